From an optimization exercise on the open Yosys and OpenROAD flow, aimed at small area and a short achievable clock period; shortcuts taken in it are not production practice. Where RTL was checked, it was by simulation tests only, not by an equivalence proof against the original. The runs stand in the order in which they began. Some may have run side by side, so a run need not build on the results above it, and the first need not be the original design. The series may have gaps, and a smaller design here may also do less where the tests do not look. Function not checked in runs 2 to 14, 17, 18, 20, 21, 25 to 27, 29, 30, 33, 35 to 39, 45, 47, 48, 58 and 59: the RTL went through the layout flow alone. No activity file was given, so power comes from the tool's default toggle rates.

File: flow/design.v
`timescale 1ns / 1ps
module top_fp_mul_N32_M23_E8(input  wire clk,
			  input  wire[32-1:0] a1,
              input  wire[32-1:0] b1,
              output reg[32-1:0] y);
      reg [24-2:0] m;
      reg [8-1:0] e;
      reg s;
      reg [24*2-1:0] product;
      reg [24*2-1:0] product_raw;
      reg G;
      reg R;
      reg S;
      reg normalized;
      reg [32-1:0] a,b;
      wire [32-1:0] y1;
      always @(posedge clk) begin
          a <= {a1};
          b <= {b1};
          y <= y1; 
      end
      always @(*) begin
          product_raw = {1'b1, a[22:0]} * {1'b1, b[22:0]};
          S = |product_raw[21:0]; 
          normalized = product_raw[2*23+1];
          if(!normalized) product = product_raw << 1; 
          else product = product_raw;
          s = a[31] ^ b[31];
          m = product[2*23:23+1] + (product[23] & (product[22] | S));
          e = a[30:23] + b[30:23] - 127 + normalized;
      end
      assign y1 = {s, e, m};
    endmodule
File: flow/run.sh
#!/bin/bash
# synth_recipe.tcl (not shown) runs the flow's synth.tcl, then flattens the netlist and writes it again
# the make line also repeats each setting of config.mk as NAME=value (left out here)
make -C /OpenROAD-flow-scripts/flow DESIGN_CONFIG=/design/flow/config.mk WORK_HOME=/design/flow/orfs CLKGATE_MAP_FILE= SYNTH_SCRIPT=/design/flow/synth_recipe.tcl finish
File: flow/config.mk
export PLATFORM = sky130hd
export DESIGN_NAME = top_fp_mul_N32_M23_E8
export DESIGN_NICKNAME = top_fp_mul_N32_M23_E8
export VERILOG_FILES = /design/flow/design.v
export SDC_FILE = /design/flow/constraint.sdc
export NUM_CORES = 4
export LEC_CHECK = 0
export CAP_MARGIN = 20
export CORE_MARGIN = 2
export CORE_UTILIZATION = 40
export SLEW_MARGIN = 20
File: flow/constraint.sdc
create_clock -name core_clock -period 8.5 [get_ports {clk}]
set_input_delay 1.7000 -clock core_clock [delete_from_list [all_inputs] [get_ports {clk}]]
set_output_delay 1.7000 -clock core_clock [all_outputs]
set_load 0.01 [all_outputs]
==> results of run 1 <==
==> cell usage in the layout, fill, tap and decap left out, types with 26 or more instances in the layout <==
master           instances
ha_1                   179
dfxtp_1                 59
nand3_1                 26
fa_1                   474
nor2_1                  82
o21ai_0                 26
buf_4                  147
dfxtp_4                 28
xnor2_1                 40
nand2_1                349
and2_1                 223
inv_1                  566
a21oi_1                 56
clkdlybuf4s50_1         96
==> metrics by stage <==
step | utilization | setup slack [ns] | hold slack [ns] | cell area, um^2
finish | 0.472 | 0.287 | 0.423 | 26600
global route | 0.472 | -0.0650 | 0.451 | 26600
CTS | 0.459 | 0.00183 | 0.429 | 25900
detailed placement | 0.454 | -0.0280 | 0.415 | 25600
global placement | 0.454 | 0.00632 | 0.407 | 25600
floorplan | - | 0.000466 | 0.406 | 23100
==> cell type report <==
cell class,count,area share
multi-input cells,1745,0.696
repair buffers,278,0.0994
inverters,574,0.0816
flip-flops and latches,96,0.0766
well taps,756,0.0356
clock buffers,9,0.00847
clock inverters,7,0.00254
diodes,1,0.0000941
==> timing repair <==
item / 4_1_cts / 5_1_grt
resized for setup: 6 / 136
buffers inserted: 0 / 23
endpoints found under the setup margin: 10 / 20
pin swaps: 0 / 35
cloned: 0 / 4
==> routing by layer <==
layer | global-route usage | share of wire | vias to the layer above
met4 | 0.0826 | 0.038 | 4
met3 | 0.0428 | 0.065 | 105
li1 | - | - | 7971
met5 | 0 | 0.00039 | -
met2 | 0.359 | 0.46 | 568
met1 | 0.310 | 0.43 | 8780
==> how the worst min path moves through the flow <==
| stage | start | endpoint | slack, ns | cells after the start |
|---|---|---|---|---|
| after floorplan | a[31] | y[31] | 0.41 | 1 |
| after global placement | a[31] | y[31] | 0.41 | 1 |
| after detailed placement | a[31] | y[31] | 0.41 | 1 |
| after CTS | a[31] | y[31] | 0.43 | 1 |
| after global routing | a[31] | y[31] | 0.45 | 1 |
| final | a[31] | y[31] | 0.42 | 1 |
==> logic make-up after synthesis <==
kind of cell	count (synthesis)	share of synthesized area
xor gates and xnor gates	65	0.0250
and+or+nand+nor	779	0.167
adders and majority gates	672	0.528
muxes	13	0.00609
DFF	96	0.0843
AOI/OAI and AO/OA	216	0.0727
buffers and inverters	698	0.117
==> synthesized netlist by cell type, types with 4 or more instances <==
cell type | n | share of area
and3_1 | 4 | 0.0011
nor4_1 | 16 | 0.0044
xor2_1 | 25 | 0.0096
nand2_1 | 351 | 0.058
nand2b_1 | 6 | 0.0016
fa_1 | 483 | 0.42
o2111ai_1 | 4 | 0.0015
nor2_1 | 86 | 0.014
o21bai_1 | 10 | 0.0033
ha_1 | 189 | 0.10
o211ai_1 | 9 | 0.0030
a21oi_1 | 63 | 0.014
dfxtp_1 | 96 | 0.084
o21ai_1 | 7 | 0.0015
and2_1 | 224 | 0.061
nand3_1 | 26 | 0.0057
inv_1 | 571 | 0.094
nor3_1 | 13 | 0.0029
nand4_1 | 19 | 0.0052
clkbuf_1 | 101 | 0.017
o21ai_0 | 31 | 0.0068
a21o_1 | 13 | 0.0043
xnor2_1 | 40 | 0.015
o21a_1 | 11 | 0.0036
buf_2 | 15 | 0.0033
mux2i_1 | 6 | 0.0026
a31oi_1 | 6 | 0.0016
o21ai_2 | 4 | 0.0015
mux2_2 | 7 | 0.0035
==> worst max-delay path: cells and delay by family, from the launching register on <==
kind	cells	cell delay, ns
buffers and inverters	5	0.52
AO/OA/AOI/OAI	5	0.93
flip-flops	1	0.44
AND/OR/NAND/NOR	9	1.85
adder cells (fa/ha/maj)	10	4.31
==> results.sh, run 1 <==
export IMPL_dp_cells=3422
export IMPL_slew_headroom=0.495
export IMPL_period_share=0.966
export IMPL_r2r_start="a[9]"
export IMPL_cts_made_buffers=9
export IMPL_setup_viol=0
export IMPL_nFillCells=5378
export IMPL_synth_edf_count=0
export IMPL_multi_input_area_mm2=0.0185
export IMPL_clk_pin_slew_ns=0.10
export IMPL_grt_overflow=0
export IMPL_seq_area_frac_synth=0.0843
export IMPL_endpoint_kind="flop"
export IMPL_period_needed_ns=8.21
export IMPL_worst_pin_slew_ns=0.749
export IMPL_ys_types=91
export IMPL_hp_class="reg -> reg"
export IMPL_nNetsFinal=3441
export IMPL_grt_pass1_wl_um=104000
export IMPL_slowest_stage="fa_1"
export IMPL_viasPerCell=5.03
export IMPL_crit_type="reg -> reg"
export IMPL_die_x_um=243
export IMPL_crit_path_frequent_cell="fa_1"
export IMPL_hold_viol=0
export IMPL_io_pins=97
export IMPL_clock_path_buffers=2
export IMPL_clock_skew_ns=0.0288
export IMPL_drc=0
export IMPL_numClockSinks=96
export IMPL_postSynthCellCount=2539
export IMPL_timing_critical_path_from="a[9]"
export IMPL_holdBufCountCts=0
export IMPL_fmax_ghz=0.122
export IMPL_core_rowCount=87
export IMPL_syn_area_per_cell_um2=8.98
export IMPL_io_buffers=96
export IMPL_start_kind="flop"
export IMPL_drive_above_1_share=0.128
export IMPL_dieHeight_um=243
export IMPL_tritoncts="yes"
export IMPL_fp_dieArea_mm2=0.0589
export IMPL_synth_flop_cell="dfxtp_1"
export IMPL_area_growth_pct=16.6
export IMPL_r2r_end="y[16]"
export IMPL_seqCellArea_mm2=0.00204
export IMPL_syn_area_mm2=0.0228
export IMPL_critical_path_endpoint="y[16]"
export IMPL_async_flop_share=0
export IMPL_drt_wl_total_um=64700
export IMPL_fin_cells=3466
export IMPL_ys_seq_elements=96
export IMPL_status="no timing/DRC/antenna violations"
export IMPL_drv_cap=0
export IMPL_drtIter0Drc=965
export IMPL_tns_ns=0
export IMPL_cp_data_arrival_time_ns=8.49
export IMPL_ant_nets=0
export IMPL_wire_per_inst_um=18.7
export IMPL_grt_use_total=0.227
export IMPL_r2r_slack_ns=0.29
export IMPL_clock_latency_ns=0.41
export IMPL_dr_pass1_iters=5
export IMPL_initial_core_util=0.404
export IMPL_crit_fanout=9
export IMPL_hpwl_um=54600
export IMPL_htree_num_levels=3
export IMPL_reg2reg_depth=29
export IMPL_yosysWarnings=1
export IMPL_slew_viol_final=0
export IMPL_grt_pass1_vias=19100
export IMPL_slowest_delay_ns=0.61
export IMPL_antenna_found_initial=3
export IMPL_vias=17400
export IMPL_root_buffer="clkbuf_16"
export IMPL_core_mm2=0.0564
export IMPL_grt_max_degree=32
export IMPL_required_ns=8.77
export IMPL_place_congestion=0.932
Power of run 1 is not shown: default switching activity piles up to over one toggle a cycle in this logic, so the estimate is an artifact.
## Run 2: large edit since run 1, in outline
flow/design.v: 33 -> 1346 lines; modules unchanged: 0
  fa: new, 4 lines
  ha: new, 4 lines
  top_fp_mul_N32_M23_E8: edited, 32 -> 1337 lines, shown in part
==> module fa as of run 2 <==
module fa(input wire a, input wire b, input wire ci, output wire s, output wire co);
  assign s = a ^ b ^ ci;
  assign co = (a & b) | (a & ci) | (b & ci);
endmodule
==> module ha as of run 2 <==
module ha(input wire a, input wire b, output wire s, output wire co);
  assign s = a ^ b;
  assign co = a & b;
endmodule
==> module top_fp_mul_N32_M23_E8, changes in run 2, first 42 of 1368 lines <==
@@ -1,32 +1,1337 @@
 module top_fp_mul_N32_M23_E8(input  wire clk,
-			  input  wire[32-1:0] a1,
-              input  wire[32-1:0] b1,
-              output reg[32-1:0] y);
-      reg [24-2:0] m;
-      reg [8-1:0] e;
-      reg s;
-      reg [24*2-1:0] product;
-      reg [24*2-1:0] product_raw;
-      reg G;
-      reg R;
-      reg S;
-      reg normalized;
-      reg [32-1:0] a,b;
-      wire [32-1:0] y1;
-      always @(posedge clk) begin
-          a <= {a1};
-          b <= {b1};
-          y <= y1; 
+                             input  wire [31:0] a1,
+                             input  wire [31:0] b1,
+                             output wire [31:0] y);
+  reg  [22:0] ra, rb;
+  reg  [7:0]  re;
+  reg         rs, rS;
+  wire [22:0] za, zb;    
+  genvar k;
+  assign za[0] = 1'b1;
+  assign zb[0] = 1'b1;
+  generate for (k = 1; k < 23; k = k + 1) begin : g_tz
+    assign za[k] = ~|a1[k-1:0];
+    assign zb[k] = ~|b1[k-1:0];
+  end endgenerate
+  wire [22:0] zab;
+  generate for (k = 0; k < 23; k = k + 1) begin : g_zab
+    assign zab[k] = za[k] & zb[22-k];
+  end endgenerate
+  wire sticky = ~|zab;
+  always @(posedge clk) begin
+    ra <= a1[22:0];
+    rb <= b1[22:0];
==> run 2 against run 1 <==
Still clean. Register-to-register slack improved by 1.4 ns. Worst hold slack got worse by 0.10 ns. Via count increased by 24%. Cell count decreased by 1.3%. Count of clock-buffer cells in the layout increased by 8. Non-clock buffer count decreased by 109. Wire length increased by 30%. Global-route usage increased by 7.6 points. Clock skew decreased by 0.0071 ns. Die area decreased by 5.4%. Final area decreased by 13%. Critical endpoint is now rp22.
==> results.sh, run 2 <==
export IMPL_fmax_ghz=0.148
export IMPL_grt_use_total=0.303
export IMPL_clock_skew_ns=0.0216
export IMPL_r2r_slack_ns=1.72
export IMPL_synth_simple_area_share=0.116
export IMPL_layout_commonest_cell="inv_1"
export IMPL_hold_end="re2[0]"
export IMPL_crit_fanout=31
export IMPL_crit_type="reg -> reg"
export IMPL_place_congestion=0.935
export IMPL_tns_ns=0
export IMPL_core_mm2=0.0535
export IMPL_grt_max_degree=83
export IMPL_tritoncts="yes"
export IMPL_postLayoutCellArea_mm2=0.0232
export IMPL_nNetsFinal=3124
export IMPL_syn_area_per_cell_um2=7.52
export IMPL_holdBufCountCts=0
export IMPL_n_antenna_cell=0
export IMPL_nFillCells=5369
export IMPL_postSynthCellCount=2866
export IMPL_endpoint_kind="flop"
export IMPL_grt_overflow=0
export IMPL_r2r_end="rp22"
export IMPL_slowest_delay_ns=1.03
export IMPL_slowest_stage="dfxtp_1"
export IMPL_die_x_um=236
export IMPL_reg2reg_depth=19
export IMPL_cts_made_buffers=17
export IMPL_synth_flop_cell="dfxtp_1"
export IMPL_slew_headroom=0.244
export IMPL_hpwl_um=60200
export IMPL_drt_wl_total_um=84400
export IMPL_htree_num_levels=4
export IMPL_viasPerCell=6.31
export IMPL_io_pins=97
export IMPL_fin_cells=3421
export IMPL_synthAdderAreaFrac=0.305
export IMPL_synth_top_cells_by_count="inv_1 (309), clkbuf_1 (283), a21oi_1 (281)"
export IMPL_worstHoldPathCells=0
export IMPL_drive_above_1_share=0.0547
export IMPL_status="no timing/DRC/antenna violations"
export IMPL_dr_pass1_iters=5
export IMPL_yosysTopAreaCellShare=0.245
export IMPL_numClockSinks=117
export IMPL_yosysMostFrequentCell="inv_1"
export IMPL_required_ns=8.89
export IMPL_post_cts_buffers=0
export IMPL_slew_viol_final=0
export IMPL_hold_viol=0
export IMPL_dieHeight_um=236
export IMPL_cp_data_arrival_time_ns=7.17
export IMPL_setup_viol=0
export IMPL_syn_area_mm2=0.0216
export IMPL_critical_path_endpoint="rp22"
export IMPL_hp_start="re[0]"
export IMPL_clock_path_buffers=2
export IMPL_wire_per_inst_um=24.7
export IMPL_r2r_start="rb[10]"
export IMPL_timing_critical_path_from="rb[10]"
export IMPL_synthMuxAreaShare=0.00447
export IMPL_synth_compound_area_frac=0.310
export IMPL_ys_seq_elements=117
export IMPL_synth_xor_area_frac=0.0386
export IMPL_start_kind="flop"
export IMPL_initial_core_util=0.403
export IMPL_seq_area_frac_synth=0.109
export IMPL_final_cell_mix="inv_1 (309), a21oi_1 (281), fa_1 (264), nor2_1 (259), o21ai_0 (211)"
export IMPL_synth_area_leaders="fa_1 (25%), dfxtp_1 (11%), a21oi_1 (6.5%), inv_1 (5.4%), a22oi_1 (5.1%)"
export IMPL_ant_nets=0
export IMPL_core_rowCount=85
==> run 2: changes by cell type in the layout (fill, tap and decap cells not counted), moves of 150 or more <==
cell	previous run	this run
nor2_1	82	259
nand2_1	349	199
o21ai_0	26	211
and2_1	223	20
inv_1	566	309
a21oi_1	56	281
fa_1	474	264
==> run 2: metrics by stage <==
stage                     hold slack, ns  total power [mW]
after floorplan                    0.310              5.01
after global placement             0.311              6.82
after detailed placement           0.312              6.93
after CTS                          0.323              7.70
after global routing               0.331              8.60
final                              0.322              7.62
==> run 2: final cells by class <==
type | count | area [um^2] | area share
Tap cell | 696 | 871 | 0.0375
Clock buffer | 17 | 425 | 0.0183
Clock inverter | 15 | 156 | 0.00674
Inverter | 314 | 1180 | 0.0508
Multi-Input combinational cell | 2093 | 16700 | 0.720
Timing Repair Buffer | 169 | 1510 | 0.0650
Sequential cell | 117 | 2360 | 0.102
==> run 2: layer usage <==
layer | share of wire | up-vias | global-route usage
li1 | - | 9565 | -
met1 | 0.40 | 10400 | 0.399
met2 | 0.44 | 1315 | 0.468
met3 | 0.098 | 256 | 0.0559
met4 | 0.062 | 0 | 0.168
met5 | 0 | - | 0
==> run 2: cell families (layout without fill, tap and decap cells) <==
kind of cell,after synthesis,count (layout)
AO/OA/AOI/OAI,1032,1032
XOR/XNOR,95,95
flip-flops,117,117
AND/OR/NAND/NOR,584,584
buffers and inverters,656,515
adder cells (fa/ha/maj),373,373
multiplexers,9,9
==> run 2: critical path: cells and delay by family (launching register included) <==
kind / cells / cell delay, ns
AO/OA/AOI/OAI: 8 / 1.91
XOR/XNOR: 1 / 0.15
adder cells (fa/ha/maj): 6 / 2.70
buffers and inverters: 4 / 0.92
flip-flops: 1 / 1.03
==> run 2: report_power, final <==
group          switching [mW]  leakage [nW]  total (mW)  internal (mW)
Combinational            3.33          8.22        6.04           2.71
Sequential              0.113         0.987       0.873          0.760
Clock                   0.320         0.281       0.711          0.391
==> run 3: too many edits to list; what changed since run 2 <==
flow/design.v: 1346 -> 2660 lines; modules unchanged: 2
  top_fp_mul_N32_M23_E8: edited, 1337 -> 2651 lines, shown in part
==> module top_fp_mul_N32_M23_E8 as of run 3, first 87 of 2651 lines <==
module top_fp_mul_N32_M23_E8(input  wire clk,
                             input  wire [31:0] a1,
                             input  wire [31:0] b1,
                             output wire [31:0] y);
  reg  [22:0] ra, rb;
  reg  [7:0]  re;
  reg         rs, rS;
  wire [22:0] za, zb;    
  genvar k;
  assign za[0] = 1'b1;
  assign zb[0] = 1'b1;
  generate for (k = 1; k < 23; k = k + 1) begin : g_tz
    assign za[k] = ~|a1[k-1:0];
    assign zb[k] = ~|b1[k-1:0];
  end endgenerate
  wire [22:0] zab;
  generate for (k = 0; k < 23; k = k + 1) begin : g_zab
    assign zab[k] = za[k] & zb[22-k];
  end endgenerate
  wire sticky = ~|zab;
  always @(posedge clk) begin
    ra <= a1[22:0];
    rb <= b1[22:0];
    re <= a1[30:23] + b1[30:23] + 8'd129;
    rs <= a1[31] ^ b1[31];
    rS <= sticky;
  end
  wire p1;
  wire p2;
  wire p3;
  wire p4;
  wire p5;
  wire p6;
  wire p7;
  wire p8;
  wire p9;
  wire p10;
  wire p11;
  wire p12;
  wire p13;
  wire p14;
  wire p15;
  wire p16;
  wire p17;
  wire p18;
  wire p19;
  wire p20;
  wire p21;
  wire p22;
  wire p23;
  wire p24;
  wire p25;
  wire p26;
  wire p27;
  wire p28;
  wire p29;
  wire p30;
  wire p31;
  wire p32;
  wire p33;
  wire p34;
  wire p35;
  wire p36;
  wire p37;
  wire p38;
  wire p39;
  wire p40;
  wire p41;
  wire p42;
  wire p43;
  wire p44;
  wire p45;
  wire p46;
  wire p47;
  wire p48;
  wire p49;
  wire p50;
  wire p51;
  wire p52;
  wire p53;
  wire p54;
  wire p55;
  wire p56;
  wire p57;
  wire p58;
  wire p59;
  wire p60;
==> run 3 against run 2 <==
Still clean on timing, DRC and antenna. Setup slack improved by 0.82 ns. Power grew 5.7%. Count of clock-buffer cells in the layout stayed put. Critical path depth is 6 lower. Maximum frequency is 14% higher. Core utilization rose by 1.5 points. Combinational power up 5.8%.
==> results.sh, run 3 <==
export IMPL_slowest_delay_ns=0.58
export IMPL_synth_top_cells_by_count="inv_1 (542), fa_1 (486), and2_1 (353)"
export IMPL_seq_area_frac_synth=0.111
export IMPL_core_rowCount=83
export IMPL_seqCellArea_mm2=0.00228
export IMPL_cts_made_buffers=17
export IMPL_synth_area_leaders="fa_1 (47%), dfxtp_1 (11%), and2_1 (11%), inv_1 (9.9%), ha_1 (6.3%)"
export IMPL_postSynthCellCount=2169
export IMPL_n_antenna_cell=2
export IMPL_holdBufCountCts=0
export IMPL_grt_use_total=0.231
export IMPL_synth_top_cell_by_area="fa_1"
export IMPL_largest_reg_flops=24
export IMPL_initial_core_util=0.402
export IMPL_dr_pass1_iters=5
export IMPL_synth_flop_cell="dfxtp_1"
export IMPL_hp_start="re[0]"
export IMPL_io_buffers=96
export IMPL_start_kind="flop"
export IMPL_tns_ns=0
export IMPL_clkbuf_count=17
export IMPL_place_congestion=0.857
export IMPL_multi_input_area_mm2=0.0158
export IMPL_drive_above_1_share=0.0384
export IMPL_slew_viol_final=0
export IMPL_buffers_excl_clock=141
export IMPL_syn_area_per_cell_um2=9.47
export IMPL_ys_seq_elements=114
export IMPL_drt_wl_total_um=57600
export IMPL_yosysMostFrequentCell="inv_1"
export IMPL_worstHoldPathCells=0
export IMPL_viasPerCell=4.99
export IMPL_multi_input_area_share=0.688
export IMPL_endpoint_kind="primary output"
export IMPL_die_x_um=231
export IMPL_status="no timing/DRC/antenna violations"
export IMPL_tritoncts="yes"
export IMPL_ant_nets=0
export IMPL_seq_cell_share=0.0994
export IMPL_n_tap_cell=680
export IMPL_setup_viol=0
export IMPL_numClockSinks=114
export IMPL_syn_area_mm2=0.0206
export IMPL_ys_types=58
export IMPL_clkCellAreaFrac=0.0296
export IMPL_r2r_end="ry[0]"
export IMPL_nFillCells=4938
export IMPL_nNonClkInverters=543
export IMPL_path_buf_inv=3
export IMPL_hold_viol=0
export IMPL_dieHeight_um=231
export IMPL_clock_skew_ns=0.0270
export IMPL_nNetsFinal=2879
export IMPL_largest_class="multi-input combinational cells"
export IMPL_slowest_stage="clkdlybuf4s50_1"
export IMPL_wire_per_inst_um=19.7
export IMPL_reg2reg_depth=18
export IMPL_clock_path_buffers=2
export IMPL_r2r_start="ra[5]"
export IMPL_io_pins=97
export IMPL_r2r_slack_ns=2.65
export IMPL_required_ns=6.80
export IMPL_layout_commonest_cell="inv_1"
export IMPL_seq_cells=114
export IMPL_cp_data_arrival_time_ns=4.26
export IMPL_hpwl_um=42200
export IMPL_cp_top_family="compound AO/OA/AOI/OAI gates"
export IMPL_htree_num_levels=4
export IMPL_multi_input_cells=1408
export IMPL_post_cts_buffers=0
export IMPL_fmax_ghz=0.168
==> run 3: changes by cell type after synthesis, moves of 123 or more <==
cell / change
a22oi_1: -146
fa_1: +222
inv_1: +233
clkbuf_1: -189
a21oi_1: -232
nor2_1: -223
o21ai_0: -192
a211oi_1: -123
and2_1: +334
==> run 3: cell families after synthesis <==
kind of cell	count (synthesis)	share of synthesized area
adders and majority gates	589	0.536
AOI/OAI and AO/OA	139	0.0455
and+or+nand+nor	622	0.162
buffers and inverters	647	0.120
muxes	7	0.00341
xor gates and xnor gates	51	0.0217
DFF	114	0.111
==> run 3: how the worst max path moves through the flow <==
stage / from / end / cells after the start
5_1_grt: ry[5] / y[28] / 13
4_1_cts: rx[3] / y[28] / 13
3_3_place_gp: rb[3] / ry[0] / 16
3_5_place_dp: ra[5] / ry[0] / 19
2_1_floorplan: rb[7] / ry[0] / 19
6_report: rx[3] / y[28] / 13
==> run 3: power by group <==
part           internal, mW  switching [mW]  total (mW)
clock network         0.554           0.284       0.837
logic                  2.83            3.56        6.39
registers             0.755          0.0729       0.828
==> run 3: layer usage <==
metal	vias up	wire, um	GRT usage
met2	542	27800	0.385
met4	2	2170	0.0893
met3	123	4360	0.0477
met5	-	13	0
li1	6368	-	-
met1	7522	23300	0.296
==> run 3: metrics by stage <==
stage | std cells | utilization | power, mW | cell area [um^2]
after floorplan | 2169 | - | 5.05 | 20600
after global placement | 2886 | 0.436 | 7.24 | 22300
after detailed placement | 2886 | 0.436 | 7.34 | 22300
after CTS | 2918 | 0.449 | 8.25 | 23000
after global routing | 2918 | 0.449 | 9.09 | 23000
final | 2920 | 0.450 | 8.06 | 23000
==> run 4: changes to the inputs <==
==> flow/design.v: back to that of run 2 <==
--- a/flow/config.mk
+++ b/flow/config.mk
@@ -5,7 +5,9 @@
 export SDC_FILE = /design/flow/constraint.sdc
 export NUM_CORES = 4
 export LEC_CHECK = 0
+export ABC_AREA = 1
 export CAP_MARGIN = 20
 export CORE_MARGIN = 2
 export CORE_UTILIZATION = 40
 export SLEW_MARGIN = 20
+export SYNTH_HIERARCHICAL = 1
==> run 4 against run 3 <==
Still clean on timing, DRC and antenna. Sequential share of layout area increased by 2.8 points. First-iteration DRC count increased by 65%. Register-to-register slack got worse by 0.12 ns. Critical path type is now reg -> reg. Highest routed layer is now met4.
==> results.sh, run 4 <==
export IMPL_status="no timing/DRC/antenna violations"
export IMPL_post_cts_buffers=0
export IMPL_yosysWarnings=7
export IMPL_drtIter0Drc=1449
export IMPL_wire_per_inst_um=22.0
export IMPL_start_kind="flop"
export IMPL_clock_skew_ns=0.0212
export IMPL_clock_path_buffers=2
export IMPL_drc=0
export IMPL_seq_area_frac_synth=0.143
export IMPL_core_mm2=0.0406
export IMPL_drive_above_1_share=0.0598
export IMPL_drv_cap=0
export IMPL_hp_class="reg -> reg"
export IMPL_slowest_delay_ns=0.89
export IMPL_layout_commonest_cell="xor2_1"
export IMPL_cp_top_family="adder cells"
export IMPL_tritoncts="yes"
export IMPL_drt_wl_total_um=52200
export IMPL_hold_viol=0
export IMPL_synth_top_cell_by_area="fa_1"
export IMPL_setup_ws_ns=2.53
export IMPL_yosysTopAreaCellShare=0.325
export IMPL_syn_area_per_cell_um2=9.07
export IMPL_setup_viol=0
export IMPL_ctsResizeCount=0
export IMPL_area_growth_pct=11.8
export IMPL_period_needed_ns=5.97
export IMPL_fp_dieArea_mm2=0.0427
export IMPL_nFillCells=3867
export IMPL_ant_nets=0
export IMPL_htree_num_levels=4
export IMPL_antenna_found_initial=0
export IMPL_final_cell_mix="xor2_1 (295), fa_1 (266), o22ai_1 (264), nand2_1 (241), inv_1 (127)"
export IMPL_clock_latency_ns=0.44
export IMPL_synth_top_cells_by_count="xor2_1 (295), fa_1 (266), o22ai_1 (264)"
export IMPL_io_buffers=96
export IMPL_rsz0062_at_grt="false"
export IMPL_ys_seq_elements=117
export IMPL_period_share=0.702
export IMPL_holdBufCountCts=0
export IMPL_slowest_stage="dfxtp_1"
export IMPL_path_buf_inv=1
export IMPL_tns_ns=0
export IMPL_io_pins=97
export IMPL_cp_data_arrival_time_ns=6.30
export IMPL_hpwl_um=37500
export IMPL_fmax_ghz=0.168
export IMPL_clk_pin_slew_ns=0.08
export IMPL_crit_path_cell_trace="nor2_1 -> inv_1 -> nand2_1 -> nand2_1 -> o22ai_1 -> xor2_1 -> fa_1 -> fa_1 -> fa_1 -> fa_1 -> fa_1 -> ha_1 -> ha_1 -> a21oi_1 -> a21oi_1 -> nor3_1 -> nand3_1 -> nand2_1 -> nand2_1"
export IMPL_post_place_ws_ns=2.59
export IMPL_required_ns=8.84
export IMPL_initial_core_util=0.404
export IMPL_slew_viol_final=0
export IMPL_cts_made_buffers=17
export IMPL_yosysMostFrequentCell="xor2_1"
export IMPL_slew_headroom=0.270
export IMPL_grt_overflow=0
export IMPL_synth_flop_cell="dfxtp_1"
export IMPL_syn_area_mm2=0.0164
export IMPL_async_flop_share=0
export IMPL_postSynthCellCount=1810
export IMPL_viasPerCell=5.69
export IMPL_dieHeight_um=207
export IMPL_grt_pass1_wl_um=80500
export IMPL_root_buffer="clkbuf_16"
export IMPL_nNetsFinal=2241
export IMPL_die_x_um=207
export IMPL_worst_pin_slew_ns=1.09
export IMPL_synth_area_leaders="fa_1 (32%), xor2_1 (16%), dfxtp_1 (14%), o22ai_1 (10%), ha_1 (6.3%)"
export IMPL_vias=13500
export IMPL_synth_edf_count=0
export IMPL_crit_fanout=23
export IMPL_crit_type="reg -> reg"
export IMPL_crit_path_frequent_cell="fa_1"
export IMPL_grt_pass1_vias=13500
export IMPL_dr_pass1_iters=5
export IMPL_n_antenna_cell=0
export IMPL_numClockSinks=117
export IMPL_core_rowCount=74
export IMPL_grt_use_total=0.248
export IMPL_grt_max_degree=30
export IMPL_place_congestion=0.880
export IMPL_endpoint_kind="flop"
export IMPL_ys_types=40
run 4: cells by family after synthesis:
group | Yosys count | synth area share
flops | 117 | 0.143
buf+inv | 276 | 0.0664
simple gates | 404 | 0.107
fa+ha+maj | 349 | 0.388
compound gates | 357 | 0.133
xor+xnor | 306 | 0.163
other cells | 1 | 0.000229
run 4: per-stage QoR:
step | hold slack [ns] | cells | cell area, um^2 | utilization
5_1_grt | 0.332 | 2372 | 18300 | 0.451
6_report | 0.325 | 2372 | 18300 | 0.451
3_5_place_dp | 0.314 | 2339 | 17700 | 0.437
3_3_place_gp | 0.310 | 2339 | 17700 | 0.437
4_1_cts | 0.327 | 2371 | 18300 | 0.451
2_1_floorplan | 0.310 | 1811 | 16400 | -
run 4: modules after synthesis (local to each module, per instance):
module / cell area (um^2) / copies in the design
fa: 20.0 / 264
ha: 12.5 / 22
top_fp_mul_N32_M23_E8: 10800 / 1
run 4: worst paths after layout:
check        start      to  slack [ns]  cells past startpoint
min          re[2]  re2[2]        0.32                      0
min reg2reg  re[2]  re2[2]        0.32                      0
max reg2reg  rb[5]    rp22        2.53                     19
max          rb[5]    rp22        2.53                     19
run 4: layout make-up:
class / instances / area [um^2] / area share
repair buffers: 133 / 1250 / 0.0679
inverters: 140 / 526 / 0.0286
flip-flops and latches: 117 / 2340 / 0.128
clock buffers: 20 / 447 / 0.0243
clock inverters: 12 / 143 / 0.00777
multi-input cells: 1418 / 13000 / 0.707
well taps: 532 / 666 / 0.0363
run 4: per-layer routing:
layer  track usage  share of wire
met5             0              0
met4        0.0709          0.023
met3        0.0874           0.13
met2         0.368           0.43
met1         0.342           0.42
Power of run 4 is not shown: the default activity estimate is doubtful for this run.
==> run 5: changes to the inputs <==
==> flow/design.v: back to that of run 3 <==
==> run 5 against run 4 <==
Area after synthesis is 22% higher. Maximum frequency is 6.9% higher. Sequential share of layout area is 2.4 points lower. Final area is 21% higher. Core utilization is 0.13 points higher. Synthesized cell count is 29% higher. Clock skew is 0.0018 ns lower.
==> results.sh, run 5 <==
export IMPL_slowest_delay_ns=0.68
export IMPL_n_antenna_cell=0
export IMPL_slew_viol_final=0
export IMPL_drive_above_1_share=0.0475
export IMPL_status="no timing/DRC/antenna violations"
export IMPL_holdBufCountCts=0
export IMPL_grt_util_met3=0.0401
export IMPL_drt_wl_total_um=57800
export IMPL_r2r_start="rb[15]"
export IMPL_dieHeight_um=227
export IMPL_yosysTopAreaCellShare=0.488
export IMPL_hp_start="re[7]"
export IMPL_grt_pass1_vias=16500
export IMPL_clock_latency_ns=0.46
export IMPL_placed_area_mm2=0.0216
export IMPL_postSynthCellCount=2333
export IMPL_grtUsageMet1=0.307
export IMPL_dp_cells=3032
export IMPL_crit_path_frequent_cell="fa_1"
export IMPL_grt_busiest_layer="met2"
export IMPL_post_cts_buffers=0
export IMPL_cp_data_arrival_time_ns=5.93
export IMPL_ant_nets=0
export IMPL_slew_headroom=0.474
export IMPL_place_congestion=0.880
export IMPL_clk_pin_slew_ns=0.06
export IMPL_root_buffer="clkbuf_16"
export IMPL_crit_type="reg -> reg"
export IMPL_cts_made_buffers=17
export IMPL_hold_viol=0
export IMPL_r2r_slack_ns=2.92
export IMPL_yosysMostFrequentCell="nand2_1"
export IMPL_core_mm2=0.0491
export IMPL_drc=0
export IMPL_hpwl_um=42500
export IMPL_ys_types=42
export IMPL_antenna_found_initial=0
export IMPL_start_kind="flop"
export IMPL_period_needed_ns=5.58
export IMPL_period_share=0.657
export IMPL_nNetsFinal=3019
export IMPL_post_place_ws_ns=2.85
export IMPL_initial_core_util=0.406
export IMPL_final_cell_mix="nand2_1 (685), inv_1 (592), fa_1 (486), dfxtp_1 (107), clkdlybuf4s50_1 (96)"
export IMPL_wire_per_inst_um=18.9
export IMPL_grt_overflow=0
export IMPL_synth_top_cells_by_count="nand2_1 (685), inv_1 (592), fa_1 (486)"
export IMPL_tritoncts="yes"
export IMPL_vias=15000
export IMPL_reg2reg_depth=18
export IMPL_yosysWarnings=7
export IMPL_endpoint_kind="flop"
export IMPL_synth_edf_count=0
export IMPL_synth_flop_cell="dfxtp_1"
export IMPL_gr_usage_met2=0.406
export IMPL_r2r_end="rp22"
export IMPL_utilization=0.453
export IMPL_hp_class="reg -> reg"
export IMPL_rsz0062_at_grt="false"
export IMPL_slowest_stage="dfxtp_1"
export IMPL_ys_seq_elements=114
export IMPL_path_buf_inv=2
export IMPL_drtIter0Drc=1362
export IMPL_io_pins=97
export IMPL_nFillCells=4809
export IMPL_numClockSinks=114
export IMPL_io_buffers=96
export IMPL_area_growth_pct=11.4
export IMPL_async_flop_share=0
export IMPL_fp_dieArea_mm2=0.0516
export IMPL_syn_area_mm2=0.0199
run 5: per-module statistics from Yosys (local to each module, per instance):
module / flops+latches / cell area (um^2)
fa: 0 / 20.0
ha: 0 / 12.5
top_fp_mul_N32_M23_E8: 114 / 9970
run 5: metal layers:
metal	up-vias	share of wire
met1	7507	0.40
met5	-	0
met4	0	0.028
met3	108	0.081
met2	692	0.49
li1	6716	-
run 5: worst max path at each step:
stage | depth (start not counted) | to | slack [ns] | from
2_1_floorplan | 18 | rp22 | 3.65 | ra[5]
3_3_place_gp | 17 | rp22 | 2.89 | rb[6]
3_5_place_dp | 17 | rp22 | 2.85 | ra[5]
4_1_cts | 17 | rp22 | 2.80 | ra[5]
5_1_grt | 18 | rp22 | 2.70 | rb[4]
6_report | 18 | rp22 | 2.92 | rb[15]
run 5: kinds of logic after synthesis:
group	after synthesis	share of synthesized area
simple gates	826	0.169
xor+xnor	45	0.0198
compound gates	84	0.0250
flops	114	0.114
fa+ha+maj	567	0.539
buf+inv	697	0.133
run 5: layout make-up:
class	count	area, um^2	share of cell area
multi-input cells	1522	15000	0.676
inverters	597	2240	0.101
flip-flops and latches	114	2290	0.103
clock buffers	17	425	0.0192
well taps	664	831	0.0374
repair buffers	135	1250	0.0565
clock inverters	15	161	0.00727
run 5: power groups by stage:
stage	Sequential (mW)	Combinational (mW)	Clock, mW
after floorplan	0.813	4.41	0
after global placement	0.846	6.39	0
after detailed placement	0.847	6.47	0
after CTS	0.836	6.54	0.736
after global routing	0.847	7.30	0.757
final	0.834	6.40	0.718
==> run 6: changes to the inputs <==
==> flow/design.v: back to that of run 2 <==
--- a/flow/config.mk
+++ b/flow/config.mk
@@ -9,5 +9,6 @@
 export CAP_MARGIN = 20
 export CORE_MARGIN = 2
 export CORE_UTILIZATION = 40
+export SETUP_SLACK_MARGIN = 4.5
 export SLEW_MARGIN = 20
 export SYNTH_HIERARCHICAL = 1
==> run 6 against run 5 <==
Still clean. Area after synthesis fell by 18%. Via count grew 0.75%. Maximum frequency up 19%. Setup slack gained 0.90 ns. Count of clock-buffer cells in the layout did not move. Wire length rose by 5.3%. Critical path type unchanged.
==> results.sh, run 6 <==
export IMPL_fin_hold_ws_ns=0.326
export IMPL_grt_use_total=0.275
export IMPL_io_buffers=96
export IMPL_numClockSinks=117
export IMPL_period_needed_ns=4.68
export IMPL_area_growth_pct=34.9
export IMPL_worst_pin_slew_ns=0.793
export IMPL_crit_type="reg -> reg"
export IMPL_yosysTopAreaCellShare=0.325
export IMPL_root_buffer="clkbuf_16"
export IMPL_grt_overflow=0
export IMPL_io_pins=97
export IMPL_crit_path_cell_trace="inv_2 -> o22ai_2 -> xor2_1 -> fa_2 -> fa_2 -> fa_2 -> fa_1 -> fa_1 -> ha_4 -> ha_4 -> inv_2 -> nor3_2 -> nand3_1 -> inv_1 -> nand3_1 -> nand4_1"
export IMPL_grt_pass1_wl_um=88400
export IMPL_core_rowCount=74
export IMPL_synth_area_leaders="fa_1 (32%), xor2_1 (16%), dfxtp_1 (14%), o22ai_1 (10%), ha_1 (6.3%)"
export IMPL_start_kind="flop"
export IMPL_final_cell_mix="xor2_1 (284), o22ai_1 (232), fa_1 (214), nand2_1 (173), buf_4 (129)"
export IMPL_nFillCells=3367
export IMPL_post_cts_buffers=80
export IMPL_placed_area_mm2=0.0180
export IMPL_fmax_ghz=0.213
export IMPL_core_mm2=0.0406
export IMPL_clock_path_buffers=2
export IMPL_required_ns=8.87
export IMPL_hp_class="reg -> reg"
export IMPL_grt_pass1_vias=14800
export IMPL_tritoncts="yes"
export IMPL_ys_seq_elements=117
export IMPL_endpoint_kind="flop"
export IMPL_drive_above_1_share=0.291
export IMPL_synth_flop_cell="dfxtp_1"
export IMPL_tns_ns=0
export IMPL_slowest_delay_ns=0.55
export IMPL_antenna_found_initial=0
export IMPL_postSynthCellCount=1810
export IMPL_n_antenna_cell=0
export IMPL_hold_viol=0
export IMPL_slew_viol_final=0
export IMPL_drc=0
export IMPL_syn_area_per_cell_um2=9.07
export IMPL_ant_nets=0
export IMPL_grt_max_degree=26
export IMPL_cts_made_buffers=17
export IMPL_slowest_stage="fa_2"
export IMPL_dr_pass1_iters=6
export IMPL_synth_edf_count=0
export IMPL_initial_core_util=0.404
export IMPL_yosysWarnings=7
export IMPL_syn_area_mm2=0.0164
export IMPL_hpwl_um=36400
export IMPL_cp_data_arrival_time_ns=5.05
export IMPL_die_x_um=207
export IMPL_clk_pin_slew_ns=0.07
export IMPL_fp_dieArea_mm2=0.0427
export IMPL_postLayoutCellArea_mm2=0.0221
export IMPL_clock_latency_ns=0.43
export IMPL_viasPerCell=5.96
export IMPL_clock_skew_ns=0.0146
export IMPL_vias=15100
export IMPL_rsz0062_at_grt="true"
export IMPL_crit_fanout=25
export IMPL_timing_critical_path_from="ra[20]"
export IMPL_layout_commonest_cell="xor2_1"
export IMPL_async_flop_share=0
export IMPL_drv_cap=0
export IMPL_synth_top_cell_by_area="fa_1"
export IMPL_drtIter0Drc=1800
export IMPL_slew_headroom=0.469
export IMPL_setup_viol=0
export IMPL_place_congestion=0.901
export IMPL_nNetsFinal=2410
export IMPL_hp_start="re[5]"
export IMPL_period_share=0.551
export IMPL_cp_top_family="adder cells"
export IMPL_path_buf_inv=3
export IMPL_ys_types=40
export IMPL_wire_per_inst_um=24.0
export IMPL_drt_wl_total_um=60900
export IMPL_crit_path_frequent_cell="fa_2"
export IMPL_synth_top_cells_by_count="xor2_1 (295), fa_1 (266), o22ai_1 (264)"
export IMPL_r2r_start="ra[20]"
export IMPL_seq_area_frac_synth=0.143
export IMPL_dieHeight_um=207
export IMPL_ctsResizeCount=291
export IMPL_yosysMostFrequentCell="xor2_1"
export IMPL_holdBufCountCts=0
export IMPL_htree_num_levels=4
export IMPL_status="no timing/DRC/antenna violations"
run 6: changes by cell type in the layout (fill, tap and decap cells not counted), moves of 90 or more:
cell	change
nand2_1	-512
inv_1	-480
fa_1	-272
xor2_1	+246
o22ai_1	+232
buf_4	+90
run 6: metal layers:
layer  vias to the layer above  wire length [um]  share of wire  GRT usage
met2                      1097             26900           0.44      0.413
met4                         4              2660          0.044      0.121
met1                      7392             23900           0.39      0.370
met3                       217              7340           0.12     0.0785
li1                       6425                 -              -          -
met5                         -                87         0.0014    0.00691
run 6: cells by family (layout without fill, tap and decap cells):
kind of cell,Yosys count,after routing,share of synthesized area
AO/OA/AOI/OAI,357,357,0.133
XOR/XNOR,306,306,0.163
adder cells (fa/ha/maj),349,349,0.388
buffers and inverters,276,460,0.0664
flip-flops,117,117,0.143
other,1,2,0.000229
AND/OR/NAND/NOR,404,418,0.107
run 6: final timing paths:
kind / end / slack, ns / cells past startpoint
setup / recovery: ry[0] / 3.82 / 16
hold / removal: re2[5] / 0.33 / 0
setup reg to reg: ry[0] / 3.82 / 16
hold reg to reg: re2[5] / 0.33 / 0
run 6: cell type report:
| class | instances | area [um^2] | area share |
|---|---|---|---|
| sequential | 117 | 2410 | 0.109 |
| multi-input combinational | 1432 | 14900 | 0.674 |
| tap | 532 | 666 | 0.0301 |
| inverter | 140 | 577 | 0.0261 |
| clock inverter | 15 | 159 | 0.00718 |
| timing repair inverter | 4 | 22.5 | 0.00102 |
| timing repair buffer | 284 | 2970 | 0.134 |
| clock buffer | 17 | 425 | 0.0192 |
run 6: through the flow:
| stage | utilization | instances | setup WS [ns] |
|---|---|---|---|
| global placement | 0.443 | 2332 | 2.67 |
| floorplan | - | 1811 | 3.99 |
| CTS | 0.514 | 2471 | 3.79 |
| finish | 0.545 | 2541 | 3.82 |
| detailed placement | 0.443 | 2332 | 2.58 |
| global route | 0.545 | 2541 | 3.65 |
Power of run 6 is not shown: the default activity estimate is doubtful for this run.
==> run 7: changes to the inputs <==
--- a/flow/config.mk
+++ b/flow/config.mk
@@ -9,6 +9,6 @@
 export CAP_MARGIN = 20
 export CORE_MARGIN = 2
 export CORE_UTILIZATION = 40
-export SETUP_SLACK_MARGIN = 4.5
+export SETUP_SLACK_MARGIN = 3.5
 export SLEW_MARGIN = 20
 export SYNTH_HIERARCHICAL = 1
==> run 7 against run 6 <==
Sequential share of layout area rose by 1.1 points. Sequential cell count unchanged. Non-clock buffer count down 106. Worst hold slack got worse by 0.00086 ns. Setup slack got worse by 0.26 ns. First-iteration DRC count fell by 14%. Core utilization shrank 5.7 points. Still clean. Critical path depth up 2. Maximum frequency shrank 5.2%. Cell count shrank 4.6%. Final area fell by 10%. Wire length fell by 6.8%.
==> results.sh, run 7 <==
export IMPL_hold_viol=0
export IMPL_cts_made_buffers=17
export IMPL_worst_pin_slew_ns=0.927
export IMPL_syn_area_mm2=0.0164
export IMPL_critical_path_endpoint="rp22"
export IMPL_grt_pass1_wl_um=85200
export IMPL_ys_types=40
export IMPL_start_kind="flop"
export IMPL_initial_core_util=0.404
export IMPL_layout_commonest_cell="xor2_1"
export IMPL_worst_path_stages=18
export IMPL_r2r_slack_ns=3.56
export IMPL_drtIter0Drc=1544
export IMPL_slowest_stage="fa_1"
export IMPL_synth_flop_cell="dfxtp_1"
export IMPL_ant_nets=0
export IMPL_clk_pin_slew_ns=0.08
export IMPL_htree_num_levels=4
export IMPL_status="no timing/DRC/antenna violations"
export IMPL_crit_type="reg -> reg"
export IMPL_postSynthCellCount=1810
export IMPL_utilization=0.488
export IMPL_yosysMostFrequentCell="xor2_1"
export IMPL_core_mm2=0.0406
export IMPL_dr_pass1_iters=8
export IMPL_endpoint_kind="flop"
export IMPL_io_buffers=96
export IMPL_numClockSinks=117
export IMPL_synth_edf_count=0
export IMPL_viasPerCell=5.91
export IMPL_cp_top_family="adder cells"
export IMPL_r2r_start="rb[0]"
export IMPL_tritoncts="yes"
export IMPL_crit_fanout=5
export IMPL_antenna_found_initial=0
export IMPL_hp_class="reg -> reg"
export IMPL_holdBufCountCts=0
export IMPL_setup_viol=0
export IMPL_async_flop_share=0
export IMPL_reg2reg_depth=18
export IMPL_syn_area_per_cell_um2=9.07
export IMPL_fmax_ghz=0.202
export IMPL_synth_top_cells_by_count="xor2_1 (295), fa_1 (266), o22ai_1 (264)"
export IMPL_period_needed_ns=4.94
export IMPL_clock_skew_ns=0.0214
export IMPL_area_growth_pct=20.8
export IMPL_fin_cells=2425
export IMPL_die_x_um=207
export IMPL_grt_use_total=0.264
export IMPL_rsz0062_at_grt="true"
export IMPL_seq_area_frac_synth=0.143
export IMPL_grt_max_degree=30
export IMPL_dieHeight_um=207
export IMPL_clock_latency_ns=0.44
export IMPL_worstHoldPathCells=0
export IMPL_slew_headroom=0.381
export IMPL_final_cell_mix="xor2_1 (295), fa_1 (261), o22ai_1 (259), nand2_1 (216), inv_1 (122)"
export IMPL_required_ns=8.89
export IMPL_drt_wl_total_um=56700
export IMPL_crit_path_frequent_cell="fa_1"
export IMPL_drc=0
export IMPL_io_pins=97
export IMPL_grt_pass1_vias=14100
export IMPL_setup_ws_ns=3.56
export IMPL_cp_data_arrival_time_ns=5.33
export IMPL_yosysWarnings=7
export IMPL_post_place_ws_ns=2.59
export IMPL_synth_area_leaders="fa_1 (32%), xor2_1 (16%), dfxtp_1 (14%), o22ai_1 (10%), ha_1 (6.3%)"
export IMPL_drv_cap=0
export IMPL_clock_path_buffers=2
export IMPL_grt_overflow=0
export IMPL_synth_top_cell_by_area="fa_1"
export IMPL_n_antenna_cell=0
export IMPL_tns_ns=0
export IMPL_root_buffer="clkbuf_16"
export IMPL_crit_path_cell_trace="clkinvlp_4 -> buf_4 -> o22ai_1 -> xor2_1 -> fa_1 -> fa_1 -> fa_1 -> fa_1 -> fa_1 -> ha_1 -> ha_1 -> nand2_1 -> nor2_2 -> a21boi_0 -> nor3_2 -> nand3_1 -> nand2_1 -> nand2_1"
export IMPL_nNetsFinal=2294
export IMPL_timing_critical_path_from="rb[0]"
export IMPL_hpwl_um=37500
export IMPL_period_share=0.582
export IMPL_ys_seq_elements=117
export IMPL_slowest_delay_ns=0.52
export IMPL_yosysTopAreaCellShare=0.325
export IMPL_slew_viol_final=0
export IMPL_wire_per_inst_um=23.4
export IMPL_r2r_end="rp22"
export IMPL_place_congestion=0.880
export IMPL_core_rowCount=74
export IMPL_dp_cells=2339
export IMPL_fp_dieArea_mm2=0.0427
export IMPL_vias=14300
export IMPL_drive_above_1_share=0.132
export IMPL_path_buf_inv=2
run 7: cell type report:
type,instances,area (um^2)
Timing Repair Buffer,178,2040
Timing Repair inverter,2,10.0
Clock buffer,20,447
Sequential cell,117,2370
Inverter,140,544
Multi-Input combinational cell,1424,13600
Clock inverter,12,143
Tap cell,532,666
Fill cell,3688,20800
run 7: routing by layer:
metal,GRT usage,part of all wire,up-vias
met5,0,0,-
met4,0.0786,0.033,0
met3,0.0931,0.13,148
met2,0.398,0.43,968
met1,0.358,0.40,7037
li1,-,-,6178
run 7: cell families (layout without fill, tap and decap cells):
kind of cell               after synthesis  in the layout  share of synthesized area
other                                    1              2                   0.000229
buffers and inverters                  276            352                     0.0664
AOI/OAI and AO/OA                      357            357                      0.133
adders and majority gates              349            349                      0.388
xor gates and xnor gates               306            306                      0.163
and+or+nand+nor                        404            410                      0.107
DFF                                    117            117                      0.143
run 7: stage by stage:
stage               cell area [um^2]  hold slack (ns)
finish                         19800            0.325
global route                   19800            0.332
CTS                            19400            0.327
detailed placement             17700            0.314
global placement               17700            0.310
floorplan                      16400            0.310
run 7: timing repair:
item,CTS,global route
gates cloned,16,4
pin swaps,11,20
gates resized for setup,126,72
endpoints found under the setup margin,13,15
buffers inserted,22,12
run 7: worst min-delay path by stage:
stage          start     end
2_1_floorplan     rS     rS2
3_3_place_gp   re[4]  re2[4]
3_5_place_dp   re[7]  re2[7]
4_1_cts        re[2]  re2[2]
5_1_grt        re[7]  re2[7]
6_report       re[2]  re2[2]
run 7: per-module statistics from Yosys, one instance, submodules excluded:
module                 copies in the design  area, um^2  flip-flops and latches
top_fp_mul_N32_M23_E8                     1       10800                     117
fa                                      264        20.0                       0
ha                                       22        12.5                       0
Power of run 7 is not shown: the default activity estimate is doubtful for this run.
--- run 8: outline of the changes from run 7 ---
flow/design.v: 1346 -> 1291 lines; modules unchanged: 2
  bsel: new, 3 lines
  top_fp_mul_N32_M23_E8: edited, 1337 -> 1279 lines, shown in part
==> module bsel as of run 8 <==
module bsel(input wire a, input wire am1, input wire one, input wire two, input wire neg, output wire pp);
  assign pp = neg ^ ((a & one) | (am1 & two));
endmodule
==> module top_fp_mul_N32_M23_E8, changes in run 8, first 34 of 939 lines <==
@@ -2,11 +2,22 @@
                              input  wire [31:0] a1,
                              input  wire [31:0] b1,
                              output wire [31:0] y);
-  reg  [22:0] ra, rb;
+  genvar k;
+  reg  [22:0] ra;
+  reg  [11:0] one, two;
+  reg  [10:0] negr;
+  wire [11:0] neg = {1'b1, negr};    
+  wire [11:0] nneg = ~neg;
+  wire [24:0] bx = {1'b1, b1[22:0], 1'b0};
+  wire [11:0] one_d, two_d, neg_d;
+  generate for (k = 0; k < 12; k = k + 1) begin : g_enc
+    assign one_d[k] = bx[2*k+1] ^ bx[2*k];
+    assign two_d[k] = (bx[2*k+2] & ~bx[2*k+1] & ~bx[2*k]) | (~bx[2*k+2] & bx[2*k+1] & bx[2*k]);
+    assign neg_d[k] = bx[2*k+2];
+  end endgenerate
   reg  [7:0]  re;
   reg         rs, rS;
   wire [22:0] za, zb;    
-  genvar k;
   assign za[0] = 1'b1;
   assign zb[0] = 1'b1;
   generate for (k = 1; k < 23; k = k + 1) begin : g_tz
@@ -20,47 +31,25 @@
   wire sticky = ~|zab;
   always @(posedge clk) begin
     ra <= a1[22:0];
-    rb <= b1[22:0];
+    one <= one_d;
+    two <= two_d;
+    negr <= neg_d[10:0];
     re <= a1[30:23] + b1[30:23] + 8'd129;
--- a/flow/config.mk
+++ b/flow/config.mk
@@ -9,6 +9,6 @@
 export CAP_MARGIN = 20
 export CORE_MARGIN = 2
 export CORE_UTILIZATION = 40
-export SETUP_SLACK_MARGIN = 3.5
+export SETUP_SLACK_MARGIN = 4.0
 export SLEW_MARGIN = 20
 export SYNTH_HIERARCHICAL = 1
==> run 8 against run 7 <==
Core utilization grew 2.9 points. Count of clock-buffer cells in the layout shrank 1. Synthesized cell count grew 68%. Final area grew 28%. Cell count grew 68%. Maximum frequency grew 5.8%. Area after synthesis grew 21%. Die area grew 21%. Setup slack gained 0.27 ns. Wire length grew 38%.
==> results.sh, run 8 <==
export IMPL_status="no timing/DRC/antenna violations"
export IMPL_yosysTopAreaCellShare=0.288
export IMPL_synthMuxAreaShare=0.00284
export IMPL_io_pins=97
export IMPL_antenna_found_initial=1
export IMPL_root_buffer="clkbuf_16"
export IMPL_setup_viol=0
export IMPL_numClockSinks=129
export IMPL_synth_xor_area_frac=0.0340
export IMPL_grt_pass1_vias=20700
export IMPL_grt_max_degree=48
export IMPL_worst_pin_slew_ns=0.701
export IMPL_fin_cells=4063
export IMPL_setup_ws_ns=3.83
export IMPL_fin_hold_ws_ns=0.325
export IMPL_ctsResizeCount=154
export IMPL_grt_pass1_wl_um=117000
export IMPL_ys_types=43
export IMPL_syn_area_per_cell_um2=6.54
export IMPL_reg2reg_depth=18
export IMPL_critical_path_endpoint="y[17]"
export IMPL_viasPerCell=5.35
export IMPL_final_cell_mix="nand2_1 (1511), inv_1 (367), nand3_1 (321), fa_1 (243), buf_4 (115)"
export IMPL_synth_top_cells_by_count="nand2_1 (1524), inv_1 (369), nand3_1 (327)"
export IMPL_dr_wl_met2_um=33400
export IMPL_layout_commonest_cell="nand2_1"
export IMPL_core_rowCount=81
export IMPL_yosysWarnings=7
export IMPL_r2r_start="negr[3]"
export IMPL_synthAdderAreaFrac=0.320
export IMPL_clk_pin_slew_ns=0.06
export IMPL_timing_critical_path_from="ry[4]"
export IMPL_slew_headroom=0.529
export IMPL_grt_util_met3=0.0665
export IMPL_highest_signal_layer="met5"
export IMPL_die_x_um=227
export IMPL_rsz0062_at_grt="true"
export IMPL_grt_use_total=0.304
export IMPL_hp_class="reg -> reg"
export IMPL_seqCellArea_mm2=0.00278
export IMPL_postSynthCellCount=3037
export IMPL_post_cts_buffers=112
export IMPL_grt_overflow=0
export IMPL_cts_made_buffers=17
export IMPL_post_place_ws_ns=3.25
export IMPL_tns_ns=0
export IMPL_yosysMostFrequentCell="nand2_1"
export IMPL_gr_usage_met2=0.466
export IMPL_worstHoldPathCells=0
export IMPL_nFillCells=4591
export IMPL_hold_end="re2[7]"
export IMPL_met1Wirelength_um=31600
export IMPL_drt_wl_total_um=78300
export IMPL_holdBufCountCts=0
export IMPL_period_share=0.550
export IMPL_tritoncts="yes"
export IMPL_placed_area_mm2=0.0219
export IMPL_crit_fanout=5
export IMPL_seq_area_frac_synth=0.130
export IMPL_wire_per_inst_um=19.3
export IMPL_period_needed_ns=4.67
export IMPL_synth_simple_area_share=0.406
export IMPL_fp_dieArea_mm2=0.0514
export IMPL_grt_busiest_layer="met2"
export IMPL_r2r_end="rp22"
export IMPL_core_mm2=0.0490
export IMPL_ant_nets=0
export IMPL_synth_area_leaders="nand2_1 (29%), fa_1 (27%), dfxtp_1 (13%), nand3_1 (8.2%), inv_1 (7.0%)"
export IMPL_area_growth_pct=27.3
export IMPL_ys_seq_elements=129
export IMPL_hp_start="re[7]"
-- run 8: cell count changes in the layout (fill, tap and decap cells not counted), sizes merged, moves of 5 or more --
| cell | previous run | this run |
|---|---|---|
| nand3 | 59 | 327 |
| buf | 72 | 192 |
| clkdlybuf4s50 | 91 | 67 |
| conb | 2 | 46 |
| dlymetal6s2s | 1 | 7 |
| mux2 | 0 | 5 |
| o22ai | 264 | 0 |
| a21oi | 42 | 55 |
| xor2 | 295 | 66 |
| nor2 | 55 | 68 |
| dlygate4sd2 | 1 | 15 |
| dfxtp | 117 | 129 |
| inv | 141 | 377 |
| nand2 | 264 | 1549 |
-- run 8: Yosys stat by module, one instance, submodules excluded --
| module | times used | flops+latches |
|---|---|---|
| bsel | 264 | 0 |
| fa | 264 | 0 |
| ha | 22 | 0 |
| top_fp_mul_N32_M23_E8 | 1 | 129 |
-- run 8: power by group --
part | total [mW] | switching [mW] | internal [mW]
Combinational | 7.35 | 4.05 | 3.31
Clock | 0.728 | 0.313 | 0.415
Sequential | 0.979 | 0.154 | 0.825
Total | 9.06 | 4.51 | 4.55
-- run 8: metrics by stage --
stage | util | power (mW)
2_1_floorplan | - | 5.16
3_3_place_gp | 0.447 | 6.94
3_5_place_dp | 0.447 | 7.10
4_1_cts | 0.497 | 8.31
5_1_grt | 0.516 | 9.91
6_report | 0.516 | 9.06
-- run 8: critical path, cell delays in order, from the launching register on --
cell             delay (ns)
dfxtp_1                0.32
ha_4                   0.29
nand2_2                0.10
nor2_4                 0.20
buf_4                  0.16
nand3_2                0.12
nand3_2                0.17
nand2_1                0.09
nand2_2                0.15
nand2_1                0.09
nand2_1                0.07
nand2_1                0.04
nand2_1                0.07
nand2_1                0.05
nand2_1                0.05
clkdlybuf4s50_1        0.53
-- run 8: area by class of cell --
cell class	count	area share
multi-input cells	2568	0.657
clock buffers	19	0.0175
repair buffers	296	0.122
clock inverters	13	0.00515
flip-flops and latches	129	0.110
inverters	374	0.0557
well taps	664	0.0329
==> run 9: changes to the inputs <==
--- a/flow/config.mk
+++ b/flow/config.mk
@@ -9,6 +9,6 @@
 export CAP_MARGIN = 20
 export CORE_MARGIN = 2
 export CORE_UTILIZATION = 40
-export SETUP_SLACK_MARGIN = 4.0
+export SETUP_SLACK_MARGIN = 3.5
 export SLEW_MARGIN = 20
 export SYNTH_HIERARCHICAL = 1
==> run 9 against run 8 <==
Critical endpoint is now y[10]. Count of clock-buffer cells in the layout rose by 2. Setup slack worse by 0.21 ns. Area after synthesis unchanged. Via count decreased by 6.4%. Sequential power shrank 4.8%. Still clean on timing, DRC and antenna. Synthesized cell count stayed put.
==> results.sh, run 9 <==
export IMPL_hp_class="reg -> reg"
export IMPL_reg2reg_depth=15
export IMPL_grt_overflow=0
export IMPL_period_share=0.574
export IMPL_crit_path_frequent_cell="nand2_2"
export IMPL_p_leak_nw=13.0
export IMPL_cp_top_family="simple AND/OR/NAND/NOR gates"
export IMPL_r2r_end="ry[0]"
export IMPL_core_rowCount=81
export IMPL_slowest_stage="clkdlybuf4s50_1"
export IMPL_synth_area_leaders="nand2_1 (29%), fa_1 (27%), dfxtp_1 (13%), nand3_1 (8.2%), inv_1 (7.0%)"
export IMPL_holdBufCountCts=0
export IMPL_post_cts_buffers=0
export IMPL_syn_area_per_cell_um2=6.54
export IMPL_io_pins=97
export IMPL_setup_viol=0
export IMPL_viasPerCell=5.19
export IMPL_synth_top_cells_by_count="nand2_1 (1524), inv_1 (369), nand3_1 (327)"
export IMPL_cts_made_buffers=17
export IMPL_r2r_start="ra[0]"
export IMPL_grt_pass1_vias=19500
export IMPL_grt_pass1_wl_um=108000
export IMPL_ant_nets=0
export IMPL_ys_seq_elements=129
export IMPL_grt_max_degree=50
export IMPL_yosysWarnings=7
export IMPL_core_mm2=0.0490
export IMPL_required_ns=6.80
export IMPL_timing_critical_path_from="rx[8]"
export IMPL_rsz0062_at_grt="true"
export IMPL_fin_hold_ws_ns=0.326
export IMPL_postSynthCellCount=3037
export IMPL_crit_fanout=15
export IMPL_slew_headroom=0.521
export IMPL_dp_cells=3876
export IMPL_ctsResizeCount=17
export IMPL_clk_pin_slew_ns=0.06
export IMPL_die_x_um=227
export IMPL_nFillCells=4924
export IMPL_path_buf_inv=1
export IMPL_crit_path_cell_trace="ha_1 -> nand2_2 -> nor2_4 -> nand2_2 -> nor2_4 -> nand2_2 -> nand2_4 -> nand2_4 -> nand2_2 -> nand2_4 -> nand2_8 -> nand3_1 -> nand2_1 -> clkdlybuf4s50_1"
export IMPL_slowest_delay_ns=0.54
export IMPL_yosysTopAreaCellShare=0.288
export IMPL_worst_path_stages=14
export IMPL_fin_cells=3916
export IMPL_utilization=0.470
export IMPL_final_cell_mix="nand2_1 (1523), inv_1 (369), nand3_1 (324), fa_1 (266), dfxtp_1 (111)"
export IMPL_tritoncts="yes"
export IMPL_slew_viol_final=0
export IMPL_critical_path_endpoint="y[10]"
export IMPL_drt_wl_total_um=69700
export IMPL_placed_area_mm2=0.0221
export IMPL_fp_dieArea_mm2=0.0514
export IMPL_tns_ns=0
export IMPL_status="no timing/DRC/antenna violations"
export IMPL_worst_pin_slew_ns=0.718
export IMPL_period_needed_ns=4.88
export IMPL_grt_use_total=0.277
export IMPL_antenna_found_initial=0
export IMPL_numClockSinks=129
export IMPL_yosysMostFrequentCell="nand2_1"
export IMPL_seq_area_frac_synth=0.130
export IMPL_wire_per_inst_um=17.8
export IMPL_layout_commonest_cell="nand2_1"
export IMPL_root_buffer="clkbuf_16"
export IMPL_seqCellArea_mm2=0.00264
export IMPL_setup_ws_ns=3.62
export IMPL_ys_types=43
export IMPL_area_growth_pct=15.9
export IMPL_finalPower_mw=7.99
export IMPL_post_place_ws_ns=3.19
-- run 9: worst min path at each step --
stage	startpoint	to	slack, ns	depth (start not counted)
after floorplan	rS	rS2	0.31	0
after global placement	rs	rs2	0.31	0
after detailed placement	rS	rS2	0.31	0
after CTS	rs	rs2	0.33	0
after global routing	rS	rS2	0.33	0
final	rs	rs2	0.33	0
-- run 9: modules after synthesis, one instance, submodules excluded --
module                 flip-flops and latches  copies in the design  cells inside  cell area, um^2
fa                                          0                   264             1             20.0
top_fp_mul_N32_M23_E8                     129                     1           903             7030
ha                                          0                    22             1             12.5
bsel                                        0                   264             7             27.5
-- run 9: logic make-up (layout without fill, tap and decap cells) --
| logic type | count (synthesis) | after routing | synth area share |
|---|---|---|---|
| multiplexers | 5 | 5 | 0.00284 |
| AND/OR/NAND/NOR | 1983 | 1988 | 0.406 |
| adder cells (fa/ha/maj) | 348 | 348 | 0.320 |
| flip-flops | 129 | 129 | 0.130 |
| other | 1 | 46 | 0.000189 |
| AO/OA/AOI/OAI | 106 | 106 | 0.0308 |
| XOR/XNOR | 77 | 77 | 0.0340 |
| buffers and inverters | 388 | 553 | 0.0763 |
-- run 9: report_power, final --
part	leakage, nW	internal (mW)	total (mW)	switching [mW]
clock network	0.262	0.396	0.705	0.309
registers	1.09	0.825	0.932	0.107
logic	11.6	2.71	6.35	3.64
-- run 9: area by class of cell --
type | count | share of cell area
inverter | 374 | 0.0610
clock buffer | 21 | 0.0204
tap | 664 | 0.0361
sequential | 129 | 0.115
multi-input combinational | 2570 | 0.701
clock inverter | 11 | 0.00348
timing repair buffer | 147 | 0.0635
-- run 9: metal layers --
layer	share of wire	up-vias	GRT usage	wire length [um]
met5	0	-	0	0
met4	0.035	0	0.0970	2460
met3	0.092	163	0.0505	6390
met2	0.44	923	0.440	30700
met1	0.43	9474	0.378	30100
li1	-	9766	-	-
==> run 10: too many edits to list; what changed since run 9 <==
flow/design.v: 1291 -> 1284 lines; modules unchanged: 2
  top_fp_mul_N32_M23_E8: edited, 1279 -> 1275 lines, shown in part
  removed: bsel
==> module top_fp_mul_N32_M23_E8 as of run 10, first 38 of 1275 lines <==
module top_fp_mul_N32_M23_E8(input  wire clk,
                             input  wire [31:0] a1,
                             input  wire [31:0] b1,
                             output wire [31:0] y);
  genvar k;
  reg  [22:0] ra;
  reg  [11:0] one, two;
  reg  [10:0] negr;
  wire [11:0] neg = {1'b1, negr};    
  wire [11:0] nneg = ~neg;
  wire [24:0] bx = {1'b1, b1[22:0], 1'b0};
  wire [11:0] one_d, two_d, neg_d;
  generate for (k = 0; k < 12; k = k + 1) begin : g_enc
    assign one_d[k] = bx[2*k+1] ^ bx[2*k];
    assign two_d[k] = (bx[2*k+2] & ~bx[2*k+1] & ~bx[2*k]) | (~bx[2*k+2] & bx[2*k+1] & bx[2*k]);
    assign neg_d[k] = bx[2*k+2];
  end endgenerate
  reg  [7:0]  re;
  reg         rs, rS;
  wire [22:0] za, zb;    
  assign za[0] = 1'b1;
  assign zb[0] = 1'b1;
  generate for (k = 1; k < 23; k = k + 1) begin : g_tz
    assign za[k] = ~|a1[k-1:0];
    assign zb[k] = ~|b1[k-1:0];
  end endgenerate
  wire [22:0] zab;
  generate for (k = 0; k < 23; k = k + 1) begin : g_zab
    assign zab[k] = za[k] & zb[22-k];
  end endgenerate
  wire sticky = ~|zab;
  always @(posedge clk) begin
    ra <= a1[22:0];
    one <= one_d;
    two <= two_d;
    negr <= neg_d[10:0];
    re <= a1[30:23] + b1[30:23] + 8'd129;
    rs <= a1[31] ^ b1[31];
--- a/flow/config.mk
+++ b/flow/config.mk
@@ -9,6 +9,6 @@
 export CAP_MARGIN = 20
 export CORE_MARGIN = 2
 export CORE_UTILIZATION = 40
-export SETUP_SLACK_MARGIN = 3.5
+export SETUP_SLACK_MARGIN = 3.0
 export SLEW_MARGIN = 20
 export SYNTH_HIERARCHICAL = 1
==> run 10 against run 9 <==
Critical path depth rose by 2. Non-clock buffer count fell by 18. Sequential cell count did not move. Die area fell by 14%. Clock skew fell by 0.0075 ns. Setup slack got worse by 0.31 ns. Final area fell by 17%. Worst hold slack got worse by 0.0013 ns. Still clean on timing, DRC and antenna. First-iteration DRC count fell by 43%. Maximum frequency fell by 6.0%. Via count fell by 32%. Cell count fell by 38%.
==> results.sh, run 10 <==
export IMPL_r2r_start="ra[2]"
export IMPL_clkbuf_count=17
export IMPL_slew_viol_final=0
export IMPL_period_share=0.611
export IMPL_status="no timing/DRC/antenna violations"
export IMPL_multi_input_area_share=0.699
export IMPL_grt_pass1_wl_um=80900
export IMPL_utilization=0.452
export IMPL_period_needed_ns=5.19
export IMPL_slew_headroom=0.352
export IMPL_r2r_end="rp22"
export IMPL_clkCellAreaFrac=0.0323
export IMPL_syn_area_per_cell_um2=9.08
export IMPL_hp_start="re[4]"
export IMPL_die_x_um=211
export IMPL_synth_area_leaders="fa_1 (31%), xor2_1 (16%), dfxtp_1 (15%), o22ai_1 (9.6%), ha_1 (5.8%)"
export IMPL_synth_flop_cell="dfxtp_1"
export IMPL_fin_cells=2444
export IMPL_antenna_found_initial=0
export IMPL_root_buffer="clkbuf_16"
export IMPL_tns_ns=0
export IMPL_crit_fanout=24
export IMPL_reg2reg_depth=16
export IMPL_setup_viol=0
export IMPL_clk_pin_slew_ns=0.06
export IMPL_n_tap_cell=539
export IMPL_io_pins=97
export IMPL_dp_cells=2412
export IMPL_numClockSinks=129
export IMPL_fp_dieArea_mm2=0.0445
export IMPL_required_ns=8.88
export IMPL_ant_nets=0
export IMPL_buffers_excl_clock=129
export IMPL_yosysMostFrequentCell="xor2_1"
export IMPL_seq_area_frac_synth=0.151
export IMPL_layout_commonest_cell="xor2_1"
export IMPL_grt_use_total=0.237
export IMPL_nNonClkInverters=171
export IMPL_ctsResizeCount=0
export IMPL_post_cts_buffers=0
export IMPL_grt_overflow=0
export IMPL_area_growth_pct=11.2
export IMPL_yosysWarnings=7
export IMPL_seq_cells=129
export IMPL_hold_end="re2[4]"
export IMPL_tritoncts="yes"
export IMPL_synth_edf_count=0
export IMPL_holdBufCountCts=0
export IMPL_viasPerCell=5.65
export IMPL_postSynthCellCount=1884
export IMPL_yosysTopAreaCellShare=0.311
export IMPL_post_place_ws_ns=3.38
export IMPL_fin_hold_ws_ns=0.325
export IMPL_largest_class="multi-input combinational cells"
export IMPL_wire_per_inst_um=21.0
export IMPL_ys_types=48
export IMPL_worstHoldPathCells=0
export IMPL_seqCellArea_mm2=0.00258
export IMPL_multi_input_cells=1444
export IMPL_synth_top_cells_by_count="xor2_1 (307), fa_1 (266), o22ai_1 (263)"
export IMPL_core_mm2=0.0421
export IMPL_placed_area_mm2=0.0184
export IMPL_seq_cell_share=0.136
export IMPL_worst_pin_slew_ns=0.971
export IMPL_grt_max_degree=33
export IMPL_rsz0062_at_grt="false"
export IMPL_hp_class="reg -> reg"
export IMPL_nFillCells=4067
export IMPL_final_cell_mix="xor2_1 (307), fa_1 (266), o22ai_1 (263), nand2_1 (203), inv_1 (158)"
export IMPL_area_share_nonclk_buffers=0.0635
export IMPL_core_rowCount=75
## run 10: cell types whose count changed after synthesis, sizes merged, moves of 3 or more
| cell | before | now |
|---|---|---|
| clkbuf | 3 | 104 |
| nand3 | 327 | 61 |
| o21ai | 30 | 36 |
| nor2 | 68 | 64 |
| o21bai | 6 | 3 |
| o22ai | 0 | 263 |
| buf | 11 | 36 |
| nand2 | 1546 | 234 |
| a21oi | 55 | 60 |
| inv | 373 | 169 |
| xor2 | 66 | 307 |
## run 10: logic make-up after synthesis
group                      synth area share
and+or+nand+nor                       0.106
AOI/OAI and AO/OA                     0.135
adders and majority gates             0.370
xor gates and xnor gates              0.163
buffers and inverters                0.0716
DFF                                   0.151
muxes                               0.00329
## run 10: per-layer routing
metal	global-route usage	routed length, um	vias to the layer above
met3	0.0598	4460	87
met4	0.0765	1350	0
met2	0.363	22700	626
li1	-	-	6283
met1	0.328	22800	6806
met5	0	0	-
## run 10: worst max path at each step
| stage | from | to | depth (start not counted) |
|---|---|---|---|
| 6_report | ra[2] | rp22 | 16 |
| 5_1_grt | ra[2] | rp22 | 16 |
| 4_1_cts | ra[2] | ry[0] | 16 |
| 3_5_place_dp | ra[2] | ry[0] | 16 |
| 3_3_place_gp | ra[2] | rp22 | 15 |
| 2_1_floorplan | negr[1] | ry[0] | 16 |
## run 10: critical path, stage by stage, from the launching register on
cell	delay (ns)
dfxtp_1	0.33
inv_1	0.64
o22ai_1	0.22
xor2_1	0.20
fa_1	0.46
fa_1	0.45
fa_1	0.41
fa_1	0.51
fa_1	0.42
ha_1	0.31
ha_1	0.35
nand4_1	0.16
nor4_1	0.31
nand2_1	0.11
nand3_1	0.12
nand2_1	0.05
nand2_1	0.05
## run 10: Yosys stat by module, one instance, submodules excluded
module | copies in the design | area [um^2] | cells | flip-flops and latches
fa | 264 | 20.0 | 1 | 0
top_fp_mul_N32_M23_E8 | 1 | 11600 | 1600 | 129
ha | 20 | 12.5 | 1 | 0
Power of run 10 is not shown: the default activity estimate is doubtful for this run.
==> run 11: changes to the inputs <==
--- a/flow/config.mk
+++ b/flow/config.mk
@@ -9,6 +9,6 @@
 export CAP_MARGIN = 20
 export CORE_MARGIN = 2
 export CORE_UTILIZATION = 40
-export SETUP_SLACK_MARGIN = 3.0
+export SETUP_SLACK_MARGIN = 3.5
 export SLEW_MARGIN = 20
 export SYNTH_HIERARCHICAL = 1
==> run 11 against run 10 <==
Still clean. Count of clock-buffer cells in the layout is the same. Via count grew 4.2%. Final area grew 4.2%.
==> results.sh, run 11 <==
export IMPL_final_cell_mix="xor2_1 (306), fa_1 (266), o22ai_1 (256), nand2_1 (202), inv_1 (143)"
export IMPL_die_x_um=211
export IMPL_wire_per_inst_um=22.0
export IMPL_fin_cells=2509
export IMPL_slew_headroom=0.422
export IMPL_postSynthCellCount=1884
export IMPL_synth_top_cells_by_count="xor2_1 (307), fa_1 (266), o22ai_1 (263)"
export IMPL_slowest_stage="fa_1"
export IMPL_core_mm2=0.0421
export IMPL_ctsResizeCount=15
export IMPL_fp_dieArea_mm2=0.0445
export IMPL_ant_nets=0
export IMPL_grt_overflow=0
export IMPL_slowest_delay_ns=0.61
export IMPL_synth_flop_cell="dfxtp_1"
export IMPL_status="no timing/DRC/antenna violations"
export IMPL_timing_critical_path_from="ra[22]"
export IMPL_grt_max_degree=33
export IMPL_core_rowCount=75
export IMPL_slew_viol_final=0
export IMPL_crit_path_cell_trace="buf_4 -> inv_1 -> o22ai_1 -> xor2_1 -> fa_1 -> fa_1 -> fa_1 -> fa_1 -> ha_1 -> inv_1 -> nor3_2 -> nand4_1 -> inv_1 -> nand2_1 -> o21ai_0"
export IMPL_viasPerCell=5.73
export IMPL_setup_viol=0
export IMPL_hp_start="re[4]"
export IMPL_clk_pin_slew_ns=0.06
export IMPL_path_buf_inv=4
export IMPL_grt_use_total=0.244
export IMPL_syn_area_per_cell_um2=9.08
export IMPL_synth_area_leaders="fa_1 (31%), xor2_1 (16%), dfxtp_1 (15%), o22ai_1 (9.6%), ha_1 (5.8%)"
export IMPL_yosysMostFrequentCell="xor2_1"
export IMPL_crit_path_frequent_cell="fa_1"
export IMPL_seq_area_frac_synth=0.151
export IMPL_ys_types=48
export IMPL_holdBufCountCts=0
export IMPL_r2r_end="ry[0]"
export IMPL_seqCellArea_mm2=0.00262
export IMPL_nNetsFinal=2368
export IMPL_r2r_start="ra[22]"
export IMPL_yosysWarnings=7
export IMPL_yosysTopAreaCellShare=0.311
export IMPL_io_pins=97
export IMPL_synth_edf_count=0
export IMPL_utilization=0.471
export IMPL_dp_cells=2412
export IMPL_area_growth_pct=15.9
export IMPL_tritoncts="yes"
export IMPL_grt_pass1_wl_um=83000
export IMPL_placed_area_mm2=0.0184
export IMPL_fin_hold_ws_ns=0.325
export IMPL_dr_wl_met2_um=24200
export IMPL_nFillCells=4027
export IMPL_crit_fanout=14
export IMPL_tns_ns=0
export IMPL_worstHoldPathCells=0
export IMPL_post_cts_buffers=9
export IMPL_rsz0062_at_grt="true"
export IMPL_period_share=0.584
export IMPL_reg2reg_depth=15
export IMPL_numClockSinks=129
export IMPL_met1Wirelength_um=23400
export IMPL_worst_path_stages=15
export IMPL_root_buffer="clkbuf_16"
export IMPL_antenna_found_initial=0
export IMPL_highest_signal_layer="met4"
export IMPL_dr_wl_met3_um=5480
export IMPL_cp_top_family="adder cells"
export IMPL_required_ns=8.85
export IMPL_dr_pass1_iters=5
export IMPL_layout_commonest_cell="xor2_1"
export IMPL_post_place_ws_ns=3.38
export IMPL_hold_end="re2[4]"
-- run 11: cell types whose count changed in the layout (fill, tap and decap cells not counted), sizes merged --
cell,change
nand2,+5
inv,-15
clkinvlp,+34
buf,+41
-- run 11: worst register-to-register path: cells and delay by family (launching register included) --
kind | cells | cell delay (ns)
adder cells (fa/ha/maj) | 5 | 2.48
buffers and inverters | 4 | 0.70
XOR/XNOR | 1 | 0.52
AO/OA/AOI/OAI | 2 | 0.49
AND/OR/NAND/NOR | 3 | 0.37
flip-flops | 1 | 0.31
-- run 11: final cells by class --
type                       count  area share
clock inverter                15     0.00953
timing repair buffer         170      0.0782
tap                          539      0.0340
clock buffer                  17      0.0215
sequential                   129       0.132
timing repair inverter        19     0.00568
inverter                     171      0.0362
multi-input combinational   1449       0.683
-- run 11: per-layer routing --
metal | track usage | vias to the layer above
met2 | 0.370 | 759
met5 | 0 | -
met4 | 0.0952 | 0
met1 | 0.337 | 7079
met3 | 0.0598 | 123
li1 | - | 6417
-- run 11: modules after synthesis (local to each module, per instance) --
| module | flops+latches | copies in the design | cells inside | cell area, um^2 |
|---|---|---|---|---|
| top_fp_mul_N32_M23_E8 | 129 | 1 | 1600 | 11600 |
| fa | 0 | 264 | 1 | 20.0 |
| ha | 0 | 20 | 1 | 12.5 |
-- run 11: how the worst max path moves through the flow --
stage,to
final,ry[0]
after global routing,rp22
after detailed placement,ry[0]
after floorplan,ry[0]
after CTS,ry[0]
after global placement,rp22
-- run 11: kinds of logic after synthesis --
family / count (synthesis) / share of synthesized area
DFF: 129 / 0.151
xor gates and xnor gates: 318 / 0.163
buffers and inverters: 311 / 0.0716
and+or+nand+nor: 401 / 0.106
muxes: 5 / 0.00329
adders and majority gates: 346 / 0.370
AOI/OAI and AO/OA: 374 / 0.135
Power of run 11 is not shown: the default activity estimate is doubtful for this run.
==> run 12: changes to the inputs <==
==> flow/flow/run.sh (new file) <==
#!/bin/bash
bash standard.sh MATCH_CELL_FOOTPRINT=0 "BUFFER_PORTS_ARGS=-buffer_cell sky130_fd_sc_hd__buf_2" finish > standard.log 2>&1
==> flow/standard.sh (new file) <==
#!/bin/bash
# synth_recipe.tcl (not shown) runs the flow's synth.tcl, then flattens the netlist and writes it again
# the make line also repeats each setting of config.mk as NAME=value (left out here)
make -C /OpenROAD-flow-scripts/flow DESIGN_CONFIG=/design/flow/config.mk WORK_HOME=/design/flow/orfs CLKGATE_MAP_FILE= SYNTH_SCRIPT=/design/flow/synth_recipe.tcl "${@:-finish}"
removed: flow/run.sh
==> run 12 against run 11 <==
Critical endpoint unchanged. Via count is 0.21% lower. Count of clock-buffer cells in the layout up 2. Critical path depth unchanged. Clock skew increased by 0.0016 ns. Still clean. Register-to-register slack gained 0.05 ns.
==> results.sh, run 12 <==
export IMPL_synth_flop_cell="dfxtp_1"
export IMPL_ant_nets=0
export IMPL_synthAdderAreaFrac=0.370
export IMPL_layout_commonest_cell="xor2_1"
export IMPL_required_ns=8.81
export IMPL_async_flop_share=0
export IMPL_status="no timing/DRC/antenna violations"
export IMPL_seq_area_frac_synth=0.151
export IMPL_postSynthCellCount=1884
export IMPL_io_buffers=96
export IMPL_root_buffer="clkbuf_16"
export IMPL_vias=14300
export IMPL_synth_xor_area_frac=0.163
export IMPL_fp_dieArea_mm2=0.0445
export IMPL_ctsResizeCount=15
export IMPL_viasPerCell=5.71
export IMPL_grt_util_met3=0.0633
export IMPL_post_cts_buffers=13
export IMPL_fmax_ghz=0.204
export IMPL_slew_viol_final=0
export IMPL_synth_top_cell_by_area="fa_1"
export IMPL_ys_types=48
export IMPL_drt_wl_total_um=54200
export IMPL_synth_edf_count=0
export IMPL_synth_top_family_by_area="adder cells"
export IMPL_die_x_um=211
export IMPL_syn_area_mm2=0.0171
export IMPL_grt_overflow=0
export IMPL_crit_fanout=14
export IMPL_clock_skew_ns=0.0131
export IMPL_nNetsFinal=2369
export IMPL_slowest_stage="dfxtp_2"
export IMPL_htree_num_levels=4
export IMPL_clock_latency_ns=0.45
export IMPL_synth_top_cells_by_count="xor2_1 (307), fa_1 (266), o22ai_1 (263)"
export IMPL_slew_headroom=0.335
export IMPL_final_cell_mix="xor2_1 (304), fa_1 (265), o22ai_1 (257), nand2_1 (203), inv_1 (143)"
export IMPL_numClockSinks=129
export IMPL_area_growth_pct=12.2
export IMPL_grt_pass1_vias=14400
export IMPL_initial_core_util=0.406
export IMPL_period_share=0.578
export IMPL_hpwl_um=38800
export IMPL_synth_simple_area_share=0.106
export IMPL_gr_usage_met2=0.369
export IMPL_dieHeight_um=211
export IMPL_endpoint_kind="flop"
export IMPL_yosysWarnings=7
export IMPL_synthMuxAreaShare=0.00329
export IMPL_core_rowCount=75
export IMPL_drive_above_1_share=0.174
export IMPL_synth_compound_area_frac=0.135
export IMPL_yosysTopAreaCellShare=0.311
export IMPL_grt_busiest_layer="met2"
export IMPL_hold_viol=0
export IMPL_start_kind="flop"
export IMPL_setup_viol=0
export IMPL_yosysMostFrequentCell="xor2_1"
export IMPL_grt_max_degree=33
export IMPL_drv_cap=0
export IMPL_worst_pin_slew_ns=0.987
export IMPL_cts_made_buffers=17
export IMPL_antenna_found_initial=0
export IMPL_rsz0062_at_grt="false"
export IMPL_drc=0
export IMPL_cp_top_family="adder cells"
export IMPL_slowest_delay_ns=0.54
export IMPL_crit_type="reg -> reg"
export IMPL_ys_seq_elements=129
export IMPL_grt_pass1_wl_um=82600
export IMPL_clock_path_buffers=2
export IMPL_grtUsageMet1=0.333
export IMPL_syn_area_per_cell_um2=9.08
export IMPL_crit_path_frequent_cell="fa_1"
export IMPL_synth_area_leaders="fa_1 (31%), xor2_1 (16%), dfxtp_1 (15%), o22ai_1 (9.6%), ha_1 (5.8%)"
export IMPL_period_needed_ns=4.91
export IMPL_drtIter0Drc=1501
export IMPL_grt_use_total=0.243
export IMPL_io_pins=97
export IMPL_core_mm2=0.0421
export IMPL_tritoncts="yes"
export IMPL_path_buf_inv=2
export IMPL_dr_pass1_iters=6
export IMPL_place_congestion=0.951
export IMPL_holdBufCountCts=0
export IMPL_clk_pin_slew_ns=0.06
export IMPL_wire_per_inst_um=21.6
export IMPL_hp_class="reg -> reg"
export IMPL_crit_path_cell_trace="buf_4 -> xor2_1 -> fa_1 -> fa_1 -> fa_1 -> fa_1 -> fa_1 -> fa_1 -> ha_1 -> inv_1 -> nor3_2 -> nand2_1 -> o311ai_0 -> a21oi_1 -> o21ai_0"
export IMPL_cp_data_arrival_time_ns=5.22
export IMPL_tns_ns=0
==> run 12: cell counts after synthesis <==
Identical to the previous run, type by type.
==> run 12: layout make-up <==
| type | instances | area, um^2 |
|---|---|---|
| tap | 539 | 674 |
| clock inverter | 13 | 151 |
| timing repair buffer | 173 | 1100 |
| antenna | 1 | 2.50 |
| timing repair inverter | 22 | 118 |
| inverter | 171 | 723 |
| multi-input combinational | 1444 | 13400 |
| fill | 3995 | 22900 |
| sequential | 129 | 2620 |
| clock buffer | 19 | 433 |
==> run 12: final timing paths <==
path / depth (start not counted) / end / slack (ns) / from
worst max register to register: 15 / ry[0] / 3.59 / negr[3]
worst min-delay path: 0 / re2[7] / 0.33 / re[7]
worst min register to register: 0 / re2[7] / 0.33 / re[7]
worst max-delay path: 15 / ry[0] / 3.59 / negr[3]
==> run 12: through the flow <==
step / util / hold WS [ns] / area, um^2 / worst slack [ns] / instances
2_1_floorplan: - / 0.310 / 17100 / 3.75 / 1884
6_report: 0.456 / 0.325 / 19200 / 3.59 / 2511
3_5_place_dp: 0.426 / 0.312 / 17900 / 3.35 / 2412
3_3_place_gp: 0.426 / 0.310 / 17900 / 3.51 / 2412
4_1_cts: 0.445 / 0.326 / 18800 / 3.50 / 2470
5_1_grt: 0.456 / 0.328 / 19200 / 3.44 / 2510
==> run 12: kinds of logic after synthesis <==
| group | count (synthesis) |
|---|---|
| buf+inv | 311 |
| mux | 5 |
| flops | 129 |
| compound gates | 374 |
| simple gates | 401 |
| xor+xnor | 318 |
| fa+ha+maj | 346 |
==> run 12: modules after synthesis, one instance, submodules excluded <==
module	flops+latches	times used	area (um^2)
ha	0	20	12.5
top_fp_mul_N32_M23_E8	129	1	11600
fa	0	264	20.0
==> run 12: routing by layer <==
| layer | share of wire | wire, um |
|---|---|---|
| met1 | 0.42 | 22600 |
| met2 | 0.43 | 23400 |
| met3 | 0.11 | 6000 |
| met5 | 0 | 0 |
| met4 | 0.040 | 2190 |
Power of run 12 is not shown: the default activity estimate is doubtful for this run.
==> run 13: changes to the inputs <==
--- a/flow/config.mk
+++ b/flow/config.mk
@@ -9,6 +9,6 @@
 export CAP_MARGIN = 20
 export CORE_MARGIN = 2
 export CORE_UTILIZATION = 40
-export SETUP_SLACK_MARGIN = 3.5
+export SETUP_SLACK_MARGIN = 4.0
 export SLEW_MARGIN = 20
 export SYNTH_HIERARCHICAL = 1
==> run 13 against run 12 <==
Maximum frequency is 4.5% higher. Core utilization is 3.1 points higher. Sequential share of layout area is 0.61 points lower. Sequential cell count stayed put. Setup slack better by 0.21 ns. Die area stayed put. Worst hold slack worse by 0.00054 ns. Global-route usage is 1.1 points higher. Synthesized cell count stayed put. Critical path depth is 2 higher. First-iteration DRC count is 4.4% higher. Cell count is 1.6% higher. Critical endpoint is now rp22.
==> results.sh, run 13 <==
export IMPL_grt_overflow=0
export IMPL_drc=0
export IMPL_synthMuxAreaShare=0.00329
export IMPL_slew_viol_final=0
export IMPL_cp_data_arrival_time_ns=5.08
export IMPL_clk_pin_slew_ns=0.06
export IMPL_grt_use_total=0.254
export IMPL_io_buffers=96
export IMPL_period_share=0.553
export IMPL_area_growth_pct=19.8
export IMPL_clock_path_buffers=2
export IMPL_endpoint_kind="flop"
export IMPL_synth_compound_area_frac=0.135
export IMPL_synth_flop_cell="dfxtp_1"
export IMPL_ant_nets=0
export IMPL_slowest_delay_ns=0.49
export IMPL_holdBufCountCts=0
export IMPL_cp_top_family="adder cells"
export IMPL_grt_pass1_wl_um=86600
export IMPL_drtIter0Drc=1567
export IMPL_rsz0062_at_grt="true"
export IMPL_synth_top_cells_by_count="xor2_1 (307), fa_1 (266), o22ai_1 (263)"
export IMPL_nFillCells=3855
export IMPL_slew_headroom=0.338
export IMPL_synth_top_family_by_area="adder cells"
export IMPL_path_buf_inv=2
export IMPL_io_pins=97
export IMPL_drive_above_1_share=0.249
export IMPL_grt_max_degree=33
export IMPL_ys_seq_elements=129
export IMPL_worst_pin_slew_ns=0.983
export IMPL_core_mm2=0.0421
export IMPL_viasPerCell=5.79
export IMPL_hpwl_um=38800
export IMPL_yosysTopAreaCellShare=0.311
export IMPL_drt_wl_total_um=57800
export IMPL_tritoncts="yes"
export IMPL_drv_cap=0
export IMPL_synth_area_leaders="fa_1 (31%), xor2_1 (16%), dfxtp_1 (15%), o22ai_1 (9.6%), ha_1 (5.8%)"
export IMPL_synth_xor_area_frac=0.163
export IMPL_status="no timing/DRC/antenna violations"
export IMPL_seq_area_frac_synth=0.151
export IMPL_vias=14800
export IMPL_numClockSinks=129
export IMPL_wire_per_inst_um=22.7
export IMPL_seqCellArea_mm2=0.00267
export IMPL_synth_top_cell_by_area="fa_1"
export IMPL_crit_fanout=8
export IMPL_required_ns=8.88
export IMPL_yosysMostFrequentCell="xor2_1"
export IMPL_crit_path_cell_trace="clkinvlp_4 -> buf_4 -> o22ai_1 -> xor2_1 -> fa_1 -> fa_1 -> fa_2 -> fa_1 -> ha_1 -> ha_1 -> ha_1 -> nand4_1 -> nor4_2 -> nand2_1 -> nand3_1 -> nand2_1 -> nand2_1"
export IMPL_fmax_ghz=0.213
export IMPL_slowest_stage="fa_2"
export IMPL_postSynthCellCount=1884
export IMPL_antenna_found_initial=0
export IMPL_place_congestion=0.937
export IMPL_htree_num_levels=4
export IMPL_crit_type="reg -> reg"
export IMPL_clock_latency_ns=0.44
export IMPL_final_cell_mix="xor2_1 (291), fa_1 (240), o22ai_1 (232), nand2_1 (202), inv_1 (136)"
export IMPL_async_flop_share=0
export IMPL_grt_pass1_vias=15100
export IMPL_fp_dieArea_mm2=0.0445
export IMPL_root_buffer="clkbuf_16"
export IMPL_setup_viol=0
export IMPL_cts_made_buffers=17
export IMPL_multi_input_area_mm2=0.0141
export IMPL_post_cts_buffers=62
export IMPL_hp_class="reg -> reg"
export IMPL_ctsResizeCount=166
export IMPL_syn_area_per_cell_um2=9.08
## run 13: cell types whose count changed in the layout (fill, tap and decap cells not counted), moves of 13 or more
cell / change
ha_1: -16
fa_2: +25
dfxtp_1: -14
o22ai_2: +21
o22ai_1: -25
dfxtp_4: +13
xor2_1: -13
fa_1: -25
buf_4: +18
## run 13: per-module statistics from Yosys (local to each module, per instance)
module,flops+latches,copies in the design
fa,0,264
ha,0,20
top_fp_mul_N32_M23_E8,129,1
## run 13: metrics by stage
step / utilization / setup WS (ns) / hold slack (ns) / instance area (um^2) / instances
3_5_place_dp: 0.425 / 3.23 / 0.312 / 17900 / 2407
2_1_floorplan: - / 3.98 / 0.310 / 17100 / 1884
6_report: 0.486 / 3.80 / 0.325 / 20500 / 2550
4_1_cts: 0.466 / 3.88 / 0.326 / 19600 / 2519
3_3_place_gp: 0.425 / 3.35 / 0.310 / 17900 / 2407
5_1_grt: 0.486 / 3.63 / 0.330 / 20500 / 2550
## run 13: cell type report
| class | instances | area share |
|---|---|---|
| clock buffer | 19 | 0.0211 |
| clock inverter | 13 | 0.00867 |
| inverter | 171 | 0.0371 |
| multi-input combinational | 1450 | 0.690 |
| sequential | 129 | 0.130 |
| tap | 539 | 0.0329 |
| timing repair buffer | 211 | 0.0745 |
| timing repair inverter | 18 | 0.00562 |
## run 13: worst paths after layout
| path | from | end | slack, ns | depth (start not counted) |
|---|---|---|---|---|
| hold reg to reg | rs | rs2 | 0.32 | 0 |
| hold / removal | rs | rs2 | 0.32 | 0 |
| setup reg to reg | two[3] | rp22 | 3.80 | 17 |
| setup / recovery | two[3] | rp22 | 3.80 | 17 |
## run 13: routing by layer
layer  up-vias  GRT usage  part of all wire
li1       6478          -                 -
met1      7205      0.345              0.42
met2       927      0.379              0.44
met3       148     0.0729              0.11
met4         0      0.105             0.034
met5         -          0                 0
Power of run 13 is not shown: the default activity estimate is doubtful for this run.
==> run 14: changes to the inputs <==
--- a/flow/design.v
+++ b/flow/design.v
@@ -1233,33 +1233,47 @@
   fa u575 (.a(nneg[10]), .b(ra[20]), .ci(ra[21]), .s(s574), .co(c575));
   fa u577 (.a(pp11[23]), .b(s574), .ci(c571), .s(s576), .co(c577));
   fa u579 (.a(n11), .b(c575), .ci(pp11[24]), .s(s578), .co(c579));
-  wire [22:0] lx = {c231, c211, c191, s188, c155, c139, c123, c109, c95, s92, c71, c61, c51, s48, c35, s32, s26, s20, s16, c13, pp1[0], pp0[1], neg[0]};
-  wire [22:0] ly = {s250, s230, s210, s190, s172, s154, s138, s122, s108, s94, s82, s70, s60, s50, s42, s34, s28, s22, s18, s14, s12, 1'b0, pp0[0]};
-  wire [23:0] lsum = {1'b0, lx} + {1'b0, ly};
+  wire [16:0] lx = {c123, c109, c95, s92, c71, c61, c51, s48, c35, s32, s26, s20, s16, c13, pp1[0], pp0[1], neg[0]};
+  wire [16:0] ly = {s138, s122, s108, s94, s82, s70, s60, s50, s42, s34, s28, s22, s18, s14, s12, 1'b0, pp0[0]};
+  wire [17:0] lsum = {1'b0, lx} + {1'b0, ly};
+  wire [5:0] mx = {c231, c211, c191, s188, c155, c139};
+  wire [5:0] my = {s250, s230, s210, s190, s172, s154};
   wire [24:0] hx = {c579, c577, c573, c569, c563, c557, c549, c541, c531, c521, c509, c497, c483, c469, c453, c437, c419, c401, c381, c361, c339, c317, c295, c273, s272};
-  wire [24:0] hy = {n11, s578, s576, s572, s568, s562, s556, s548, s540, s530, s520, s508, s496, s482, s468, s452, s436, s418, s400, s380, s360, s338, s316, s294, lsum[23]};
-  reg  [24:0] rx, ry;      
-  reg         rp22, rS2, rs2;
+  wire [23:0] hy = {n11, s578, s576, s572, s568, s562, s556, s548, s540, s530, s520, s508, s496, s482, s468, s452, s436, s418, s400, s380, s360, s338, s316, s294};
+  reg  [24:0] rx;           
+  reg  [23:0] ry;
+  reg  [5:0] rmx, rmy;     
+  reg         rcj, rS2, rs2;
   reg  [7:0]  re2;
   always @(posedge clk) begin
     rx   <= hx;
     ry   <= hy;
-    rp22 <= lsum[22];
+    rmx  <= mx;
+    rmy  <= my;
+    rcj  <= lsum[17];
     rS2  <= rS;
     rs2  <= rs;
     re2  <= re;
   end
-  wire r1 = rp22 | rS2;
-  wire r0 = rp22 & rS2;
-  wire [24:0] p = rx ^ ry;
-  wire [24:0] g = rx & ry;
-  wire [24:0] gl [0:5];
-  wire [24:0] pl [0:5];
-  assign gl[0] = g;
-  assign pl[0] = p;
+  wire [5+1:0] msum = {1'b0, rmx} + {1'b0, rmy} + {{(5+1){1'b0}}, rcj};
+  wire q_p22 = msum[5];
+  wire q_c23 = msum[5+1];
+  wire r1 = q_p22 | rS2;
+  wire r0 = q_p22 & rS2;
+  wire q_p0 = rx[0] ^ q_c23;
+  wire q_g0 = rx[0] & q_c23;
+  wire ci_n  = q_g0;                  
+  wire ci_r0 = q_g0 | (q_p0 & r0);
+  wire ci_r1 = q_g0 | (q_p0 & r1);
+  wire [24:1] p = rx[24:1] ^ ry[23:0];
+  wire [24:1] g = rx[24:1] & ry[23:0];
+  wire [23:0] gl [0:5];
+  wire [23:0] pl [0:5];
+  assign gl[0] = g[24:1];
+  assign pl[0] = p[24:1];
   genvar l, i;
   generate for (l = 0; l < 5; l = l + 1) begin : g_lvl
-    for (i = 0; i < 25; i = i + 1) begin : g_bit
+    for (i = 0; i < 24; i = i + 1) begin : g_bit
       if ((i >> l) & 1) begin : g_comb
         localparam integer J = ((i >> l) << l) - 1;
         assign gl[l+1][i] = gl[l][i] | (pl[l][i] & gl[l][J]);
@@ -1270,13 +1284,13 @@
       end
     end
   end endgenerate
-  wire [24:0] G = gl[5];
-  wire [24:0] Pp = pl[5];
-  wire [24:0] c0 = {G[23:0] | (Pp[23:0] & {24{r0}}), r0};
-  wire [24:0] c1 = {G[23:0] | (Pp[23:0] & {24{r1}}), r1};
-  wire [24:0] w0 = p ^ c0;
-  wire [24:0] w1 = p ^ c1;
-  wire n = p[24] ^ G[23];
+  wire [23:0] G = gl[5];
+  wire [23:0] Pp = pl[5];
+  wire [24:1] cr0 = {G[22:0] | (Pp[22:0] & {23{ci_r0}}), ci_r0};
+  wire [24:1] cr1 = {G[22:0] | (Pp[22:0] & {23{ci_r1}}), ci_r1};
+  wire [24:0] w0 = {p ^ cr0, q_p0 ^ r0};
+  wire [24:0] w1 = {p ^ cr1, q_p0 ^ r1};
+  wire n = p[24] ^ (G[22] | (Pp[22] & ci_n));
   wire [7:0] re2p1 = re2 + 8'd1;
   wire [7:0] e = n ? re2p1 : re2;
   wire [22:0] m = n ? w1[23:1] : w0[22:0];
==> run 14 against run 13 <==
Core utilization down 2.7 points. Maximum frequency up 0.70%. Die area up 0.59%. Worst hold slack worse by 0.0014 ns. Critical path depth down 1. First-iteration DRC count down 14%. Register-to-register slack better by 0.30 ns. Area after synthesis up 0.60%. Setup slack better by 0.032 ns. Cell count down 0.98%. Wire length down 5.3%. Global-route usage down 0.74 points.
==> results.sh, run 14 <==
export IMPL_status="no timing/DRC/antenna violations"
export IMPL_htree_num_levels=4
export IMPL_grt_pass1_wl_um=84200
export IMPL_crit_type="reg -> out"
export IMPL_seqCellArea_mm2=0.00282
export IMPL_r2r_end="rx[0]"
export IMPL_synth_flop_cell="dfxtp_1"
export IMPL_synth_top_cell_by_area="fa_1"
export IMPL_drive_above_1_share=0.185
export IMPL_fp_dieArea_mm2=0.0447
export IMPL_crit_fanout=3
export IMPL_worstHoldPathCells=0
export IMPL_clk_pin_slew_ns=0.06
export IMPL_timing_critical_path_from="rmy[4]"
export IMPL_holdBufCountCts=0
export IMPL_grt_pass1_vias=14800
export IMPL_grtUsageMet1=0.328
export IMPL_postLayoutCellArea_mm2=0.0197
export IMPL_multi_input_area_mm2=0.0135
export IMPL_slew_headroom=0.379
export IMPL_synthMuxAreaShare=0.00262
export IMPL_grt_use_total=0.246
export IMPL_root_buffer="clkbuf_16"
export IMPL_ant_nets=0
export IMPL_ctsResizeCount=62
export IMPL_required_ns=6.80
export IMPL_viasPerCell=5.73
export IMPL_synth_top_family_by_area="adder cells"
export IMPL_drv_cap=0
export IMPL_place_congestion=0.891
export IMPL_endpoint_kind="primary output"
export IMPL_tritoncts="yes"
export IMPL_async_flop_share=0
export IMPL_r2r_slack_ns=4.10
export IMPL_placed_area_mm2=0.0181
export IMPL_synth_area_leaders="fa_1 (31%), dfxtp_1 (16%), xor2_1 (15%), o22ai_1 (9.6%), ha_1 (5.8%)"
export IMPL_ys_seq_elements=140
export IMPL_numClockSinks=140
export IMPL_vias=14500
export IMPL_slew_viol_final=0
export IMPL_worst_pin_slew_ns=0.931
export IMPL_cp_data_arrival_time_ns=2.97
export IMPL_clock_latency_ns=0.45
export IMPL_setup_viol=0
export IMPL_core_mm2=0.0428
export IMPL_grt_max_degree=27
export IMPL_io_pins=97
export IMPL_utilization=0.459
export IMPL_period_share=0.549
export IMPL_setup_ws_ns=3.83
export IMPL_synth_xor_area_frac=0.152
export IMPL_reg2reg_depth=10
export IMPL_post_cts_buffers=16
export IMPL_hp_class="reg -> reg"
export IMPL_antenna_found_initial=0
export IMPL_io_buffers=96
export IMPL_yosysMostFrequentCell="xor2_1"
export IMPL_grt_overflow=0
export IMPL_hp_start="re[3]"
export IMPL_yosysTopAreaCellShare=0.312
export IMPL_gr_usage_met2=0.366
export IMPL_wire_per_inst_um=21.7
export IMPL_synth_compound_area_frac=0.128
export IMPL_final_cell_mix="xor2_1 (287), fa_1 (265), o22ai_1 (263), nand2_1 (210), inv_1 (156)"
export IMPL_drc=0
export IMPL_fmax_ghz=0.214
export IMPL_syn_area_per_cell_um2=9.11
export IMPL_synth_top_cells_by_count="xor2_1 (289), fa_1 (268), o22ai_1 (263)"
export IMPL_r2r_start="ra[14]"
export IMPL_grt_util_met3=0.0757
export IMPL_dr_wl_met2_um=23600
run 14: changes by cell type in the layout (fill, tap and decap cells not counted), sizes merged, moves of 3 or more:
cell      delta
clkinv       -3
nand4       -12
clkinvlp    -17
xor2        -18
a211oi       +3
nand2       +20
nor3        -10
buf         -36
inv         +26
dfxtp       +11
nand3b       -5
nand3       +13
o21ai       -13
nor2        +11
run 14: how the worst max path moves through the flow:
stage             to  depth (start not counted)
4_1_cts        y[27]                         23
2_1_floorplan  rx[0]                         10
3_5_place_dp    y[1]                         18
3_3_place_gp    y[1]                         18
5_1_grt        y[22]                         23
6_report        y[2]                         16
run 14: per-stage QoR:
step	hold WS, ns	instances	total power, mW
final	0.323	2525	8.00
after global routing	0.330	2525	8.94
after CTS	0.324	2498	7.82
after detailed placement	0.313	2438	6.69
after global placement	0.312	2438	6.57
after floorplan	0.310	1891	5.07
run 14: layout make-up:
cell class | instances | share of cell area
multi-input combinational | 1439 | 0.687
sequential | 140 | 0.143
timing repair buffer | 175 | 0.0616
inverter | 182 | 0.0390
tap | 546 | 0.0348
clock buffer | 18 | 0.0223
clock inverter | 14 | 0.00808
timing repair inverter | 11 | 0.00376
run 14: power groups by stage:
stage                     Clock, mW  Sequential [mW]  Combinational (mW)
after floorplan                   0            0.998                4.07
after global placement            0             1.01                5.55
after detailed placement          0             1.02                5.67
after CTS                     0.764             1.01                6.04
after global routing          0.795             1.04                7.11
final                         0.748             1.02                6.23
run 14: modules after synthesis, one instance, submodules excluded:
module	cells inside	area, um^2
fa	1	20.0
ha	1	12.5
top_fp_mul_N32_M23_E8	1607	11700
run 14: worst max-delay path, stage by stage, from the launching register on:
cell and delay [ns]:
dfxtp_2 0.33, ha_4 0.27, nand2_2 0.06, nor2_2 0.11
nand2_2 0.07, nand3_2 0.09, nand2_2 0.05, inv_2 0.06
nor2_4 0.03, buf_4 0.13, fa_2 0.43, buf_6 0.15
fa_2 0.33, xnor2_1 0.15, nand2_1 0.07, nand2_1 0.07
buf_2 0.12
==> run 15: changes to the inputs <==
--- a/flow/design.v
+++ b/flow/design.v
@@ -1233,16 +1233,16 @@
   fa u575 (.a(nneg[10]), .b(ra[20]), .ci(ra[21]), .s(s574), .co(c575));
   fa u577 (.a(pp11[23]), .b(s574), .ci(c571), .s(s576), .co(c577));
   fa u579 (.a(n11), .b(c575), .ci(pp11[24]), .s(s578), .co(c579));
-  wire [16:0] lx = {c123, c109, c95, s92, c71, c61, c51, s48, c35, s32, s26, s20, s16, c13, pp1[0], pp0[1], neg[0]};
-  wire [16:0] ly = {s138, s122, s108, s94, s82, s70, s60, s50, s42, s34, s28, s22, s18, s14, s12, 1'b0, pp0[0]};
-  wire [17:0] lsum = {1'b0, lx} + {1'b0, ly};
-  wire [5:0] mx = {c231, c211, c191, s188, c155, c139};
-  wire [5:0] my = {s250, s230, s210, s190, s172, s154};
+  wire [18:0] lx = {c155, c139, c123, c109, c95, s92, c71, c61, c51, s48, c35, s32, s26, s20, s16, c13, pp1[0], pp0[1], neg[0]};
+  wire [18:0] ly = {s172, s154, s138, s122, s108, s94, s82, s70, s60, s50, s42, s34, s28, s22, s18, s14, s12, 1'b0, pp0[0]};
+  wire [19:0] lsum = {1'b0, lx} + {1'b0, ly};
+  wire [3:0] mx = {c231, c211, c191, s188};
+  wire [3:0] my = {s250, s230, s210, s190};
   wire [24:0] hx = {c579, c577, c573, c569, c563, c557, c549, c541, c531, c521, c509, c497, c483, c469, c453, c437, c419, c401, c381, c361, c339, c317, c295, c273, s272};
   wire [23:0] hy = {n11, s578, s576, s572, s568, s562, s556, s548, s540, s530, s520, s508, s496, s482, s468, s452, s436, s418, s400, s380, s360, s338, s316, s294};
   reg  [24:0] rx;           
   reg  [23:0] ry;
-  reg  [5:0] rmx, rmy;     
+  reg  [3:0] rmx, rmy;     
   reg         rcj, rS2, rs2;
   reg  [7:0]  re2;
   always @(posedge clk) begin
@@ -1250,14 +1250,14 @@
     ry   <= hy;
     rmx  <= mx;
     rmy  <= my;
-    rcj  <= lsum[17];
+    rcj  <= lsum[19];
     rS2  <= rS;
     rs2  <= rs;
     re2  <= re;
   end
-  wire [5+1:0] msum = {1'b0, rmx} + {1'b0, rmy} + {{(5+1){1'b0}}, rcj};
-  wire q_p22 = msum[5];
-  wire q_c23 = msum[5+1];
+  wire [3+1:0] msum = {1'b0, rmx} + {1'b0, rmy} + {{(3+1){1'b0}}, rcj};
+  wire q_p22 = msum[3];
+  wire q_c23 = msum[3+1];
   wire r1 = q_p22 | rS2;
   wire r0 = q_p22 & rS2;
   wire q_p0 = rx[0] ^ q_c23;
==> run 15 against run 14 <==
Setup slack better by 0.15 ns. Core utilization is 2.1 points higher. Area after synthesis shrank 0.20%. Still clean. Non-clock buffer count increased by 14. Global-route usage fell by 0.19 points.
==> results.sh, run 15 <==
export IMPL_final_cell_mix="xor2_1 (293), fa_1 (265), o22ai_1 (263), nand2_1 (248), inv_1 (154)"
export IMPL_synth_flop_cell="dfxtp_1"
export IMPL_root_buffer="clkbuf_16"
export IMPL_ant_nets=0
export IMPL_yosysMostFrequentCell="xor2_1"
export IMPL_synth_area_leaders="fa_1 (31%), dfxtp_1 (16%), xor2_1 (15%), o22ai_1 (9.6%), nand2_1 (6.4%)"
export IMPL_setup_viol=0
export IMPL_slew_viol_final=0
export IMPL_grt_pass1_vias=14800
export IMPL_ys_seq_elements=136
export IMPL_yosysTopAreaCellShare=0.312
export IMPL_core_mm2=0.0421
export IMPL_drc=0
export IMPL_placed_area_mm2=0.0180
export IMPL_grt_use_total=0.244
export IMPL_r2r_start="two[1]"
export IMPL_cts_made_buffers=17
export IMPL_dr_wl_met2_um=24500
export IMPL_grtUsageMet1=0.328
export IMPL_postLayoutCellArea_mm2=0.0202
export IMPL_antenna_found_initial=1
export IMPL_crit_type="reg -> out"
export IMPL_grt_util_met3=0.0592
export IMPL_cp_data_arrival_time_ns=2.82
export IMPL_grt_busiest_layer="met2"
export IMPL_io_buffers=96
export IMPL_slew_headroom=0.376
export IMPL_post_cts_buffers=8
export IMPL_synth_top_cells_by_count="xor2_1 (295), nand2_1 (294), fa_1 (268)"
export IMPL_comb_cell_power_mw=6.90
export IMPL_r2r_slack_ns=4.05
export IMPL_htree_num_levels=4
export IMPL_ctsResizeCount=72
export IMPL_seq_area_frac_synth=0.158
export IMPL_endpoint_kind="primary output"
export IMPL_n_antenna_cell=0
export IMPL_required_ns=6.80
export IMPL_syn_area_per_cell_um2=8.94
export IMPL_grt_pass1_wl_um=83800
export IMPL_power_clock_mw=0.729
export IMPL_synth_top_cell_by_area="fa_1"
export IMPL_fmax_ghz=0.221
export IMPL_holdBufCountCts=0
export IMPL_worst_pin_slew_ns=0.935
export IMPL_wire_per_inst_um=21.5
export IMPL_gr_usage_met2=0.375
export IMPL_p_seq_mw=1.04
export IMPL_numClockSinks=136
export IMPL_period_share=0.531
export IMPL_crit_fanout=3
export IMPL_status="no timing/DRC/antenna violations"
export IMPL_drv_cap=0
export IMPL_reg2reg_depth=15
export IMPL_clock_latency_ns=0.44
export IMPL_tritoncts="yes"
export IMPL_hp_class="reg -> reg"
export IMPL_postSynthCellCount=1922
export IMPL_top_power_group="combinational cells"
export IMPL_utilization=0.480
export IMPL_vias=14700
export IMPL_viasPerCell=5.73
export IMPL_place_congestion=0.883
export IMPL_clk_pin_slew_ns=0.06
export IMPL_powerDensity_mw_per_mm2=428
export IMPL_fp_dieArea_mm2=0.0446
export IMPL_hp_start="re[0]"
export IMPL_r2r_end="rcj"
export IMPL_drive_above_1_share=0.201
export IMPL_io_pins=97
export IMPL_grt_overflow=0
export IMPL_synth_edf_count=0
==> run 15: changes by cell type in the layout (fill, tap and decap cells not counted), sizes merged, moves of 3 or more <==
cell and change:
a211oi -4, a21oi -3, buf +14, dfxtp -4
inv -3, nand2 +60, nand3 -22, nand3b +4
nand4 -3, o21bai +3, xor2 +6
==> run 15: kinds of logic (layout without fill, tap and decap cells) <==
family	Yosys count	count (layout)	share of synthesized area
buf+inv	321	413	0.0737
flops	136	136	0.158
mux	4	4	0.00262
compound gates	361	361	0.128
fa+ha+maj	348	348	0.370
xor+xnor	303	303	0.154
simple gates	449	460	0.112
==> run 15: worst max-delay path, stage by stage (launching register included) <==
cell     delay (ns)
dfxtp_1        0.32
ha_4           0.27
nand2_1        0.05
inv_1          0.04
nand2_1        0.06
nand2_1        0.07
nand2_2        0.06
nand2_2        0.08
inv_2          0.04
fa_2           0.41
buf_4          0.15
buf_6          0.11
nor2_4         0.09
nor2_2         0.05
nor2_1         0.10
nor2_1         0.06
xor2_1         0.14
nand2_1        0.07
nand2_1        0.08
buf_6          0.11
==> run 15: worst max path at each step <==
stage	slack, ns	from	to	cells after the start
floorplan	4.23	negr[1]	rx[0]	10
global placement	3.80	rmx[2]	y[0]	12
detailed placement	3.75	ra[0]	rcj	15
CTS	3.97	rmy[2]	y[11]	18
global route	3.80	rmy[2]	y[21]	19
finish	3.98	rmy[2]	y[7]	19
==> run 15: area by class of cell <==
type	count	area (um^2)	area share
flip-flops and latches	136	2750	0.136
multi-input cells	1476	14100	0.696
repair buffers	189	1360	0.0671
clock buffers	19	443	0.0219
clock inverters	13	145	0.00717
well taps	539	674	0.0333
inverters	181	733	0.0362
repair inverters	11	57.6	0.00284
==> run 15: through the flow <==
step	total power [mW]	cells	hold slack [ns]	worst slack [ns]
global route	9.61	2564	0.333	3.80
CTS	7.93	2509	0.325	3.97
floorplan	5.15	1922	0.310	4.23
global placement	6.60	2456	0.312	3.80
finish	8.67	2564	0.325	3.98
detailed placement	6.76	2456	0.312	3.75
==> run 16: changes to the inputs <==
--- a/flow/config.mk
+++ b/flow/config.mk
@@ -9,6 +9,6 @@
 export CAP_MARGIN = 20
 export CORE_MARGIN = 2
 export CORE_UTILIZATION = 40
-export SETUP_SLACK_MARGIN = 4.0
+export SETUP_SLACK_MARGIN = 3.5
 export SLEW_MARGIN = 20
 export SYNTH_HIERARCHICAL = 1
==> run 16 against run 15 <==
Still clean. Sequential cell count unchanged. Clock power barely moved. Sequential power shrank 6%. Sequential share of layout area is 1.0 points higher. Wire length fell by 7.1%. Final area is 7.7% lower. Non-clock buffer count fell by 51. Largest cell class unchanged.
==> results.sh, run 16 <==
export IMPL_io_pins=97
export IMPL_synth_top_cells_by_count="xor2_1 (295), nand2_1 (294), fa_1 (268)"
export IMPL_grt_pass1_wl_um=80800
export IMPL_root_buffer="clkbuf_16"
export IMPL_die_x_um=211
export IMPL_yosysMostFrequentCell="xor2_1"
export IMPL_n_antenna_cell=0
export IMPL_tritoncts="yes"
export IMPL_antenna_found_initial=1
export IMPL_syn_area_per_cell_um2=8.94
export IMPL_place_congestion=0.883
export IMPL_viasPerCell=5.62
export IMPL_synth_flop_cell="dfxtp_1"
export IMPL_power_clock_mw=0.730
export IMPL_postLayoutCellArea_mm2=0.0187
export IMPL_powerDensity_mw_per_mm2=401
export IMPL_post_place_ws_ns=3.75
export IMPL_cts_made_buffers=17
export IMPL_io_buffers=96
export IMPL_grt_use_total=0.234
export IMPL_slowest_stage="fa_2"
export IMPL_final_cell_mix="xor2_1 (295), nand2_1 (293), fa_1 (267), o22ai_1 (263), inv_1 (165)"
export IMPL_htree_num_levels=4
export IMPL_setup_ws_ns=3.82
export IMPL_synth_area_leaders="fa_1 (31%), dfxtp_1 (16%), xor2_1 (15%), o22ai_1 (9.6%), nand2_1 (6.4%)"
export IMPL_fmax_ghz=0.214
export IMPL_fp_dieArea_mm2=0.0446
export IMPL_cp_data_arrival_time_ns=2.98
export IMPL_vias=14000
export IMPL_crit_path_cell_trace="ha_1 -> a21oi_1 -> nand2_1 -> nand2_1 -> nand3_1 -> fa_2 -> clkinvlp_4 -> nand2_1 -> nand3_2 -> inv_1 -> o21ai_0 -> xor2_1 -> nand2_1 -> nand2_1 -> buf_2"
export IMPL_holdBufCountCts=0
export IMPL_drc=0
export IMPL_period_share=0.551
export IMPL_ant_nets=0
export IMPL_p_seq_mw=0.977
export IMPL_slew_viol_final=0
export IMPL_slew_headroom=0.380
export IMPL_yosysTopAreaCellShare=0.312
export IMPL_synth_edf_count=0
export IMPL_top_power_group="combinational cells"
export IMPL_nNetsFinal=2352
export IMPL_slowest_delay_ns=0.43
export IMPL_grt_overflow=0
export IMPL_required_ns=6.80
export IMPL_finalPower_mw=7.49
export IMPL_crit_path_frequent_cell="nand2_1"
export IMPL_path_buf_inv=3
export IMPL_drive_above_1_share=0.115
export IMPL_status="no timing/DRC/antenna violations"
export IMPL_numClockSinks=136
export IMPL_clock_latency_ns=0.45
export IMPL_clk_pin_slew_ns=0.06
export IMPL_p_leak_nw=8.48
export IMPL_drv_cap=0
export IMPL_endpoint_kind="primary output"
export IMPL_seq_area_frac_synth=0.158
export IMPL_crit_type="reg -> out"
export IMPL_setup_viol=0
export IMPL_core_mm2=0.0421
export IMPL_postSynthCellCount=1922
export IMPL_cp_top_family="adder cells"
export IMPL_seq_power_share=0.130
export IMPL_wire_per_inst_um=20.6
export IMPL_utilization=0.443
export IMPL_comb_cell_power_mw=5.79
export IMPL_ys_seq_elements=136
export IMPL_worst_pin_slew_ns=0.928
export IMPL_grt_pass1_vias=14500
export IMPL_synth_top_cell_by_area="fa_1"
export IMPL_area_growth_pct=8.65
export IMPL_placed_area_mm2=0.0180
run 16: cell types whose count changed in the layout (fill, tap and decap cells not counted), sizes merged:
cell / change
inv: +8
clkinvlp: -19
buf: -50
clkbuf: -1
nand2: -11
run 16: worst paths after layout:
check	from	to	slack (ns)	cells after the start
hold reg to reg	re[2]	re2[2]	0.32	0
setup / recovery	rmx[2]	y[11]	3.82	15
hold / removal	re[2]	re2[2]	0.32	0
setup reg to reg	one[2]	rcj	3.83	15
run 16: repair_timing:
item,in CTS,in global routing
buffers inserted,0,3
endpoints found under the setup margin,5,9
resized for setup,2,4
hold endpoints to repair,0,0
run 16: through the flow:
stage | std cells | hold WS (ns)
global route | 2491 | 0.332
global placement | 2456 | 0.312
finish | 2491 | 0.324
CTS | 2488 | 0.325
detailed placement | 2456 | 0.312
floorplan | 1922 | 0.310
run 16: cells by family (layout without fill, tap and decap cells):
kind of cell | count (synthesis) | count (layout) | share of synthesized area
adders and majority gates | 348 | 348 | 0.370
AOI/OAI and AO/OA | 361 | 361 | 0.128
muxes | 4 | 4 | 0.00262
DFF | 136 | 136 | 0.158
and+or+nand+nor | 449 | 449 | 0.112
buffers and inverters | 321 | 351 | 0.0737
xor gates and xnor gates | 303 | 303 | 0.154
run 16: per-module statistics from Yosys, one instance, submodules excluded:
module,cells,area (um^2),copies in the design
ha,1,12.5,20
fa,1,20.0,264
top_fp_mul_N32_M23_E8,1638,11600,1
run 16: layer usage:
metal / GRT usage / up-vias / routed length [um]
met3: 0.0559 / 123 / 4870
met1: 0.319 / 6824 / 22100
met4: 0.0894 / 0 / 1690
met5: 0 / - / 0
met2: 0.361 / 739 / 22500
li1: - / 6316 / -
run 16: final cells by class:
type,count,area [um^2]
Fill cell,4060,23500
Sequential cell,136,2720
Tap cell,539,674
Multi-Input combinational cell,1465,13200
Timing Repair Buffer,138,796
Clock buffer,19,443
Inverter,181,683
Clock inverter,13,145
## Run 17: large edit since run 16, in outline
flow/design.v: 1298 -> 1361 lines; modules unchanged: 2
  top_fp_mul_N32_M23_E8: edited, 1289 -> 1352 lines, shown in part
==> module top_fp_mul_N32_M23_E8, changes in run 17, first 48 of 2051 lines <==
@@ -3,20 +3,6 @@
                              input  wire [31:0] b1,
                              output wire [31:0] y);
   genvar k;
-  reg  [22:0] ra;
-  reg  [11:0] one, two;
-  reg  [10:0] negr;
-  wire [11:0] neg = {1'b1, negr};    
-  wire [11:0] nneg = ~neg;
-  wire [24:0] bx = {1'b1, b1[22:0], 1'b0};
-  wire [11:0] one_d, two_d, neg_d;
-  generate for (k = 0; k < 12; k = k + 1) begin : g_enc
-    assign one_d[k] = bx[2*k+1] ^ bx[2*k];
-    assign two_d[k] = (bx[2*k+2] & ~bx[2*k+1] & ~bx[2*k]) | (~bx[2*k+2] & bx[2*k+1] & bx[2*k]);
-    assign neg_d[k] = bx[2*k+2];
-  end endgenerate
-  reg  [7:0]  re;
-  reg         rs, rS;
   wire [22:0] za, zb;    
   assign za[0] = 1'b1;
   assign zb[0] = 1'b1;
@@ -29,18 +15,114 @@
     assign zab[k] = za[k] & zb[22-k];
   end endgenerate
   wire sticky = ~|zab;
-  always @(posedge clk) begin
-    ra <= a1[22:0];
-    one <= one_d;
-    two <= two_d;
-    negr <= neg_d[10:0];
-    re <= a1[30:23] + b1[30:23] + 8'd129;
-    rs <= a1[31] ^ b1[31];
-    rS <= sticky;
-  end
+  wire [24:0] bx = {1'b1, b1[22:0], 1'b0};
+  wire [11:0] one_d, two_d, neg_d;
+  generate for (k = 0; k < 12; k = k + 1) begin : g_enc
+    assign one_d[k] = bx[2*k+1] ^ bx[2*k];
+    assign two_d[k] = (bx[2*k+2] & ~bx[2*k+1] & ~bx[2*k]) | (~bx[2*k+2] & bx[2*k+1] & bx[2*k]);
+    assign neg_d[k] = bx[2*k+2];
+  end endgenerate
+  wire [11:0] nneg_d = ~neg_d;
+  wire [31:0] rsum1;    
   wire [24:0] pp0;
   wire [24:0] pp1;
   wire [24:0] pp2;
+  wire s1;
+  wire c2;
==> run 17 against run 16 <==
Die area increased by 9.8%. Sequential cell count increased by 16. Core utilization increased by 0.15 points. Largest cell class unchanged. Cell count increased by 15%. Still clean on timing, DRC and antenna. Count of clock-buffer cells in the layout decreased by 1.
==> results.sh, run 17 <==
export IMPL_status="no timing/DRC/antenna violations"
export IMPL_synth_top_cells_by_count="nand2_1 (373), xor2_1 (309), o22ai_1 (263)"
export IMPL_ant_nets=0
export IMPL_placed_area_mm2=0.0198
export IMPL_yosysTopAreaCellShare=0.261
export IMPL_synthMuxAreaShare=0.00119
export IMPL_setup_ws_ns=3.64
export IMPL_timing_critical_path_from="b1[0]"
export IMPL_hp_class="reg -> reg"
export IMPL_grt_pass1_wl_um=88600
export IMPL_initial_core_util=0.406
export IMPL_required_ns=8.85
export IMPL_slew_headroom=0.409
export IMPL_synth_area_leaders="fa_1 (26%), dfxtp_1 (16%), xor2_1 (14%), ha_1 (9.4%), o22ai_1 (8.7%)"
export IMPL_fin_hold_ws_ns=0.327
export IMPL_synth_xor_area_frac=0.148
export IMPL_endpoint_kind="flop"
export IMPL_crit_fanout=25
export IMPL_crit_type="in -> reg"
export IMPL_drive_above_1_share=0.0965
export IMPL_place_congestion=0.935
export IMPL_vias=16000
export IMPL_utilization=0.445
export IMPL_reg2reg_depth=12
export IMPL_syn_area_mm2=0.0189
export IMPL_r2r_end="rcj"
export IMPL_core_mm2=0.0466
export IMPL_postLayoutCellArea_mm2=0.0207
export IMPL_die_x_um=221
export IMPL_fp_dieArea_mm2=0.0490
export IMPL_grt_pass1_vias=15800
export IMPL_numClockSinks=152
export IMPL_fin_cells=2867
export IMPL_r2r_slack_ns=4.07
export IMPL_clk_pin_slew_ns=0.06
export IMPL_drtIter0Drc=1176
export IMPL_drc=0
export IMPL_nNetsFinal=2700
export IMPL_final_cell_mix="nand2_1 (366), xor2_1 (309), o22ai_1 (263), fa_1 (245), inv_1 (187)"
export IMPL_seq_area_frac_synth=0.161
export IMPL_hp_start="re[0]"
export IMPL_hpwl_um=43900
export IMPL_critical_path_endpoint="rR[22]"
export IMPL_clock_skew_ns=0.0117
export IMPL_ys_types=43
export IMPL_yosysMostFrequentCell="nand2_1"
export IMPL_slew_viol_final=0
export IMPL_tritoncts="yes"
export IMPL_post_place_ws_ns=2.13
export IMPL_synth_edf_count=0
export IMPL_synth_simple_area_share=0.133
export IMPL_synth_top_cell_by_area="fa_1"
export IMPL_period_share=0.572
export IMPL_synth_top_family_by_area="adder cells"
export IMPL_yosysWarnings=7
export IMPL_grt_overflow=0
export IMPL_ys_seq_elements=152
export IMPL_clock_path_buffers=2
export IMPL_rsz0062_at_grt="true"
export IMPL_tns_ns=0
export IMPL_dr_pass1_iters=6
export IMPL_dieHeight_um=221
export IMPL_period_needed_ns=4.86
export IMPL_async_flop_share=0
export IMPL_wire_per_inst_um=19.6
export IMPL_hold_viol=0
export IMPL_grt_max_degree=32
export IMPL_start_kind="primary input"
export IMPL_htree_num_levels=4
export IMPL_fmax_ghz=0.206
export IMPL_antenna_found_initial=2
export IMPL_synthAdderAreaFrac=0.355
export IMPL_area_growth_pct=9.51
export IMPL_postSynthCellCount=2215
export IMPL_syn_area_per_cell_um2=8.53
export IMPL_synth_compound_area_frac=0.133
export IMPL_grt_use_total=0.228
export IMPL_layout_commonest_cell="nand2_1"
export IMPL_dp_cells=2823
export IMPL_synth_flop_cell="dfxtp_1"
export IMPL_io_pins=97
export IMPL_core_rowCount=79
export IMPL_viasPerCell=5.56
export IMPL_cp_data_arrival_time_ns=5.21
export IMPL_worst_pin_slew_ns=0.885
export IMPL_io_buffers=96
export IMPL_drv_cap=0
export IMPL_setup_viol=0
export IMPL_clock_latency_ns=0.45
export IMPL_cts_made_buffers=17
export IMPL_r2r_start="ra[8]"
export IMPL_root_buffer="clkbuf_16"
export IMPL_drt_wl_total_um=56300
-- run 17: cell types whose count changed after synthesis, sizes merged, moves of 22 or more --
cell | before | now
clkinv | 0 | 24
nand3 | 52 | 80
fa | 268 | 246
nand2 | 309 | 387
clkbuf | 103 | 75
ha | 80 | 142
a21oi | 58 | 88
-- run 17: area by class of cell --
class	count	area (um^2)
Fill cell	4573	25900
Multi-Input combinational cell	1726	14700
Timing Repair inverter	2	12.5
Timing Repair Buffer	127	758
Sequential cell	152	3040
Clock inverter	13	171
Antenna cell	1	2.50
Inverter	221	842
Clock buffer	18	429
Tap cell	607	759
-- run 17: per-layer routing --
layer | GRT usage | wire (um) | vias to the layer above
met5 | 0 | 14 | -
met4 | 0.0847 | 1630 | 2
met3 | 0.0368 | 3860 | 96
met2 | 0.375 | 26400 | 683
met1 | 0.303 | 24400 | 7761
li1 | - | - | 7412
-- run 17: cells by family after synthesis --
logic type / Yosys count
other: 1
adder cells (fa/ha/maj): 388
AND/OR/NAND/NOR: 598
XOR/XNOR: 319
buffers and inverters: 337
flip-flops: 152
multiplexers: 2
AO/OA/AOI/OAI: 418
-- run 17: worst min path at each step --
stage / endpoint / cells past startpoint
final: re2[0] / 0
after global routing: re2[5] / 0
after CTS: rS2 / 0
after detailed placement: rS2 / 0
after global placement: re2[0] / 0
after floorplan: rS2 / 0
-- run 17: worst max-delay path: stages --
cell	delay, ns
buf_2	0.17
clkinv_2	0.38
nand2_8	0.31
o22ai_1	0.11
xor2_1	0.18
fa_1	0.54
ha_1	0.22
ha_1	0.40
nand2_1	0.15
nor2_2	0.20
inv_1	0.08
nor3_1	0.23
nand4_1	0.13
nand3_1	0.14
xor2_1	0.24
-- run 17: repair_timing --
action | 4_1_cts | 5_1_grt
pin swaps | 0 | 3
hold buffers | 0 | 0
buffers inserted | 4 | 6
gates resized for setup | 26 | 34
endpoints found under the setup margin | 47 | 51
cloned | 1 | 1
Power of run 17 is not shown: the default activity estimate is doubtful for this run.
==> run 18: too many edits to list; what changed since run 17 <==
flow/design.v: 1361 -> 1307 lines; modules unchanged: 2
  top_fp_mul_N32_M23_E8: edited, 1352 -> 1298 lines, shown in part
==> module top_fp_mul_N32_M23_E8 as of run 18, first 67 of 1298 lines <==
module top_fp_mul_N32_M23_E8(input  wire clk,
                             input  wire [31:0] a1,
                             input  wire [31:0] b1,
                             output wire [31:0] y);
  genvar k;
  wire [22:0] za, zb;    
  assign za[0] = 1'b1;
  assign zb[0] = 1'b1;
  generate for (k = 1; k < 23; k = k + 1) begin : g_tz
    assign za[k] = ~|a1[k-1:0];
    assign zb[k] = ~|b1[k-1:0];
  end endgenerate
  wire [22:0] zab;
  generate for (k = 0; k < 23; k = k + 1) begin : g_zab
    assign zab[k] = za[k] & zb[22-k];
  end endgenerate
  wire sticky = ~|zab;
  wire [24:0] bx = {1'b1, b1[22:0], 1'b0};
  wire [11:0] one_d, two_d, neg_d;
  generate for (k = 0; k < 12; k = k + 1) begin : g_enc
    assign one_d[k] = bx[2*k+1] ^ bx[2*k];
    assign two_d[k] = (bx[2*k+2] & ~bx[2*k+1] & ~bx[2*k]) | (~bx[2*k+2] & bx[2*k+1] & bx[2*k]);
    assign neg_d[k] = bx[2*k+2];
  end endgenerate
  wire [11:0] nneg_d = ~neg_d;
  wire [24:0] pp0;
  wire [24:0] pp1;
  wire [24:0] pp2;
  wire [24:0] pp3;
  wire [24:0] pp4;
  wire [24:0] pp5;
  wire [24:0] pp6;
  wire [24:0] pp7;
  wire [24:0] pp8;
  wire [24:0] pp9;
  wire [24:0] pp10;
  wire [24:0] pp11;
  wire i1;
  wire i2;
  wire i3;
  wire i4;
  wire i5;
  wire i6;
  wire i7;
  wire i8;
  wire i9;
  wire i10;
  wire i11;
  wire s12;
  wire c13;
  wire s14;
  wire c15;
  wire s16;
  wire c17;
  wire s18;
  wire c19;
  wire s20;
  wire c21;
  wire s22;
  wire c23;
  wire s24;
  wire c25;
  wire s26;
  wire c27;
  wire s28;
  wire c29;
  wire s30;
==> run 18 against run 17 <==
Cell count fell by 14%. Maximum frequency fell by 1.2%. Count of clock-buffer cells in the layout rose by 3. Worst hold slack got worse by 0.0020 ns. Non-clock buffer count rose by 59. Final area fell by 5.0%. Sequential cell count fell by 16. Clock skew rose by 0.0053 ns. Highest routed layer unchanged.
==> results.sh, run 18 <==
export IMPL_slew_headroom=0.545
export IMPL_clock_path_buffers=2
export IMPL_grt_max_degree=33
export IMPL_final_cell_mix="xor2_1 (291), fa_1 (256), o22ai_1 (239), nand2_1 (219), inv_1 (151)"
export IMPL_wire_per_inst_um=21.7
export IMPL_n_antenna_cell=0
export IMPL_reg2reg_depth=19
export IMPL_cp_top_family="adder cells"
export IMPL_core_rowCount=75
export IMPL_nNetsFinal=2328
export IMPL_syn_area_mm2=0.0170
export IMPL_endpoint_kind="flop"
export IMPL_crit_path_frequent_cell="fa_2"
export IMPL_viasPerCell=5.78
export IMPL_drt_wl_total_um=53300
export IMPL_clock_latency_ns=0.45
export IMPL_highest_signal_layer="met5"
export IMPL_grt_use_total=0.239
export IMPL_initial_core_util=0.406
export IMPL_post_place_ws_ns=2.88
export IMPL_slowest_stage="fa_2"
export IMPL_root_buffer="clkbuf_16"
export IMPL_dp_cells=2381
export IMPL_drc=0
export IMPL_postSynthCellCount=1844
export IMPL_dr_pass1_iters=6
export IMPL_worstHoldPathCells=0
export IMPL_crit_path_cell_trace="buf_12 -> inv_6 -> fa_2 -> fa_2 -> fa_2 -> fa_2 -> fa_2 -> fa_1 -> ha_2 -> fa_2 -> nand3_2 -> nand2_4 -> nand3_2 -> nand2_2 -> nand2_2 -> nand2_4 -> fa_2 -> o21bai_4 -> xor2_1"
export IMPL_slowest_delay_ns=0.57
export IMPL_core_mm2=0.0419
export IMPL_period_needed_ns=4.92
export IMPL_ys_seq_elements=136
export IMPL_setup_viol=0
export IMPL_tritoncts="yes"
export IMPL_hold_end="re2[2]"
export IMPL_r2r_start="ra_n[5]"
export IMPL_yosysMostFrequentCell="xor2_1"
export IMPL_met1Wirelength_um=21700
export IMPL_dieHeight_um=210
export IMPL_synth_area_leaders="fa_1 (32%), dfxtp_1 (16%), xor2_1 (15%), o22ai_1 (8.9%), ha_1 (6.0%)"
export IMPL_yosysWarnings=7
export IMPL_synth_top_cell_by_area="fa_1"
export IMPL_synth_flop_cell="dfxtp_1"
export IMPL_seq_area_frac_synth=0.160
export IMPL_dr_wl_met2_um=23500
export IMPL_drive_above_1_share=0.168
export IMPL_fp_dieArea_mm2=0.0442
export IMPL_area_growth_pct=15.5
export IMPL_placed_area_mm2=0.0180
export IMPL_async_flop_share=0
export IMPL_numClockSinks=136
export IMPL_fin_hold_ws_ns=0.325
export IMPL_period_share=0.579
export IMPL_antenna_found_initial=1
export IMPL_clk_pin_slew_ns=0.06
export IMPL_fmax_ghz=0.203
export IMPL_ant_nets=0
export IMPL_required_ns=8.82
export IMPL_worst_pin_slew_ns=0.677
export IMPL_clock_skew_ns=0.0170
export IMPL_cp_data_arrival_time_ns=5.24
export IMPL_holdBufCountCts=0
export IMPL_synth_top_cells_by_count="xor2_1 (292), fa_1 (272), o22ai_1 (241)"
export IMPL_status="no timing/DRC/antenna violations"
export IMPL_synth_edf_count=0
export IMPL_ys_types=48
export IMPL_r2r_end="rh1[9]"
export IMPL_syn_area_per_cell_um2=9.24
export IMPL_setup_ws_ns=3.58
export IMPL_crit_type="reg -> reg"
export IMPL_hold_viol=0
==> run 18: cell count changes after synthesis, moves of 15 or more <==
cell / delta
clkbuf_1: +19
inv_1: -34
nor2_1: -48
a22oi_1: +22
xor2_1: -17
nand2_1: -148
nand4_1: -15
dfxtp_1: -16
o22ai_1: -22
clkinv_1: -24
fa_1: +26
ha_1: -61
nand3_1: -16
a21oi_1: -42
==> run 18: per-layer routing <==
layer	track usage	vias to the layer above
met5	0	-
met4	0.0866	2
met3	0.0691	165
met2	0.371	861
met1	0.318	6946
li1	-	6247
==> run 18: repair_timing <==
action,CTS,global route
endpoints found under the setup margin,52,38
pin swaps,6,8
endpoints found under the hold margin,0,0
buffers inserted,24,12
gates cloned,8,5
resized for setup,103,61
==> run 18: per-module statistics from Yosys, one instance, submodules excluded <==
module | cell area [um^2] | flip-flops and latches
ha | 12.5 | 0
fa | 20.0 | 0
top_fp_mul_N32_M23_E8 | 11500 | 136
==> run 18: layout make-up <==
| class | count | area (um^2) | area share |
|---|---|---|---|
| Multi-Input combinational cell | 1406 | 13300 | 0.675 |
| Tap cell | 539 | 674 | 0.0343 |
| Clock buffer | 21 | 450 | 0.0229 |
| Inverter | 161 | 624 | 0.0317 |
| Sequential cell | 136 | 2830 | 0.144 |
| Clock inverter | 11 | 138 | 0.00700 |
| Timing Repair inverter | 2 | 15.0 | 0.000763 |
| Timing Repair Buffer | 186 | 1670 | 0.0848 |
==> run 18: cell families (layout without fill, tap and decap cells) <==
kind of cell / after synthesis / after routing / share of synthesized area
AND/OR/NAND/NOR: 373 / 373 / 0.0951
AO/OA/AOI/OAI: 366 / 366 / 0.133
adder cells (fa/ha/maj): 353 / 353 / 0.379
XOR/XNOR: 312 / 312 / 0.160
buffers and inverters: 302 / 381 / 0.0713
flip-flops: 136 / 136 / 0.160
multiplexers: 2 / 2 / 0.00132
Power of run 18 is not shown: the default activity estimate is doubtful for this run.
==> run 19: changes to the inputs <==
==> flow/design.v: back to that of run 15 <==
--- a/flow/config.mk
+++ b/flow/config.mk
@@ -8,7 +8,8 @@
 export ABC_AREA = 1
 export CAP_MARGIN = 20
 export CORE_MARGIN = 2
-export CORE_UTILIZATION = 40
+export CORE_UTILIZATION = 60
+export CTS_BUF_LIST = sky130_fd_sc_hd__clkbuf_8
 export SETUP_SLACK_MARGIN = 3.5
 export SLEW_MARGIN = 20
 export SYNTH_HIERARCHICAL = 1
==> run 19 against run 18 <==
Wire length is 3.5% lower. Global-route usage is 11 points higher. Sequential cell count stayed put. Register-to-register slack better by 0.13 ns. Highest routed layer is now met4. Critical path type is now reg -> out. Sequential share of layout area is 0.53 points higher.
==> results.sh, run 19 <==
export IMPL_status="no timing/DRC/antenna violations"
export IMPL_clock_path_buffers=2
export IMPL_crit_type="reg -> out"
export IMPL_dp_cells=2292
export IMPL_clock_latency_ns=0.47
export IMPL_tritoncts="yes"
export IMPL_fmax_ghz=0.209
export IMPL_crit_path_cell_trace="ha_1 -> a21oi_1 -> nand2_1 -> nand2_1 -> nand3_1 -> fa_2 -> clkinvlp_4 -> nand2_1 -> nand3_2 -> nand2_1 -> nand2_1 -> nand2_1 -> nand2_1 -> nand2_1 -> nand2_1 -> nand2_1 -> nand2_1 -> buf_2"
export IMPL_ys_types=44
export IMPL_slowest_delay_ns=0.43
export IMPL_grt_max_degree=37
export IMPL_initial_core_util=0.613
export IMPL_reg2reg_depth=15
export IMPL_fin_cells=2326
export IMPL_setup_ws_ns=3.71
export IMPL_synth_edf_count=0
export IMPL_drive_above_1_share=0.113
export IMPL_r2r_end="rcj"
export IMPL_period_share=0.564
export IMPL_slew_headroom=0.290
export IMPL_postSynthCellCount=1922
export IMPL_seq_area_frac_synth=0.158
export IMPL_numClockSinks=136
export IMPL_setup_viol=0
export IMPL_syn_area_per_cell_um2=8.94
export IMPL_n_antenna_cell=0
export IMPL_power_clock_mw=0.566
export IMPL_synth_area_leaders="fa_1 (31%), dfxtp_1 (16%), xor2_1 (15%), o22ai_1 (9.6%), nand2_1 (6.4%)"
export IMPL_synth_flop_cell="dfxtp_1"
export IMPL_syn_area_mm2=0.0172
export IMPL_yosysMostFrequentCell="xor2_1"
export IMPL_nNetsFinal=2348
export IMPL_endpoint_kind="primary output"
export IMPL_holdBufCountCts=0
export IMPL_hold_viol=0
export IMPL_synth_top_cell_by_area="fa_1"
export IMPL_area_growth_pct=6.31
export IMPL_r2r_start="two[4]"
export IMPL_yosysWarnings=7
export IMPL_p_seq_mw=0.974
export IMPL_crit_path_frequent_cell="nand2_1"
export IMPL_final_cell_mix="xor2_1 (295), nand2_1 (293), fa_1 (267), o22ai_1 (263), inv_1 (165)"
export IMPL_worst_pin_slew_ns=1.06
export IMPL_grt_use_total=0.353
export IMPL_hold_end="re2[6]"
export IMPL_dr_pass1_iters=5
export IMPL_slowest_stage="fa_2"
export IMPL_drc=0
export IMPL_p_leak_nw=8.38
export IMPL_fin_hold_ws_ns=0.318
export IMPL_io_buffers=96
export IMPL_core_mm2=0.0280
export IMPL_placed_area_mm2=0.0178
export IMPL_post_place_ws_ns=3.71
export IMPL_clk_pin_slew_ns=0.10
export IMPL_async_flop_share=0
export IMPL_worstHoldPathCells=0
export IMPL_core_rowCount=61
export IMPL_drt_wl_total_um=51500
export IMPL_hp_start="re[6]"
export IMPL_clock_skew_ns=0.0219
export IMPL_cp_data_arrival_time_ns=3.09
export IMPL_root_buffer="clkbuf_8"
export IMPL_fp_dieArea_mm2=0.0300
export IMPL_wire_per_inst_um=22.1
export IMPL_synth_top_cells_by_count="xor2_1 (295), nand2_1 (294), fa_1 (268)"
export IMPL_dieHeight_um=173
export IMPL_period_needed_ns=4.79
export IMPL_required_ns=6.80
export IMPL_antenna_found_initial=0
export IMPL_yosysTopAreaCellShare=0.312
run 19: changes by cell type in the layout (fill, tap and decap cells not counted), sizes merged, moves of 14 or more:
cell,delta
nor2,+31
nand2,+72
o21ai,-22
a22oi,-21
clkbuf,-14
a21oi,+14
buf,-41
inv,+22
o22ai,+22
run 19: cell type report:
type | count | area (um^2)
timing repair buffer | 134 | 766
sequential | 136 | 2720
multi-input combinational | 1465 | 13200
fill | 2448 | 9740
clock inverter | 14 | 161
tap | 378 | 473
inverter | 181 | 683
clock buffer | 18 | 248
run 19: timing repair:
item                       in CTS  in global routing
gates cloned                    0                  0
buffers inserted                2                  0
resized for setup               2                  4
setup endpoints to repair       8                  8
run 19: worst max-delay path by stage:
stage,endpoint,cells past startpoint,slack [ns]
floorplan,rx[0],10,4.23
finish,y[20],18,3.71
CTS,y[20],18,3.59
global placement,y[20],18,3.84
global route,rcj,15,3.49
detailed placement,rcj,15,3.71
run 19: per-layer routing:
metal / part of all wire / GRT usage
met1: 0.41 / 0.496
met2: 0.43 / 0.528
met3: 0.12 / 0.0928
met4: 0.029 / 0.132
met5: 0 / 0
run 19: kinds of logic after synthesis:
family / share of synthesized area
AND/OR/NAND/NOR: 0.112
flip-flops: 0.158
AO/OA/AOI/OAI: 0.128
multiplexers: 0.00262
buffers and inverters: 0.0737
adder cells (fa/ha/maj): 0.370
XOR/XNOR: 0.154
run 19: modules after synthesis (local to each module, per instance):
module	area (um^2)	flops+latches	times used
fa	20.0	0	264
ha	12.5	0	20
top_fp_mul_N32_M23_E8	11600	136	1
run 19: critical path, delay by kind of cell, from the launching register on:
family	cells	cell delay (ns)
compound gates	1	0.21
fa+ha+maj	2	0.73
buf+inv	2	0.26
flops	1	0.32
simple gates	13	1.12
==> run 20: too many edits to list; what changed since run 19 <==
flow/design.v: 1298 -> 1307 lines; modules unchanged: 2
  top_fp_mul_N32_M23_E8: edited, 1289 -> 1298 lines, shown in part
==> module top_fp_mul_N32_M23_E8, changes in run 20, first 37 of 917 lines <==
@@ -3,20 +3,6 @@
                              input  wire [31:0] b1,
                              output wire [31:0] y);
   genvar k;
-  reg  [22:0] ra;
-  reg  [11:0] one, two;
-  reg  [10:0] negr;
-  wire [11:0] neg = {1'b1, negr};    
-  wire [11:0] nneg = ~neg;
-  wire [24:0] bx = {1'b1, b1[22:0], 1'b0};
-  wire [11:0] one_d, two_d, neg_d;
-  generate for (k = 0; k < 12; k = k + 1) begin : g_enc
-    assign one_d[k] = bx[2*k+1] ^ bx[2*k];
-    assign two_d[k] = (bx[2*k+2] & ~bx[2*k+1] & ~bx[2*k]) | (~bx[2*k+2] & bx[2*k+1] & bx[2*k]);
-    assign neg_d[k] = bx[2*k+2];
-  end endgenerate
-  reg  [7:0]  re;
-  reg         rs, rS;
   wire [22:0] za, zb;    
   assign za[0] = 1'b1;
   assign zb[0] = 1'b1;
@@ -29,15 +15,14 @@
     assign zab[k] = za[k] & zb[22-k];
   end endgenerate
   wire sticky = ~|zab;
-  always @(posedge clk) begin
-    ra <= a1[22:0];
-    one <= one_d;
-    two <= two_d;
-    negr <= neg_d[10:0];
-    re <= a1[30:23] + b1[30:23] + 8'd129;
-    rs <= a1[31] ^ b1[31];
-    rS <= sticky;
-  end
+  wire [24:0] bx = {1'b1, b1[22:0], 1'b0};
+  wire [11:0] one_d, two_d, neg_d;
+  generate for (k = 0; k < 12; k = k + 1) begin : g_enc
--- a/flow/config.mk
+++ b/flow/config.mk
@@ -8,8 +8,7 @@
 export ABC_AREA = 1
 export CAP_MARGIN = 20
 export CORE_MARGIN = 2
-export CORE_UTILIZATION = 60
-export CTS_BUF_LIST = sky130_fd_sc_hd__clkbuf_8
+export CORE_UTILIZATION = 40
 export SETUP_SLACK_MARGIN = 3.5
 export SLEW_MARGIN = 20
 export SYNTH_HIERARCHICAL = 1
==> run 20 against run 19 <==
Critical path type is now reg -> reg. Wire length shrank 4.7%. Area after synthesis down 1.2%. Maximum frequency is 0.76% higher. Largest cell class unchanged. Final area is 1.9% higher. Synthesized cell count fell by 3.1%. Setup slack better by 0.036 ns. Critical path depth is 4 lower. Non-clock buffer count is 15 higher. Count of clock-buffer cells in the layout is 1 higher. Register-to-register slack better by 0.04 ns. Die area is 47% higher.
==> results.sh, run 20 <==
export IMPL_ys_types=42
export IMPL_period_share=0.560
export IMPL_fp_dieArea_mm2=0.0441
export IMPL_reg2reg_depth=14
export IMPL_syn_area_mm2=0.0170
export IMPL_grt_use_total=0.226
export IMPL_synth_top_cells_by_count="xor2_1 (281), fa_1 (270), o22ai_1 (241)"
export IMPL_hold_viol=0
export IMPL_final_cell_mix="xor2_1 (281), fa_1 (269), o22ai_1 (241), nand2_1 (235), inv_1 (160)"
export IMPL_wire_per_inst_um=20.0
export IMPL_endpoint_kind="flop"
export IMPL_period_needed_ns=4.76
export IMPL_clk_pin_slew_ns=0.07
export IMPL_status="no timing/DRC/antenna violations"
export IMPL_synth_edf_count=0
export IMPL_dp_cells=2407
export IMPL_yosysTopAreaCellShare=0.318
export IMPL_largest_register="ra_n"
export IMPL_dieHeight_um=210
export IMPL_synth_top_cell_by_area="fa_1"
export IMPL_core_rowCount=75
export IMPL_grt_pass1_wl_um=77700
export IMPL_r2r_end="rcj"
export IMPL_slew_headroom=0.239
export IMPL_io_pins=97
export IMPL_utilization=0.444
export IMPL_initial_core_util=0.405
export IMPL_layout_commonest_cell="xor2_1"
export IMPL_required_ns=8.89
export IMPL_synth_area_leaders="fa_1 (32%), dfxtp_1 (16%), xor2_1 (15%), o22ai_1 (8.9%), ha_1 (6.0%)"
export IMPL_fin_cells=2448
export IMPL_cp_data_arrival_time_ns=5.15
export IMPL_worst_pin_slew_ns=1.14
export IMPL_drc=0
export IMPL_numClockSinks=136
export IMPL_synth_flop_cell="dfxtp_1"
export IMPL_grt_max_degree=37
export IMPL_seq_area_frac_synth=0.160
export IMPL_ant_nets=0
export IMPL_slowest_delay_ns=1.06
export IMPL_nNetsFinal=2311
export IMPL_clock_latency_ns=0.44
export IMPL_drive_above_1_share=0.115
export IMPL_yosysWarnings=7
export IMPL_slowest_stage="dfxtp_1"
export IMPL_tritoncts="yes"
export IMPL_grt_overflow=0
export IMPL_setup_viol=0
export IMPL_core_mm2=0.0419
export IMPL_place_congestion=0.900
export IMPL_io_buffers=96
export IMPL_async_flop_share=0
export IMPL_yosysMostFrequentCell="xor2_1"
export IMPL_root_buffer="clkbuf_16"
export IMPL_clock_path_buffers=2
export IMPL_hp_start="re[4]"
export IMPL_antenna_found_initial=1
export IMPL_crit_path_cell_trace="o22ai_1 -> xor2_1 -> fa_1 -> fa_1 -> fa_1 -> fa_1 -> ha_1 -> ha_1 -> nand2_1 -> inv_1 -> nand3_1 -> nor3_1 -> o2111ai_1 -> nand3_1"
export IMPL_drt_wl_total_um=49100
export IMPL_fin_hold_ws_ns=0.326
export IMPL_area_growth_pct=9.64
export IMPL_crit_type="reg -> reg"
export IMPL_crit_path_frequent_cell="fa_1"
export IMPL_syn_area_per_cell_um2=9.11
export IMPL_grt_pass1_vias=14000
export IMPL_clock_skew_ns=0.0126
export IMPL_r2r_start="two_n[2]"
export IMPL_critical_path_endpoint="rcj"
export IMPL_postSynthCellCount=1863
export IMPL_fmax_ghz=0.210
export IMPL_dr_pass1_iters=8
==> run 20: stage by stage <==
| step | setup WS (ns) | instance area [um^2] |
|---|---|---|
| finish | 3.74 | 18600 |
| global route | 3.50 | 18600 |
| CTS | 3.48 | 18500 |
| detailed placement | 3.52 | 17900 |
| global placement | 3.66 | 17900 |
| floorplan | 3.67 | 17000 |
==> run 20: layout make-up <==
cell class              count  area (um^2)
diodes                      1         2.50
clock buffers              19          453
clock inverters            13          155
fillers                  4016        23300
inverters                 164          624
multi-input cells        1427        13100
flip-flops and latches    136         2730
well taps                 539          674
repair buffers            149          895
==> run 20: cells by family (layout without fill, tap and decap cells) <==
family,after synthesis,in the layout,share of synthesized area
and+or+nand+nor,414,414,0.106
AOI/OAI and AO/OA,360,360,0.129
adders and majority gates,351,351,0.378
xor gates and xnor gates,301,301,0.155
buffers and inverters,300,345,0.0703
DFF,136,136,0.160
muxes,1,1,0.000663
other,0,1,0
==> run 20: routing by layer <==
layer	global-route usage	part of all wire	wire (um)
met3	0.0603	0.10	5130
met2	0.339	0.43	21300
met5	0	0	0
met1	0.319	0.44	21500
met4	0.0690	0.022	1090
==> run 20: worst min-delay path by stage <==
stage	endpoint	slack [ns]	cells after the start
after floorplan	rS2	0.31	0
after global placement	re2[7]	0.31	0
after detailed placement	re2[4]	0.31	0
after CTS	re2[4]	0.33	0
after global routing	re2[3]	0.33	0
final	re2[4]	0.33	0
==> run 20: worst max-delay path: cells and delay by family (launching register included) <==
kind                       cells  cell delay, ns
AOI/OAI and AO/OA              2            0.34
adders and majority gates      6            2.54
xor gates and xnor gates       1            0.21
DFF                            1            1.06
buffers and inverters          1            0.06
and+or+nand+nor                4            0.46
==> run 20: timing repair <==
action / in CTS / in global routing
pin swaps: 0 / 2
setup endpoints to repair: 22 / 28
buffers inserted: 0 / 8
hold buffers: 0 / 0
gates cloned: 0 / 0
resized for setup: 6 / 8
Power of run 20 is not shown: the default activity estimate is doubtful for this run.
==> run 21: changes to the inputs <==
--- a/flow/design.v
+++ b/flow/design.v
@@ -1237,7 +1237,44 @@
   fa u579 (.a(i11), .b(c575), .ci(pp11[24]), .s(s578), .co(c579));
   wire [18:0] lx = {c155, c139, c123, c109, c95, s92, c71, c61, c51, s48, c35, s32, s26, s20, s16, c13, pp1[0], pp0[1], neg[0]};
   wire [18:0] ly = {s172, s154, s138, s122, s108, s94, s82, s70, s60, s50, s42, s34, s28, s22, s18, s14, s12, 1'b0, pp0[0]};
-  wire [19:0] lsum = {1'b0, lx} + {1'b0, ly};
+  wire cg1 = (lx[1] & ly[1]) | ((lx[1] | ly[1]) & (lx[0] & ly[0]));
+  wire cp1 = (lx[1] | ly[1]) & (lx[0] | ly[0]);
+  wire cg2 = (lx[3] & ly[3]) | ((lx[3] | ly[3]) & (lx[2] & ly[2]));
+  wire cp2 = (lx[3] | ly[3]) & (lx[2] | ly[2]);
+  wire cg3 = cg2 | (cp2 & cg1);
+  wire cp3 = cp2 & cp1;
+  wire cg4 = (lx[4] & ly[4]) | ((lx[4] | ly[4]) & cg3);
+  wire cp4 = (lx[4] | ly[4]) & cp3;
+  wire cg5 = (lx[5] & ly[5]) | ((lx[5] | ly[5]) & cg4);
+  wire cp5 = (lx[5] | ly[5]) & cp4;
+  wire cg6 = (lx[6] & ly[6]) | ((lx[6] | ly[6]) & cg5);
+  wire cp6 = (lx[6] | ly[6]) & cp5;
+  wire cg7 = (lx[7] & ly[7]) | ((lx[7] | ly[7]) & cg6);
+  wire cp7 = (lx[7] | ly[7]) & cp6;
+  wire cg8 = (lx[8] & ly[8]) | ((lx[8] | ly[8]) & cg7);
+  wire cp8 = (lx[8] | ly[8]) & cp7;
+  wire cg9 = (lx[9] & ly[9]) | ((lx[9] | ly[9]) & cg8);
+  wire cp9 = (lx[9] | ly[9]) & cp8;
+  wire cg10 = (lx[11] & ly[11]) | ((lx[11] | ly[11]) & (lx[10] & ly[10]));
+  wire cp10 = (lx[11] | ly[11]) & (lx[10] | ly[10]);
+  wire cg11 = (lx[12] & ly[12]) | ((lx[12] | ly[12]) & cg10);
+  wire cp11 = (lx[12] | ly[12]) & cp10;
+  wire cg12 = cg11 | (cp11 & cg9);
+  wire cp12 = cp11 & cp9;
+  wire cg13 = (lx[14] & ly[14]) | ((lx[14] | ly[14]) & (lx[13] & ly[13]));
+  wire cp13 = (lx[14] | ly[14]) & (lx[13] | ly[13]);
+  wire cg14 = (lx[16] & ly[16]) | ((lx[16] | ly[16]) & (lx[15] & ly[15]));
+  wire cp14 = (lx[16] | ly[16]) & (lx[15] | ly[15]);
+  wire cg15 = (lx[18] & ly[18]) | ((lx[18] | ly[18]) & (lx[17] & ly[17]));
+  wire cp15 = (lx[18] | ly[18]) & (lx[17] | ly[17]);
+  wire cg16 = cg13 | (cp13 & cg12);
+  wire cp16 = cp13 & cp12;
+  wire cg17 = cg15 | (cp15 & cg14);
+  wire cp17 = cp15 & cp14;
+  wire cg18 = cg17 | (cp17 & cg16);
+  wire cp18 = cp17 & cp16;
+  wire [19:19] lsum;
+  assign lsum[19] = cg18;
   wire [3:0] mx = {c231, c211, c191, s188};
   wire [3:0] my = {s250, s230, s210, s190};
   wire x23 = s272;
==> run 21 against run 20 <==
Setup slack worse by 0.068 ns. Final area down 1.1%. First-iteration DRC count up 8.0%. Cell count down 1.9%. Clock skew up 0.0053 ns. Core utilization up 0.42 points. Area after synthesis down 1.4%. Register-to-register slack worse by 0.07 ns. Highest routed layer unchanged. Critical path depth up 6. Non-clock buffer count up 4. Synthesized cell count down 2.2%. Worst hold slack worse by 0.0035 ns. Critical endpoint is now rh1[7].
==> results.sh, run 21 <==
export IMPL_ys_types=50
export IMPL_endpoint_kind="flop"
export IMPL_grtUsageMet1=0.320
export IMPL_core_rowCount=74
export IMPL_synth_top_cell_by_area="fa_1"
export IMPL_fin_cells=2402
export IMPL_postSynthCellCount=1822
export IMPL_clk_pin_slew_ns=0.07
export IMPL_status="no timing/DRC/antenna violations"
export IMPL_syn_area_per_cell_um2=9.18
export IMPL_grt_util_met3=0.0518
export IMPL_dr_pass1_iters=6
export IMPL_fmax_ghz=0.207
export IMPL_slew_headroom=0.260
export IMPL_utilization=0.448
export IMPL_drive_above_1_share=0.122
export IMPL_clock_latency_ns=0.45
export IMPL_drt_wl_total_um=49300
export IMPL_dr_wl_met2_um=22300
export IMPL_grt_pass1_vias=13900
export IMPL_gr_usage_met2=0.358
export IMPL_dieHeight_um=209
export IMPL_synth_flop_cell="dfxtp_1"
export IMPL_clock_path_buffers=2
export IMPL_grt_pass1_wl_um=78300
export IMPL_setup_ws_ns=3.67
export IMPL_n_antenna_cell=0
export IMPL_r2r_end="rh1[7]"
export IMPL_seqCellArea_mm2=0.00273
export IMPL_post_place_ws_ns=3.38
export IMPL_antenna_found_initial=0
export IMPL_final_cell_mix="xor2_1 (286), fa_1 (270), o22ai_1 (245), nand2_1 (218), inv_1 (152)"
export IMPL_grt_overflow=0
export IMPL_area_growth_pct=10.0
export IMPL_fin_hold_ws_ns=0.323
export IMPL_nFillCells=4009
export IMPL_core_mm2=0.0411
export IMPL_yosysTopAreaCellShare=0.324
export IMPL_synth_area_leaders="fa_1 (32%), dfxtp_1 (16%), xor2_1 (15%), o22ai_1 (9.2%), nand2_1 (4.9%)"
export IMPL_seq_area_frac_synth=0.163
export IMPL_wire_per_inst_um=20.5
export IMPL_r2r_start="negr[6]"
export IMPL_setup_viol=0
export IMPL_syn_area_mm2=0.0167
export IMPL_dp_cells=2364
export IMPL_drc=0
export IMPL_die_x_um=209
export IMPL_synth_edf_count=0
export IMPL_fp_dieArea_mm2=0.0435
export IMPL_placed_area_mm2=0.0177
export IMPL_root_buffer="clkbuf_16"
export IMPL_largest_register="ra_n"
export IMPL_crit_type="reg -> reg"
export IMPL_io_buffers=96
export IMPL_cp_data_arrival_time_ns=5.20
export IMPL_postLayoutCellArea_mm2=0.0184
export IMPL_highest_signal_layer="met4"
export IMPL_period_needed_ns=4.83
export IMPL_numClockSinks=136
export IMPL_initial_core_util=0.407
export IMPL_grt_busiest_layer="met2"
export IMPL_ant_nets=0
export IMPL_nNetsFinal=2257
export IMPL_hp_start="re[3]"
export IMPL_place_congestion=0.886
export IMPL_clock_skew_ns=0.0179
export IMPL_required_ns=8.87
export IMPL_async_flop_share=0
export IMPL_tritoncts="yes"
export IMPL_yosysMostFrequentCell="xor2_1"
export IMPL_worst_pin_slew_ns=1.11
## run 21: timing repair
action / in CTS / in global routing
pin swaps: 1 / 1
setup endpoints to repair: 32 / 35
gates resized for setup: 14 / 11
setup buffers: 3 / 2
cloned: 1 / 0
hold buffers: 0 / 0
## run 21: layout make-up
cell class / count / share of cell area
Timing Repair Buffer: 153 / 0.0502
Clock buffer: 18 / 0.0239
Multi-Input combinational cell: 1389 / 0.702
Tap cell: 532 / 0.0362
Sequential cell: 136 / 0.148
Clock inverter: 14 / 0.00700
Inverter: 160 / 0.0330
## run 21: cells by family after synthesis
group / count (synthesis) / share of synthesized area
adder cells (fa/ha/maj): 335 / 0.372
XOR/XNOR: 307 / 0.161
flip-flops: 136 / 0.163
AO/OA/AOI/OAI: 395 / 0.148
AND/OR/NAND/NOR: 351 / 0.0881
buffers and inverters: 298 / 0.0689
## run 21: how the worst max path moves through the flow
stage | startpoint | end | slack (ns)
CTS | rlx[1] | y[0] | 3.48
detailed placement | rlx[1] | y[0] | 3.38
global route | negr[6] | rh1[7] | 3.36
global placement | rlx[1] | y[0] | 3.41
finish | negr[6] | rh1[7] | 3.67
floorplan | negr[5] | rh1[5] | 3.62
## run 21: worst max-delay path, stage by stage, from the launching register on
cell and delay [ns]:
dfxtp_1 0.34, buf_8 0.28, inv_1 0.12, fa_1 0.52, fa_1 0.39, fa_1 0.40, fa_1 0.39, fa_1 0.51
ha_1 0.14, inv_1 0.05, fa_1 0.38, inv_1 0.10, a31oi_1 0.08, nand2_1 0.12, inv_1 0.05, o21ai_0 0.25
inv_1 0.07, nor2_1 0.17, nor2_1 0.09, o21ai_0 0.12, xor2_1 0.19
## run 21: modules after synthesis (local to each module, per instance)
module	cells	cell area, um^2	copies in the design	flip-flops and latches
fa	1	20.0	264	0
ha	1	12.5	20	0
top_fp_mul_N32_M23_E8	1538	11200	1	136
Power of run 21 is not shown: the default activity estimate is doubtful for this run.
==> run 22: changes to the inputs <==
==> flow/design.v: back to that of run 15 <==
--- a/flow/config.mk
+++ b/flow/config.mk
@@ -10,5 +10,5 @@
 export CORE_MARGIN = 2
 export CORE_UTILIZATION = 40
 export SETUP_SLACK_MARGIN = 3.5
-export SLEW_MARGIN = 20
+export SLEW_MARGIN = 70
 export SYNTH_HIERARCHICAL = 1
==> run 22 against run 21 <==
Count of clock-buffer cells in the layout grew 2. Via count increased by 3.2%. Core utilization shrank 0.22 points.
==> results.sh, run 22 <==
export IMPL_largest_register="rx"
export IMPL_postSynthCellCount=1922
export IMPL_clock_path_buffers=2
export IMPL_post_cts_buffers=0
export IMPL_drc=0
export IMPL_ys_types=44
export IMPL_slew_headroom=0.716
export IMPL_crit_path_frequent_cell="nand2_2"
export IMPL_synth_flop_cell="dfxtp_1"
export IMPL_syn_area_mm2=0.0172
export IMPL_grt_overflow=0
export IMPL_nFillCells=4034
export IMPL_dieHeight_um=211
export IMPL_crit_type="reg -> out"
export IMPL_drive_above_1_share=0.122
export IMPL_initial_core_util=0.408
export IMPL_crit_path_cell_trace="ha_1 -> nand2_2 -> nor2_4 -> inv_2 -> nor2_2 -> nand2_1 -> nand2_2 -> nand3_4 -> nand2_4 -> nand2_2 -> nand2_4 -> nand2_1 -> o21ai_1 -> buf_2"
export IMPL_yosysMostFrequentCell="xor2_1"
export IMPL_core_rowCount=75
export IMPL_grt_pass1_wl_um=81500
export IMPL_r2r_end="rcj"
export IMPL_n_antenna_cell=0
export IMPL_nNetsFinal=2349
export IMPL_grt_pass1_vias=14500
export IMPL_status="no timing/DRC/antenna violations"
export IMPL_place_congestion=0.883
export IMPL_required_ns=6.80
export IMPL_endpoint_kind="primary output"
export IMPL_cp_data_arrival_time_ns=2.99
export IMPL_hp_start="re[4]"
export IMPL_wire_per_inst_um=20.6
export IMPL_antenna_found_initial=0
export IMPL_clk_pin_slew_ns=0.06
export IMPL_fp_dieArea_mm2=0.0446
export IMPL_async_flop_share=0
export IMPL_ant_nets=0
export IMPL_synth_area_leaders="fa_1 (31%), dfxtp_1 (16%), xor2_1 (15%), o22ai_1 (9.6%), nand2_1 (6.4%)"
export IMPL_ctsResizeCount=0
export IMPL_postLayoutCellArea_mm2=0.0188
export IMPL_seq_area_frac_synth=0.158
export IMPL_holdBufCountCts=0
export IMPL_slowest_delay_ns=0.43
export IMPL_root_buffer="clkbuf_16"
export IMPL_layout_commonest_cell="nand2_1"
export IMPL_core_mm2=0.0421
export IMPL_dp_cells=2456
export IMPL_clock_skew_ns=0.0116
export IMPL_cp_top_family="simple AND/OR/NAND/NOR gates"
export IMPL_die_x_um=211
export IMPL_peakVddDrop_uv=197
export IMPL_synth_top_cell_by_area="fa_1"
export IMPL_worst_pin_slew_ns=0.426
export IMPL_area_growth_pct=9.27
export IMPL_slowest_stage="ha_1"
export IMPL_synth_edf_count=0
export IMPL_hold_viol=0
export IMPL_yosysTopAreaCellShare=0.312
export IMPL_setup_viol=0
export IMPL_drt_wl_total_um=51300
export IMPL_fin_cells=2488
export IMPL_worst_path_stages=14
export IMPL_period_needed_ns=4.69
export IMPL_io_buffers=96
export IMPL_fmax_ghz=0.213
export IMPL_clock_latency_ns=0.44
export IMPL_path_buf_inv=2
export IMPL_tritoncts="yes"
export IMPL_syn_area_per_cell_um2=8.94
export IMPL_placed_area_mm2=0.0182
export IMPL_final_cell_mix="nand2_1 (293), xor2_1 (289), fa_1 (267), o22ai_1 (263), inv_1 (155)"
export IMPL_r2r_start="one[2]"
-- run 22: kinds of logic after synthesis --
logic type,count (synthesis),synth area share
and+or+nand+nor,449,0.112
AOI/OAI and AO/OA,361,0.128
adders and majority gates,348,0.370
buffers and inverters,321,0.0737
xor gates and xnor gates,303,0.154
DFF,136,0.158
muxes,4,0.00262
-- run 22: stage by stage --
step,hold WS (ns),setup WS [ns],power [mW],util
2_1_floorplan,0.310,4.23,5.15,-
3_3_place_gp,0.312,3.80,6.60,0.428
3_5_place_dp,0.314,4.03,6.77,0.431
4_1_cts,0.324,3.54,7.57,0.445
5_1_grt,0.330,3.49,8.47,0.446
6_report,0.323,3.81,7.50,0.446
-- run 22: power by group --
part	switching (mW)	total, mW	internal (mW)
sequential	0.0807	0.978	0.898
clock	0.281	0.747	0.467
combinational	3.39	5.77	2.38
-- run 22: worst max path at each step --
stage             from  endpoint  slack (ns)
3_5_place_dp     ra[0]       rcj        4.03
4_1_cts         rmx[2]     y[11]        3.54
5_1_grt         rmx[2]     y[11]        3.49
6_report         rx[9]      y[0]        3.81
2_1_floorplan  negr[1]     rx[0]        4.23
3_3_place_gp    rmx[2]      y[0]        3.80
-- run 22: Yosys stat by module (local to each module, per instance) --
module	copies in the design	cells inside
top_fp_mul_N32_M23_E8	1	1638
ha	20	1
fa	264	1
-- run 22: final cells by class --
type,instances,area (um^2),area share
Multi-Input combinational cell,1465,13300,0.706
Sequential cell,136,2730,0.145
Timing Repair Buffer,135,811,0.0432
Inverter,181,712,0.0379
Tap cell,539,674,0.0359
Clock buffer,20,447,0.0238
Clock inverter,12,150,0.00800
-- run 22: metal layers --
metal	vias up	global-route usage	wire length [um]	share of wire
met1	6785	0.324	22200	0.43
li1	6320	-	-	-
met5	-	0	0	0
met4	0	0.0906	1680	0.033
met2	767	0.360	22400	0.44
met3	107	0.0599	5000	0.097
==> run 23: changes to the inputs <==
--- a/flow/config.mk
+++ b/flow/config.mk
@@ -9,6 +9,6 @@
 export CAP_MARGIN = 20
 export CORE_MARGIN = 2
 export CORE_UTILIZATION = 40
-export SETUP_SLACK_MARGIN = 3.5
+export SETUP_SLACK_MARGIN = 3.75
 export SLEW_MARGIN = 70
 export SYNTH_HIERARCHICAL = 1
==> run 23 against run 22 <==
Still clean on timing, DRC and antenna. Combinational power grew 2%. Global-route usage is essentially flat. Critical path depth shrank 1. Cell count grew 0.20%. Worst hold slack is essentially flat. Critical endpoint is now y[13]. Largest cell class unchanged. Highest routed layer unchanged.
==> results.sh, run 23 <==
export IMPL_slowest_delay_ns=0.38
export IMPL_internal_power_mw=3.81
export IMPL_postSynthCellCount=1922
export IMPL_r2r_start="one[2]"
export IMPL_root_buffer="clkbuf_16"
export IMPL_status="no timing/DRC/antenna violations"
export IMPL_ys_types=44
export IMPL_wire_per_inst_um=20.7
export IMPL_core_rowCount=75
export IMPL_area_growth_pct=9.94
export IMPL_switching_share=0.500
export IMPL_fp_dieArea_mm2=0.0446
export IMPL_dr_wl_met3_um=5130
export IMPL_synthAdderAreaFrac=0.370
export IMPL_syn_area_per_cell_um2=8.94
export IMPL_cp_data_arrival_time_ns=2.90
export IMPL_synth_top_family_by_area="adder cells"
export IMPL_hp_start="re[4]"
export IMPL_drive_above_1_share=0.130
export IMPL_n_antenna_cell=0
export IMPL_clock_latency_ns=0.44
export IMPL_synth_xor_area_frac=0.154
export IMPL_p_comb_frac=0.773
export IMPL_grt_pass1_wl_um=81500
export IMPL_worst_pin_slew_ns=0.430
export IMPL_hold_viol=0
export IMPL_die_x_um=211
export IMPL_seq_area_frac_synth=0.158
export IMPL_highest_signal_layer="met4"
export IMPL_slew_headroom=0.713
export IMPL_pwr_share_clk=0.098
export IMPL_clk_pin_slew_ns=0.06
export IMPL_seq_power_share=0.129
export IMPL_met1Wirelength_um=22200
export IMPL_timing_critical_path_from="rx[6]"
export IMPL_slowest_stage="ha_1"
export IMPL_io_buffers=96
export IMPL_syn_area_mm2=0.0172
export IMPL_synth_flop_cell="dfxtp_1"
export IMPL_tritoncts="yes"
export IMPL_antenna_found_initial=0
export IMPL_crit_path_cell_trace="ha_1 -> nand2_1 -> nand2_1 -> a21oi_2 -> nand2_4 -> nand2_1 -> nand2_4 -> nand3_4 -> nand3_2 -> nand2_4 -> nand2_1 -> nand2_1 -> buf_2"
export IMPL_final_cell_mix="nand2_1 (289), xor2_1 (289), fa_1 (267), o22ai_1 (263), inv_1 (155)"
export IMPL_required_ns=6.80
export IMPL_synth_area_leaders="fa_1 (31%), dfxtp_1 (16%), xor2_1 (15%), o22ai_1 (9.6%), nand2_1 (6.4%)"
export IMPL_holdBufCountCts=0
export IMPL_synth_compound_area_frac=0.128
export IMPL_placed_area_mm2=0.0182
export IMPL_path_buf_inv=1
export IMPL_gr_usage_met2=0.360
export IMPL_yosysTopAreaCellShare=0.312
export IMPL_peakVddDrop_uv=197
export IMPL_clock_skew_ns=0.0128
export IMPL_initial_core_util=0.408
export IMPL_nNetsFinal=2354
export IMPL_dr_wl_met2_um=22700
export IMPL_drc=0
export IMPL_postLayoutCellArea_mm2=0.0189
export IMPL_nFillCells=4026
export IMPL_yosysMostFrequentCell="xor2_1"
export IMPL_synthMuxAreaShare=0.00262
export IMPL_clock_path_buffers=2
export IMPL_crit_type="reg -> out"
export IMPL_cp_top_family="simple AND/OR/NAND/NOR gates"
export IMPL_largest_register="rx"
export IMPL_grt_pass1_vias=14500
export IMPL_core_mm2=0.0421
export IMPL_grt_util_met3=0.0599
export IMPL_async_flop_share=0
export IMPL_place_congestion=0.883
export IMPL_setup_viol=0
run 23: cell counts after synthesis:
Identical to the previous run, type by type.
run 23: power by group through the flow:
stage | Clock [mW] | Combinational, mW | Sequential [mW]
5_1_grt | 0.786 | 6.80 | 0.998
4_1_cts | 0.764 | 5.86 | 0.980
2_1_floorplan | 0 | 4.18 | 0.966
6_report | 0.748 | 5.89 | 0.981
3_3_place_gp | 0 | 5.62 | 0.986
3_5_place_dp | 0 | 5.78 | 0.993
run 23: path summary, 6_finish.rpt:
check	to	slack, ns	cells after the start
worst min register to register	re2[4]	0.32	0
worst max register to register	rcj	4.04	15
worst max-delay path	y[13]	3.90	13
worst min-delay path	re2[4]	0.32	0
run 23: cells by family (layout without fill, tap and decap cells):
logic type,after synthesis,in the layout
mux,4,4
compound gates,361,361
xor+xnor,303,303
flops,136,136
buf+inv,321,352
fa+ha+maj,348,348
simple gates,449,450
run 23: timing repair:
action | in CTS | in global routing
pin swaps | 0 | 3
gates cloned | 0 | 1
gates resized for setup | 6 | 15
endpoints found under the setup margin | 7 | 28
hold endpoints to repair | 0 | 0
setup buffers | 0 | 4
run 23: per-stage QoR:
stage / setup WS [ns] / std cells / hold slack (ns) / power [mW] / utilization
floorplan: 4.23 / 1922 / 0.310 / 5.15 / -
global placement: 3.80 / 2456 / 0.312 / 6.60 / 0.428
detailed placement: 4.03 / 2456 / 0.314 / 6.77 / 0.431
CTS: 3.75 / 2488 / 0.324 / 7.60 / 0.446
global route: 3.73 / 2493 / 0.330 / 8.59 / 0.448
finish: 3.90 / 2493 / 0.323 / 7.62 / 0.448
run 23: area by class of cell:
| cell class | count | area (um^2) | area share |
|---|---|---|---|
| clock buffers | 20 | 447 | 0.0236 |
| clock inverters | 12 | 150 | 0.00795 |
| inverters | 181 | 712 | 0.0377 |
| multi-input cells | 1466 | 13300 | 0.706 |
| flip-flops and latches | 136 | 2730 | 0.144 |
| well taps | 539 | 674 | 0.0357 |
| repair buffers | 139 | 841 | 0.0445 |
==> run 24: changes to the inputs <==
--- a/flow/config.mk
+++ b/flow/config.mk
@@ -8,7 +8,7 @@
 export ABC_AREA = 1
 export CAP_MARGIN = 20
 export CORE_MARGIN = 2
-export CORE_UTILIZATION = 40
-export SETUP_SLACK_MARGIN = 3.75
+export CORE_UTILIZATION = 55
+export SETUP_SLACK_MARGIN = 3.5
 export SLEW_MARGIN = 70
 export SYNTH_HIERARCHICAL = 1
==> run 24 against run 23 <==
Non-clock buffer count shrank 3. Largest power group unchanged. Clock skew grew 0.013 ns. First-iteration DRC count shrank 4.4%. Final area shrank 1.9%. Cell count shrank 5.9%. Count of clock-buffer cells in the layout shrank 3. Highest routed layer unchanged. Core utilization grew 16 points. Wire length shrank 1.2%. Clock power shrank 6.1%. Combinational power shrank 3%.
==> results.sh, run 24 <==
export IMPL_status="no timing/DRC/antenna violations"
export IMPL_cp_data_arrival_time_ns=3.04
export IMPL_comb_cell_power_mw=5.73
export IMPL_slowest_delay_ns=0.50
export IMPL_dr_wl_met2_um=22800
export IMPL_endpoint_kind="primary output"
export IMPL_area_growth_pct=7.87
export IMPL_ys_types=44
export IMPL_p_comb_frac=0.773
export IMPL_clock_skew_ns=0.0257
export IMPL_fin_cells=2347
export IMPL_wire_per_inst_um=21.8
export IMPL_internal_power_mw=3.66
export IMPL_synth_edf_count=0
export IMPL_largest_register="rx"
export IMPL_dr_wl_met3_um=4830
export IMPL_die_x_um=181
export IMPL_clock_latency_ns=0.44
export IMPL_synth_area_leaders="fa_1 (31%), dfxtp_1 (16%), xor2_1 (15%), o22ai_1 (9.6%), nand2_1 (6.4%)"
export IMPL_antenna_found_initial=0
export IMPL_top_power_group="combinational cells"
export IMPL_required_ns=6.80
export IMPL_timing_critical_path_from="rmx[2]"
export IMPL_hold_viol=0
export IMPL_critical_path_endpoint="y[20]"
export IMPL_hp_start="re[2]"
export IMPL_postSynthCellCount=1922
export IMPL_p_seq_mw=0.978
export IMPL_tritoncts="yes"
export IMPL_worstHoldPathCells=0
export IMPL_slew_headroom=0.674
export IMPL_switching_share=0.507
export IMPL_highest_signal_layer="met4"
export IMPL_peakVddDrop_uv=497
export IMPL_met1Wirelength_um=22100
export IMPL_final_cell_mix="nand2_1 (293), xor2_1 (292), fa_1 (268), o22ai_1 (263), inv_1 (155)"
export IMPL_yosysTopAreaCellShare=0.312
export IMPL_clock_path_buffers=2
export IMPL_seq_area_frac_synth=0.158
export IMPL_core_mm2=0.0307
export IMPL_drive_above_1_share=0.122
export IMPL_ctsResizeCount=0
export IMPL_drc=0
export IMPL_setup_viol=0
export IMPL_seq_power_share=0.132
export IMPL_fp_dieArea_mm2=0.0327
export IMPL_syn_area_mm2=0.0172
export IMPL_nNetsFinal=2350
export IMPL_place_congestion=0.878
export IMPL_synth_flop_cell="dfxtp_1"
export IMPL_grt_pass1_vias=14400
export IMPL_async_flop_share=0
export IMPL_r2r_end="rcj"
export IMPL_syn_area_per_cell_um2=8.94
export IMPL_initial_core_util=0.560
export IMPL_powerDensity_mw_per_mm2=400
export IMPL_grt_pass1_wl_um=80600
export IMPL_r2r_slack_ns=4.00
export IMPL_slowest_stage="fa_1"
export IMPL_pwr_share_clk=0.095
export IMPL_r2r_start="two[2]"
export IMPL_dp_cells=2314
export IMPL_core_rowCount=64
export IMPL_hold_end="re2[2]"
export IMPL_io_buffers=96
export IMPL_clk_pin_slew_ns=0.06
export IMPL_crit_path_cell_trace="ha_1 -> a21oi_1 -> nand2_1 -> nand2_1 -> nand3_1 -> fa_1 -> clkinv_4 -> nand2_1 -> nand3_2 -> nand2_1 -> nand2_1 -> nand2_1 -> nand2_1 -> nand2_1 -> nand2_1 -> nand2_1 -> nand2_1 -> buf_2"
export IMPL_post_cts_buffers=0
export IMPL_root_buffer="clkbuf_16"
export IMPL_yosysMostFrequentCell="xor2_1"
export IMPL_holdBufCountCts=0
run 24: cell types whose count changed in the layout (fill, tap and decap cells not counted), sizes merged, moves of 3 or more:
cell    change
inv         +6
clkbuf      -3
bufinv      -3
buf         -3
run 24: cell families (layout without fill, tap and decap cells):
group,after synthesis,count (layout),share of synthesized area
flops,136,136,0.158
simple gates,449,449,0.112
mux,4,4,0.00262
fa+ha+maj,348,348,0.370
xor+xnor,303,303,0.154
buf+inv,321,349,0.0737
other cells,0,1,0
compound gates,361,361,0.128
run 24: area by class of cell:
cell class              count  area [um^2]
inverters                 181          711
well taps                 396          495
clock inverters            15          134
multi-input cells        1465        13200
clock buffers              17          425
fillers                  2718        12100
repair buffers            136          815
flip-flops and latches    136         2730
diodes                      1         2.50
run 24: Yosys stat by module (local to each module, per instance):
module                 cells  flops+latches  area, um^2  copies in the design
top_fp_mul_N32_M23_E8   1638            136       11600                     1
fa                         1              0        20.0                   264
ha                         1              0        12.5                    20
run 24: per-layer routing:
layer,vias to the layer above,GRT usage
met5,-,0
met4,0,0.110
met3,91,0.0669
met2,754,0.489
met1,6785,0.445
li1,6329,-
run 24: critical path, delay by kind of cell (launching register included):
| family | cells | cell delay (ns) |
|---|---|---|
| adder cells (fa/ha/maj) | 2 | 0.79 |
| AND/OR/NAND/NOR | 13 | 1.03 |
| flip-flops | 1 | 0.30 |
| AO/OA/AOI/OAI | 1 | 0.19 |
| buffers and inverters | 2 | 0.28 |
run 24: metrics by stage:
stage | hold slack [ns] | utilization | power [mW] | area (um^2) | setup WS, ns
global route | 0.330 | 0.604 | 8.36 | 18500 | 3.50
floorplan | 0.310 | - | 5.15 | 17200 | 4.23
finish | 0.325 | 0.604 | 7.41 | 18500 | 3.76
detailed placement | 0.312 | 0.585 | 6.73 | 17900 | 4.08
global placement | 0.309 | 0.583 | 6.54 | 17900 | 3.92
CTS | 0.327 | 0.603 | 7.48 | 18500 | 3.60
==> run 25: changes to the inputs <==
--- a/flow/design.v
+++ b/flow/design.v
@@ -1238,8 +1238,8 @@
   wire [19:0] lsum = {1'b0, lx} + {1'b0, ly};
   wire [3:0] mx = {c231, c211, c191, s188};
   wire [3:0] my = {s250, s230, s210, s190};
-  wire [24:0] hx = {c579, c577, c573, c569, c563, c557, c549, c541, c531, c521, c509, c497, c483, c469, c453, c437, c419, c401, c381, c361, c339, c317, c295, c273, s272};
-  wire [23:0] hy = {n11, s578, s576, s572, s568, s562, s556, s548, s540, s530, s520, s508, s496, s482, s468, s452, s436, s418, s400, s380, s360, s338, s316, s294};
+  wire [24:0] hx = {(c579 ^ n11), (c577 ^ s578), (c573 ^ s576), (c569 ^ s572), (c563 ^ s568), (c557 ^ s562), (c549 ^ s556), (c541 ^ s548), (c531 ^ s540), (c521 ^ s530), (c509 ^ s520), (c497 ^ s508), (c483 ^ s496), (c469 ^ s482), (c453 ^ s468), (c437 ^ s452), (c419 ^ s436), (c401 ^ s418), (c381 ^ s400), (c361 ^ s380), (c339 ^ s360), (c317 ^ s338), c295, c273, s272};
+  wire [23:0] hy = {(c579 & n11), (c577 & s578), (c573 & s576), (c569 & s572), (c563 & s568), (c557 & s562), (c549 & s556), (c541 & s548), (c531 & s540), (c521 & s530), (c509 & s520), (c497 & s508), (c483 & s496), (c469 & s482), (c453 & s468), (c437 & s452), (c419 & s436), (c401 & s418), (c381 & s400), (c361 & s380), (c339 & s360), (c317 & s338), s316, s294};
   reg  [24:0] rx;           
   reg  [23:0] ry;
   reg  [3:0] rmx, rmy;     
@@ -1265,8 +1265,17 @@
   wire ci_n  = q_g0;                  
   wire ci_r0 = q_g0 | (q_p0 & r0);
   wire ci_r1 = q_g0 | (q_p0 & r1);
-  wire [24:1] p = rx[24:1] ^ ry[23:0];
-  wire [24:1] g = rx[24:1] & ry[23:0];
+  wire [24:1] p, g;
+  genvar b;
+  generate for (b = 1; b <= 24; b = b + 1) begin : g_pg
+    if (b > 2) begin : g_reg
+      assign p[b] = rx[b];
+      assign g[b] = ry[b-1];
+    end else begin : g_add
+      assign p[b] = rx[b] ^ ry[b-1];
+      assign g[b] = rx[b] & ry[b-1];
+    end
+  end endgenerate
   wire [23:0] gl [0:5];
   wire [23:0] pl [0:5];
   assign gl[0] = g[24:1];
--- a/flow/config.mk
+++ b/flow/config.mk
@@ -8,7 +8,7 @@
 export ABC_AREA = 1
 export CAP_MARGIN = 20
 export CORE_MARGIN = 2
-export CORE_UTILIZATION = 55
+export CORE_UTILIZATION = 40
 export SETUP_SLACK_MARGIN = 3.5
 export SLEW_MARGIN = 70
 export SYNTH_HIERARCHICAL = 1
==> run 25 against run 24 <==
Synthesized cell count increased by 0.21%. Worst hold slack gained 0.00075 ns. Area after synthesis decreased by 0.17%. Via count up 1.6%. Critical path depth stayed put. Wire length rose by 2.8%. Critical endpoint unchanged.
==> results.sh, run 25 <==
export IMPL_drc=0
export IMPL_cp_top_family="simple AND/OR/NAND/NOR gates"
export IMPL_seqCellArea_mm2=0.00271
export IMPL_status="no timing/DRC/antenna violations"
export IMPL_grt_busiest_layer="met2"
export IMPL_setup_ws_ns=3.76
export IMPL_synth_edf_count=0
export IMPL_ys_types=43
export IMPL_grt_util_met3=0.0669
export IMPL_postSynthCellCount=1926
export IMPL_r2r_start="two[2]"
export IMPL_syn_area_mm2=0.0172
export IMPL_placed_area_mm2=0.0181
export IMPL_synthMuxAreaShare=0.00131
export IMPL_multi_input_area_mm2=0.0133
export IMPL_timing_critical_path_from="rmx[2]"
export IMPL_core_rowCount=75
export IMPL_setup_viol=0
export IMPL_utilization=0.448
export IMPL_place_congestion=0.957
export IMPL_powerDensity_mw_per_mm2=391
export IMPL_crit_path_cell_trace="ha_1 -> a21oi_1 -> nand2_1 -> nand2_1 -> nand3_1 -> fa_2 -> inv_4 -> nand2_1 -> nand3_2 -> nand2_1 -> nand2_1 -> nand2_1 -> nand2_1 -> nand2_1 -> nand2_1 -> nand2_1 -> nand2_1 -> buf_2"
export IMPL_initial_core_util=0.407
export IMPL_worstHoldPathCells=0
export IMPL_finalPower_mw=7.37
export IMPL_n_antenna_cell=0
export IMPL_nNetsFinal=2357
export IMPL_slowest_delay_ns=0.44
export IMPL_io_buffers=96
export IMPL_r2r_end="rcj"
export IMPL_fin_hold_ws_ns=0.326
export IMPL_seq_area_frac_synth=0.158
export IMPL_worst_path_stages=18
export IMPL_fin_cells=2495
export IMPL_required_ns=6.80
export IMPL_drive_above_1_share=0.126
export IMPL_synth_xor_area_frac=0.155
export IMPL_cp_data_arrival_time_ns=3.04
export IMPL_slowest_stage="fa_2"
export IMPL_hp_start="re[5]"
export IMPL_core_mm2=0.0421
export IMPL_clk_pin_slew_ns=0.06
export IMPL_postLayoutCellArea_mm2=0.0189
export IMPL_grtUsageMet1=0.325
export IMPL_async_flop_share=0
export IMPL_synthAdderAreaFrac=0.371
export IMPL_clock_skew_ns=0.0122
export IMPL_fp_dieArea_mm2=0.0446
export IMPL_critical_path_endpoint="y[20]"
export IMPL_nFillCells=4043
export IMPL_viasPerCell=5.68
export IMPL_peakVddDrop_uv=194
export IMPL_synth_flop_cell="dfxtp_1"
export IMPL_wire_per_inst_um=21.1
export IMPL_holdBufCountCts=0
export IMPL_tritoncts="yes"
export IMPL_area_growth_pct=9.93
export IMPL_final_cell_mix="nand2_1 (298), xor2_1 (288), fa_1 (267), o22ai_1 (263), inv_1 (156)"
export IMPL_hold_viol=0
export IMPL_yosysTopAreaCellShare=0.313
export IMPL_endpoint_kind="primary output"
export IMPL_dp_cells=2459
export IMPL_hp_class="reg -> reg"
export IMPL_r2r_slack_ns=3.94
export IMPL_slew_headroom=0.699
export IMPL_synth_area_leaders="fa_1 (31%), dfxtp_1 (16%), xor2_1 (15%), o22ai_1 (9.6%), nand2_1 (6.5%)"
export IMPL_synth_simple_area_share=0.113
export IMPL_clock_path_buffers=2
export IMPL_clock_latency_ns=0.45
export IMPL_antenna_found_initial=0
export IMPL_largest_register="rx"
[run 25: changes by cell type after synthesis, moves of 3 or more]
cell,delta
o21ai_2,+3
nor2_1,+4
inv_1,+3
nand2_1,+5
a21oi_1,-3
[run 25: cell type report]
type / count / area share
well taps: 539 / 0.0358
inverters: 183 / 0.0384
multi-input cells: 1468 / 0.703
clock inverters: 13 / 0.0117
repair buffers: 139 / 0.0446
flip-flops and latches: 135 / 0.144
clock buffers: 18 / 0.0233
[run 25: cell families after synthesis]
| family | count (synthesis) |
|---|---|
| flip-flops | 135 |
| AO/OA/AOI/OAI | 360 |
| multiplexers | 2 |
| AND/OR/NAND/NOR | 455 |
| XOR/XNOR | 303 |
| adder cells (fa/ha/maj) | 348 |
| buffers and inverters | 323 |
[run 25: routing by layer]
layer  up-vias  routed length [um]
met1      6849               22100
met5         -                   0
met4         0                1950
met2       884               22700
met3       123                5740
li1       6325                   -
[run 25: power breakdown]
part,switching (mW),internal [mW]
Sequential,0.161,0.916
Combinational,3.13,2.34
Clock,0.295,0.530
[run 25: per-module statistics from Yosys (local to each module, per instance)]
module	flip-flops and latches	area, um^2	cells inside
ha	0	12.5	1
top_fp_mul_N32_M23_E8	135	11600	1642
fa	0	20.0	1
[run 25: worst reg2reg max path, stage by stage, from the launching register on]
cell and delay [ns]:
dfxtp_1 0.39, clkinv_2 0.35, o22ai_1 0.33, xor2_1 0.20, fa_1 0.48, fa_1 0.47, fa_1 0.56, fa_1 0.43
ha_1 0.30, ha_1 0.30, nand2_1 0.05, inv_1 0.06, nand3_1 0.10, nor3_1 0.20, nand3_1 0.11, o211ai_1 0.16
[run 25: what timing repair did]
action,in CTS,in global routing
endpoints found under the setup margin,2,7
hold endpoints to repair,0,0
resized for setup,1,4
buffers inserted,0,5
## Run 26: large edit since run 25, in outline
flow/design.v: 1307 -> 925 lines; modules unchanged: 2
  top_fp_mul_N32_M23_E8: edited, 1298 -> 916 lines, not shown
--- a/flow/config.mk
+++ b/flow/config.mk
@@ -9,6 +9,6 @@
 export CAP_MARGIN = 20
 export CORE_MARGIN = 2
 export CORE_UTILIZATION = 40
-export SETUP_SLACK_MARGIN = 3.5
+export SETUP_SLACK_MARGIN = 3.75
 export SLEW_MARGIN = 70
 export SYNTH_HIERARCHICAL = 1
==> run 26 against run 25 <==
Wire length is 25% higher. Die area is 2.9% higher. Global-route usage is 3.4 points higher. Synthesized cell count is 7.2% higher. Critical path depth is 4 lower. Power is 8.1% higher. Sequential power is 13% higher. Sequential share of layout area is 1.9 points higher. Non-clock buffer count is 39 higher. Cell count is 8.0% higher. Largest cell class unchanged.
==> results.sh, run 26 <==
export IMPL_area_growth_pct=14.0
export IMPL_multi_input_area_share=0.676
export IMPL_hp_class="reg -> reg"
export IMPL_drc=0
export IMPL_r2r_slack_ns=3.97
export IMPL_holdBufCountCts=0
export IMPL_antenna_found_initial=0
export IMPL_tritoncts="yes"
export IMPL_n_tap_cell=585
export IMPL_area_share_nonclk_buffers=0.0560
export IMPL_postSynthCellCount=2064
export IMPL_die_x_um=214
export IMPL_clkbuf_count=18
export IMPL_buffers_excl_clock=178
export IMPL_viasPerCell=6.14
export IMPL_fmax_ghz=0.213
export IMPL_slowest_delay_ns=0.43
export IMPL_powerDensity_mw_per_mm2=396
export IMPL_initial_core_util=0.407
export IMPL_place_congestion=0.983
export IMPL_hold_viol=0
export IMPL_core_mm2=0.0434
export IMPL_cp_data_arrival_time_ns=2.99
export IMPL_n_antenna_cell=0
export IMPL_required_ns=6.80
export IMPL_ys_types=49
export IMPL_core_rowCount=76
export IMPL_drtIter0Drc=2070
export IMPL_fp_dieArea_mm2=0.0459
export IMPL_ctsResizeCount=14
export IMPL_setup_viol=0
export IMPL_r2r_start="s2[0]"
export IMPL_io_buffers=96
export IMPL_clk_pin_slew_ns=0.07
export IMPL_seqCellArea_mm2=0.00328
export IMPL_hp_start="re[3]"
export IMPL_final_cell_mix="nand2_1 (277), xor2_1 (229), fa_1 (172), o22ai_1 (169), inv_1 (152)"
export IMPL_crit_path_cell_trace="ha_4 -> a21oi_4 -> fa_1 -> inv_2 -> nand2_2 -> fa_2 -> clkinv_4 -> buf_6 -> nand3_1 -> nand3_1 -> xor2_1 -> nand2_1 -> nand2_1 -> buf_2"
export IMPL_multi_input_cells=1547
export IMPL_seq_area_frac_synth=0.182
export IMPL_seq_cells=161
export IMPL_wire_per_inst_um=24.4
export IMPL_multi_input_area_mm2=0.0136
export IMPL_root_buffer="clkbuf_16"
export IMPL_async_flop_share=0
export IMPL_slowest_stage="fa_1"
export IMPL_status="no timing/DRC/antenna violations"
export IMPL_peakVddDrop_uv=240
export IMPL_synth_area_leaders="fa_1 (20%), dfxtp_1 (18%), xor2_1 (12%), ha_1 (9.6%), a221oi_1 (9.1%)"
export IMPL_vias=16600
export IMPL_drt_wl_total_um=65700
export IMPL_worst_pin_slew_ns=0.638
export IMPL_synth_flop_cell="dfxtp_1"
export IMPL_timing_critical_path_from="rmy[0]"
export IMPL_slew_headroom=0.574
export IMPL_clkCellAreaFrac=0.0298
export IMPL_nNonClkInverters=192
export IMPL_utilization=0.464
export IMPL_clock_latency_ns=0.45
export IMPL_drive_above_1_share=0.173
export IMPL_nFillCells=4287
export IMPL_synth_edf_count=0
export IMPL_nNetsFinal=2472
export IMPL_post_cts_buffers=3
export IMPL_seq_cell_share=0.163
export IMPL_yosysTopAreaCellShare=0.197
export IMPL_clock_skew_ns=0.0239
export IMPL_endpoint_kind="primary output"
export IMPL_worstHoldPathCells=0
export IMPL_htree_num_levels=4
export IMPL_syn_area_mm2=0.0177
run 26: report_power, final:
part	total, mW	switching [mW]	internal, mW
Combinational	5.96	3.50	2.46
Sequential	1.22	0.201	1.02
Clock	0.784	0.381	0.403
Total	7.97	4.08	3.89
run 26: worst max-delay path: cells and delay by family (launching register included):
family	cells	cell delay, ns
xor gates and xnor gates	1	0.14
AOI/OAI and AO/OA	1	0.12
adders and majority gates	3	1.07
DFF	1	0.33
buffers and inverters	4	0.45
and+or+nand+nor	5	0.43
run 26: metal layers:
layer  wire [um]  share of wire  track usage  vias to the layer above
met5           0              0            0                        -
met4        3110          0.047        0.113                        0
met3        7420           0.11       0.0776                      209
met2       28200           0.43        0.417                     1109
met1       26900           0.41        0.371                     7931
li1            -              -            -                     7309
run 26: cell families (layout without fill, tap and decap cells):
logic type / Yosys count / after routing / share of synthesized area
AO/OA/AOI/OAI: 508 / 508 / 0.201
adder cells (fa/ha/maj): 310 / 310 / 0.294
buffers and inverters: 360 / 402 / 0.0824
flip-flops: 161 / 161 / 0.182
XOR/XNOR: 250 / 250 / 0.124
AND/OR/NAND/NOR: 475 / 479 / 0.117
run 26: per-module statistics from Yosys (local to each module, per instance):
module / cells / copies in the design
top_fp_mul_N32_M23_E8: 1877 / 1
fa: 1 / 168
ha: 1 / 19
run 26: stage by stage:
| stage | setup slack, ns | power, mW | hold slack, ns | std cells | area (um^2) |
|---|---|---|---|---|---|
| 6_report | 3.81 | 7.97 | 0.326 | 2695 | 20100 |
| 2_1_floorplan | 4.16 | 5.12 | 0.310 | 2064 | 17700 |
| 3_3_place_gp | 3.57 | 6.55 | 0.312 | 2602 | 18300 |
| 5_1_grt | 3.67 | 8.80 | 0.335 | 2695 | 20100 |
| 4_1_cts | 3.74 | 7.68 | 0.327 | 2664 | 19600 |
| 3_5_place_dp | 3.74 | 6.79 | 0.312 | 2629 | 18900 |
==> run 27: too many edits to list; what changed since run 26 <==
flow/design.v: 925 -> 1344 lines; modules unchanged: 2
  top_fp_mul_N32_M23_E8: edited, 916 -> 1335 lines, not shown
==> run 27 against run 26 <==
Setup slack improved by 0.11 ns. Largest power group unchanged. Sequential power down 19%. Critical path type unchanged. Critical path depth increased by 1. Largest cell class unchanged. Combinational power is 4.7% higher. Clock skew shrank 0.015 ns. Sequential cell count decreased by 25.
==> results.sh, run 27 <==
export IMPL_p_leak_nw=8.41
export IMPL_hp_class="reg -> reg"
export IMPL_synth_flop_cell="dfxtp_1"
export IMPL_tritoncts="yes"
export IMPL_antenna_found_initial=0
export IMPL_internal_power_mw=3.96
export IMPL_dr_wl_met2_um=23200
export IMPL_multi_input_area_mm2=0.0133
export IMPL_seq_cell_share=0.144
export IMPL_ys_types=52
export IMPL_core_mm2=0.0419
export IMPL_comb_cell_power_mw=6.24
export IMPL_clkCellAreaFrac=0.0303
export IMPL_nNonClkInverters=173
export IMPL_wire_per_inst_um=21.6
export IMPL_seq_power_share=0.125
export IMPL_status="no timing/DRC/antenna violations"
export IMPL_pwr_share_clk=0.090
export IMPL_postSynthCellCount=1878
export IMPL_endpoint_kind="primary output"
export IMPL_grt_overflow=0
export IMPL_seq_cells=136
export IMPL_power_clock_mw=0.719
export IMPL_seqCellArea_mm2=0.00274
export IMPL_synth_area_leaders="fa_1 (32%), dfxtp_1 (16%), xor2_1 (16%), o22ai_1 (9.8%), nand2_1 (5.7%)"
export IMPL_nNetsFinal=2316
export IMPL_p_sw_mw=3.98
export IMPL_multi_input_cells=1434
export IMPL_place_congestion=0.907
export IMPL_slowest_stage="fa_2"
export IMPL_highest_signal_layer="met4"
export IMPL_syn_area_mm2=0.0169
export IMPL_clock_skew_ns=0.00928
export IMPL_setup_viol=0
export IMPL_seq_area_frac_synth=0.161
export IMPL_clkbuf_count=18
export IMPL_fmax_ghz=0.218
export IMPL_async_flop_share=0
export IMPL_met1Wirelength_um=22900
export IMPL_viasPerCell=5.72
export IMPL_cp_top_family="adder cells"
export IMPL_n_antenna_cell=0
export IMPL_drive_above_1_share=0.153
export IMPL_p_comb_frac=0.785
export IMPL_area_share_nonclk_buffers=0.0539
export IMPL_synth_top_cell_by_area="fa_1"
export IMPL_top_power_group="combinational cells"
export IMPL_dr_wl_met3_um=5300
export IMPL_p_seq_mw=0.989
export IMPL_clock_latency_ns=0.45
export IMPL_grt_util_met3=0.0543
export IMPL_io_buffers=96
export IMPL_synth_edf_count=0
export IMPL_powerDensity_mw_per_mm2=418
export IMPL_postLayoutCellArea_mm2=0.0190
export IMPL_area_growth_pct=12.4
export IMPL_gr_usage_met2=0.369
export IMPL_root_buffer="clkbuf_16"
export IMPL_drt_wl_total_um=53300
export IMPL_worst_pin_slew_ns=0.466
export IMPL_peakVddDrop_uv=246
export IMPL_htree_num_levels=4
export IMPL_multi_input_area_share=0.700
export IMPL_grt_busiest_layer="met2"
export IMPL_hold_viol=0
export IMPL_path_buf_inv=2
export IMPL_die_x_um=210
export IMPL_slew_headroom=0.687
export IMPL_fp_dieArea_mm2=0.0439
export IMPL_crit_path_cell_trace="ha_4 -> a21oi_2 -> o21ai_1 -> nand2_1 -> nand2_1 -> nand2_2 -> nand2_4 -> nor2_4 -> fa_2 -> buf_12 -> fa_2 -> xor2_1 -> nand2_1 -> nand2_1 -> buf_2"
export IMPL_core_rowCount=75
-- run 27: cell count changes after synthesis, moves of 18 or more --
cell / before / now
o21ai_0: 50 / 20
a221oi_1: 183 / 1
a21oi_1: 65 / 47
buf_2: 27 / 3
xor2_1: 232 / 301
o22ai_1: 169 / 264
dfxtp_1: 161 / 136
ha_1: 136 / 63
nand2_1: 284 / 257
fa_1: 174 / 268
inv_1: 178 / 158
nor3_1: 30 / 10
clkbuf_2: 18 / 0
-- run 27: kinds of logic after synthesis --
kind of cell / after synthesis / share of synthesized area
XOR/XNOR: 304 / 0.157
multiplexers: 5 / 0.00333
buffers and inverters: 312 / 0.0720
flip-flops: 136 / 0.161
adder cells (fa/ha/maj): 331 / 0.364
AO/OA/AOI/OAI: 376 / 0.138
AND/OR/NAND/NOR: 414 / 0.104
-- run 27: per-stage QoR --
| stage | power, mW | hold slack (ns) | worst slack (ns) | util | instances |
|---|---|---|---|---|---|
| after floorplan | 5.01 | 0.310 | 4.25 | - | 1878 |
| after detailed placement | 6.78 | 0.312 | 3.86 | 0.429 | 2416 |
| after global routing | 8.79 | 0.332 | 3.73 | 0.454 | 2472 |
| after global placement | 6.67 | 0.311 | 3.74 | 0.425 | 2414 |
| after CTS | 7.69 | 0.325 | 3.74 | 0.446 | 2458 |
| final | 7.95 | 0.325 | 3.92 | 0.454 | 2472 |
-- run 27: worst paths after layout --
check | cells after the start | slack, ns | endpoint | start
max | 15 | 3.92 | y[2] | rmx[0]
min | 0 | 0.32 | re2[6] | re[6]
max reg2reg | 10 | 3.93 | rx[0] | two[1]
min reg2reg | 0 | 0.32 | re2[6] | re[6]
-- run 27: repair_timing --
action	CTS	global route
gates cloned	2	2
gates resized for setup	12	53
buffers inserted	8	12
setup endpoints to repair	31	31
pin swaps	5	22
-- run 27: modules after synthesis (local to each module, per instance) --
module,copies in the design,cells inside,flip-flops and latches
top_fp_mul_N32_M23_E8,1,1594,136
fa,264,1,0
ha,20,1,0
==> run 28: changes to the inputs <==
==> flow/design.v: back to that of run 15 <==
--- a/flow/config.mk
+++ b/flow/config.mk
@@ -9,6 +9,8 @@
 export CAP_MARGIN = 20
 export CORE_MARGIN = 2
 export CORE_UTILIZATION = 40
+export CTS_CLUSTER_SIZE = 30
+export PLACE_DENSITY = 0.75
 export SETUP_SLACK_MARGIN = 3.75
 export SLEW_MARGIN = 70
 export SYNTH_HIERARCHICAL = 1
==> run 28 against run 27 <==
Maximum frequency rose by 1.1%. Count of clock-buffer cells in the layout down 1. Sequential power shrank 0.7%. Cell count grew 0.69%. Non-clock buffer count down 22. Sequential share of layout area increased by 0.074 points. Via count grew 3.5%.
==> results.sh, run 28 <==
export IMPL_synth_edf_count=0
export IMPL_rsz0062_at_grt="false"
export IMPL_n_antenna_cell=0
export IMPL_tns_ns=0
export IMPL_p_leak_nw=8.50
export IMPL_tritoncts="yes"
export IMPL_cp_top_family="adder cells"
export IMPL_powerDensity_mw_per_mm2=407
export IMPL_seq_area_frac_synth=0.158
export IMPL_hold_viol=0
export IMPL_synth_flop_cell="dfxtp_1"
export IMPL_endpoint_kind="primary output"
export IMPL_root_buffer="clkbuf_16"
export IMPL_htree_num_levels=4
export IMPL_largest_reg_flops=25
export IMPL_grt_overflow=0
export IMPL_syn_area_mm2=0.0172
export IMPL_core_mm2=0.0421
export IMPL_drive_above_1_share=0.127
export IMPL_io_pins=97
export IMPL_synth_area_leaders="fa_1 (31%), dfxtp_1 (16%), xor2_1 (15%), o22ai_1 (9.6%), nand2_1 (6.4%)"
export IMPL_die_x_um=211
export IMPL_grt_util_met3=0.0717
export IMPL_met1Wirelength_um=20700
export IMPL_crit_fanout=6
export IMPL_drt_wl_total_um=52100
export IMPL_period_share=0.533
export IMPL_ant_nets=0
export IMPL_fmax_ghz=0.221
export IMPL_dr_wl_met3_um=6770
export IMPL_nNetsFinal=2350
export IMPL_dieHeight_um=211
export IMPL_crit_path_cell_trace="ha_1 -> a21oi_1 -> nand2_1 -> nand2_1 -> nand2_1 -> inv_1 -> fa_2 -> clkinv_4 -> buf_4 -> fa_1 -> xor2_1 -> nand2_1 -> nand2_1 -> buf_2"
export IMPL_fp_dieArea_mm2=0.0446
export IMPL_drc=0
export IMPL_peakVddDrop_uv=229
export IMPL_gr_usage_met2=0.351
export IMPL_worst_pin_slew_ns=0.435
export IMPL_status="no timing/DRC/antenna violations"
export IMPL_grt_busiest_layer="met2"
export IMPL_grt_pass1_wl_um=82100
export IMPL_synth_top_cell_by_area="fa_1"
export IMPL_start_kind="flop"
export IMPL_path_buf_inv=4
export IMPL_drv_cap=0
export IMPL_drtIter0Drc=1850
export IMPL_clock_latency_ns=0.44
export IMPL_slew_headroom=0.710
export IMPL_wire_per_inst_um=20.9
export IMPL_highest_signal_layer="met4"
export IMPL_viasPerCell=5.88
export IMPL_slowest_stage="fa_1"
export IMPL_dr_wl_met2_um=22100
export IMPL_antenna_found_initial=0
export IMPL_crit_path_frequent_cell="nand2_1"
export IMPL_hp_class="reg -> reg"
export IMPL_core_rowCount=75
export IMPL_crit_type="reg -> out"
export IMPL_area_growth_pct=9.53
export IMPL_io_buffers=96
export IMPL_place_congestion=0.949
export IMPL_postSynthCellCount=1922
export IMPL_yosysMostFrequentCell="xor2_1"
export IMPL_clock_skew_ns=0.0191
export IMPL_hpwl_um=37200
export IMPL_ys_types=44
export IMPL_utilization=0.447
export IMPL_setup_viol=0
export IMPL_largest_register="rx"
export IMPL_async_flop_share=0
export IMPL_synth_top_cells_by_count="xor2_1 (295), nand2_1 (294), fa_1 (268)"
==> run 28: metrics by stage <==
step                      hold slack (ns)  area (um^2)  instances  worst slack (ns)  total power [mW]
after floorplan                     0.310        17200       1922              4.23              5.15
after global placement              0.310        18000       2454              3.94              6.55
after detailed placement            0.313        18100       2454              3.87              6.79
after CTS                           0.327        18700       2486              3.82              7.60
after global routing                0.327        18800       2489              3.76              8.56
final                               0.326        18800       2489              3.97              7.67
==> run 28: worst paths after layout <==
kind	start	end	slack, ns	cells past startpoint
hold reg to reg	re[2]	re2[2]	0.33	0
setup / recovery	rmx[2]	y[2]	3.97	14
setup reg to reg	ra[5]	rcj	4.04	15
hold / removal	re[2]	re2[2]	0.33	0
==> run 28: layout make-up <==
class	instances	area (um^2)
fillers	3892	23300
multi-input cells	1465	13300
flip-flops and latches	136	2720
repair buffers	136	818
inverters	181	717
well taps	539	674
clock buffers	17	425
clock inverters	15	163
==> run 28: worst register-to-register path, delay by kind of cell (launching register included) <==
kind	cells	cell delay (ns)
adder cells (fa/ha/maj)	6	2.44
AO/OA/AOI/OAI	2	0.47
AND/OR/NAND/NOR	4	0.47
buffers and inverters	2	0.43
flip-flops	1	0.37
XOR/XNOR	1	0.25
==> run 28: kinds of logic after synthesis <==
kind of cell    after synthesis  share of synthesized area
simple gates                449                      0.112
compound gates              361                      0.128
fa+ha+maj                   348                      0.370
buf+inv                     321                     0.0737
xor+xnor                    303                      0.154
flops                       136                      0.158
mux                           4                    0.00262
==> run 28: report_power, final <==
| group | internal (mW) | leakage, nW | switching, mW |
|---|---|---|---|
| clock network | 0.416 | 0.281 | 0.333 |
| registers | 0.897 | 1.15 | 0.0846 |
| logic | 2.44 | 7.07 | 3.50 |
==> run 28: repair_timing <==
action	in CTS	in global routing
pin swaps	0	2
buffers inserted	0	3
hold buffers	0	0
endpoints found under the hold margin	0	0
gates cloned	0	0
gates resized for setup	3	9
endpoints found under the setup margin	3	26
==> run 29: changes to the inputs <==
--- a/flow/design.v
+++ b/flow/design.v
@@ -1233,16 +1233,16 @@
   fa u575 (.a(nneg[10]), .b(ra[20]), .ci(ra[21]), .s(s574), .co(c575));
   fa u577 (.a(pp11[23]), .b(s574), .ci(c571), .s(s576), .co(c577));
   fa u579 (.a(n11), .b(c575), .ci(pp11[24]), .s(s578), .co(c579));
-  wire [18:0] lx = {c155, c139, c123, c109, c95, s92, c71, c61, c51, s48, c35, s32, s26, s20, s16, c13, pp1[0], pp0[1], neg[0]};
-  wire [18:0] ly = {s172, s154, s138, s122, s108, s94, s82, s70, s60, s50, s42, s34, s28, s22, s18, s14, s12, 1'b0, pp0[0]};
-  wire [19:0] lsum = {1'b0, lx} + {1'b0, ly};
-  wire [3:0] mx = {c231, c211, c191, s188};
-  wire [3:0] my = {s250, s230, s210, s190};
+  wire [20:0] lx = {c191, s188, c155, c139, c123, c109, c95, s92, c71, c61, c51, s48, c35, s32, s26, s20, s16, c13, pp1[0], pp0[1], neg[0]};
+  wire [20:0] ly = {s210, s190, s172, s154, s138, s122, s108, s94, s82, s70, s60, s50, s42, s34, s28, s22, s18, s14, s12, 1'b0, pp0[0]};
+  wire [21:0] lsum = {1'b0, lx} + {1'b0, ly};
+  wire [1:0] mx = {c231, c211};
+  wire [1:0] my = {s250, s230};
   wire [24:0] hx = {c579, c577, c573, c569, c563, c557, c549, c541, c531, c521, c509, c497, c483, c469, c453, c437, c419, c401, c381, c361, c339, c317, c295, c273, s272};
   wire [23:0] hy = {n11, s578, s576, s572, s568, s562, s556, s548, s540, s530, s520, s508, s496, s482, s468, s452, s436, s418, s400, s380, s360, s338, s316, s294};
   reg  [24:0] rx;           
   reg  [23:0] ry;
-  reg  [3:0] rmx, rmy;     
+  reg  [1:0] rmx, rmy;     
   reg         rcj, rS2, rs2;
   reg  [7:0]  re2;
   always @(posedge clk) begin
@@ -1250,14 +1250,14 @@
     ry   <= hy;
     rmx  <= mx;
     rmy  <= my;
-    rcj  <= lsum[19];
+    rcj  <= lsum[21];
     rS2  <= rS;
     rs2  <= rs;
     re2  <= re;
   end
-  wire [3+1:0] msum = {1'b0, rmx} + {1'b0, rmy} + {{(3+1){1'b0}}, rcj};
-  wire q_p22 = msum[3];
-  wire q_c23 = msum[3+1];
+  wire [1+1:0] msum = {1'b0, rmx} + {1'b0, rmy} + {{(1+1){1'b0}}, rcj};
+  wire q_p22 = msum[1];
+  wire q_c23 = msum[1+1];
   wire r1 = q_p22 | rS2;
   wire r0 = q_p22 & rS2;
   wire q_p0 = rx[0] ^ q_c23;
--- a/flow/config.mk
+++ b/flow/config.mk
@@ -9,8 +9,6 @@
 export CAP_MARGIN = 20
 export CORE_MARGIN = 2
 export CORE_UTILIZATION = 40
-export CTS_CLUSTER_SIZE = 30
-export PLACE_DENSITY = 0.75
 export SETUP_SLACK_MARGIN = 3.75
 export SLEW_MARGIN = 70
 export SYNTH_HIERARCHICAL = 1
==> run 29 against run 28 <==
Still clean on timing, DRC and antenna. Wire length decreased by 1.4%. Maximum frequency decreased by 3.7%. Sequential cell count fell by 4. Via count down 7.0%. Final area shrank 0.45%. Critical path type unchanged. Largest cell class unchanged. Largest power group unchanged. Highest routed layer unchanged.
==> results.sh, run 29 <==
export IMPL_status="no timing/DRC/antenna violations"
export IMPL_reg2reg_depth=15
export IMPL_highest_signal_layer="met4"
export IMPL_crit_path_cell_trace="ha_4 -> a21oi_4 -> fa_1 -> inv_2 -> nand2_2 -> fa_2 -> clkinv_4 -> buf_4 -> fa_2 -> nand2_1 -> nand2_1 -> buf_2"
export IMPL_peakVddDrop_uv=370
export IMPL_post_place_ws_ns=3.82
export IMPL_drtIter0Drc=1106
export IMPL_multi_input_area_mm2=0.0132
export IMPL_met1Wirelength_um=21600
export IMPL_synth_area_leaders="fa_1 (32%), xor2_1 (16%), dfxtp_1 (16%), o22ai_1 (9.9%), ha_1 (5.9%)"
export IMPL_postLayoutCellArea_mm2=0.0187
export IMPL_nFillCells=3999
export IMPL_fp_dieArea_mm2=0.0437
export IMPL_period_share=0.554
export IMPL_p_leak_nw=8.31
export IMPL_area_growth_pct=11.5
export IMPL_nNetsFinal=2263
export IMPL_core_mm2=0.0417
export IMPL_ant_nets=0
export IMPL_crit_fanout=7
export IMPL_n_antenna_cell=0
export IMPL_utilization=0.450
export IMPL_cp_data_arrival_time_ns=3.01
export IMPL_slew_headroom=0.711
export IMPL_htree_num_levels=4
export IMPL_crit_type="reg -> out"
export IMPL_grt_overflow=0
export IMPL_io_buffers=96
export IMPL_rsz0062_at_grt="true"
export IMPL_synth_flop_cell="dfxtp_1"
export IMPL_yosysMostFrequentCell="xor2_1"
export IMPL_worst_pin_slew_ns=0.431
export IMPL_wire_per_inst_um=21.4
export IMPL_cp_top_family="adder cells"
export IMPL_hold_viol=0
export IMPL_synth_top_cell_by_area="fa_1"
export IMPL_postSynthCellCount=1823
export IMPL_tns_ns=0
export IMPL_start_kind="flop"
export IMPL_timing_critical_path_from="rmy[0]"
export IMPL_hp_class="reg -> reg"
export IMPL_placed_area_mm2=0.0178
export IMPL_clock_skew_ns=0.0169
export IMPL_slew_viol_final=0
export IMPL_largest_reg_flops=25
export IMPL_worstHoldPathCells=0
export IMPL_dp_cells=2361
export IMPL_path_buf_inv=4
export IMPL_viasPerCell=5.67
export IMPL_die_x_um=209
export IMPL_slowest_stage="fa_1"
export IMPL_dieHeight_um=209
export IMPL_setup_viol=0
export IMPL_core_rowCount=75
export IMPL_largest_register="rx"
export IMPL_synth_edf_count=0
export IMPL_fmax_ghz=0.212
export IMPL_place_congestion=0.920
export IMPL_hold_end="re2[3]"
export IMPL_async_flop_share=0
export IMPL_synth_top_cells_by_count="xor2_1 (312), fa_1 (269), o22ai_1 (266)"
export IMPL_endpoint_kind="primary output"
export IMPL_powerDensity_mw_per_mm2=418
export IMPL_r2r_start="ra[5]"
export IMPL_hpwl_um=36700
export IMPL_tritoncts="yes"
export IMPL_clock_latency_ns=0.44
export IMPL_drv_cap=0
export IMPL_dr_wl_met2_um=22600
export IMPL_fin_cells=2402
export IMPL_drc=0
==> run 29: changes by cell type after synthesis, sizes merged, moves of 8 or more <==
| cell | before | now |
|---|---|---|
| o21ai | 23 | 15 |
| nand2 | 309 | 241 |
| nor2 | 75 | 51 |
| nand4 | 2 | 14 |
| xor2 | 295 | 312 |
| inv | 181 | 161 |
==> run 29: metal layers <==
metal  vias to the layer above  global-route usage
li1                       6066                   -
met1                      6646               0.323
met4                         0              0.0980
met2                       790               0.356
met3                       114              0.0625
met5                         -                   0
==> run 29: final cells by class <==
type / instances / share of cell area
well taps: 539 / 0.0360
multi-input cells: 1389 / 0.705
clock buffers: 19 / 0.0236
clock inverters: 13 / 0.00908
inverters: 163 / 0.0345
repair buffers: 147 / 0.0497
flip-flops and latches: 132 / 0.142
==> run 29: how the worst max path moves through the flow <==
stage / end / depth (start not counted)
6_report: y[1] / 12
4_1_cts: y[20] / 18
3_5_place_dp: y[20] / 18
2_1_floorplan: rcj / 14
3_3_place_gp: y[20] / 18
5_1_grt: y[17] / 16
==> run 29: power by group <==
| part | leakage [nW] | internal [mW] | total, mW | switching, mW |
|---|---|---|---|---|
| clock network | 0.291 | 0.473 | 0.764 | 0.292 |
| registers | 1.11 | 0.863 | 0.944 | 0.0812 |
| logic | 6.91 | 2.61 | 6.11 | 3.51 |
| total | 8.31 | 3.94 | 7.82 | 3.88 |
==> run 29: kinds of logic (layout without fill, tap and decap cells) <==
family          Yosys count  count (layout)  synth area share
simple gates            363             363            0.0946
compound gates          353             353             0.129
fa+ha+maj               348             348             0.379
xor+xnor                321             321             0.167
buf+inv                 302             342            0.0701
flops                   132             132             0.157
mux                       4               4           0.00268
==> run 29: what timing repair did <==
action,CTS,global route
cloned,1,0
endpoints found under the setup margin,22,22
gates resized for setup,13,49
setup buffers,3,5
pin swaps,1,21
==> run 30: changes to the inputs <==
--- a/flow/design.v
+++ b/flow/design.v
@@ -1238,8 +1238,8 @@
   wire [21:0] lsum = {1'b0, lx} + {1'b0, ly};
   wire [1:0] mx = {c231, c211};
   wire [1:0] my = {s250, s230};
-  wire [24:0] hx = {c579, c577, c573, c569, c563, c557, c549, c541, c531, c521, c509, c497, c483, c469, c453, c437, c419, c401, c381, c361, c339, c317, c295, c273, s272};
-  wire [23:0] hy = {n11, s578, s576, s572, s568, s562, s556, s548, s540, s530, s520, s508, s496, s482, s468, s452, s436, s418, s400, s380, s360, s338, s316, s294};
+  wire [24:0] hx = {(c579 ^ n11), (c577 ^ s578), (c573 ^ s576), (c569 ^ s572), (c563 ^ s568), (c557 ^ s562), (c549 ^ s556), (c541 ^ s548), (c531 ^ s540), (c521 ^ s530), (c509 ^ s520), (c497 ^ s508), (c483 ^ s496), (c469 ^ s482), (c453 ^ s468), (c437 ^ s452), (c419 ^ s436), (c401 ^ s418), (c381 ^ s400), (c361 ^ s380), (c339 ^ s360), (c317 ^ s338), c295, c273, s272};
+  wire [23:0] hy = {(c579 & n11), (c577 & s578), (c573 & s576), (c569 & s572), (c563 & s568), (c557 & s562), (c549 & s556), (c541 & s548), (c531 & s540), (c521 & s530), (c509 & s520), (c497 & s508), (c483 & s496), (c469 & s482), (c453 & s468), (c437 & s452), (c419 & s436), (c401 & s418), (c381 & s400), (c361 & s380), (c339 & s360), (c317 & s338), s316, s294};
   reg  [24:0] rx;           
   reg  [23:0] ry;
   reg  [1:0] rmx, rmy;     
@@ -1265,8 +1265,17 @@
   wire ci_n  = q_g0;                  
   wire ci_r0 = q_g0 | (q_p0 & r0);
   wire ci_r1 = q_g0 | (q_p0 & r1);
-  wire [24:1] p = rx[24:1] ^ ry[23:0];
-  wire [24:1] g = rx[24:1] & ry[23:0];
+  wire [24:1] p, g;
+  genvar b;
+  generate for (b = 1; b <= 24; b = b + 1) begin : g_pg
+    if (b > 2) begin : g_reg
+      assign p[b] = rx[b];
+      assign g[b] = ry[b-1];
+    end else begin : g_add
+      assign p[b] = rx[b] ^ ry[b-1];
+      assign g[b] = rx[b] & ry[b-1];
+    end
+  end endgenerate
   wire [23:0] gl [0:5];
   wire [23:0] pl [0:5];
   assign gl[0] = g[24:1];
==> run 30 against run 29 <==
First-iteration DRC count rose by 8.7%. Still clean on timing, DRC and antenna. Sequential cell count fell by 1. Register-to-register slack got worse by 0.12 ns. Clock power rose by 6.3%. Die area rose by 0.40%. Maximum frequency fell by 0.80%. Sequential share of layout area fell by 0.089 points. Via count rose by 1.1%. Area after synthesis rose by 0.41%. Sequential power rose by 9%. Synthesized cell count rose by 1.8%.
==> results.sh, run 30 <==
export IMPL_fp_dieArea_mm2=0.0438
export IMPL_hold_end="re2[6]"
export IMPL_hp_class="reg -> reg"
export IMPL_grt_util_met3=0.0524
export IMPL_grt_busiest_layer="met2"
export IMPL_dr_pass1_iters=5
export IMPL_slowest_stage="fa_1"
export IMPL_htree_num_levels=4
export IMPL_clock_skew_ns=0.0236
export IMPL_synth_flop_cell="dfxtp_1"
export IMPL_wire_per_inst_um=21.1
export IMPL_start_kind="flop"
export IMPL_endpoint_kind="primary output"
export IMPL_tritoncts="yes"
export IMPL_place_congestion=0.923
export IMPL_grt_overflow=0
export IMPL_slew_headroom=0.693
export IMPL_drtIter0Drc=1202
export IMPL_worst_pin_slew_ns=0.459
export IMPL_reg2reg_depth=13
export IMPL_async_flop_share=0
export IMPL_synth_area_leaders="fa_1 (32%), xor2_1 (16%), dfxtp_1 (16%), o22ai_1 (9.8%), ha_1 (5.9%)"
export IMPL_slew_viol_final=0
export IMPL_yosysMostFrequentCell="xor2_1"
export IMPL_crit_path_cell_trace="ha_1 -> a21oi_2 -> fa_1 -> inv_2 -> nand2_2 -> fa_2 -> clkinv_4 -> nand3_2 -> nand3_2 -> buf_4 -> a21oi_1 -> xor2_1 -> nand2_1 -> nand2_1 -> buf_2"
export IMPL_grtUsageMet1=0.324
export IMPL_syn_area_per_cell_um2=9.10
export IMPL_crit_type="reg -> out"
export IMPL_post_place_ws_ns=3.76
export IMPL_core_mm2=0.0418
export IMPL_die_x_um=209
export IMPL_nFillCells=4007
export IMPL_r2r_start="negr[10]"
export IMPL_hp_start="re[6]"
export IMPL_hpwl_um=36900
export IMPL_path_buf_inv=4
export IMPL_rsz0062_at_grt="true"
export IMPL_peakVddDrop_uv=182
export IMPL_worstHoldPathCells=0
export IMPL_largest_register="rx"
export IMPL_period_share=0.558
export IMPL_viasPerCell=5.67
export IMPL_gr_usage_met2=0.359
export IMPL_tns_ns=0
export IMPL_fin_cells=2429
export IMPL_ant_nets=0
export IMPL_highest_signal_layer="met4"
export IMPL_r2r_slack_ns=3.80
export IMPL_met1Wirelength_um=22300
export IMPL_area_growth_pct=10.6
export IMPL_p_leak_nw=8.29
export IMPL_dieHeight_um=209
export IMPL_drv_cap=0
export IMPL_cp_top_family="adder cells"
export IMPL_clock_latency_ns=0.44
export IMPL_status="no timing/DRC/antenna violations"
export IMPL_drc=0
export IMPL_crit_fanout=5
export IMPL_io_buffers=96
export IMPL_setup_viol=0
export IMPL_postSynthCellCount=1855
export IMPL_synth_top_cell_by_area="fa_1"
export IMPL_core_rowCount=75
export IMPL_fmax_ghz=0.211
export IMPL_timing_critical_path_from="rmy[0]"
export IMPL_powerDensity_mw_per_mm2=400
export IMPL_hold_viol=0
export IMPL_cp_data_arrival_time_ns=3.05
export IMPL_period_needed_ns=4.75
export IMPL_synth_top_cells_by_count="xor2_1 (310), fa_1 (269), o22ai_1 (263)"
export IMPL_dp_cells=2388
-- run 30: report_power, final --
| group | total, mW | leakage [nW] | switching (mW) | internal (mW) |
|---|---|---|---|---|
| combinational | 5.64 | 6.89 | 3.19 | 2.45 |
| clock | 0.812 | 0.306 | 0.285 | 0.527 |
| sequential | 1.03 | 1.10 | 0.146 | 0.881 |
| total | 7.48 | 8.29 | 3.62 | 3.86 |
-- run 30: through the flow --
step,util,instance area [um^2]
detailed placement,0.427,17800
finish,0.447,18700
global placement,0.425,17800
CTS,0.444,18500
floorplan,-,16900
global route,0.447,18700
-- run 30: area by class of cell --
class,count,area (um^2),area share
multi-input cells,1419,13200,0.706
flip-flops and latches,131,2630,0.141
repair buffers,142,870,0.0466
well taps,539,674,0.0361
inverters,166,672,0.0360
clock buffers,19,443,0.0237
clock inverters,12,204,0.0109
diodes,1,2.50,0.000134
-- run 30: cells by family after synthesis --
logic type,Yosys count,share of synthesized area
DFF,131,0.155
muxes,4,0.00267
AOI/OAI and AO/OA,349,0.126
buffers and inverters,305,0.0698
xor gates and xnor gates,320,0.166
and+or+nand+nor,398,0.102
adders and majority gates,348,0.378
-- run 30: what timing repair did --
item | in CTS | in global routing
resized for setup | 8 | 19
pin swaps | 1 | 12
setup endpoints to repair | 22 | 22
gates cloned | 0 | 0
setup buffers | 2 | 7
endpoints found under the hold margin | 0 | 0
-- run 30: modules after synthesis, one instance, submodules excluded --
module	area (um^2)	copies in the design
top_fp_mul_N32_M23_E8	11300	1
fa	20.0	264
ha	12.5	20
-- run 30: how the worst max path moves through the flow --
stage            end  slack (ns)  cells after the start
3_3_place_gp     rcj        3.62                     14
6_report       y[13]        3.75                     15
4_1_cts        y[20]        3.71                     18
3_5_place_dp     rcj        3.76                     14
5_1_grt        y[15]        3.59                     14
2_1_floorplan    rcj        3.99                     14
==> run 31: changes to the inputs <==
--- a/flow/design.v
+++ b/flow/design.v
@@ -1233,16 +1233,16 @@
   fa u575 (.a(nneg[10]), .b(ra[20]), .ci(ra[21]), .s(s574), .co(c575));
   fa u577 (.a(pp11[23]), .b(s574), .ci(c571), .s(s576), .co(c577));
   fa u579 (.a(n11), .b(c575), .ci(pp11[24]), .s(s578), .co(c579));
-  wire [20:0] lx = {c191, s188, c155, c139, c123, c109, c95, s92, c71, c61, c51, s48, c35, s32, s26, s20, s16, c13, pp1[0], pp0[1], neg[0]};
-  wire [20:0] ly = {s210, s190, s172, s154, s138, s122, s108, s94, s82, s70, s60, s50, s42, s34, s28, s22, s18, s14, s12, 1'b0, pp0[0]};
-  wire [21:0] lsum = {1'b0, lx} + {1'b0, ly};
-  wire [1:0] mx = {c231, c211};
-  wire [1:0] my = {s250, s230};
+  wire [21:0] lx = {c211, c191, s188, c155, c139, c123, c109, c95, s92, c71, c61, c51, s48, c35, s32, s26, s20, s16, c13, pp1[0], pp0[1], neg[0]};
+  wire [21:0] ly = {s230, s210, s190, s172, s154, s138, s122, s108, s94, s82, s70, s60, s50, s42, s34, s28, s22, s18, s14, s12, 1'b0, pp0[0]};
+  wire [22:0] lsum = {1'b0, lx} + {1'b0, ly};
+  wire [0:0] mx = {c231};
+  wire [0:0] my = {s250};
   wire [24:0] hx = {(c579 ^ n11), (c577 ^ s578), (c573 ^ s576), (c569 ^ s572), (c563 ^ s568), (c557 ^ s562), (c549 ^ s556), (c541 ^ s548), (c531 ^ s540), (c521 ^ s530), (c509 ^ s520), (c497 ^ s508), (c483 ^ s496), (c469 ^ s482), (c453 ^ s468), (c437 ^ s452), (c419 ^ s436), (c401 ^ s418), (c381 ^ s400), (c361 ^ s380), (c339 ^ s360), (c317 ^ s338), c295, c273, s272};
   wire [23:0] hy = {(c579 & n11), (c577 & s578), (c573 & s576), (c569 & s572), (c563 & s568), (c557 & s562), (c549 & s556), (c541 & s548), (c531 & s540), (c521 & s530), (c509 & s520), (c497 & s508), (c483 & s496), (c469 & s482), (c453 & s468), (c437 & s452), (c419 & s436), (c401 & s418), (c381 & s400), (c361 & s380), (c339 & s360), (c317 & s338), s316, s294};
   reg  [24:0] rx;           
   reg  [23:0] ry;
-  reg  [1:0] rmx, rmy;     
+  reg  [0:0] rmx, rmy;     
   reg         rcj, rS2, rs2;
   reg  [7:0]  re2;
   always @(posedge clk) begin
@@ -1250,14 +1250,14 @@
     ry   <= hy;
     rmx  <= mx;
     rmy  <= my;
-    rcj  <= lsum[21];
+    rcj  <= lsum[22];
     rS2  <= rS;
     rs2  <= rs;
     re2  <= re;
   end
-  wire [1+1:0] msum = {1'b0, rmx} + {1'b0, rmy} + {{(1+1){1'b0}}, rcj};
-  wire q_p22 = msum[1];
-  wire q_c23 = msum[1+1];
+  wire [0+1:0] msum = {1'b0, rmx} + {1'b0, rmy} + {{(0+1){1'b0}}, rcj};
+  wire q_p22 = msum[0];
+  wire q_c23 = msum[0+1];
   wire r1 = q_p22 | rS2;
   wire r0 = q_p22 & rS2;
   wire q_p0 = rx[0] ^ q_c23;
==> run 31 against run 30 <==
Sequential share of layout area increased by 0.055 points. Non-clock buffer count decreased by 19. Still clean on timing, DRC and antenna. Largest cell class unchanged. Setup slack improved by 0.091 ns. Critical endpoint is now rcj.
==> results.sh, run 31 <==
export IMPL_status="no timing/DRC/antenna violations"
export IMPL_dr_pass1_iters=5
export IMPL_endpoint_kind="flop"
export IMPL_cts_made_buffers=17
export IMPL_hpwl_um=38300
export IMPL_io_buffers=96
export IMPL_start_kind="flop"
export IMPL_r2r_slack_ns=3.85
export IMPL_drc=0
export IMPL_period_needed_ns=4.65
export IMPL_slowest_stage="fa_1"
export IMPL_utilization=0.446
export IMPL_crit_fanout=22
export IMPL_peakVddDrop_uv=221
export IMPL_largest_register="rx"
export IMPL_slew_headroom=0.708
export IMPL_core_mm2=0.0410
export IMPL_fp_dieArea_mm2=0.0435
export IMPL_worst_pin_slew_ns=0.438
export IMPL_fin_cells=2369
export IMPL_powerDensity_mw_per_mm2=397
export IMPL_synthMuxAreaShare=0.00269
export IMPL_path_buf_inv=2
export IMPL_yosysMostFrequentCell="xor2_1"
export IMPL_synth_area_leaders="fa_1 (32%), xor2_1 (16%), dfxtp_1 (15%), o22ai_1 (9.8%), ha_1 (5.9%)"
export IMPL_seq_area_frac_synth=0.154
export IMPL_slew_viol_final=0
export IMPL_syn_area_per_cell_um2=9.19
export IMPL_cp_top_family="adder cells"
export IMPL_viasPerCell=5.63
export IMPL_post_place_ws_ns=3.71
export IMPL_postSynthCellCount=1821
export IMPL_synth_compound_area_frac=0.128
export IMPL_clock_skew_ns=0.0168
export IMPL_required_ns=8.87
export IMPL_fmax_ghz=0.215
export IMPL_clock_latency_ns=0.44
export IMPL_crit_path_frequent_cell="fa_1"
export IMPL_rsz0062_at_grt="true"
export IMPL_n_antenna_cell=0
export IMPL_place_congestion=0.933
export IMPL_dieHeight_um=209
export IMPL_synth_xor_area_frac=0.168
export IMPL_tritoncts="yes"
export IMPL_drv_cap=0
export IMPL_area_growth_pct=9.28
export IMPL_period_share=0.548
export IMPL_cp_data_arrival_time_ns=5.03
export IMPL_setup_viol=0
export IMPL_nNetsFinal=2238
export IMPL_grt_overflow=0
export IMPL_drtIter0Drc=1302
export IMPL_crit_path_cell_trace="clkinv_2 -> o22ai_1 -> xor2_1 -> fa_1 -> fa_1 -> fa_1 -> fa_1 -> fa_1 -> ha_1 -> ha_1 -> nand2_1 -> inv_1 -> nand3_1 -> nor3_2 -> nand3_1 -> nand3_1"
export IMPL_grt_use_total=0.237
export IMPL_die_x_um=209
export IMPL_synth_top_cell_by_area="fa_1"
export IMPL_syn_area_mm2=0.0167
export IMPL_tns_ns=0
export IMPL_largest_reg_flops=25
export IMPL_dp_cells=2336
export IMPL_synthAdderAreaFrac=0.381
export IMPL_hold_viol=0
export IMPL_hp_class="reg -> reg"
export IMPL_synth_flop_cell="dfxtp_1"
export IMPL_synth_top_family_by_area="adder cells"
export IMPL_synth_simple_area_share=0.0971
export IMPL_p_leak_nw=8.06
export IMPL_htree_num_levels=4
export IMPL_crit_type="reg -> reg"
export IMPL_placed_area_mm2=0.0176
export IMPL_synth_top_cells_by_count="xor2_1 (305), fa_1 (269), o22ai_1 (263)"
-- run 31: per-module statistics from Yosys (local to each module, per instance) --
module                 cell area (um^2)  flip-flops and latches  copies in the design  cells inside
top_fp_mul_N32_M23_E8             11200                     129                     1          1537
fa                                 20.0                       0                   264             1
ha                                 12.5                       0                    20             1
-- run 31: kinds of logic (layout without fill, tap and decap cells) --
| family | count (synthesis) | in the layout |
|---|---|---|
| compound gates | 351 | 351 |
| xor+xnor | 320 | 320 |
| fa+ha+maj | 348 | 348 |
| buf+inv | 294 | 310 |
| flops | 129 | 129 |
| mux | 4 | 4 |
| simple gates | 375 | 375 |
-- run 31: power by group --
group          internal (mW)  switching, mW  total (mW)  leakage [nW]
clock network          0.405          0.297       0.701         0.276
registers              0.862          0.156        1.02          1.08
logic                   2.41           3.13        5.54          6.70
-- run 31: cell type report --
class,instances,area (um^2)
Timing Repair Buffer,123,721
Inverter,156,647
Fill cell,3923,22700
Multi-Input combinational cell,1398,13100
Tap cell,532,666
Sequential cell,129,2580
Clock buffer,17,425
Clock inverter,14,134
-- run 31: per-layer routing --
metal | vias to the layer above | GRT usage | share of wire
met5 | - | 0 | 0
met4 | 0 | 0.0585 | 0.016
met3 | 79 | 0.0531 | 0.094
met2 | 679 | 0.362 | 0.44
met1 | 6565 | 0.341 | 0.45
li1 | 6021 | - | -
-- run 31: timing repair --
item,CTS,global route
buffers inserted,2,0
cloned,0,0
resized for setup,2,16
pin swaps,1,1
setup endpoints to repair,2,7
-- run 31: path summary, 6_finish.rpt --
check	endpoint	start	cells after the start
min	re2[4]	re[4]	0
min reg2reg	re2[4]	re[4]	0
max	rcj	two[6]	16
max reg2reg	rcj	two[6]	16
==> run 32: changes to the inputs <==
==> flow/design.v: back to that of run 15 <==
--- a/flow/config.mk
+++ b/flow/config.mk
@@ -9,6 +9,8 @@
 export CAP_MARGIN = 20
 export CORE_MARGIN = 2
 export CORE_UTILIZATION = 40
+export CTS_CLUSTER_SIZE = 40
+export PLACE_DENSITY = 0.9
 export SETUP_SLACK_MARGIN = 3.75
 export SLEW_MARGIN = 70
 export SYNTH_HIERARCHICAL = 1
==> run 32 against run 31 <==
First-iteration DRC count rose by 88%. Still clean. Non-clock buffer count rose by 13. Cell count up 5.1%. Critical endpoint is now y[1]. Sequential share of layout area rose by 0.34 points. Sequential cell count is 7 higher. Setup slack improved by 0.055 ns.
==> results.sh, run 32 <==
export IMPL_yosysWarnings=7
export IMPL_period_needed_ns=4.60
export IMPL_worst_pin_slew_ns=0.446
export IMPL_grt_use_total=0.247
export IMPL_hp_start="rs"
export IMPL_nNetsFinal=2351
export IMPL_drtIter0Drc=2452
export IMPL_htree_num_levels=4
export IMPL_cts_made_buffers=17
export IMPL_area_growth_pct=9.60
export IMPL_syn_area_per_cell_um2=8.94
export IMPL_die_x_um=211
export IMPL_largest_register="rx"
export IMPL_required_ns=6.80
export IMPL_period_share=0.541
export IMPL_rsz0062_at_grt="false"
export IMPL_viasPerCell=6.19
export IMPL_fp_dieArea_mm2=0.0446
export IMPL_cp_top_family="adder cells"
export IMPL_syn_area_mm2=0.0172
export IMPL_status="no timing/DRC/antenna violations"
export IMPL_slew_headroom=0.702
export IMPL_slew_viol_final=0
export IMPL_reg2reg_depth=10
export IMPL_ys_types=44
export IMPL_tritoncts="yes"
export IMPL_timing_critical_path_from="rmx[2]"
export IMPL_worst_path_stages=14
export IMPL_synth_top_cells_by_count="xor2_1 (295), nand2_1 (294), fa_1 (268)"
export IMPL_hold_end="rs2"
export IMPL_hpwl_um=38800
export IMPL_initial_core_util=0.408
export IMPL_synth_top_cell_by_area="fa_1"
export IMPL_slowest_stage="fa_1"
export IMPL_start_kind="flop"
export IMPL_clock_latency_ns=0.43
export IMPL_cp_data_arrival_time_ns=2.90
export IMPL_core_mm2=0.0421
export IMPL_hold_viol=0
export IMPL_io_buffers=96
export IMPL_seq_area_frac_synth=0.158
export IMPL_r2r_end="rx[0]"
export IMPL_dieHeight_um=211
export IMPL_worstHoldPathCells=0
export IMPL_hp_class="reg -> reg"
export IMPL_clock_skew_ns=0.0108
export IMPL_r2r_start="ra[14]"
export IMPL_critical_path_endpoint="y[1]"
export IMPL_path_buf_inv=2
export IMPL_r2r_slack_ns=3.96
export IMPL_crit_fanout=11
export IMPL_setup_viol=0
export IMPL_postSynthCellCount=1922
export IMPL_synth_flop_cell="dfxtp_1"
export IMPL_place_congestion=0.999
export IMPL_tns_ns=0
export IMPL_yosysMostFrequentCell="xor2_1"
export IMPL_endpoint_kind="primary output"
export IMPL_wire_per_inst_um=22.4
export IMPL_crit_type="reg -> out"
export IMPL_drc=0
export IMPL_fmax_ghz=0.217
export IMPL_largest_reg_flops=25
export IMPL_nFillCells=3761
export IMPL_drv_cap=0
export IMPL_synth_area_leaders="fa_1 (31%), dfxtp_1 (16%), xor2_1 (15%), o22ai_1 (9.6%), nand2_1 (6.4%)"
export IMPL_crit_path_frequent_cell="nand2_1"
export IMPL_n_antenna_cell=0
export IMPL_grt_overflow=0
export IMPL_dr_pass1_iters=22
export IMPL_crit_path_cell_trace="ha_1 -> nand2_1 -> inv_1 -> nand2_1 -> nand2_1 -> nand2_1 -> nand2_1 -> ha_1 -> nand2_4 -> nand2_4 -> fa_1 -> xnor2_1 -> o21ai_2 -> buf_2"
## run 32: cell count changes after synthesis, moves of 4 or more
cell | before | now
xnor2_1 | 15 | 8
nand4_1 | 15 | 2
nor2_1 | 56 | 67
nand2_1 | 225 | 294
o21ai_2 | 0 | 4
dfxtp_1 | 129 | 136
a21oi_1 | 53 | 57
inv_2 | 10 | 15
inv_1 | 146 | 166
xor2_1 | 305 | 295
## run 32: final cells by class
class,count,area [um^2],area share
tap,539,674,0.0358
timing repair buffer,136,815,0.0432
inverter,181,713,0.0379
clock buffer,17,425,0.0226
multi-input combinational,1466,13300,0.706
clock inverter,15,178,0.00943
sequential,136,2730,0.145
## run 32: repair_timing
item / 4_1_cts / 5_1_grt
setup endpoints to repair: 4 / 31
gates cloned: 0 / 1
buffers inserted: 0 / 1
resized for setup: 2 / 10
pin swaps: 0 / 3
## run 32: stage by stage
stage,util,area (um^2),cells,setup WS [ns]
3_3_place_gp,0.428,18000,2456,3.93
5_1_grt,0.447,18800,2490,3.76
2_1_floorplan,-,17200,1922,4.23
6_report,0.447,18800,2490,3.90
4_1_cts,0.445,18700,2488,3.69
3_5_place_dp,0.430,18100,2456,3.95
## run 32: logic make-up (layout without fill, tap and decap cells)
| kind of cell | Yosys count | in the layout | synth area share |
|---|---|---|---|
| xor gates and xnor gates | 303 | 303 | 0.154 |
| DFF | 136 | 136 | 0.158 |
| buffers and inverters | 321 | 349 | 0.0737 |
| muxes | 4 | 4 | 0.00262 |
| adders and majority gates | 348 | 348 | 0.370 |
| AOI/OAI and AO/OA | 361 | 361 | 0.128 |
| and+or+nand+nor | 449 | 450 | 0.112 |
## run 32: layer usage
layer  vias up  part of all wire  GRT usage
li1       6321                 -          -
met1      7206              0.35      0.299
met2      1474              0.43      0.377
met3       418              0.15     0.0944
met4         4             0.067      0.139
met5         -           0.00081          0
## run 32: Yosys stat by module (local to each module, per instance)
module | flip-flops and latches | cells
top_fp_mul_N32_M23_E8 | 136 | 1638
fa | 0 | 1
ha | 0 | 1
Power of run 32 is not shown: the default activity estimate is doubtful for this run.
==> run 33: changes to the inputs <==
--- a/flow/design.v
+++ b/flow/design.v
@@ -1233,16 +1233,59 @@
   fa u575 (.a(nneg[10]), .b(ra[20]), .ci(ra[21]), .s(s574), .co(c575));
   fa u577 (.a(pp11[23]), .b(s574), .ci(c571), .s(s576), .co(c577));
   fa u579 (.a(n11), .b(c575), .ci(pp11[24]), .s(s578), .co(c579));
-  wire [18:0] lx = {c155, c139, c123, c109, c95, s92, c71, c61, c51, s48, c35, s32, s26, s20, s16, c13, pp1[0], pp0[1], neg[0]};
-  wire [18:0] ly = {s172, s154, s138, s122, s108, s94, s82, s70, s60, s50, s42, s34, s28, s22, s18, s14, s12, 1'b0, pp0[0]};
-  wire [19:0] lsum = {1'b0, lx} + {1'b0, ly};
-  wire [3:0] mx = {c231, c211, c191, s188};
-  wire [3:0] my = {s250, s230, s210, s190};
-  wire [24:0] hx = {c579, c577, c573, c569, c563, c557, c549, c541, c531, c521, c509, c497, c483, c469, c453, c437, c419, c401, c381, c361, c339, c317, c295, c273, s272};
-  wire [23:0] hy = {n11, s578, s576, s572, s568, s562, s556, s548, s540, s530, s520, s508, s496, s482, s468, s452, s436, s418, s400, s380, s360, s338, s316, s294};
+  wire [21:0] lx = {c211, c191, s188, c155, c139, c123, c109, c95, s92, c71, c61, c51, s48, c35, s32, s26, s20, s16, c13, pp1[0], pp0[1], neg[0]};
+  wire [21:0] ly = {s230, s210, s190, s172, s154, s138, s122, s108, s94, s82, s70, s60, s50, s42, s34, s28, s22, s18, s14, s12, 1'b0, pp0[0]};
+  wire cg1 = (lx[1] & ly[1]) | ((lx[1] | ly[1]) & (lx[0] & ly[0]));
+  wire cp1 = (lx[1] | ly[1]) & (lx[0] | ly[0]);
+  wire cg2 = (lx[3] & ly[3]) | ((lx[3] | ly[3]) & (lx[2] & ly[2]));
+  wire cp2 = (lx[3] | ly[3]) & (lx[2] | ly[2]);
+  wire cg3 = cg2 | (cp2 & cg1);
+  wire cp3 = cp2 & cp1;
+  wire cg4 = (lx[4] & ly[4]) | ((lx[4] | ly[4]) & cg3);
+  wire cp4 = (lx[4] | ly[4]) & cp3;
+  wire cg5 = (lx[5] & ly[5]) | ((lx[5] | ly[5]) & cg4);
+  wire cp5 = (lx[5] | ly[5]) & cp4;
+  wire cg6 = (lx[6] & ly[6]) | ((lx[6] | ly[6]) & cg5);
+  wire cp6 = (lx[6] | ly[6]) & cp5;
+  wire cg7 = (lx[7] & ly[7]) | ((lx[7] | ly[7]) & cg6);
+  wire cp7 = (lx[7] | ly[7]) & cp6;
+  wire cg8 = (lx[8] & ly[8]) | ((lx[8] | ly[8]) & cg7);
+  wire cp8 = (lx[8] | ly[8]) & cp7;
+  wire cg9 = (lx[9] & ly[9]) | ((lx[9] | ly[9]) & cg8);
+  wire cp9 = (lx[9] | ly[9]) & cp8;
+  wire cg10 = (lx[11] & ly[11]) | ((lx[11] | ly[11]) & (lx[10] & ly[10]));
+  wire cp10 = (lx[11] | ly[11]) & (lx[10] | ly[10]);
+  wire cg11 = (lx[12] & ly[12]) | ((lx[12] | ly[12]) & cg10);
+  wire cp11 = (lx[12] | ly[12]) & cp10;
+  wire cg12 = (lx[13] & ly[13]) | ((lx[13] | ly[13]) & cg11);
+  wire cp12 = (lx[13] | ly[13]) & cp11;
+  wire cg13 = (lx[14] & ly[14]) | ((lx[14] | ly[14]) & cg12);
+  wire cp13 = (lx[14] | ly[14]) & cp12;
+  wire cg14 = (lx[16] & ly[16]) | ((lx[16] | ly[16]) & (lx[15] & ly[15]));
+  wire cp14 = (lx[16] | ly[16]) & (lx[15] | ly[15]);
+  wire cg15 = (lx[18] & ly[18]) | ((lx[18] | ly[18]) & (lx[17] & ly[17]));
+  wire cp15 = (lx[18] | ly[18]) & (lx[17] | ly[17]);
+  wire cg16 = cg13 | (cp13 & cg9);
+  wire cp16 = cp13 & cp9;
+  wire cg17 = cg15 | (cp15 & cg14);
+  wire cp17 = cp15 & cp14;
+  wire cg18 = (lx[19] & ly[19]) | ((lx[19] | ly[19]) & cg17);
+  wire cp18 = (lx[19] | ly[19]) & cp17;
+  wire cg19 = (lx[21] & ly[21]) | ((lx[21] | ly[21]) & (lx[20] & ly[20]));
+  wire cp19 = (lx[21] | ly[21]) & (lx[20] | ly[20]);
+  wire cg20 = cg18 | (cp18 & cg16);
+  wire cp20 = cp18 & cp16;
+  wire cg21 = cg19 | (cp19 & cg20);
+  wire cp21 = cp19 & cp20;
+  wire [22:22] lsum;
+  assign lsum[22] = cg21;
+  wire [0:0] mx = {c231};
+  wire [0:0] my = {s250};
+  wire [24:0] hx = {(c579 ^ n11), (c577 ^ s578), (c573 ^ s576), (c569 ^ s572), (c563 ^ s568), (c557 ^ s562), (c549 ^ s556), (c541 ^ s548), (c531 ^ s540), (c521 ^ s530), (c509 ^ s520), (c497 ^ s508), (c483 ^ s496), (c469 ^ s482), (c453 ^ s468), (c437 ^ s452), (c419 ^ s436), (c401 ^ s418), (c381 ^ s400), (c361 ^ s380), (c339 ^ s360), (c317 ^ s338), c295, c273, s272};
+  wire [23:0] hy = {(c579 & n11), (c577 & s578), (c573 & s576), (c569 & s572), (c563 & s568), (c557 & s562), (c549 & s556), (c541 & s548), (c531 & s540), (c521 & s530), (c509 & s520), (c497 & s508), (c483 & s496), (c469 & s482), (c453 & s468), (c437 & s452), (c419 & s436), (c401 & s418), (c381 & s400), (c361 & s380), (c339 & s360), (c317 & s338), s316, s294};
   reg  [24:0] rx;           
   reg  [23:0] ry;
-  reg  [3:0] rmx, rmy;     
+  reg  [0:0] rmx, rmy;     
   reg         rcj, rS2, rs2;
   reg  [7:0]  re2;
   always @(posedge clk) begin
@@ -1250,14 +1293,14 @@
     ry   <= hy;
     rmx  <= mx;
     rmy  <= my;
-    rcj  <= lsum[19];
+    rcj  <= lsum[22];
     rS2  <= rS;
     rs2  <= rs;
     re2  <= re;
   end
-  wire [3+1:0] msum = {1'b0, rmx} + {1'b0, rmy} + {{(3+1){1'b0}}, rcj};
-  wire q_p22 = msum[3];
-  wire q_c23 = msum[3+1];
+  wire [0+1:0] msum = {1'b0, rmx} + {1'b0, rmy} + {{(0+1){1'b0}}, rcj};
+  wire q_p22 = msum[0];
+  wire q_c23 = msum[0+1];
   wire r1 = q_p22 | rS2;
   wire r0 = q_p22 & rS2;
   wire q_p0 = rx[0] ^ q_c23;
@@ -1265,8 +1308,17 @@
   wire ci_n  = q_g0;                  
   wire ci_r0 = q_g0 | (q_p0 & r0);
   wire ci_r1 = q_g0 | (q_p0 & r1);
-  wire [24:1] p = rx[24:1] ^ ry[23:0];
-  wire [24:1] g = rx[24:1] & ry[23:0];
+  wire [24:1] p, g;
+  genvar b;
+  generate for (b = 1; b <= 24; b = b + 1) begin : g_pg
+    if (b > 2) begin : g_reg
+      assign p[b] = rx[b];
+      assign g[b] = ry[b-1];
+    end else begin : g_add
+      assign p[b] = rx[b] ^ ry[b-1];
+      assign g[b] = rx[b] & ry[b-1];
+    end
+  end endgenerate
   wire [23:0] gl [0:5];
   wire [23:0] pl [0:5];
   assign gl[0] = g[24:1];
--- a/flow/config.mk
+++ b/flow/config.mk
@@ -9,8 +9,8 @@
 export CAP_MARGIN = 20
 export CORE_MARGIN = 2
 export CORE_UTILIZATION = 40
-export CTS_CLUSTER_SIZE = 40
-export PLACE_DENSITY = 0.9
+export CTS_CLUSTER_SIZE = 30
+export PLACE_DENSITY = 0.75
 export SETUP_SLACK_MARGIN = 3.75
 export SLEW_MARGIN = 70
 export SYNTH_HIERARCHICAL = 1
==> run 33 against run 32 <==
Cell count is 5.6% lower. Register-to-register slack improved by 0.03 ns. Core utilization decreased by 0.24 points. First-iteration DRC count shrank 18%. Synthesized cell count down 7.3%. Sequential cell count fell by 7. Sequential share of layout area shrank 0.20 points. Maximum frequency is 0.29% higher.
==> results.sh, run 33 <==
export IMPL_dr_wl_met2_um=22300
export IMPL_tritoncts="yes"
export IMPL_crit_path_cell_trace="ha_2 -> nand2_1 -> nor2_1 -> nand2_1 -> inv_1 -> nand2_2 -> inv_2 -> nand3_2 -> nand4_1 -> buf_6 -> nand2_8 -> inv_8 -> nand2_1 -> nand2_1 -> buf_2"
export IMPL_slew_headroom=0.699
export IMPL_drtIter0Drc=2016
export IMPL_multi_input_area_mm2=0.0128
export IMPL_syn_area_per_cell_um2=9.22
export IMPL_area_share_nonclk_buffers=0.0458
export IMPL_multi_input_area_share=0.708
export IMPL_grt_util_met3=0.0906
export IMPL_seq_cells=129
export IMPL_largest_reg_flops=25
export IMPL_grtUsageMet1=0.319
export IMPL_hold_viol=0
export IMPL_largest_class="multi-input combinational cells"
export IMPL_io_buffers=96
export IMPL_synth_flop_cell="dfxtp_1"
export IMPL_period_share=0.540
export IMPL_postSynthCellCount=1782
export IMPL_n_antenna_cell=1
export IMPL_worst_path_stages=15
export IMPL_area_growth_pct=10.2
export IMPL_endpoint_kind="primary output"
export IMPL_nNonClkInverters=159
export IMPL_clkbuf_count=18
export IMPL_crit_fanout=17
export IMPL_setup_viol=0
export IMPL_cp_data_arrival_time_ns=2.89
export IMPL_wire_per_inst_um=22.0
export IMPL_highest_signal_layer="met4"
export IMPL_n_tap_cell=532
export IMPL_reg2reg_depth=17
export IMPL_period_needed_ns=4.59
export IMPL_r2r_slack_ns=3.99
export IMPL_start_kind="flop"
export IMPL_met1Wirelength_um=19900
export IMPL_post_cts_buffers=2
export IMPL_clock_latency_ns=0.42
export IMPL_buffers_excl_clock=137
export IMPL_dr_pass1_iters=6
export IMPL_dieHeight_um=207
export IMPL_die_x_um=207
export IMPL_worst_pin_slew_ns=0.450
export IMPL_fmax_ghz=0.218
export IMPL_r2r_start="ra[0]"
export IMPL_multi_input_cells=1360
export IMPL_tns_ns=0
export IMPL_gr_usage_met2=0.368
export IMPL_core_mm2=0.0407
export IMPL_drc=0
export IMPL_cts_made_buffers=17
export IMPL_grt_use_total=0.243
export IMPL_nNetsFinal=2197
export IMPL_dp_cells=2308
export IMPL_slew_viol_final=0
export IMPL_critical_path_endpoint="y[4]"
export IMPL_place_congestion=0.943
export IMPL_fin_cells=2350
export IMPL_status="no timing/DRC/antenna violations"
export IMPL_hp_class="reg -> reg"
export IMPL_seq_cell_share=0.143
export IMPL_yosysMostFrequentCell="xor2_1"
export IMPL_r2r_end="rcj"
export IMPL_syn_area_mm2=0.0164
export IMPL_dr_wl_met3_um=7570
export IMPL_clkCellAreaFrac=0.0314
export IMPL_initial_core_util=0.403
export IMPL_grt_overflow=0
export IMPL_rsz0062_at_grt="true"
export IMPL_yosysWarnings=7
export IMPL_crit_path_frequent_cell="nand2_1"
==> run 33: cell types whose count changed in the layout (fill, tap and decap cells not counted), sizes merged, moves of 4 or more <==
cell / before / now
nand2: 310 / 208
nor2: 75 / 58
xnor2: 8 / 21
a21oi: 58 / 51
dfxtp: 136 / 129
inv: 187 / 157
o211ai: 2 / 6
ha: 80 / 59
clkinv: 6 / 11
nand3: 52 / 44
o21ai: 23 / 33
==> run 33: worst min-delay path by stage <==
stage                     startpoint  endpoint  cells past startpoint  slack [ns]
after floorplan                   rS       rS2                      0        0.31
after global placement            rs       rs2                      0        0.31
after detailed placement       re[0]    re2[0]                      0        0.31
after CTS                      re[0]    re2[0]                      0        0.33
after global routing           re[0]    re2[0]                      0        0.33
final                          re[0]    re2[0]                      0        0.32
==> run 33: stage by stage <==
| stage | worst slack, ns | instance area (um^2) | hold WS (ns) |
|---|---|---|---|
| floorplan | 4.22 | 16400 | 0.310 |
| global placement | 3.85 | 17300 | 0.310 |
| detailed placement | 3.78 | 17400 | 0.312 |
| CTS | 3.74 | 18000 | 0.326 |
| global route | 3.69 | 18100 | 0.334 |
| finish | 3.91 | 18100 | 0.325 |
==> run 33: report_power, final <==
group | total [mW] | switching (mW) | internal (mW) | leakage [nW]
clock network | 0.693 | 0.281 | 0.412 | 0.273
logic | 5.74 | 3.25 | 2.49 | 6.57
registers | 1.02 | 0.155 | 0.861 | 1.08
==> run 33: kinds of logic (layout without fill, tap and decap cells) <==
| group | after synthesis | count (layout) | share of synthesized area |
|---|---|---|---|
| XOR/XNOR | 319 | 319 | 0.170 |
| flip-flops | 129 | 129 | 0.157 |
| AO/OA/AOI/OAI | 380 | 380 | 0.142 |
| multiplexers | 5 | 5 | 0.00343 |
| adder cells (fa/ha/maj) | 328 | 328 | 0.373 |
| other | 0 | 1 | 0 |
| buffers and inverters | 296 | 328 | 0.0709 |
| AND/OR/NAND/NOR | 325 | 328 | 0.0840 |
==> run 34: changes to the inputs <==
==> flow/design.v: back to that of run 31 <==
==> run 34 against run 33 <==
Area after synthesis up 1.8%. Sequential power about the same. Combinational power down 0.7%. Non-clock buffer count down 13. Clock skew up 0.0057 ns. Final area up 1.3%. Still clean.
==> results.sh, run 34 <==
export IMPL_n_tap_cell=532
export IMPL_buffers_excl_clock=124
export IMPL_seq_cells=129
export IMPL_hpwl_um=38800
export IMPL_synth_edf_count=0
export IMPL_slowest_delay_ns=0.49
export IMPL_io_pins=97
export IMPL_status="no timing/DRC/antenna violations"
export IMPL_slew_viol_final=0
export IMPL_setup_viol=0
export IMPL_synth_flop_cell="dfxtp_1"
export IMPL_drc=0
export IMPL_yosysMostFrequentCell="xor2_1"
export IMPL_fin_hold_ws_ns=0.322
export IMPL_multi_input_area_share=0.713
export IMPL_start_kind="flop"
export IMPL_io_buffers=96
export IMPL_n_antenna_cell=0
export IMPL_clkbuf_count=17
export IMPL_largest_reg_flops=25
export IMPL_rsz0062_at_grt="true"
export IMPL_endpoint_kind="primary output"
export IMPL_tns_ns=0
export IMPL_grt_overflow=0
export IMPL_postLayoutCellArea_mm2=0.0184
export IMPL_dieHeight_um=209
export IMPL_core_mm2=0.0410
export IMPL_fin_cells=2371
export IMPL_nNetsFinal=2239
export IMPL_grt_use_total=0.238
export IMPL_viasPerCell=5.77
export IMPL_crit_path_cell_trace="fa_1 -> ha_1 -> inv_1 -> nand2_2 -> inv_1 -> nor2_4 -> o21ai_0 -> nand2_1 -> xor2_1 -> nand2_1 -> nand2_1 -> buf_2"
export IMPL_nNonClkInverters=156
export IMPL_initial_core_util=0.408
export IMPL_syn_area_per_cell_um2=9.19
export IMPL_crit_path_frequent_cell="nand2_1"
export IMPL_postSynthCellCount=1821
export IMPL_dp_cells=2337
export IMPL_drtIter0Drc=1386
export IMPL_path_buf_inv=3
export IMPL_place_congestion=0.971
export IMPL_largest_class="multi-input combinational cells"
export IMPL_dr_pass1_iters=5
export IMPL_clock_latency_ns=0.44
export IMPL_multi_input_cells=1398
export IMPL_worst_pin_slew_ns=0.480
export IMPL_slew_headroom=0.679
export IMPL_htree_num_levels=4
export IMPL_clkCellAreaFrac=0.0335
export IMPL_tritoncts="yes"
export IMPL_r2r_slack_ns=3.92
export IMPL_post_place_ws_ns=3.67
export IMPL_nFillCells=3867
export IMPL_multi_input_area_mm2=0.0131
export IMPL_period_needed_ns=4.61
export IMPL_area_growth_pct=9.68
export IMPL_wire_per_inst_um=21.6
export IMPL_syn_area_mm2=0.0167
export IMPL_period_share=0.542
export IMPL_hp_class="reg -> reg"
export IMPL_utilization=0.447
export IMPL_crit_fanout=10
export IMPL_grt_pass1_vias=14300
export IMPL_hold_viol=0
export IMPL_seq_cell_share=0.141
export IMPL_antenna_found_initial=1
export IMPL_area_share_nonclk_buffers=0.0406
export IMPL_fmax_ghz=0.217
export IMPL_yosysWarnings=7
export IMPL_cts_made_buffers=17
export IMPL_die_x_um=209
run 34: worst register-to-register path, stage by stage (launching register included):
cell,delay [ns]
dfxtp_1,0.36
inv_1,0.08
buf_4,0.35
o22ai_1,0.16
xor2_1,0.21
fa_1,0.45
fa_1,0.44
fa_1,0.39
fa_1,0.51
fa_1,0.43
ha_1,0.29
ha_1,0.31
nand2_1,0.06
inv_1,0.07
nand3_1,0.08
nor3_2,0.14
nand3_1,0.10
nand3_1,0.11
run 34: per-layer routing:
layer  up-vias  wire length [um]  global-route usage
met5         -                 0                   0
met4         0              1290              0.0816
met1      6697             20700               0.313
met2       854             23100               0.373
li1       6023                 -                   -
met3       107              6120              0.0732
run 34: path summary, 6_finish.rpt:
| check | from | endpoint | depth (start not counted) |
|---|---|---|---|
| worst min register to register | re[4] | re2[4] | 0 |
| worst max-delay path | rmx | y[12] | 12 |
| worst max register to register | two[6] | rcj | 17 |
| worst min-delay path | re[4] | re2[4] | 0 |
run 34: cell families (layout without fill, tap and decap cells):
kind of cell / Yosys count / count (layout) / synth area share
flops: 129 / 129 / 0.154
simple gates: 375 / 375 / 0.0971
compound gates: 351 / 351 / 0.128
xor+xnor: 320 / 320 / 0.168
mux: 4 / 4 / 0.00269
buf+inv: 294 / 312 / 0.0691
fa+ha+maj: 348 / 348 / 0.381
run 34: modules after synthesis, one instance, submodules excluded:
module / cells / flip-flops and latches / times used / area (um^2)
top_fp_mul_N32_M23_E8: 1537 / 129 / 1 / 11200
fa: 1 / 0 / 264 / 20.0
ha: 1 / 0 / 20 / 12.5
run 34: where the power goes:
part           total, mW  leakage [nW]  switching [mW]  internal [mW]
sequential          1.01          1.08           0.154          0.861
clock              0.760         0.300           0.313          0.447
combinational       5.70          6.70            3.24           2.46
run 34: what timing repair did:
action,CTS,global route
pin swaps,1,0
endpoints found under the setup margin,6,8
setup buffers,2,0
hold endpoints to repair,0,0
gates resized for setup,2,21
--- run 35: outline of the changes from run 34 ---
flow/design.v: 1307 -> 1350 lines; modules unchanged: 2
  top_fp_mul_N32_M23_E8: edited, 1298 -> 1341 lines, shown in part
==> module top_fp_mul_N32_M23_E8, changes in run 35, first 40 of 700 lines <==
@@ -3,8 +3,9 @@
                              input  wire [31:0] b1,
                              output wire [31:0] y);
   genvar k;
-  reg  [22:0] ra;
-  reg  [11:0] one, two;
+  reg  [22:0] ra_n;           
+  reg  [11:0] one_n, two_n;   
+  wire [22:0] ra = ~ra_n;
   reg  [10:0] negr;
   wire [11:0] neg = {1'b1, negr};    
   wire [11:0] nneg = ~neg;
@@ -30,9 +31,9 @@
   end endgenerate
   wire sticky = ~|zab;
   always @(posedge clk) begin
-    ra <= a1[22:0];
-    one <= one_d;
-    two <= two_d;
+    ra_n <= ~a1[22:0];
+    one_n <= ~one_d;
+    two_n <= ~two_d;
     negr <= neg_d[10:0];
     re <= a1[30:23] + b1[30:23] + 8'd129;
     rs <= a1[31] ^ b1[31];
@@ -629,306 +630,306 @@
   wire c577;
   wire s578;
   wire c579;
-  assign pp0[0] = neg[0] ^ ((ra[0] & one[0]));
-  assign pp0[1] = neg[0] ^ ((ra[1] & one[0]) | (ra[0] & two[0]));
-  assign pp0[2] = neg[0] ^ ((ra[2] & one[0]) | (ra[1] & two[0]));
-  assign pp0[3] = neg[0] ^ ((ra[3] & one[0]) | (ra[2] & two[0]));
-  assign pp0[4] = neg[0] ^ ((ra[4] & one[0]) | (ra[3] & two[0]));
-  assign pp0[5] = neg[0] ^ ((ra[5] & one[0]) | (ra[4] & two[0]));
-  assign pp0[6] = neg[0] ^ ((ra[6] & one[0]) | (ra[5] & two[0]));
-  assign pp0[7] = neg[0] ^ ((ra[7] & one[0]) | (ra[6] & two[0]));
-  assign pp0[8] = neg[0] ^ ((ra[8] & one[0]) | (ra[7] & two[0]));
-  assign pp0[9] = neg[0] ^ ((ra[9] & one[0]) | (ra[8] & two[0]));
-  assign pp0[10] = neg[0] ^ ((ra[10] & one[0]) | (ra[9] & two[0]));
==> run 35 against run 34 <==
Cell count decreased by 1.8%. Area after synthesis decreased by 2.3%. Final area decreased by 1.4%. Highest routed layer unchanged. Power decreased by 2.5%. Clock power decreased by 4.1%. Non-clock buffer count increased by 13. Setup slack improved by 0.012 ns.
==> results.sh, run 35 <==
export IMPL_nNetsFinal=2178
export IMPL_die_x_um=206
export IMPL_period_share=0.541
export IMPL_critical_path_endpoint="y[2]"
export IMPL_hpwl_um=35200
export IMPL_cts_made_buffers=17
export IMPL_crit_fanout=10
export IMPL_grt_pass1_vias=13800
export IMPL_multi_input_cells=1359
export IMPL_grt_use_total=0.232
export IMPL_p_comb_frac=0.756
export IMPL_slew_viol_final=0
export IMPL_drtIter0Drc=1493
export IMPL_synth_top_family_by_area="adder cells"
export IMPL_nNonClkInverters=140
export IMPL_synthMuxAreaShare=0.000689
export IMPL_postSynthCellCount=1765
export IMPL_tritoncts="yes"
export IMPL_pwr_share_clk=0.100
export IMPL_endpoint_kind="primary output"
export IMPL_synth_simple_area_share=0.0828
export IMPL_place_congestion=0.920
export IMPL_multi_input_area_share=0.707
export IMPL_slew_headroom=0.693
export IMPL_synth_top_cell_by_area="fa_1"
export IMPL_largest_class="multi-input combinational cells"
export IMPL_dp_cells=2288
export IMPL_initial_core_util=0.403
export IMPL_r2r_end="rcj"
export IMPL_switching_share=0.493
export IMPL_viasPerCell=5.75
export IMPL_n_antenna_cell=0
export IMPL_r2r_start="one_n[5]"
export IMPL_yosysMostFrequentCell="xor2_1"
export IMPL_seq_power_share=0.144
export IMPL_fin_hold_ws_ns=0.328
export IMPL_timing_critical_path_from="rx[2]"
export IMPL_clkCellAreaFrac=0.0324
export IMPL_required_ns=6.80
export IMPL_synth_edf_count=0
export IMPL_worst_pin_slew_ns=0.460
export IMPL_multi_input_area_mm2=0.0128
export IMPL_drc=0
export IMPL_n_tap_cell=532
export IMPL_tns_ns=0
export IMPL_fin_cells=2329
export IMPL_io_pins=97
export IMPL_syn_area_per_cell_um2=9.26
export IMPL_postLayoutCellArea_mm2=0.0181
export IMPL_hp_class="reg -> reg"
export IMPL_yosysWarnings=7
export IMPL_htree_num_levels=4
export IMPL_start_kind="flop"
export IMPL_r2r_slack_ns=4.04
export IMPL_wire_per_inst_um=20.9
export IMPL_setup_viol=0
export IMPL_dieHeight_um=206
export IMPL_clkbuf_count=18
export IMPL_syn_area_mm2=0.0163
export IMPL_status="no timing/DRC/antenna violations"
export IMPL_largest_reg_flops=25
export IMPL_worstHoldPathCells=0
export IMPL_antenna_found_initial=0
export IMPL_synth_compound_area_frac=0.146
export IMPL_buffers_excl_clock=137
export IMPL_rsz0062_at_grt="false"
export IMPL_p_sw_mw=3.59
export IMPL_area_growth_pct=10.7
export IMPL_grt_overflow=0
export IMPL_nFillCells=3875
export IMPL_synthAdderAreaFrac=0.375
## run 35: changes by cell type in the layout (fill, tap and decap cells not counted), moves of 22 or more
cell,delta
a22oi_1,+25
dfxtp_1,-22
dfxtp_4,+22
inv_4,-26
nand2_1,-29
o21ai_0,+36
## run 35: what timing repair did
| item | CTS | global route |
|---|---|---|
| resized for setup | 12 | 20 |
| endpoints found under the setup margin | 27 | 31 |
| pin swaps | 2 | 3 |
| buffers inserted | 3 | 4 |
| gates cloned | 1 | 1 |
## run 35: power groups by stage
stage	combinational [mW]	clock [mW]	sequential [mW]
after CTS	5.50	0.741	1.04
after global routing	6.33	0.769	1.07
final	5.51	0.729	1.05
after floorplan	3.85	0	0.970
after detailed placement	5.35	0	1.05
after global placement	5.12	0	1.04
## run 35: kinds of logic after synthesis
family	Yosys count
AO/OA/AOI/OAI	388
XOR/XNOR	320
adder cells (fa/ha/maj)	329
buffers and inverters	279
flip-flops	129
multiplexers	1
AND/OR/NAND/NOR	319
## run 35: how the worst min path moves through the flow
stage | slack, ns | to | startpoint
after detailed placement | 0.31 | re2[1] | re[1]
after global routing | 0.33 | re2[1] | re[1]
after global placement | 0.31 | rs2 | rs
after floorplan | 0.31 | rS2 | rS
after CTS | 0.33 | re2[1] | re[1]
final | 0.33 | re2[1] | re[1]
## run 35: layer usage
metal | up-vias | track usage | part of all wire
met1 | 6612 | 0.313 | 0.42
met3 | 114 | 0.0564 | 0.099
met2 | 755 | 0.369 | 0.46
met4 | 0 | 0.0702 | 0.025
li1 | 5921 | - | -
met5 | - | 0 | 0
## run 35: worst max-delay path: stages (launching register included)
cell and delay [ns]:
dfxtp_1 0.33, ha_4 0.29, a21o_1 0.14, a21oi_2 0.06, o21bai_2 0.20, nand2_1 0.12, nand2_4 0.14, nand2_2 0.09
nand2_2 0.12, nand2_1 0.09, nand3_1 0.12, nand2_4 0.12, nand2_8 0.16, buf_6 0.15, nand2_1 0.05, o21ai_0 0.10
buf_2 0.18
## Run 36: large edit since run 35, in outline
flow/design.v: 1350 -> 1350 lines; modules unchanged: 2
  top_fp_mul_N32_M23_E8: edited, 1341 -> 1341 lines, not shown
==> run 36 against run 35 <==
Final area up 0.37%. Combinational power down 3%. Non-clock buffer count up 2. Core utilization up 0.065 points. Still clean. Critical path type unchanged. Area after synthesis up 0.17%. Sequential share of layout area down 0.50 points.
==> results.sh, run 36 <==
export IMPL_dieHeight_um=206
export IMPL_synth_edf_count=0
export IMPL_postSynthCellCount=1775
export IMPL_die_x_um=206
export IMPL_grt_busiest_layer="met2"
export IMPL_p_seq_mw=1.01
export IMPL_p_comb_frac=0.748
export IMPL_slew_viol_final=0
export IMPL_hpwl_um=35800
export IMPL_io_pins=97
export IMPL_hp_class="reg -> reg"
export IMPL_pwr_share_clk=0.110
export IMPL_root_buffer="clkbuf_16"
export IMPL_p_sw_mw=3.43
export IMPL_grtUsageMet1=0.320
export IMPL_endpoint_kind="primary output"
export IMPL_timing_critical_path_from="rmx"
export IMPL_initial_core_util=0.403
export IMPL_n_tap_cell=532
export IMPL_nNetsFinal=2191
export IMPL_buffers_excl_clock=139
export IMPL_syn_area_mm2=0.0164
export IMPL_syn_area_per_cell_um2=9.22
export IMPL_clkbuf_count=17
export IMPL_clkCellAreaFrac=0.0348
export IMPL_nNonClkInverters=154
export IMPL_reg2reg_depth=9
export IMPL_grt_pass1_vias=14200
export IMPL_cts_made_buffers=17
export IMPL_top_power_group="combinational cells"
export IMPL_met1Wirelength_um=19700
export IMPL_cp_data_arrival_time_ns=2.85
export IMPL_grt_util_met3=0.0705
export IMPL_yosysWarnings=7
export IMPL_highest_signal_layer="met4"
export IMPL_grt_overflow=0
export IMPL_layout_commonest_cell="xor2_1"
export IMPL_drtIter0Drc=1759
export IMPL_worstHoldPathCells=0
export IMPL_required_ns=6.80
export IMPL_nFillCells=3797
export IMPL_hold_end="re2[3]"
export IMPL_synth_top_cell_by_area="fa_1"
export IMPL_n_antenna_cell=0
export IMPL_period_share=0.536
export IMPL_dr_wl_met2_um=21800
export IMPL_crit_fanout=4
export IMPL_fin_cells=2343
export IMPL_htree_num_levels=4
export IMPL_multi_input_cells=1357
export IMPL_fp_dieArea_mm2=0.0426
export IMPL_multi_input_area_share=0.705
export IMPL_area_growth_pct=11.0
export IMPL_grt_use_total=0.240
export IMPL_largest_reg_flops=25
export IMPL_dr_wl_met3_um=6600
export IMPL_dp_cells=2304
export IMPL_drc=0
export IMPL_tns_ns=0
export IMPL_hp_start="re[3]"
export IMPL_setup_viol=0
export IMPL_yosysMostFrequentCell="xor2_1"
export IMPL_worst_pin_slew_ns=0.471
export IMPL_rsz0062_at_grt="true"
export IMPL_wire_per_inst_um=21.4
export IMPL_comb_cell_power_mw=5.32
export IMPL_critical_path_endpoint="y[14]"
export IMPL_start_kind="flop"
export IMPL_largest_class="multi-input combinational cells"
export IMPL_status="no timing/DRC/antenna violations"
export IMPL_r2r_slack_ns=4.19
==> run 36: changes by cell type after synthesis, sizes merged, moves of 3 or more <==
cell | before | now
o311ai | 0 | 3
nand3 | 42 | 36
inv | 139 | 154
o22ai | 244 | 266
a22oi | 25 | 0
nand2 | 204 | 214
xnor2 | 27 | 17
o21ai | 56 | 37
mux2 | 1 | 5
xor2 | 293 | 300
==> run 36: Yosys stat by module (local to each module, per instance) <==
module                 flops+latches  area, um^2  times used
top_fp_mul_N32_M23_E8            129       10800           1
fa                                 0        20.0         264
ha                                 0        12.5          20
==> run 36: critical path: stages (launching register included) <==
cell and delay [ns]:
dfxtp_1 0.32, fa_1 0.55, nand2_1 0.05, inv_1 0.08, fa_2 0.23, inv_1 0.09, nor2_1 0.11, inv_1 0.07
nor2_2 0.12, inv_1 0.09, o311ai_2 0.25, xor2_1 0.19, nand2_1 0.07, nand2_1 0.06, buf_2 0.12
==> run 36: timing repair <==
item	4_1_cts	5_1_grt
setup endpoints to repair	26	31
hold buffers	0	0
pin swaps	3	1
buffers inserted	2	2
gates resized for setup	8	13
cloned	3	0
endpoints found under the hold margin	0	0
==> run 36: through the flow <==
| step | power, mW | hold WS (ns) | area [um^2] | setup slack [ns] |
|---|---|---|---|---|
| 2_1_floorplan | 4.63 | 0.310 | 16400 | 4.44 |
| 3_3_place_gp | 5.89 | 0.310 | 17200 | 3.82 |
| 3_5_place_dp | 6.10 | 0.312 | 17400 | 3.93 |
| 4_1_cts | 7.06 | 0.325 | 18100 | 3.76 |
| 5_1_grt | 7.90 | 0.326 | 18200 | 3.73 |
| 6_report | 7.12 | 0.325 | 18200 | 3.95 |
==> run 36: cell families (layout without fill, tap and decap cells) <==
group,after synthesis,after routing,synth area share
AOI/OAI and AO/OA,376,376,0.141
xor gates and xnor gates,317,317,0.170
adders and majority gates,328,328,0.374
buffers and inverters,292,325,0.0691
DFF,129,129,0.158
muxes,5,5,0.00344
and+or+nand+nor,328,331,0.0847
## Run 37: large edit since run 36, in outline
flow/design.v: 1350 -> 1350 lines; modules unchanged: 2
  top_fp_mul_N32_M23_E8: edited, 1341 -> 1341 lines, shown in part
==> module top_fp_mul_N32_M23_E8, changes in run 37, first 40 of 670 lines <==
@@ -3,8 +3,9 @@
                              input  wire [31:0] b1,
                              output wire [31:0] y);
   genvar k;
-  reg  [22:0] ra;
-  reg  [11:0] one, two;
+  reg  [22:0] ra_n;           
+  reg  [11:0] one_n, two_n;   
+  wire [22:0] ra = ~ra_n;
   reg  [10:0] negr;
   wire [11:0] neg = {1'b1, negr};    
   wire [11:0] nneg = ~neg;
@@ -30,9 +31,9 @@
   end endgenerate
   wire sticky = ~|zab;
   always @(posedge clk) begin
-    ra <= a1[22:0];
-    one <= one_d;
-    two <= two_d;
+    ra_n <= ~a1[22:0];
+    one_n <= ~one_d;
+    two_n <= ~two_d;
     negr <= neg_d[10:0];
     re <= a1[30:23] + b1[30:23] + 8'd129;
     rs <= a1[31] ^ b1[31];
@@ -629,306 +630,306 @@
   wire c577;
   wire s578;
   wire c579;
-  assign pp0[0] = neg[0] ^ ((ra[0] & one[0]));
-  assign pp0[1] = neg[0] ^ ((ra[1] & one[0]) | (ra[0] & two[0]));
-  assign pp0[2] = neg[0] ^ ((ra[2] & one[0]) | (ra[1] & two[0]));
-  assign pp0[3] = neg[0] ^ ((ra[3] & one[0]) | (ra[2] & two[0]));
-  assign pp0[4] = neg[0] ^ ((ra[4] & one[0]) | (ra[3] & two[0]));
-  assign pp0[5] = neg[0] ^ ((ra[5] & one[0]) | (ra[4] & two[0]));
-  assign pp0[6] = neg[0] ^ ((ra[6] & one[0]) | (ra[5] & two[0]));
-  assign pp0[7] = neg[0] ^ ((ra[7] & one[0]) | (ra[6] & two[0]));
-  assign pp0[8] = neg[0] ^ ((ra[8] & one[0]) | (ra[7] & two[0]));
-  assign pp0[9] = neg[0] ^ ((ra[9] & one[0]) | (ra[8] & two[0]));
-  assign pp0[10] = neg[0] ^ ((ra[10] & one[0]) | (ra[9] & two[0]));
==> run 37 against run 36 <==
Core utilization is 0.41 points higher. Count of clock-buffer cells in the layout increased by 1. Sequential cell count decreased by 1. Largest power group unchanged. Area after synthesis decreased by 0.94%. Combinational power up 2%. Global-route usage down 0.55 points. Still clean. Worst hold slack improved by 0.00054 ns.
==> results.sh, run 37 <==
export IMPL_largest_class="multi-input combinational cells"
export IMPL_grt_busiest_layer="met2"
export IMPL_clkbuf_count=18
export IMPL_met1Wirelength_um=20300
export IMPL_period_share=0.547
export IMPL_dieHeight_um=205
export IMPL_drtIter0Drc=1535
export IMPL_crit_path_cell_trace="buf_4 -> o22ai_1 -> xor2_1 -> fa_1 -> fa_1 -> fa_1 -> fa_1 -> fa_1 -> or2_2 -> o221a_2 -> nand2_1 -> nand3_1 -> a21oi_1 -> fa_1 -> inv_1"
export IMPL_htree_num_levels=4
export IMPL_layout_commonest_cell="xor2_1"
export IMPL_clkCellAreaFrac=0.0325
export IMPL_path_buf_inv=2
export IMPL_clock_skew_ns=0.0225
export IMPL_yosysMostFrequentCell="xor2_1"
export IMPL_crit_fanout=24
export IMPL_crit_path_frequent_cell="fa_1"
export IMPL_status="no timing/DRC/antenna violations"
export IMPL_nFillCells=3727
export IMPL_slowest_delay_ns=0.50
export IMPL_cts_made_buffers=17
export IMPL_hold_end="re2[6]"
export IMPL_wire_per_inst_um=21.3
export IMPL_hp_start="re[6]"
export IMPL_io_pins=97
export IMPL_n_tap_cell=525
export IMPL_hp_class="reg -> reg"
export IMPL_worst_pin_slew_ns=0.456
export IMPL_rsz0062_at_grt="false"
export IMPL_endpoint_kind="flop"
export IMPL_postSynthCellCount=1732
export IMPL_holdBufCountCts=0
export IMPL_nNetsFinal=2154
export IMPL_grt_pass1_vias=13800
export IMPL_clock_path_buffers=2
export IMPL_setup_viol=0
export IMPL_multi_input_cells=1327
export IMPL_tns_ns=0
export IMPL_n_antenna_cell=0
export IMPL_worst_path_stages=15
export IMPL_cp_data_arrival_time_ns=5.02
export IMPL_area_growth_pct=11.0
export IMPL_dr_wl_met3_um=5760
export IMPL_dr_wl_met2_um=21800
export IMPL_grt_util_met3=0.0736
export IMPL_syn_area_per_cell_um2=9.36
export IMPL_start_kind="flop"
export IMPL_io_buffers=96
export IMPL_drc=0
export IMPL_root_buffer="clkbuf_16"
export IMPL_highest_signal_layer="met4"
export IMPL_largest_register="rx"
export IMPL_synth_top_cell_by_area="fa_1"
export IMPL_hpwl_um=34600
export IMPL_grtUsageMet1=0.316
export IMPL_initial_core_util=0.406
export IMPL_required_ns=8.87
export IMPL_reg2reg_depth=15
export IMPL_timing_critical_path_from="ra_n[8]"
export IMPL_grt_use_total=0.234
export IMPL_yosysWarnings=7
export IMPL_r2r_start="ra_n[8]"
export IMPL_slew_viol_final=0
export IMPL_grt_overflow=0
export IMPL_r2r_slack_ns=3.85
export IMPL_buffers_excl_clock=146
export IMPL_fp_dieArea_mm2=0.0422
export IMPL_finalPower_mw=7.17
export IMPL_critical_path_endpoint="rp22"
export IMPL_die_x_um=205
export IMPL_largest_reg_flops=25
export IMPL_synth_edf_count=0
==> run 37: changes by cell type in the layout (fill, tap and decap cells not counted), moves of 7 or more <==
| cell | previous run | this run |
|---|---|---|
| a22oi_1 | 0 | 23 |
| buf_6 | 8 | 21 |
| dfxtp_1 | 126 | 111 |
| dfxtp_4 | 0 | 16 |
| inv_1 | 128 | 135 |
| inv_2 | 10 | 3 |
| inv_4 | 9 | 1 |
| nand2_1 | 208 | 166 |
| nand3_1 | 35 | 26 |
| nor2_1 | 52 | 59 |
| o21ai_0 | 24 | 41 |
| o22ai_1 | 266 | 243 |
| xnor2_1 | 17 | 27 |
==> run 37: cells by family (layout without fill, tap and decap cells) <==
group                    count (synthesis)  in the layout  share of synthesized area
AO/OA/AOI/OAI                          395            395                      0.151
XOR/XNOR                               327            327                      0.177
adder cells (fa/ha/maj)                328            328                      0.378
buffers and inverters                  279            319                     0.0672
flip-flops                             128            128                      0.158
AND/OR/NAND/NOR                        275            277                     0.0694
==> run 37: repair_timing <==
item | in CTS | in global routing
setup buffers | 0 | 8
pin swaps | 0 | 5
endpoints found under the setup margin | 17 | 31
gates cloned | 0 | 2
gates resized for setup | 5 | 23
==> run 37: per-stage QoR <==
| stage | util | std cells | cell area [um^2] | setup WS (ns) | hold WS, ns |
|---|---|---|---|---|---|
| 2_1_floorplan | - | 1732 | 16200 | 3.78 | 0.310 |
| 6_report | 0.451 | 2299 | 18000 | 3.85 | 0.325 |
| 4_1_cts | 0.446 | 2289 | 17800 | 3.81 | 0.328 |
| 5_1_grt | 0.451 | 2299 | 18000 | 3.73 | 0.332 |
| 3_3_place_gp | 0.429 | 2257 | 17100 | 3.51 | 0.310 |
| 3_5_place_dp | 0.431 | 2257 | 17200 | 3.90 | 0.315 |
==> run 37: where the power goes <==
group          internal, mW  switching, mW  leakage [nW]
Clock                 0.436          0.288         0.284
Combinational          2.39           3.03          6.42
Sequential            0.856          0.162          1.08
==> run 38: changes to the inputs <==
--- a/flow/design.v
+++ b/flow/design.v
@@ -1280,27 +1280,27 @@
   wire cp21 = cp20 & cp16;
   wire [22:22] lsum;
   assign lsum[22] = cg21;
-  wire q_h22 = c231 ^ s250;
-  wire q_k22 = c231 & s250;
-  wire q_p22s = q_h22 ^ lsum[22];
-  wire q_c23s = q_k22 | (q_h22 & lsum[22]);
-  wire [24:0] hx = {(c579 ^ n11), (c577 ^ s578), (c573 ^ s576), (c569 ^ s572), (c563 ^ s568), (c557 ^ s562), (c549 ^ s556), (c541 ^ s548), (c531 ^ s540), (c521 ^ s530), (c509 ^ s520), (c497 ^ s508), (c483 ^ s496), (c469 ^ s482), (c453 ^ s468), (c437 ^ s452), (c419 ^ s436), (c401 ^ s418), (c381 ^ s400), (c361 ^ s380), (c339 ^ s360), (c317 ^ s338), c295, c273, s272};
-  wire [23:0] hy = {(c579 & n11), (c577 & s578), (c573 & s576), (c569 & s572), (c563 & s568), (c557 & s562), (c549 & s556), (c541 & s548), (c531 & s540), (c521 & s530), (c509 & s520), (c497 & s508), (c483 & s496), (c469 & s482), (c453 & s468), (c437 & s452), (c419 & s436), (c401 & s418), (c381 & s400), (c361 & s380), (c339 & s360), (c317 & s338), s316, s294};
+  wire [0:0] mx = {c231 ^ s250};    
+  wire [0:0] my = {c231 & s250};    
+  wire [24:0] hx = {(c579 ^ n11), (c577 ^ s578), (c573 ^ s576), (c569 ^ s572), (c563 ^ s568), (c557 ^ s562), (c549 ^ s556), (c541 ^ s548), (c531 ^ s540), (c521 ^ s530), (c509 ^ s520), (c497 ^ s508), (c483 ^ s496), (c469 ^ s482), (c453 ^ s468), (c437 ^ s452), (c419 ^ s436), (c401 ^ s418), (c381 ^ s400), (c361 ^ s380), (c339 ^ s360), (c317 ^ s338), (c295 ^ s316), (c273 ^ s294), s272};
+  wire [23:0] hy = {(c579 & n11), (c577 & s578), (c573 & s576), (c569 & s572), (c563 & s568), (c557 & s562), (c549 & s556), (c541 & s548), (c531 & s540), (c521 & s530), (c509 & s520), (c497 & s508), (c483 & s496), (c469 & s482), (c453 & s468), (c437 & s452), (c419 & s436), (c401 & s418), (c381 & s400), (c361 & s380), (c339 & s360), (c317 & s338), (c295 & s316), (c273 & s294)};
   reg  [24:0] rx;           
   reg  [23:0] ry;
-  reg         rp22, rc23, rS2, rs2;
+  reg  [0:0] rmx, rmy;     
+  reg         rcj, rS2, rs2;
   reg  [7:0]  re2;
   always @(posedge clk) begin
     rx   <= hx;
     ry   <= hy;
-    rp22 <= q_p22s;
-    rc23 <= q_c23s;
+    rmx  <= mx;
+    rmy  <= my;
+    rcj  <= lsum[22];
     rS2  <= rS;
     rs2  <= rs;
     re2  <= re;
   end
-  wire q_p22 = rp22;
-  wire q_c23 = rc23;
+  wire q_p22 = rmx[0] ^ rcj;
+  wire q_c23 = rmy[0] | (rmx[0] & rcj);
   wire r1 = q_p22 | rS2;
   wire r0 = q_p22 & rS2;
   wire q_p0 = rx[0] ^ q_c23;
@@ -1311,7 +1311,7 @@
   wire [24:1] p, g;
   genvar b;
   generate for (b = 1; b <= 24; b = b + 1) begin : g_pg
-    if (b > 2) begin : g_reg
+    if (b > 0) begin : g_reg
       assign p[b] = rx[b];
       assign g[b] = ry[b-1];
     end else begin : g_add
==> run 38 against run 37 <==
Core utilization shrank 0.12 points. Power shrank 0.19%. Sequential cell count grew 1. Synthesized cell count grew 1.8%. Clock skew is essentially flat. Non-clock buffer count grew 5.
==> results.sh, run 38 <==
export IMPL_status="no timing/DRC/antenna violations"
export IMPL_cp_top_family="adder cells"
export IMPL_grt_util_met3=0.0900
export IMPL_syn_area_per_cell_um2=9.25
export IMPL_cp_data_arrival_time_ns=2.87
export IMPL_post_cts_buffers=0
export IMPL_period_needed_ns=4.57
export IMPL_cts_made_buffers=17
export IMPL_crit_path_cell_trace="ha_1 -> or2_2 -> fa_1 -> inv_1 -> o21ai_0 -> a21oi_1 -> xor2_1 -> nand2_1 -> nand2_1 -> buf_2"
export IMPL_grt_use_total=0.237
export IMPL_pwr_share_clk=0.103
export IMPL_n_antenna_cell=0
export IMPL_postSynthCellCount=1763
export IMPL_reg2reg_depth=10
export IMPL_slowest_delay_ns=0.58
export IMPL_largest_reg_flops=25
export IMPL_p_comb_frac=0.757
export IMPL_dp_cells=2302
export IMPL_synth_edf_count=0
export IMPL_hp_start="re[2]"
export IMPL_r2r_start="ra_n[4]"
export IMPL_place_congestion=0.921
export IMPL_internal_power_mw=3.66
export IMPL_synth_top_cell_by_area="fa_1"
export IMPL_root_buffer="clkbuf_16"
export IMPL_holdBufCountCts=0
export IMPL_yosysWarnings=7
export IMPL_fin_cells=2334
export IMPL_grt_pass1_vias=14500
export IMPL_dieHeight_um=206
export IMPL_slew_viol_final=0
export IMPL_nNetsFinal=2191
export IMPL_r2r_slack_ns=4.21
export IMPL_wire_per_inst_um=21.3
export IMPL_htree_num_levels=4
export IMPL_layout_commonest_cell="xor2_1"
export IMPL_crit_type="reg -> out"
export IMPL_postLayoutCellArea_mm2=0.0180
export IMPL_crit_fanout=8
export IMPL_vias=13900
export IMPL_clock_path_buffers=2
export IMPL_hold_end="re2[2]"
export IMPL_setup_viol=0
export IMPL_worst_pin_slew_ns=0.445
export IMPL_seq_power_share=0.140
export IMPL_rsz0062_at_grt="true"
export IMPL_p_sw_mw=3.49
export IMPL_path_buf_inv=2
export IMPL_start_kind="flop"
export IMPL_tns_ns=0
export IMPL_ctsResizeCount=1
export IMPL_endpoint_kind="primary output"
export IMPL_crit_path_frequent_cell="nand2_1"
export IMPL_worst_path_stages=10
export IMPL_fmax_ghz=0.219
export IMPL_fin_hold_ws_ns=0.326
export IMPL_io_pins=97
export IMPL_switching_share=0.489
export IMPL_grtUsageMet1=0.302
export IMPL_period_share=0.538
export IMPL_io_buffers=96
export IMPL_yosysMostFrequentCell="xor2_1"
export IMPL_grt_busiest_layer="met2"
export IMPL_drc=0
export IMPL_hp_class="reg -> reg"
export IMPL_hpwl_um=33800
export IMPL_placed_area_mm2=0.0174
export IMPL_grt_overflow=0
export IMPL_numClockSinks=129
export IMPL_area_growth_pct=10.4
export IMPL_clock_skew_ns=0.0220
## run 38: worst max path at each step
stage                  from    end  slack (ns)
detailed placement      rcj  y[16]        4.26
floorplan           negr[2]  rx[8]        4.23
CTS                  rx[10]  y[14]        3.83
global placement        rcj  y[16]        4.04
finish                  rcj   y[4]        3.93
global route            rcj  y[12]        3.73
## run 38: metrics by stage
step | setup slack, ns | total power [mW]
2_1_floorplan | 4.23 | 4.68
3_3_place_gp | 4.04 | 6.04
3_5_place_dp | 4.26 | 6.30
4_1_cts | 3.83 | 7.13
5_1_grt | 3.73 | 7.94
6_report | 3.93 | 7.15
## run 38: cell families after synthesis
family	Yosys count	synth area share
xor+xnor	318	0.171
fa+ha+maj	329	0.375
flops	129	0.158
compound gates	382	0.147
simple gates	337	0.0861
buf+inv	268	0.0634
## run 38: power by group through the flow
stage	sequential, mW	combinational, mW	clock (mW)
CTS	0.999	5.38	0.749
global route	1.02	6.15	0.773
detailed placement	1.01	5.29	0
global placement	1.00	5.04	0
floorplan	0.976	3.70	0
finish	1.00	5.42	0.734
## run 38: layout make-up
| cell class | count | area, um^2 |
|---|---|---|
| clock inverter | 11 | 130 |
| multi-input combinational | 1366 | 12700 |
| fill | 3762 | 22000 |
| tap | 525 | 657 |
| clock buffer | 20 | 457 |
| timing repair buffer | 151 | 935 |
| sequential | 129 | 2600 |
| inverter | 132 | 500 |
## run 38: layer usage
| layer | share of wire | routed length [um] |
|---|---|---|
| met5 | 0 | 0 |
| met3 | 0.14 | 6950 |
| met2 | 0.43 | 21500 |
| met1 | 0.38 | 19000 |
| met4 | 0.046 | 2270 |
## run 38: per-module statistics from Yosys, one instance, submodules excluded
| module | cells | flip-flops and latches | area, um^2 | times used |
|---|---|---|---|---|
| fa | 1 | 0 | 20.0 | 264 |
| ha | 1 | 0 | 12.5 | 20 |
| top_fp_mul_N32_M23_E8 | 1479 | 129 | 10800 | 1 |
==> run 39: changes to the inputs <==
--- a/flow/design.v
+++ b/flow/design.v
@@ -1282,8 +1282,8 @@
   assign lsum[22] = cg21;
   wire [0:0] mx = {c231 ^ s250};    
   wire [0:0] my = {c231 & s250};    
-  wire [24:0] hx = {(c579 ^ n11), (c577 ^ s578), (c573 ^ s576), (c569 ^ s572), (c563 ^ s568), (c557 ^ s562), (c549 ^ s556), (c541 ^ s548), (c531 ^ s540), (c521 ^ s530), (c509 ^ s520), (c497 ^ s508), (c483 ^ s496), (c469 ^ s482), (c453 ^ s468), (c437 ^ s452), (c419 ^ s436), (c401 ^ s418), (c381 ^ s400), (c361 ^ s380), (c339 ^ s360), (c317 ^ s338), (c295 ^ s316), (c273 ^ s294), s272};
-  wire [23:0] hy = {(c579 & n11), (c577 & s578), (c573 & s576), (c569 & s572), (c563 & s568), (c557 & s562), (c549 & s556), (c541 & s548), (c531 & s540), (c521 & s530), (c509 & s520), (c497 & s508), (c483 & s496), (c469 & s482), (c453 & s468), (c437 & s452), (c419 & s436), (c401 & s418), (c381 & s400), (c361 & s380), (c339 & s360), (c317 & s338), (c295 & s316), (c273 & s294)};
+  wire [24:0] hx = {(c579 ^ n11), (c577 ^ s578), (c573 ^ s576), (c569 ^ s572), (c563 ^ s568), (c557 ^ s562), (c549 ^ s556), (c541 ^ s548), (c531 ^ s540), (c521 ^ s530), (c509 ^ s520), (c497 ^ s508), (c483 ^ s496), (c469 ^ s482), (c453 ^ s468), (c437 ^ s452), (c419 ^ s436), (c401 ^ s418), (c381 ^ s400), (c361 ^ s380), (c339 ^ s360), (c317 ^ s338), (c295 ^ s316), c273, s272};
+  wire [23:0] hy = {(c579 & n11), (c577 & s578), (c573 & s576), (c569 & s572), (c563 & s568), (c557 & s562), (c549 & s556), (c541 & s548), (c531 & s540), (c521 & s530), (c509 & s520), (c497 & s508), (c483 & s496), (c469 & s482), (c453 & s468), (c437 & s452), (c419 & s436), (c401 & s418), (c381 & s400), (c361 & s380), (c339 & s360), (c317 & s338), (c295 & s316), s294};
   reg  [24:0] rx;           
   reg  [23:0] ry;
   reg  [0:0] rmx, rmy;     
@@ -1311,7 +1311,7 @@
   wire [24:1] p, g;
   genvar b;
   generate for (b = 1; b <= 24; b = b + 1) begin : g_pg
-    if (b > 0) begin : g_reg
+    if (b > 1) begin : g_reg
       assign p[b] = rx[b];
       assign g[b] = ry[b-1];
     end else begin : g_add
==> run 39 against run 38 <==
Via count shrank 1.2%. First-iteration DRC count shrank 5.2%. Clock power shrank 4.2%. Critical path type unchanged. Largest cell class unchanged. Highest routed layer unchanged.
==> results.sh, run 39 <==
export IMPL_status="no timing/DRC/antenna violations"
export IMPL_rsz0062_at_grt="false"
export IMPL_met1Wirelength_um=19300
export IMPL_pwr_share_clk=0.099
export IMPL_n_antenna_cell=0
export IMPL_nNetsFinal=2189
export IMPL_yosysWarnings=7
export IMPL_endpoint_kind="primary output"
export IMPL_comb_cell_power_mw=5.38
export IMPL_highest_signal_layer="met4"
export IMPL_postSynthCellCount=1760
export IMPL_reg2reg_depth=14
export IMPL_root_buffer="clkbuf_16"
export IMPL_tns_ns=0
export IMPL_area_growth_pct=10.8
export IMPL_top_power_group="combinational cells"
export IMPL_slew_viol_final=0
export IMPL_seq_power_share=0.142
export IMPL_synth_area_leaders="fa_1 (33%), dfxtp_1 (16%), xor2_1 (16%), o22ai_1 (9.3%), nand2_1 (5.0%)"
export IMPL_post_place_ws_ns=4.04
export IMPL_switching_share=0.488
export IMPL_p_comb_frac=0.759
export IMPL_dr_wl_met2_um=21400
export IMPL_io_buffers=96
export IMPL_required_ns=6.80
export IMPL_p_sw_mw=3.46
export IMPL_slowest_delay_ns=0.36
export IMPL_yosysMostFrequentCell="xor2_1"
export IMPL_internal_power_mw=3.63
export IMPL_clock_skew_ns=0.00932
export IMPL_largest_reg_flops=25
export IMPL_numClockSinks=129
export IMPL_start_kind="flop"
export IMPL_synth_edf_count=0
export IMPL_syn_area_per_cell_um2=9.27
export IMPL_holdBufCountCts=0
export IMPL_drc=0
export IMPL_setup_ws_ns=3.96
export IMPL_synth_top_cells_by_count="xor2_1 (294), fa_1 (268), o22ai_1 (243)"
export IMPL_wire_per_inst_um=20.9
export IMPL_hpwl_um=33400
export IMPL_crit_fanout=10
export IMPL_fin_cells=2340
export IMPL_hp_class="reg -> reg"
export IMPL_grt_overflow=0
export IMPL_clock_path_buffers=2
export IMPL_p_seq_mw=1.01
export IMPL_power_clock_mw=0.703
export IMPL_core_mm2=0.0406
export IMPL_postLayoutCellArea_mm2=0.0181
export IMPL_vias=13800
export IMPL_dr_wl_met3_um=6490
export IMPL_finalPower_mw=7.09
export IMPL_fin_hold_ws_ns=0.325
export IMPL_yosysTopAreaCellShare=0.329
export IMPL_layout_commonest_cell="xor2_1"
export IMPL_htree_num_levels=4
export IMPL_fmax_ghz=0.220
export IMPL_crit_type="reg -> out"
export IMPL_crit_path_cell_trace="ha_1 -> nand2_1 -> nor3_4 -> inv_2 -> nor2_4 -> inv_2 -> nor2_4 -> nand3_2 -> nand4_4 -> nand2_4 -> o21ai_0 -> buf_2"
export IMPL_setup_viol=0
export IMPL_seq_area_frac_synth=0.158
export IMPL_cts_made_buffers=17
export IMPL_io_pins=97
export IMPL_grt_use_total=0.231
export IMPL_place_congestion=0.915
export IMPL_period_share=0.534
export IMPL_placed_area_mm2=0.0174
export IMPL_cp_data_arrival_time_ns=2.84
export IMPL_worst_pin_slew_ns=0.421
export IMPL_period_needed_ns=4.54
==> run 39: Yosys stat by module (local to each module, per instance) <==
module                 times used  cells
top_fp_mul_N32_M23_E8           1   1476
ha                             20      1
fa                            264      1
==> run 39: worst max-delay path: cells and delay by family, from the launching register on <==
| family | cells | cell delay (ns) |
|---|---|---|
| buffers and inverters | 3 | 0.37 |
| AND/OR/NAND/NOR | 7 | 1.12 |
| flip-flops | 1 | 0.36 |
| adder cells (fa/ha/maj) | 1 | 0.29 |
| AO/OA/AOI/OAI | 1 | 0.27 |
==> run 39: what timing repair did <==
item                                    4_1_cts  5_1_grt
hold endpoints to repair                      0        0
cloned                                        0        3
setup buffers                                 0        2
pin swaps                                     0        2
resized for setup                             5        7
endpoints found under the setup margin       22       25
==> run 39: worst paths after layout <==
| path | slack [ns] | end | startpoint |
|---|---|---|---|
| setup reg to reg | 4.23 | rcj | one_n[5] |
| hold reg to reg | 0.33 | rs2 | rs |
| setup / recovery | 3.96 | y[2] | rx[1] |
| hold / removal | 0.33 | rs2 | rs |
==> run 39: final cells by class <==
type	count	area (um^2)
Multi-Input combinational cell	1370	12800
Tap cell	532	666
Inverter	127	492
Clock buffer	19	453
Timing Repair Buffer	150	943
Fill cell	3807	22500
Sequential cell	129	2600
Clock inverter	13	126
==> run 39: cell families (layout without fill, tap and decap cells) <==
group,Yosys count,count (layout),share of synthesized area
AO/OA/AOI/OAI,380,380,0.145
flip-flops,129,129,0.158
buffers and inverters,264,309,0.0625
AND/OR/NAND/NOR,339,342,0.0879
multiplexers,1,1,0.000690
adder cells (fa/ha/maj),329,329,0.375
XOR/XNOR,318,318,0.171
==> run 39: routing by layer <==
layer | GRT usage | up-vias
li1 | - | 5938
met1 | 0.301 | 6570
met2 | 0.350 | 1067
met3 | 0.0823 | 197
met4 | 0.0946 | 0
met5 | 0 | -
==> run 40: changes to the inputs <==
--- a/flow/design.v
+++ b/flow/design.v
@@ -1282,8 +1282,8 @@
   assign lsum[22] = cg21;
   wire [0:0] mx = {c231 ^ s250};    
   wire [0:0] my = {c231 & s250};    
-  wire [24:0] hx = {(c579 ^ n11), (c577 ^ s578), (c573 ^ s576), (c569 ^ s572), (c563 ^ s568), (c557 ^ s562), (c549 ^ s556), (c541 ^ s548), (c531 ^ s540), (c521 ^ s530), (c509 ^ s520), (c497 ^ s508), (c483 ^ s496), (c469 ^ s482), (c453 ^ s468), (c437 ^ s452), (c419 ^ s436), (c401 ^ s418), (c381 ^ s400), (c361 ^ s380), (c339 ^ s360), (c317 ^ s338), (c295 ^ s316), c273, s272};
-  wire [23:0] hy = {(c579 & n11), (c577 & s578), (c573 & s576), (c569 & s572), (c563 & s568), (c557 & s562), (c549 & s556), (c541 & s548), (c531 & s540), (c521 & s530), (c509 & s520), (c497 & s508), (c483 & s496), (c469 & s482), (c453 & s468), (c437 & s452), (c419 & s436), (c401 & s418), (c381 & s400), (c361 & s380), (c339 & s360), (c317 & s338), (c295 & s316), s294};
+  wire [24:0] hx = {(c579 ^ n11), (c577 ^ s578), (c573 ^ s576), (c569 ^ s572), (c563 ^ s568), (c557 ^ s562), (c549 ^ s556), (c541 ^ s548), (c531 ^ s540), (c521 ^ s530), (c509 ^ s520), (c497 ^ s508), (c483 ^ s496), (c469 ^ s482), (c453 ^ s468), (c437 ^ s452), (c419 ^ s436), (c401 ^ s418), (c381 ^ s400), (c361 ^ s380), (c339 ^ s360), (c317 ^ s338), c295, c273, s272};
+  wire [23:0] hy = {(c579 & n11), (c577 & s578), (c573 & s576), (c569 & s572), (c563 & s568), (c557 & s562), (c549 & s556), (c541 & s548), (c531 & s540), (c521 & s530), (c509 & s520), (c497 & s508), (c483 & s496), (c469 & s482), (c453 & s468), (c437 & s452), (c419 & s436), (c401 & s418), (c381 & s400), (c361 & s380), (c339 & s360), (c317 & s338), s316, s294};
   reg  [24:0] rx;           
   reg  [23:0] ry;
   reg  [0:0] rmx, rmy;     
@@ -1311,7 +1311,7 @@
   wire [24:1] p, g;
   genvar b;
   generate for (b = 1; b <= 24; b = b + 1) begin : g_pg
-    if (b > 1) begin : g_reg
+    if (b > 2) begin : g_reg
       assign p[b] = rx[b];
       assign g[b] = ry[b-1];
     end else begin : g_add
==> run 40 against run 39 <==
Still clean. Worst hold slack improved by 0.0022 ns. Critical path depth rose by 2. Sequential power is essentially flat. Wire length increased by 0.42%. Count of clock-buffer cells in the layout is the same. Combinational power about the same. Critical path type unchanged. Critical endpoint is now y[15]. Largest power group unchanged.
==> results.sh, run 40 <==
export IMPL_status="no timing/DRC/antenna violations"
export IMPL_final_cell_mix="xor2_1 (294), fa_1 (268), o22ai_1 (243), nand2_1 (217), dfxtp_1 (121)"
export IMPL_clock_skew_ns=0.00944
export IMPL_htree_num_levels=4
export IMPL_postLayoutCellArea_mm2=0.0181
export IMPL_finalPower_mw=7.16
export IMPL_syn_area_per_cell_um2=9.28
export IMPL_layout_commonest_cell="xor2_1"
export IMPL_n_antenna_cell=0
export IMPL_grt_pass1_vias=14200
export IMPL_dp_cells=2301
export IMPL_crit_fanout=20
export IMPL_fin_hold_ws_ns=0.327
export IMPL_fin_cells=2337
export IMPL_cp_data_arrival_time_ns=2.84
export IMPL_fmax_ghz=0.220
export IMPL_period_needed_ns=4.54
export IMPL_place_congestion=0.900
export IMPL_post_place_ws_ns=4.06
export IMPL_viasPerCell=5.94
export IMPL_period_share=0.535
export IMPL_slowest_stage="ha_1"
export IMPL_hp_class="reg -> reg"
export IMPL_dr_pass1_iters=6
export IMPL_holdBufCountCts=0
export IMPL_seq_area_frac_synth=0.158
export IMPL_cp_top_family="simple AND/OR/NAND/NOR gates"
export IMPL_grt_overflow=0
export IMPL_tritoncts="yes"
export IMPL_grt_use_total=0.233
export IMPL_die_x_um=206
export IMPL_drt_wl_total_um=49200
export IMPL_synth_top_cells_by_count="xor2_1 (294), fa_1 (268), o22ai_1 (243)"
export IMPL_drtIter0Drc=1504
export IMPL_antenna_found_initial=0
export IMPL_numClockSinks=129
export IMPL_synth_flop_cell="dfxtp_1"
export IMPL_powerDensity_mw_per_mm2=396
export IMPL_crit_path_frequent_cell="nand2_2"
export IMPL_cts_made_buffers=17
export IMPL_largest_reg_flops=25
export IMPL_core_mm2=0.0406
export IMPL_grt_max_degree=42
export IMPL_io_pins=97
export IMPL_p_leak_nw=7.90
export IMPL_crit_path_cell_trace="ha_1 -> a21o_1 -> a21oi_2 -> o21bai_4 -> nand2_1 -> nand2_2 -> nand2_2 -> nand2_2 -> nand2_1 -> nand3_1 -> nand2_4 -> nand2_4 -> o21ai_2 -> buf_2"
export IMPL_hold_viol=0
export IMPL_setup_viol=0
export IMPL_worstHoldPathCells=0
export IMPL_clock_path_buffers=2
export IMPL_fp_dieArea_mm2=0.0425
export IMPL_rsz0062_at_grt="true"
export IMPL_root_buffer="clkbuf_16"
export IMPL_nNetsFinal=2186
export IMPL_setup_ws_ns=3.96
export IMPL_slew_viol_final=0
export IMPL_worst_pin_slew_ns=0.443
export IMPL_dieHeight_um=206
export IMPL_slowest_delay_ns=0.35
export IMPL_postSynthCellCount=1763
export IMPL_endpoint_kind="primary output"
export IMPL_vias=13900
export IMPL_wire_per_inst_um=21.1
export IMPL_required_ns=6.80
export IMPL_ys_types=51
export IMPL_synth_top_cell_by_area="fa_1"
export IMPL_drive_above_1_share=0.125
export IMPL_placed_area_mm2=0.0174
export IMPL_syn_area_mm2=0.0164
export IMPL_synth_area_leaders="fa_1 (33%), dfxtp_1 (16%), xor2_1 (16%), o22ai_1 (9.3%), nand2_1 (5.0%)"
export IMPL_peakVddDrop_uv=210
export IMPL_ant_nets=0
export IMPL_slew_headroom=0.705
export IMPL_start_kind="flop"
export IMPL_clock_latency_ns=0.43
export IMPL_yosysWarnings=7
export IMPL_area_growth_pct=10.4
export IMPL_async_flop_share=0
export IMPL_drc=0
export IMPL_worst_path_stages=14
export IMPL_crit_type="reg -> out"
export IMPL_core_rowCount=74
export IMPL_synth_edf_count=0
export IMPL_tns_ns=0
export IMPL_ys_seq_elements=129
export IMPL_clk_pin_slew_ns=0.06
export IMPL_hpwl_um=33600
export IMPL_drv_cap=0
export IMPL_io_buffers=96
export IMPL_path_buf_inv=1
export IMPL_reg2reg_depth=16
export IMPL_yosysMostFrequentCell="xor2_1"
export IMPL_grt_pass1_wl_um=76900
export IMPL_initial_core_util=0.403
export IMPL_utilization=0.445
export IMPL_yosysTopAreaCellShare=0.328
export IMPL_largest_register="rx"
-- run 40: Yosys stat by module (local to each module, per instance) --
module,cells inside,cell area [um^2],flops+latches,times used
fa,1,20.0,0,264
top_fp_mul_N32_M23_E8,1479,10800,129,1
ha,1,12.5,0,20
-- run 40: final timing paths --
check        slack (ns)  startpoint     to
max                3.96       rx[2]  y[15]
min                0.33          rs    rs2
max reg2reg        4.40    ra_n[17]    rcj
min reg2reg        0.33          rs    rs2
-- run 40: cells by family (layout without fill, tap and decap cells) --
group	count (synthesis)	after routing	synth area share
mux	1	1	0.000688
flops	129	129	0.158
compound gates	381	381	0.148
buf+inv	268	308	0.0642
fa+ha+maj	329	329	0.374
xor+xnor	318	318	0.170
simple gates	337	339	0.0851
-- run 40: report_power, final --
part / internal [mW] / leakage, nW / switching (mW)
clock: 0.454 / 0.296 / 0.286
combinational: 2.35 / 6.52 / 3.06
sequential: 0.860 / 1.09 / 0.152
total: 3.66 / 7.90 / 3.50
-- run 40: timing repair --
item	CTS	global route
setup endpoints to repair	21	31
pin swaps	0	1
endpoints found under the hold margin	0	0
cloned	0	2
setup buffers	0	2
gates resized for setup	3	9
-- run 40: layout make-up --
type                            instances  area, um^2
Sequential cell                       129        2610
Clock buffer                           19         454
Inverter                              130         503
Tap cell                              532         666
Fill cell                            3753       22600
Clock inverter                         13         148
Timing Repair Buffer                  146         897
Multi-Input combinational cell       1368       12800
-- run 40: routing by layer --
layer  track usage  wire length (um)  vias to the layer above
met5             0                 0                        -
met4        0.0895              1720                        0
met3        0.0826              6970                      170
met2         0.351             21500                     1082
met1         0.308             19000                     6698
li1              -                 -                     5935
==> run 41: changes to the inputs <==
--- a/flow/config.mk
+++ b/flow/config.mk
@@ -5,7 +5,7 @@
 export SDC_FILE = /design/flow/constraint.sdc
 export NUM_CORES = 4
 export LEC_CHECK = 0
-export ABC_AREA = 1
+export ABC_AREA = 0
 export CAP_MARGIN = 20
 export CORE_MARGIN = 2
 export CORE_UTILIZATION = 40
==> run 41 against run 40 <==
Non-clock buffer count decreased by 5. Sequential cell count unchanged. Cell count decreased by 7.1%. Highest routed layer unchanged. Via count decreased by 4.8%. Register-to-register slack got worse by 0.53 ns. Sequential share of layout area increased by 0.36 points. First-iteration DRC count decreased by 2.3%. Wire length increased by 1.8%. Clock skew increased by 0.0042 ns. Critical endpoint is now y[18]. Synthesized cell count decreased by 7.8%.
==> results.sh, run 41 <==
export IMPL_endpoint_kind="primary output"
export IMPL_cp_top_family="simple AND/OR/NAND/NOR gates"
export IMPL_synth_area_leaders="fa_1 (33%), xnor2_1 (17%), dfxtp_1 (16%), o22ai_1 (9.5%), ha_1 (4.7%)"
export IMPL_htree_num_levels=4
export IMPL_clk_pin_slew_ns=0.07
export IMPL_slew_viol_final=0
export IMPL_viasPerCell=6.08
export IMPL_fp_dieArea_mm2=0.0420
export IMPL_setup_viol=0
export IMPL_seqCellArea_mm2=0.00266
export IMPL_hold_viol=0
export IMPL_timing_critical_path_from="rcj"
export IMPL_ant_nets=0
export IMPL_r2r_slack_ns=3.87
export IMPL_hp_class="reg -> reg"
export IMPL_grt_max_degree=38
export IMPL_utilization=0.452
export IMPL_core_mm2=0.0398
export IMPL_postSynthCellCount=1626
export IMPL_area_growth_pct=11.4
export IMPL_ys_seq_elements=129
export IMPL_numClockSinks=129
export IMPL_tritoncts="yes"
export IMPL_drt_wl_total_um=50100
export IMPL_place_congestion=1.04
export IMPL_grt_overflow=0
export IMPL_yosysTopAreaCellShare=0.332
export IMPL_clock_latency_ns=0.44
export IMPL_worst_pin_slew_ns=0.470
export IMPL_clock_skew_ns=0.0136
export IMPL_reg2reg_depth=13
export IMPL_seq_area_frac_synth=0.160
export IMPL_nFillCells=3753
export IMPL_async_flop_share=0
export IMPL_status="no timing/DRC/antenna violations"
export IMPL_cts_made_buffers=17
export IMPL_synth_top_cell_by_area="fa_1"
export IMPL_r2r_end="rcj"
export IMPL_tns_ns=0
export IMPL_cp_data_arrival_time_ns=2.95
export IMPL_largest_reg_flops=25
export IMPL_core_rowCount=73
export IMPL_dp_cells=2125
export IMPL_syn_area_mm2=0.0161
export IMPL_grt_use_total=0.242
export IMPL_largest_register="rx"
export IMPL_drc=0
export IMPL_p_leak_nw=6.65
export IMPL_worstHoldPathCells=0
export IMPL_drv_cap=0
export IMPL_crit_type="reg -> out"
export IMPL_initial_core_util=0.405
export IMPL_wire_per_inst_um=23.1
export IMPL_period_needed_ns=4.65
export IMPL_yosysMostFrequentCell="xnor2_1"
export IMPL_antenna_found_initial=0
export IMPL_n_antenna_cell=0
export IMPL_final_cell_mix="xnor2_1 (314), fa_1 (267), o22ai_1 (246), dfxtp_1 (104), buf_2 (96)"
export IMPL_crit_fanout=6
export IMPL_clock_path_buffers=2
export IMPL_vias=13200
export IMPL_postLayoutCellArea_mm2=0.0180
export IMPL_dr_pass1_iters=5
export IMPL_finalPower_mw=7.63
export IMPL_yosysWarnings=7
export IMPL_nNetsFinal=2028
export IMPL_drive_above_1_share=0.155
export IMPL_io_pins=97
export IMPL_grt_pass1_vias=13700
export IMPL_crit_path_cell_trace="ha_1 -> or2_2 -> ha_2 -> o21ai_0 -> nand2b_2 -> buf_6 -> a211oi_4 -> or4b_1 -> a41oi_2 -> a21o_1 -> buf_2"
export IMPL_fmax_ghz=0.215
-- run 41: changes by cell type after synthesis, sizes merged, moves of 19 or more --
cell | before | now
a22oi | 23 | 1
inv | 130 | 75
a21oi | 33 | 57
xnor2 | 24 | 318
nand3 | 33 | 10
xor2 | 294 | 20
nand2 | 224 | 37
o22a | 3 | 22
-- run 41: modules after synthesis (local to each module, per instance) --
module,times used,cells
ha,20,1
fa,264,1
top_fp_mul_N32_M23_E8,1,1342
-- run 41: kinds of logic after synthesis --
family / after synthesis / share of synthesized area
XOR/XNOR: 338 / 0.183
buffers and inverters: 227 / 0.0539
AND/OR/NAND/NOR: 163 / 0.0470
adder cells (fa/ha/maj): 335 / 0.384
flip-flops: 129 / 0.160
multiplexers: 7 / 0.00457
AO/OA/AOI/OAI: 427 / 0.167
-- run 41: report_power, final --
part | leakage (nW) | internal, mW | total (mW) | switching, mW
combinational | 5.27 | 2.72 | 5.78 | 3.07
sequential | 1.09 | 0.868 | 1.12 | 0.253
clock | 0.291 | 0.395 | 0.721 | 0.326
total | 6.65 | 3.98 | 7.63 | 3.64
-- run 41: what timing repair did --
item,CTS,global route
cloned,0,0
resized for setup,14,23
endpoints found under the setup margin,30,20
buffers inserted,8,7
pin swaps,6,6
hold buffers,0,0
-- run 41: final cells by class --
type,count,area share
clock buffers,17,0.0237
repair buffers,141,0.0472
clock inverters,15,0.00898
multi-input cells,1270,0.717
inverters,75,0.0182
flip-flops and latches,129,0.148
well taps,525,0.0365
-- run 41: per-layer routing --
layer,global-route usage,share of wire,up-vias
li1,-,-,5608
met1,0.310,0.39,6522
met2,0.380,0.45,905
met3,0.0670,0.11,179
met4,0.110,0.043,0
met5,0,0,-
-- run 41: worst max path at each step --
stage | end | slack, ns | cells past startpoint
global route | y[18] | 3.70 | 11
global placement | rcj | 3.47 | 12
detailed placement | y[0] | 3.64 | 10
floorplan | rcj | 3.96 | 14
CTS | y[13] | 3.75 | 11
finish | y[18] | 3.85 | 11
==> run 42: changes to the inputs <==
--- a/flow/config.mk
+++ b/flow/config.mk
@@ -5,12 +5,12 @@
 export SDC_FILE = /design/flow/constraint.sdc
 export NUM_CORES = 4
 export LEC_CHECK = 0
-export ABC_AREA = 0
+export ABC_AREA = 1
 export CAP_MARGIN = 20
 export CORE_MARGIN = 2
 export CORE_UTILIZATION = 40
 export CTS_CLUSTER_SIZE = 30
 export PLACE_DENSITY = 0.75
-export SETUP_SLACK_MARGIN = 3.75
+export SETUP_SLACK_MARGIN = 4.0
 export SLEW_MARGIN = 70
 export SYNTH_HIERARCHICAL = 1
==> run 42 against run 41 <==
Combinational power down 3.5%. Area after synthesis is 1.4% higher. Setup slack better by 0.21 ns. Die area rose by 1.4%. Critical path depth rose by 5. Largest power group unchanged.
==> results.sh, run 42 <==
export IMPL_cp_data_arrival_time_ns=2.74
export IMPL_grt_use_total=0.237
export IMPL_clock_skew_ns=0.0108
export IMPL_pwr_share_clk=0.101
export IMPL_yosysWarnings=7
export IMPL_layout_commonest_cell="xor2_1"
export IMPL_fp_dieArea_mm2=0.0425
export IMPL_yosysTopAreaCellShare=0.328
export IMPL_yosysMostFrequentCell="xor2_1"
export IMPL_status="no timing/DRC/antenna violations"
export IMPL_antenna_found_initial=0
export IMPL_core_rowCount=74
export IMPL_tritoncts="yes"
export IMPL_r2r_slack_ns=4.38
export IMPL_hp_class="reg -> reg"
export IMPL_post_place_ws_ns=4.06
export IMPL_wire_per_inst_um=21.3
export IMPL_clk_pin_slew_ns=0.06
export IMPL_final_cell_mix="xor2_1 (294), fa_1 (267), o22ai_1 (243), nand2_1 (215), inv_1 (120)"
export IMPL_fmax_ghz=0.225
export IMPL_grt_max_degree=28
export IMPL_worst_pin_slew_ns=0.440
export IMPL_setup_viol=0
export IMPL_crit_type="reg -> out"
export IMPL_p_seq_mw=1.02
export IMPL_worstHoldPathCells=0
export IMPL_n_antenna_cell=0
export IMPL_largest_register="rx"
export IMPL_initial_core_util=0.403
export IMPL_drt_wl_total_um=50200
export IMPL_dp_cells=2301
export IMPL_hold_viol=0
export IMPL_r2r_end="rcj"
export IMPL_utilization=0.451
export IMPL_internal_power_mw=3.76
export IMPL_area_growth_pct=12.1
export IMPL_p_leak_nw=8.05
export IMPL_nFillCells=3710
export IMPL_place_congestion=0.900
export IMPL_timing_critical_path_from="ry[1]"
export IMPL_crit_path_cell_trace="ha_4 -> a21o_1 -> a21oi_2 -> o21bai_4 -> nand2_2 -> nand2_4 -> nand2_4 -> nand2_4 -> nand2_4 -> nand4_1 -> buf_6 -> nand2_8 -> clkinv_8 -> nand2_1 -> nand2_1 -> buf_2"
export IMPL_p_comb_frac=0.760
export IMPL_cts_made_buffers=17
export IMPL_vias=14100
export IMPL_seqCellArea_mm2=0.00262
export IMPL_grt_overflow=0
export IMPL_period_needed_ns=4.44
export IMPL_ant_nets=0
export IMPL_switching_share=0.488
export IMPL_top_power_group="combinational cells"
export IMPL_tns_ns=0
export IMPL_grt_pass1_vias=14400
export IMPL_slew_viol_final=0
export IMPL_synth_area_leaders="fa_1 (33%), dfxtp_1 (16%), xor2_1 (16%), o22ai_1 (9.3%), nand2_1 (5.0%)"
export IMPL_reg2reg_depth=16
export IMPL_numClockSinks=129
export IMPL_viasPerCell=5.97
export IMPL_endpoint_kind="primary output"
export IMPL_io_pins=97
export IMPL_drc=0
export IMPL_seq_power_share=0.139
export IMPL_dr_pass1_iters=6
export IMPL_clock_path_buffers=2
export IMPL_largest_reg_flops=25
export IMPL_async_flop_share=0
export IMPL_p_sw_mw=3.58
export IMPL_postLayoutCellArea_mm2=0.0184
export IMPL_cp_top_family="simple AND/OR/NAND/NOR gates"
export IMPL_nNetsFinal=2203
export IMPL_core_mm2=0.0406
export IMPL_htree_num_levels=4
-- run 42: cell types whose count changed in the layout (fill, tap and decap cells not counted), moves of 11 or more --
cell	before	now
xor2_1	20	294
xnor2_1	314	23
nand2_1	36	215
dfxtp_1	104	118
a21oi_1	50	26
dfxtp_4	20	8
buf_4	39	50
inv_1	64	120
a22oi_1	0	23
o22a_1	22	3
nand3_1	10	30
nor2_1	68	57
-- run 42: worst max path at each step --
stage	endpoint	slack, ns
4_1_cts	y[15]	4.03
6_report	y[13]	4.06
3_5_place_dp	y[11]	4.06
2_1_floorplan	rx[8]	4.23
3_3_place_gp	y[11]	4.14
5_1_grt	y[13]	3.93
-- run 42: area by class of cell --
type | instances | share of cell area
Multi-Input combinational cell | 1370 | 0.705
Sequential cell | 129 | 0.143
Timing Repair Buffer | 159 | 0.0551
Tap cell | 532 | 0.0363
Inverter | 130 | 0.0275
Clock buffer | 19 | 0.0248
Clock inverter | 13 | 0.00805
Timing Repair inverter | 2 | 0.00109
-- run 42: per-module statistics from Yosys, one instance, submodules excluded --
module | copies in the design | cells inside
ha | 20 | 1
fa | 264 | 1
top_fp_mul_N32_M23_E8 | 1 | 1479
-- run 42: cells by family after synthesis --
family                     after synthesis  synth area share
AOI/OAI and AO/OA                      381             0.148
xor gates and xnor gates               318             0.170
adders and majority gates              329             0.374
buffers and inverters                  268            0.0642
DFF                                    129             0.158
muxes                                    1          0.000688
and+or+nand+nor                        337            0.0851
-- run 42: routing by layer --
layer / share of wire / track usage / up-vias
li1: - / - / 5968
met1: 0.39 / 0.310 / 6856
met2: 0.44 / 0.359 / 1048
met3: 0.14 / 0.0836 / 181
met4: 0.038 / 0.0916 / 0
met5: 0 / 0 / -
-- run 42: what timing repair did --
action,in CTS,in global routing
pin swaps,5,12
setup buffers,4,11
resized for setup,18,23
cloned,5,1
setup endpoints to repair,31,31
hold buffers,0,0
==> run 43: changes to the inputs <==
--- a/flow/config.mk
+++ b/flow/config.mk
@@ -8,9 +8,9 @@
 export ABC_AREA = 1
 export CAP_MARGIN = 20
 export CORE_MARGIN = 2
-export CORE_UTILIZATION = 40
+export CORE_UTILIZATION = 50
 export CTS_CLUSTER_SIZE = 30
-export PLACE_DENSITY = 0.75
+export PLACE_DENSITY = 0.8
 export SETUP_SLACK_MARGIN = 4.0
 export SLEW_MARGIN = 70
 export SYNTH_HIERARCHICAL = 1
==> run 43 against run 42 <==
Final area down 0.72%. Still clean on timing, DRC and antenna. Cell count down 4.1%. Worst hold slack worse by 0.0023 ns.
==> results.sh, run 43 <==
export IMPL_status="no timing/DRC/antenna violations"
export IMPL_yosysMostFrequentCell="xor2_1"
export IMPL_synth_simple_area_share=0.0851
export IMPL_htree_num_levels=4
export IMPL_synth_compound_area_frac=0.148
export IMPL_timing_critical_path_from="ry[1]"
export IMPL_nNetsFinal=2197
export IMPL_tritoncts="yes"
export IMPL_layout_commonest_cell="xor2_1"
export IMPL_grt_max_degree=28
export IMPL_crit_type="reg -> out"
export IMPL_endpoint_kind="primary output"
export IMPL_cp_top_family="simple AND/OR/NAND/NOR gates"
export IMPL_ctsResizeCount=18
export IMPL_numClockSinks=129
export IMPL_pwr_share_clk=0.099
export IMPL_fp_dieArea_mm2=0.0342
export IMPL_antenna_found_initial=1
export IMPL_synthAdderAreaFrac=0.374
export IMPL_core_mm2=0.0324
export IMPL_area_growth_pct=11.3
export IMPL_grt_overflow=0
export IMPL_fmax_ghz=0.226
export IMPL_period_needed_ns=4.42
export IMPL_ant_nets=0
export IMPL_synth_top_family_by_area="adder cells"
export IMPL_n_antenna_cell=0
export IMPL_largest_register="rx"
export IMPL_dp_cells=2203
export IMPL_drc=0
export IMPL_slew_headroom=0.699
export IMPL_cts_made_buffers=17
export IMPL_hp_class="reg -> reg"
export IMPL_postLayoutCellArea_mm2=0.0182
export IMPL_synth_xor_area_frac=0.170
export IMPL_async_flop_share=0
export IMPL_synth_area_leaders="fa_1 (33%), dfxtp_1 (16%), xor2_1 (16%), o22ai_1 (9.3%), nand2_1 (5.0%)"
export IMPL_clock_skew_ns=0.0132
export IMPL_post_cts_buffers=4
export IMPL_viasPerCell=6.21
export IMPL_initial_core_util=0.506
export IMPL_internal_power_mw=3.72
export IMPL_place_congestion=0.922
export IMPL_hpwl_um=32000
export IMPL_final_cell_mix="xor2_1 (294), fa_1 (267), o22ai_1 (243), nand2_1 (212), inv_1 (120)"
export IMPL_holdBufCountCts=0
export IMPL_dr_pass1_iters=7
export IMPL_post_place_ws_ns=4.03
export IMPL_seq_power_share=0.144
export IMPL_yosysTopAreaCellShare=0.328
export IMPL_p_leak_nw=8.00
export IMPL_crit_path_cell_trace="ha_4 -> a21o_1 -> a21oi_2 -> o21bai_4 -> nand2_2 -> nand2_4 -> nand2_4 -> nand2_4 -> nand2_2 -> nand3_2 -> nand2_8 -> nand2_4 -> inv_8 -> nand2_1 -> nand2_1 -> buf_2"
export IMPL_grt_use_total=0.282
export IMPL_tns_ns=0
export IMPL_utilization=0.563
export IMPL_yosysWarnings=7
export IMPL_synthMuxAreaShare=0.000688
export IMPL_hold_viol=0
export IMPL_core_rowCount=66
export IMPL_nFillCells=2758
export IMPL_clk_pin_slew_ns=0.07
export IMPL_cp_data_arrival_time_ns=2.72
export IMPL_p_sw_mw=3.56
export IMPL_drt_wl_total_um=47800
export IMPL_clock_path_buffers=2
export IMPL_largest_reg_flops=25
export IMPL_wire_per_inst_um=21.2
export IMPL_switching_share=0.489
export IMPL_die_x_um=185
export IMPL_p_comb_frac=0.757
export IMPL_worst_pin_slew_ns=0.446
==> run 43: cell counts after synthesis <==
Identical to the previous run, type by type.
==> run 43: modules after synthesis (local to each module, per instance) <==
module,area [um^2],cells
ha,12.5,1
fa,20.0,1
top_fp_mul_N32_M23_E8,10800,1479
==> run 43: worst register-to-register path: stages (launching register included) <==
cell and delay (ns):
dfxtp_1 0.31, buf_4 0.28, buf_8 0.21, inv_1 0.10, fa_1 0.46, fa_1 0.50, fa_1 0.52, fa_1 0.43
fa_1 0.54, fa_1 0.45, ha_1 0.29
==> run 43: metal layers <==
layer	part of all wire	track usage	up-vias
li1	-	-	5963
met4	0.049	0.123	0
met1	0.37	0.357	6751
met3	0.12	0.0861	250
met2	0.46	0.446	1060
met5	0	0	-
==> run 43: area by class of cell <==
| type | count | area, um^2 | area share |
|---|---|---|---|
| inverter | 130 | 508 | 0.0279 |
| sequential | 129 | 2650 | 0.146 |
| timing repair buffer | 152 | 965 | 0.0529 |
| clock buffer | 18 | 439 | 0.0241 |
| tap | 442 | 553 | 0.0304 |
| timing repair inverter | 3 | 36.3 | 0.00199 |
| multi-input combinational | 1370 | 12900 | 0.709 |
| clock inverter | 14 | 148 | 0.00810 |
==> run 43: power groups by stage <==
stage,registers (mW),logic (mW),clock network (mW)
after floorplan,0.970,3.74,0
after global placement,1.04,4.84,0
after detailed placement,1.04,5.12,0
after CTS,1.04,5.33,0.727
after global routing,1.07,6.26,0.760
final,1.05,5.51,0.717
==> run 43: path summary, 6_finish.rpt <==
check	cells past startpoint	endpoint	slack (ns)
worst max register to register	10	rx[6]	4.30
worst max-delay path	16	y[13]	4.08
worst min register to register	0	rs2	0.33
worst min-delay path	0	rs2	0.33
==> run 43: cells by family after synthesis <==
family	Yosys count
adder cells (fa/ha/maj)	329
AO/OA/AOI/OAI	381
XOR/XNOR	318
AND/OR/NAND/NOR	337
multiplexers	1
buffers and inverters	268
flip-flops	129
==> run 44: changes to the inputs <==
--- a/flow/config.mk
+++ b/flow/config.mk
@@ -8,9 +8,9 @@
 export ABC_AREA = 1
 export CAP_MARGIN = 20
 export CORE_MARGIN = 2
-export CORE_UTILIZATION = 50
+export CORE_UTILIZATION = 40
 export CTS_CLUSTER_SIZE = 30
-export PLACE_DENSITY = 0.8
-export SETUP_SLACK_MARGIN = 4.0
+export PLACE_DENSITY = 0.75
+export SETUP_SLACK_MARGIN = 4.25
 export SLEW_MARGIN = 70
 export SYNTH_HIERARCHICAL = 1
==> run 44 against run 43 <==
Largest power group unchanged. Still clean. Die area grew 24%. Final area up 2.6%. Power is 4.0% higher. Cell count increased by 4.5%. Area after synthesis unchanged. First-iteration DRC count is 13% lower. Sequential power about the same. Via count grew 0.42%. Sequential share of layout area down 0.53 points.
==> results.sh, run 44 <==
export IMPL_ys_seq_elements=129
export IMPL_largest_register="rx"
export IMPL_area_growth_pct=14.2
export IMPL_layout_commonest_cell="xor2_1"
export IMPL_grt_overflow=0
export IMPL_gr_usage_met2=0.381
export IMPL_powerDensity_mw_per_mm2=405
export IMPL_async_flop_share=0
export IMPL_crit_type="reg -> out"
export IMPL_grt_busiest_layer="met2"
export IMPL_slew_headroom=0.692
export IMPL_cp_data_arrival_time_ns=2.65
export IMPL_n_antenna_cell=0
export IMPL_initial_core_util=0.403
export IMPL_highest_signal_layer="met4"
export IMPL_grtUsageMet1=0.304
export IMPL_drt_wl_total_um=51300
export IMPL_clock_path_buffers=2
export IMPL_setup_viol=0
export IMPL_synth_top_family_by_area="adder cells"
export IMPL_worst_pin_slew_ns=0.456
export IMPL_p_comb_frac=0.760
export IMPL_viasPerCell=5.97
export IMPL_antenna_found_initial=0
export IMPL_final_cell_mix="xor2_1 (294), fa_1 (267), o22ai_1 (243), nand2_1 (195), inv_1 (120)"
export IMPL_start_kind="flop"
export IMPL_switching_share=0.487
export IMPL_yosysWarnings=7
export IMPL_htree_num_levels=4
export IMPL_fmax_ghz=0.230
export IMPL_synthMuxAreaShare=0.000688
export IMPL_synth_compound_area_frac=0.148
export IMPL_met1Wirelength_um=19500
export IMPL_p_leak_nw=8.17
export IMPL_dr_wl_met2_um=23300
export IMPL_dieHeight_um=206
export IMPL_synth_simple_area_share=0.0851
export IMPL_drc=0
export IMPL_dp_cells=2301
export IMPL_core_mm2=0.0406
export IMPL_yosysMostFrequentCell="xor2_1"
export IMPL_holdBufCountCts=0
export IMPL_grt_pass1_wl_um=79100
export IMPL_multi_input_area_mm2=0.0131
export IMPL_grt_util_met3=0.0817
export IMPL_synth_area_leaders="fa_1 (33%), dfxtp_1 (16%), xor2_1 (16%), o22ai_1 (9.3%), nand2_1 (5.0%)"
export IMPL_ant_nets=0
export IMPL_period_needed_ns=4.35
export IMPL_largest_reg_flops=25
export IMPL_wire_per_inst_um=21.7
export IMPL_seqCellArea_mm2=0.00262
export IMPL_status="no timing/DRC/antenna violations"
export IMPL_place_congestion=0.904
export IMPL_hpwl_um=33600
export IMPL_cts_made_buffers=17
export IMPL_synthAdderAreaFrac=0.374
export IMPL_hold_viol=0
export IMPL_dr_wl_met3_um=6570
export IMPL_hp_class="reg -> reg"
export IMPL_grt_use_total=0.241
export IMPL_tns_ns=0
export IMPL_endpoint_kind="primary output"
export IMPL_seq_power_share=0.137
export IMPL_fp_dieArea_mm2=0.0425
export IMPL_die_x_um=206
export IMPL_yosysTopAreaCellShare=0.328
export IMPL_crit_path_cell_trace="ha_1 -> a21o_1 -> a21oi_2 -> o21bai_4 -> nand2_2 -> nand2_4 -> nand2_4 -> nand2_4 -> nand2_4 -> nand4_1 -> buf_12 -> nand2_8 -> clkinv_8 -> nand2_2 -> nand2_1 -> buf_2"
export IMPL_clock_skew_ns=0.0215
export IMPL_core_rowCount=74
export IMPL_pwr_share_clk=0.103
export IMPL_internal_power_mw=3.88
[run 44: worst max-delay path: cells and delay by family (launching register included)]
family | cells | cell delay [ns]
and+or+nand+nor | 9 | 0.77
buffers and inverters | 3 | 0.46
AOI/OAI and AO/OA | 3 | 0.45
DFF | 1 | 0.35
adders and majority gates | 1 | 0.20
[run 44: final timing paths]
check / start / endpoint / slack (ns) / depth (start not counted)
hold reg to reg: re[0] / re2[0] / 0.32 / 0
hold / removal: re[0] / re2[0] / 0.32 / 0
setup reg to reg: ra_n[4] / rx[8] / 4.38 / 9
setup / recovery: rx[1] / y[12] / 4.15 / 16
[run 44: layout make-up]
class | count | share of cell area
clock buffers | 18 | 0.0235
clock inverters | 14 | 0.0104
inverters | 130 | 0.0272
multi-input cells | 1371 | 0.702
flip-flops and latches | 129 | 0.140
well taps | 532 | 0.0356
repair buffers | 163 | 0.0594
repair inverters | 3 | 0.00181
[run 44: timing repair]
action	CTS	global route
gates resized for setup	54	52
setup endpoints to repair	31	32
buffers inserted	12	7
hold endpoints to repair	0	0
cloned	7	1
pin swaps	17	18
[run 44: stage by stage]
step	cell area, um^2	util	total power [mW]	setup WS [ns]	hold slack [ns]
after floorplan	16400	-	4.71	4.27	0.310
after global placement	17300	0.426	6.02	3.99	0.310
after detailed placement	17400	0.428	6.22	4.07	0.314
after CTS	18400	0.452	7.32	4.14	0.323
after global routing	18700	0.460	8.34	4.03	0.331
final	18700	0.460	7.56	4.15	0.323
[run 44: power by group through the flow]
stage	Sequential, mW	Clock (mW)	Combinational (mW)
2_1_floorplan	0.970	0	3.74
3_3_place_gp	1.02	0	5.01
3_5_place_dp	1.02	0	5.20
4_1_cts	1.02	0.792	5.51
5_1_grt	1.05	0.821	6.47
6_report	1.03	0.779	5.75
[run 44: Yosys stat by module, one instance, submodules excluded]
module / area [um^2] / cells / copies in the design / flops+latches
fa: 20.0 / 1 / 264 / 0
ha: 12.5 / 1 / 20 / 0
top_fp_mul_N32_M23_E8: 10800 / 1479 / 1 / 129
==> run 45: changes to the inputs <==
--- a/flow/design.v
+++ b/flow/design.v
@@ -1270,39 +1270,36 @@
   wire cp16 = cp14 & cp13;
   wire cg17 = (lx[18] & ly[18]) | ((lx[18] | ly[18]) & cg15);
   wire cp17 = (lx[18] | ly[18]) & cp15;
-  wire cg18 = (lx[21] & ly[21]) | ((lx[21] | ly[21]) & (lx[20] & ly[20]));
-  wire cp18 = (lx[21] | ly[21]) & (lx[20] | ly[20]);
-  wire cg19 = (lx[19] & ly[19]) | ((lx[19] | ly[19]) & cg17);
-  wire cp19 = (lx[19] | ly[19]) & cp17;
+  wire cg18 = (lx[20] & ly[20]) | ((lx[20] | ly[20]) & (lx[19] & ly[19]));
+  wire cp18 = (lx[20] | ly[20]) & (lx[19] | ly[19]);
+  wire cg19 = cg17 | (cp17 & cg16);
+  wire cp19 = cp17 & cp16;
   wire cg20 = cg18 | (cp18 & cg19);
   wire cp20 = cp18 & cp19;
-  wire cg21 = cg20 | (cp20 & cg16);
-  wire cp21 = cp20 & cp16;
-  wire [22:22] lsum;
-  assign lsum[22] = cg21;
-  wire [0:0] mx = {c231 ^ s250};    
-  wire [0:0] my = {c231 & s250};    
-  wire [24:0] hx = {(c579 ^ n11), (c577 ^ s578), (c573 ^ s576), (c569 ^ s572), (c563 ^ s568), (c557 ^ s562), (c549 ^ s556), (c541 ^ s548), (c531 ^ s540), (c521 ^ s530), (c509 ^ s520), (c497 ^ s508), (c483 ^ s496), (c469 ^ s482), (c453 ^ s468), (c437 ^ s452), (c419 ^ s436), (c401 ^ s418), (c381 ^ s400), (c361 ^ s380), (c339 ^ s360), (c317 ^ s338), c295, c273, s272};
-  wire [23:0] hy = {(c579 & n11), (c577 & s578), (c573 & s576), (c569 & s572), (c563 & s568), (c557 & s562), (c549 & s556), (c541 & s548), (c531 & s540), (c521 & s530), (c509 & s520), (c497 & s508), (c483 & s496), (c469 & s482), (c453 & s468), (c437 & s452), (c419 & s436), (c401 & s418), (c381 & s400), (c361 & s380), (c339 & s360), (c317 & s338), s316, s294};
+  wire q_c21 = cg20;    
+  wire q_g21 = lx[21] & ly[21], q_t21 = lx[21] | ly[21];
+  wire q_g22 = c231 & s250, q_t22 = c231 | s250;
+  wire q_c22 = q_g21 | (q_t21 & q_c21);
+  wire q_c23n = q_g22 | (q_t22 & q_g21) | (q_t22 & q_t21 & q_c21);
+  wire q_p22n = (c231 ^ s250) ^ q_c22;
+  wire [24:0] hx = {(c579 ^ n11), (c577 ^ s578), (c573 ^ s576), (c569 ^ s572), (c563 ^ s568), (c557 ^ s562), (c549 ^ s556), (c541 ^ s548), (c531 ^ s540), (c521 ^ s530), (c509 ^ s520), (c497 ^ s508), (c483 ^ s496), (c469 ^ s482), (c453 ^ s468), (c437 ^ s452), (c419 ^ s436), (c401 ^ s418), (c381 ^ s400), (c361 ^ s380), (c339 ^ s360), (c317 ^ s338), (c295 ^ s316), (c273 ^ s294), s272};
+  wire [23:0] hy = {(c579 & n11), (c577 & s578), (c573 & s576), (c569 & s572), (c563 & s568), (c557 & s562), (c549 & s556), (c541 & s548), (c531 & s540), (c521 & s530), (c509 & s520), (c497 & s508), (c483 & s496), (c469 & s482), (c453 & s468), (c437 & s452), (c419 & s436), (c401 & s418), (c381 & s400), (c361 & s380), (c339 & s360), (c317 & s338), (c295 & s316), (c273 & s294)};
   reg  [24:0] rx;           
   reg  [23:0] ry;
-  reg  [0:0] rmx, rmy;     
-  reg         rcj, rS2, rs2;
+  reg         rc23, rr0, rr1, rs2;   
   reg  [7:0]  re2;
   always @(posedge clk) begin
     rx   <= hx;
     ry   <= hy;
-    rmx  <= mx;
-    rmy  <= my;
-    rcj  <= lsum[22];
-    rS2  <= rS;
+    rc23 <= q_c23n;
+    rr0  <= q_p22n & rS;
+    rr1  <= q_p22n | rS;
     rs2  <= rs;
     re2  <= re;
   end
-  wire q_p22 = rmx[0] ^ rcj;
-  wire q_c23 = rmy[0] | (rmx[0] & rcj);
-  wire r1 = q_p22 | rS2;
-  wire r0 = q_p22 & rS2;
+  wire q_c23 = rc23;
+  wire r1 = rr1;
+  wire r0 = rr0;
   wire q_p0 = rx[0] ^ q_c23;
   wire q_g0 = rx[0] & q_c23;
   wire ci_n  = q_g0;                  
@@ -1311,7 +1308,7 @@
   wire [24:1] p, g;
   genvar b;
   generate for (b = 1; b <= 24; b = b + 1) begin : g_pg
-    if (b > 2) begin : g_reg
+    if (b > 0) begin : g_reg
       assign p[b] = rx[b];
       assign g[b] = ry[b-1];
     end else begin : g_add
--- a/flow/config.mk
+++ b/flow/config.mk
@@ -11,6 +11,6 @@
 export CORE_UTILIZATION = 40
 export CTS_CLUSTER_SIZE = 30
 export PLACE_DENSITY = 0.75
-export SETUP_SLACK_MARGIN = 4.25
+export SETUP_SLACK_MARGIN = 4.0
 export SLEW_MARGIN = 70
 export SYNTH_HIERARCHICAL = 1
==> run 45 against run 44 <==
Sequential share of layout area up 0.54 points. Core utilization down 0.51 points. Largest cell class unchanged. Register-to-register slack worse by 0.03 ns.
==> results.sh, run 45 <==
export IMPL_viasPerCell=5.99
export IMPL_seq_area_frac_synth=0.160
export IMPL_grt_overflow=0
export IMPL_core_rowCount=73
export IMPL_ys_seq_elements=128
export IMPL_htree_num_levels=4
export IMPL_yosysTopAreaCellShare=0.332
export IMPL_grt_use_total=0.232
export IMPL_tns_ns=0
export IMPL_endpoint_kind="primary output"
export IMPL_crit_type="reg -> out"
export IMPL_grt_util_met3=0.0717
export IMPL_cts_made_buffers=17
export IMPL_largest_reg_flops=25
export IMPL_async_flop_share=0
export IMPL_grt_pass1_wl_um=75900
export IMPL_post_cts_buffers=4
export IMPL_area_growth_pct=12.4
export IMPL_hpwl_um=32500
export IMPL_hp_class="reg -> reg"
export IMPL_path_buf_inv=2
export IMPL_met1Wirelength_um=18600
export IMPL_yosysMostFrequentCell="xor2_1"
export IMPL_clock_skew_ns=0.0141
export IMPL_dieHeight_um=204
export IMPL_grtUsageMet1=0.296
export IMPL_ant_nets=0
export IMPL_clock_latency_ns=0.44
export IMPL_postSynthCellCount=1708
export IMPL_powerDensity_mw_per_mm2=413
export IMPL_initial_core_util=0.405
export IMPL_place_congestion=0.906
export IMPL_crit_path_cell_trace="nand2_1 -> nor3_4 -> nand2_2 -> nor2_4 -> nand3_1 -> nand3_4 -> or2_4 -> nand2_8 -> buf_12 -> nor2_1 -> xor2_1 -> buf_2"
export IMPL_final_cell_mix="xor2_1 (312), fa_1 (266), o22ai_1 (245), nand2_1 (141), inv_1 (135)"
export IMPL_fp_dieArea_mm2=0.0417
export IMPL_status="no timing/DRC/antenna violations"
export IMPL_worstHoldPathCells=0
export IMPL_die_x_um=204
export IMPL_p_leak_nw=7.83
export IMPL_layout_commonest_cell="xor2_1"
export IMPL_wire_per_inst_um=21.3
export IMPL_io_pins=97
export IMPL_synth_flop_cell="dfxtp_1"
export IMPL_fmax_ghz=0.223
export IMPL_clock_path_buffers=2
export IMPL_gr_usage_met2=0.367
export IMPL_antenna_found_initial=0
export IMPL_highest_signal_layer="met4"
export IMPL_period_needed_ns=4.49
export IMPL_cp_top_family="simple AND/OR/NAND/NOR gates"
export IMPL_r2r_slack_ns=4.35
export IMPL_synth_area_leaders="fa_1 (33%), xor2_1 (17%), dfxtp_1 (16%), o22ai_1 (9.6%), ha_1 (4.9%)"
export IMPL_drc=0
export IMPL_r2r_start="ra_n[12]"
export IMPL_start_kind="flop"
export IMPL_dr_wl_met3_um=6290
export IMPL_slew_headroom=0.696
export IMPL_core_mm2=0.0396
export IMPL_worst_pin_slew_ns=0.452
export IMPL_drt_wl_total_um=48800
export IMPL_cp_data_arrival_time_ns=2.79
export IMPL_hold_end="re2[2]"
export IMPL_hp_start="re[2]"
export IMPL_setup_viol=0
export IMPL_holdBufCountCts=0
export IMPL_worst_path_stages=12
export IMPL_r2r_end="rr1"
export IMPL_dr_wl_met2_um=21900
export IMPL_yosysWarnings=7
export IMPL_ctsResizeCount=16
export IMPL_hold_viol=0
## run 45: cells by family (layout without fill, tap and decap cells)
group | count (synthesis) | after routing | synth area share
other | 0 | 1 | 0
buffers and inverters | 274 | 325 | 0.0662
AND/OR/NAND/NOR | 258 | 260 | 0.0639
AO/OA/AOI/OAI | 391 | 391 | 0.150
adder cells (fa/ha/maj) | 329 | 329 | 0.381
flip-flops | 128 | 128 | 0.160
XOR/XNOR | 328 | 328 | 0.179
## run 45: worst max-delay path by stage
stage,start,end,slack (ns)
6_report,rx[13],y[26],4.01
5_1_grt,rx[13],y[30],3.86
4_1_cts,g[0],y[1],4.00
3_5_place_dp,rx[2],y[0],3.89
3_3_place_gp,rx[2],y[0],3.92
2_1_floorplan,negr[2],rx[8],4.23
## run 45: through the flow
step | hold slack [ns] | worst slack [ns] | util | total power, mW | std cells
after CTS | 0.324 | 4.00 | 0.448 | 7.28 | 2274
after detailed placement | 0.312 | 3.89 | 0.430 | 6.38 | 2236
after global routing | 0.324 | 3.86 | 0.455 | 8.30 | 2286
after global placement | 0.311 | 3.92 | 0.428 | 6.08 | 2236
after floorplan | 0.310 | 4.23 | - | 4.78 | 1708
final | 0.324 | 4.01 | 0.455 | 7.45 | 2287
## run 45: area by class of cell
cell class,count,area (um^2)
fill,3697,21600
multi-input combinational,1308,12600
sequential,128,2630
timing repair buffer,154,970
tap,525,657
inverter,139,537
clock buffer,19,433
clock inverter,13,175
antenna,1,2.50
## run 45: report_power, final
group	leakage [nW]	switching, mW	internal, mW	total [mW]
sequential	1.08	0.166	0.863	1.03
combinational	6.45	3.20	2.47	5.67
clock	0.300	0.285	0.468	0.752
total	7.83	3.65	3.80	7.45
## run 45: Yosys stat by module (local to each module, per instance)
module / copies in the design / cells inside / flip-flops and latches
fa: 264 / 1 / 0
ha: 20 / 1 / 0
top_fp_mul_N32_M23_E8: 1 / 1424 / 128
==> run 46: changes to the inputs <==
==> flow/design.v: back to that of run 40 <==
--- a/flow/config.mk
+++ b/flow/config.mk
@@ -8,9 +8,9 @@
 export ABC_AREA = 1
 export CAP_MARGIN = 20
 export CORE_MARGIN = 2
-export CORE_UTILIZATION = 40
+export CORE_UTILIZATION = 50
 export CTS_CLUSTER_SIZE = 30
-export PLACE_DENSITY = 0.75
-export SETUP_SLACK_MARGIN = 4.0
+export PLACE_DENSITY = 0.8
+export SETUP_SLACK_MARGIN = 4.5
 export SLEW_MARGIN = 70
 export SYNTH_HIERARCHICAL = 1
==> run 46 against run 45 <==
Setup slack better by 0.075 ns. Sequential power hardly changed. Register-to-register slack better by 0.18 ns.
==> results.sh, run 46 <==
export IMPL_status="no timing/DRC/antenna violations"
export IMPL_core_mm2=0.0324
export IMPL_path_buf_inv=3
export IMPL_hpwl_um=31900
export IMPL_grt_pass1_wl_um=76600
export IMPL_fmax_ghz=0.226
export IMPL_drt_wl_total_um=50600
export IMPL_period_needed_ns=4.42
export IMPL_dp_cells=2209
export IMPL_postSynthCellCount=1763
export IMPL_io_pins=97
export IMPL_post_place_ws_ns=4.11
export IMPL_p_sw_mw=3.74
export IMPL_r2r_end="rx[9]"
export IMPL_top_power_group="combinational cells"
export IMPL_worstHoldPathCells=0
export IMPL_yosysTopAreaCellShare=0.328
export IMPL_place_congestion=0.933
export IMPL_crit_type="reg -> out"
export IMPL_largest_reg_flops=25
export IMPL_yosysMostFrequentCell="xor2_1"
export IMPL_p_seq_mw=1.05
export IMPL_seq_area_frac_synth=0.158
export IMPL_power_clock_mw=0.795
export IMPL_grt_use_total=0.289
export IMPL_ys_seq_elements=129
export IMPL_hold_viol=0
export IMPL_ant_nets=0
export IMPL_root_buffer="clkbuf_16"
export IMPL_pwr_share_clk=0.103
export IMPL_setup_ws_ns=4.08
export IMPL_p_comb_frac=0.761
export IMPL_switching_share=0.485
export IMPL_fp_dieArea_mm2=0.0342
export IMPL_final_cell_mix="xor2_1 (292), fa_1 (265), o22ai_1 (237), nand2_1 (194), inv_1 (119)"
export IMPL_clock_skew_ns=0.0185
export IMPL_drc=0
export IMPL_tns_ns=0
export IMPL_cts_made_buffers=17
export IMPL_wire_per_inst_um=22.2
export IMPL_reg2reg_depth=9
export IMPL_r2r_start="ra_n[5]"
export IMPL_powerDensity_mw_per_mm2=405
export IMPL_period_share=0.519
export IMPL_dieHeight_um=185
export IMPL_clock_latency_ns=0.42
export IMPL_setup_viol=0
export IMPL_crit_path_cell_trace="ha_4 -> a21o_1 -> a21oi_2 -> o21bai_4 -> nand2_1 -> nand2_2 -> nand2_2 -> nand2_4 -> nand2_4 -> nand4_1 -> buf_6 -> nand2_8 -> clkinv_8 -> nand2_1 -> nand2_1 -> buf_2"
export IMPL_fin_hold_ws_ns=0.325
export IMPL_comb_cell_power_mw=5.86
export IMPL_async_flop_share=0
export IMPL_hp_start="rs"
export IMPL_cp_top_family="simple AND/OR/NAND/NOR gates"
export IMPL_die_x_um=185
export IMPL_hold_end="rs2"
export IMPL_endpoint_kind="primary output"
export IMPL_antenna_found_initial=0
export IMPL_start_kind="flop"
export IMPL_worst_pin_slew_ns=0.395
export IMPL_cp_data_arrival_time_ns=2.72
export IMPL_fin_cells=2280
export IMPL_r2r_slack_ns=4.53
export IMPL_area_growth_pct=16.2
export IMPL_layout_commonest_cell="xor2_1"
export IMPL_synth_area_leaders="fa_1 (33%), dfxtp_1 (16%), xor2_1 (16%), o22ai_1 (9.3%), nand2_1 (5.0%)"
export IMPL_yosysWarnings=7
export IMPL_grt_overflow=0
export IMPL_htree_num_levels=4
export IMPL_core_rowCount=66
export IMPL_hp_class="reg -> reg"
export IMPL_synth_flop_cell="dfxtp_1"
run 46: Yosys stat by module, one instance, submodules excluded:
module	flip-flops and latches	cell area, um^2	cells inside
top_fp_mul_N32_M23_E8	129	10800	1479
fa	0	20.0	1
ha	0	12.5	1
run 46: per-stage QoR:
step	utilization	power, mW
after global routing	0.587	8.44
after CTS	0.565	7.29
after detailed placement	0.533	6.15
after floorplan	-	4.71
after global placement	0.531	5.90
final	0.587	7.70
run 46: per-layer routing:
layer | vias up | wire length, um | track usage
li1 | 6018 | - | -
met1 | 6800 | 18500 | 0.374
met2 | 1213 | 23100 | 0.459
met3 | 232 | 6900 | 0.0775
met4 | 0 | 2060 | 0.117
met5 | - | 0 | 0
run 46: repair_timing:
| item | 4_1_cts | 5_1_grt |
|---|---|---|
| setup buffers | 12 | 14 |
| hold buffers | 0 | 0 |
| gates resized for setup | 59 | 114 |
| endpoints found under the setup margin | 38 | 46 |
| gates cloned | 7 | 6 |
| pin swaps | 16 | 26 |
run 46: layout make-up:
class	instances	area, um^2
tap	442	553
clock inverter	10	129
inverter	130	509
fill	2658	13400
timing repair buffer	173	1480
timing repair inverter	3	38.8
clock buffer	22	518
sequential	129	2640
multi-input combinational	1371	13100
run 46: cells by family (layout without fill, tap and decap cells):
logic type | Yosys count | in the layout | share of synthesized area
AO/OA/AOI/OAI | 381 | 381 | 0.148
XOR/XNOR | 318 | 318 | 0.170
flip-flops | 129 | 129 | 0.158
adder cells (fa/ha/maj) | 329 | 329 | 0.374
multiplexers | 1 | 1 | 0.000688
buffers and inverters | 268 | 338 | 0.0642
AND/OR/NAND/NOR | 337 | 342 | 0.0851
run 46: worst max path at each step:
stage                        from  slack [ns]     to  cells after the start
after global placement      rx[2]        4.20  y[14]                     16
final                       rx[2]        4.08  y[12]                     16
after global routing        rx[2]        3.99  y[14]                     16
after detailed placement    rx[2]        4.11  y[18]                     16
after floorplan           negr[9]        4.51    rcj                     12
after CTS                   ry[1]        4.16  y[12]                     16
==> run 47: changes to the inputs <==
==> flow/design.v: back to that of run 45 <==
--- a/flow/config.mk
+++ b/flow/config.mk
@@ -11,6 +11,6 @@
 export CORE_UTILIZATION = 50
 export CTS_CLUSTER_SIZE = 30
 export PLACE_DENSITY = 0.8
-export SETUP_SLACK_MARGIN = 4.5
+export SETUP_SLACK_MARGIN = 4.25
 export SLEW_MARGIN = 70
 export SYNTH_HIERARCHICAL = 1
==> run 47 against run 46 <==
Still clean. Final area decreased by 4.7%. Global-route usage about the same. Worst hold slack worse by 0.00059 ns. Combinational power decreased by 0.9%. Via count decreased by 3.1%. First-iteration DRC count decreased by 7.2%. Sequential share of layout area is 0.49 points higher. Clock skew is 0.0099 ns lower. Core utilization fell by 1.3 points. Critical endpoint is now y[22]. Largest cell class unchanged.
==> results.sh, run 47 <==
export IMPL_endpoint_kind="primary output"
export IMPL_worst_pin_slew_ns=0.426
export IMPL_layout_commonest_cell="xor2_1"
export IMPL_fp_dieArea_mm2=0.0335
export IMPL_switching_share=0.492
export IMPL_ys_seq_elements=128
export IMPL_tns_ns=0
export IMPL_fin_cells=2170
export IMPL_io_pins=97
export IMPL_period_needed_ns=4.48
export IMPL_hp_class="reg -> reg"
export IMPL_final_cell_mix="xor2_1 (311), fa_1 (266), o22ai_1 (242), nand2_1 (137), inv_1 (135)"
export IMPL_cp_top_family="simple AND/OR/NAND/NOR gates"
export IMPL_required_ns=6.80
export IMPL_grt_pass1_vias=14400
export IMPL_viasPerCell=6.37
export IMPL_synth_flop_cell="dfxtp_1"
export IMPL_post_place_ws_ns=4.14
export IMPL_die_x_um=183
export IMPL_path_buf_inv=3
export IMPL_dp_cells=2119
export IMPL_largest_reg_flops=25
export IMPL_area_growth_pct=13.0
export IMPL_core_mm2=0.0316
export IMPL_pwr_share_clk=0.093
export IMPL_cp_data_arrival_time_ns=2.78
export IMPL_yosysTopAreaCellShare=0.332
export IMPL_postSynthCellCount=1708
export IMPL_crit_path_frequent_cell="nand2_1"
export IMPL_synth_edf_count=0
export IMPL_powerDensity_mw_per_mm2=415
export IMPL_cts_made_buffers=17
export IMPL_wire_per_inst_um=22.5
export IMPL_antenna_found_initial=0
export IMPL_crit_type="reg -> out"
export IMPL_utilization=0.574
export IMPL_multi_input_area_mm2=0.0127
export IMPL_ant_nets=0
export IMPL_setup_ws_ns=4.02
export IMPL_drc=0
export IMPL_fin_hold_ws_ns=0.325
export IMPL_period_share=0.526
export IMPL_n_antenna_cell=0
export IMPL_p_comb_frac=0.772
export IMPL_grt_pass1_wl_um=75600
export IMPL_nFillCells=2562
export IMPL_place_congestion=0.939
export IMPL_clock_skew_ns=0.00859
export IMPL_async_flop_share=0
export IMPL_grt_overflow=0
export IMPL_seqCellArea_mm2=0.00261
export IMPL_hold_viol=0
export IMPL_tritoncts="yes"
export IMPL_seq_area_frac_synth=0.160
export IMPL_hpwl_um=31500
export IMPL_yosysWarnings=7
export IMPL_start_kind="flop"
export IMPL_setup_viol=0
export IMPL_yosysMostFrequentCell="xor2_1"
export IMPL_status="no timing/DRC/antenna violations"
export IMPL_fmax_ghz=0.223
export IMPL_p_sw_mw=3.70
export IMPL_crit_fanout=5
export IMPL_clock_latency_ns=0.43
export IMPL_slowest_stage="dfxtp_2"
export IMPL_grt_use_total=0.289
export IMPL_root_buffer="clkbuf_16"
export IMPL_drt_wl_total_um=48900
export IMPL_finalPower_mw=7.53
export IMPL_dieHeight_um=183
export IMPL_crit_path_cell_trace="a21oi_2 -> nor2_1 -> nor2_2 -> nor2_1 -> nor2_2 -> inv_2 -> a21oi_4 -> o21ai_4 -> buf_4 -> a21oi_4 -> o21ai_1 -> nand2_1 -> nand2_1 -> nand2_1 -> nand3_1 -> and2_1 -> buf_2"
## run 47: cells by family after synthesis
| kind of cell | after synthesis | synth area share |
|---|---|---|
| adder cells (fa/ha/maj) | 329 | 0.381 |
| AND/OR/NAND/NOR | 258 | 0.0639 |
| flip-flops | 128 | 0.160 |
| buffers and inverters | 274 | 0.0662 |
| AO/OA/AOI/OAI | 391 | 0.150 |
| XOR/XNOR | 328 | 0.179 |
## run 47: layout make-up
type	instances	share of cell area
clock buffer	20	0.0253
clock inverter	12	0.00676
inverter	139	0.0298
multi-input combinational	1307	0.699
sequential	128	0.144
tap	402	0.0277
timing repair buffer	162	0.0674
## run 47: per-layer routing
layer | wire (um) | vias to the layer above | track usage | part of all wire
met4 | 2680 | 0 | 0.155 | 0.055
met1 | 17900 | 6569 | 0.360 | 0.37
met2 | 21800 | 1200 | 0.445 | 0.45
li1 | - | 5765 | - | -
met5 | 0 | - | 0 | 0
met3 | 6540 | 289 | 0.0977 | 0.13
## run 47: power by group through the flow
stage               clock network (mW)  logic, mW  registers [mW]
floorplan                            0       3.81           0.969
global placement                     0       4.99           0.998
detailed placement                   0       5.31            1.00
CTS                              0.712       5.54           0.993
global route                     0.739       6.52            1.03
finish                           0.703       5.81            1.01
## run 47: worst reg2reg max path: cells and delay by family (launching register included)
kind	cells	cell delay, ns
flip-flops	1	0.32
adder cells (fa/ha/maj)	7	3.02
AO/OA/AOI/OAI	1	0.18
buffers and inverters	1	0.33
XOR/XNOR	1	0.19
## run 47: worst paths after layout
path / start / to / slack, ns / cells after the start
max: rx[10] / y[22] / 4.02 / 17
min: re[6] / re2[6] / 0.32 / 0
max reg2reg: ra_n[18] / rx[1] / 4.33 / 10
min reg2reg: re[6] / re2[6] / 0.32 / 0
## run 47: what timing repair did
item,in CTS,in global routing
resized for setup,31,86
setup endpoints to repair,31,34
cloned,1,0
hold buffers,0,0
pin swaps,9,16
buffers inserted,7,11
endpoints found under the hold margin,0,0
==> run 48: changes to the inputs <==
--- a/flow/config.mk
+++ b/flow/config.mk
@@ -11,6 +11,6 @@
 export CORE_UTILIZATION = 50
 export CTS_CLUSTER_SIZE = 30
 export PLACE_DENSITY = 0.8
-export SETUP_SLACK_MARGIN = 4.25
+export SETUP_SLACK_MARGIN = 4.0
 export SLEW_MARGIN = 70
 export SYNTH_HIERARCHICAL = 1
==> run 48 against run 47 <==
Via count is 1.6% lower. Largest power group unchanged. Count of clock-buffer cells in the layout stayed put. Cell count is 0.23% lower. Still clean on timing, DRC and antenna.
==> results.sh, run 48 <==
export IMPL_status="no timing/DRC/antenna violations"
export IMPL_ant_nets=0
export IMPL_final_cell_mix="xor2_1 (312), fa_1 (266), o22ai_1 (245), nand2_1 (144), inv_1 (136)"
export IMPL_hp_start="re[7]"
export IMPL_cts_made_buffers=17
export IMPL_async_flop_share=0
export IMPL_layout_commonest_cell="xor2_1"
export IMPL_io_pins=97
export IMPL_largest_class="multi-input combinational cells"
export IMPL_required_ns=6.80
export IMPL_synth_simple_area_share=0.0639
export IMPL_die_x_um=183
export IMPL_multi_input_cells=1307
export IMPL_clkbuf_count=20
export IMPL_synthMuxAreaShare=0
export IMPL_seq_cell_share=0.146
export IMPL_hold_viol=0
export IMPL_slowest_stage="dfxtp_1"
export IMPL_wire_per_inst_um=21.8
export IMPL_area_share_nonclk_buffers=0.0575
export IMPL_fin_cells=2165
export IMPL_period_share=0.527
export IMPL_yosysMostFrequentCell="xor2_1"
export IMPL_reg2reg_depth=14
export IMPL_yosysTopAreaCellShare=0.332
export IMPL_synth_compound_area_frac=0.150
export IMPL_postSynthCellCount=1708
export IMPL_worst_path_stages=12
export IMPL_antenna_found_initial=0
export IMPL_cp_data_arrival_time_ns=2.78
export IMPL_numClockSinks=128
export IMPL_buffers_excl_clock=157
export IMPL_viasPerCell=6.28
export IMPL_clock_skew_ns=0.00941
export IMPL_path_buf_inv=3
export IMPL_multi_input_area_share=0.704
export IMPL_dp_cells=2121
export IMPL_fin_hold_ws_ns=0.328
export IMPL_drt_wl_total_um=47100
export IMPL_grt_overflow=0
export IMPL_n_tap_cell=402
export IMPL_crit_path_cell_trace="inv_1 -> nor3_2 -> nand2_2 -> nor2_4 -> nand3_1 -> nand3_2 -> or2_4 -> nand2_8 -> buf_12 -> nor2_1 -> xor2_1 -> buf_2"
export IMPL_grt_pass1_vias=14000
export IMPL_nNonClkInverters=139
export IMPL_yosysWarnings=7
export IMPL_fmax_ghz=0.223
export IMPL_clock_latency_ns=0.44
export IMPL_start_kind="flop"
export IMPL_synthAdderAreaFrac=0.381
export IMPL_worstHoldPathCells=0
export IMPL_dieHeight_um=183
export IMPL_endpoint_kind="primary output"
export IMPL_largest_reg_flops=25
export IMPL_grt_use_total=0.282
export IMPL_ys_seq_elements=128
export IMPL_grt_pass1_wl_um=73800
export IMPL_core_mm2=0.0316
export IMPL_crit_type="reg -> out"
export IMPL_hpwl_um=31600
export IMPL_synth_edf_count=0
export IMPL_fp_dieArea_mm2=0.0335
export IMPL_crit_fanout=6
export IMPL_root_buffer="clkbuf_16"
export IMPL_tritoncts="yes"
export IMPL_powerDensity_mw_per_mm2=406
export IMPL_multi_input_area_mm2=0.0125
export IMPL_cp_top_family="simple AND/OR/NAND/NOR gates"
export IMPL_seqCellArea_mm2=0.00260
export IMPL_drc=0
export IMPL_holdBufCountCts=0
export IMPL_hp_class="reg -> reg"
==> run 48: cell count changes in the layout (fill, tap and decap cells not counted), moves of 3 or more <==
cell     previous run  this run
o22ai_1           242       245
buf_4              25        48
nor2_2             10         6
a21oi_2             7        10
o21ai_0            57        60
nand2_4             5         1
o22ai_2             3         0
buf_12              6         2
buf_6              30         9
nor2_1             65        69
buf_8               7         1
nand2_1           137       144
==> run 48: worst paths after layout <==
check	slack, ns	endpoint
max	4.02	y[26]
min	0.33	re2[7]
max reg2reg	4.29	rr1
min reg2reg	0.33	re2[7]
==> run 48: per-module statistics from Yosys, one instance, submodules excluded <==
module	flip-flops and latches	cells	area (um^2)	copies in the design
top_fp_mul_N32_M23_E8	128	1424	10500	1
fa	0	1	20.0	264
ha	0	1	12.5	20
==> run 48: metal layers <==
| layer | part of all wire | vias to the layer above | wire length (um) | global-route usage |
|---|---|---|---|---|
| met2 | 0.45 | 1139 | 21200 | 0.447 |
| met3 | 0.14 | 229 | 6400 | 0.0917 |
| met4 | 0.043 | 0 | 2030 | 0.116 |
| li1 | - | 5755 | - | - |
| met5 | 0 | - | 0 | 0 |
| met1 | 0.37 | 6476 | 17500 | 0.358 |
==> run 48: per-stage QoR <==
stage,instance area (um^2),total power [mW],utilization,setup WS [ns]
after detailed placement,17000,6.26,0.537,3.99
after CTS,17600,7.11,0.559,4.02
after global placement,16800,5.98,0.534,4.00
after floorplan,16000,4.78,-,4.23
final,17800,7.24,0.565,4.02
after global routing,17800,8.05,0.565,3.88
==> run 48: what timing repair did <==
action,in CTS,in global routing
gates resized for setup,8,29
buffers inserted,2,9
pin swaps,2,12
cloned,1,0
setup endpoints to repair,22,31
==> run 48: power breakdown <==
group	switching [mW]	internal (mW)	total [mW]	leakage, nW
clock network	0.283	0.456	0.739	0.293
registers	0.152	0.863	1.02	1.08
logic	3.08	2.40	5.49	6.44
==> run 49: changes to the inputs <==
--- a/flow/design.v
+++ b/flow/design.v
@@ -1282,64 +1282,58 @@
   wire q_c22 = q_g21 | (q_t21 & q_c21);
   wire q_c23n = q_g22 | (q_t22 & q_g21) | (q_t22 & q_t21 & q_c21);
   wire q_p22n = (c231 ^ s250) ^ q_c22;
-  wire [24:0] hx = {(c579 ^ n11), (c577 ^ s578), (c573 ^ s576), (c569 ^ s572), (c563 ^ s568), (c557 ^ s562), (c549 ^ s556), (c541 ^ s548), (c531 ^ s540), (c521 ^ s530), (c509 ^ s520), (c497 ^ s508), (c483 ^ s496), (c469 ^ s482), (c453 ^ s468), (c437 ^ s452), (c419 ^ s436), (c401 ^ s418), (c381 ^ s400), (c361 ^ s380), (c339 ^ s360), (c317 ^ s338), (c295 ^ s316), (c273 ^ s294), s272};
-  wire [23:0] hy = {(c579 & n11), (c577 & s578), (c573 & s576), (c569 & s572), (c563 & s568), (c557 & s562), (c549 & s556), (c541 & s548), (c531 & s540), (c521 & s530), (c509 & s520), (c497 & s508), (c483 & s496), (c469 & s482), (c453 & s468), (c437 & s452), (c419 & s436), (c401 & s418), (c381 & s400), (c361 & s380), (c339 & s360), (c317 & s338), (c295 & s316), (c273 & s294)};
-  reg  [24:0] rx;           
-  reg  [23:0] ry;
-  reg         rc23, rr0, rr1, rs2;   
+  wire x23 = s272;
+  wire [15:0] lgp = {c531 ^ s540, c521 ^ s530, c509 ^ s520, c497 ^ s508, c483 ^ s496, c469 ^ s482, c453 ^ s468, c437 ^ s452, c419 ^ s436, c401 ^ s418, c381 ^ s400, c361 ^ s380, c339 ^ s360, c317 ^ s338, c295 ^ s316, c273 ^ s294};
+  wire [15:0] lgg = {c531 & s540, c521 & s530, c509 & s520, c497 & s508, c483 & s496, c469 & s482, c453 & s468, c437 & s452, c419 & s436, c401 & s418, c381 & s400, c361 & s380, c339 & s360, c317 & s338, c295 & s316, c273 & s294};
+  wire [7:0] hgx = {c579, c577, c573, c569, c563, c557, c549, c541};
+  wire [7:0] hgy = {n11, s578, s576, s572, s568, s562, s556, s548};
+  wire [7:0] hg0 = hgx & hgy;
+  wire [7:0] hp0 = hgx ^ hgy;
+  wire [7:0] hg1 = {(hg0[7] | (hp0[7] & hg0[6])), (hg0[6]), (hg0[5] | (hp0[5] & hg0[4])), (hg0[4]), (hg0[3] | (hp0[3] & hg0[2])), (hg0[2]), (hg0[1] | (hp0[1] & hg0[0])), (hg0[0])};
+  wire [7:0] hp1 = {(hp0[7] & hp0[6]), (hp0[6]), (hp0[5] & hp0[4]), (hp0[4]), (hp0[3] & hp0[2]), (hp0[2]), (hp0[1] & hp0[0]), (hp0[0])};
+  wire [7:0] hg2 = {(hg1[7] | (hp1[7] & hg1[5])), (hg1[6] | (hp1[6] & hg1[5])), (hg1[5]), (hg1[4]), (hg1[3] | (hp1[3] & hg1[1])), (hg1[2] | (hp1[2] & hg1[1])), (hg1[1]), (hg1[0])};
+  wire [7:0] hp2 = {(hp1[7] & hp1[5]), (hp1[6] & hp1[5]), (hp1[5]), (hp1[4]), (hp1[3] & hp1[1]), (hp1[2] & hp1[1]), (hp1[1]), (hp1[0])};
+  wire [7:0] hg3 = {(hg2[7] | (hp2[7] & hg2[3])), (hg2[6] | (hp2[6] & hg2[3])), (hg2[5] | (hp2[5] & hg2[3])), (hg2[4] | (hp2[4] & hg2[3])), (hg2[3]), (hg2[2]), (hg2[1]), (hg2[0])};
+  wire [7:0] hp3 = {(hp2[7] & hp2[3]), (hp2[6] & hp2[3]), (hp2[5] & hp2[3]), (hp2[4] & hp2[3]), (hp2[3]), (hp2[2]), (hp2[1]), (hp2[0])};
+  wire [7:0] hs0 = (hgx ^ hgy) ^ {hg3[6:0], 1'b0};
+  wire [7:0] hs1 = (hgx ^ hgy) ^ {hg3[6:0] | hp3[6:0], 1'b1};
+  reg         rx23, rc23, rr0, rr1, rs2;   
+  reg  [15:0] rlp, rlg;     
+  reg  [7:0] rh0, rh1;     
   reg  [7:0]  re2;
   always @(posedge clk) begin
-    rx   <= hx;
-    ry   <= hy;
+    rx23 <= x23;
+    rlp  <= lgp;
+    rlg  <= lgg;
+    rh0  <= hs0;
+    rh1  <= hs1;
     rc23 <= q_c23n;
     rr0  <= q_p22n & rS;
     rr1  <= q_p22n | rS;
     rs2  <= rs;
     re2  <= re;
   end
-  wire q_c23 = rc23;
-  wire r1 = rr1;
-  wire r0 = rr0;
-  wire q_p0 = rx[0] ^ q_c23;
-  wire q_g0 = rx[0] & q_c23;
-  wire ci_n  = q_g0;                  
-  wire ci_r0 = q_g0 | (q_p0 & r0);
-  wire ci_r1 = q_g0 | (q_p0 & r1);
-  wire [24:1] p, g;
-  genvar b;
-  generate for (b = 1; b <= 24; b = b + 1) begin : g_pg
-    if (b > 0) begin : g_reg
-      assign p[b] = rx[b];
-      assign g[b] = ry[b-1];
-    end else begin : g_add
-      assign p[b] = rx[b] ^ ry[b-1];
-      assign g[b] = rx[b] & ry[b-1];
-    end
-  end endgenerate
-  wire [23:0] gl [0:5];
-  wire [23:0] pl [0:5];
-  assign gl[0] = g[24:1];
-  assign pl[0] = p[24:1];
-  genvar l, i;
-  generate for (l = 0; l < 5; l = l + 1) begin : g_lvl
-    for (i = 0; i < 24; i = i + 1) begin : g_bit
-      if ((i >> l) & 1) begin : g_comb
-        localparam integer J = ((i >> l) << l) - 1;
-        assign gl[l+1][i] = gl[l][i] | (pl[l][i] & gl[l][J]);
-        assign pl[l+1][i] = pl[l][i] & pl[l][J];
-      end else begin : g_pass
-        assign gl[l+1][i] = gl[l][i];
-        assign pl[l+1][i] = pl[l][i];
-      end
-    end
-  end endgenerate
-  wire [23:0] G = gl[5];
-  wire [23:0] Pp = pl[5];
-  wire [24:1] cr0 = {G[22:0] | (Pp[22:0] & {23{ci_r0}}), ci_r0};
-  wire [24:1] cr1 = {G[22:0] | (Pp[22:0] & {23{ci_r1}}), ci_r1};
-  wire [24:0] w0 = {p ^ cr0, q_p0 ^ r0};
-  wire [24:0] w1 = {p ^ cr1, q_p0 ^ r1};
-  wire n = p[24] ^ (G[22] | (Pp[22] & ci_n));
+  wire q_p0 = rx23 ^ rc23;
+  wire q_g0 = rx23 & rc23;
+  wire ci_n  = q_g0;                    
+  wire ci_r0 = q_g0 | (q_p0 & rr0);
+  wire ci_r1 = q_g0 | (q_p0 & rr1);
+  wire [15:0] lg0 = rlg;
+  wire [15:0] lp0 = rlp;
+  wire [15:0] lg1 = {(lg0[15] | (lp0[15] & lg0[14])), (lg0[14]), (lg0[13] | (lp0[13] & lg0[12])), (lg0[12]), (lg0[11] | (lp0[11] & lg0[10])), (lg0[10]), (lg0[9] | (lp0[9] & lg0[8])), (lg0[8]), (lg0[7] | (lp0[7] & lg0[6])), (lg0[6]), (lg0[5] | (lp0[5] & lg0[4])), (lg0[4]), (lg0[3] | (lp0[3] & lg0[2])), (lg0[2]), (lg0[1] | (lp0[1] & lg0[0])), (lg0[0])};
+  wire [15:0] lp1 = {(lp0[15] & lp0[14]), (lp0[14]), (lp0[13] & lp0[12]), (lp0[12]), (lp0[11] & lp0[10]), (lp0[10]), (lp0[9] & lp0[8]), (lp0[8]), (lp0[7] & lp0[6]), (lp0[6]), (lp0[5] & lp0[4]), (lp0[4]), (lp0[3] & lp0[2]), (lp0[2]), (lp0[1] & lp0[0]), (lp0[0])};
+  wire [15:0] lg2 = {(lg1[15] | (lp1[15] & lg1[13])), (lg1[14] | (lp1[14] & lg1[13])), (lg1[13]), (lg1[12]), (lg1[11] | (lp1[11] & lg1[9])), (lg1[10] | (lp1[10] & lg1[9])), (lg1[9]), (lg1[8]), (lg1[7] | (lp1[7] & lg1[5])), (lg1[6] | (lp1[6] & lg1[5])), (lg1[5]), (lg1[4]), (lg1[3] | (lp1[3] & lg1[1])), (lg1[2] | (lp1[2] & lg1[1])), (lg1[1]), (lg1[0])};
+  wire [15:0] lp2 = {(lp1[15] & lp1[13]), (lp1[14] & lp1[13]), (lp1[13]), (lp1[12]), (lp1[11] & lp1[9]), (lp1[10] & lp1[9]), (lp1[9]), (lp1[8]), (lp1[7] & lp1[5]), (lp1[6] & lp1[5]), (lp1[5]), (lp1[4]), (lp1[3] & lp1[1]), (lp1[2] & lp1[1]), (lp1[1]), (lp1[0])};
+  wire [15:0] lg3 = {(lg2[15] | (lp2[15] & lg2[11])), (lg2[14] | (lp2[14] & lg2[11])), (lg2[13] | (lp2[13] & lg2[11])), (lg2[12] | (lp2[12] & lg2[11])), (lg2[11]), (lg2[10]), (lg2[9]), (lg2[8]), (lg2[7] | (lp2[7] & lg2[3])), (lg2[6] | (lp2[6] & lg2[3])), (lg2[5] | (lp2[5] & lg2[3])), (lg2[4] | (lp2[4] & lg2[3])), (lg2[3]), (lg2[2]), (lg2[1]), (lg2[0])};
+  wire [15:0] lp3 = {(lp2[15] & lp2[11]), (lp2[14] & lp2[11]), (lp2[13] & lp2[11]), (lp2[12] & lp2[11]), (lp2[11]), (lp2[10]), (lp2[9]), (lp2[8]), (lp2[7] & lp2[3]), (lp2[6] & lp2[3]), (lp2[5] & lp2[3]), (lp2[4] & lp2[3]), (lp2[3]), (lp2[2]), (lp2[1]), (lp2[0])};
+  wire [15:0] lg4 = {(lg3[15] | (lp3[15] & lg3[7])), (lg3[14] | (lp3[14] & lg3[7])), (lg3[13] | (lp3[13] & lg3[7])), (lg3[12] | (lp3[12] & lg3[7])), (lg3[11] | (lp3[11] & lg3[7])), (lg3[10] | (lp3[10] & lg3[7])), (lg3[9] | (lp3[9] & lg3[7])), (lg3[8] | (lp3[8] & lg3[7])), (lg3[7]), (lg3[6]), (lg3[5]), (lg3[4]), (lg3[3]), (lg3[2]), (lg3[1]), (lg3[0])};
+  wire [15:0] lp4 = {(lp3[15] & lp3[7]), (lp3[14] & lp3[7]), (lp3[13] & lp3[7]), (lp3[12] & lp3[7]), (lp3[11] & lp3[7]), (lp3[10] & lp3[7]), (lp3[9] & lp3[7]), (lp3[8] & lp3[7]), (lp3[7]), (lp3[6]), (lp3[5]), (lp3[4]), (lp3[3]), (lp3[2]), (lp3[1]), (lp3[0])};
+  wire [16:0] cn  = {lg4 | (lp4 & {16{ci_n}}),  ci_n};
+  wire [16:0] cr0 = {lg4 | (lp4 & {16{ci_r0}}), ci_r0};
+  wire [16:0] cr1 = {lg4 | (lp4 & {16{ci_r1}}), ci_r1};
+  wire [24:0] w0 = {cr0[16] ? rh1 : rh0, rlp ^ cr0[15:0], q_p0 ^ rr0};
+  wire [24:0] w1 = {cr1[16] ? rh1 : rh0, rlp ^ cr1[15:0], q_p0 ^ rr1};
+  wire n = cn[16] ? rh1[7] : rh0[7];
   wire [7:0] re2p1 = re2 + 8'd1;
   wire [7:0] e = n ? re2p1 : re2;
   wire [22:0] m = n ? w1[23:1] : w0[22:0];
--- a/flow/config.mk
+++ b/flow/config.mk
@@ -8,9 +8,9 @@
 export ABC_AREA = 1
 export CAP_MARGIN = 20
 export CORE_MARGIN = 2
-export CORE_UTILIZATION = 50
+export CORE_UTILIZATION = 40
 export CTS_CLUSTER_SIZE = 30
-export PLACE_DENSITY = 0.8
+export PLACE_DENSITY = 0.75
 export SETUP_SLACK_MARGIN = 4.0
 export SLEW_MARGIN = 70
 export SYNTH_HIERARCHICAL = 1
==> run 49 against run 48 <==
Critical endpoint is now y[30]. Area after synthesis rose by 1.4%. Largest cell class unchanged. Maximum frequency is 2.2% higher. Worst hold slack got worse by 0.0099 ns. Power up 4.4%. Wire length up 5.4%.
==> results.sh, run 49 <==
export IMPL_power_clock_mw=0.726
export IMPL_io_pins=97
export IMPL_async_flop_share=0
export IMPL_hp_class="reg -> reg"
export IMPL_largest_reg_flops=23
export IMPL_utilization=0.458
export IMPL_dp_cells=2259
export IMPL_p_seq_mw=1.06
export IMPL_switching_share=0.495
export IMPL_clock_skew_ns=0.0187
export IMPL_cts_made_buffers=17
export IMPL_path_buf_inv=2
export IMPL_pwr_share_clk=0.096
export IMPL_ant_nets=0
export IMPL_io_buffers=96
export IMPL_post_place_ws_ns=3.88
export IMPL_die_x_um=206
export IMPL_period_share=0.515
export IMPL_root_buffer="clkbuf_16"
export IMPL_placed_area_mm2=0.0172
export IMPL_ctsResizeCount=27
export IMPL_yosysMostFrequentCell="xor2_1"
export IMPL_drt_wl_total_um=49700
export IMPL_setup_ws_ns=4.12
export IMPL_grt_pass1_wl_um=76800
export IMPL_holdBufCountCts=0
export IMPL_top_power_group="combinational cells"
export IMPL_multi_input_area_share=0.692
export IMPL_seq_power_share=0.140
export IMPL_crit_type="reg -> out"
export IMPL_final_cell_mix="xor2_1 (298), fa_1 (262), o22ai_1 (245), nand2_1 (154), inv_1 (145)"
export IMPL_ys_seq_elements=129
export IMPL_endpoint_kind="primary output"
export IMPL_grt_use_total=0.237
export IMPL_antenna_found_initial=0
export IMPL_seqCellArea_mm2=0.00267
export IMPL_hpwl_um=34800
export IMPL_postSynthCellCount=1739
export IMPL_clkbuf_count=17
export IMPL_powerDensity_mw_per_mm2=413
export IMPL_slowest_delay_ns=0.35
export IMPL_postLayoutCellArea_mm2=0.0183
export IMPL_crit_fanout=5
export IMPL_buffers_excl_clock=150
export IMPL_numClockSinks=129
export IMPL_seq_cell_share=0.146
export IMPL_post_cts_buffers=4
export IMPL_dieHeight_um=206
export IMPL_clock_latency_ns=0.44
export IMPL_yosysWarnings=7
export IMPL_crit_path_cell_trace="a21o_1 -> a21boi_4 -> o21ai_4 -> a21oi_4 -> inv_2 -> nand3_2 -> a31o_4 -> nand2_8 -> nor2_2 -> nand4_1 -> xnor2_1 -> buf_2"
export IMPL_synth_edf_count=0
export IMPL_vias=13500
export IMPL_tritoncts="yes"
export IMPL_status="no timing/DRC/antenna violations"
export IMPL_n_tap_cell=525
export IMPL_wire_per_inst_um=21.5
export IMPL_largest_class="multi-input combinational cells"
export IMPL_grt_overflow=0
export IMPL_grt_pass1_vias=13900
export IMPL_multi_input_area_mm2=0.0127
export IMPL_fin_hold_ws_ns=0.318
export IMPL_fmax_ghz=0.228
export IMPL_p_comb_frac=0.764
export IMPL_hold_viol=0
export IMPL_yosysTopAreaCellShare=0.331
export IMPL_slowest_stage="dfxtp_1"
export IMPL_layout_commonest_cell="xor2_1"
export IMPL_start_kind="flop"
export IMPL_required_ns=6.80
export IMPL_internal_power_mw=3.81
## run 49: cell count changes after synthesis, sizes merged, moves of 2 or more
| cell | delta |
|---|---|
| xnor2 | +9 |
| xor2 | -14 |
| nand2 | +6 |
| fa | +3 |
| nand4 | +4 |
| buf | +4 |
| nand3 | -5 |
| o211ai | +2 |
| inv | +16 |
| nor2 | -4 |
| a31oi | +5 |
## run 49: Yosys stat by module, one instance, submodules excluded
| module | cells inside | copies in the design | flip-flops and latches | area, um^2 |
|---|---|---|---|---|
| fa | 1 | 264 | 0 | 20.0 |
| ha | 1 | 20 | 0 | 12.5 |
| top_fp_mul_N32_M23_E8 | 1455 | 1 | 129 | 10700 |
## run 49: per-layer routing
layer	routed length, um	track usage	share of wire
met1	20200	0.318	0.41
met2	21800	0.362	0.44
met3	6170	0.0698	0.12
met4	1530	0.0884	0.031
met5	0	0	0
## run 49: worst register-to-register path: stages (launching register included)
cell	delay [ns]
dfxtp_4	0.39
buf_12	0.17
inv_1	0.11
fa_1	0.49
fa_2	0.37
fa_2	0.36
fa_2	0.36
fa_1	0.50
ha_1	0.20
inv_1	0.06
fa_1	0.20
inv_2	0.05
a31oi_1	0.12
nand2_1	0.12
fa_2	0.35
xor2_1	0.17
a21oi_1	0.13
nor2_1	0.07
## run 49: logic make-up after synthesis
logic type                 Yosys count  share of synthesized area
and+or+nand+nor                    259                     0.0651
xor gates and xnor gates           323                      0.174
adders and majority gates          333                      0.380
muxes                                1                   0.000615
DFF                                129                      0.159
AOI/OAI and AO/OA                  400                      0.152
buffers and inverters              294                     0.0697
## run 49: final timing paths
check | start | endpoint | slack (ns) | depth (start not counted)
worst max-delay path | rlp[1] | y[30] | 4.12 | 12
worst min-delay path | re[5] | re2[5] | 0.32 | 0
worst max register to register | ra_n[13] | rh1[5] | 4.18 | 17
worst min register to register | re[5] | re2[5] | 0.32 | 0
==> run 50: changes to the inputs <==
--- a/flow/config.mk
+++ b/flow/config.mk
@@ -8,9 +8,9 @@
 export ABC_AREA = 1
 export CAP_MARGIN = 20
 export CORE_MARGIN = 2
-export CORE_UTILIZATION = 40
+export CORE_UTILIZATION = 50
 export CTS_CLUSTER_SIZE = 30
-export PLACE_DENSITY = 0.75
+export PLACE_DENSITY = 0.8
 export SETUP_SLACK_MARGIN = 4.0
 export SLEW_MARGIN = 70
 export SYNTH_HIERARCHICAL = 1
==> run 50 against run 49 <==
Still clean. Non-clock buffer count is 3 lower. Sequential cell count stayed put. Setup slack better by 0.0026 ns. Core utilization is 10 points higher. Wire length is 3.2% lower. Via count is 0.97% higher. First-iteration DRC count is 7.9% higher. Maximum frequency hardly changed. Clock power is 7.3% higher. Clock skew is 0.0015 ns lower. Count of clock-buffer cells in the layout is 2 higher. Largest power group unchanged.
==> results.sh, run 50 <==
export IMPL_grt_busiest_layer="met2"
export IMPL_grt_util_met3=0.0812
export IMPL_powerDensity_mw_per_mm2=427
export IMPL_crit_type="reg -> out"
export IMPL_synth_top_cell_by_area="fa_1"
export IMPL_root_buffer="clkbuf_16"
export IMPL_largest_reg_flops=23
export IMPL_hp_class="reg -> reg"
export IMPL_cts_made_buffers=17
export IMPL_reg2reg_depth=17
export IMPL_async_flop_share=0
export IMPL_ant_nets=0
export IMPL_gr_usage_met2=0.439
export IMPL_clock_latency_ns=0.43
export IMPL_required_ns=6.80
export IMPL_synth_edf_count=0
export IMPL_worst_path_stages=11
export IMPL_ys_seq_elements=129
export IMPL_postSynthCellCount=1739
export IMPL_slew_headroom=0.725
export IMPL_drt_wl_total_um=48100
export IMPL_slowest_delay_ns=0.35
export IMPL_holdBufCountCts=0
export IMPL_multi_input_area_mm2=0.0127
export IMPL_die_x_um=184
export IMPL_n_tap_cell=442
export IMPL_nNonClkInverters=155
export IMPL_hold_viol=0
export IMPL_clkCellAreaFrac=0.0344
export IMPL_dr_wl_met3_um=5970
export IMPL_clkbuf_count=19
export IMPL_yosysTopAreaCellShare=0.331
export IMPL_layout_commonest_cell="xor2_1"
export IMPL_buffers_excl_clock=147
export IMPL_grt_use_total=0.280
export IMPL_fmax_ghz=0.229
export IMPL_slowest_stage="dfxtp_2"
export IMPL_status="no timing/DRC/antenna violations"
export IMPL_seq_area_frac_synth=0.159
export IMPL_yosysMostFrequentCell="xor2_1"
export IMPL_crit_path_cell_trace="a21o_1 -> a21boi_2 -> o21ai_4 -> a21oi_4 -> o21ai_1 -> a21oi_1 -> o21ai_0 -> nand2_1 -> nand3_1 -> a31oi_1 -> buf_2"
export IMPL_worstHoldPathCells=0
export IMPL_highest_signal_layer="met4"
export IMPL_crit_fanout=5
export IMPL_final_cell_mix="xor2_1 (298), fa_1 (265), o22ai_1 (245), nand2_1 (154), inv_1 (147)"
export IMPL_wire_per_inst_um=21.6
export IMPL_met1Wirelength_um=18600
export IMPL_dr_wl_met2_um=22100
export IMPL_clock_skew_ns=0.0172
export IMPL_io_buffers=96
export IMPL_endpoint_kind="primary output"
export IMPL_period_share=0.515
export IMPL_grt_overflow=0
export IMPL_grt_pass1_vias=13800
export IMPL_start_kind="flop"
export IMPL_hpwl_um=32900
export IMPL_numClockSinks=129
export IMPL_seqCellArea_mm2=0.00268
export IMPL_dieHeight_um=184
export IMPL_area_growth_pct=11.4
export IMPL_antenna_found_initial=0
export IMPL_io_pins=97
export IMPL_grt_pass1_wl_um=74000
export IMPL_multi_input_area_share=0.698
export IMPL_yosysWarnings=7
export IMPL_path_buf_inv=1
export IMPL_seq_cell_share=0.148
export IMPL_grtUsageMet1=0.374
export IMPL_largest_class="multi-input combinational cells"
export IMPL_vias=13600
export IMPL_tritoncts="yes"
==> run 50: per-stage QoR <==
| step | setup slack (ns) | area, um^2 | instances | hold WS (ns) | util |
|---|---|---|---|---|---|
| detailed placement | 3.93 | 17100 | 2174 | 0.312 | 0.531 |
| global route | 3.95 | 18100 | 2223 | 0.334 | 0.561 |
| floorplan | 4.01 | 16300 | 1739 | 0.310 | - |
| CTS | 4.01 | 17800 | 2207 | 0.326 | 0.552 |
| global placement | 3.63 | 17000 | 2174 | 0.310 | 0.527 |
| finish | 4.12 | 18100 | 2223 | 0.325 | 0.561 |
==> run 50: worst paths after layout <==
path | start | end | slack (ns)
min reg2reg | re[3] | re2[3] | 0.33
min | re[3] | re2[3] | 0.33
max reg2reg | ra_n[16] | rh1[5] | 4.16
max | rlp[1] | y[14] | 4.12
==> run 50: report_power, final <==
part	switching, mW	internal (mW)	leakage, nW	total, mW
clock	0.295	0.484	0.305	0.779
combinational	3.34	2.56	6.54	5.90
sequential	0.171	0.886	1.09	1.06
total	3.80	3.93	7.94	7.73
==> run 50: timing repair <==
action,CTS,global route
pin swaps,0,7
cloned,1,5
gates resized for setup,11,30
buffers inserted,0,11
endpoints found under the setup margin,22,32
==> run 50: modules after synthesis (local to each module, per instance) <==
| module | cells inside | flip-flops and latches | copies in the design |
|---|---|---|---|
| top_fp_mul_N32_M23_E8 | 1455 | 129 | 1 |
| ha | 1 | 0 | 20 |
| fa | 1 | 0 | 264 |
==> run 50: kinds of logic (layout without fill, tap and decap cells) <==
family | count (synthesis) | in the layout | synth area share
AND/OR/NAND/NOR | 259 | 261 | 0.0651
flip-flops | 129 | 129 | 0.159
XOR/XNOR | 323 | 323 | 0.174
adder cells (fa/ha/maj) | 333 | 333 | 0.380
multiplexers | 1 | 1 | 0.000615
AO/OA/AOI/OAI | 400 | 400 | 0.152
buffers and inverters | 294 | 334 | 0.0697
==> run 51: changes to the inputs <==
--- a/flow/config.mk
+++ b/flow/config.mk
@@ -11,6 +11,6 @@
 export CORE_UTILIZATION = 50
 export CTS_CLUSTER_SIZE = 30
 export PLACE_DENSITY = 0.8
-export SETUP_SLACK_MARGIN = 4.0
+export SETUP_SLACK_MARGIN = 4.25
 export SLEW_MARGIN = 70
 export SYNTH_HIERARCHICAL = 1
==> run 51 against run 50 <==
Still clean. Non-clock buffer count rose by 24. Maximum frequency rose by 3.0%. Critical path type unchanged. Register-to-register slack improved by 0.15 ns. First-iteration DRC count rose by 15%.
==> results.sh, run 51 <==
export IMPL_synth_simple_area_share=0.0651
export IMPL_area_growth_pct=15.8
export IMPL_synth_top_cells_by_count="xor2_1 (298), fa_1 (269), o22ai_1 (245)"
export IMPL_synth_top_family_by_area="adder cells"
export IMPL_area_share_nonclk_buffers=0.0740
export IMPL_synth_compound_area_frac=0.152
export IMPL_clock_latency_ns=0.44
export IMPL_multi_input_area_share=0.687
export IMPL_root_buffer="clkbuf_16"
export IMPL_status="no timing/DRC/antenna violations"
export IMPL_cts_made_buffers=17
export IMPL_cp_data_arrival_time_ns=2.55
export IMPL_slew_viol_final=0
export IMPL_drc=0
export IMPL_rsz0062_at_grt="true"
export IMPL_final_cell_mix="xor2_1 (295), fa_1 (256), o22ai_1 (240), nand2_1 (147), inv_1 (143)"
export IMPL_vias=14100
export IMPL_async_flop_share=0
export IMPL_drive_above_1_share=0.185
export IMPL_largest_reg_flops=23
export IMPL_multi_input_area_mm2=0.0129
export IMPL_crit_type="reg -> out"
export IMPL_reg2reg_depth=10
export IMPL_synth_flop_cell="dfxtp_1"
export IMPL_htree_num_levels=4
export IMPL_grt_pass1_vias=14400
export IMPL_n_tap_cell=442
export IMPL_nFillCells=2541
export IMPL_clock_path_buffers=2
export IMPL_hold_viol=0
export IMPL_io_buffers=96
export IMPL_clk_pin_slew_ns=0.06
export IMPL_grt_overflow=0
export IMPL_yosysTopAreaCellShare=0.331
export IMPL_clkbuf_count=17
export IMPL_largest_class="multi-input combinational cells"
export IMPL_seq_area_frac_synth=0.159
export IMPL_buffers_excl_clock=171
export IMPL_clkCellAreaFrac=0.0317
export IMPL_hpwl_um=33100
export IMPL_hp_class="reg -> reg"
export IMPL_core_rowCount=66
export IMPL_tns_ns=0
export IMPL_initial_core_util=0.504
export IMPL_drv_cap=0
export IMPL_largest_register="ra_n"
export IMPL_seq_cell_share=0.144
export IMPL_hp_start="re[1]"
export IMPL_drt_wl_total_um=50700
export IMPL_dr_pass1_iters=7
export IMPL_r2r_slack_ns=4.31
export IMPL_slew_headroom=0.695
export IMPL_hold_end="re2[1]"
export IMPL_setup_viol=0
export IMPL_antenna_found_initial=0
export IMPL_seqCellArea_mm2=0.00271
export IMPL_core_mm2=0.0323
export IMPL_syn_area_per_cell_um2=9.36
export IMPL_grt_use_total=0.287
export IMPL_endpoint_kind="primary output"
export IMPL_layout_commonest_cell="xor2_1"
export IMPL_numClockSinks=129
export IMPL_synthMuxAreaShare=0.000615
export IMPL_r2r_start="ra_n[21]"
export IMPL_postLayoutCellArea_mm2=0.0188
export IMPL_nNetsFinal=2193
export IMPL_place_congestion=0.970
export IMPL_start_kind="flop"
export IMPL_fmax_ghz=0.235
export IMPL_crit_fanout=4
export IMPL_yosysWarnings=7
export IMPL_grt_max_degree=30
export IMPL_synth_xor_area_frac=0.174
export IMPL_syn_area_mm2=0.0163
export IMPL_wire_per_inst_um=22.6
export IMPL_dieHeight_um=184
export IMPL_synth_top_cell_by_area="fa_1"
export IMPL_ys_seq_elements=129
export IMPL_synth_edf_count=0
export IMPL_worstHoldPathCells=0
export IMPL_tritoncts="yes"
export IMPL_period_share=0.500
export IMPL_r2r_end="rlp[0]"
export IMPL_postSynthCellCount=1739
export IMPL_grt_pass1_wl_um=75500
export IMPL_multi_input_cells=1319
export IMPL_synthAdderAreaFrac=0.380
export IMPL_drtIter0Drc=2256
export IMPL_seq_cells=129
export IMPL_ys_types=50
export IMPL_nNonClkInverters=157
export IMPL_yosysMostFrequentCell="xor2_1"
export IMPL_required_ns=6.80
export IMPL_ant_nets=0
export IMPL_die_x_um=184
export IMPL_worst_pin_slew_ns=0.456
export IMPL_io_pins=97
export IMPL_n_antenna_cell=0
export IMPL_viasPerCell=6.27
export IMPL_holdBufCountCts=0
export IMPL_clock_skew_ns=0.0142
export IMPL_placed_area_mm2=0.0171
## run 51: cell counts after synthesis
Identical to the previous run, type by type.
## run 51: timing repair
item,4_1_cts,5_1_grt
endpoints found under the setup margin,33,41
pin swaps,5,23
setup buffers,13,22
hold endpoints to repair,0,0
gates resized for setup,60,111
gates cloned,5,6
## run 51: critical path, stage by stage, from the launching register on
cell and delay, ns:
dfxtp_1 0.36, nand2_1 0.08, nand2_1 0.04, a21oi_1 0.25
o21ai_4 0.12, a21oi_4 0.19, inv_2 0.09, nand3_4 0.09
a31o_4 0.25, nand2_8 0.11, nor2_4 0.12, nand4_1 0.11
xnor2_1 0.14, buf_2 0.14
## run 51: modules after synthesis, one instance, submodules excluded
module / flip-flops and latches / area (um^2) / copies in the design
fa: 0 / 20.0 / 264
ha: 0 / 12.5 / 20
top_fp_mul_N32_M23_E8: 129 / 10700 / 1
## run 51: stage by stage
step	hold slack [ns]	utilization	std cells	setup WS [ns]
floorplan	0.310	-	1739	4.24
global placement	0.310	0.527	2171	3.90
detailed placement	0.312	0.531	2172	3.97
CTS	0.326	0.562	2222	4.23
global route	0.328	0.584	2250	4.08
finish	0.324	0.584	2250	4.25
## run 51: worst max path at each step
| stage | start | to | cells after the start |
|---|---|---|---|
| after floorplan | negr[6] | rh1[5] | 18 |
| after CTS | rlp[8] | y[10] | 13 |
| final | rlp[5] | y[30] | 13 |
| after detailed placement | ra_n[12] | rh1[5] | 17 |
| after global routing | rlp[5] | y[29] | 13 |
| after global placement | ra_n[16] | rh1[5] | 16 |
## run 51: layer usage
| layer | track usage | part of all wire | up-vias |
|---|---|---|---|
| met2 | 0.443 | 0.44 | 1184 |
| li1 | - | - | 5886 |
| met3 | 0.0937 | 0.14 | 291 |
| met1 | 0.362 | 0.36 | 6754 |
| met5 | 0 | 0 | - |
| met4 | 0.145 | 0.058 | 0 |
Power of run 51 is not shown: the default activity estimate is doubtful for this run.
==> run 52: changes to the inputs <==
--- a/flow/config.mk
+++ b/flow/config.mk
@@ -9,8 +9,9 @@
 export CAP_MARGIN = 20
 export CORE_MARGIN = 2
 export CORE_UTILIZATION = 50
+export CTS_BUF_LIST = sky130_fd_sc_hd__clkbuf_4 sky130_fd_sc_hd__clkbuf_8
 export CTS_CLUSTER_SIZE = 30
 export PLACE_DENSITY = 0.8
-export SETUP_SLACK_MARGIN = 4.25
-export SLEW_MARGIN = 70
+export SETUP_SLACK_MARGIN = 4.0
+export SLEW_MARGIN = 80
 export SYNTH_HIERARCHICAL = 1
==> run 52 against run 51 <==
Still clean. Final area fell by 1.2%. Non-clock buffer count rose by 7. Count of clock-buffer cells in the layout rose by 1. Clock skew fell by 0.00070 ns. Maximum frequency fell by 2.8%. Register-to-register slack got worse by 0.11 ns. Area after synthesis did not move. Cell count rose by 0.13%. Critical path depth fell by 2. Wire length fell by 6.1%. Synthesized cell count did not move.
==> results.sh, run 52 <==
export IMPL_start_kind="flop"
export IMPL_period_share=0.514
export IMPL_status="no timing/DRC/antenna violations"
export IMPL_io_pins=97
export IMPL_postSynthCellCount=1739
export IMPL_grt_pass1_wl_um=73300
export IMPL_grt_busiest_layer="met2"
export IMPL_timing_critical_path_from="rlp[1]"
export IMPL_reg2reg_depth=17
export IMPL_seq_area_frac_synth=0.159
export IMPL_clk_pin_slew_ns=0.08
export IMPL_critical_path_endpoint="y[22]"
export IMPL_grt_pass1_vias=13800
export IMPL_r2r_slack_ns=4.20
export IMPL_ys_types=50
export IMPL_yosysTopAreaCellShare=0.331
export IMPL_synth_top_cell_by_area="fa_1"
export IMPL_area_growth_pct=14.4
export IMPL_worstHoldPathCells=0
export IMPL_syn_area_mm2=0.0163
export IMPL_dr_wl_met3_um=5880
export IMPL_yosysMostFrequentCell="xor2_1"
export IMPL_htree_num_levels=4
export IMPL_antenna_found_initial=0
export IMPL_placed_area_mm2=0.0175
export IMPL_slew_viol_final=0
export IMPL_core_rowCount=66
export IMPL_root_buffer="clkbuf_8"
export IMPL_setup_viol=0
export IMPL_hp_start="re[6]"
export IMPL_required_ns=6.80
export IMPL_hold_viol=0
export IMPL_drtIter0Drc=1763
export IMPL_clock_path_buffers=2
export IMPL_drive_above_1_share=0.161
export IMPL_drt_wl_total_um=47600
export IMPL_drv_cap=0
export IMPL_nFillCells=2672
export IMPL_vias=13700
export IMPL_cts_made_buffers=17
export IMPL_grt_use_total=0.278
export IMPL_synth_top_cells_by_count="xor2_1 (298), fa_1 (269), o22ai_1 (245)"
export IMPL_gr_usage_met2=0.434
export IMPL_r2r_end="rh1[5]"
export IMPL_io_buffers=96
export IMPL_crit_type="reg -> out"
export IMPL_dr_pass1_iters=6
export IMPL_largest_register="ra_n"
export IMPL_largest_reg_flops=23
export IMPL_rsz0062_at_grt="true"
export IMPL_n_antenna_cell=0
export IMPL_r2r_start="ra_n[12]"
export IMPL_postLayoutCellArea_mm2=0.0186
export IMPL_fmax_ghz=0.229
export IMPL_core_mm2=0.0323
export IMPL_tns_ns=0
export IMPL_ys_seq_elements=129
export IMPL_synth_edf_count=0
export IMPL_ant_nets=0
export IMPL_final_cell_mix="xor2_1 (292), fa_1 (259), o22ai_1 (244), nand2_1 (153), inv_1 (146)"
export IMPL_synth_flop_cell="dfxtp_1"
export IMPL_dieHeight_um=184
export IMPL_tritoncts="yes"
export IMPL_drc=0
export IMPL_cp_data_arrival_time_ns=2.67
export IMPL_crit_fanout=12
export IMPL_dr_wl_met2_um=21800
export IMPL_slew_headroom=0.782
export IMPL_clock_latency_ns=0.46
export IMPL_post_cts_buffers=0
export IMPL_initial_core_util=0.504
## run 52: cell counts after synthesis
No cell type changed its count.
## run 52: critical path, stage by stage (launching register included)
cell	delay, ns
dfxtp_2	0.35
a21o_1	0.22
a21boi_2	0.22
o21ai_4	0.09
a21oi_4	0.23
inv_2	0.10
nand3_4	0.10
nand4_1	0.23
buf_4	0.24
nand2_4	0.16
o21ai_0	0.13
buf_2	0.15
## run 52: power by group through the flow
stage / logic [mW] / clock network [mW] / registers (mW)
floorplan: 4.12 / 0 / 0.984
global placement: 5.27 / 0 / 1.05
detailed placement: 5.73 / 0 / 1.05
CTS: 5.80 / 0.624 / 1.04
global route: 6.77 / 0.656 / 1.05
finish: 5.95 / 0.615 / 1.04
## run 52: layout make-up
class	instances	area, um^2	share of cell area
clock inverter	14	226	0.0122
timing repair buffer	178	1570	0.0844
multi-input combinational	1317	12700	0.685
inverter	155	594	0.0319
sequential	129	2680	0.144
tap	442	553	0.0297
clock buffer	18	241	0.0130
## run 52: cell families after synthesis
| kind of cell | synth area share |
|---|---|
| AO/OA/AOI/OAI | 0.152 |
| XOR/XNOR | 0.174 |
| adder cells (fa/ha/maj) | 0.380 |
| buffers and inverters | 0.0697 |
| flip-flops | 0.159 |
| multiplexers | 0.000615 |
| AND/OR/NAND/NOR | 0.0651 |
## run 52: stage by stage
step                       util  setup WS, ns  hold slack [ns]  std cells  power (mW)
final                     0.576          4.13            0.331       2253        7.60
after global routing      0.576          3.95            0.335       2253        8.48
after CTS                 0.560          3.99            0.333       2223        7.46
after detailed placement  0.543          3.94            0.315       2189        6.78
after global placement    0.527          3.63            0.310       2174        6.32
after floorplan               -          4.01            0.310       1739        5.11
## run 52: Yosys stat by module, one instance, submodules excluded
| module | flip-flops and latches | cell area (um^2) | copies in the design | cells |
|---|---|---|---|---|
| top_fp_mul_N32_M23_E8 | 129 | 10700 | 1 | 1455 |
| fa | 0 | 20.0 | 264 | 1 |
| ha | 0 | 12.5 | 20 | 1 |
==> run 53: changes to the inputs <==
--- a/flow/config.mk
+++ b/flow/config.mk
@@ -8,10 +8,10 @@
 export ABC_AREA = 1
 export CAP_MARGIN = 20
 export CORE_MARGIN = 2
-export CORE_UTILIZATION = 50
+export CORE_UTILIZATION = 55
 export CTS_BUF_LIST = sky130_fd_sc_hd__clkbuf_4 sky130_fd_sc_hd__clkbuf_8
 export CTS_CLUSTER_SIZE = 30
-export PLACE_DENSITY = 0.8
+export PLACE_DENSITY = 0.85
 export SETUP_SLACK_MARGIN = 4.0
-export SLEW_MARGIN = 80
+export SLEW_MARGIN = 70
 export SYNTH_HIERARCHICAL = 1
==> run 53 against run 52 <==
Setup slack lost 0.026 ns. Synthesized cell count did not move. Combinational power down 1%. Clock power decreased by 18%. Critical endpoint is now y[1]. Highest routed layer is now met5.
==> results.sh, run 53 <==
export IMPL_status="no timing/DRC/antenna violations"
export IMPL_start_kind="flop"
export IMPL_path_buf_inv=3
export IMPL_grt_busiest_layer="met2"
export IMPL_drc=0
export IMPL_final_cell_mix="xor2_1 (298), fa_1 (260), o22ai_1 (245), nand2_1 (154), inv_1 (146)"
export IMPL_drt_wl_total_um=47400
export IMPL_clock_path_buffers=2
export IMPL_area_growth_pct=9.53
export IMPL_synth_top_cell_by_area="fa_1"
export IMPL_dieHeight_um=176
export IMPL_synth_edf_count=0
export IMPL_drive_above_1_share=0.137
export IMPL_hp_class="reg -> reg"
export IMPL_setup_ws_ns=4.10
export IMPL_ant_nets=0
export IMPL_synth_top_cells_by_count="xor2_1 (298), fa_1 (269), o22ai_1 (245)"
export IMPL_vias=13700
export IMPL_io_pins=97
export IMPL_period_share=0.517
export IMPL_clock_latency_ns=0.46
export IMPL_htree_num_levels=4
export IMPL_slew_viol_final=0
export IMPL_crit_path_cell_trace="a21o_1 -> a21boi_2 -> o21ai_4 -> a21oi_4 -> inv_2 -> nand3_2 -> nand4_1 -> buf_4 -> nand2_4 -> o21ai_0 -> buf_2"
export IMPL_hold_viol=0
export IMPL_antenna_found_initial=1
export IMPL_crit_fanout=12
export IMPL_worstHoldPathCells=0
export IMPL_highest_signal_layer="met5"
export IMPL_slowest_stage="dfxtp_2"
export IMPL_cp_data_arrival_time_ns=2.70
export IMPL_largest_reg_flops=23
export IMPL_rsz0062_at_grt="true"
export IMPL_required_ns=6.80
export IMPL_slew_headroom=0.728
export IMPL_drv_cap=0
export IMPL_core_mm2=0.0289
export IMPL_worst_path_stages=11
export IMPL_dr_wl_met3_um=6220
export IMPL_io_buffers=96
export IMPL_nFillCells=2223
export IMPL_core_rowCount=62
export IMPL_setup_viol=0
export IMPL_cts_made_buffers=17
export IMPL_syn_area_mm2=0.0163
export IMPL_grt_overflow=0
export IMPL_reg2reg_depth=17
export IMPL_cp_top_family="compound AO/OA/AOI/OAI gates"
export IMPL_gr_usage_met2=0.469
export IMPL_clk_pin_slew_ns=0.08
export IMPL_n_antenna_cell=0
export IMPL_tritoncts="yes"
export IMPL_drtIter0Drc=1682
export IMPL_yosysTopAreaCellShare=0.331
export IMPL_initial_core_util=0.562
export IMPL_post_cts_buffers=0
export IMPL_seq_area_frac_synth=0.159
export IMPL_ys_types=50
export IMPL_tns_ns=0
export IMPL_grt_pass1_wl_um=73300
export IMPL_grt_use_total=0.301
export IMPL_crit_type="reg -> out"
export IMPL_grt_pass1_vias=14000
export IMPL_slowest_delay_ns=0.36
export IMPL_synth_flop_cell="dfxtp_1"
export IMPL_root_buffer="clkbuf_8"
export IMPL_ys_seq_elements=129
export IMPL_dr_pass1_iters=8
export IMPL_yosysMostFrequentCell="xor2_1"
export IMPL_post_place_ws_ns=3.89
export IMPL_dr_wl_met2_um=21500
==> run 53: cell counts after synthesis <==
Identical to the previous run, type by type.
==> run 53: logic make-up (layout without fill, tap and decap cells) <==
logic type      after synthesis  after routing  share of synthesized area
simple gates                259            260                     0.0651
mux                           1              1                   0.000615
compound gates              400            400                      0.152
flops                       129            129                      0.159
xor+xnor                    323            323                      0.174
fa+ha+maj                   333            333                      0.380
buf+inv                     294            328                     0.0697
==> run 53: cell type report <==
| type | instances | area, um^2 | area share |
|---|---|---|---|
| Clock buffer | 17 | 234 | 0.0131 |
| Clock inverter | 15 | 148 | 0.00829 |
| Inverter | 155 | 592 | 0.0332 |
| Multi-Input combinational cell | 1317 | 12600 | 0.710 |
| Sequential cell | 129 | 2690 | 0.151 |
| Tap cell | 384 | 480 | 0.0270 |
| Timing Repair Buffer | 141 | 1030 | 0.0576 |
==> run 53: power by group through the flow <==
stage | Clock, mW | Combinational, mW | Sequential (mW)
CTS | 0.510 | 5.75 | 1.05
finish | 0.504 | 5.87 | 1.06
global route | 0.536 | 6.68 | 1.08
detailed placement | 0 | 5.59 | 1.06
global placement | 0 | 5.23 | 1.06
floorplan | 0 | 4.12 | 0.984
==> run 53: final timing paths <==
| kind | start | endpoint | slack, ns |
|---|---|---|---|
| setup / recovery | rlp[1] | y[1] | 4.10 |
| hold / removal | re[7] | re2[7] | 0.33 |
| setup reg to reg | ra_n[12] | rh1[5] | 4.18 |
| hold reg to reg | re[7] | re2[7] | 0.33 |
==> run 53: per-stage QoR <==
step	hold slack (ns)	area [um^2]	power (mW)	utilization	std cells
2_1_floorplan	0.310	16300	5.11	-	1739
3_3_place_gp	0.311	16900	6.29	0.585	2112
3_5_place_dp	0.312	17100	6.65	0.589	2112
4_1_cts	0.331	17500	7.31	0.606	2146
5_1_grt	0.338	17800	8.30	0.616	2158
6_report	0.331	17800	7.44	0.616	2158
==> run 54: changes to the inputs <==
--- a/flow/config.mk
+++ b/flow/config.mk
@@ -8,10 +8,10 @@
 export ABC_AREA = 1
 export CAP_MARGIN = 20
 export CORE_MARGIN = 2
-export CORE_UTILIZATION = 55
+export CORE_UTILIZATION = 50
 export CTS_BUF_LIST = sky130_fd_sc_hd__clkbuf_4 sky130_fd_sc_hd__clkbuf_8
 export CTS_CLUSTER_SIZE = 30
-export PLACE_DENSITY = 0.85
+export PLACE_DENSITY = 0.8
 export SETUP_SLACK_MARGIN = 4.0
 export SLEW_MARGIN = 70
 export SYNTH_HIERARCHICAL = 1
==> run 54 against run 53 <==
Area after synthesis unchanged. Sequential cell count unchanged. Setup slack improved by 0.052 ns. Count of clock-buffer cells in the layout increased by 1. Critical path type unchanged.
==> results.sh, run 54 <==
export IMPL_seqCellArea_mm2=0.00268
export IMPL_multi_input_area_mm2=0.0127
export IMPL_grt_overflow=0
export IMPL_final_cell_mix="xor2_1 (298), fa_1 (265), o22ai_1 (245), nand2_1 (153), inv_1 (147)"
export IMPL_grt_pass1_wl_um=73100
export IMPL_grt_busiest_layer="met2"
export IMPL_slowest_delay_ns=0.35
export IMPL_hold_viol=0
export IMPL_clk_pin_slew_ns=0.09
export IMPL_tritoncts="yes"
export IMPL_seq_area_frac_synth=0.159
export IMPL_highest_signal_layer="met4"
export IMPL_cts_made_buffers=17
export IMPL_drc=0
export IMPL_dr_wl_met2_um=21500
export IMPL_worstHoldPathCells=0
export IMPL_synthMuxAreaShare=0.000615
export IMPL_yosysMostFrequentCell="xor2_1"
export IMPL_drive_above_1_share=0.140
export IMPL_synth_xor_area_frac=0.174
export IMPL_timing_critical_path_from="rlp[1]"
export IMPL_dr_wl_met3_um=5840
export IMPL_crit_fanout=12
export IMPL_grt_use_total=0.276
export IMPL_r2r_start="ra_n[12]"
export IMPL_hp_start="re[3]"
export IMPL_setup_ws_ns=4.15
export IMPL_post_cts_buffers=0
export IMPL_drtIter0Drc=1794
export IMPL_drv_cap=0
export IMPL_synth_top_cells_by_count="xor2_1 (298), fa_1 (269), o22ai_1 (245)"
export IMPL_synth_edf_count=0
export IMPL_n_antenna_cell=0
export IMPL_hold_end="re2[3]"
export IMPL_r2r_slack_ns=4.20
export IMPL_vias=13600
export IMPL_post_place_ws_ns=3.93
export IMPL_start_kind="flop"
export IMPL_initial_core_util=0.504
export IMPL_ys_seq_elements=129
export IMPL_core_mm2=0.0323
export IMPL_period_share=0.511
export IMPL_core_rowCount=66
export IMPL_largest_reg_flops=23
export IMPL_slew_viol_final=0
export IMPL_synth_simple_area_share=0.0651
export IMPL_clock_path_buffers=2
export IMPL_setup_viol=0
export IMPL_grt_pass1_vias=13700
export IMPL_gr_usage_met2=0.434
export IMPL_clock_skew_ns=0.0197
export IMPL_rsz0062_at_grt="true"
export IMPL_cp_data_arrival_time_ns=2.65
export IMPL_yosysTopAreaCellShare=0.331
export IMPL_htree_num_levels=4
export IMPL_nFillCells=2730
export IMPL_status="no timing/DRC/antenna violations"
export IMPL_dr_pass1_iters=6
export IMPL_synth_compound_area_frac=0.152
export IMPL_slowest_stage="dfxtp_2"
export IMPL_ys_types=50
export IMPL_tns_ns=0
export IMPL_crit_type="reg -> out"
export IMPL_hp_class="reg -> reg"
export IMPL_required_ns=6.80
export IMPL_dieHeight_um=184
export IMPL_crit_path_cell_trace="a21o_1 -> a21boi_2 -> o21ai_4 -> a21oi_4 -> inv_2 -> nand3_4 -> a31o_4 -> buf_4 -> nand2_4 -> o21ai_0 -> buf_2"
export IMPL_root_buffer="clkbuf_8"
export IMPL_io_pins=97
export IMPL_antenna_found_initial=0
export IMPL_syn_area_mm2=0.0163
==> run 54: worst max-delay path by stage <==
stage	endpoint	slack [ns]	cells after the start
after CTS	y[30]	4.01	13
after global placement	rh1[5]	3.63	16
final	y[1]	4.15	11
after floorplan	rh1[5]	4.01	18
after detailed placement	rh1[5]	3.93	17
after global routing	y[14]	3.96	11
==> run 54: cell type report <==
type	instances	share of cell area
Timing Repair Buffer	149	0.0583
Multi-Input combinational cell	1318	0.704
Sequential cell	129	0.149
Clock inverter	14	0.0111
Inverter	155	0.0333
Tap cell	442	0.0308
Clock buffer	18	0.0134
==> run 54: per-stage QoR <==
step | util | cell area (um^2) | cells | power (mW) | hold WS, ns
floorplan | - | 16300 | 1739 | 5.11 | 0.310
global placement | 0.527 | 17000 | 2174 | 6.32 | 0.310
detailed placement | 0.531 | 17100 | 2174 | 6.69 | 0.312
CTS | 0.546 | 17600 | 2207 | 7.37 | 0.332
global route | 0.557 | 18000 | 2225 | 8.37 | 0.340
finish | 0.557 | 18000 | 2225 | 7.50 | 0.328
==> run 54: worst max-delay path, delay by kind of cell (launching register included) <==
| kind | cells | cell delay [ns] |
|---|---|---|
| flops | 1 | 0.35 |
| compound gates | 6 | 1.22 |
| simple gates | 2 | 0.21 |
| buf+inv | 3 | 0.41 |
==> run 54: power groups by stage <==
| stage | Sequential (mW) | Clock (mW) | Combinational, mW |
|---|---|---|---|
| 5_1_grt | 1.07 | 0.637 | 6.66 |
| 2_1_floorplan | 0.984 | 0 | 4.12 |
| 4_1_cts | 1.04 | 0.605 | 5.72 |
| 3_3_place_gp | 1.05 | 0 | 5.27 |
| 6_report | 1.06 | 0.598 | 5.84 |
| 3_5_place_dp | 1.06 | 0 | 5.63 |
==> run 54: Yosys stat by module, one instance, submodules excluded <==
module	flops+latches	copies in the design	cells	area (um^2)
fa	0	264	1	20.0
ha	0	20	1	12.5
top_fp_mul_N32_M23_E8	129	1	1455	10700
==> run 55: changes to the inputs <==
--- a/flow/config.mk
+++ b/flow/config.mk
@@ -13,5 +13,5 @@
 export CTS_CLUSTER_SIZE = 30
 export PLACE_DENSITY = 0.8
 export SETUP_SLACK_MARGIN = 4.0
-export SLEW_MARGIN = 70
+export SLEW_MARGIN = 60
 export SYNTH_HIERARCHICAL = 1
==> run 55 against run 54 <==
Maximum frequency shrank 0.70%. Core utilization shrank 0.38 points. Combinational power shrank 1%. Count of clock-buffer cells in the layout is the same. Critical endpoint is now y[10]. Largest power group unchanged. Highest routed layer is now met5.
==> results.sh, run 55 <==
export IMPL_switching_share=0.504
export IMPL_synth_edf_count=0
export IMPL_tritoncts="yes"
export IMPL_crit_fanout=7
export IMPL_dp_cells=2174
export IMPL_status="no timing/DRC/antenna violations"
export IMPL_io_buffers=96
export IMPL_vias=13500
export IMPL_setup_ws_ns=4.12
export IMPL_ys_types=50
export IMPL_utilization=0.553
export IMPL_clock_path_buffers=2
export IMPL_synth_simple_area_share=0.0651
export IMPL_synth_compound_area_frac=0.152
export IMPL_place_congestion=0.930
export IMPL_fin_hold_ws_ns=0.331
export IMPL_drtIter0Drc=1589
export IMPL_final_cell_mix="xor2_1 (298), fa_1 (266), o22ai_1 (245), nand2_1 (153), inv_1 (147)"
export IMPL_core_mm2=0.0323
export IMPL_drv_cap=0
export IMPL_grt_pass1_vias=13800
export IMPL_cts_made_buffers=17
export IMPL_synth_xor_area_frac=0.174
export IMPL_required_ns=6.80
export IMPL_drive_above_1_share=0.139
export IMPL_holdBufCountCts=0
export IMPL_yosysTopAreaCellShare=0.331
export IMPL_p_sw_mw=3.69
export IMPL_n_antenna_cell=0
export IMPL_dieHeight_um=184
export IMPL_drt_wl_total_um=46700
export IMPL_root_buffer="clkbuf_8"
export IMPL_drc=0
export IMPL_period_share=0.515
export IMPL_io_pins=97
export IMPL_grt_pass1_wl_um=72700
export IMPL_worstHoldPathCells=0
export IMPL_dr_pass1_iters=6
export IMPL_cp_data_arrival_time_ns=2.68
export IMPL_hp_class="reg -> reg"
export IMPL_initial_core_util=0.504
export IMPL_seq_area_frac_synth=0.159
export IMPL_synth_top_cells_by_count="xor2_1 (298), fa_1 (269), o22ai_1 (245)"
export IMPL_postLayoutCellArea_mm2=0.0179
export IMPL_htree_num_levels=4
export IMPL_post_place_ws_ns=3.78
export IMPL_synthMuxAreaShare=0.000615
export IMPL_fin_cells=2224
export IMPL_setup_viol=0
export IMPL_clock_skew_ns=0.0136
export IMPL_hold_viol=0
export IMPL_ys_seq_elements=129
export IMPL_tns_ns=0
export IMPL_slew_viol_final=0
export IMPL_layout_commonest_cell="xor2_1"
export IMPL_synth_area_leaders="fa_1 (33%), xor2_1 (16%), dfxtp_1 (16%), o22ai_1 (9.4%), ha_1 (4.9%)"
export IMPL_nFillCells=2778
export IMPL_finalPower_mw=7.32
export IMPL_grt_use_total=0.275
export IMPL_rsz0062_at_grt="true"
export IMPL_core_rowCount=66
export IMPL_placed_area_mm2=0.0171
export IMPL_crit_type="reg -> out"
export IMPL_antenna_found_initial=1
export IMPL_clk_pin_slew_ns=0.08
export IMPL_yosysMostFrequentCell="xor2_1"
export IMPL_start_kind="flop"
export IMPL_fmax_ghz=0.228
export IMPL_grt_overflow=0
export IMPL_syn_area_mm2=0.0163
export IMPL_largest_reg_flops=23
==> run 55: cell counts after synthesis <==
No cell type changed its count.
==> run 55: cells by family after synthesis <==
kind of cell,Yosys count
mux,1
compound gates,400
simple gates,259
flops,129
fa+ha+maj,333
buf+inv,294
xor+xnor,323
==> run 55: per-module statistics from Yosys (local to each module, per instance) <==
module                 flip-flops and latches  times used  cells inside  area, um^2
fa                                          0         264             1        20.0
ha                                          0          20             1        12.5
top_fp_mul_N32_M23_E8                     129           1          1455       10700
==> run 55: timing repair <==
action	in CTS	in global routing
buffers inserted	0	12
pin swaps	0	11
endpoints found under the setup margin	31	33
resized for setup	22	51
cloned	2	3
==> run 55: final timing paths <==
check,to,start,slack (ns)
max,y[10],rlp[1],4.12
min reg2reg,re2[6],re[6],0.33
max reg2reg,rh1[5],ra_n[12],4.13
min,re2[6],re[6],0.33
==> run 55: critical path: stages, from the launching register on <==
cell and delay, ns:
dfxtp_4 0.37, a21o_1 0.19, a21boi_2 0.22, o21ai_4 0.09
a21oi_4 0.22, inv_2 0.10, nand3_4 0.09, nand4_1 0.25
nand2_8 0.21, buf_6 0.14, nand2_1 0.05, o21ai_0 0.09
buf_2 0.17
==> run 55: cell type report <==
class                   instances  area [um^2]  area share
clock inverters                14          119     0.00665
clock buffers                  18          248      0.0139
inverters                     155          594      0.0333
flip-flops and latches        129         2660       0.149
multi-input cells            1317        12700       0.709
well taps                     442          553      0.0310
repair buffers                149         1020      0.0572
==> run 55: metal layers <==
layer / vias to the layer above / part of all wire / track usage
met5: - / 0.00028 / 0.00296
met4: 2 / 0.033 / 0.104
met3: 152 / 0.12 / 0.0860
met2: 901 / 0.45 / 0.421
met1: 6577 / 0.39 / 0.365
li1: 5821 / - / -
==> run 55: power groups by stage <==
stage,sequential (mW),clock (mW),combinational [mW]
after CTS,1.04,0.494,5.69
after detailed placement,1.06,0,5.62
after global routing,1.07,0.520,6.61
final,1.06,0.482,5.78
after floorplan,0.984,0,4.12
after global placement,1.05,0,5.27
==> run 56: changes to the inputs <==
--- a/flow/config.mk
+++ b/flow/config.mk
@@ -10,8 +10,8 @@
 export CORE_MARGIN = 2
 export CORE_UTILIZATION = 50
 export CTS_BUF_LIST = sky130_fd_sc_hd__clkbuf_4 sky130_fd_sc_hd__clkbuf_8
-export CTS_CLUSTER_SIZE = 30
+export CTS_CLUSTER_SIZE = 20
 export PLACE_DENSITY = 0.8
 export SETUP_SLACK_MARGIN = 4.0
-export SLEW_MARGIN = 60
+export SLEW_MARGIN = 70
 export SYNTH_HIERARCHICAL = 1
==> run 56 against run 55 <==
Clock power increased by 24%. Non-clock buffer count unchanged. Wire length increased by 1.7%. Synthesized cell count unchanged. First-iteration DRC count increased by 13%. Clock skew increased by 0.0060 ns. Global-route usage increased by 0.11 points. Critical path type unchanged. Highest routed layer is now met4.
==> results.sh, run 56 <==
export IMPL_slowest_delay_ns=0.35
export IMPL_setup_viol=0
export IMPL_synth_top_cells_by_count="xor2_1 (298), fa_1 (269), o22ai_1 (245)"
export IMPL_fin_cells=2225
export IMPL_drtIter0Drc=1794
export IMPL_dieHeight_um=184
export IMPL_slowest_stage="dfxtp_2"
export IMPL_multi_input_area_mm2=0.0127
export IMPL_hp_class="reg -> reg"
export IMPL_htree_num_levels=4
export IMPL_root_buffer="clkbuf_8"
export IMPL_hold_end="re2[3]"
export IMPL_vias=13600
export IMPL_syn_area_mm2=0.0163
export IMPL_endpoint_kind="primary output"
export IMPL_drt_wl_total_um=47500
export IMPL_clock_path_buffers=2
export IMPL_core_rowCount=66
export IMPL_setup_ws_ns=4.15
export IMPL_crit_path_cell_trace="a21o_1 -> a21boi_2 -> o21ai_4 -> a21oi_4 -> inv_2 -> nand3_4 -> a31o_4 -> buf_4 -> nand2_4 -> o21ai_0 -> buf_2"
export IMPL_start_kind="flop"
export IMPL_postSynthCellCount=1739
export IMPL_drv_cap=0
export IMPL_largest_reg_flops=23
export IMPL_core_mm2=0.0323
export IMPL_slew_viol_final=0
export IMPL_synth_area_leaders="fa_1 (33%), xor2_1 (16%), dfxtp_1 (16%), o22ai_1 (9.4%), ha_1 (4.9%)"
export IMPL_seqCellArea_mm2=0.00268
export IMPL_placed_area_mm2=0.0171
export IMPL_io_buffers=96
export IMPL_status="no timing/DRC/antenna violations"
export IMPL_drc=0
export IMPL_hold_viol=0
export IMPL_r2r_end="rh1[7]"
export IMPL_fp_dieArea_mm2=0.0340
export IMPL_ys_types=50
export IMPL_tritoncts="yes"
export IMPL_fmax_ghz=0.230
export IMPL_dp_cells=2174
export IMPL_grt_use_total=0.276
export IMPL_grt_overflow=0
export IMPL_layout_commonest_cell="xor2_1"
export IMPL_period_share=0.511
export IMPL_r2r_start="ra_n[12]"
export IMPL_initial_core_util=0.504
export IMPL_utilization=0.557
export IMPL_grt_pass1_wl_um=73100
export IMPL_path_buf_inv=3
export IMPL_worstHoldPathCells=0
export IMPL_postLayoutCellArea_mm2=0.0180
export IMPL_antenna_found_initial=0
export IMPL_synth_edf_count=0
export IMPL_post_place_ws_ns=3.93
export IMPL_seq_area_frac_synth=0.159
export IMPL_yosysTopAreaCellShare=0.331
export IMPL_fin_hold_ws_ns=0.328
export IMPL_r2r_slack_ns=4.20
export IMPL_io_pins=97
export IMPL_required_ns=6.80
export IMPL_nFillCells=2730
export IMPL_hp_start="re[3]"
export IMPL_crit_type="reg -> out"
export IMPL_n_antenna_cell=0
export IMPL_clk_pin_slew_ns=0.09
export IMPL_final_cell_mix="xor2_1 (298), fa_1 (265), o22ai_1 (245), nand2_1 (153), inv_1 (147)"
export IMPL_tns_ns=0
export IMPL_finalPower_mw=7.50
export IMPL_place_congestion=0.930
export IMPL_crit_fanout=12
export IMPL_cp_data_arrival_time_ns=2.65
export IMPL_grt_pass1_vias=13700
==> run 56: logic make-up (layout without fill, tap and decap cells) <==
| group | count (synthesis) | in the layout | share of synthesized area |
|---|---|---|---|
| buffers and inverters | 294 | 336 | 0.0697 |
| multiplexers | 1 | 1 | 0.000615 |
| flip-flops | 129 | 129 | 0.159 |
| AND/OR/NAND/NOR | 259 | 261 | 0.0651 |
| XOR/XNOR | 323 | 323 | 0.174 |
| adder cells (fa/ha/maj) | 333 | 333 | 0.380 |
| AO/OA/AOI/OAI | 400 | 400 | 0.152 |
==> run 56: power by group <==
group / switching (mW) / leakage (nW) / internal [mW]
registers: 0.171 / 1.09 / 0.887
clock network: 0.270 / 0.223 / 0.328
logic: 3.30 / 6.55 / 2.55
==> run 56: how the worst max path moves through the flow <==
| stage | slack, ns | cells after the start | to | startpoint |
|---|---|---|---|---|
| after detailed placement | 3.93 | 17 | rh1[5] | negr[6] |
| after CTS | 4.01 | 13 | y[30] | rlp[9] |
| after global routing | 3.96 | 11 | y[14] | rlg[0] |
| final | 4.15 | 11 | y[1] | rlp[1] |
| after floorplan | 4.01 | 18 | rh1[5] | negr[5] |
| after global placement | 3.63 | 16 | rh1[5] | ra_n[11] |
==> run 56: layout make-up <==
type                    count  share of cell area
inverters                 155              0.0333
flip-flops and latches    129               0.149
multi-input cells        1318               0.704
well taps                 442              0.0308
repair buffers            149              0.0583
clock inverters            14              0.0111
clock buffers              18              0.0134
==> run 56: layer usage <==
metal,vias to the layer above,GRT usage,share of wire
li1,5845,-,-
met1,6669,0.367,0.39
met2,951,0.434,0.45
met3,173,0.0832,0.12
met4,0,0.0867,0.032
met5,-,0,0
==> run 56: what timing repair did <==
action / CTS / global route
cloned: 1 / 5
buffers inserted: 0 / 13
endpoints found under the hold margin: 0 / 0
endpoints found under the setup margin: 22 / 33
gates resized for setup: 11 / 40
pin swaps: 0 / 8
==> run 57: changes to the inputs <==
--- a/flow/config.mk
+++ b/flow/config.mk
@@ -10,8 +10,8 @@
 export CORE_MARGIN = 2
 export CORE_UTILIZATION = 50
 export CTS_BUF_LIST = sky130_fd_sc_hd__clkbuf_4 sky130_fd_sc_hd__clkbuf_8
-export CTS_CLUSTER_SIZE = 20
+export CTS_CLUSTER_SIZE = 30
 export PLACE_DENSITY = 0.8
-export SETUP_SLACK_MARGIN = 4.0
+export SETUP_SLACK_MARGIN = 4.1
 export SLEW_MARGIN = 70
 export SYNTH_HIERARCHICAL = 1
==> run 57 against run 56 <==
Non-clock buffer count is 10 higher. Clock skew is 0.0056 ns lower. Final area is 1.2% higher. Critical path type unchanged. Critical endpoint unchanged. Highest routed layer unchanged. First-iteration DRC count is 2.3% lower. Synthesized cell count stayed put.
==> results.sh, run 57 <==
export IMPL_crit_path_cell_trace="a21oi_2 -> nor2_1 -> nor2_1 -> inv_2 -> a21oi_2 -> inv_2 -> a21oi_4 -> nand4_1 -> buf_4 -> buf_8 -> nand2_8 -> o21ai_0 -> buf_2"
export IMPL_period_needed_ns=4.41
export IMPL_synthMuxAreaShare=0.000615
export IMPL_core_mm2=0.0323
export IMPL_synth_top_family_by_area="adder cells"
export IMPL_required_ns=6.80
export IMPL_path_buf_inv=5
export IMPL_r2r_start="ra_n[10]"
export IMPL_worstHoldPathCells=0
export IMPL_io_buffers=96
export IMPL_hold_end="re2[4]"
export IMPL_place_congestion=0.934
export IMPL_period_share=0.519
export IMPL_synth_xor_area_frac=0.174
export IMPL_highest_signal_layer="met4"
export IMPL_cp_data_arrival_time_ns=2.71
export IMPL_hold_viol=0
export IMPL_clk_pin_slew_ns=0.08
export IMPL_tns_ns=0
export IMPL_wire_per_inst_um=21.6
export IMPL_dr_wl_met2_um=21700
export IMPL_synth_simple_area_share=0.0651
export IMPL_synthAdderAreaFrac=0.380
export IMPL_antenna_found_initial=0
export IMPL_synth_edf_count=0
export IMPL_clock_skew_ns=0.0140
export IMPL_drt_wl_total_um=48200
export IMPL_layout_commonest_cell="xor2_1"
export IMPL_root_buffer="clkbuf_8"
export IMPL_slew_viol_final=0
export IMPL_grtUsageMet1=0.378
export IMPL_htree_num_levels=4
export IMPL_grt_pass1_wl_um=75400
export IMPL_dieHeight_um=184
export IMPL_seq_area_frac_synth=0.159
export IMPL_r2r_end="rh1[5]"
export IMPL_gr_usage_met2=0.443
export IMPL_tritoncts="yes"
export IMPL_post_place_ws_ns=3.88
export IMPL_grt_overflow=0
export IMPL_drtIter0Drc=1752
export IMPL_syn_area_mm2=0.0163
export IMPL_largest_reg_flops=23
export IMPL_initial_core_util=0.504
export IMPL_fmax_ghz=0.227
export IMPL_grt_use_total=0.287
export IMPL_status="no timing/DRC/antenna violations"
export IMPL_vias=13600
export IMPL_grt_pass1_vias=14100
export IMPL_holdBufCountCts=0
export IMPL_start_kind="flop"
export IMPL_core_rowCount=66
export IMPL_postSynthCellCount=1739
export IMPL_slowest_stage="dfxtp_1"
export IMPL_slowest_delay_ns=0.36
export IMPL_setup_viol=0
export IMPL_grt_busiest_layer="met2"
export IMPL_utilization=0.564
export IMPL_synth_compound_area_frac=0.152
export IMPL_grt_util_met3=0.0836
export IMPL_crit_fanout=6
export IMPL_drv_cap=0
export IMPL_hp_class="reg -> reg"
export IMPL_drc=0
export IMPL_fp_dieArea_mm2=0.0340
export IMPL_io_pins=97
export IMPL_crit_type="reg -> out"
export IMPL_r2r_slack_ns=4.24
export IMPL_n_antenna_cell=0
export IMPL_endpoint_kind="primary output"
export IMPL_ys_types=50
run 57: changes by cell type in the layout (fill, tap and decap cells not counted), moves of 4 or more:
cell,before,now
o21ai_0,66,54
nand2_1,153,142
nand2_2,2,11
o21ai_1,1,9
buf_4,34,40
a21oi_1,32,28
a21oi_2,1,5
buf_2,96,92
buf_6,10,14
o21ai_2,0,4
run 57: cell families (layout without fill, tap and decap cells):
| kind of cell | count (synthesis) | in the layout |
|---|---|---|
| flops | 129 | 129 |
| simple gates | 259 | 261 |
| buf+inv | 294 | 346 |
| compound gates | 400 | 400 |
| mux | 1 | 1 |
| xor+xnor | 323 | 323 |
| fa+ha+maj | 333 | 333 |
run 57: through the flow:
step,cells,hold WS (ns),area [um^2]
6_report,2235,0.331,18200
2_1_floorplan,1739,0.310,16300
4_1_cts,2217,0.333,17800
5_1_grt,2235,0.346,18200
3_3_place_gp,2175,0.311,17000
3_5_place_dp,2175,0.314,17100
run 57: cell type report:
type,instances,area (um^2)
clock buffer,17,234
clock inverter,15,146
fill,2740,14100
inverter,155,606
multi-input combinational,1318,12800
sequential,129,2680
tap,442,553
timing repair buffer,159,1190
run 57: what timing repair did:
action,in CTS,in global routing
setup buffers,5,17
pin swaps,2,18
gates resized for setup,32,79
setup endpoints to repair,27,38
gates cloned,5,1
run 57: Yosys stat by module (local to each module, per instance):
module | area (um^2) | flops+latches | times used | cells inside
top_fp_mul_N32_M23_E8 | 10700 | 129 | 1 | 1455
fa | 20.0 | 0 | 264 | 1
ha | 12.5 | 0 | 20 | 1
run 57: worst max path at each step:
stage | start | to | cells past startpoint | slack [ns]
global placement | ra_n[17] | rh1[5] | 16 | 3.86
finish | rlg[8] | y[1] | 13 | 4.09
CTS | ra_n[14] | rh1[5] | 16 | 4.10
floorplan | ra_n[12] | rh1[5] | 17 | 4.10
global route | rlp[0] | y[16] | 10 | 3.95
detailed placement | ra_n[12] | rh1[5] | 17 | 3.88
Power of run 57 is not shown: the default activity estimate is doubtful for this run.
--- run 58: outline of the changes from run 57 ---
flow/design.v: 1341 -> 1343 lines; modules unchanged: 2
  top_fp_mul_N32_M23_E8: edited, 1332 -> 1334 lines, not shown
--- a/flow/config.mk
+++ b/flow/config.mk
@@ -12,6 +12,6 @@
 export CTS_BUF_LIST = sky130_fd_sc_hd__clkbuf_4 sky130_fd_sc_hd__clkbuf_8
 export CTS_CLUSTER_SIZE = 30
 export PLACE_DENSITY = 0.8
-export SETUP_SLACK_MARGIN = 4.1
+export SETUP_SLACK_MARGIN = 4.0
 export SLEW_MARGIN = 70
 export SYNTH_HIERARCHICAL = 1
==> run 58 against run 57 <==
Highest routed layer unchanged. First-iteration DRC count down 5.3%. Final area is 1.8% lower. Synthesized cell count shrank 0.63%. Clock skew grew 0.0035 ns. Core utilization decreased by 1.0 points. Register-to-register slack got worse by 0.07 ns. Sequential share of layout area rose by 0.34 points.
==> results.sh, run 58 <==
export IMPL_root_buffer="clkbuf_8"
export IMPL_syn_area_mm2=0.0163
export IMPL_slew_viol_final=0
export IMPL_crit_type="reg -> out"
export IMPL_hp_class="reg -> reg"
export IMPL_start_kind="flop"
export IMPL_grt_use_total=0.283
export IMPL_post_cts_buffers=8
export IMPL_holdBufCountCts=0
export IMPL_slowest_delay_ns=0.37
export IMPL_p_leak_nw=7.76
export IMPL_utilization=0.554
export IMPL_endpoint_kind="primary output"
export IMPL_layout_commonest_cell="xor2_1"
export IMPL_placed_area_mm2=0.0171
export IMPL_ctsResizeCount=23
export IMPL_slowest_stage="dfxtp_4"
export IMPL_seq_area_frac_synth=0.159
export IMPL_crit_fanout=4
export IMPL_r2r_slack_ns=4.17
export IMPL_synth_edf_count=0
export IMPL_period_share=0.521
export IMPL_n_antenna_cell=0
export IMPL_pwr_share_clk=0.069
export IMPL_worstHoldPathCells=0
export IMPL_core_mm2=0.0323
export IMPL_period_needed_ns=4.43
export IMPL_setup_viol=0
export IMPL_r2r_start="ra_n[13]"
export IMPL_yosysWarnings=7
export IMPL_io_pins=97
export IMPL_drt_wl_total_um=47100
export IMPL_cp_data_arrival_time_ns=2.73
export IMPL_crit_path_cell_trace="a21o_1 -> a21oi_2 -> o21bai_2 -> nand2_1 -> nand2_2 -> a21oi_4 -> inv_1 -> a21oi_2 -> o21bai_1 -> a21oi_2 -> nand2_1 -> nand2_1 -> nand2_1 -> nand2_1 -> nand2_1 -> buf_2"
export IMPL_nFillCells=2701
export IMPL_postSynthCellCount=1728
export IMPL_status="no timing/DRC/antenna violations"
export IMPL_fin_cells=2211
export IMPL_hold_end="re2[3]"
export IMPL_place_congestion=0.929
export IMPL_yosysMostFrequentCell="xor2_1"
export IMPL_vias=13500
export IMPL_required_ns=6.80
export IMPL_path_buf_inv=2
export IMPL_drv_cap=0
export IMPL_ys_types=50
export IMPL_grt_pass1_vias=14100
export IMPL_tns_ns=0
export IMPL_core_rowCount=66
export IMPL_dr_wl_met2_um=21700
export IMPL_io_buffers=96
export IMPL_r2r_end="rh1[5]"
export IMPL_numClockSinks=129
export IMPL_highest_signal_layer="met4"
export IMPL_fin_hold_ws_ns=0.328
export IMPL_clock_skew_ns=0.0175
export IMPL_fp_dieArea_mm2=0.0340
export IMPL_dr_wl_met3_um=5750
export IMPL_dp_cells=2165
export IMPL_antenna_found_initial=0
export IMPL_post_place_ws_ns=4.13
export IMPL_htree_num_levels=4
export IMPL_clock_path_buffers=2
export IMPL_wire_per_inst_um=21.3
export IMPL_hold_viol=0
export IMPL_tritoncts="yes"
export IMPL_grt_overflow=0
export IMPL_grt_pass1_wl_um=74800
export IMPL_drtIter0Drc=1659
export IMPL_initial_core_util=0.504
export IMPL_clk_pin_slew_ns=0.09
[run 58: cell count changes in the layout (fill, tap and decap cells not counted), sizes merged, moves of 3 or more]
cell    change
a31oi       -3
buf        -12
clkbuf      -3
clkinv      +3
inv         -4
nand2       -4
nand3       -4
nor2        -6
nor3        +3
o211ai      +4
o21ai       +3
xor2        +5
[run 58: routing by layer]
metal	vias up	global-route usage
li1	5794	-
met1	6594	0.358
met2	972	0.453
met3	182	0.0840
met4	0	0.116
met5	-	0
[run 58: worst max-delay path by stage]
stage	slack (ns)	cells after the start	to	from
finish	4.07	16	y[15]	rlp[1]
global route	3.88	16	y[15]	rlp[1]
CTS	4.00	16	y[27]	rlp[0]
detailed placement	4.13	15	rh1[5]	negr[6]
global placement	4.00	9	rlp[0]	ra_n[18]
floorplan	4.06	13	rh0[4]	negr[7]
[run 58: per-module statistics from Yosys, one instance, submodules excluded]
module	flops+latches	copies in the design
fa	0	264
ha	0	20
top_fp_mul_N32_M23_E8	129	1
[run 58: area by class of cell]
class | count | area (um^2) | share of cell area
repair buffers | 143 | 895 | 0.0501
clock inverters | 14 | 144 | 0.00805
repair inverters | 1 | 11.3 | 0.000630
clock buffers | 18 | 248 | 0.0139
flip-flops and latches | 129 | 2690 | 0.151
well taps | 442 | 553 | 0.0309
multi-input cells | 1312 | 12700 | 0.712
inverters | 152 | 602 | 0.0337
[run 58: cell families (layout without fill, tap and decap cells)]
logic type	count (synthesis)	count (layout)	share of synthesized area
flops	129	129	0.159
buf+inv	288	328	0.0685
fa+ha+maj	333	333	0.380
compound gates	402	402	0.152
mux	1	1	0.000692
xor+xnor	326	326	0.176
simple gates	249	250	0.0639
[run 58: worst reg2reg max path: cells and delay by family (launching register included)]
| family | cells | cell delay, ns |
|---|---|---|
| AOI/OAI and AO/OA | 2 | 0.32 |
| xor gates and xnor gates | 1 | 0.14 |
| adders and majority gates | 8 | 2.89 |
| buffers and inverters | 4 | 0.61 |
| DFF | 1 | 0.32 |
==> run 59: changes to the inputs <==
--- a/flow/design.v
+++ b/flow/design.v
@@ -1283,23 +1283,25 @@
   wire q_c23n = q_g22 | (q_t22 & q_g21) | (q_t22 & q_t21 & q_c21);
   wire q_p22n = (c231 ^ s250) ^ q_c22;
   wire x23 = s272;
-  wire [16:0] lgp = {c541 ^ s548, c531 ^ s540, c521 ^ s530, c509 ^ s520, c497 ^ s508, c483 ^ s496, c469 ^ s482, c453 ^ s468, c437 ^ s452, c419 ^ s436, c401 ^ s418, c381 ^ s400, c361 ^ s380, c339 ^ s360, c317 ^ s338, c295 ^ s316, c273 ^ s294};
-  wire [16:0] lgg = {c541 & s548, c531 & s540, c521 & s530, c509 & s520, c497 & s508, c483 & s496, c469 & s482, c453 & s468, c437 & s452, c419 & s436, c401 & s418, c381 & s400, c361 & s380, c339 & s360, c317 & s338, c295 & s316, c273 & s294};
-  wire [6:0] hgx = {c579, c577, c573, c569, c563, c557, c549};
-  wire [6:0] hgy = {n11, s578, s576, s572, s568, s562, s556};
-  wire [6:0] hg0 = hgx & hgy;
-  wire [6:0] hp0 = hgx ^ hgy;
-  wire [6:0] hg1 = {(hg0[6]), (hg0[5] | (hp0[5] & hg0[4])), (hg0[4]), (hg0[3] | (hp0[3] & hg0[2])), (hg0[2]), (hg0[1] | (hp0[1] & hg0[0])), (hg0[0])};
-  wire [6:0] hp1 = {(hp0[6]), (hp0[5] & hp0[4]), (hp0[4]), (hp0[3] & hp0[2]), (hp0[2]), (hp0[1] & hp0[0]), (hp0[0])};
-  wire [6:0] hg2 = {(hg1[6] | (hp1[6] & hg1[5])), (hg1[5]), (hg1[4]), (hg1[3] | (hp1[3] & hg1[1])), (hg1[2] | (hp1[2] & hg1[1])), (hg1[1]), (hg1[0])};
-  wire [6:0] hp2 = {(hp1[6] & hp1[5]), (hp1[5]), (hp1[4]), (hp1[3] & hp1[1]), (hp1[2] & hp1[1]), (hp1[1]), (hp1[0])};
-  wire [6:0] hg3 = {(hg2[6] | (hp2[6] & hg2[3])), (hg2[5] | (hp2[5] & hg2[3])), (hg2[4] | (hp2[4] & hg2[3])), (hg2[3]), (hg2[2]), (hg2[1]), (hg2[0])};
-  wire [6:0] hp3 = {(hp2[6] & hp2[3]), (hp2[5] & hp2[3]), (hp2[4] & hp2[3]), (hp2[3]), (hp2[2]), (hp2[1]), (hp2[0])};
-  wire [6:0] hs0 = (hgx ^ hgy) ^ {hg3[5:0], 1'b0};
-  wire [6:0] hs1 = (hgx ^ hgy) ^ {hg3[5:0] | hp3[5:0], 1'b1};
+  wire [14:0] lgp = {c521 ^ s530, c509 ^ s520, c497 ^ s508, c483 ^ s496, c469 ^ s482, c453 ^ s468, c437 ^ s452, c419 ^ s436, c401 ^ s418, c381 ^ s400, c361 ^ s380, c339 ^ s360, c317 ^ s338, c295 ^ s316, c273 ^ s294};
+  wire [14:0] lgg = {c521 & s530, c509 & s520, c497 & s508, c483 & s496, c469 & s482, c453 & s468, c437 & s452, c419 & s436, c401 & s418, c381 & s400, c361 & s380, c339 & s360, c317 & s338, c295 & s316, c273 & s294};
+  wire [8:0] hgx = {c579, c577, c573, c569, c563, c557, c549, c541, c531};
+  wire [8:0] hgy = {n11, s578, s576, s572, s568, s562, s556, s548, s540};
+  wire [8:0] hg0 = hgx & hgy;
+  wire [8:0] hp0 = hgx ^ hgy;
+  wire [8:0] hg1 = {(hg0[8]), (hg0[7] | (hp0[7] & hg0[6])), (hg0[6]), (hg0[5] | (hp0[5] & hg0[4])), (hg0[4]), (hg0[3] | (hp0[3] & hg0[2])), (hg0[2]), (hg0[1] | (hp0[1] & hg0[0])), (hg0[0])};
+  wire [8:0] hp1 = {(hp0[8]), (hp0[7] & hp0[6]), (hp0[6]), (hp0[5] & hp0[4]), (hp0[4]), (hp0[3] & hp0[2]), (hp0[2]), (hp0[1] & hp0[0]), (hp0[0])};
+  wire [8:0] hg2 = {(hg1[8]), (hg1[7] | (hp1[7] & hg1[5])), (hg1[6] | (hp1[6] & hg1[5])), (hg1[5]), (hg1[4]), (hg1[3] | (hp1[3] & hg1[1])), (hg1[2] | (hp1[2] & hg1[1])), (hg1[1]), (hg1[0])};
+  wire [8:0] hp2 = {(hp1[8]), (hp1[7] & hp1[5]), (hp1[6] & hp1[5]), (hp1[5]), (hp1[4]), (hp1[3] & hp1[1]), (hp1[2] & hp1[1]), (hp1[1]), (hp1[0])};
+  wire [8:0] hg3 = {(hg2[8]), (hg2[7] | (hp2[7] & hg2[3])), (hg2[6] | (hp2[6] & hg2[3])), (hg2[5] | (hp2[5] & hg2[3])), (hg2[4] | (hp2[4] & hg2[3])), (hg2[3]), (hg2[2]), (hg2[1]), (hg2[0])};
+  wire [8:0] hp3 = {(hp2[8]), (hp2[7] & hp2[3]), (hp2[6] & hp2[3]), (hp2[5] & hp2[3]), (hp2[4] & hp2[3]), (hp2[3]), (hp2[2]), (hp2[1]), (hp2[0])};
+  wire [8:0] hg4 = {(hg3[8] | (hp3[8] & hg3[7])), (hg3[7]), (hg3[6]), (hg3[5]), (hg3[4]), (hg3[3]), (hg3[2]), (hg3[1]), (hg3[0])};
+  wire [8:0] hp4 = {(hp3[8] & hp3[7]), (hp3[7]), (hp3[6]), (hp3[5]), (hp3[4]), (hp3[3]), (hp3[2]), (hp3[1]), (hp3[0])};
+  wire [8:0] hs0 = (hgx ^ hgy) ^ {hg4[7:0], 1'b0};
+  wire [8:0] hs1 = (hgx ^ hgy) ^ {hg4[7:0] | hp4[7:0], 1'b1};
   reg         rx23, rc23, rr0, rr1, rs2;   
-  reg  [16:0] rlp, rlg;     
-  reg  [6:0] rh0, rh1;     
+  reg  [14:0] rlp, rlg;     
+  reg  [8:0] rh0, rh1;     
   reg  [7:0]  re2;
   always @(posedge clk) begin
     rx23 <= x23;
@@ -1318,24 +1320,22 @@
   wire ci_n  = q_g0;                    
   wire ci_r0 = q_g0 | (q_p0 & rr0);
   wire ci_r1 = q_g0 | (q_p0 & rr1);
-  wire [16:0] lg0 = rlg;
-  wire [16:0] lp0 = rlp;
-  wire [16:0] lg1 = {(lg0[16]), (lg0[15] | (lp0[15] & lg0[14])), (lg0[14]), (lg0[13] | (lp0[13] & lg0[12])), (lg0[12]), (lg0[11] | (lp0[11] & lg0[10])), (lg0[10]), (lg0[9] | (lp0[9] & lg0[8])), (lg0[8]), (lg0[7] | (lp0[7] & lg0[6])), (lg0[6]), (lg0[5] | (lp0[5] & lg0[4])), (lg0[4]), (lg0[3] | (lp0[3] & lg0[2])), (lg0[2]), (lg0[1] | (lp0[1] & lg0[0])), (lg0[0])};
-  wire [16:0] lp1 = {(lp0[16]), (lp0[15] & lp0[14]), (lp0[14]), (lp0[13] & lp0[12]), (lp0[12]), (lp0[11] & lp0[10]), (lp0[10]), (lp0[9] & lp0[8]), (lp0[8]), (lp0[7] & lp0[6]), (lp0[6]), (lp0[5] & lp0[4]), (lp0[4]), (lp0[3] & lp0[2]), (lp0[2]), (lp0[1] & lp0[0]), (lp0[0])};
-  wire [16:0] lg2 = {(lg1[16]), (lg1[15] | (lp1[15] & lg1[13])), (lg1[14] | (lp1[14] & lg1[13])), (lg1[13]), (lg1[12]), (lg1[11] | (lp1[11] & lg1[9])), (lg1[10] | (lp1[10] & lg1[9])), (lg1[9]), (lg1[8]), (lg1[7] | (lp1[7] & lg1[5])), (lg1[6] | (lp1[6] & lg1[5])), (lg1[5]), (lg1[4]), (lg1[3] | (lp1[3] & lg1[1])), (lg1[2] | (lp1[2] & lg1[1])), (lg1[1]), (lg1[0])};
-  wire [16:0] lp2 = {(lp1[16]), (lp1[15] & lp1[13]), (lp1[14] & lp1[13]), (lp1[13]), (lp1[12]), (lp1[11] & lp1[9]), (lp1[10] & lp1[9]), (lp1[9]), (lp1[8]), (lp1[7] & lp1[5]), (lp1[6] & lp1[5]), (lp1[5]), (lp1[4]), (lp1[3] & lp1[1]), (lp1[2] & lp1[1]), (lp1[1]), (lp1[0])};
-  wire [16:0] lg3 = {(lg2[16]), (lg2[15] | (lp2[15] & lg2[11])), (lg2[14] | (lp2[14] & lg2[11])), (lg2[13] | (lp2[13] & lg2[11])), (lg2[12] | (lp2[12] & lg2[11])), (lg2[11]), (lg2[10]), (lg2[9]), (lg2[8]), (lg2[7] | (lp2[7] & lg2[3])), (lg2[6] | (lp2[6] & lg2[3])), (lg2[5] | (lp2[5] & lg2[3])), (lg2[4] | (lp2[4] & lg2[3])), (lg2[3]), (lg2[2]), (lg2[1]), (lg2[0])};
-  wire [16:0] lp3 = {(lp2[16]), (lp2[15] & lp2[11]), (lp2[14] & lp2[11]), (lp2[13] & lp2[11]), (lp2[12] & lp2[11]), (lp2[11]), (lp2[10]), (lp2[9]), (lp2[8]), (lp2[7] & lp2[3]), (lp2[6] & lp2[3]), (lp2[5] & lp2[3]), (lp2[4] & lp2[3]), (lp2[3]), (lp2[2]), (lp2[1]), (lp2[0])};
-  wire [16:0] lg4 = {(lg3[16]), (lg3[15] | (lp3[15] & lg3[7])), (lg3[14] | (lp3[14] & lg3[7])), (lg3[13] | (lp3[13] & lg3[7])), (lg3[12] | (lp3[12] & lg3[7])), (lg3[11] | (lp3[11] & lg3[7])), (lg3[10] | (lp3[10] & lg3[7])), (lg3[9] | (lp3[9] & lg3[7])), (lg3[8] | (lp3[8] & lg3[7])), (lg3[7]), (lg3[6]), (lg3[5]), (lg3[4]), (lg3[3]), (lg3[2]), (lg3[1]), (lg3[0])};
-  wire [16:0] lp4 = {(lp3[16]), (lp3[15] & lp3[7]), (lp3[14] & lp3[7]), (lp3[13] & lp3[7]), (lp3[12] & lp3[7]), (lp3[11] & lp3[7]), (lp3[10] & lp3[7]), (lp3[9] & lp3[7]), (lp3[8] & lp3[7]), (lp3[7]), (lp3[6]), (lp3[5]), (lp3[4]), (lp3[3]), (lp3[2]), (lp3[1]), (lp3[0])};
-  wire [16:0] lg5 = {(lg4[16] | (lp4[16] & lg4[15])), (lg4[15]), (lg4[14]), (lg4[13]), (lg4[12]), (lg4[11]), (lg4[10]), (lg4[9]), (lg4[8]), (lg4[7]), (lg4[6]), (lg4[5]), (lg4[4]), (lg4[3]), (lg4[2]), (lg4[1]), (lg4[0])};
-  wire [16:0] lp5 = {(lp4[16] & lp4[15]), (lp4[15]), (lp4[14]), (lp4[13]), (lp4[12]), (lp4[11]), (lp4[10]), (lp4[9]), (lp4[8]), (lp4[7]), (lp4[6]), (lp4[5]), (lp4[4]), (lp4[3]), (lp4[2]), (lp4[1]), (lp4[0])};
-  wire [17:0] cn  = {lg5 | (lp5 & {17{ci_n}}),  ci_n};
-  wire [17:0] cr0 = {lg5 | (lp5 & {17{ci_r0}}), ci_r0};
-  wire [17:0] cr1 = {lg5 | (lp5 & {17{ci_r1}}), ci_r1};
-  wire [24:0] w0 = {cr0[17] ? rh1 : rh0, rlp ^ cr0[16:0], q_p0 ^ rr0};
-  wire [24:0] w1 = {cr1[17] ? rh1 : rh0, rlp ^ cr1[16:0], q_p0 ^ rr1};
-  wire n = cn[17] ? rh1[6] : rh0[6];
+  wire [14:0] lg0 = rlg;
+  wire [14:0] lp0 = rlp;
+  wire [14:0] lg1 = {(lg0[14]), (lg0[13] | (lp0[13] & lg0[12])), (lg0[12]), (lg0[11] | (lp0[11] & lg0[10])), (lg0[10]), (lg0[9] | (lp0[9] & lg0[8])), (lg0[8]), (lg0[7] | (lp0[7] & lg0[6])), (lg0[6]), (lg0[5] | (lp0[5] & lg0[4])), (lg0[4]), (lg0[3] | (lp0[3] & lg0[2])), (lg0[2]), (lg0[1] | (lp0[1] & lg0[0])), (lg0[0])};
+  wire [14:0] lp1 = {(lp0[14]), (lp0[13] & lp0[12]), (lp0[12]), (lp0[11] & lp0[10]), (lp0[10]), (lp0[9] & lp0[8]), (lp0[8]), (lp0[7] & lp0[6]), (lp0[6]), (lp0[5] & lp0[4]), (lp0[4]), (lp0[3] & lp0[2]), (lp0[2]), (lp0[1] & lp0[0]), (lp0[0])};
+  wire [14:0] lg2 = {(lg1[14] | (lp1[14] & lg1[13])), (lg1[13]), (lg1[12]), (lg1[11] | (lp1[11] & lg1[9])), (lg1[10] | (lp1[10] & lg1[9])), (lg1[9]), (lg1[8]), (lg1[7] | (lp1[7] & lg1[5])), (lg1[6] | (lp1[6] & lg1[5])), (lg1[5]), (lg1[4]), (lg1[3] | (lp1[3] & lg1[1])), (lg1[2] | (lp1[2] & lg1[1])), (lg1[1]), (lg1[0])};
+  wire [14:0] lp2 = {(lp1[14] & lp1[13]), (lp1[13]), (lp1[12]), (lp1[11] & lp1[9]), (lp1[10] & lp1[9]), (lp1[9]), (lp1[8]), (lp1[7] & lp1[5]), (lp1[6] & lp1[5]), (lp1[5]), (lp1[4]), (lp1[3] & lp1[1]), (lp1[2] & lp1[1]), (lp1[1]), (lp1[0])};
+  wire [14:0] lg3 = {(lg2[14] | (lp2[14] & lg2[11])), (lg2[13] | (lp2[13] & lg2[11])), (lg2[12] | (lp2[12] & lg2[11])), (lg2[11]), (lg2[10]), (lg2[9]), (lg2[8]), (lg2[7] | (lp2[7] & lg2[3])), (lg2[6] | (lp2[6] & lg2[3])), (lg2[5] | (lp2[5] & lg2[3])), (lg2[4] | (lp2[4] & lg2[3])), (lg2[3]), (lg2[2]), (lg2[1]), (lg2[0])};
+  wire [14:0] lp3 = {(lp2[14] & lp2[11]), (lp2[13] & lp2[11]), (lp2[12] & lp2[11]), (lp2[11]), (lp2[10]), (lp2[9]), (lp2[8]), (lp2[7] & lp2[3]), (lp2[6] & lp2[3]), (lp2[5] & lp2[3]), (lp2[4] & lp2[3]), (lp2[3]), (lp2[2]), (lp2[1]), (lp2[0])};
+  wire [14:0] lg4 = {(lg3[14] | (lp3[14] & lg3[7])), (lg3[13] | (lp3[13] & lg3[7])), (lg3[12] | (lp3[12] & lg3[7])), (lg3[11] | (lp3[11] & lg3[7])), (lg3[10] | (lp3[10] & lg3[7])), (lg3[9] | (lp3[9] & lg3[7])), (lg3[8] | (lp3[8] & lg3[7])), (lg3[7]), (lg3[6]), (lg3[5]), (lg3[4]), (lg3[3]), (lg3[2]), (lg3[1]), (lg3[0])};
+  wire [14:0] lp4 = {(lp3[14] & lp3[7]), (lp3[13] & lp3[7]), (lp3[12] & lp3[7]), (lp3[11] & lp3[7]), (lp3[10] & lp3[7]), (lp3[9] & lp3[7]), (lp3[8] & lp3[7]), (lp3[7]), (lp3[6]), (lp3[5]), (lp3[4]), (lp3[3]), (lp3[2]), (lp3[1]), (lp3[0])};
+  wire [15:0] cn  = {lg4 | (lp4 & {15{ci_n}}),  ci_n};
+  wire [15:0] cr0 = {lg4 | (lp4 & {15{ci_r0}}), ci_r0};
+  wire [15:0] cr1 = {lg4 | (lp4 & {15{ci_r1}}), ci_r1};
+  wire [24:0] w0 = {cr0[15] ? rh1 : rh0, rlp ^ cr0[14:0], q_p0 ^ rr0};
+  wire [24:0] w1 = {cr1[15] ? rh1 : rh0, rlp ^ cr1[14:0], q_p0 ^ rr1};
+  wire n = cn[15] ? rh1[8] : rh0[8];
   wire [7:0] re2p1 = re2 + 8'd1;
   wire [7:0] e = n ? re2p1 : re2;
   wire [22:0] m = n ? w1[23:1] : w0[22:0];
==> run 59 against run 58 <==
Final area grew 1.9%. Area after synthesis grew 0.47%. Global-route usage grew 0.35 points. Count of clock-buffer cells in the layout is the same. Register-to-register slack lost 0.12 ns. Critical path depth grew 3. Die area grew 0.46%. Clock skew grew 0.0024 ns. Non-clock buffer count grew 11. Maximum frequency shrank 0.52%. Highest routed layer is now met5.
==> results.sh, run 59 <==
export IMPL_status="no timing/DRC/antenna violations"
export IMPL_io_buffers=96
export IMPL_cts_made_buffers=17
export IMPL_cp_data_arrival_time_ns=4.78
export IMPL_postSynthCellCount=1741
export IMPL_crit_type="reg -> reg"
export IMPL_ant_nets=0
export IMPL_fin_cells=2232
export IMPL_clk_pin_slew_ns=0.10
export IMPL_die_x_um=185
export IMPL_core_mm2=0.0324
export IMPL_drt_wl_total_um=49200
export IMPL_grt_pass1_wl_um=75700
export IMPL_worst_pin_slew_ns=0.471
export IMPL_drv_cap=0
export IMPL_endpoint_kind="flop"
export IMPL_slowest_stage="fa_1"
export IMPL_slew_viol_final=0
export IMPL_async_flop_share=0
export IMPL_ys_types=50
export IMPL_layout_commonest_cell="xor2_1"
export IMPL_dieHeight_um=185
export IMPL_grt_pass1_vias=13900
export IMPL_slowest_delay_ns=0.51
export IMPL_fmax_ghz=0.225
export IMPL_multi_input_area_mm2=0.0128
export IMPL_synth_top_cells_by_count="xor2_1 (305), fa_1 (269), o22ai_1 (245)"
export IMPL_dr_pass1_iters=7
export IMPL_seq_area_frac_synth=0.158
export IMPL_required_ns=8.83
export IMPL_hold_viol=0
export IMPL_tns_ns=0
export IMPL_cp_top_family="adder cells"
export IMPL_synth_flop_cell="dfxtp_1"
export IMPL_core_rowCount=66
export IMPL_path_buf_inv=4
export IMPL_place_congestion=0.953
export IMPL_crit_fanout=3
export IMPL_crit_path_cell_trace="buf_12 -> inv_4 -> fa_1 -> fa_2 -> fa_2 -> fa_1 -> fa_1 -> ha_2 -> inv_2 -> fa_2 -> inv_2 -> a21oi_2 -> o21bai_2 -> a221o_1 -> a21oi_2 -> nor2_1 -> nor2_1 -> nand2_1 -> xnor2_1"
export IMPL_yosysWarnings=7
export IMPL_tritoncts="yes"
export IMPL_largest_reg_flops=23
export IMPL_grt_overflow=0
export IMPL_utilization=0.563
export IMPL_drtIter0Drc=1867
export IMPL_clock_path_buffers=2
export IMPL_viasPerCell=6.15
export IMPL_fin_hold_ws_ns=0.322
export IMPL_r2r_start="negr[6]"
export IMPL_ys_seq_elements=129
export IMPL_rsz0062_at_grt="true"
export IMPL_clock_skew_ns=0.0200
export IMPL_yosysTopAreaCellShare=0.330
export IMPL_antenna_found_initial=1
export IMPL_n_antenna_cell=0
export IMPL_initial_core_util=0.505
export IMPL_clock_latency_ns=0.46
export IMPL_drc=0
export IMPL_grt_max_degree=29
export IMPL_seqCellArea_mm2=0.00272
export IMPL_syn_area_per_cell_um2=9.39
export IMPL_io_pins=97
export IMPL_final_cell_mix="xor2_1 (305), fa_1 (261), o22ai_1 (243), nand2_1 (161), inv_1 (142)"
export IMPL_synth_top_cell_by_area="fa_1"
export IMPL_nNetsFinal=2175
export IMPL_vias=13700
export IMPL_hp_start="re[1]"
export IMPL_synth_edf_count=0
export IMPL_wire_per_inst_um=22.0
export IMPL_synth_area_leaders="fa_1 (33%), xor2_1 (16%), dfxtp_1 (16%), o22ai_1 (9.4%), ha_1 (4.9%)"
export IMPL_start_kind="flop"
export IMPL_syn_area_mm2=0.0163
export IMPL_numClockSinks=129
export IMPL_root_buffer="clkbuf_8"
export IMPL_largest_register="ra_n"
export IMPL_grt_use_total=0.286
export IMPL_period_needed_ns=4.45
export IMPL_dp_cells=2169
export IMPL_timing_critical_path_from="negr[6]"
export IMPL_nFillCells=2753
export IMPL_yosysMostFrequentCell="xor2_1"
export IMPL_drive_above_1_share=0.159
export IMPL_fp_dieArea_mm2=0.0341
export IMPL_setup_viol=0
export IMPL_hp_class="reg -> reg"
export IMPL_slew_headroom=0.684
export IMPL_area_growth_pct=11.4
export IMPL_htree_num_levels=4
export IMPL_hpwl_um=33800
export IMPL_period_share=0.524
## run 59: worst paths after layout
| kind | to | slack, ns | cells after the start |
|---|---|---|---|
| min | re2[1] | 0.32 | 0 |
| min reg2reg | re2[1] | 0.32 | 0 |
| max reg2reg | rh1[8] | 4.05 | 19 |
| max | rh1[8] | 4.05 | 19 |
## run 59: repair_timing
action / CTS / global route
gates resized for setup: 32 / 55
hold buffers: 0 / 0
setup buffers: 12 / 13
endpoints found under the hold margin: 0 / 0
pin swaps: 5 / 11
gates cloned: 4 / 2
endpoints found under the setup margin: 32 / 42
## run 59: routing by layer
metal	vias to the layer above	global-route usage	wire length (um)
met5	-	0	9
met1	6594	0.384	19100
met3	216	0.0818	6120
met4	2	0.104	1900
li1	5858	-	-
met2	1054	0.442	22000
## run 59: through the flow
stage / worst slack [ns] / cell area (um^2)
after floorplan: 3.93 / 16400
after global placement: 3.29 / 17000
after detailed placement: 3.55 / 17200
after CTS: 3.99 / 17900
after global routing: 3.87 / 18200
final: 4.05 / 18200
## run 59: cells by family (layout without fill, tap and decap cells)
family / after synthesis / after routing / synth area share
AO/OA/AOI/OAI: 395 / 395 / 0.148
adder cells (fa/ha/maj): 333 / 333 / 0.379
XOR/XNOR: 328 / 328 / 0.176
buffers and inverters: 289 / 337 / 0.0692
AND/OR/NAND/NOR: 265 / 266 / 0.0682
flip-flops: 129 / 129 / 0.158
multiplexers: 2 / 2 / 0.00138
## run 59: final cells by class
cell class	instances	area share
multi-input combinational	1324	0.702
tap	442	0.0304
inverter	150	0.0328
sequential	129	0.149
clock inverter	14	0.00790
timing repair buffer	154	0.0636
timing repair inverter	1	0.000618
clock buffer	18	0.0133
## run 59: modules after synthesis (local to each module, per instance)
module                 times used  cell area (um^2)
top_fp_mul_N32_M23_E8           1             10800
fa                            264              20.0
ha                             20              12.5
Power of run 59 is not shown: the default activity estimate is doubtful for this run.
==> run 60: changes to the inputs <==
==> flow/design.v: back to that of run 49 <==
--- a/flow/config.mk
+++ b/flow/config.mk
@@ -12,6 +12,6 @@
 export CTS_BUF_LIST = sky130_fd_sc_hd__clkbuf_4 sky130_fd_sc_hd__clkbuf_8
 export CTS_CLUSTER_SIZE = 30
 export PLACE_DENSITY = 0.8
-export SETUP_SLACK_MARGIN = 4.0
+export SETUP_SLACK_MARGIN = 3.9
 export SLEW_MARGIN = 70
 export SYNTH_HIERARCHICAL = 1
==> run 60 against run 59 <==
Maximum frequency fell by 0.28%. Core utilization down 1.1 points. Sequential cell count stayed put. Non-clock buffer count decreased by 16. Cell count shrank 0.81%. Synthesized cell count decreased by 0.11%. Highest routed layer is now met4. Clock skew fell by 0.0026 ns. Count of clock-buffer cells in the layout did not move. Die area shrank 0.42%. Setup slack got worse by 0.012 ns. First-iteration DRC count shrank 3.6%. Sequential share of layout area grew 0.15 points.
==> results.sh, run 60 <==
export IMPL_endpoint_kind="flop"
export IMPL_period_share=0.525
export IMPL_rsz0062_at_grt="true"
export IMPL_syn_area_per_cell_um2=9.36
export IMPL_met1Wirelength_um=18400
export IMPL_path_buf_inv=4
export IMPL_hold_viol=0
export IMPL_core_rowCount=66
export IMPL_synth_compound_area_frac=0.152
export IMPL_clock_path_buffers=2
export IMPL_ys_types=50
export IMPL_grt_pass1_vias=13700
export IMPL_hp_start="re[5]"
export IMPL_synth_flop_cell="dfxtp_1"
export IMPL_antenna_found_initial=0
export IMPL_dr_pass1_iters=6
export IMPL_crit_path_cell_trace="buf_12 -> inv_1 -> fa_1 -> fa_1 -> fa_1 -> fa_1 -> fa_1 -> ha_1 -> inv_1 -> fa_1 -> inv_1 -> a31oi_1 -> nand2_1 -> fa_1 -> xor2_1 -> a21oi_1 -> nor2_1"
export IMPL_synthMuxAreaShare=0.000615
export IMPL_seqCellArea_mm2=0.00269
export IMPL_fmax_ghz=0.224
export IMPL_grt_use_total=0.275
export IMPL_synth_top_cell_by_area="fa_1"
export IMPL_clock_latency_ns=0.46
export IMPL_synth_top_family_by_area="adder cells"
export IMPL_viasPerCell=6.04
export IMPL_multi_input_area_mm2=0.0126
export IMPL_crit_fanout=24
export IMPL_final_cell_mix="xor2_1 (298), fa_1 (267), o22ai_1 (245), nand2_1 (154), inv_1 (147)"
export IMPL_synth_simple_area_share=0.0651
export IMPL_yosysMostFrequentCell="xor2_1"
export IMPL_synth_edf_count=0
export IMPL_tritoncts="yes"
export IMPL_start_kind="flop"
export IMPL_grtUsageMet1=0.369
export IMPL_ys_seq_elements=129
export IMPL_cp_top_family="adder cells"
export IMPL_grt_overflow=0
export IMPL_hpwl_um=32700
export IMPL_dieHeight_um=184
export IMPL_grt_busiest_layer="met2"
export IMPL_holdBufCountCts=0
export IMPL_dr_wl_met3_um=5630
export IMPL_largest_reg_flops=23
export IMPL_gr_usage_met2=0.427
export IMPL_io_pins=97
export IMPL_cts_made_buffers=17
export IMPL_dr_wl_met2_um=20900
export IMPL_ant_nets=0
export IMPL_slew_viol_final=0
export IMPL_drtIter0Drc=1799
export IMPL_hold_end="re2[5]"
export IMPL_setup_ws_ns=4.04
export IMPL_nNetsFinal=2156
export IMPL_io_buffers=96
export IMPL_largest_register="ra_n"
export IMPL_setup_viol=0
export IMPL_worst_pin_slew_ns=0.438
export IMPL_cp_data_arrival_time_ns=4.82
export IMPL_hp_class="reg -> reg"
export IMPL_required_ns=8.86
export IMPL_grt_pass1_wl_um=72800
export IMPL_synth_area_leaders="fa_1 (33%), xor2_1 (16%), dfxtp_1 (16%), o22ai_1 (9.4%), ha_1 (4.9%)"
export IMPL_drv_cap=0
export IMPL_grt_util_met3=0.0794
export IMPL_nFillCells=2777
export IMPL_place_congestion=0.906
export IMPL_async_flop_share=0
export IMPL_status="no timing/DRC/antenna violations"
export IMPL_drt_wl_total_um=46300
export IMPL_clk_pin_slew_ns=0.08
export IMPL_numClockSinks=129
[run 60: worst max-delay path by stage]
| stage | start | end | slack, ns | cells after the start |
|---|---|---|---|---|
| after floorplan | negr[5] | rh1[5] | 3.99 | 18 |
| after global placement | ra_n[11] | rh1[5] | 3.64 | 16 |
| after detailed placement | ra_n[10] | rh1[5] | 3.88 | 17 |
| after CTS | negr[6] | rh1[5] | 3.92 | 17 |
| after global routing | ra_n[12] | rh1[5] | 3.84 | 17 |
| final | ra_n[12] | rh1[5] | 4.04 | 17 |
[run 60: worst register-to-register path, delay by kind of cell, from the launching register on]
| kind | cells | cell delay [ns] |
|---|---|---|
| flip-flops | 1 | 0.37 |
| buffers and inverters | 4 | 0.45 |
| adder cells (fa/ha/maj) | 8 | 2.91 |
| AO/OA/AOI/OAI | 2 | 0.27 |
| AND/OR/NAND/NOR | 2 | 0.18 |
| XOR/XNOR | 1 | 0.19 |
[run 60: modules after synthesis, one instance, submodules excluded]
module / flops+latches / times used
ha: 0 / 20
fa: 0 / 264
top_fp_mul_N32_M23_E8: 129 / 1
[run 60: area by class of cell]
class | count | area share
multi-input combinational | 1317 | 0.709
sequential | 129 | 0.151
antenna | 1 | 0.000141
clock buffer | 18 | 0.0136
inverter | 155 | 0.0335
tap | 442 | 0.0311
clock inverter | 14 | 0.00886
timing repair buffer | 138 | 0.0531
[run 60: stage by stage]
| stage | cells | utilization | instance area, um^2 | total power, mW |
|---|---|---|---|---|
| after floorplan | 1739 | - | 16300 | 5.11 |
| after global placement | 2170 | 0.526 | 17000 | 6.33 |
| after detailed placement | 2170 | 0.530 | 17100 | 6.67 |
| after CTS | 2202 | 0.543 | 17500 | 7.29 |
| after global routing | 2213 | 0.551 | 17800 | 8.25 |
| final | 2214 | 0.551 | 17800 | 7.36 |
[run 60: repair_timing]
item / in CTS / in global routing
resized for setup: 4 / 24
setup buffers: 0 / 6
pin swaps: 0 / 1
setup endpoints to repair: 21 / 31
gates cloned: 0 / 4
==> run 61: changes to the inputs <==
--- a/flow/config.mk
+++ b/flow/config.mk
@@ -11,7 +11,8 @@
 export CORE_UTILIZATION = 50
 export CTS_BUF_LIST = sky130_fd_sc_hd__clkbuf_4 sky130_fd_sc_hd__clkbuf_8
 export CTS_CLUSTER_SIZE = 30
+export GPL_ROUTABILITY_DRIVEN = 0
 export PLACE_DENSITY = 0.8
-export SETUP_SLACK_MARGIN = 3.9
+export SETUP_SLACK_MARGIN = 4.0
 export SLEW_MARGIN = 70
 export SYNTH_HIERARCHICAL = 1
==> run 61 against run 60 <==
Largest cell class unchanged. Count of clock-buffer cells in the layout is the same. Maximum frequency up 2.4%. Critical path depth is 4 lower. Sequential power is essentially flat. Sequential share of layout area decreased by 0.15 points. Worst hold slack better by 0.0056 ns. Still clean on timing, DRC and antenna.
==> results.sh, run 61 <==
export IMPL_status="no timing/DRC/antenna violations"
export IMPL_clock_path_buffers=2
export IMPL_seqCellArea_mm2=0.00269
export IMPL_tritoncts="yes"
export IMPL_cp_top_family="compound AO/OA/AOI/OAI gates"
export IMPL_path_buf_inv=4
export IMPL_rsz0062_at_grt="true"
export IMPL_io_buffers=96
export IMPL_period_share=0.513
export IMPL_drv_cap=0
export IMPL_hold_viol=0
export IMPL_nFillCells=2667
export IMPL_grt_pass1_wl_um=73200
export IMPL_clock_latency_ns=0.48
export IMPL_clk_pin_slew_ns=0.08
export IMPL_final_cell_mix="xor2_1 (298), fa_1 (263), o22ai_1 (245), nand2_1 (153), inv_1 (147)"
export IMPL_pwr_share_clk=0.070
export IMPL_syn_area_per_cell_um2=9.36
export IMPL_setup_viol=0
export IMPL_core_rowCount=66
export IMPL_cts_made_buffers=17
export IMPL_nNetsFinal=2164
export IMPL_grt_overflow=0
export IMPL_synth_edf_count=0
export IMPL_cp_data_arrival_time_ns=2.66
export IMPL_utilization=0.557
export IMPL_synth_top_cell_by_area="fa_1"
export IMPL_largest_reg_flops=23
export IMPL_drt_wl_total_um=46400
export IMPL_numClockSinks=129
export IMPL_endpoint_kind="primary output"
export IMPL_placed_area_mm2=0.0172
export IMPL_antenna_found_initial=0
export IMPL_fmax_ghz=0.229
export IMPL_ys_seq_elements=129
export IMPL_fp_dieArea_mm2=0.0340
export IMPL_holdBufCountCts=0
export IMPL_dieHeight_um=184
export IMPL_slowest_stage="dfxtp_2"
export IMPL_yosysMostFrequentCell="xor2_1"
export IMPL_multi_input_area_mm2=0.0127
export IMPL_io_pins=97
export IMPL_drtIter0Drc=2152
export IMPL_worst_pin_slew_ns=0.415
export IMPL_crit_path_frequent_cell="buf_4"
export IMPL_crit_path_cell_trace="a21o_1 -> a21boi_2 -> o21ai_4 -> a21oi_4 -> inv_2 -> nand3_2 -> nand4_1 -> buf_4 -> nand2_8 -> buf_4 -> nand2_1 -> o21ai_0 -> buf_2"
export IMPL_switching_share=0.502
export IMPL_dr_pass1_iters=10
export IMPL_crit_type="reg -> out"
export IMPL_hp_class="reg -> reg"
export IMPL_largest_register="ra_n"
export IMPL_power_clock_mw=0.520
export IMPL_required_ns=6.80
export IMPL_ant_nets=0
export IMPL_start_kind="flop"
export IMPL_synth_area_leaders="fa_1 (33%), xor2_1 (16%), dfxtp_1 (16%), o22ai_1 (9.4%), ha_1 (4.9%)"
export IMPL_finalPower_mw=7.40
export IMPL_setup_ws_ns=4.14
export IMPL_viasPerCell=6.15
export IMPL_async_flop_share=0
export IMPL_root_buffer="clkbuf_8"
export IMPL_grt_use_total=0.276
export IMPL_crit_fanout=8
export IMPL_slew_viol_final=0
export IMPL_postLayoutCellArea_mm2=0.0180
export IMPL_ys_types=50
export IMPL_hpwl_um=33000
export IMPL_synth_flop_cell="dfxtp_1"
export IMPL_grt_max_degree=30
export IMPL_grt_pass1_vias=13900
export IMPL_n_antenna_cell=0
[run 61: path summary, 6_finish.rpt]
path	from	to	slack (ns)	depth (start not counted)
hold / removal	re[7]	re2[7]	0.33	0
setup / recovery	rlp[1]	y[10]	4.14	13
setup reg to reg	ra_n[12]	rh1[5]	4.20	17
hold reg to reg	re[7]	re2[7]	0.33	0
[run 61: area by class of cell]
| class | instances | share of cell area |
|---|---|---|
| clock inverter | 14 | 0.00814 |
| sequential | 129 | 0.149 |
| clock buffer | 18 | 0.0138 |
| inverter | 155 | 0.0333 |
| timing repair buffer | 146 | 0.0605 |
| multi-input combinational | 1317 | 0.704 |
| tap | 442 | 0.0308 |
[run 61: layer usage]
layer | track usage | part of all wire
met5 | 0 | 0.00022
met4 | 0.121 | 0.044
met3 | 0.0941 | 0.14
met2 | 0.426 | 0.45
met1 | 0.354 | 0.37
[run 61: timing repair]
action	CTS	global route
resized for setup	10	49
endpoints found under the setup margin	22	36
pin swaps	2	8
buffers inserted	1	10
cloned	1	4
[run 61: kinds of logic (layout without fill, tap and decap cells)]
kind of cell	after synthesis	count (layout)	share of synthesized area
XOR/XNOR	323	323	0.174
buffers and inverters	294	333	0.0697
AO/OA/AOI/OAI	400	400	0.152
adder cells (fa/ha/maj)	333	333	0.380
multiplexers	1	1	0.000615
AND/OR/NAND/NOR	259	260	0.0651
flip-flops	129	129	0.159
[run 61: modules after synthesis, one instance, submodules excluded]
module                 cell area, um^2  flops+latches
fa                                20.0              0
ha                                12.5              0
top_fp_mul_N32_M23_E8            10700            129
[run 61: metrics by stage]
stage | hold slack (ns) | cells
finish | 0.333 | 2221
global route | 0.342 | 2221
CTS | 0.335 | 2207
detailed placement | 0.315 | 2173
global placement | 0.311 | 2171
floorplan | 0.310 | 1739
==> run 62: changes to the inputs <==
==> flow/flow/run.sh (replaced) <==
#!/bin/bash
bash standard.sh MATCH_CELL_FOOTPRINT=0 RECOVER_POWER=100 "BUFFER_PORTS_ARGS=-buffer_cell sky130_fd_sc_hd__buf_2" finish > standard.log 2>&1
--- a/flow/config.mk
+++ b/flow/config.mk
@@ -11,7 +11,6 @@
 export CORE_UTILIZATION = 50
 export CTS_BUF_LIST = sky130_fd_sc_hd__clkbuf_4 sky130_fd_sc_hd__clkbuf_8
 export CTS_CLUSTER_SIZE = 30
-export GPL_ROUTABILITY_DRIVEN = 0
 export PLACE_DENSITY = 0.8
 export SETUP_SLACK_MARGIN = 4.0
 export SLEW_MARGIN = 70
==> run 62 against run 61 <==
The layout now fails its checks (max-capacitance violations, max-slew violations). Non-clock buffer count rose by 3. Count of clock-buffer cells in the layout is the same. Clock power is 15% higher. Cell count rose by 0.18%. Combinational power down 1%. Sequential share of layout area rose by 0.095 points. Setup slack worse by 1.7 ns. Synthesized cell count stayed put. Clock skew rose by 0.00061 ns. Maximum frequency down 28%. Critical endpoint is now y[0]. Largest cell class unchanged.
==> results.sh, run 62 <==
export IMPL_failed_checks="max-capacitance violations, max-slew violations"
export IMPL_tritoncts="yes"
export IMPL_synth_xor_area_frac=0.174
export IMPL_reg2reg_depth=20
export IMPL_ant_nets=0
export IMPL_path_buf_inv=4
export IMPL_dieHeight_um=184
export IMPL_grt_use_total=0.276
export IMPL_slowest_stage="clkinvlp_2"
export IMPL_synthAdderAreaFrac=0.380
export IMPL_yosysMostFrequentCell="xor2_1"
export IMPL_drtIter0Drc=1804
export IMPL_grt_overflow=0
export IMPL_slew_headroom=-0.166
export IMPL_n_antenna_cell=0
export IMPL_fp_dieArea_mm2=0.0340
export IMPL_synth_edf_count=0
export IMPL_seqCellArea_mm2=0.00268
export IMPL_io_buffers=96
export IMPL_clk_pin_slew_ns=0.09
export IMPL_start_kind="flop"
export IMPL_synth_area_leaders="fa_1 (33%), xor2_1 (16%), dfxtp_1 (16%), o22ai_1 (9.4%), ha_1 (4.9%)"
export IMPL_clock_latency_ns=0.44
export IMPL_utilization=0.553
export IMPL_crit_path_frequent_cell="clkbuf_1"
export IMPL_hpwl_um=32900
export IMPL_drt_wl_total_um=47500
export IMPL_dr_pass1_iters=6
export IMPL_cp_data_arrival_time_ns=4.32
export IMPL_root_buffer="clkbuf_8"
export IMPL_final_cell_mix="xor2_1 (298), fa_1 (267), o22ai_1 (245), nand2_1 (155), inv_1 (148)"
export IMPL_viasPerCell=6.09
export IMPL_synth_compound_area_frac=0.152
export IMPL_synth_flop_cell="dfxtp_1"
export IMPL_multi_input_area_mm2=0.0126
export IMPL_cts_made_buffers=17
export IMPL_async_flop_share=0
export IMPL_synth_top_cells_by_count="xor2_1 (298), fa_1 (269), o22ai_1 (245)"
export IMPL_numClockSinks=129
export IMPL_crit_fanout=29
export IMPL_clock_path_buffers=2
export IMPL_wire_per_inst_um=21.4
export IMPL_r2r_end="rr0"
export IMPL_rsz0062_at_grt="true"
export IMPL_cp_top_family="compound AO/OA/AOI/OAI gates"
export IMPL_worstHoldPathCells=0
export IMPL_setup_viol=0
export IMPL_synth_top_cell_by_area="fa_1"
export IMPL_hp_class="reg -> reg"
export IMPL_power_clock_mw=0.598
export IMPL_grt_pass1_vias=13700
export IMPL_syn_area_per_cell_um2=9.36
export IMPL_period_share=0.708
export IMPL_nNetsFinal=2168
export IMPL_core_rowCount=66
export IMPL_nFillCells=2761
export IMPL_hp_start="re[3]"
export IMPL_ys_types=50
export IMPL_largest_reg_flops=23
export IMPL_grt_max_degree=30
export IMPL_pwr_share_clk=0.081
export IMPL_antenna_found_initial=0
export IMPL_slew_viol_final=25
export IMPL_switching_share=0.501
export IMPL_status="complete, but fails checks"
export IMPL_worst_pin_slew_ns=1.75
export IMPL_required_ns=6.80
export IMPL_drv_cap=1
export IMPL_htree_num_levels=4
export IMPL_ys_seq_elements=129
export IMPL_synth_simple_area_share=0.0651
==> run 62: through the flow <==
| stage | power (mW) | instance area, um^2 | setup WS (ns) | hold WS [ns] | instances |
|---|---|---|---|---|---|
| floorplan | 5.11 | 16300 | 4.01 | 0.310 | 1739 |
| CTS | 7.37 | 17600 | 4.01 | 0.332 | 2207 |
| global placement | 6.32 | 17000 | 3.63 | 0.310 | 2174 |
| detailed placement | 6.69 | 17100 | 3.93 | 0.312 | 2174 |
| global route | 8.29 | 17800 | 2.08 | 0.340 | 2225 |
| finish | 7.40 | 17800 | 2.48 | 0.327 | 2225 |
==> run 62: worst max path at each step <==
stage,from,endpoint,slack [ns],cells after the start
after floorplan,negr[5],rh1[5],4.01,18
after global placement,ra_n[11],rh1[5],3.63,16
after detailed placement,negr[6],rh1[5],3.93,17
after CTS,rlp[9],y[30],4.01,13
after global routing,rlg[0],y[0],2.08,12
final,rlp[1],y[0],2.48,12
==> run 62: cell type report <==
type / instances / area share
well taps: 442 / 0.0310
inverters: 155 / 0.0329
flip-flops and latches: 129 / 0.150
clock inverters: 14 / 0.0112
multi-input cells: 1318 / 0.705
repair buffers: 149 / 0.0555
clock buffers: 18 / 0.0135
==> run 62: layer usage <==
layer  global-route usage  vias up  part of all wire
met1                0.367     6619              0.39
li1                     -     5841                 -
met4               0.0867        0             0.031
met3               0.0832      159              0.12
met5                    0        -                 0
met2                0.434      935              0.45
==> run 62: timing repair <==
item,4_1_cts,5_1_grt
pin swaps,0,8
buffers inserted,0,13
endpoints found under the hold margin,0,0
gates cloned,1,5
resized for setup,11,40
hold buffers,0,0
setup endpoints to repair,22,33
==> run 62: per-module statistics from Yosys, one instance, submodules excluded <==
module	cells inside	area (um^2)	flip-flops and latches	times used
top_fp_mul_N32_M23_E8	1455	10700	129	1
fa	1	20.0	0	264
ha	1	12.5	0	20
==> run 63: changes to the inputs <==
==> flow/flow/run.sh (replaced) <==
#!/bin/bash
bash standard.sh MATCH_CELL_FOOTPRINT=0 RECOVER_POWER=50 "BUFFER_PORTS_ARGS=-buffer_cell sky130_fd_sc_hd__buf_2" finish > standard.log 2>&1
==> run 63 against run 62 <==
The run now finishes clean. Combinational power grew 2%. Worst hold slack gained 0.0027 ns. Critical path depth grew 4. Largest power group unchanged. Core utilization grew 0.36 points. Sequential cell count is the same.
==> results.sh, run 63 <==
export IMPL_postLayoutCellArea_mm2=0.0180
export IMPL_synthAdderAreaFrac=0.380
export IMPL_cts_made_buffers=17
export IMPL_post_place_ws_ns=3.93
export IMPL_peakVddDrop_uv=228
export IMPL_p_leak_nw=7.81
export IMPL_drtIter0Drc=1785
export IMPL_numClockSinks=129
export IMPL_synth_area_leaders="fa_1 (33%), xor2_1 (16%), dfxtp_1 (16%), o22ai_1 (9.4%), ha_1 (4.9%)"
export IMPL_hpwl_um=32900
export IMPL_viasPerCell=6.11
export IMPL_endpoint_kind="flop"
export IMPL_holdBufCountCts=0
export IMPL_crit_fanout=24
export IMPL_synth_simple_area_share=0.0651
export IMPL_largest_reg_flops=23
export IMPL_io_pins=97
export IMPL_final_cell_mix="xor2_1 (298), fa_1 (266), o22ai_1 (245), nand2_1 (153), inv_1 (147)"
export IMPL_ys_types=50
export IMPL_synth_compound_area_frac=0.152
export IMPL_worst_pin_slew_ns=0.947
export IMPL_async_flop_share=0
export IMPL_start_kind="flop"
export IMPL_synth_xor_area_frac=0.174
export IMPL_post_cts_buffers=0
export IMPL_required_ns=8.84
export IMPL_htree_num_levels=4
export IMPL_synth_top_family_by_area="adder cells"
export IMPL_seq_area_frac_synth=0.159
export IMPL_yosysMostFrequentCell="xor2_1"
export IMPL_root_buffer="clkbuf_8"
export IMPL_drc=0
export IMPL_wire_per_inst_um=21.4
export IMPL_nNetsFinal=2168
export IMPL_clk_pin_slew_ns=0.09
export IMPL_rsz0062_at_grt="true"
export IMPL_status="no timing/DRC/antenna violations"
export IMPL_dp_cells=2174
export IMPL_yosysWarnings=7
export IMPL_fin_hold_ws_ns=0.330
export IMPL_drive_above_1_share=0.127
export IMPL_drt_wl_total_um=47700
export IMPL_syn_area_mm2=0.0163
export IMPL_utilization=0.556
export IMPL_hold_viol=0
export IMPL_synth_top_cells_by_count="xor2_1 (298), fa_1 (269), o22ai_1 (245)"
export IMPL_nFillCells=2742
export IMPL_hp_class="reg -> reg"
export IMPL_ant_nets=0
export IMPL_core_rowCount=66
export IMPL_yosysTopAreaCellShare=0.331
export IMPL_place_congestion=0.930
export IMPL_period_needed_ns=4.88
export IMPL_cp_data_arrival_time_ns=5.23
export IMPL_synth_top_cell_by_area="fa_1"
export IMPL_placed_area_mm2=0.0171
export IMPL_initial_core_util=0.504
export IMPL_setup_ws_ns=3.62
export IMPL_clock_path_buffers=2
export IMPL_crit_type="reg -> reg"
export IMPL_grt_overflow=0
export IMPL_grt_pass1_vias=13700
export IMPL_powerDensity_mw_per_mm2=418
export IMPL_tritoncts="yes"
export IMPL_layout_commonest_cell="xor2_1"
export IMPL_fin_cells=2225
export IMPL_die_x_um=184
export IMPL_slew_viol_final=0
export IMPL_synth_edf_count=0
export IMPL_ys_seq_elements=129
export IMPL_syn_area_per_cell_um2=9.36
export IMPL_dr_pass1_iters=6
export IMPL_synthMuxAreaShare=0.000615
export IMPL_grt_use_total=0.276
export IMPL_io_buffers=96
export IMPL_clock_latency_ns=0.45
export IMPL_fmax_ghz=0.205
export IMPL_area_growth_pct=10.4
export IMPL_period_share=0.575
export IMPL_grt_pass1_wl_um=73100
export IMPL_drv_cap=0
export IMPL_dieHeight_um=184
export IMPL_clock_skew_ns=0.0206
export IMPL_postSynthCellCount=1739
export IMPL_vias=13600
export IMPL_finalPower_mw=7.50
export IMPL_n_antenna_cell=0
export IMPL_setup_viol=0
export IMPL_fp_dieArea_mm2=0.0340
export IMPL_core_mm2=0.0323
export IMPL_grt_max_degree=30
export IMPL_antenna_found_initial=0
export IMPL_slew_headroom=0.365
export IMPL_synth_flop_cell="dfxtp_1"
export IMPL_tns_ns=0
export IMPL_largest_register="ra_n"
export IMPL_ctsResizeCount=11
## run 63: area by class of cell
type                       count  area (um^2)  share of cell area
clock buffer                  18          241              0.0134
clock inverter                14          200              0.0111
inverter                     155          598              0.0333
multi-input combinational   1318        12700               0.705
sequential                   129         2680               0.149
tap                          442          553              0.0308
timing repair buffer         149         1020              0.0569
## run 63: layer usage
layer  GRT usage  part of all wire
met1       0.367              0.39
met2       0.434              0.45
met3      0.0832              0.12
met4      0.0867             0.030
met5           0                 0
## run 63: power by group
group	internal, mW	total [mW]	leakage, nW	switching, mW
Sequential	0.887	1.06	1.09	0.171
Clock	0.328	0.599	0.223	0.271
Combinational	2.54	5.84	6.49	3.30
## run 63: worst max-delay path, stage by stage (launching register included)
cell and delay, ns:
dfxtp_1 0.33, clkinvlp_2 0.74, a22oi_1 0.52, fa_1 0.49, fa_1 0.39, fa_1 0.40, fa_1 0.42, ha_1 0.21
inv_1 0.06, fa_1 0.18, inv_1 0.08, a31oi_1 0.12, nand2_1 0.12, fa_2 0.35, xor2_1 0.18, a21oi_1 0.12
nor2_1 0.06
## run 63: cell families (layout without fill, tap and decap cells)
group | count (synthesis) | in the layout
AO/OA/AOI/OAI | 400 | 400
XOR/XNOR | 323 | 323
adder cells (fa/ha/maj) | 333 | 333
buffers and inverters | 294 | 336
flip-flops | 129 | 129
multiplexers | 1 | 1
AND/OR/NAND/NOR | 259 | 261
## run 63: final timing paths
kind / startpoint / endpoint / slack [ns] / cells past startpoint
max reg2reg: one_n[11] / rh1[5] / 3.62 / 16
min reg2reg: re[3] / re2[3] / 0.33 / 0
max: one_n[11] / rh1[5] / 3.62 / 16
min: re[3] / re2[3] / 0.33 / 0
## run 63: per-module statistics from Yosys, one instance, submodules excluded
module | cell area [um^2] | copies in the design | flip-flops and latches | cells inside
fa | 20.0 | 264 | 0 | 1
top_fp_mul_N32_M23_E8 | 10700 | 1 | 129 | 1455
ha | 12.5 | 20 | 0 | 1

[afterwards: timing with drivers on the ports]
The results above use ideal ports. As a check the final layouts listed here were re-extracted and re-timed, cells and wires unchanged. Step 1 (the two cells are an assumption about what drives the block):
set clk [get_ports {clk}]
set_driving_cell -lib_cell sky130_fd_sc_hd__clkbuf_16 $clk
set_driving_cell -lib_cell sky130_fd_sc_hd__buf_2 [delete_from_list [all_inputs] $clk]
Step 2, shift: input delay + t, output delay - t, t = (earliest + latest rising clock arrival at the registers) / 2. This alone moves slack from input paths to output paths. a / b / c = ideal ports / drivers / drivers and shift; a / b = the first two.
run	shift t [ns]	slack for setup (ns)	hold slack, ns	clock arrival spread, ns
run 1	0.458	0.287 / 0.287 / 0.287	0.423 / 0.423 / 0.423	0.030 / 0.029
run 2	0.498	1.724 / 1.724 / 1.724	0.322 / 0.322 / 0.322	0.024 / 0.025
run 3	0.502	2.545 / 2.489 / 2.647	0.325 / 0.325 / 0.325	0.031 / 0.031
run 4	0.481	2.533 / 2.533 / 2.533	0.325 / 0.325 / 0.325	0.022 / 0.022
run 5	0.502	2.917 / 2.917 / 2.917	0.321 / 0.321 / 0.321	0.019 / 0.019
run 6	0.481	3.815 / 3.814 / 3.815	0.326 / 0.326 / 0.326	0.015 / 0.015
run 7	0.481	3.556 / 3.556 / 3.556	0.325 / 0.325 / 0.325	0.022 / 0.021
run 8	0.506	3.826 / 3.771 / 3.994	0.325 / 0.325 / 0.325	0.011 / 0.011
run 9	0.509	3.620 / 3.565 / 3.652	0.326 / 0.326 / 0.326	0.019 / 0.018
run 10	0.484	3.306 / 3.306 / 3.306	0.325 / 0.325 / 0.325	0.011 / 0.011
run 11	0.485	3.534 / 3.534 / 3.534	0.325 / 0.325 / 0.325	0.013 / 0.013
run 12	0.488	3.588 / 3.588 / 3.588	0.325 / 0.325 / 0.325	0.014 / 0.013
run 13	0.485	3.801 / 3.801 / 3.801	0.325 / 0.325 / 0.325	0.013 / 0.013
run 14	0.500	3.833 / 3.774 / 4.104	0.323 / 0.323 / 0.323	0.012 / 0.011
run 15	0.494	3.983 / 3.925 / 4.046	0.325 / 0.325 / 0.325	0.017 / 0.017
run 16	0.494	3.817 / 3.761 / 3.833	0.324 / 0.324 / 0.324	0.017 / 0.017
run 17	0.506	3.641 / 3.653 / 3.146	0.327 / 0.327 / 0.327	0.015 / 0.015
run 18	0.496	3.580 / 3.580 / 3.580	0.325 / 0.325 / 0.325	0.017 / 0.017
run 19	0.504	3.706 / 3.659 / 3.706	0.318 / 0.318 / 0.318	0.023 / 0.023
run 20	0.487	3.742 / 3.712 / 3.742	0.326 / 0.326 / 0.326	0.012 / 0.013
run 21	0.492	3.674 / 3.674 / 3.674	0.323 / 0.323 / 0.323	0.019 / 0.018
run 22	0.496	3.811 / 3.752 / 4.001	0.323 / 0.323 / 0.323	0.013 / 0.014
run 23	0.496	3.897 / 3.839 / 4.038	0.323 / 0.323 / 0.323	0.014 / 0.014
run 24	0.485	3.760 / 3.706 / 4.002	0.325 / 0.325 / 0.325	0.026 / 0.026
run 25	0.503	3.762 / 3.708 / 3.937	0.326 / 0.326 / 0.326	0.012 / 0.012
run 26	0.491	3.805 / 3.750 / 3.967	0.326 / 0.326 / 0.326	0.025 / 0.024
run 27	0.497	3.918 / 3.861 / 3.929	0.325 / 0.325 / 0.325	0.009 / 0.010
run 28	0.483	3.966 / 3.912 / 4.045	0.326 / 0.326 / 0.326	0.021 / 0.021
run 29	0.482	3.793 / 3.740 / 3.922	0.323 / 0.323 / 0.323	0.018 / 0.018
run 30	0.480	3.755 / 3.702 / 3.803	0.325 / 0.325 / 0.325	0.025 / 0.024
run 31	0.484	3.846 / 3.846 / 3.846	0.321 / 0.321 / 0.321	0.017 / 0.017
run 32	0.479	3.901 / 3.852 / 3.961	0.327 / 0.327 / 0.327	0.015 / 0.014
run 33	0.464	3.914 / 3.867 / 3.990	0.325 / 0.325 / 0.325	0.015 / 0.015
run 34	0.481	3.889 / 3.839 / 3.925	0.322 / 0.322 / 0.322	0.020 / 0.019
run 35	0.487	3.901 / 3.855 / 4.037	0.328 / 0.328 / 0.328	0.020 / 0.020
run 36	0.475	3.948 / 3.901 / 4.188	0.325 / 0.325 / 0.325	0.013 / 0.012
run 37	0.477	3.853 / 3.853 / 3.853	0.325 / 0.325 / 0.325	0.023 / 0.023
run 38	0.495	3.928 / 3.879 / 4.212	0.326 / 0.326 / 0.326	0.022 / 0.022
run 39	0.475	3.958 / 3.914 / 4.233	0.325 / 0.325 / 0.325	0.010 / 0.009
run 40	0.466	3.955 / 3.911 / 4.377	0.327 / 0.327 / 0.327	0.009 / 0.009
run 41	0.474	3.850 / 3.806 / 3.870	0.326 / 0.326 / 0.326	0.014 / 0.014
run 42	0.468	4.063 / 4.018 / 4.381	0.327 / 0.327 / 0.327	0.011 / 0.010
run 43	0.480	4.078 / 4.036 / 4.302	0.325 / 0.325 / 0.325	0.014 / 0.014
run 44	0.479	4.148 / 4.101 / 4.382	0.323 / 0.323 / 0.323	0.022 / 0.021
run 45	0.478	4.010 / 3.961 / 4.345	0.324 / 0.324 / 0.324	0.014 / 0.014
run 46	0.458	4.084 / 4.040 / 4.498	0.325 / 0.325 / 0.325	0.019 / 0.019
run 47	0.475	4.025 / 3.976 / 4.330	0.325 / 0.325 / 0.325	0.008 / 0.009
run 48	0.476	4.023 / 3.978 / 4.293	0.328 / 0.328 / 0.328	0.009 / 0.009
run 49	0.473	4.121 / 4.077 / 4.181	0.318 / 0.318 / 0.318	0.019 / 0.019
run 50	0.464	4.124 / 4.078 / 4.162	0.325 / 0.325 / 0.325	0.017 / 0.017
run 51	0.484	4.251 / 4.200 / 4.314	0.324 / 0.324 / 0.324	0.015 / 0.015
run 52	0.499	4.129 / 4.084 / 4.204	0.331 / 0.331 / 0.331	0.013 / 0.014
run 53	0.498	4.102 / 4.060 / 4.178	0.331 / 0.331 / 0.331	0.012 / 0.012
run 54	0.474	4.154 / 4.117 / 4.195	0.328 / 0.328 / 0.328	0.022 / 0.022
run 55	0.512	4.123 / 4.080 / 4.130	0.331 / 0.331 / 0.331	0.014 / 0.014
run 56	0.474	4.154 / 4.117 / 4.195	0.328 / 0.328 / 0.328	0.022 / 0.022
run 57	0.514	4.091 / 4.052 / 4.244	0.331 / 0.331 / 0.331	0.015 / 0.014
run 58	0.499	4.071 / 4.024 / 4.173	0.328 / 0.328 / 0.328	0.019 / 0.019
run 59	0.485	4.048 / 4.031 / 4.048	0.322 / 0.322 / 0.322	0.024 / 0.025
run 60	0.495	4.036 / 4.036 / 4.036	0.327 / 0.327 / 0.327	0.018 / 0.018
run 61	0.514	4.140 / 4.096 / 4.202	0.333 / 0.333 / 0.333	0.019 / 0.019
run 62	0.473	2.484 / 2.446 / 2.919	0.327 / 0.327 / 0.327	0.022 / 0.022
run 63	0.474	3.616 / 3.616 / 3.616	0.330 / 0.330 / 0.330	0.022 / 0.022
The setup slack of run 17, which loses most, moves by +0.012 ns with the drivers and by -0.495 ns with both steps.
